Source: an optimization exercise on an open RTL-to-GDS flow (aim: small area). Production flows keep margins and buffers that such runs may drop. At most, simulation tests tie the RTL to the original design; equivalence was not proved. Runs are listed by start time; runs that overlapped did not see each other's results, and the first one shown may already differ from the original design. The series may have gaps, and a smaller design here may also do less where the tests do not look. The RTL of runs 4, 7 to 13, 16, 21 and 22 was laid out without a check of its function. Power and IR drop assume default switching activity.

## flow/config.mk

```make
export PLATFORM = sky130hd
export DESIGN_NAME = playrec
export DESIGN_NICKNAME = playrec
export VERILOG_FILES = /design/flow/design.v
export SDC_FILE = /design/flow/constraint.sdc
export NUM_CORES = 4
export LEC_CHECK = 0
export CAP_MARGIN = 20
export CORE_MARGIN = 2
export CORE_UTILIZATION = 40
export SLEW_MARGIN = 20
```

## flow/constraint.sdc

```tcl
create_clock -name core_clock -period 10.0 [get_ports {CLOCK_50}]
set_input_delay 2.0000 -clock core_clock [delete_from_list [all_inputs] [get_ports {CLOCK_50}]]
set_output_delay 2.0000 -clock core_clock [all_outputs]
set_load 0.01 [all_outputs]
```

## flow/design.v

```verilog
module filter1 #(parameter N = 8, parameter W = 16, parameter H = 8)
               (input clock,
                input signed [W-1:0]Xin,
                output signed [W-1:0]Y);
  reg signed [W+H-1:0] y[0:N-1];
  wire signed [H-1:0] h[0:N-1];
  assign h[0] = -2;
  assign h[1] = 8;
  assign h[2] = -35;
  assign h[3] = 157;
  assign h[4] = 157;
  assign h[5] = -35;
  assign h[6] = 8;
  assign h[7] = -2;
  assign Y = y[N-1]>>H;
  integer i;
  always @(posedge clock)begin
      y[0] <= h[0]*Xin;
		for(i = 1; i < N; i = i + 1)
		   y[i] <= y[i-1]+h[N-1-i]*Xin;
  end
endmodule
module filter2 #(parameter N = 8, parameter W = 16)
               (input clock,
                input signed [W-1:0]Xin,
                output signed [W-1:0]Y);
  reg signed [W:0] y[0:N-1];  
  assign Y = y[N-1][W-1:0];
  always @(posedge clock)begin
      y[0] <= Xin;
		y[1] <= y[0];
		y[2] <= y[1];
		y[3] <= y[2];
		y[4] <= y[3];
		y[5] <= y[4];
		y[6] <= y[5];
		y[7] <= (y[6]>>1)+Xin;
  end
endmodule
module filter3 #(parameter N = 8, parameter W = 16, parameter H = 8)
               (input clock,
                input signed [W-1:0]Xin,
                output signed [W-1:0]Y);
  reg signed [W+H-1:0] y[0:N-1];
  wire signed [H-1:0] h[0:N-1];
  assign h[0] = -1;
  assign h[1] = 5;
  assign h[2] = 39;
  assign h[3] = 86;
  assign h[4] = 86;
  assign h[5] = 39;
  assign h[6] = 5;
  assign h[7] = -1;
  assign Y = y[N-1]>>H;
  integer i;
  always @(posedge clock)begin
      y[0] <= h[0]*Xin;
		for(i = 1; i < N; i = i + 1)
		   y[i] <= y[i-1]+h[N-1-i]*Xin;
  end
endmodule
module filter4 #(parameter N2 = 9, parameter W = 16, parameter H = 8)
               (input clock,
                input signed [W-1:0]Xin,
                output signed [W-1:0]Y);
  reg signed [W+H-1:0] y[0:N2-1];
  wire signed [H-1:0] h[0:N2-1];
  assign h[0] = 0;
  assign h[1] = -4;
  assign h[2] = -22;
  assign h[3] = -50;
  assign h[4] = 192;
  assign h[5] = -50;
  assign h[6] = -22;
  assign h[7] = -4;
  assign h[8] = 0;
  assign Y = y[N2-1]>>H;
  integer i;
  always @(posedge clock)begin
      y[0] <= h[0]*Xin;
		for(i = 1; i < N2; i = i + 1)
		   y[i] <= y[i-1]+h[N2-1-i]*Xin;
  end
endmodule
module playrec(
	input			CLOCK_50, reset,
	output reg	[21:0]	ram_addr,
	output	[15:0]	ram_data_in,
	output			ram_read, ram_write,
	input	[15:0]	ram_data_out,
	input			ram_valid, ram_waitrq,
	output	[15:0]	audio_out,
	input	[15:0]	audio_in,
	input			audio_out_allowed, audio_in_available,
	output			write_audio_out, read_audio_in,
	input			play, record, pause,
	input	[1:0]	speed,
	input [2:0] sel
);
localparam W = 16;
wire signed [W-1:0] Y1, Y2, Y3, Y4;
reg signed [W-1:0] Y;
filter1 filter (.clock(CLOCK_50), .Xin(audio_in), .Y(Y1));
filter2 echo (.clock(CLOCK_50), .Xin(audio_in), .Y(Y2));
filter3 hc1 (.clock(CLOCK_50), .Xin(audio_in), .Y(Y3));
filter4 hc (.clock(CLOCK_50), .Xin(audio_in), .Y(Y4));
always @(*)begin
  case(sel)
  0: Y = audio_in;
  1: Y = Y1;
  2: Y = Y2;
  3: Y = Y3;
  4: Y = Y4;
  default: Y = audio_in;
  endcase
end
reg [2:0] st, streg;
localparam	st_start = 0,
			st_rc_audio_wait = 1,
			st_rc_ram_nextaddr = 2,
			st_rc_ram_wait = 3,
			st_pl_ram_rd = 4,
			st_pl_audio_wait = 5,
			st_pl_ram_nextaddr = 6,
			st_input_check = 7;
always @(*) begin
	st = streg;
	case(streg)
		st_start: st = st_input_check;
		st_input_check:
			if(!pause)
				if(play) st = st_pl_audio_wait;
				else if(record) st = st_rc_audio_wait;
				else st = st_start;
		st_rc_audio_wait: if(audio_in_available) st = st_rc_ram_nextaddr;
		st_rc_ram_nextaddr: st = st_rc_ram_wait;
		st_rc_ram_wait: if(!ram_waitrq) st = st_input_check;
		st_pl_audio_wait: if(audio_out_allowed) st = st_pl_ram_rd;
		st_pl_ram_rd: if(!ram_waitrq && ram_valid) st = st_pl_ram_nextaddr;  
		st_pl_ram_nextaddr: st = st_input_check;
	endcase
end
always @(posedge CLOCK_50)
	if(reset) streg <= st_input_check;
	else streg <= st;
always @(posedge CLOCK_50)
	if(reset) ram_addr <= 0;
	else
		case(streg)
			st_start: ram_addr <= 0;
			st_rc_ram_nextaddr: ram_addr <= ram_addr + 1;
			st_pl_ram_nextaddr: ram_addr <= ram_addr + 1 + speed;
		endcase
assign read_audio_in = (streg == st_rc_ram_nextaddr) || (streg == st_start && audio_in_available);
assign write_audio_out = (st == st_pl_ram_nextaddr);
assign ram_data_in = Y;
assign audio_out = ram_data_out;
assign ram_write = (streg == st_rc_ram_wait);
assign ram_read = (streg == st_pl_ram_rd);
endmodule
```

## flow/run.sh

```bash
#!/bin/bash
# synth_recipe.tcl (not shown) runs the flow's synth.tcl, then flattens the netlist and writes it again
# the make line also repeats each setting of config.mk as NAME=value (left out here)
make -C /OpenROAD-flow-scripts/flow DESIGN_CONFIG=/design/flow/config.mk WORK_HOME=/design/flow/orfs CLKGATE_MAP_FILE= SYNTH_SCRIPT=/design/flow/synth_recipe.tcl finish
```

==> Implementation_results.wiki, run 1 <==
{| class="wikitable"
! Metric !! Value
|-
| Global-route total usage across every layer || between 20% and 30%
|-
| CTS tree || built
|-
| Worst setup path category || input port to flop
|-
| Crit path time final || around 8400 ps
|-
| Crit path setup slack, layout || between 1500 and 2000 ps
|-
| Cell count of the worst reg-to-reg path || 13
|-
| Worst Setup Start Kind || input port
|-
| Row Count || 124
|-
| H-Tree Depth || 3
|-
| HPWL after DPL || ~110000 µm
|-
| Longest Clk Path Bufs || 3
|-
| Post-CTS setup repair buffer count || 0
|-
| Leading cell type by number of instances after synthesis || sky130_fd_sc_hd__ha_1
|-
| Port bufs || roughly 70
|-
| Sum of negative setup slack || 0 ps
|-
| Seq cells post-synth || 628
|-
| Number of nets with antenna violations after detailed routing || 0
|-
| Launch instance of the worst register-to-register path || hc1.y[0][0]
|-
| Clock root buffer || sky130_fd_sc_hd__clkbuf_16
|-
| Setup repair after global routing missed its margin || no
|-
| Fmax || 119 MHz
|-
| Worst R2R Setup Slack || between 6000 and 7000 ps
|-
| Number of synthesized flops with an enable pin || 0
|-
| Clock-pin slew reported for the worst setup and hold paths after clock tree synthesis || about 60 ps
|-
| Post-synthesis instance total || 5039
|-
| Largest net degree at the start of global routing || 49
|-
| Boundary Pins || 104
|-
| Global-route wire length before repair || around 200000 µm
|-
| Cell depth of the worst hold path || 0
|-
| Main area contributors after synthesis || sky130_fd_sc_hd__dfxtp_1 (27%), sky130_fd_sc_hd__ha_1 (20%), sky130_fd_sc_hd__fa_1 (8.0%)
|-
| Total setup violations reported at the end of the flow || 0
|-
| Worst max-slew margin expressed relative to the limit || 33.0%
|-
| Required time at the worst-slack endpoint || about 11000 ps
|-
| Path category of the worst min-delay check || flop to flop
|-
| Sequential cell area || roughly 13000 µm²
|-
| Sequential fraction of the synthesis area || between 20% and 30%
|-
| Commonest cells post-synth || sky130_fd_sc_hd__ha_1 (759), sky130_fd_sc_hd__dfxtp_1 (628), sky130_fd_sc_hd__inv_1 (533)
|-
| First drt pass iteration count || 5
|-
| CTS buffer count || 73
|-
| Insertion delay of the later-clocked pin in the worst-skew pair || approximately 670 ps
|-
| Core Area || about 110000 µm²
|-
| DRT Wirelength || about 130000 µm
|-
| Post-CTS Resized || 0
|-
| Share of layout cells above drive strength 1 || 4.99%
|-
| Status || finished clean
|-
| Yosys synthesis warning count || 9
|-
| Final RePlAce weighted congestion || between 0.9 and 1
|-
| Initial standard-cell utilization of the core || 40.4%
|-
| Multi-input combinational cell area || approximately 32000 µm²
|-
| Number of failing hold endpoints at the final stage || 0
|-
| Final net count || approximately 6200
|-
| Slew @ Worst Pin || between 900 and 1000 ps
|-
| Maximum fanout count along the critical path || 4
|-
| Most used flip-flop cell after synthesis || sky130_fd_sc_hd__dfxtp_1
|-
| Total die area || roughly 120000 µm²
|-
| Hold buffer count at cts || 0
|-
| Hold path startpoint || echo.y[0][9]
|-
| Post-synthesis cell type count || 97
|-
| Worst endpoint data arrival time || around 8900 ps
|-
| Mean routed wirelength per cell || 19.5 µm
|-
| Num Clock Sinks || between 600 and 700
|-
| Via-per-instance ratio || 5.34
|-
| Fraction of registers with async set or reset after synthesis || 0%
|-
| Detailed-route DRC error count || 0
|-
| Post-synthesis area per instance || around 9 µm²
|-
| DIE WIDTH || roughly 340 µm
|-
| Most area-hungry cell type in the Yosys netlist || sky130_fd_sc_hd__dfxtp_1
|-
| Max-slew violation total from the final report || 0
|-
| Remaining global-route overflow || 0
|-
| Initial antenna violation count || 6
|-
| Layout fillers || between 10000 and 15000
|-
| Post-route clock period utilization || between 80% and 90%
|-
| Setup slack after placement || between 900 and 1000 ps
|-
| Via count of the routed design || roughly 36000
|-
| Number of violations of the max-capacitance limit || 0
|-
| Largest clock skew in the final design || 26.2 ps
|-
| End of the worst register-to-register path || filter.y[3][22]
|-
| Area Growth Syn to Fin || 11.1%
|-
| Fraction of synthesized cell area taken by the top area cell type || 27.1%
|-
| Floorplan die height || ~340 µm
|-
| Number of DRC markers after the initial detailed-route iteration || slightly above 2000
|-
| Vias in the first global route || between 30000 and 40000
|-
| Critical path endpoint category || flop
|-
| Synthesized cell area || 46400 µm²
|-
| Endpoint, Worst Hold || echo.y[1][9]
|}
[state kept, by name (all words and copies together), names as in the netlist]
| name | count |
|---|---|
| echo.y | 122 |
| filter.y | 153 |
| hc.y | 144 |
| hc1.y | 184 |
| ram_addr | 22 |
| streg | 3 |
[worst max-delay path by stage]
stage | start | end | depth (start not counted)
after detailed placement | audio_in[1] | hc.y[2][23] | 21
after CTS | audio_in[1] | hc.y[2][23] | 21
after global routing | audio_in[7] | hc1.y[3][22] | 26
final | audio_in[1] | hc.y[2][23] | 22
after floorplan | audio_in[15] | hc1.y[2][23] | 22
after global placement | audio_in[5] | hc.y[5][23] | 24
[stage by stage]
step	std cells	hold WS, ps	cell area [µm²]	util (%)
6_report	6744	311	51500	44.9
5_1_grt	6743	312	51500	44.9
4_1_cts	6742	307	51500	44.9
3_5_place_dp	6612	312	49000	42.8
3_3_place_gp	6612	310	49000	42.8
2_1_floorplan	5039	310	46400	-
[per-layer routing]
metal / wire length, µm / global-route usage [%] / part of all wire, %
met2: 60100 / 37.3 / 46
met4: 4580 / 7.95 / 3.5
met1: 60600 / 29.3 / 46
met3: 6080 / 2.47 / 4.6
met5: 0 / 0 / 0
[cell type report]
cell class,instances,share of cell area (%)
timing repair buffer,119,2.08
clock inverter,31,0.860
sequential,628,24.4
inverter,533,3.88
tap,1512,3.67
antenna,1,0.00486
multi-input combinational,3821,61.1
clock buffer,99,3.97
[cell families after synthesis]
family | share of synthesized area (%)
AO/OA/AOI/OAI | 17.0
AND/OR/NAND/NOR | 11.6
XOR/XNOR | 10.2
flip-flops | 27.1
adder cells (fa/ha/maj) | 28.6
buffers and inverters | 4.97
multiplexers | 0.572
[placed cells by master, fill, tap and decap left out, types with 35 or more instances in the layout]
master,n
sky130_fd_sc_hd__o21bai_1,51
sky130_fd_sc_hd__a211oi_1,53
sky130_fd_sc_hd__nor3_1,109
sky130_fd_sc_hd__ha_1,759
sky130_fd_sc_hd__nand2_1,205
sky130_fd_sc_hd__nor2_1,359
sky130_fd_sc_hd__clkbuf_16,73
sky130_fd_sc_hd__a31oi_1,35
sky130_fd_sc_hd__clkdlybuf4s50_1,69
sky130_fd_sc_hd__a21oi_1,367
sky130_fd_sc_hd__xor2_1,126
sky130_fd_sc_hd__fa_1,185
sky130_fd_sc_hd__a21o_1,134
sky130_fd_sc_hd__xnor2_1,406
sky130_fd_sc_hd__o21a_1,65
sky130_fd_sc_hd__inv_1,533
sky130_fd_sc_hd__nand3_1,107
sky130_fd_sc_hd__nand2b_1,58
sky130_fd_sc_hd__nor2b_1,68
sky130_fd_sc_hd__dfxtp_1,628
sky130_fd_sc_hd__or3_1,38
sky130_fd_sc_hd__o21ai_0,204
sky130_fd_sc_hd__buf_4,46
sky130_fd_sc_hd__and2_1,36
[worst max-delay path, stage by stage]
cell                              delay [ps]
sky130_fd_sc_hd__clkdlybuf4s50_1         800
sky130_fd_sc_hd__inv_1                   220
sky130_fd_sc_hd__ha_1                    400
sky130_fd_sc_hd__fa_1                    500
sky130_fd_sc_hd__inv_1                    60
sky130_fd_sc_hd__fa_1                    370
sky130_fd_sc_hd__inv_1                    70
sky130_fd_sc_hd__ha_1                    250
sky130_fd_sc_hd__nor2b_1                 140
sky130_fd_sc_hd__o21ai_1                 180
sky130_fd_sc_hd__a21oi_1                 160
sky130_fd_sc_hd__o41ai_1                 710
sky130_fd_sc_hd__o21ai_1                 240
sky130_fd_sc_hd__o41ai_2                 400
sky130_fd_sc_hd__o21bai_1                130
sky130_fd_sc_hd__a21oi_1                 190
sky130_fd_sc_hd__xor2_1                  550
sky130_fd_sc_hd__inv_1                   300
sky130_fd_sc_hd__ha_1                    300
sky130_fd_sc_hd__or4_1                   520
sky130_fd_sc_hd__a21oi_1                 180
sky130_fd_sc_hd__xor3_1                  250
Power of run 1 is left out: the tool's default activity adds up to more than one toggle a clock period on the data nets, which glitch-free logic cannot reach.
==> run 2: changes to the inputs <==
==> flow/design.v (replaced) <==
module playrec(
	input			CLOCK_50, reset,
	output reg	[21:0]	ram_addr,
	output	[15:0]	ram_data_in,
	output			ram_read, ram_write,
	input	[15:0]	ram_data_out,
	input			ram_valid, ram_waitrq,
	output	[15:0]	audio_out,
	input	[15:0]	audio_in,
	input			audio_out_allowed, audio_in_available,
	output			write_audio_out, read_audio_in,
	input			play, record, pause,
	input	[1:0]	speed,
	input [2:0] sel
);
reg signed [15:0] x1, x2, x3, x4, x5, x6, x7, x8;
always @(posedge CLOCK_50) begin
  x1 <= audio_in; x2 <= x1; x3 <= x2; x4 <= x3;
  x5 <= x4; x6 <= x5; x7 <= x6; x8 <= x7;
end
wire signed [16:0] s1 = x1 + x8;
wire signed [16:0] s2 = x2 + x7;
wire signed [16:0] s3 = x3 + x6;
wire signed [16:0] s4 = x4 + x5;
wire signed [16:0] u2 = x2 + x8;
wire signed [16:0] u3 = x3 + x7;
wire signed [16:0] u4 = x4 + x6;
wire f1_s1 = ~(s1[6] ^ s3[2]);
wire f1_k2 = s1[6] | s3[2];
wire f1_s3 = ~(s1[7] ^ s3[3]);
wire f1_k4 = s1[7] | s3[3];
wire f1_s5 = ~(s1[8] ^ s3[4]);
wire f1_k6 = s1[8] | s3[4];
wire f1_s7 = ~(s1[9] ^ s3[5]);
wire f1_k8 = s1[9] | s3[5];
wire f1_s9 = ~(s1[10] ^ s3[6]);
wire f1_k10 = s1[10] | s3[6];
wire f1_s11 = ~(s1[11] ^ s3[7]);
wire f1_k12 = s1[11] | s3[7];
wire f1_s13 = ~(s1[12] ^ s3[8]);
wire f1_k14 = s1[12] | s3[8];
wire f1_s15 = ~(s1[13] ^ s3[9]);
wire f1_k16 = s1[13] | s3[9];
wire f1_s17 = ~(s1[14] ^ s3[10]);
wire f1_k18 = s1[14] | s3[10];
wire f1_s19 = ~(s1[15] ^ s3[11]);
wire f1_k20 = s1[15] | s3[11];
wire f1_s21 = ~(s1[2] ^ s3[2]);
wire f1_k22 = s1[2] | s3[2];
wire f1_s23 = ~(s1[3] ^ s3[3]);
wire f1_k24 = s1[3] | s3[3];
wire f1_s25, f1_k26;
fa_cell u_f1_s25 (.a(s1[4]), .b(s3[0]), .c(s3[4]), .s(f1_s25), .k(f1_k26));
wire f1_s27 = ~(s3[5] ^ s4[0]);
wire f1_k28 = s3[5] | s4[0];
wire f1_s29, f1_k30;
fa_cell u_f1_s29 (.a(s1[5]), .b(s3[1]), .c(s3[5]), .s(f1_s29), .k(f1_k30));
wire f1_s31, f1_k32;
fa_cell u_f1_s31 (.a(s3[6]), .b(s4[0]), .c(s4[1]), .s(f1_s31), .k(f1_k32));
wire f1_s33 = ~(s4[5] ^ s4[6]);
wire f1_k34 = s4[5] | s4[6];
wire f1_s35, f1_k36;
fa_cell u_f1_s35 (.a(f1_s1), .b(s3[6]), .c(s3[7]), .s(f1_s35), .k(f1_k36));
wire f1_s37, f1_k38;
fa_cell u_f1_s37 (.a(s4[1]), .b(s4[2]), .c(s4[6]), .s(f1_s37), .k(f1_k38));
wire nx39 = ~s4[7];
wire f1_s40 = ~(s2[4] ^ nx39);
wire f1_k41 = s2[4] | nx39;
wire f1_s42, f1_k43;
fa_cell u_f1_s42 (.a(f1_k2), .b(f1_s3), .c(s3[7]), .s(f1_s42), .k(f1_k43));
wire f1_s44, f1_k45;
fa_cell u_f1_s44 (.a(s3[8]), .b(s4[2]), .c(s4[3]), .s(f1_s44), .k(f1_k45));
wire nx46 = ~s2[5];
wire f1_s47, f1_k48;
fa_cell u_f1_s47 (.a(nx46), .b(s4[7]), .c(s4[8]), .s(f1_s47), .k(f1_k48));
wire f1_s49, f1_k50;
fa_cell u_f1_s49 (.a(f1_k4), .b(f1_s5), .c(s3[8]), .s(f1_s49), .k(f1_k50));
wire f1_s51, f1_k52;
fa_cell u_f1_s51 (.a(s3[9]), .b(s4[3]), .c(s4[4]), .s(f1_s51), .k(f1_k52));
wire nx53 = ~s2[6];
wire f1_s54, f1_k55;
fa_cell u_f1_s54 (.a(nx53), .b(s4[8]), .c(s4[9]), .s(f1_s54), .k(f1_k55));
wire f1_s56, f1_k57;
fa_cell u_f1_s56 (.a(f1_k6), .b(f1_s7), .c(s3[9]), .s(f1_s56), .k(f1_k57));
wire f1_s58, f1_k59;
fa_cell u_f1_s58 (.a(s3[10]), .b(s4[4]), .c(s4[5]), .s(f1_s58), .k(f1_k59));
wire nx60 = ~s2[7];
wire f1_s61, f1_k62;
fa_cell u_f1_s61 (.a(nx60), .b(s4[9]), .c(s4[10]), .s(f1_s61), .k(f1_k62));
wire f1_s63, f1_k64;
fa_cell u_f1_s63 (.a(f1_k8), .b(f1_s9), .c(s3[10]), .s(f1_s63), .k(f1_k64));
wire f1_s65, f1_k66;
fa_cell u_f1_s65 (.a(s3[11]), .b(s4[5]), .c(s4[6]), .s(f1_s65), .k(f1_k66));
wire nx67 = ~s2[8];
wire f1_s68, f1_k69;
fa_cell u_f1_s68 (.a(nx67), .b(s4[10]), .c(s4[11]), .s(f1_s68), .k(f1_k69));
wire f1_s70, f1_k71;
fa_cell u_f1_s70 (.a(f1_k10), .b(f1_s11), .c(s3[11]), .s(f1_s70), .k(f1_k71));
wire f1_s72, f1_k73;
fa_cell u_f1_s72 (.a(s3[12]), .b(s4[6]), .c(s4[7]), .s(f1_s72), .k(f1_k73));
wire nx74 = ~s2[9];
wire f1_s75, f1_k76;
fa_cell u_f1_s75 (.a(nx74), .b(s4[11]), .c(s4[12]), .s(f1_s75), .k(f1_k76));
wire f1_s77, f1_k78;
fa_cell u_f1_s77 (.a(f1_k12), .b(f1_s13), .c(s3[12]), .s(f1_s77), .k(f1_k78));
wire f1_s79, f1_k80;
fa_cell u_f1_s79 (.a(s3[13]), .b(s4[7]), .c(s4[8]), .s(f1_s79), .k(f1_k80));
wire nx81 = ~s2[10];
wire f1_s82, f1_k83;
fa_cell u_f1_s82 (.a(nx81), .b(s4[12]), .c(s4[13]), .s(f1_s82), .k(f1_k83));
wire f1_s84, f1_k85;
fa_cell u_f1_s84 (.a(f1_k14), .b(f1_s15), .c(s3[13]), .s(f1_s84), .k(f1_k85));
wire f1_s86, f1_k87;
fa_cell u_f1_s86 (.a(s3[14]), .b(s4[8]), .c(s4[9]), .s(f1_s86), .k(f1_k87));
wire nx88 = ~s2[11];
wire f1_s89, f1_k90;
fa_cell u_f1_s89 (.a(nx88), .b(s4[13]), .c(s4[14]), .s(f1_s89), .k(f1_k90));
wire f1_s91, f1_k92;
fa_cell u_f1_s91 (.a(f1_k16), .b(f1_s17), .c(s3[14]), .s(f1_s91), .k(f1_k92));
wire f1_s93, f1_k94;
fa_cell u_f1_s93 (.a(s3[15]), .b(s4[9]), .c(s4[10]), .s(f1_s93), .k(f1_k94));
wire nx95 = ~s2[12];
wire f1_s96, f1_k97;
fa_cell u_f1_s96 (.a(nx95), .b(s4[14]), .c(s4[15]), .s(f1_s96), .k(f1_k97));
wire f1_s98, f1_k99;
fa_cell u_f1_s98 (.a(f1_k18), .b(f1_s19), .c(s3[15]), .s(f1_s98), .k(f1_k99));
wire f1_s100, f1_k101;
fa_cell u_f1_s100 (.a(s4[10]), .b(s4[11]), .c(s4[15]), .s(f1_s100), .k(f1_k101));
wire f1_s102, f1_k103;
fa_cell u_f1_s102 (.a(s2[13]), .b(s3[16]), .c(s4[16]), .s(f1_s102), .k(f1_k103));
wire f1_s104, f1_k105;
fa_cell u_f1_s104 (.a(f1_k20), .b(s3[12]), .c(s4[11]), .s(f1_s104), .k(f1_k105));
wire f1_s106, f1_k107;
fa_cell u_f1_s106 (.a(s1[16]), .b(s2[14]), .c(s3[16]), .s(f1_s106), .k(f1_k107));
wire nx108 = ~s4[12];
wire f1_s109, f1_k110;
ha_cell u_f1_s109 (.a(nx108), .b(s4[16]), .s(f1_s109), .k(f1_k110));
wire f1_s111 = ~(s3[13] ^ s4[12]);
wire f1_k112 = s3[13] | s4[12];
wire f1_s113 = ~(s1[0] ^ s3[0]);
wire f1_k114 = s1[0] | s3[0];
wire f1_s115, f1_k116;
fa_cell u_f1_s115 (.a(s1[1]), .b(s3[1]), .c(s3[2]), .s(f1_s115), .k(f1_k116));
wire f1_s117, f1_k118;
fa_cell u_f1_s117 (.a(f1_s21), .b(s3[3]), .c(s4[2]), .s(f1_s117), .k(f1_k118));
wire f1_s119 = ~s4[3];
wire f1_k120 = s4[3];
wire f1_s121, f1_k122;
fa_cell u_f1_s121 (.a(f1_k22), .b(f1_s23), .c(s3[4]), .s(f1_s121), .k(f1_k122));
wire nx123 = ~s2[1];
wire f1_s124, f1_k125;
fa_cell u_f1_s124 (.a(nx123), .b(s4[3]), .c(s4[4]), .s(f1_s124), .k(f1_k125));
wire f1_s126, f1_k127;
fa_cell u_f1_s126 (.a(f1_k24), .b(f1_s25), .c(f1_s27), .s(f1_s126), .k(f1_k127));
wire nx128 = ~s2[2];
wire f1_s129, f1_k130;
fa_cell u_f1_s129 (.a(nx128), .b(s4[4]), .c(s4[5]), .s(f1_s129), .k(f1_k130));
wire f1_s131, f1_k132;
fa_cell u_f1_s131 (.a(f1_k26), .b(f1_k28), .c(f1_s29), .s(f1_s131), .k(f1_k132));
wire nx133 = ~s2[3];
wire f1_s134, f1_k135;
fa_cell u_f1_s134 (.a(f1_s31), .b(f1_s33), .c(nx133), .s(f1_s134), .k(f1_k135));
wire f1_s136, f1_k137;
fa_cell u_f1_s136 (.a(f1_k30), .b(f1_k32), .c(f1_k34), .s(f1_s136), .k(f1_k137));
wire nx138 = ~f1_s40;
wire f1_s139, f1_k140;
fa_cell u_f1_s139 (.a(f1_s35), .b(f1_s37), .c(nx138), .s(f1_s139), .k(f1_k140));
wire f1_s141, f1_k142;
fa_cell u_f1_s141 (.a(f1_k36), .b(f1_k38), .c(f1_s42), .s(f1_s141), .k(f1_k142));
wire nx143 = ~f1_k41;
wire f1_s144, f1_k145;
fa_cell u_f1_s144 (.a(nx143), .b(f1_s44), .c(f1_s47), .s(f1_s144), .k(f1_k145));
wire f1_s146, f1_k147;
fa_cell u_f1_s146 (.a(f1_k43), .b(f1_k45), .c(f1_k48), .s(f1_s146), .k(f1_k147));
wire f1_s148, f1_k149;
fa_cell u_f1_s148 (.a(f1_s49), .b(f1_s51), .c(f1_s54), .s(f1_s148), .k(f1_k149));
wire f1_s150, f1_k151;
fa_cell u_f1_s150 (.a(f1_k50), .b(f1_k52), .c(f1_k55), .s(f1_s150), .k(f1_k151));
wire f1_s152, f1_k153;
fa_cell u_f1_s152 (.a(f1_s56), .b(f1_s58), .c(f1_s61), .s(f1_s152), .k(f1_k153));
wire f1_s154, f1_k155;
fa_cell u_f1_s154 (.a(f1_k57), .b(f1_k59), .c(f1_k62), .s(f1_s154), .k(f1_k155));
wire f1_s156, f1_k157;
fa_cell u_f1_s156 (.a(f1_s63), .b(f1_s65), .c(f1_s68), .s(f1_s156), .k(f1_k157));
wire f1_s158, f1_k159;
fa_cell u_f1_s158 (.a(f1_k64), .b(f1_k66), .c(f1_k69), .s(f1_s158), .k(f1_k159));
wire f1_s160, f1_k161;
fa_cell u_f1_s160 (.a(f1_s70), .b(f1_s72), .c(f1_s75), .s(f1_s160), .k(f1_k161));
wire f1_s162, f1_k163;
fa_cell u_f1_s162 (.a(f1_k71), .b(f1_k73), .c(f1_k76), .s(f1_s162), .k(f1_k163));
wire f1_s164, f1_k165;
fa_cell u_f1_s164 (.a(f1_s77), .b(f1_s79), .c(f1_s82), .s(f1_s164), .k(f1_k165));
wire f1_s166, f1_k167;
fa_cell u_f1_s166 (.a(f1_k78), .b(f1_k80), .c(f1_k83), .s(f1_s166), .k(f1_k167));
wire f1_s168, f1_k169;
fa_cell u_f1_s168 (.a(f1_s84), .b(f1_s86), .c(f1_s89), .s(f1_s168), .k(f1_k169));
wire f1_s170, f1_k171;
fa_cell u_f1_s170 (.a(f1_k85), .b(f1_k87), .c(f1_k90), .s(f1_s170), .k(f1_k171));
wire f1_s172, f1_k173;
fa_cell u_f1_s172 (.a(f1_s91), .b(f1_s93), .c(f1_s96), .s(f1_s172), .k(f1_k173));
wire f1_s174, f1_k175;
fa_cell u_f1_s174 (.a(f1_k92), .b(f1_k94), .c(f1_k97), .s(f1_s174), .k(f1_k175));
wire nx176 = ~f1_s102;
wire f1_s177, f1_k178;
fa_cell u_f1_s177 (.a(f1_s98), .b(f1_s100), .c(nx176), .s(f1_s177), .k(f1_k178));
wire f1_s179, f1_k180;
fa_cell u_f1_s179 (.a(f1_k99), .b(f1_k101), .c(f1_s104), .s(f1_s179), .k(f1_k180));
wire f1_s181, f1_k182;
fa_cell u_f1_s181 (.a(f1_k103), .b(f1_s106), .c(f1_s109), .s(f1_s181), .k(f1_k182));
wire f1_s183, f1_k184;
fa_cell u_f1_s183 (.a(f1_k105), .b(f1_s111), .c(s4[13]), .s(f1_s183), .k(f1_k184));
wire f1_s185, f1_k186;
fa_cell u_f1_s185 (.a(f1_k107), .b(f1_k110), .c(s2[15]), .s(f1_s185), .k(f1_k186));
wire f1_s187, f1_k188;
fa_cell u_f1_s187 (.a(f1_k112), .b(s2[16]), .c(s3[14]), .s(f1_s187), .k(f1_k188));
wire f1_s189 = ~(s4[13] ^ s4[14]);
wire f1_k190 = s4[13] | s4[14];
wire f1_s191, f1_k192;
fa_cell u_f1_s191 (.a(s3[15]), .b(s4[14]), .c(s4[15]), .s(f1_s191), .k(f1_k192));
wire f1_s193 = ~s4[15];
wire f1_k194 = s4[15];
wire f1_s195 = ~(f1_s113 ^ s3[1]);
wire f1_k196 = f1_s113 | s3[1];
wire f1_s197, f1_k198;
fa_cell u_f1_s197 (.a(f1_k114), .b(f1_s115), .c(s4[1]), .s(f1_s197), .k(f1_k198));
wire f1_s199, f1_k200;
fa_cell u_f1_s199 (.a(f1_k116), .b(f1_s117), .c(f1_s119), .s(f1_s199), .k(f1_k200));
wire f1_s201, f1_k202;
fa_cell u_f1_s201 (.a(f1_k118), .b(f1_k120), .c(f1_s121), .s(f1_s201), .k(f1_k202));
wire f1_s203, f1_k204;
fa_cell u_f1_s203 (.a(f1_k122), .b(f1_k125), .c(f1_s126), .s(f1_s203), .k(f1_k204));
wire f1_s205, f1_k206;
fa_cell u_f1_s205 (.a(f1_k127), .b(f1_k130), .c(f1_s131), .s(f1_s205), .k(f1_k206));
wire f1_s207, f1_k208;
fa_cell u_f1_s207 (.a(f1_k132), .b(f1_k135), .c(f1_s136), .s(f1_s207), .k(f1_k208));
wire f1_s209, f1_k210;
fa_cell u_f1_s209 (.a(f1_k137), .b(f1_k140), .c(f1_s141), .s(f1_s209), .k(f1_k210));
wire f1_s211, f1_k212;
fa_cell u_f1_s211 (.a(f1_k142), .b(f1_k145), .c(f1_s146), .s(f1_s211), .k(f1_k212));
wire f1_s213, f1_k214;
fa_cell u_f1_s213 (.a(f1_k147), .b(f1_k149), .c(f1_s150), .s(f1_s213), .k(f1_k214));
wire f1_s215, f1_k216;
fa_cell u_f1_s215 (.a(f1_k151), .b(f1_k153), .c(f1_s154), .s(f1_s215), .k(f1_k216));
wire f1_s217, f1_k218;
fa_cell u_f1_s217 (.a(f1_k155), .b(f1_k157), .c(f1_s158), .s(f1_s217), .k(f1_k218));
wire f1_s219, f1_k220;
fa_cell u_f1_s219 (.a(f1_k159), .b(f1_k161), .c(f1_s162), .s(f1_s219), .k(f1_k220));
wire f1_s221, f1_k222;
fa_cell u_f1_s221 (.a(f1_k163), .b(f1_k165), .c(f1_s166), .s(f1_s221), .k(f1_k222));
wire f1_s223, f1_k224;
fa_cell u_f1_s223 (.a(f1_k167), .b(f1_k169), .c(f1_s170), .s(f1_s223), .k(f1_k224));
wire f1_s225, f1_k226;
fa_cell u_f1_s225 (.a(f1_k171), .b(f1_k173), .c(f1_s174), .s(f1_s225), .k(f1_k226));
wire f1_s227, f1_k228;
fa_cell u_f1_s227 (.a(f1_k175), .b(f1_k178), .c(f1_s179), .s(f1_s227), .k(f1_k228));
wire nx229 = ~f1_k182;
wire f1_s230, f1_k231;
fa_cell u_f1_s230 (.a(f1_k180), .b(nx229), .c(f1_s183), .s(f1_s230), .k(f1_k231));
wire f1_s232, f1_k233;
fa_cell u_f1_s232 (.a(f1_k184), .b(f1_s187), .c(f1_s189), .s(f1_s232), .k(f1_k233));
wire f1_s234, f1_k235;
fa_cell u_f1_s234 (.a(f1_k188), .b(f1_k190), .c(f1_s191), .s(f1_s234), .k(f1_k235));
wire nx236 = ~s3[16];
wire f1_s237, f1_k238;
fa_cell u_f1_s237 (.a(f1_k192), .b(f1_s193), .c(nx236), .s(f1_s237), .k(f1_k238));
wire f1_s239 = ~f1_k194;
wire f1_k240 = f1_k194;
wire f1_s241 = ~(f1_s195 ^ s4[0]);
wire f1_k242 = f1_s195 | s4[0];
wire f1_s243, f1_k244;
fa_cell u_f1_s243 (.a(f1_k196), .b(f1_s197), .c(s4[2]), .s(f1_s243), .k(f1_k244));
wire nx245 = ~s2[0];
wire f1_s246, f1_k247;
fa_cell u_f1_s246 (.a(f1_k198), .b(f1_s199), .c(nx245), .s(f1_s246), .k(f1_k247));
wire f1_s248, f1_k249;
fa_cell u_f1_s248 (.a(f1_k200), .b(f1_s201), .c(f1_s124), .s(f1_s248), .k(f1_k249));
wire f1_s250, f1_k251;
fa_cell u_f1_s250 (.a(f1_k202), .b(f1_s203), .c(f1_s129), .s(f1_s250), .k(f1_k251));
wire f1_s252, f1_k253;
fa_cell u_f1_s252 (.a(f1_k204), .b(f1_s205), .c(f1_s134), .s(f1_s252), .k(f1_k253));
wire f1_s254, f1_k255;
fa_cell u_f1_s254 (.a(f1_k206), .b(f1_s207), .c(f1_s139), .s(f1_s254), .k(f1_k255));
wire f1_s256, f1_k257;
fa_cell u_f1_s256 (.a(f1_k208), .b(f1_s209), .c(f1_s144), .s(f1_s256), .k(f1_k257));
wire f1_s258, f1_k259;
fa_cell u_f1_s258 (.a(f1_k210), .b(f1_s211), .c(f1_s148), .s(f1_s258), .k(f1_k259));
wire f1_s260, f1_k261;
fa_cell u_f1_s260 (.a(f1_k212), .b(f1_s213), .c(f1_s152), .s(f1_s260), .k(f1_k261));
wire f1_s262, f1_k263;
fa_cell u_f1_s262 (.a(f1_k214), .b(f1_s215), .c(f1_s156), .s(f1_s262), .k(f1_k263));
wire f1_s264, f1_k265;
fa_cell u_f1_s264 (.a(f1_k216), .b(f1_s217), .c(f1_s160), .s(f1_s264), .k(f1_k265));
wire f1_s266, f1_k267;
fa_cell u_f1_s266 (.a(f1_k218), .b(f1_s219), .c(f1_s164), .s(f1_s266), .k(f1_k267));
wire f1_s268, f1_k269;
fa_cell u_f1_s268 (.a(f1_k220), .b(f1_s221), .c(f1_s168), .s(f1_s268), .k(f1_k269));
wire f1_s270, f1_k271;
fa_cell u_f1_s270 (.a(f1_k222), .b(f1_s223), .c(f1_s172), .s(f1_s270), .k(f1_k271));
wire f1_s272, f1_k273;
fa_cell u_f1_s272 (.a(f1_k224), .b(f1_s225), .c(f1_s177), .s(f1_s272), .k(f1_k273));
wire nx274 = ~f1_s181;
wire f1_s275, f1_k276;
fa_cell u_f1_s275 (.a(f1_k226), .b(f1_s227), .c(nx274), .s(f1_s275), .k(f1_k276));
wire nx277 = ~f1_s185;
wire f1_s278, f1_k279;
fa_cell u_f1_s278 (.a(f1_k228), .b(f1_s230), .c(nx277), .s(f1_s278), .k(f1_k279));
wire nx280 = ~f1_k186;
wire f1_s281, f1_k282;
fa_cell u_f1_s281 (.a(f1_k231), .b(f1_s232), .c(nx280), .s(f1_s281), .k(f1_k282));
wire f1_s283, f1_k284;
ha_cell u_f1_s283 (.a(f1_k233), .b(f1_s234), .s(f1_s283), .k(f1_k284));
wire nx285 = ~s4[16];
wire f1_s286, f1_k287;
fa_cell u_f1_s286 (.a(f1_k235), .b(f1_s237), .c(nx285), .s(f1_s286), .k(f1_k287));
wire nx288 = ~s4[16];
wire f1_s289, f1_k290;
fa_cell u_f1_s289 (.a(f1_k238), .b(f1_s239), .c(nx288), .s(f1_s289), .k(f1_k290));
wire f1_lc291 = (~s3[0]&~s4[0])|(~s3[0]&1'b0)|(~s4[0]&1'b0);
wire f1_lc292 = (~f1_s241&~s4[1])|(~f1_s241&f1_lc291)|(~s4[1]&f1_lc291);
wire f1_lc293 = (~f1_k242&~f1_s243)|(~f1_k242&f1_lc292)|(~f1_s243&f1_lc292);
wire f1_lc294 = (~f1_k244&~f1_s246)|(~f1_k244&f1_lc293)|(~f1_s246&f1_lc293);
wire f1_lc295 = (~f1_k247&~f1_s248)|(~f1_k247&f1_lc294)|(~f1_s248&f1_lc294);
wire f1_lc296 = (~f1_k249&~f1_s250)|(~f1_k249&f1_lc295)|(~f1_s250&f1_lc295);
wire f1_lc297 = (~f1_k251&~f1_s252)|(~f1_k251&f1_lc296)|(~f1_s252&f1_lc296);
wire f1_lc298 = (~f1_k253&~f1_s254)|(~f1_k253&f1_lc297)|(~f1_s254&f1_lc297);
wire [15:0] f1_A = {~f1_k290, ~f1_k287, ~f1_k284, ~f1_k282, ~f1_k279, ~f1_k276, ~f1_k273, ~f1_k271, ~f1_k269, ~f1_k267, ~f1_k265, ~f1_k263, ~f1_k261, ~f1_k259, ~f1_k257, ~f1_k255};
wire [15:0] f1_B = {~f1_k240, ~f1_s289, ~f1_s286, ~f1_s283, ~f1_s281, ~f1_s278, ~f1_s275, ~f1_s272, ~f1_s270, ~f1_s268, ~f1_s266, ~f1_s264, ~f1_s262, ~f1_s260, ~f1_s258, ~f1_s256};
wire f1_ci = f1_lc298;
wire f3_s299 = ~(s1[6] ^ s3[6]);
wire f3_k300 = s1[6] | s3[6];
wire f3_s301, f3_k302;
fa_cell u_f3_s301 (.a(s2[5]), .b(s2[7]), .c(s3[2]), .s(f3_s301), .k(f3_k302));
wire f3_s303, f3_k304;
fa_cell u_f3_s303 (.a(s2[6]), .b(s2[8]), .c(s3[3]), .s(f3_s303), .k(f3_k304));
wire f3_s305, f3_k306;
fa_cell u_f3_s305 (.a(s2[7]), .b(s2[9]), .c(s3[4]), .s(f3_s305), .k(f3_k306));
wire f3_s307, f3_k308;
fa_cell u_f3_s307 (.a(s2[8]), .b(s2[10]), .c(s3[5]), .s(f3_s307), .k(f3_k308));
wire f3_s309, f3_k310;
fa_cell u_f3_s309 (.a(s2[9]), .b(s2[11]), .c(s3[6]), .s(f3_s309), .k(f3_k310));
wire f3_s311, f3_k312;
fa_cell u_f3_s311 (.a(s2[10]), .b(s2[12]), .c(s3[7]), .s(f3_s311), .k(f3_k312));
wire f3_s313, f3_k314;
fa_cell u_f3_s313 (.a(s2[11]), .b(s2[13]), .c(s3[8]), .s(f3_s313), .k(f3_k314));
wire f3_s315, f3_k316;
fa_cell u_f3_s315 (.a(s2[12]), .b(s2[14]), .c(s3[9]), .s(f3_s315), .k(f3_k316));
wire f3_s317, f3_k318;
fa_cell u_f3_s317 (.a(s2[13]), .b(s2[15]), .c(s3[10]), .s(f3_s317), .k(f3_k318));
wire f3_s319, f3_k320;
fa_cell u_f3_s319 (.a(s1[16]), .b(s2[14]), .c(s3[11]), .s(f3_s319), .k(f3_k320));
wire f3_s321 = ~s2[16];
wire f3_k322 = s2[16];
wire f3_s323 = ~s4[16];
wire f3_k324 = s4[16];
wire f3_s325 = ~(s1[3] ^ s3[3]);
wire f3_k326 = s1[3] | s3[3];
wire f3_s327, f3_k328;
fa_cell u_f3_s327 (.a(s2[2]), .b(s2[4]), .c(s3[1]), .s(f3_s327), .k(f3_k328));
wire f3_s329 = ~(s1[4] ^ s3[4]);
wire f3_k330 = s1[4] | s3[4];
wire f3_s331, f3_k332;
fa_cell u_f3_s331 (.a(s2[3]), .b(s2[5]), .c(s3[0]), .s(f3_s331), .k(f3_k332));
wire f3_s333, f3_k334;
fa_cell u_f3_s333 (.a(s3[2]), .b(s4[1]), .c(s4[3]), .s(f3_s333), .k(f3_k334));
wire f3_s335 = ~(s1[5] ^ s3[5]);
wire f3_k336 = s1[5] | s3[5];
wire f3_s337, f3_k338;
fa_cell u_f3_s337 (.a(s2[4]), .b(s2[6]), .c(s3[1]), .s(f3_s337), .k(f3_k338));
wire f3_s339, f3_k340;
fa_cell u_f3_s339 (.a(s3[3]), .b(s4[0]), .c(s4[2]), .s(f3_s339), .k(f3_k340));
wire nx341 = ~f3_s299;
wire f3_s342, f3_k343;
fa_cell u_f3_s342 (.a(nx341), .b(s4[4]), .c(s4[5]), .s(f3_s342), .k(f3_k343));
wire f3_s344, f3_k345;
fa_cell u_f3_s344 (.a(f3_k300), .b(s1[7]), .c(s3[7]), .s(f3_s344), .k(f3_k345));
wire f3_s346, f3_k347;
fa_cell u_f3_s346 (.a(f3_s301), .b(s3[4]), .c(s4[1]), .s(f3_s346), .k(f3_k347));
wire f3_s348, f3_k349;
fa_cell u_f3_s348 (.a(s4[3]), .b(s4[5]), .c(s4[6]), .s(f3_s348), .k(f3_k349));
wire f3_s350, f3_k351;
fa_cell u_f3_s350 (.a(f3_k302), .b(f3_s303), .c(s3[5]), .s(f3_s350), .k(f3_k351));
wire f3_s352, f3_k353;
fa_cell u_f3_s352 (.a(s4[2]), .b(s4[4]), .c(s4[6]), .s(f3_s352), .k(f3_k353));
wire nx354 = ~s4[7];
wire f3_s355, f3_k356;
fa_cell u_f3_s355 (.a(s1[8]), .b(s3[8]), .c(nx354), .s(f3_s355), .k(f3_k356));
wire f3_s357, f3_k358;
fa_cell u_f3_s357 (.a(f3_k304), .b(f3_s305), .c(s3[6]), .s(f3_s357), .k(f3_k358));
wire f3_s359, f3_k360;
fa_cell u_f3_s359 (.a(s4[3]), .b(s4[5]), .c(s4[7]), .s(f3_s359), .k(f3_k360));
wire nx361 = ~s4[8];
wire f3_s362, f3_k363;
fa_cell u_f3_s362 (.a(s1[9]), .b(s3[9]), .c(nx361), .s(f3_s362), .k(f3_k363));
wire f3_s364, f3_k365;
fa_cell u_f3_s364 (.a(f3_k306), .b(f3_s307), .c(s3[7]), .s(f3_s364), .k(f3_k365));
wire f3_s366, f3_k367;
fa_cell u_f3_s366 (.a(s4[4]), .b(s4[6]), .c(s4[8]), .s(f3_s366), .k(f3_k367));
wire nx368 = ~s4[9];
wire f3_s369, f3_k370;
fa_cell u_f3_s369 (.a(s1[10]), .b(s3[10]), .c(nx368), .s(f3_s369), .k(f3_k370));
wire f3_s371, f3_k372;
fa_cell u_f3_s371 (.a(f3_k308), .b(f3_s309), .c(s3[8]), .s(f3_s371), .k(f3_k372));
wire f3_s373, f3_k374;
fa_cell u_f3_s373 (.a(s4[5]), .b(s4[7]), .c(s4[9]), .s(f3_s373), .k(f3_k374));
wire nx375 = ~s4[10];
wire f3_s376, f3_k377;
fa_cell u_f3_s376 (.a(s1[11]), .b(s3[11]), .c(nx375), .s(f3_s376), .k(f3_k377));
wire f3_s378, f3_k379;
fa_cell u_f3_s378 (.a(f3_k310), .b(f3_s311), .c(s3[9]), .s(f3_s378), .k(f3_k379));
wire f3_s380, f3_k381;
fa_cell u_f3_s380 (.a(s4[6]), .b(s4[8]), .c(s4[10]), .s(f3_s380), .k(f3_k381));
wire nx382 = ~s4[11];
wire f3_s383, f3_k384;
fa_cell u_f3_s383 (.a(s1[12]), .b(s3[12]), .c(nx382), .s(f3_s383), .k(f3_k384));
wire f3_s385, f3_k386;
fa_cell u_f3_s385 (.a(f3_k312), .b(f3_s313), .c(s3[10]), .s(f3_s385), .k(f3_k386));
wire f3_s387, f3_k388;
fa_cell u_f3_s387 (.a(s4[7]), .b(s4[9]), .c(s4[11]), .s(f3_s387), .k(f3_k388));
wire nx389 = ~s4[12];
wire f3_s390, f3_k391;
fa_cell u_f3_s390 (.a(s1[13]), .b(s3[13]), .c(nx389), .s(f3_s390), .k(f3_k391));
wire f3_s392, f3_k393;
fa_cell u_f3_s392 (.a(f3_k314), .b(f3_s315), .c(s3[11]), .s(f3_s392), .k(f3_k393));
wire f3_s394, f3_k395;
fa_cell u_f3_s394 (.a(s4[8]), .b(s4[10]), .c(s4[12]), .s(f3_s394), .k(f3_k395));
wire nx396 = ~s4[13];
wire f3_s397, f3_k398;
fa_cell u_f3_s397 (.a(s1[14]), .b(s3[14]), .c(nx396), .s(f3_s397), .k(f3_k398));
wire f3_s399, f3_k400;
fa_cell u_f3_s399 (.a(f3_k316), .b(f3_s317), .c(s3[12]), .s(f3_s399), .k(f3_k400));
wire f3_s401, f3_k402;
fa_cell u_f3_s401 (.a(s4[9]), .b(s4[11]), .c(s4[13]), .s(f3_s401), .k(f3_k402));
wire nx403 = ~s4[14];
wire f3_s404, f3_k405;
fa_cell u_f3_s404 (.a(s1[15]), .b(s3[15]), .c(nx403), .s(f3_s404), .k(f3_k405));
wire f3_s406, f3_k407;
fa_cell u_f3_s406 (.a(f3_k318), .b(f3_s319), .c(s3[13]), .s(f3_s406), .k(f3_k407));
wire f3_s408, f3_k409;
fa_cell u_f3_s408 (.a(s3[16]), .b(s4[10]), .c(s4[12]), .s(f3_s408), .k(f3_k409));
wire nx410 = ~f3_s321;
wire f3_s411, f3_k412;
fa_cell u_f3_s411 (.a(nx410), .b(s4[14]), .c(s4[15]), .s(f3_s411), .k(f3_k412));
wire f3_s413, f3_k414;
fa_cell u_f3_s413 (.a(f3_k320), .b(s2[15]), .c(s3[12]), .s(f3_s413), .k(f3_k414));
wire f3_s415, f3_k416;
fa_cell u_f3_s415 (.a(s3[14]), .b(s4[11]), .c(s4[13]), .s(f3_s415), .k(f3_k416));
wire nx417 = ~s4[15];
wire f3_s418, f3_k419;
fa_cell u_f3_s418 (.a(f3_k322), .b(f3_s323), .c(nx417), .s(f3_s418), .k(f3_k419));
wire f3_s420, f3_k421;
fa_cell u_f3_s420 (.a(f3_k324), .b(s2[16]), .c(s4[16]), .s(f3_s420), .k(f3_k421));
wire f3_s422, f3_k423;
fa_cell u_f3_s422 (.a(s3[13]), .b(s3[15]), .c(s4[12]), .s(f3_s422), .k(f3_k423));
wire f3_s424 = ~s3[16];
wire f3_k425 = s3[16];
wire f3_s426 = ~(s1[1] ^ s3[1]);
wire f3_k427 = s1[1] | s3[1];
wire f3_s428, f3_k429;
fa_cell u_f3_s428 (.a(s2[0]), .b(s2[2]), .c(s4[0]), .s(f3_s428), .k(f3_k429));
wire f3_s430 = ~(s1[2] ^ s3[2]);
wire f3_k431 = s1[2] | s3[2];
wire f3_s432, f3_k433;
fa_cell u_f3_s432 (.a(s2[1]), .b(s2[3]), .c(s3[0]), .s(f3_s432), .k(f3_k433));
wire nx434 = ~f3_s325;
wire f3_s435, f3_k436;
fa_cell u_f3_s435 (.a(nx434), .b(s4[1]), .c(s4[2]), .s(f3_s435), .k(f3_k436));
wire f3_s437, f3_k438;
fa_cell u_f3_s437 (.a(f3_s327), .b(s4[0]), .c(s4[2]), .s(f3_s437), .k(f3_k438));
wire nx439 = ~s4[3];
wire f3_s440, f3_k441;
fa_cell u_f3_s440 (.a(f3_k326), .b(f3_s329), .c(nx439), .s(f3_s440), .k(f3_k441));
wire f3_s442, f3_k443;
fa_cell u_f3_s442 (.a(f3_k328), .b(f3_s331), .c(f3_s333), .s(f3_s442), .k(f3_k443));
wire nx444 = ~s4[4];
wire f3_s445, f3_k446;
fa_cell u_f3_s445 (.a(f3_k330), .b(f3_s335), .c(nx444), .s(f3_s445), .k(f3_k446));
wire f3_s447, f3_k448;
fa_cell u_f3_s447 (.a(f3_k332), .b(f3_k334), .c(f3_s337), .s(f3_s447), .k(f3_k448));
wire nx449 = ~f3_k336;
wire f3_s450, f3_k451;
fa_cell u_f3_s450 (.a(nx449), .b(f3_s339), .c(f3_s342), .s(f3_s450), .k(f3_k451));
wire f3_s452, f3_k453;
fa_cell u_f3_s452 (.a(f3_k338), .b(f3_k340), .c(f3_k343), .s(f3_s452), .k(f3_k453));
wire nx454 = ~f3_s344;
wire f3_s455, f3_k456;
fa_cell u_f3_s455 (.a(nx454), .b(f3_s346), .c(f3_s348), .s(f3_s455), .k(f3_k456));
wire f3_s457, f3_k458;
fa_cell u_f3_s457 (.a(f3_k347), .b(f3_k349), .c(f3_s350), .s(f3_s457), .k(f3_k458));
wire nx459 = ~f3_s352;
wire f3_s460, f3_k461;
fa_cell u_f3_s460 (.a(f3_k345), .b(nx459), .c(f3_s355), .s(f3_s460), .k(f3_k461));
wire f3_s462, f3_k463;
fa_cell u_f3_s462 (.a(f3_k351), .b(f3_k353), .c(f3_s357), .s(f3_s462), .k(f3_k463));
wire nx464 = ~f3_s359;
wire f3_s465, f3_k466;
fa_cell u_f3_s465 (.a(f3_k356), .b(nx464), .c(f3_s362), .s(f3_s465), .k(f3_k466));
wire f3_s467, f3_k468;
fa_cell u_f3_s467 (.a(f3_k358), .b(f3_k360), .c(f3_s364), .s(f3_s467), .k(f3_k468));
wire nx469 = ~f3_s366;
wire f3_s470, f3_k471;
fa_cell u_f3_s470 (.a(f3_k363), .b(nx469), .c(f3_s369), .s(f3_s470), .k(f3_k471));
wire f3_s472, f3_k473;
fa_cell u_f3_s472 (.a(f3_k365), .b(f3_k367), .c(f3_s371), .s(f3_s472), .k(f3_k473));
wire nx474 = ~f3_s373;
wire f3_s475, f3_k476;
fa_cell u_f3_s475 (.a(f3_k370), .b(nx474), .c(f3_s376), .s(f3_s475), .k(f3_k476));
wire f3_s477, f3_k478;
fa_cell u_f3_s477 (.a(f3_k372), .b(f3_k374), .c(f3_s378), .s(f3_s477), .k(f3_k478));
wire nx479 = ~f3_s380;
wire f3_s480, f3_k481;
fa_cell u_f3_s480 (.a(f3_k377), .b(nx479), .c(f3_s383), .s(f3_s480), .k(f3_k481));
wire f3_s482, f3_k483;
fa_cell u_f3_s482 (.a(f3_k379), .b(f3_k381), .c(f3_s385), .s(f3_s482), .k(f3_k483));
wire nx484 = ~f3_s387;
wire f3_s485, f3_k486;
fa_cell u_f3_s485 (.a(f3_k384), .b(nx484), .c(f3_s390), .s(f3_s485), .k(f3_k486));
wire f3_s487, f3_k488;
fa_cell u_f3_s487 (.a(f3_k386), .b(f3_k388), .c(f3_s392), .s(f3_s487), .k(f3_k488));
wire nx489 = ~f3_s394;
wire f3_s490, f3_k491;
fa_cell u_f3_s490 (.a(f3_k391), .b(nx489), .c(f3_s397), .s(f3_s490), .k(f3_k491));
wire f3_s492, f3_k493;
fa_cell u_f3_s492 (.a(f3_k393), .b(f3_k395), .c(f3_s399), .s(f3_s492), .k(f3_k493));
wire nx494 = ~f3_s401;
wire f3_s495, f3_k496;
fa_cell u_f3_s495 (.a(f3_k398), .b(nx494), .c(f3_s404), .s(f3_s495), .k(f3_k496));
wire f3_s497, f3_k498;
fa_cell u_f3_s497 (.a(f3_k400), .b(f3_k402), .c(f3_s406), .s(f3_s497), .k(f3_k498));
wire nx499 = ~f3_k405;
wire f3_s500, f3_k501;
fa_cell u_f3_s500 (.a(nx499), .b(f3_s408), .c(f3_s411), .s(f3_s500), .k(f3_k501));
wire f3_s502, f3_k503;
fa_cell u_f3_s502 (.a(f3_k407), .b(f3_k409), .c(f3_k412), .s(f3_s502), .k(f3_k503));
wire nx504 = ~f3_s418;
wire f3_s505, f3_k506;
fa_cell u_f3_s505 (.a(f3_s413), .b(f3_s415), .c(nx504), .s(f3_s505), .k(f3_k506));
wire f3_s507, f3_k508;
fa_cell u_f3_s507 (.a(f3_k414), .b(f3_k416), .c(f3_s422), .s(f3_s507), .k(f3_k508));
wire nx509 = ~s4[14];
wire f3_s510, f3_k511;
fa_cell u_f3_s510 (.a(f3_k419), .b(f3_s420), .c(nx509), .s(f3_s510), .k(f3_k511));
wire f3_s512, f3_k513;
fa_cell u_f3_s512 (.a(f3_k423), .b(s3[14]), .c(s4[13]), .s(f3_s512), .k(f3_k513));
wire nx514 = ~s4[15];
wire f3_s515, f3_k516;
fa_cell u_f3_s515 (.a(f3_k421), .b(f3_s424), .c(nx514), .s(f3_s515), .k(f3_k516));
wire f3_s517, f3_k518;
ha_cell u_f3_s517 (.a(f3_k425), .b(s4[16]), .s(f3_s517), .k(f3_k518));
wire f3_s519, f3_k520;
ha_cell u_f3_s519 (.a(s3[15]), .b(s4[14]), .s(f3_s519), .k(f3_k520));
wire f3_s521 = ~s3[16];
wire f3_k522 = s3[16];
wire f3_s523 = ~f3_s426;
wire f3_k524 = f3_s426;
wire nx525 = ~f3_s428;
wire f3_s526, f3_k527;
fa_cell u_f3_s526 (.a(f3_k427), .b(nx525), .c(f3_s430), .s(f3_s526), .k(f3_k527));
wire f3_s528, f3_k529;
fa_cell u_f3_s528 (.a(f3_k429), .b(f3_s432), .c(f3_s435), .s(f3_s528), .k(f3_k529));
wire f3_s530, f3_k531;
fa_cell u_f3_s530 (.a(f3_k433), .b(f3_k436), .c(f3_s437), .s(f3_s530), .k(f3_k531));
wire nx532 = ~f3_k441;
wire f3_s533, f3_k534;
fa_cell u_f3_s533 (.a(f3_k438), .b(nx532), .c(f3_s442), .s(f3_s533), .k(f3_k534));
wire f3_s535, f3_k536;
fa_cell u_f3_s535 (.a(f3_k443), .b(f3_s447), .c(f3_s450), .s(f3_s535), .k(f3_k536));
wire f3_s537, f3_k538;
fa_cell u_f3_s537 (.a(f3_k448), .b(f3_k451), .c(f3_s452), .s(f3_s537), .k(f3_k538));
wire f3_s539, f3_k540;
fa_cell u_f3_s539 (.a(f3_k453), .b(f3_k456), .c(f3_s457), .s(f3_s539), .k(f3_k540));
wire nx541 = ~f3_k461;
wire f3_s542, f3_k543;
fa_cell u_f3_s542 (.a(f3_k458), .b(nx541), .c(f3_s462), .s(f3_s542), .k(f3_k543));
wire nx544 = ~f3_k466;
wire f3_s545, f3_k546;
fa_cell u_f3_s545 (.a(f3_k463), .b(nx544), .c(f3_s467), .s(f3_s545), .k(f3_k546));
wire nx547 = ~f3_k471;
wire f3_s548, f3_k549;
fa_cell u_f3_s548 (.a(f3_k468), .b(nx547), .c(f3_s472), .s(f3_s548), .k(f3_k549));
wire nx550 = ~f3_k476;
wire f3_s551, f3_k552;
fa_cell u_f3_s551 (.a(f3_k473), .b(nx550), .c(f3_s477), .s(f3_s551), .k(f3_k552));
wire nx553 = ~f3_k481;
wire f3_s554, f3_k555;
fa_cell u_f3_s554 (.a(f3_k478), .b(nx553), .c(f3_s482), .s(f3_s554), .k(f3_k555));
wire nx556 = ~f3_k486;
wire f3_s557, f3_k558;
fa_cell u_f3_s557 (.a(f3_k483), .b(nx556), .c(f3_s487), .s(f3_s557), .k(f3_k558));
wire nx559 = ~f3_k491;
wire f3_s560, f3_k561;
fa_cell u_f3_s560 (.a(f3_k488), .b(nx559), .c(f3_s492), .s(f3_s560), .k(f3_k561));
wire f3_s562, f3_k563;
fa_cell u_f3_s562 (.a(f3_k493), .b(f3_s497), .c(f3_s500), .s(f3_s562), .k(f3_k563));
wire f3_s564, f3_k565;
fa_cell u_f3_s564 (.a(f3_k498), .b(f3_k501), .c(f3_s502), .s(f3_s564), .k(f3_k565));
wire f3_s566, f3_k567;
fa_cell u_f3_s566 (.a(f3_k503), .b(f3_k506), .c(f3_s507), .s(f3_s566), .k(f3_k567));
wire nx568 = ~f3_k511;
wire f3_s569, f3_k570;
fa_cell u_f3_s569 (.a(f3_k508), .b(nx568), .c(f3_s512), .s(f3_s569), .k(f3_k570));
wire nx571 = ~f3_k513;
wire f3_s572, f3_k573;
fa_cell u_f3_s572 (.a(nx571), .b(f3_k516), .c(f3_s517), .s(f3_s572), .k(f3_k573));
wire nx574 = ~f3_k520;
wire f3_s575, f3_k576;
fa_cell u_f3_s575 (.a(f3_k518), .b(nx574), .c(f3_s521), .s(f3_s575), .k(f3_k576));
wire f3_s577 = ~(f3_k522 ^ s4[16]);
wire f3_k578 = f3_k522 | s4[16];
wire f3_s579 = ~(s1[0] ^ s3[0]);
wire f3_k580 = s1[0] | s3[0];
wire nx581 = ~f3_s523;
wire f3_s582, f3_k583;
fa_cell u_f3_s582 (.a(nx581), .b(s2[1]), .c(s4[0]), .s(f3_s582), .k(f3_k583));
wire nx584 = ~s4[1];
wire f3_s585, f3_k586;
fa_cell u_f3_s585 (.a(f3_k524), .b(f3_s526), .c(nx584), .s(f3_s585), .k(f3_k586));
wire nx587 = ~f3_s528;
wire f3_s588, f3_k589;
fa_cell u_f3_s588 (.a(f3_k527), .b(nx587), .c(f3_k431), .s(f3_s588), .k(f3_k589));
wire nx590 = ~f3_s440;
wire f3_s591, f3_k592;
fa_cell u_f3_s591 (.a(f3_k529), .b(f3_s530), .c(nx590), .s(f3_s591), .k(f3_k592));
wire nx593 = ~f3_s445;
wire f3_s594, f3_k595;
fa_cell u_f3_s594 (.a(f3_k531), .b(f3_s533), .c(nx593), .s(f3_s594), .k(f3_k595));
wire nx596 = ~f3_k446;
wire f3_s597, f3_k598;
fa_cell u_f3_s597 (.a(f3_k534), .b(f3_s535), .c(nx596), .s(f3_s597), .k(f3_k598));
wire f3_s599, f3_k600;
fa_cell u_f3_s599 (.a(f3_k536), .b(f3_s537), .c(f3_s455), .s(f3_s599), .k(f3_k600));
wire nx601 = ~f3_s460;
wire f3_s602, f3_k603;
fa_cell u_f3_s602 (.a(f3_k538), .b(f3_s539), .c(nx601), .s(f3_s602), .k(f3_k603));
wire nx604 = ~f3_s465;
wire f3_s605, f3_k606;
fa_cell u_f3_s605 (.a(f3_k540), .b(f3_s542), .c(nx604), .s(f3_s605), .k(f3_k606));
wire nx607 = ~f3_s470;
wire f3_s608, f3_k609;
fa_cell u_f3_s608 (.a(f3_k543), .b(f3_s545), .c(nx607), .s(f3_s608), .k(f3_k609));
wire nx610 = ~f3_s475;
wire f3_s611, f3_k612;
fa_cell u_f3_s611 (.a(f3_k546), .b(f3_s548), .c(nx610), .s(f3_s611), .k(f3_k612));
wire nx613 = ~f3_s480;
wire f3_s614, f3_k615;
fa_cell u_f3_s614 (.a(f3_k549), .b(f3_s551), .c(nx613), .s(f3_s614), .k(f3_k615));
wire nx616 = ~f3_s485;
wire f3_s617, f3_k618;
fa_cell u_f3_s617 (.a(f3_k552), .b(f3_s554), .c(nx616), .s(f3_s617), .k(f3_k618));
wire nx619 = ~f3_s490;
wire f3_s620, f3_k621;
fa_cell u_f3_s620 (.a(f3_k555), .b(f3_s557), .c(nx619), .s(f3_s620), .k(f3_k621));
wire nx622 = ~f3_s495;
wire f3_s623, f3_k624;
fa_cell u_f3_s623 (.a(f3_k558), .b(f3_s560), .c(nx622), .s(f3_s623), .k(f3_k624));
wire nx625 = ~f3_k496;
wire f3_s626, f3_k627;
fa_cell u_f3_s626 (.a(f3_k561), .b(f3_s562), .c(nx625), .s(f3_s626), .k(f3_k627));
wire f3_s628, f3_k629;
fa_cell u_f3_s628 (.a(f3_k563), .b(f3_s564), .c(f3_s505), .s(f3_s628), .k(f3_k629));
wire nx630 = ~f3_s510;
wire f3_s631, f3_k632;
fa_cell u_f3_s631 (.a(f3_k565), .b(f3_s566), .c(nx630), .s(f3_s631), .k(f3_k632));
wire nx633 = ~f3_s515;
wire f3_s634, f3_k635;
fa_cell u_f3_s634 (.a(f3_k567), .b(f3_s569), .c(nx633), .s(f3_s634), .k(f3_k635));
wire nx636 = ~f3_s572;
wire f3_s637, f3_k638;
fa_cell u_f3_s637 (.a(f3_k570), .b(nx636), .c(f3_s519), .s(f3_s637), .k(f3_k638));
wire nx639 = ~s4[15];
wire f3_s640, f3_k641;
fa_cell u_f3_s640 (.a(f3_k573), .b(f3_s575), .c(nx639), .s(f3_s640), .k(f3_k641));
wire f3_s642, f3_k643;
ha_cell u_f3_s642 (.a(f3_k576), .b(f3_s577), .s(f3_s642), .k(f3_k643));
wire f3_lc644 = (~f3_s579&s2[0])|(~f3_s579&1'b0)|(s2[0]&1'b0);
wire f3_lc645 = (~f3_k580&f3_s582)|(~f3_k580&f3_lc644)|(f3_s582&f3_lc644);
wire f3_lc646 = (f3_k583&~f3_s585)|(f3_k583&f3_lc645)|(~f3_s585&f3_lc645);
wire f3_lc647 = (~f3_k586&~f3_s588)|(~f3_k586&f3_lc646)|(~f3_s588&f3_lc646);
wire f3_lc648 = (~f3_k589&f3_s591)|(~f3_k589&f3_lc647)|(f3_s591&f3_lc647);
wire f3_lc649 = (f3_k592&f3_s594)|(f3_k592&f3_lc648)|(f3_s594&f3_lc648);
wire f3_lc650 = (f3_k595&f3_s597)|(f3_k595&f3_lc649)|(f3_s597&f3_lc649);
wire f3_lc651 = (f3_k598&f3_s599)|(f3_k598&f3_lc650)|(f3_s599&f3_lc650);
wire [15:0] f3_A = {~f3_k643, ~f3_k641, f3_k638, f3_k635, f3_k632, f3_k629, f3_k627, f3_k624, f3_k621, f3_k618, f3_k615, f3_k612, f3_k609, f3_k606, f3_k603, f3_k600};
wire [15:0] f3_B = {~f3_k578, ~f3_s642, ~f3_s640, f3_s637, f3_s634, f3_s631, f3_s628, f3_s626, f3_s623, f3_s620, f3_s617, f3_s614, f3_s611, f3_s608, f3_s605, f3_s602};
wire f3_ci = f3_lc651;
wire f4_s652 = ~(u2[3] ^ u3[1]);
wire f4_k653 = u2[3] | u3[1];
wire f4_s654, f4_k655;
fa_cell u_f4_s654 (.a(u2[4]), .b(u3[2]), .c(u3[4]), .s(f4_s654), .k(f4_k655));
wire f4_s656 = ~(u3[5] ^ u4[1]);
wire f4_k657 = u3[5] | u4[1];
wire f4_s658, f4_k659;
fa_cell u_f4_s658 (.a(u2[5]), .b(u3[3]), .c(u3[5]), .s(f4_s658), .k(f4_k659));
wire f4_s660, f4_k661;
fa_cell u_f4_s660 (.a(u3[6]), .b(u4[2]), .c(u4[3]), .s(f4_s660), .k(f4_k661));
wire f4_s662 = ~(u4[6] ^ x5[1]);
wire f4_k663 = u4[6] | x5[1];
wire f4_s664, f4_k665;
fa_cell u_f4_s664 (.a(u2[6]), .b(u3[4]), .c(u3[6]), .s(f4_s664), .k(f4_k665));
wire f4_s666, f4_k667;
fa_cell u_f4_s666 (.a(u3[7]), .b(u4[3]), .c(u4[4]), .s(f4_s666), .k(f4_k667));
wire f4_s668 = ~(u4[7] ^ x5[2]);
wire f4_k669 = u4[7] | x5[2];
wire f4_s670, f4_k671;
fa_cell u_f4_s670 (.a(u2[7]), .b(u3[5]), .c(u3[7]), .s(f4_s670), .k(f4_k671));
wire f4_s672, f4_k673;
fa_cell u_f4_s672 (.a(u3[8]), .b(u4[4]), .c(u4[5]), .s(f4_s672), .k(f4_k673));
wire f4_s674 = ~(u4[8] ^ x5[3]);
wire f4_k675 = u4[8] | x5[3];
wire f4_s676, f4_k677;
fa_cell u_f4_s676 (.a(u2[8]), .b(u3[6]), .c(u3[8]), .s(f4_s676), .k(f4_k677));
wire f4_s678, f4_k679;
fa_cell u_f4_s678 (.a(u3[9]), .b(u4[5]), .c(u4[6]), .s(f4_s678), .k(f4_k679));
wire f4_s680 = ~(u4[9] ^ x5[4]);
wire f4_k681 = u4[9] | x5[4];
wire f4_s682, f4_k683;
fa_cell u_f4_s682 (.a(u2[9]), .b(u3[7]), .c(u3[9]), .s(f4_s682), .k(f4_k683));
wire f4_s684, f4_k685;
fa_cell u_f4_s684 (.a(u3[10]), .b(u4[6]), .c(u4[7]), .s(f4_s684), .k(f4_k685));
wire f4_s686 = ~(u4[10] ^ x5[5]);
wire f4_k687 = u4[10] | x5[5];
wire f4_s688, f4_k689;
fa_cell u_f4_s688 (.a(u2[10]), .b(u3[8]), .c(u3[10]), .s(f4_s688), .k(f4_k689));
wire f4_s690, f4_k691;
fa_cell u_f4_s690 (.a(u3[11]), .b(u4[7]), .c(u4[8]), .s(f4_s690), .k(f4_k691));
wire f4_s692 = ~(u4[11] ^ x5[6]);
wire f4_k693 = u4[11] | x5[6];
wire f4_s694, f4_k695;
fa_cell u_f4_s694 (.a(u2[11]), .b(u3[9]), .c(u3[11]), .s(f4_s694), .k(f4_k695));
wire f4_s696, f4_k697;
fa_cell u_f4_s696 (.a(u3[12]), .b(u4[8]), .c(u4[9]), .s(f4_s696), .k(f4_k697));
wire f4_s698 = ~(u4[12] ^ x5[7]);
wire f4_k699 = u4[12] | x5[7];
wire f4_s700, f4_k701;
fa_cell u_f4_s700 (.a(u2[12]), .b(u3[10]), .c(u3[12]), .s(f4_s700), .k(f4_k701));
wire f4_s702, f4_k703;
fa_cell u_f4_s702 (.a(u3[13]), .b(u4[9]), .c(u4[10]), .s(f4_s702), .k(f4_k703));
wire f4_s704 = ~(u4[13] ^ x5[8]);
wire f4_k705 = u4[13] | x5[8];
wire f4_s706, f4_k707;
fa_cell u_f4_s706 (.a(u2[13]), .b(u3[11]), .c(u3[13]), .s(f4_s706), .k(f4_k707));
wire f4_s708, f4_k709;
fa_cell u_f4_s708 (.a(u3[14]), .b(u4[10]), .c(u4[11]), .s(f4_s708), .k(f4_k709));
wire f4_s710 = ~(u4[14] ^ x5[9]);
wire f4_k711 = u4[14] | x5[9];
wire f4_s712, f4_k713;
fa_cell u_f4_s712 (.a(u2[14]), .b(u3[12]), .c(u3[14]), .s(f4_s712), .k(f4_k713));
wire f4_s714, f4_k715;
fa_cell u_f4_s714 (.a(u3[15]), .b(u4[11]), .c(u4[12]), .s(f4_s714), .k(f4_k715));
wire f4_s716 = ~(u4[15] ^ x5[10]);
wire f4_k717 = u4[15] | x5[10];
wire f4_s718, f4_k719;
fa_cell u_f4_s718 (.a(u2[15]), .b(u3[13]), .c(u3[15]), .s(f4_s718), .k(f4_k719));
wire f4_s720, f4_k721;
fa_cell u_f4_s720 (.a(u4[12]), .b(u4[13]), .c(x5[11]), .s(f4_s720), .k(f4_k721));
wire f4_s722, f4_k723;
ha_cell u_f4_s722 (.a(u3[16]), .b(u4[16]), .s(f4_s722), .k(f4_k723));
wire f4_s724, f4_k725;
fa_cell u_f4_s724 (.a(u3[14]), .b(u4[13]), .c(u4[14]), .s(f4_s724), .k(f4_k725));
wire f4_s726 = ~(u2[16] ^ u3[16]);
wire f4_k727 = u2[16] | u3[16];
wire f4_s728 = ~(u2[0] ^ u3[0]);
wire f4_k729 = u2[0] | u3[0];
wire f4_s730, f4_k731;
fa_cell u_f4_s730 (.a(u2[1]), .b(u3[1]), .c(u3[2]), .s(f4_s730), .k(f4_k731));
wire f4_s732, f4_k733;
fa_cell u_f4_s732 (.a(u2[2]), .b(u3[0]), .c(u3[2]), .s(f4_s732), .k(f4_k733));
wire f4_s734 = ~(u3[3] ^ u4[0]);
wire f4_k735 = u3[3] | u4[0];
wire f4_s736, f4_k737;
fa_cell u_f4_s736 (.a(f4_s652), .b(u3[3]), .c(u3[4]), .s(f4_s736), .k(f4_k737));
wire f4_s738, f4_k739;
fa_cell u_f4_s738 (.a(u4[0]), .b(u4[1]), .c(u4[4]), .s(f4_s738), .k(f4_k739));
wire f4_s740, f4_k741;
fa_cell u_f4_s740 (.a(f4_k653), .b(f4_s654), .c(f4_s656), .s(f4_s740), .k(f4_k741));
wire f4_s742, f4_k743;
fa_cell u_f4_s742 (.a(u4[2]), .b(u4[5]), .c(x5[0]), .s(f4_s742), .k(f4_k743));
wire f4_s744, f4_k745;
fa_cell u_f4_s744 (.a(f4_k655), .b(f4_k657), .c(f4_s658), .s(f4_s744), .k(f4_k745));
wire f4_s746, f4_k747;
ha_cell u_f4_s746 (.a(f4_s660), .b(f4_s662), .s(f4_s746), .k(f4_k747));
wire f4_s748, f4_k749;
fa_cell u_f4_s748 (.a(f4_k659), .b(f4_k661), .c(f4_k663), .s(f4_s748), .k(f4_k749));
wire f4_s750, f4_k751;
fa_cell u_f4_s750 (.a(f4_s664), .b(f4_s666), .c(f4_s668), .s(f4_s750), .k(f4_k751));
wire f4_s752, f4_k753;
fa_cell u_f4_s752 (.a(f4_k665), .b(f4_k667), .c(f4_k669), .s(f4_s752), .k(f4_k753));
wire f4_s754, f4_k755;
fa_cell u_f4_s754 (.a(f4_s670), .b(f4_s672), .c(f4_s674), .s(f4_s754), .k(f4_k755));
wire f4_s756, f4_k757;
fa_cell u_f4_s756 (.a(f4_k671), .b(f4_k673), .c(f4_k675), .s(f4_s756), .k(f4_k757));
wire f4_s758, f4_k759;
fa_cell u_f4_s758 (.a(f4_s676), .b(f4_s678), .c(f4_s680), .s(f4_s758), .k(f4_k759));
wire f4_s760, f4_k761;
fa_cell u_f4_s760 (.a(f4_k677), .b(f4_k679), .c(f4_k681), .s(f4_s760), .k(f4_k761));
wire f4_s762, f4_k763;
fa_cell u_f4_s762 (.a(f4_s682), .b(f4_s684), .c(f4_s686), .s(f4_s762), .k(f4_k763));
wire f4_s764, f4_k765;
fa_cell u_f4_s764 (.a(f4_k683), .b(f4_k685), .c(f4_k687), .s(f4_s764), .k(f4_k765));
wire f4_s766, f4_k767;
fa_cell u_f4_s766 (.a(f4_s688), .b(f4_s690), .c(f4_s692), .s(f4_s766), .k(f4_k767));
wire f4_s768, f4_k769;
fa_cell u_f4_s768 (.a(f4_k689), .b(f4_k691), .c(f4_k693), .s(f4_s768), .k(f4_k769));
wire f4_s770, f4_k771;
fa_cell u_f4_s770 (.a(f4_s694), .b(f4_s696), .c(f4_s698), .s(f4_s770), .k(f4_k771));
wire f4_s772, f4_k773;
fa_cell u_f4_s772 (.a(f4_k695), .b(f4_k697), .c(f4_k699), .s(f4_s772), .k(f4_k773));
wire f4_s774, f4_k775;
fa_cell u_f4_s774 (.a(f4_s700), .b(f4_s702), .c(f4_s704), .s(f4_s774), .k(f4_k775));
wire f4_s776, f4_k777;
fa_cell u_f4_s776 (.a(f4_k701), .b(f4_k703), .c(f4_k705), .s(f4_s776), .k(f4_k777));
wire f4_s778, f4_k779;
fa_cell u_f4_s778 (.a(f4_s706), .b(f4_s708), .c(f4_s710), .s(f4_s778), .k(f4_k779));
wire f4_s780, f4_k781;
fa_cell u_f4_s780 (.a(f4_k707), .b(f4_k709), .c(f4_k711), .s(f4_s780), .k(f4_k781));
wire f4_s782, f4_k783;
fa_cell u_f4_s782 (.a(f4_s712), .b(f4_s714), .c(f4_s716), .s(f4_s782), .k(f4_k783));
wire f4_s784, f4_k785;
fa_cell u_f4_s784 (.a(f4_k713), .b(f4_k715), .c(f4_k717), .s(f4_s784), .k(f4_k785));
wire nx786 = ~f4_s722;
wire f4_s787, f4_k788;
fa_cell u_f4_s787 (.a(f4_s718), .b(f4_s720), .c(nx786), .s(f4_s787), .k(f4_k788));
wire f4_s789, f4_k790;
fa_cell u_f4_s789 (.a(f4_k719), .b(f4_k721), .c(f4_s724), .s(f4_s789), .k(f4_k790));
wire nx791 = ~x5[12];
wire f4_s792, f4_k793;
fa_cell u_f4_s792 (.a(f4_k723), .b(f4_s726), .c(nx791), .s(f4_s792), .k(f4_k793));
wire f4_s794, f4_k795;
fa_cell u_f4_s794 (.a(f4_k725), .b(u3[15]), .c(u4[14]), .s(f4_s794), .k(f4_k795));
wire nx796 = ~f4_k727;
wire f4_s797, f4_k798;
fa_cell u_f4_s797 (.a(nx796), .b(u4[15]), .c(x5[13]), .s(f4_s797), .k(f4_k798));
wire f4_s799, f4_k800;
ha_cell u_f4_s799 (.a(u4[15]), .b(x5[14]), .s(f4_s799), .k(f4_k800));
wire f4_s801, f4_k802;
ha_cell u_f4_s801 (.a(u3[16]), .b(u4[16]), .s(f4_s801), .k(f4_k802));
wire f4_s803 = ~(f4_s728 ^ u3[1]);
wire f4_k804 = f4_s728 | u3[1];
wire f4_s805, f4_k806;
fa_cell u_f4_s805 (.a(f4_k729), .b(f4_s730), .c(u4[2]), .s(f4_s805), .k(f4_k806));
wire f4_s807, f4_k808;
fa_cell u_f4_s807 (.a(f4_k731), .b(f4_s732), .c(f4_s734), .s(f4_s807), .k(f4_k808));
wire f4_s809, f4_k810;
fa_cell u_f4_s809 (.a(f4_k733), .b(f4_k735), .c(f4_s736), .s(f4_s809), .k(f4_k810));
wire f4_s811, f4_k812;
fa_cell u_f4_s811 (.a(f4_k737), .b(f4_k739), .c(f4_s740), .s(f4_s811), .k(f4_k812));
wire f4_s813, f4_k814;
fa_cell u_f4_s813 (.a(f4_k741), .b(f4_k743), .c(f4_s744), .s(f4_s813), .k(f4_k814));
wire f4_s815, f4_k816;
fa_cell u_f4_s815 (.a(f4_k745), .b(f4_k747), .c(f4_s748), .s(f4_s815), .k(f4_k816));
wire f4_s817, f4_k818;
fa_cell u_f4_s817 (.a(f4_k749), .b(f4_k751), .c(f4_s752), .s(f4_s817), .k(f4_k818));
wire f4_s819, f4_k820;
fa_cell u_f4_s819 (.a(f4_k753), .b(f4_k755), .c(f4_s756), .s(f4_s819), .k(f4_k820));
wire f4_s821, f4_k822;
fa_cell u_f4_s821 (.a(f4_k757), .b(f4_k759), .c(f4_s760), .s(f4_s821), .k(f4_k822));
wire f4_s823, f4_k824;
fa_cell u_f4_s823 (.a(f4_k761), .b(f4_k763), .c(f4_s764), .s(f4_s823), .k(f4_k824));
wire f4_s825, f4_k826;
fa_cell u_f4_s825 (.a(f4_k765), .b(f4_k767), .c(f4_s768), .s(f4_s825), .k(f4_k826));
wire f4_s827, f4_k828;
fa_cell u_f4_s827 (.a(f4_k769), .b(f4_k771), .c(f4_s772), .s(f4_s827), .k(f4_k828));
wire f4_s829, f4_k830;
fa_cell u_f4_s829 (.a(f4_k773), .b(f4_k775), .c(f4_s776), .s(f4_s829), .k(f4_k830));
wire f4_s831, f4_k832;
fa_cell u_f4_s831 (.a(f4_k777), .b(f4_k779), .c(f4_s780), .s(f4_s831), .k(f4_k832));
wire f4_s833, f4_k834;
fa_cell u_f4_s833 (.a(f4_k781), .b(f4_k783), .c(f4_s784), .s(f4_s833), .k(f4_k834));
wire f4_s835, f4_k836;
fa_cell u_f4_s835 (.a(f4_k785), .b(f4_k788), .c(f4_s789), .s(f4_s835), .k(f4_k836));
wire f4_s837, f4_k838;
fa_cell u_f4_s837 (.a(f4_k790), .b(f4_s794), .c(f4_s797), .s(f4_s837), .k(f4_k838));
wire f4_s839, f4_k840;
fa_cell u_f4_s839 (.a(f4_k795), .b(f4_k798), .c(f4_s799), .s(f4_s839), .k(f4_k840));
wire f4_s841, f4_k842;
fa_cell u_f4_s841 (.a(f4_k802), .b(u4[16]), .c(x5[15]), .s(f4_s841), .k(f4_k842));
wire f4_s843 = ~(f4_s803 ^ u4[1]);
wire f4_k844 = f4_s803 | u4[1];
wire f4_s845, f4_k846;
ha_cell u_f4_s845 (.a(f4_k804), .b(f4_s805), .s(f4_s845), .k(f4_k846));
wire f4_s847, f4_k848;
fa_cell u_f4_s847 (.a(f4_k806), .b(f4_s807), .c(u4[3]), .s(f4_s847), .k(f4_k848));
wire f4_s849, f4_k850;
fa_cell u_f4_s849 (.a(f4_k808), .b(f4_s809), .c(f4_s738), .s(f4_s849), .k(f4_k850));
wire f4_s851, f4_k852;
fa_cell u_f4_s851 (.a(f4_k810), .b(f4_s811), .c(f4_s742), .s(f4_s851), .k(f4_k852));
wire f4_s853, f4_k854;
fa_cell u_f4_s853 (.a(f4_k812), .b(f4_s813), .c(f4_s746), .s(f4_s853), .k(f4_k854));
wire f4_s855, f4_k856;
fa_cell u_f4_s855 (.a(f4_k814), .b(f4_s815), .c(f4_s750), .s(f4_s855), .k(f4_k856));
wire f4_s857, f4_k858;
fa_cell u_f4_s857 (.a(f4_k816), .b(f4_s817), .c(f4_s754), .s(f4_s857), .k(f4_k858));
wire f4_s859, f4_k860;
fa_cell u_f4_s859 (.a(f4_k818), .b(f4_s819), .c(f4_s758), .s(f4_s859), .k(f4_k860));
wire f4_s861, f4_k862;
fa_cell u_f4_s861 (.a(f4_k820), .b(f4_s821), .c(f4_s762), .s(f4_s861), .k(f4_k862));
wire f4_s863, f4_k864;
fa_cell u_f4_s863 (.a(f4_k822), .b(f4_s823), .c(f4_s766), .s(f4_s863), .k(f4_k864));
wire f4_s865, f4_k866;
fa_cell u_f4_s865 (.a(f4_k824), .b(f4_s825), .c(f4_s770), .s(f4_s865), .k(f4_k866));
wire f4_s867, f4_k868;
fa_cell u_f4_s867 (.a(f4_k826), .b(f4_s827), .c(f4_s774), .s(f4_s867), .k(f4_k868));
wire f4_s869, f4_k870;
fa_cell u_f4_s869 (.a(f4_k828), .b(f4_s829), .c(f4_s778), .s(f4_s869), .k(f4_k870));
wire f4_s871, f4_k872;
fa_cell u_f4_s871 (.a(f4_k830), .b(f4_s831), .c(f4_s782), .s(f4_s871), .k(f4_k872));
wire f4_s873, f4_k874;
fa_cell u_f4_s873 (.a(f4_k832), .b(f4_s833), .c(f4_s787), .s(f4_s873), .k(f4_k874));
wire nx875 = ~f4_s792;
wire f4_s876, f4_k877;
fa_cell u_f4_s876 (.a(f4_k834), .b(f4_s835), .c(nx875), .s(f4_s876), .k(f4_k877));
wire nx878 = ~f4_k793;
wire f4_s879, f4_k880;
fa_cell u_f4_s879 (.a(f4_k836), .b(f4_s837), .c(nx878), .s(f4_s879), .k(f4_k880));
wire nx881 = ~f4_s801;
wire f4_s882, f4_k883;
fa_cell u_f4_s882 (.a(f4_k838), .b(f4_s839), .c(nx881), .s(f4_s882), .k(f4_k883));
wire nx884 = ~f4_s841;
wire f4_s885, f4_k886;
fa_cell u_f4_s885 (.a(f4_k840), .b(nx884), .c(f4_k800), .s(f4_s885), .k(f4_k886));
wire f4_lc887 = (1'b0&1'b0)|(1'b0&1'b0)|(1'b0&1'b0);
wire f4_lc888 = (~u3[0]&~u4[0])|(~u3[0]&f4_lc887)|(~u4[0]&f4_lc887);
wire f4_lc889 = (~f4_s843&1'b1)|(~f4_s843&f4_lc888)|(1'b1&f4_lc888);
wire f4_lc890 = (~f4_k844&~f4_s845)|(~f4_k844&f4_lc889)|(~f4_s845&f4_lc889);
wire f4_lc891 = (~f4_k846&~f4_s847)|(~f4_k846&f4_lc890)|(~f4_s847&f4_lc890);
wire f4_lc892 = (~f4_k848&~f4_s849)|(~f4_k848&f4_lc891)|(~f4_s849&f4_lc891);
wire f4_lc893 = (~f4_k850&~f4_s851)|(~f4_k850&f4_lc892)|(~f4_s851&f4_lc892);
wire f4_lc894 = (~f4_k852&~f4_s853)|(~f4_k852&f4_lc893)|(~f4_s853&f4_lc893);
wire [15:0] f4_A = {1'b1, ~f4_k886, ~f4_k883, ~f4_k880, ~f4_k877, ~f4_k874, ~f4_k872, ~f4_k870, ~f4_k868, ~f4_k866, ~f4_k864, ~f4_k862, ~f4_k860, ~f4_k858, ~f4_k856, ~f4_k854};
wire [15:0] f4_B = {1'b0, f4_k842, ~f4_s885, ~f4_s882, ~f4_s879, ~f4_s876, ~f4_s873, ~f4_s871, ~f4_s869, ~f4_s867, ~f4_s865, ~f4_s863, ~f4_s861, ~f4_s859, ~f4_s857, ~f4_s855};
wire f4_ci = f4_lc894;
reg [15:0] mA, mB; reg mC;
always @(*) begin
  case (sel)
  3'd1: begin mA = f1_A; mB = f1_B; mC = f1_ci; end
  3'd2: begin mA = x1; mB = {x8[15], x8[15:1]}; mC = 1'b0; end
  3'd3: begin mA = f3_A; mB = f3_B; mC = f3_ci; end
  3'd4: begin mA = f4_A; mB = f4_B; mC = f4_ci; end
  default: begin mA = audio_in; mB = 16'd0; mC = 1'b0; end
  endcase
end
assign ram_data_in = mA + mB + mC;
reg [2:0] st, streg;
localparam	st_start = 0,
			st_rc_audio_wait = 1,
			st_rc_ram_nextaddr = 2,
			st_rc_ram_wait = 3,
			st_pl_ram_rd = 4,
			st_pl_audio_wait = 5,
			st_pl_ram_nextaddr = 6,
			st_input_check = 7;
always @(*) begin
	st = streg;
	case(streg)
		st_start: st = st_input_check;
		st_input_check:
			if(!pause)
				if(play) st = st_pl_audio_wait;
				else if(record) st = st_rc_audio_wait;
				else st = st_start;
		st_rc_audio_wait: if(audio_in_available) st = st_rc_ram_nextaddr;
		st_rc_ram_nextaddr: st = st_rc_ram_wait;
		st_rc_ram_wait: if(!ram_waitrq) st = st_input_check;
		st_pl_audio_wait: if(audio_out_allowed) st = st_pl_ram_rd;
		st_pl_ram_rd: if(!ram_waitrq && ram_valid) st = st_pl_ram_nextaddr;  
		st_pl_ram_nextaddr: st = st_input_check;
	endcase
end
always @(posedge CLOCK_50)
	if(reset) streg <= st_input_check;
	else streg <= st;
always @(posedge CLOCK_50)
	if(reset) ram_addr <= 0;
	else
		case(streg)
			st_start: ram_addr <= 0;
			st_rc_ram_nextaddr: ram_addr <= ram_addr + 1;
			st_pl_ram_nextaddr: ram_addr <= ram_addr + 1 + speed;
		endcase
assign read_audio_in = (streg == st_rc_ram_nextaddr) || (streg == st_start && audio_in_available);
assign write_audio_out = (st == st_pl_ram_nextaddr);
assign audio_out = ram_data_out;
assign ram_write = (streg == st_rc_ram_wait);
assign ram_read = (streg == st_pl_ram_rd);
endmodule
module fa_cell(input a, input b, input c, output s, output k);
  assign {k, s} = a + b + c;
endmodule
module ha_cell(input a, input b, output s, output k);
  assign {k, s} = a + b;
endmodule
--- a/flow/config.mk
+++ b/flow/config.mk
@@ -9,3 +9,5 @@
 export CORE_MARGIN = 2
 export CORE_UTILIZATION = 40
 export SLEW_MARGIN = 20
+export SYNTH_HIERARCHICAL = 1
+export SYNTH_MINIMUM_KEEP_SIZE = 0
==> Implementation_results.wiki, run 2 <==
{| class="wikitable"
! Metric !! Value
|-
| Status || finished clean
|-
| Fmax || 103 MHz (-14%)
|-
| Insertion delay of the later-clocked pin in the worst-skew pair || 440 ps (-230 ps)
|-
| Largest net degree at the start of global routing || 30 (-39%)
|-
| Crit path buf inv count || 2 (-3)
|-
| Seq cells post-synth || 153 (-76%)
|-
| Max-slew violation total from the final report || 0 (unchanged)
|-
| Longest Clk Path Bufs || 2 (-1)
|-
| Total setup violations reported at the end of the flow || 0 (unchanged)
|-
| Critical path endpoint category || output port
|-
| Number of nets with antenna violations after detailed routing || 0 (unchanged)
|-
| Largest clock skew in the final design || 10.5 ps (-15.7 ps)
|-
| CTS tree || built
|-
| Clock root buffer || sky130_fd_sc_hd__clkbuf_16
|-
| Floorplan die height || 223 µm (-35%)
|-
| Most common cell after layout, fill and taps aside || sky130_fd_sc_hd__fa_1
|-
| Mean routed wirelength per cell || 20.8 µm (+6.7%)
|-
| Share of layout cells above drive strength 1 || 7.58% (+2.6 points)
|-
| Synthesized cell area || 19200 µm² (-59%)
|-
| Boundary Pins || 104 (unchanged)
|-
| Post-route clock period utilization || 97.2% (+13 points)
|-
| Critical Path Most Common Cell || sky130_fd_sc_hd__fa_1
|-
| HPWL after DPL || 46800 µm (-57%)
|-
| Worst Setup Start Kind || flop
|-
| Worst max-slew margin expressed relative to the limit || 34.8% (+1.8 points)
|-
| Post-synthesis area per instance || 10.1 µm² (+9.5%)
|-
| Sequential fraction of the synthesis area || 15.9% (-11 points)
|-
| Vias in the first global route || 15233 (-58%)
|-
| Maximum fanout count along the critical path || 3 (-1)
|-
| Initial antenna violation count || 1 (-5)
|-
| Commonest cells post-synth || sky130_fd_sc_hd__fa_1 (337), sky130_fd_sc_hd__inv_1 (246), sky130_fd_sc_hd__ha_1 (181)
|-
| Number of synthesized flops with an enable pin || 0 (unchanged)
|-
| Core Area || 47500 µm² (-59%)
|-
| Required time at the worst-slack endpoint || 8000 ps (-2530 ps)
|-
| Total die area || 49800 µm² (-58%)
|-
| Fraction of registers with async set or reset after synthesis || 0% (unchanged)
|-
| Port bufs || 71 (unchanged)
|-
| Standard cell with the maximum stage delay on the critical path || sky130_fd_sc_hd__fa_1
|-
| Final RePlAce weighted congestion || 0.920 (-5.5%)
|-
| Detailed-route DRC error count || 0 (unchanged)
|-
| Largest stage delay on the critical path || 530 ps (-270 ps)
|-
| Number of DRC markers after the initial detailed-route iteration || 877 (-57%)
|-
| H-Tree Depth || 4 (+1)
|-
| Initial standard-cell utilization of the core || 40.4% (about the same)
|-
| Num Clock Sinks || 153 (-76%)
|-
| Final net count || 2570 (-58%)
|-
| Row Count || 80 (-35%)
|-
| Post-synthesis cell type count || 84 (-13%)
|-
| Remaining global-route overflow || 0 (unchanged)
|-
| Top register by number of flip-flops || ram_addr
|-
| Clock-pin slew reported for the worst setup and hold paths after clock tree synthesis || 60 ps (about the same)
|-
| Via-per-instance ratio || 5.45 (+2.1%)
|-
| First drt pass iteration count || 7 (+2)
|-
| DIE WIDTH || 223 µm (-35%)
|-
| Number of failing hold endpoints at the final stage || 0 (unchanged)
|-
| Path category of the worst min-delay check || flop to flop
|-
| Post-synthesis instance total || 1908 (-62%)
|-
| Via count of the routed design || 14363 (-60%)
|-
| Global-route total usage across every layer || 23.0% (+0.79 points)
|-
| Most used flip-flop cell after synthesis || sky130_fd_sc_hd__dfxtp_1
|-
| Flip-flop count of the largest register, all copies and words added || 22 (-88%)
|-
| Global-route wire length before repair || 86800 µm (-57%)
|-
| Kind of cell adding the most delay to the critical path || adder cells
|-
| Most area-hungry cell type in the Yosys netlist || sky130_fd_sc_hd__fa_1
|-
| CTS buffer count || 17 (-77%)
|-
| Worst setup path category || flop to output port
|-
| Most used cells in the layout excluding fill and tap cells || sky130_fd_sc_hd__fa_1 (336), sky130_fd_sc_hd__inv_1 (246), sky130_fd_sc_hd__ha_1 (181)
|-
| Number of violations of the max-capacitance limit || 0 (unchanged)
|-
| Crit path time final || 9720 ps (+1330 ps)
|-
| DRT Wirelength || 54700 µm (-58%)
|-
| Slew @ Worst Pin || 973 ps (-24.9 ps)
|-
| Number of inserted diodes || 0 (-1)
|-
| Yosys synthesis warning count || 7 (-2)
|-
| Leading cell type by number of instances after synthesis || sky130_fd_sc_hd__fa_1
|-
| Main area contributors after synthesis || sky130_fd_sc_hd__fa_1 (35%), sky130_fd_sc_hd__dfxtp_1 (16%), sky130_fd_sc_hd__ha_1 (12%)
|-
| Fraction of synthesized cell area taken by the top area cell type || 35.1% (+8.0 points)
|-
| Worst endpoint data arrival time || 7720 ps (-1200 ps)
|-
| Area Growth Syn to Fin || 12.7%
|-
| Finished Core Util || 45.6% (+0.62 points)
|}
-- run 2: worst paths after layout --
check	startpoint	end	slack, ps	cells past startpoint
setup / recovery	x2[0]	ram_data_in[13]	280	26
hold / removal	x5[12]	x6[12]	380	0
setup reg to reg	ram_addr[0]	ram_addr[19]	6840	9
hold reg to reg	x5[12]	x6[12]	380	0
-- run 2: per-layer routing --
metal / routed length (µm) / track usage (%) / vias to the layer above / part of all wire [%]
met5: 13 / 0 / - / 0.024
met2: 26500 / 38.6 / 390 / 48
met3: 2710 / 3.28 / 72 / 4.9
met1: 23700 / 30.3 / 7203 / 43
li1: - / - / 6696 / -
met4: 1800 / 8.16 / 2 / 3.3
-- run 2: worst reg2reg max path, cell delays in order (launching register included) --
cell,delay (ps)
sky130_fd_sc_hd__dfxtp_1,500
sky130_fd_sc_hd__ha_1,470
sky130_fd_sc_hd__nand4_2,230
sky130_fd_sc_hd__or3_1,380
sky130_fd_sc_hd__a21oi_2,210
sky130_fd_sc_hd__o221ai_2,130
sky130_fd_sc_hd__nor4_1,470
sky130_fd_sc_hd__a21oi_1,200
sky130_fd_sc_hd__or4_1,430
sky130_fd_sc_hd__nand3_1,90
-- run 2: cell type report --
| cell class | instances | area, µm² |
|---|---|---|
| clock buffers | 18 | 439 |
| clock inverters | 13 | 165 |
| fillers | 4534 | 25900 |
| inverters | 246 | 923 |
| multi-input cells | 1460 | 15200 |
| flip-flops and latches | 153 | 3060 |
| well taps | 615 | 769 |
| repair buffers | 128 | 1150 |
-- run 2: Yosys stat by module (local to each module, per instance) --
module	cell area [µm²]	times used
playrec	12500	1
fa_cell	20.0	327
ha_cell	12.5	10
-- run 2: timing repair --
action | CTS | global route
setup buffers | 0 | 3
hold buffers | 0 | 0
gates resized for setup | 24 | 30
endpoints found under the setup margin | 10 | 10
pin swaps | 5 | 10
-- run 2: cells by family after synthesis --
family | after synthesis | synth area share [%]
adders and majority gates | 524 | 47.2
xor gates and xnor gates | 123 | 5.61
buffers and inverters | 295 | 6.28
muxes | 4 | 0.221
DFF | 153 | 15.9
AOI/OAI and AO/OA | 423 | 14.7
and+or+nand+nor | 386 | 10.0
-- run 2: metrics by stage --
stage | worst slack, ps | area [µm²] | hold WS, ps | std cells | setup TNS, ps
global route | -13.7 | 21700 | 383 | 2633 | -13.7
floorplan | 1070 | 19200 | 355 | 1908 | 0
CTS | 25.7 | 21500 | 378 | 2630 | 0
global placement | 62.9 | 20800 | 364 | 2599 | 0
finish | 285 | 21700 | 379 | 2633 | 0
detailed placement | -27.4 | 20800 | 368 | 2599 | -27.4
Power of run 2 is not shown: the default activity estimate is doubtful for this run.
==> run 3: changes to the inputs <==
==> flow/design.v (replaced) <==
module playrec(
	input			CLOCK_50, reset,
	output reg	[21:0]	ram_addr,
	output	[15:0]	ram_data_in,
	output			ram_read, ram_write,
	input	[15:0]	ram_data_out,
	input			ram_valid, ram_waitrq,
	output	[15:0]	audio_out,
	input	[15:0]	audio_in,
	input			audio_out_allowed, audio_in_available,
	output			write_audio_out, read_audio_in,
	input			play, record, pause,
	input	[1:0]	speed,
	input [2:0] sel
);
reg signed [15:0] x1, x2, x3, x4, x5, x6, x7, x8;
always @(posedge CLOCK_50) begin
  x1 <= audio_in; x2 <= x1; x3 <= x2; x4 <= x3;
  x5 <= x4; x6 <= x5; x7 <= x6; x8 <= x7;
end
wire [16:0] s1_a = {x1[15], x1};
wire [16:0] s1_b = {x8[15], x8};
wire signed [16:0] s1;
wire [16:0] s1_p = s1_a ^ s1_b, s1_g = s1_a & s1_b;
wire [17:0] s1_c;
assign s1_c[0] = 1'b0;
assign s1_c[1] = s1_g[0] | (s1_p[0] & s1_c[0]);
assign s1_c[2] = s1_g[1] | (s1_p[1] & s1_g[0]) | (s1_p[1] & s1_p[0] & s1_c[0]);
assign s1_c[3] = s1_g[2] | (s1_p[2] & s1_c[2]);
assign s1_c[4] = s1_g[3] | (s1_p[3] & s1_g[2]) | (s1_p[3] & s1_p[2] & s1_c[2]);
assign s1_c[5] = s1_g[4] | (s1_p[4] & s1_c[4]);
assign s1_c[6] = s1_g[5] | (s1_p[5] & s1_g[4]) | (s1_p[5] & s1_p[4] & s1_c[4]);
assign s1_c[7] = s1_g[6] | (s1_p[6] & s1_c[6]);
assign s1_c[8] = s1_g[7] | (s1_p[7] & s1_g[6]) | (s1_p[7] & s1_p[6] & s1_c[6]);
assign s1_c[9] = s1_g[8] | (s1_p[8] & s1_c[8]);
assign s1_c[10] = s1_g[9] | (s1_p[9] & s1_g[8]) | (s1_p[9] & s1_p[8] & s1_c[8]);
assign s1_c[11] = s1_g[10] | (s1_p[10] & s1_c[10]);
assign s1_c[12] = s1_g[11] | (s1_p[11] & s1_g[10]) | (s1_p[11] & s1_p[10] & s1_c[10]);
assign s1_c[13] = s1_g[12] | (s1_p[12] & s1_c[12]);
assign s1_c[14] = s1_g[13] | (s1_p[13] & s1_g[12]) | (s1_p[13] & s1_p[12] & s1_c[12]);
assign s1_c[15] = s1_g[14] | (s1_p[14] & s1_c[14]);
assign s1_c[16] = s1_g[15] | (s1_p[15] & s1_g[14]) | (s1_p[15] & s1_p[14] & s1_c[14]);
assign s1_c[17] = s1_g[16] | (s1_p[16] & s1_c[16]);
assign s1 = s1_p ^ s1_c[16:0];
wire [16:0] s2_a = {x2[15], x2};
wire [16:0] s2_b = {x7[15], x7};
wire signed [16:0] s2;
wire [16:0] s2_p = s2_a ^ s2_b, s2_g = s2_a & s2_b;
wire [17:0] s2_c;
assign s2_c[0] = 1'b0;
assign s2_c[1] = s2_g[0] | (s2_p[0] & s2_c[0]);
assign s2_c[2] = s2_g[1] | (s2_p[1] & s2_g[0]) | (s2_p[1] & s2_p[0] & s2_c[0]);
assign s2_c[3] = s2_g[2] | (s2_p[2] & s2_c[2]);
assign s2_c[4] = s2_g[3] | (s2_p[3] & s2_g[2]) | (s2_p[3] & s2_p[2] & s2_c[2]);
assign s2_c[5] = s2_g[4] | (s2_p[4] & s2_c[4]);
assign s2_c[6] = s2_g[5] | (s2_p[5] & s2_g[4]) | (s2_p[5] & s2_p[4] & s2_c[4]);
assign s2_c[7] = s2_g[6] | (s2_p[6] & s2_c[6]);
assign s2_c[8] = s2_g[7] | (s2_p[7] & s2_g[6]) | (s2_p[7] & s2_p[6] & s2_c[6]);
assign s2_c[9] = s2_g[8] | (s2_p[8] & s2_c[8]);
assign s2_c[10] = s2_g[9] | (s2_p[9] & s2_g[8]) | (s2_p[9] & s2_p[8] & s2_c[8]);
assign s2_c[11] = s2_g[10] | (s2_p[10] & s2_c[10]);
assign s2_c[12] = s2_g[11] | (s2_p[11] & s2_g[10]) | (s2_p[11] & s2_p[10] & s2_c[10]);
assign s2_c[13] = s2_g[12] | (s2_p[12] & s2_c[12]);
assign s2_c[14] = s2_g[13] | (s2_p[13] & s2_g[12]) | (s2_p[13] & s2_p[12] & s2_c[12]);
assign s2_c[15] = s2_g[14] | (s2_p[14] & s2_c[14]);
assign s2_c[16] = s2_g[15] | (s2_p[15] & s2_g[14]) | (s2_p[15] & s2_p[14] & s2_c[14]);
assign s2_c[17] = s2_g[16] | (s2_p[16] & s2_c[16]);
assign s2 = s2_p ^ s2_c[16:0];
wire [16:0] s3_a = {x3[15], x3};
wire [16:0] s3_b = {x6[15], x6};
wire signed [16:0] s3;
wire [16:0] s3_p = s3_a ^ s3_b, s3_g = s3_a & s3_b;
wire [17:0] s3_c;
assign s3_c[0] = 1'b0;
assign s3_c[1] = s3_g[0] | (s3_p[0] & s3_c[0]);
assign s3_c[2] = s3_g[1] | (s3_p[1] & s3_g[0]) | (s3_p[1] & s3_p[0] & s3_c[0]);
assign s3_c[3] = s3_g[2] | (s3_p[2] & s3_c[2]);
assign s3_c[4] = s3_g[3] | (s3_p[3] & s3_g[2]) | (s3_p[3] & s3_p[2] & s3_c[2]);
assign s3_c[5] = s3_g[4] | (s3_p[4] & s3_c[4]);
assign s3_c[6] = s3_g[5] | (s3_p[5] & s3_g[4]) | (s3_p[5] & s3_p[4] & s3_c[4]);
assign s3_c[7] = s3_g[6] | (s3_p[6] & s3_c[6]);
assign s3_c[8] = s3_g[7] | (s3_p[7] & s3_g[6]) | (s3_p[7] & s3_p[6] & s3_c[6]);
assign s3_c[9] = s3_g[8] | (s3_p[8] & s3_c[8]);
assign s3_c[10] = s3_g[9] | (s3_p[9] & s3_g[8]) | (s3_p[9] & s3_p[8] & s3_c[8]);
assign s3_c[11] = s3_g[10] | (s3_p[10] & s3_c[10]);
assign s3_c[12] = s3_g[11] | (s3_p[11] & s3_g[10]) | (s3_p[11] & s3_p[10] & s3_c[10]);
assign s3_c[13] = s3_g[12] | (s3_p[12] & s3_c[12]);
assign s3_c[14] = s3_g[13] | (s3_p[13] & s3_g[12]) | (s3_p[13] & s3_p[12] & s3_c[12]);
assign s3_c[15] = s3_g[14] | (s3_p[14] & s3_c[14]);
assign s3_c[16] = s3_g[15] | (s3_p[15] & s3_g[14]) | (s3_p[15] & s3_p[14] & s3_c[14]);
assign s3_c[17] = s3_g[16] | (s3_p[16] & s3_c[16]);
assign s3 = s3_p ^ s3_c[16:0];
wire [16:0] s4_a = {x4[15], x4};
wire [16:0] s4_b = {x5[15], x5};
wire signed [16:0] s4;
wire [16:0] s4_p = s4_a ^ s4_b, s4_g = s4_a & s4_b;
wire [17:0] s4_c;
assign s4_c[0] = 1'b0;
assign s4_c[1] = s4_g[0] | (s4_p[0] & s4_c[0]);
assign s4_c[2] = s4_g[1] | (s4_p[1] & s4_g[0]) | (s4_p[1] & s4_p[0] & s4_c[0]);
assign s4_c[3] = s4_g[2] | (s4_p[2] & s4_c[2]);
assign s4_c[4] = s4_g[3] | (s4_p[3] & s4_g[2]) | (s4_p[3] & s4_p[2] & s4_c[2]);
assign s4_c[5] = s4_g[4] | (s4_p[4] & s4_c[4]);
assign s4_c[6] = s4_g[5] | (s4_p[5] & s4_g[4]) | (s4_p[5] & s4_p[4] & s4_c[4]);
assign s4_c[7] = s4_g[6] | (s4_p[6] & s4_c[6]);
assign s4_c[8] = s4_g[7] | (s4_p[7] & s4_g[6]) | (s4_p[7] & s4_p[6] & s4_c[6]);
assign s4_c[9] = s4_g[8] | (s4_p[8] & s4_c[8]);
assign s4_c[10] = s4_g[9] | (s4_p[9] & s4_g[8]) | (s4_p[9] & s4_p[8] & s4_c[8]);
assign s4_c[11] = s4_g[10] | (s4_p[10] & s4_c[10]);
assign s4_c[12] = s4_g[11] | (s4_p[11] & s4_g[10]) | (s4_p[11] & s4_p[10] & s4_c[10]);
assign s4_c[13] = s4_g[12] | (s4_p[12] & s4_c[12]);
assign s4_c[14] = s4_g[13] | (s4_p[13] & s4_g[12]) | (s4_p[13] & s4_p[12] & s4_c[12]);
assign s4_c[15] = s4_g[14] | (s4_p[14] & s4_c[14]);
assign s4_c[16] = s4_g[15] | (s4_p[15] & s4_g[14]) | (s4_p[15] & s4_p[14] & s4_c[14]);
assign s4_c[17] = s4_g[16] | (s4_p[16] & s4_c[16]);
assign s4 = s4_p ^ s4_c[16:0];
wire f1_0, fe_0, f3_0, f4_0, fr_0;
sel_dec u_dec0 (.sel(sel), .f1(f1_0), .fe(fe_0), .f3(f3_0), .f4(f4_0), .fr(fr_0));
wire f1_1, fe_1, f3_1, f4_1, fr_1;
sel_dec u_dec1 (.sel(sel), .f1(f1_1), .fe(fe_1), .f3(f3_1), .f4(f4_1), .fr(fr_1));
wire f1_2, fe_2, f3_2, f4_2, fr_2;
sel_dec u_dec2 (.sel(sel), .f1(f1_2), .fe(fe_2), .f3(f3_2), .f4(f4_2), .fr(fr_2));
wire f1_3, fe_3, f3_3, f4_3, fr_3;
sel_dec u_dec3 (.sel(sel), .f1(f1_3), .fe(fe_3), .f3(f3_3), .f4(f4_3), .fr(fr_3));
wire r0_6 = (f1_0 & ~s4[0]) | (f3_0 & s4[0]) | (f4_0 & ~s4[0]);
wire r0_7 = (f1_0 & ~s4[1]) | (f3_0 & s4[1]) | (f4_0 & ~s4[1]);
wire r0_8 = (f1_0 & ~s4[2]) | (f3_0 & s4[2]) | (f4_0 & ~s4[2]) | (fe_0 & x1[0]);
wire r0_9 = (f1_0 & ~s4[3]) | (f3_0 & s4[3]) | (f4_0 & ~s4[3]) | (fe_0 & x1[1]);
wire r0_10 = (f1_0 & ~s4[4]) | (f3_0 & s4[4]) | (f4_0 & ~s4[4]) | (fe_0 & x1[2]);
wire r0_11 = (f1_0 & ~s4[5]) | (f3_0 & s4[5]) | (f4_0 & ~s4[5]) | (fe_0 & x1[3]);
wire r0_12 = (f1_0 & ~s4[6]) | (f3_0 & s4[6]) | (f4_0 & ~s4[6]) | (fe_0 & x1[4]);
wire r0_13 = (f1_0 & ~s4[7]) | (f3_0 & s4[7]) | (f4_0 & ~s4[7]) | (fe_0 & x1[5]);
wire r0_14 = (f1_0 & ~s4[8]) | (f3_0 & s4[8]) | (f4_0 & ~s4[8]) | (fe_0 & x1[6]);
wire r0_15 = (f1_0 & ~s4[9]) | (f3_0 & s4[9]) | (f4_0 & ~s4[9]) | (fe_0 & x1[7]);
wire r0_16 = (f1_0 & ~s4[10]) | (f3_0 & s4[10]) | (f4_0 & ~s4[10]) | (fe_0 & x1[8]);
wire r0_17 = (f1_0 & ~s4[11]) | (f3_0 & s4[11]) | (f4_0 & ~s4[11]) | (fe_0 & x1[9]);
wire r0_18 = (f1_0 & ~s4[12]) | (f3_0 & s4[12]) | (f4_0 & ~s4[12]) | (fe_0 & x1[10]);
wire r0_19 = (f1_0 & ~s4[13]) | (f3_0 & s4[13]) | (f4_0 & ~s4[13]) | (fe_0 & x1[11]);
wire r0_20 = (f1_0 & ~s4[14]) | (f3_0 & s4[14]) | (f4_0 & ~s4[14]) | (fe_0 & x1[12]);
wire r0_21 = (f1_0 & ~s4[15]) | (f3_0 & s4[15]) | (f4_0 & ~s4[15]) | (fe_0 & x1[13]);
wire r0_22 = (f1_0 & s4[16]) | (f3_0 & ~s4[16]) | (f4_0 & s4[16]) | (fe_0 & x1[14]);
wire r0_23 = (fe_0 & ~x1[15]);
wire r1_1 = (f1_0 & ~s4[0]) | (f3_0 & ~s4[0]) | (f4_0 & ~x4[0]);
wire r1_2 = (f1_0 & ~s4[1]) | (f3_0 & ~s4[1]) | (f4_0 & ~x4[1]);
wire r1_3 = (f1_0 & ~s4[2]) | (f3_0 & ~s4[2]) | (f4_0 & ~x4[2]);
wire r1_4 = (f1_0 & ~s4[3]) | (f3_0 & ~s4[3]) | (f4_0 & ~x4[3]);
wire r1_5 = (f1_0 & ~s4[4]) | (f3_0 & ~s4[4]) | (f4_0 & ~x4[4]);
wire r1_6 = (f1_0 & ~s4[5]) | (f3_0 & ~s4[5]) | (f4_0 & ~x4[5]);
wire r1_7 = (f1_0 & ~s4[6]) | (f3_0 & ~s4[6]) | (f4_0 & ~x4[6]);
wire r1_8 = (f1_0 & ~s4[7]) | (f3_0 & ~s4[7]) | (f4_0 & ~x4[7]);
wire r1_9 = (f1_0 & ~s4[8]) | (f3_0 & ~s4[8]) | (f4_0 & ~x4[8]);
wire r1_10 = (f1_0 & ~s4[9]) | (f3_0 & ~s4[9]) | (f4_0 & ~x4[9]);
wire r1_11 = (f1_0 & ~s4[10]) | (f3_0 & ~s4[10]) | (f4_0 & ~x4[10]);
wire r1_12 = (f1_0 & ~s4[11]) | (f3_0 & ~s4[11]) | (f4_0 & ~x4[11]);
wire r1_13 = (f1_0 & ~s4[12]) | (f3_0 & ~s4[12]) | (f4_0 & ~x4[12]);
wire r1_14 = (f1_0 & ~s4[13]) | (f3_0 & ~s4[13]) | (f4_0 & ~x4[13]);
wire r1_15 = (f1_0 & ~s4[14]) | (f3_0 & ~s4[14]) | (f4_0 & ~x4[14]);
wire r1_16 = (f1_0 & ~s4[15]) | (f3_0 & ~s4[15]) | (f4_0 & x4[15]);
wire r1_17 = (f1_0 & s4[16]) | (f3_0 & s4[16]);
wire r2_2 = (f4_0 & ~x3[0]);
wire r2_3 = (f4_0 & ~x3[1]);
wire r2_4 = (f4_0 & ~x3[2]);
wire r2_5 = (f1_0 & ~s3[0]) | (f3_0 & s3[0]) | (f4_0 & ~x3[3]);
wire r2_6 = (f1_0 & ~s3[1]) | (f3_0 & s3[1]) | (f4_0 & ~x3[4]);
wire r2_7 = (f1_0 & ~s3[2]) | (f3_0 & s3[2]) | (f4_0 & ~x3[5]);
wire r2_8 = (f1_0 & ~s3[3]) | (f3_0 & s3[3]) | (f4_0 & ~x3[6]);
wire r2_9 = (f1_0 & ~s3[4]) | (f3_0 & s3[4]) | (f4_0 & ~x3[7]);
wire r2_10 = (f1_0 & ~s3[5]) | (f3_0 & s3[5]) | (f4_0 & ~x3[8]);
wire r2_11 = (f1_0 & ~s3[6]) | (f3_0 & s3[6]) | (f4_0 & ~x3[9]);
wire r2_12 = (f1_0 & ~s3[7]) | (f3_0 & s3[7]) | (f4_0 & ~x3[10]);
wire r2_13 = (f1_0 & ~s3[8]) | (f3_0 & s3[8]) | (f4_0 & ~x3[11]);
wire r2_14 = (f1_0 & ~s3[9]) | (f3_0 & s3[9]) | (f4_0 & ~x3[12]);
wire r2_15 = (f1_0 & ~s3[10]) | (f3_0 & s3[10]) | (f4_0 & ~x3[13]);
wire r2_16 = (f1_0 & ~s3[11]) | (f3_0 & s3[11]) | (f4_0 & ~x3[14]);
wire r2_17 = (f1_0 & ~s3[12]) | (f3_0 & s3[12]) | (f4_0 & x3[15]);
wire r2_18 = (f1_0 & ~s3[13]) | (f3_0 & s3[13]);
wire r2_19 = (f1_0 & ~s3[14]) | (f3_0 & s3[14]);
wire r2_20 = (f1_0 & ~s3[15]) | (f3_0 & s3[15]);
wire r2_21 = (f1_0 & s3[16]) | (f3_0 & ~s3[16]);
wire r3_1 = (f1_1 & ~s1[0]);
wire r3_2 = (f3_1 & s2[0]) | (f4_1 & ~s2[0]) | (f1_1 & ~s1[1]);
wire r3_3 = (f3_1 & s2[1]) | (f4_1 & ~s2[1]) | (f1_1 & ~s1[2]);
wire r3_4 = (f3_1 & s2[2]) | (f4_1 & ~s2[2]) | (f1_1 & ~s1[3]);
wire r3_5 = (f3_1 & s2[3]) | (f4_1 & ~s2[3]) | (f1_1 & ~s1[4]);
wire r3_6 = (f3_1 & s2[4]) | (f4_1 & ~s2[4]) | (f1_1 & ~s1[5]);
wire r3_7 = (f3_1 & s2[5]) | (f4_1 & ~s2[5]) | (f1_1 & ~s1[6]);
wire r3_8 = (f3_1 & s2[6]) | (f4_1 & ~s2[6]) | (f1_1 & ~s1[7]);
wire r3_9 = (f3_1 & s2[7]) | (f4_1 & ~s2[7]) | (f1_1 & ~s1[8]);
wire r3_10 = (f3_1 & s2[8]) | (f4_1 & ~s2[8]) | (f1_1 & ~s1[9]);
wire r3_11 = (f3_1 & s2[9]) | (f4_1 & ~s2[9]) | (f1_1 & ~s1[10]);
wire r3_12 = (f3_1 & s2[10]) | (f4_1 & ~s2[10]) | (f1_1 & ~s1[11]);
wire r3_13 = (f3_1 & s2[11]) | (f4_1 & ~s2[11]) | (f1_1 & ~s1[12]);
wire r3_14 = (f3_1 & s2[12]) | (f4_1 & ~s2[12]) | (f1_1 & ~s1[13]);
wire r3_15 = (f3_1 & s2[13]) | (f4_1 & ~s2[13]) | (f1_1 & ~s1[14]);
wire r3_16 = (f3_1 & s2[14]) | (f4_1 & ~s2[14]) | (f1_1 & ~s1[15]);
wire r3_17 = (f3_1 & s2[15]) | (f4_1 & ~s2[15]) | (f1_1 & s1[16]);
wire r3_18 = (f3_1 & ~s2[16]) | (f4_1 & s2[16]);
wire r4_0 = (f1_1 & ~s3[0]) | (f3_1 & ~s3[0]);
wire r4_1 = (f1_1 & ~s3[1]) | (f3_1 & ~s3[1]);
wire r4_2 = (f1_1 & ~s3[2]) | (f3_1 & ~s3[2]);
wire r4_3 = (f1_1 & ~s3[3]) | (f3_1 & ~s3[3]);
wire r4_4 = (f1_1 & ~s3[4]) | (f3_1 & ~s3[4]) | (f4_1 & ~s3[0]);
wire r4_5 = (f1_1 & ~s3[5]) | (f3_1 & ~s3[5]) | (f4_1 & ~s3[1]);
wire r4_6 = (f1_1 & ~s3[6]) | (f3_1 & ~s3[6]) | (f4_1 & ~s3[2]);
wire r4_7 = (f1_1 & ~s3[7]) | (f3_1 & ~s3[7]) | (f4_1 & ~s3[3]);
wire r4_8 = (f1_1 & ~s3[8]) | (f3_1 & ~s3[8]) | (f4_1 & ~s3[4]);
wire r4_9 = (f1_1 & ~s3[9]) | (f3_1 & ~s3[9]) | (f4_1 & ~s3[5]);
wire r4_10 = (f1_1 & ~s3[10]) | (f3_1 & ~s3[10]) | (f4_1 & ~s3[6]);
wire r4_11 = (f1_1 & ~s3[11]) | (f3_1 & ~s3[11]) | (f4_1 & ~s3[7]);
wire r4_12 = (f1_1 & ~s3[12]) | (f3_1 & ~s3[12]) | (f4_1 & ~s3[8]);
wire r4_13 = (f1_1 & ~s3[13]) | (f3_1 & ~s3[13]) | (f4_1 & ~s3[9]);
wire r4_14 = (f1_1 & ~s3[14]) | (f3_1 & ~s3[14]) | (f4_1 & ~s3[10]);
wire r4_15 = (f1_1 & ~s3[15]) | (f3_1 & ~s3[15]) | (f4_1 & ~s3[11]);
wire r4_16 = (f1_1 & s3[16]) | (f3_1 & s3[16]) | (f4_1 & ~s3[12]);
wire r4_17 = (f4_1 & ~s3[13]);
wire r4_18 = (f4_1 & ~s3[14]);
wire r4_19 = (f4_1 & ~s3[15]);
wire r4_20 = (f4_1 & s3[16]);
wire r5_0 = (f3_1 & ~s1[0]);
wire r5_1 = (f1_1 & ~s3[0]) | (f4_1 & ~s3[0]) | (f3_1 & ~s1[1]);
wire r5_2 = (f1_1 & ~s3[1]) | (f4_1 & ~s3[1]) | (f3_1 & ~s1[2]);
wire r5_3 = (f1_1 & ~s3[2]) | (f4_1 & ~s3[2]) | (f3_1 & ~s1[3]);
wire r5_4 = (f1_1 & ~s3[3]) | (f4_1 & ~s3[3]) | (f3_1 & ~s1[4]);
wire r5_5 = (f1_1 & ~s3[4]) | (f4_1 & ~s3[4]) | (f3_1 & ~s1[5]);
wire r5_6 = (f1_1 & ~s3[5]) | (f4_1 & ~s3[5]) | (f3_1 & ~s1[6]);
wire r5_7 = (f1_1 & ~s3[6]) | (f4_1 & ~s3[6]) | (f3_1 & ~s1[7]);
wire r5_8 = (f1_1 & ~s3[7]) | (f4_1 & ~s3[7]) | (f3_1 & ~s1[8]);
wire r5_9 = (f1_1 & ~s3[8]) | (f4_1 & ~s3[8]) | (f3_1 & ~s1[9]);
wire r5_10 = (f1_1 & ~s3[9]) | (f4_1 & ~s3[9]) | (f3_1 & ~s1[10]);
wire r5_11 = (f1_1 & ~s3[10]) | (f4_1 & ~s3[10]) | (f3_1 & ~s1[11]);
wire r5_12 = (f1_1 & ~s3[11]) | (f4_1 & ~s3[11]) | (f3_1 & ~s1[12]);
wire r5_13 = (f1_1 & ~s3[12]) | (f4_1 & ~s3[12]) | (f3_1 & ~s1[13]);
wire r5_14 = (f1_1 & ~s3[13]) | (f4_1 & ~s3[13]) | (f3_1 & ~s1[14]);
wire r5_15 = (f1_1 & ~s3[14]) | (f4_1 & ~s3[14]) | (f3_1 & ~s1[15]);
wire r5_16 = (f1_1 & ~s3[15]) | (f4_1 & ~s3[15]) | (f3_1 & s1[16]);
wire r5_17 = (f1_1 & s3[16]) | (f4_1 & s3[16]);
wire r6_3 = (f3_2 & s3[0]);
wire r6_4 = (f3_2 & s3[1]) | (f4_2 & x4[0]);
wire r6_5 = (f3_2 & s3[2]) | (f4_2 & x4[1]);
wire r6_6 = (f3_2 & s3[3]) | (f4_2 & x4[2]);
wire r6_7 = (f3_2 & s3[4]) | (f4_2 & x4[3]);
wire r6_8 = (f3_2 & s3[5]) | (f4_2 & x4[4]);
wire r6_9 = (f3_2 & s3[6]) | (f4_2 & x4[5]);
wire r6_10 = (f3_2 & s3[7]) | (f4_2 & x4[6]);
wire r6_11 = (f3_2 & s3[8]) | (f4_2 & x4[7]);
wire r6_12 = (f3_2 & s3[9]) | (f4_2 & x4[8]);
wire r6_13 = (f3_2 & s3[10]) | (f4_2 & x4[9]);
wire r6_14 = (f3_2 & s3[11]) | (f4_2 & x4[10]);
wire r6_15 = (f3_2 & s3[12]) | (f4_2 & x4[11]);
wire r6_16 = (f3_2 & s3[13]) | (f4_2 & x4[12]);
wire r6_17 = (f3_2 & s3[14]) | (f4_2 & x4[13]);
wire r6_18 = (f3_2 & s3[15]) | (f4_2 & x4[14]);
wire r6_19 = (f3_2 & ~s3[16]) | (f4_2 & ~x4[15]);
wire r7_3 = (f1_2 & s2[0]);
wire r7_4 = (f1_2 & s2[1]) | (f4_2 & ~x7[0]);
wire r7_5 = (f1_2 & s2[2]) | (f4_2 & ~x7[1]);
wire r7_6 = (f1_2 & s2[3]) | (f4_2 & ~x7[2]);
wire r7_7 = (f1_2 & s2[4]) | (f4_2 & ~x7[3]);
wire r7_8 = (f1_2 & s2[5]) | (f4_2 & ~x7[4]);
wire r7_9 = (f1_2 & s2[6]) | (f4_2 & ~x7[5]);
wire r7_10 = (f1_2 & s2[7]) | (f4_2 & ~x7[6]);
wire r7_11 = (f1_2 & s2[8]) | (f4_2 & ~x7[7]);
wire r7_12 = (f1_2 & s2[9]) | (f4_2 & ~x7[8]);
wire r7_13 = (f1_2 & s2[10]) | (f4_2 & ~x7[9]);
wire r7_14 = (f1_2 & s2[11]) | (f4_2 & ~x7[10]);
wire r7_15 = (f1_2 & s2[12]) | (f4_2 & ~x7[11]);
wire r7_16 = (f1_2 & s2[13]) | (f4_2 & ~x7[12]);
wire r7_17 = (f1_2 & s2[14]) | (f4_2 & ~x7[13]);
wire r7_18 = (f1_2 & s2[15]) | (f4_2 & ~x7[14]);
wire r7_19 = (f1_2 & ~s2[16]) | (f4_2 & x7[15]);
wire r8_1 = (f4_2 & ~x7[0]);
wire r8_2 = (f4_2 & ~x7[1]);
wire r8_3 = (f4_2 & ~x7[2]) | (f3_2 & ~s4[0]);
wire r8_4 = (f4_2 & ~x7[3]) | (f3_2 & ~s4[1]);
wire r8_5 = (f4_2 & ~x7[4]) | (f3_2 & ~s4[2]);
wire r8_6 = (f4_2 & ~x7[5]) | (f3_2 & ~s4[3]);
wire r8_7 = (f4_2 & ~x7[6]) | (f3_2 & ~s4[4]);
wire r8_8 = (f4_2 & ~x7[7]) | (f3_2 & ~s4[5]);
wire r8_9 = (f4_2 & ~x7[8]) | (f3_2 & ~s4[6]);
wire r8_10 = (f4_2 & ~x7[9]) | (f3_2 & ~s4[7]);
wire r8_11 = (f4_2 & ~x7[10]) | (f3_2 & ~s4[8]);
wire r8_12 = (f4_2 & ~x7[11]) | (f3_2 & ~s4[9]);
wire r8_13 = (f4_2 & ~x7[12]) | (f3_2 & ~s4[10]);
wire r8_14 = (f4_2 & ~x7[13]) | (f3_2 & ~s4[11]);
wire r8_15 = (f4_2 & ~x7[14]) | (f3_2 & ~s4[12]);
wire r8_16 = (f4_2 & x7[15]) | (f3_2 & ~s4[13]);
wire r8_17 = (f3_2 & ~s4[14]);
wire r8_18 = (f3_2 & ~s4[15]);
wire r8_19 = (f3_2 & s4[16]);
wire r9_0 = (f3_3 & s2[0]) | (f1_3 & ~s4[0]);
wire r9_1 = (f3_3 & s2[1]) | (f1_3 & ~s4[1]);
wire r9_2 = (f3_3 & s2[2]) | (f1_3 & ~s4[2]);
wire r9_3 = (f3_3 & s2[3]) | (f1_3 & ~s4[3]);
wire r9_4 = (f3_3 & s2[4]) | (f1_3 & ~s4[4]);
wire r9_5 = (f3_3 & s2[5]) | (f4_3 & ~x6[0]) | (f1_3 & ~s4[5]);
wire r9_6 = (f3_3 & s2[6]) | (f4_3 & ~x6[1]) | (f1_3 & ~s4[6]);
wire r9_7 = (f3_3 & s2[7]) | (f4_3 & ~x6[2]) | (f1_3 & ~s4[7]);
wire r9_8 = (f3_3 & s2[8]) | (f4_3 & ~x6[3]) | (f1_3 & ~s4[8]);
wire r9_9 = (f3_3 & s2[9]) | (f4_3 & ~x6[4]) | (f1_3 & ~s4[9]);
wire r9_10 = (f3_3 & s2[10]) | (f4_3 & ~x6[5]) | (f1_3 & ~s4[10]);
wire r9_11 = (f3_3 & s2[11]) | (f4_3 & ~x6[6]) | (f1_3 & ~s4[11]);
wire r9_12 = (f3_3 & s2[12]) | (f4_3 & ~x6[7]) | (f1_3 & ~s4[12]);
wire r9_13 = (f3_3 & s2[13]) | (f4_3 & ~x6[8]) | (f1_3 & ~s4[13]);
wire r9_14 = (f3_3 & s2[14]) | (f4_3 & ~x6[9]) | (f1_3 & ~s4[14]);
wire r9_15 = (f3_3 & s2[15]) | (f4_3 & ~x6[10]) | (f1_3 & ~s4[15]);
wire r9_16 = (f3_3 & ~s2[16]) | (f4_3 & ~x6[11]) | (f1_3 & s4[16]);
wire r9_17 = (f4_3 & ~x6[12]);
wire r9_18 = (f4_3 & ~x6[13]);
wire r9_19 = (f4_3 & ~x6[14]);
wire r9_20 = (f4_3 & x6[15]);
wire r10_2 = (f4_3 & ~x8[0]);
wire r10_3 = (f4_3 & ~x8[1]);
wire r10_4 = (f4_3 & ~x8[2]);
wire r10_5 = (f1_3 & ~s4[0]) | (f3_3 & s4[0]) | (f4_3 & ~x8[3]);
wire r10_6 = (f1_3 & ~s4[1]) | (f3_3 & s4[1]) | (f4_3 & ~x8[4]);
wire r10_7 = (f1_3 & ~s4[2]) | (f3_3 & s4[2]) | (fe_3 & x8[0]) | (f4_3 & ~x8[5]);
wire r10_8 = (f1_3 & ~s4[3]) | (f3_3 & s4[3]) | (fe_3 & x8[1]) | (fr_3 & audio_in[0]) | (f4_3 & ~x8[6]);
wire r10_9 = (f1_3 & ~s4[4]) | (f3_3 & s4[4]) | (fe_3 & x8[2]) | (fr_3 & audio_in[1]) | (f4_3 & ~x8[7]);
wire r10_10 = (f1_3 & ~s4[5]) | (f3_3 & s4[5]) | (fe_3 & x8[3]) | (fr_3 & audio_in[2]) | (f4_3 & ~x8[8]);
wire r10_11 = (f1_3 & ~s4[6]) | (f3_3 & s4[6]) | (fe_3 & x8[4]) | (fr_3 & audio_in[3]) | (f4_3 & ~x8[9]);
wire r10_12 = (f1_3 & ~s4[7]) | (f3_3 & s4[7]) | (fe_3 & x8[5]) | (fr_3 & audio_in[4]) | (f4_3 & ~x8[10]);
wire r10_13 = (f1_3 & ~s4[8]) | (f3_3 & s4[8]) | (fe_3 & x8[6]) | (fr_3 & audio_in[5]) | (f4_3 & ~x8[11]);
wire r10_14 = (f1_3 & ~s4[9]) | (f3_3 & s4[9]) | (fe_3 & x8[7]) | (fr_3 & audio_in[6]) | (f4_3 & ~x8[12]);
wire r10_15 = (f1_3 & ~s4[10]) | (f3_3 & s4[10]) | (fe_3 & x8[8]) | (fr_3 & audio_in[7]) | (f4_3 & ~x8[13]);
wire r10_16 = (f1_3 & ~s4[11]) | (f3_3 & s4[11]) | (fe_3 & x8[9]) | (fr_3 & audio_in[8]) | (f4_3 & ~x8[14]);
wire r10_17 = (f1_3 & ~s4[12]) | (f3_3 & s4[12]) | (fe_3 & x8[10]) | (fr_3 & audio_in[9]) | (f4_3 & x8[15]);
wire r10_18 = (f1_3 & ~s4[13]) | (f3_3 & s4[13]) | (fe_3 & x8[11]) | (fr_3 & audio_in[10]);
wire r10_19 = (f1_3 & ~s4[14]) | (f3_3 & s4[14]) | (fe_3 & x8[12]) | (fr_3 & audio_in[11]);
wire r10_20 = (f1_3 & ~s4[15]) | (f3_3 & s4[15]) | (fe_3 & x8[13]) | (fr_3 & audio_in[12]);
wire r10_21 = (f1_3 & s4[16]) | (f3_3 & ~s4[16]) | (fe_3 & x8[14]) | (fr_3 & audio_in[13]);
wire r10_22 = (fe_3 & ~x8[15]) | (fr_3 & audio_in[14]);
wire r10_23 = (fr_3 & ~audio_in[15]);
wire k_1 = f4_0;
wire k_2 = f3_0;
wire k_3 = f1_0 | f3_0;
wire k_4 = f4_0;
wire k_7 = f1_0 | f4_0;
wire k_16 = f3_0;
wire k_17 = f3_0;
wire k_18 = f3_0 | f4_0;
wire k_20 = f1_0;
wire k_21 = f1_0 | f3_0;
wire k_22 = f1_0 | f3_0 | fe_0;
wire k_23 = f4_0 | fr_0;
wire t_s1, t_c2;
fa_cell u_t_s1 (.a(r1_3), .b(r2_3), .c(r3_3), .s(t_s1), .k(t_c2));
wire t_s3, t_c4;
fa_cell u_t_s3 (.a(r1_4), .b(r2_4), .c(r3_4), .s(t_s3), .k(t_c4));
wire t_s5, t_c6;
ha_cell u_t_s5 (.a(r4_4), .b(r5_4), .s(t_s5), .k(t_c6));
wire t_s7, t_c8;
fa_cell u_t_s7 (.a(r1_5), .b(r2_5), .c(r3_5), .s(t_s7), .k(t_c8));
wire t_s9, t_c10;
ha_cell u_t_s9 (.a(r4_5), .b(r5_5), .s(t_s9), .k(t_c10));
wire t_s11, t_c12;
fa_cell u_t_s11 (.a(r0_6), .b(r1_6), .c(r2_6), .s(t_s11), .k(t_c12));
wire t_s13, t_c14;
fa_cell u_t_s13 (.a(r3_6), .b(r4_6), .c(r5_6), .s(t_s13), .k(t_c14));
wire t_s15, t_c16;
fa_cell u_t_s15 (.a(r0_7), .b(r1_7), .c(r2_7), .s(t_s15), .k(t_c16));
wire t_s17, t_c18;
fa_cell u_t_s17 (.a(r3_7), .b(r4_7), .c(r5_7), .s(t_s17), .k(t_c18));
wire t_s19, t_c20;
ha_cell u_t_s19 (.a(r6_7), .b(r7_7), .s(t_s19), .k(t_c20));
wire t_s21, t_c22;
fa_cell u_t_s21 (.a(r0_8), .b(r1_8), .c(r2_8), .s(t_s21), .k(t_c22));
wire t_s23, t_c24;
fa_cell u_t_s23 (.a(r3_8), .b(r4_8), .c(r5_8), .s(t_s23), .k(t_c24));
wire t_s25, t_c26;
ha_cell u_t_s25 (.a(r6_8), .b(r7_8), .s(t_s25), .k(t_c26));
wire t_s27, t_c28;
fa_cell u_t_s27 (.a(r0_9), .b(r1_9), .c(r2_9), .s(t_s27), .k(t_c28));
wire t_s29, t_c30;
fa_cell u_t_s29 (.a(r3_9), .b(r4_9), .c(r5_9), .s(t_s29), .k(t_c30));
wire t_s31, t_c32;
ha_cell u_t_s31 (.a(r6_9), .b(r7_9), .s(t_s31), .k(t_c32));
wire t_s33, t_c34;
fa_cell u_t_s33 (.a(r0_10), .b(r1_10), .c(r2_10), .s(t_s33), .k(t_c34));
wire t_s35, t_c36;
fa_cell u_t_s35 (.a(r3_10), .b(r4_10), .c(r5_10), .s(t_s35), .k(t_c36));
wire t_s37, t_c38;
ha_cell u_t_s37 (.a(r6_10), .b(r7_10), .s(t_s37), .k(t_c38));
wire t_s39, t_c40;
fa_cell u_t_s39 (.a(r0_11), .b(r1_11), .c(r2_11), .s(t_s39), .k(t_c40));
wire t_s41, t_c42;
fa_cell u_t_s41 (.a(r3_11), .b(r4_11), .c(r5_11), .s(t_s41), .k(t_c42));
wire t_s43, t_c44;
ha_cell u_t_s43 (.a(r6_11), .b(r7_11), .s(t_s43), .k(t_c44));
wire t_s45, t_c46;
fa_cell u_t_s45 (.a(r0_12), .b(r1_12), .c(r2_12), .s(t_s45), .k(t_c46));
wire t_s47, t_c48;
fa_cell u_t_s47 (.a(r3_12), .b(r4_12), .c(r5_12), .s(t_s47), .k(t_c48));
wire t_s49, t_c50;
ha_cell u_t_s49 (.a(r6_12), .b(r7_12), .s(t_s49), .k(t_c50));
wire t_s51, t_c52;
fa_cell u_t_s51 (.a(r0_13), .b(r1_13), .c(r2_13), .s(t_s51), .k(t_c52));
wire t_s53, t_c54;
fa_cell u_t_s53 (.a(r3_13), .b(r4_13), .c(r5_13), .s(t_s53), .k(t_c54));
wire t_s55, t_c56;
ha_cell u_t_s55 (.a(r6_13), .b(r7_13), .s(t_s55), .k(t_c56));
wire t_s57, t_c58;
fa_cell u_t_s57 (.a(r0_14), .b(r1_14), .c(r2_14), .s(t_s57), .k(t_c58));
wire t_s59, t_c60;
fa_cell u_t_s59 (.a(r3_14), .b(r4_14), .c(r5_14), .s(t_s59), .k(t_c60));
wire t_s61, t_c62;
ha_cell u_t_s61 (.a(r6_14), .b(r7_14), .s(t_s61), .k(t_c62));
wire t_s63, t_c64;
fa_cell u_t_s63 (.a(r0_15), .b(r1_15), .c(r2_15), .s(t_s63), .k(t_c64));
wire t_s65, t_c66;
fa_cell u_t_s65 (.a(r3_15), .b(r4_15), .c(r5_15), .s(t_s65), .k(t_c66));
wire t_s67, t_c68;
ha_cell u_t_s67 (.a(r6_15), .b(r7_15), .s(t_s67), .k(t_c68));
wire t_s69, t_c70;
fa_cell u_t_s69 (.a(r0_16), .b(r1_16), .c(r2_16), .s(t_s69), .k(t_c70));
wire t_s71, t_c72;
fa_cell u_t_s71 (.a(r3_16), .b(r4_16), .c(r5_16), .s(t_s71), .k(t_c72));
wire t_s73, t_c74;
fa_cell u_t_s73 (.a(r6_16), .b(r7_16), .c(r8_16), .s(t_s73), .k(t_c74));
wire t_s75, t_c76;
fa_cell u_t_s75 (.a(r0_17), .b(r1_17), .c(r2_17), .s(t_s75), .k(t_c76));
wire t_s77, t_c78;
fa_cell u_t_s77 (.a(r3_17), .b(r4_17), .c(r5_17), .s(t_s77), .k(t_c78));
wire t_s79, t_c80;
fa_cell u_t_s79 (.a(r6_17), .b(r7_17), .c(r8_17), .s(t_s79), .k(t_c80));
wire t_s81, t_c82;
fa_cell u_t_s81 (.a(r0_18), .b(r2_18), .c(r3_18), .s(t_s81), .k(t_c82));
wire t_s83, t_c84;
fa_cell u_t_s83 (.a(r4_18), .b(r6_18), .c(r7_18), .s(t_s83), .k(t_c84));
wire t_s85, t_c86;
ha_cell u_t_s85 (.a(r0_19), .b(r2_19), .s(t_s85), .k(t_c86));
wire t_s87, t_c88;
ha_cell u_t_s87 (.a(r1_1), .b(r3_1), .s(t_s87), .k(t_c88));
wire t_s89, t_c90;
fa_cell u_t_s89 (.a(r1_2), .b(r2_2), .c(r3_2), .s(t_s89), .k(t_c90));
wire t_s91, t_c92;
fa_cell u_t_s91 (.a(r4_2), .b(r5_2), .c(r8_2), .s(t_s91), .k(t_c92));
wire t_s93, t_c94;
fa_cell u_t_s93 (.a(t_s1), .b(r4_3), .c(r5_3), .s(t_s93), .k(t_c94));
wire t_s95, t_c96;
fa_cell u_t_s95 (.a(r6_3), .b(r7_3), .c(r8_3), .s(t_s95), .k(t_c96));
wire t_s97, t_c98;
ha_cell u_t_s97 (.a(r9_3), .b(r10_3), .s(t_s97), .k(t_c98));
wire t_s99, t_c100;
fa_cell u_t_s99 (.a(t_c2), .b(t_s3), .c(t_s5), .s(t_s99), .k(t_c100));
wire t_s101, t_c102;
fa_cell u_t_s101 (.a(r6_4), .b(r7_4), .c(r8_4), .s(t_s101), .k(t_c102));
wire t_s103, t_c104;
fa_cell u_t_s103 (.a(r9_4), .b(r10_4), .c(k_4), .s(t_s103), .k(t_c104));
wire t_s105, t_c106;
fa_cell u_t_s105 (.a(t_c4), .b(t_c6), .c(t_s7), .s(t_s105), .k(t_c106));
wire t_s107, t_c108;
fa_cell u_t_s107 (.a(t_s9), .b(r6_5), .c(r7_5), .s(t_s107), .k(t_c108));
wire t_s109, t_c110;
fa_cell u_t_s109 (.a(r8_5), .b(r9_5), .c(r10_5), .s(t_s109), .k(t_c110));
wire t_s111, t_c112;
fa_cell u_t_s111 (.a(t_c8), .b(t_c10), .c(t_s11), .s(t_s111), .k(t_c112));
wire t_s113, t_c114;
fa_cell u_t_s113 (.a(t_s13), .b(r6_6), .c(r7_6), .s(t_s113), .k(t_c114));
wire t_s115, t_c116;
fa_cell u_t_s115 (.a(r8_6), .b(r9_6), .c(r10_6), .s(t_s115), .k(t_c116));
wire t_s117, t_c118;
fa_cell u_t_s117 (.a(t_c12), .b(t_c14), .c(t_s15), .s(t_s117), .k(t_c118));
wire t_s119, t_c120;
fa_cell u_t_s119 (.a(t_s17), .b(t_s19), .c(r8_7), .s(t_s119), .k(t_c120));
wire t_s121, t_c122;
fa_cell u_t_s121 (.a(r9_7), .b(r10_7), .c(k_7), .s(t_s121), .k(t_c122));
wire t_s123, t_c124;
fa_cell u_t_s123 (.a(t_c16), .b(t_c18), .c(t_c20), .s(t_s123), .k(t_c124));
wire t_s125, t_c126;
fa_cell u_t_s125 (.a(t_s21), .b(t_s23), .c(t_s25), .s(t_s125), .k(t_c126));
wire t_s127, t_c128;
fa_cell u_t_s127 (.a(r8_8), .b(r9_8), .c(r10_8), .s(t_s127), .k(t_c128));
wire t_s129, t_c130;
fa_cell u_t_s129 (.a(t_c22), .b(t_c24), .c(t_c26), .s(t_s129), .k(t_c130));
wire t_s131, t_c132;
fa_cell u_t_s131 (.a(t_s27), .b(t_s29), .c(t_s31), .s(t_s131), .k(t_c132));
wire t_s133, t_c134;
fa_cell u_t_s133 (.a(r8_9), .b(r9_9), .c(r10_9), .s(t_s133), .k(t_c134));
wire t_s135, t_c136;
fa_cell u_t_s135 (.a(t_c28), .b(t_c30), .c(t_c32), .s(t_s135), .k(t_c136));
wire t_s137, t_c138;
fa_cell u_t_s137 (.a(t_s33), .b(t_s35), .c(t_s37), .s(t_s137), .k(t_c138));
wire t_s139, t_c140;
fa_cell u_t_s139 (.a(r8_10), .b(r9_10), .c(r10_10), .s(t_s139), .k(t_c140));
wire t_s141, t_c142;
fa_cell u_t_s141 (.a(t_c34), .b(t_c36), .c(t_c38), .s(t_s141), .k(t_c142));
wire t_s143, t_c144;
fa_cell u_t_s143 (.a(t_s39), .b(t_s41), .c(t_s43), .s(t_s143), .k(t_c144));
wire t_s145, t_c146;
fa_cell u_t_s145 (.a(r8_11), .b(r9_11), .c(r10_11), .s(t_s145), .k(t_c146));
wire t_s147, t_c148;
fa_cell u_t_s147 (.a(t_c40), .b(t_c42), .c(t_c44), .s(t_s147), .k(t_c148));
wire t_s149, t_c150;
fa_cell u_t_s149 (.a(t_s45), .b(t_s47), .c(t_s49), .s(t_s149), .k(t_c150));
wire t_s151, t_c152;
fa_cell u_t_s151 (.a(r8_12), .b(r9_12), .c(r10_12), .s(t_s151), .k(t_c152));
wire t_s153, t_c154;
fa_cell u_t_s153 (.a(t_c46), .b(t_c48), .c(t_c50), .s(t_s153), .k(t_c154));
wire t_s155, t_c156;
fa_cell u_t_s155 (.a(t_s51), .b(t_s53), .c(t_s55), .s(t_s155), .k(t_c156));
wire t_s157, t_c158;
fa_cell u_t_s157 (.a(r8_13), .b(r9_13), .c(r10_13), .s(t_s157), .k(t_c158));
wire t_s159, t_c160;
fa_cell u_t_s159 (.a(t_c52), .b(t_c54), .c(t_c56), .s(t_s159), .k(t_c160));
wire t_s161, t_c162;
fa_cell u_t_s161 (.a(t_s57), .b(t_s59), .c(t_s61), .s(t_s161), .k(t_c162));
wire t_s163, t_c164;
fa_cell u_t_s163 (.a(r8_14), .b(r9_14), .c(r10_14), .s(t_s163), .k(t_c164));
wire t_s165, t_c166;
fa_cell u_t_s165 (.a(t_c58), .b(t_c60), .c(t_c62), .s(t_s165), .k(t_c166));
wire t_s167, t_c168;
fa_cell u_t_s167 (.a(t_s63), .b(t_s65), .c(t_s67), .s(t_s167), .k(t_c168));
wire t_s169, t_c170;
fa_cell u_t_s169 (.a(r8_15), .b(r9_15), .c(r10_15), .s(t_s169), .k(t_c170));
wire t_s171, t_c172;
fa_cell u_t_s171 (.a(t_c64), .b(t_c66), .c(t_c68), .s(t_s171), .k(t_c172));
wire t_s173, t_c174;
fa_cell u_t_s173 (.a(t_s69), .b(t_s71), .c(t_s73), .s(t_s173), .k(t_c174));
wire t_s175, t_c176;
fa_cell u_t_s175 (.a(r9_16), .b(r10_16), .c(k_16), .s(t_s175), .k(t_c176));
wire t_s177, t_c178;
fa_cell u_t_s177 (.a(t_c70), .b(t_c72), .c(t_c74), .s(t_s177), .k(t_c178));
wire t_s179, t_c180;
fa_cell u_t_s179 (.a(t_s75), .b(t_s77), .c(t_s79), .s(t_s179), .k(t_c180));
wire t_s181, t_c182;
fa_cell u_t_s181 (.a(r9_17), .b(r10_17), .c(k_17), .s(t_s181), .k(t_c182));
wire t_s183, t_c184;
fa_cell u_t_s183 (.a(t_c76), .b(t_c78), .c(t_c80), .s(t_s183), .k(t_c184));
wire t_s185, t_c186;
fa_cell u_t_s185 (.a(t_s81), .b(t_s83), .c(r8_18), .s(t_s185), .k(t_c186));
wire t_s187, t_c188;
fa_cell u_t_s187 (.a(r9_18), .b(r10_18), .c(k_18), .s(t_s187), .k(t_c188));
wire t_s189, t_c190;
fa_cell u_t_s189 (.a(t_c82), .b(t_c84), .c(t_s85), .s(t_s189), .k(t_c190));
wire t_s191, t_c192;
fa_cell u_t_s191 (.a(r4_19), .b(r6_19), .c(r7_19), .s(t_s191), .k(t_c192));
wire t_s193, t_c194;
fa_cell u_t_s193 (.a(r8_19), .b(r9_19), .c(r10_19), .s(t_s193), .k(t_c194));
wire t_s195, t_c196;
fa_cell u_t_s195 (.a(t_c86), .b(r0_20), .c(r2_20), .s(t_s195), .k(t_c196));
wire t_s197, t_c198;
fa_cell u_t_s197 (.a(r4_20), .b(r9_20), .c(r10_20), .s(t_s197), .k(t_c198));
wire t_s199, t_c200;
fa_cell u_t_s199 (.a(t_s87), .b(r4_1), .c(r5_1), .s(t_s199), .k(t_c200));
wire t_s201, t_c202;
fa_cell u_t_s201 (.a(t_c88), .b(t_s89), .c(t_s91), .s(t_s201), .k(t_c202));
wire t_s203, t_c204;
ha_cell u_t_s203 (.a(r9_2), .b(r10_2), .s(t_s203), .k(t_c204));
wire t_s205, t_c206;
fa_cell u_t_s205 (.a(t_c90), .b(t_c92), .c(t_s93), .s(t_s205), .k(t_c206));
wire t_s207, t_c208;
fa_cell u_t_s207 (.a(t_s95), .b(t_s97), .c(k_3), .s(t_s207), .k(t_c208));
wire t_s209, t_c210;
fa_cell u_t_s209 (.a(t_c94), .b(t_c96), .c(t_c98), .s(t_s209), .k(t_c210));
wire t_s211, t_c212;
fa_cell u_t_s211 (.a(t_s99), .b(t_s101), .c(t_s103), .s(t_s211), .k(t_c212));
wire t_s213, t_c214;
fa_cell u_t_s213 (.a(t_c100), .b(t_c102), .c(t_c104), .s(t_s213), .k(t_c214));
wire t_s215, t_c216;
fa_cell u_t_s215 (.a(t_s105), .b(t_s107), .c(t_s109), .s(t_s215), .k(t_c216));
wire t_s217, t_c218;
fa_cell u_t_s217 (.a(t_c106), .b(t_c108), .c(t_c110), .s(t_s217), .k(t_c218));
wire t_s219, t_c220;
fa_cell u_t_s219 (.a(t_s111), .b(t_s113), .c(t_s115), .s(t_s219), .k(t_c220));
wire t_s221, t_c222;
fa_cell u_t_s221 (.a(t_c112), .b(t_c114), .c(t_c116), .s(t_s221), .k(t_c222));
wire t_s223, t_c224;
fa_cell u_t_s223 (.a(t_s117), .b(t_s119), .c(t_s121), .s(t_s223), .k(t_c224));
wire t_s225, t_c226;
fa_cell u_t_s225 (.a(t_c118), .b(t_c120), .c(t_c122), .s(t_s225), .k(t_c226));
wire t_s227, t_c228;
fa_cell u_t_s227 (.a(t_s123), .b(t_s125), .c(t_s127), .s(t_s227), .k(t_c228));
wire t_s229, t_c230;
fa_cell u_t_s229 (.a(t_c124), .b(t_c126), .c(t_c128), .s(t_s229), .k(t_c230));
wire t_s231, t_c232;
fa_cell u_t_s231 (.a(t_s129), .b(t_s131), .c(t_s133), .s(t_s231), .k(t_c232));
wire t_s233, t_c234;
fa_cell u_t_s233 (.a(t_c130), .b(t_c132), .c(t_c134), .s(t_s233), .k(t_c234));
wire t_s235, t_c236;
fa_cell u_t_s235 (.a(t_s135), .b(t_s137), .c(t_s139), .s(t_s235), .k(t_c236));
wire t_s237, t_c238;
fa_cell u_t_s237 (.a(t_c136), .b(t_c138), .c(t_c140), .s(t_s237), .k(t_c238));
wire t_s239, t_c240;
fa_cell u_t_s239 (.a(t_s141), .b(t_s143), .c(t_s145), .s(t_s239), .k(t_c240));
wire t_s241, t_c242;
fa_cell u_t_s241 (.a(t_c142), .b(t_c144), .c(t_c146), .s(t_s241), .k(t_c242));
wire t_s243, t_c244;
fa_cell u_t_s243 (.a(t_s147), .b(t_s149), .c(t_s151), .s(t_s243), .k(t_c244));
wire t_s245, t_c246;
fa_cell u_t_s245 (.a(t_c148), .b(t_c150), .c(t_c152), .s(t_s245), .k(t_c246));
wire t_s247, t_c248;
fa_cell u_t_s247 (.a(t_s153), .b(t_s155), .c(t_s157), .s(t_s247), .k(t_c248));
wire t_s249, t_c250;
fa_cell u_t_s249 (.a(t_c154), .b(t_c156), .c(t_c158), .s(t_s249), .k(t_c250));
wire t_s251, t_c252;
fa_cell u_t_s251 (.a(t_s159), .b(t_s161), .c(t_s163), .s(t_s251), .k(t_c252));
wire t_s253, t_c254;
fa_cell u_t_s253 (.a(t_c160), .b(t_c162), .c(t_c164), .s(t_s253), .k(t_c254));
wire t_s255, t_c256;
fa_cell u_t_s255 (.a(t_s165), .b(t_s167), .c(t_s169), .s(t_s255), .k(t_c256));
wire t_s257, t_c258;
fa_cell u_t_s257 (.a(t_c166), .b(t_c168), .c(t_c170), .s(t_s257), .k(t_c258));
wire t_s259, t_c260;
fa_cell u_t_s259 (.a(t_s171), .b(t_s173), .c(t_s175), .s(t_s259), .k(t_c260));
wire t_s261, t_c262;
fa_cell u_t_s261 (.a(t_c172), .b(t_c174), .c(t_c176), .s(t_s261), .k(t_c262));
wire t_s263, t_c264;
fa_cell u_t_s263 (.a(t_s177), .b(t_s179), .c(t_s181), .s(t_s263), .k(t_c264));
wire t_s265, t_c266;
fa_cell u_t_s265 (.a(t_c178), .b(t_c180), .c(t_c182), .s(t_s265), .k(t_c266));
wire t_s267, t_c268;
fa_cell u_t_s267 (.a(t_s183), .b(t_s185), .c(t_s187), .s(t_s267), .k(t_c268));
wire t_s269, t_c270;
fa_cell u_t_s269 (.a(t_c184), .b(t_c186), .c(t_c188), .s(t_s269), .k(t_c270));
wire t_s271, t_c272;
fa_cell u_t_s271 (.a(t_s189), .b(t_s191), .c(t_s193), .s(t_s271), .k(t_c272));
wire t_s273, t_c274;
fa_cell u_t_s273 (.a(t_c190), .b(t_c192), .c(t_c194), .s(t_s273), .k(t_c274));
wire t_s275, t_c276;
fa_cell u_t_s275 (.a(t_s195), .b(t_s197), .c(k_20), .s(t_s275), .k(t_c276));
wire t_s277, t_c278;
fa_cell u_t_s277 (.a(t_c196), .b(t_c198), .c(r0_21), .s(t_s277), .k(t_c278));
wire t_s279, t_c280;
fa_cell u_t_s279 (.a(r2_21), .b(r10_21), .c(k_21), .s(t_s279), .k(t_c280));
wire t_s281, t_c282;
ha_cell u_t_s281 (.a(r0_22), .b(r10_22), .s(t_s281), .k(t_c282));
wire t_s283, t_c284;
ha_cell u_t_s283 (.a(t_s199), .b(r8_1), .s(t_s283), .k(t_c284));
wire t_s285, t_c286;
fa_cell u_t_s285 (.a(t_c200), .b(t_s201), .c(t_s203), .s(t_s285), .k(t_c286));
wire t_s287, t_c288;
fa_cell u_t_s287 (.a(t_c202), .b(t_c204), .c(t_s205), .s(t_s287), .k(t_c288));
wire t_s289, t_c290;
fa_cell u_t_s289 (.a(t_c206), .b(t_c208), .c(t_s209), .s(t_s289), .k(t_c290));
wire t_s291, t_c292;
fa_cell u_t_s291 (.a(t_c210), .b(t_c212), .c(t_s213), .s(t_s291), .k(t_c292));
wire t_s293, t_c294;
fa_cell u_t_s293 (.a(t_c214), .b(t_c216), .c(t_s217), .s(t_s293), .k(t_c294));
wire t_s295, t_c296;
fa_cell u_t_s295 (.a(t_c218), .b(t_c220), .c(t_s221), .s(t_s295), .k(t_c296));
wire t_s297, t_c298;
fa_cell u_t_s297 (.a(t_c222), .b(t_c224), .c(t_s225), .s(t_s297), .k(t_c298));
wire t_s299, t_c300;
fa_cell u_t_s299 (.a(t_c226), .b(t_c228), .c(t_s229), .s(t_s299), .k(t_c300));
wire t_s301, t_c302;
fa_cell u_t_s301 (.a(t_c230), .b(t_c232), .c(t_s233), .s(t_s301), .k(t_c302));
wire t_s303, t_c304;
fa_cell u_t_s303 (.a(t_c234), .b(t_c236), .c(t_s237), .s(t_s303), .k(t_c304));
wire t_s305, t_c306;
fa_cell u_t_s305 (.a(t_c238), .b(t_c240), .c(t_s241), .s(t_s305), .k(t_c306));
wire t_s307, t_c308;
fa_cell u_t_s307 (.a(t_c242), .b(t_c244), .c(t_s245), .s(t_s307), .k(t_c308));
wire t_s309, t_c310;
fa_cell u_t_s309 (.a(t_c246), .b(t_c248), .c(t_s249), .s(t_s309), .k(t_c310));
wire t_s311, t_c312;
fa_cell u_t_s311 (.a(t_c250), .b(t_c252), .c(t_s253), .s(t_s311), .k(t_c312));
wire t_s313, t_c314;
fa_cell u_t_s313 (.a(t_c254), .b(t_c256), .c(t_s257), .s(t_s313), .k(t_c314));
wire t_s315, t_c316;
fa_cell u_t_s315 (.a(t_c258), .b(t_c260), .c(t_s261), .s(t_s315), .k(t_c316));
wire t_s317, t_c318;
fa_cell u_t_s317 (.a(t_c262), .b(t_c264), .c(t_s265), .s(t_s317), .k(t_c318));
wire t_s319, t_c320;
fa_cell u_t_s319 (.a(t_c266), .b(t_c268), .c(t_s269), .s(t_s319), .k(t_c320));
wire t_s321, t_c322;
fa_cell u_t_s321 (.a(t_c270), .b(t_c272), .c(t_s273), .s(t_s321), .k(t_c322));
wire t_s323, t_c324;
fa_cell u_t_s323 (.a(t_c274), .b(t_c276), .c(t_s277), .s(t_s323), .k(t_c324));
wire t_s325, t_c326;
fa_cell u_t_s325 (.a(t_c278), .b(t_c280), .c(t_s281), .s(t_s325), .k(t_c326));
wire t_x327 = t_c282 ^ r0_23 ^ r10_23;
wire t_s328, t_c329;
ha_cell u_t_s328 (.a(r4_0), .b(r5_0), .s(t_s328), .k(t_c329));
wire t_s330, t_c331;
fa_cell u_t_s330 (.a(t_s283), .b(r9_1), .c(k_1), .s(t_s330), .k(t_c331));
wire t_s332, t_c333;
fa_cell u_t_s332 (.a(t_c284), .b(t_s285), .c(k_2), .s(t_s332), .k(t_c333));
wire t_s334, t_c335;
fa_cell u_t_s334 (.a(t_c286), .b(t_s287), .c(t_s207), .s(t_s334), .k(t_c335));
wire t_s336, t_c337;
fa_cell u_t_s336 (.a(t_c288), .b(t_s289), .c(t_s211), .s(t_s336), .k(t_c337));
wire t_s338, t_c339;
fa_cell u_t_s338 (.a(t_c290), .b(t_s291), .c(t_s215), .s(t_s338), .k(t_c339));
wire t_s340, t_c341;
fa_cell u_t_s340 (.a(t_c292), .b(t_s293), .c(t_s219), .s(t_s340), .k(t_c341));
wire t_s342, t_c343;
fa_cell u_t_s342 (.a(t_c294), .b(t_s295), .c(t_s223), .s(t_s342), .k(t_c343));
wire t_s344, t_c345;
fa_cell u_t_s344 (.a(t_c296), .b(t_s297), .c(t_s227), .s(t_s344), .k(t_c345));
wire t_s346, t_c347;
fa_cell u_t_s346 (.a(t_c298), .b(t_s299), .c(t_s231), .s(t_s346), .k(t_c347));
wire t_s348, t_c349;
fa_cell u_t_s348 (.a(t_c300), .b(t_s301), .c(t_s235), .s(t_s348), .k(t_c349));
wire t_s350, t_c351;
fa_cell u_t_s350 (.a(t_c302), .b(t_s303), .c(t_s239), .s(t_s350), .k(t_c351));
wire t_s352, t_c353;
fa_cell u_t_s352 (.a(t_c304), .b(t_s305), .c(t_s243), .s(t_s352), .k(t_c353));
wire t_s354, t_c355;
fa_cell u_t_s354 (.a(t_c306), .b(t_s307), .c(t_s247), .s(t_s354), .k(t_c355));
wire t_s356, t_c357;
fa_cell u_t_s356 (.a(t_c308), .b(t_s309), .c(t_s251), .s(t_s356), .k(t_c357));
wire t_s358, t_c359;
fa_cell u_t_s358 (.a(t_c310), .b(t_s311), .c(t_s255), .s(t_s358), .k(t_c359));
wire t_s360, t_c361;
fa_cell u_t_s360 (.a(t_c312), .b(t_s313), .c(t_s259), .s(t_s360), .k(t_c361));
wire t_s362, t_c363;
fa_cell u_t_s362 (.a(t_c314), .b(t_s315), .c(t_s263), .s(t_s362), .k(t_c363));
wire t_s364, t_c365;
fa_cell u_t_s364 (.a(t_c316), .b(t_s317), .c(t_s267), .s(t_s364), .k(t_c365));
wire t_s366, t_c367;
fa_cell u_t_s366 (.a(t_c318), .b(t_s319), .c(t_s271), .s(t_s366), .k(t_c367));
wire t_s368, t_c369;
fa_cell u_t_s368 (.a(t_c320), .b(t_s321), .c(t_s275), .s(t_s368), .k(t_c369));
wire t_s370, t_c371;
fa_cell u_t_s370 (.a(t_c322), .b(t_s323), .c(t_s279), .s(t_s370), .k(t_c371));
wire t_s372, t_c373;
fa_cell u_t_s372 (.a(t_c324), .b(t_s325), .c(k_22), .s(t_s372), .k(t_c373));
wire t_x374 = t_c326 ^ t_x327 ^ k_23;
wire [23:0] ta = {t_c373, t_c371, t_c369, t_c367, t_c365, t_c363, t_c361, t_c359, t_c357, t_c355, t_c353, t_c351, t_c349, t_c347, t_c345, t_c343, t_c341, t_c339, t_c337, t_c335, t_c333, t_c331, t_c329, t_s328};
wire [23:0] tb = {t_x374, t_s372, t_s370, t_s368, t_s366, t_s364, t_s362, t_s360, t_s358, t_s356, t_s354, t_s352, t_s350, t_s348, t_s346, t_s344, t_s342, t_s340, t_s338, t_s336, t_s334, t_s332, t_s330, r9_0};
wire [23:0] tsum = ta + tb;
assign ram_data_in = tsum[23:8];
reg [2:0] st, streg;
localparam	st_start = 0,
			st_rc_audio_wait = 1,
			st_rc_ram_nextaddr = 2,
			st_rc_ram_wait = 3,
			st_pl_ram_rd = 4,
			st_pl_audio_wait = 5,
			st_pl_ram_nextaddr = 6,
			st_input_check = 7;
always @(*) begin
	st = streg;
	case(streg)
		st_start: st = st_input_check;
		st_input_check:
			if(!pause)
				if(play) st = st_pl_audio_wait;
				else if(record) st = st_rc_audio_wait;
				else st = st_start;
		st_rc_audio_wait: if(audio_in_available) st = st_rc_ram_nextaddr;
		st_rc_ram_nextaddr: st = st_rc_ram_wait;
		st_rc_ram_wait: if(!ram_waitrq) st = st_input_check;
		st_pl_audio_wait: if(audio_out_allowed) st = st_pl_ram_rd;
		st_pl_ram_rd: if(!ram_waitrq && ram_valid) st = st_pl_ram_nextaddr;  
		st_pl_ram_nextaddr: st = st_input_check;
	endcase
end
always @(posedge CLOCK_50)
	if(reset) streg <= st_input_check;
	else streg <= st;
always @(posedge CLOCK_50)
	if(reset) ram_addr <= 0;
	else
		case(streg)
			st_start: ram_addr <= 0;
			st_rc_ram_nextaddr: ram_addr <= ram_addr + 1;
			st_pl_ram_nextaddr: ram_addr <= ram_addr + 1 + speed;
		endcase
assign read_audio_in = (streg == st_rc_ram_nextaddr) || (streg == st_start && audio_in_available);
assign write_audio_out = (st == st_pl_ram_nextaddr);
assign audio_out = ram_data_out;
assign ram_write = (streg == st_rc_ram_wait);
assign ram_read = (streg == st_pl_ram_rd);
endmodule
module fa_cell(input a, input b, input c, output s, output k);
  assign {k, s} = a + b + c;
endmodule
module sel_dec(input [2:0] sel, output f1, output fe, output f3, output f4, output fr);
  assign f1 = (sel == 3'd1);
  assign fe = (sel == 3'd2);
  assign f3 = (sel == 3'd3);
  assign f4 = (sel == 3'd4);
  assign fr = ~(f1 | fe | f3 | f4);
endmodule
module ha_cell(input a, input b, output s, output k);
  assign {k, s} = a + b;
endmodule
==> Implementation_results.wiki, run 3 <==
{| class="wikitable"
! Metric !! Value
|-
| Number of violations of the max-capacitance limit || 0 (unchanged)
|-
| Post-synthesis area per instance || 9.85 µm² (-2.2%)
|-
| Status || complete, but fails checks
|-
| Required time at the worst-slack endpoint || 8000 ps (about the same)
|-
| Detailed-route DRC error count || 0 (unchanged)
|-
| Most common cell after layout, fill and taps aside || sky130_fd_sc_hd__buf_4
|-
| Sequential cell area || 3070 µm² (+0.16%)
|-
| Clock-pin slew reported for the worst setup and hold paths after clock tree synthesis || 60 ps (about the same)
|-
| HPWL after DPL || 40300 µm (-14%)
|-
| Number of nets with antenna violations after detailed routing || 0 (unchanged)
|-
| Worst max-slew margin expressed relative to the limit || 35.4% (+0.53 points)
|-
| Maximum fanout count along the critical path || 3 (unchanged)
|-
| Boundary Pins || 104 (unchanged)
|-
| H-Tree Depth || 4 (unchanged)
|-
| Largest net degree at the start of global routing || 27 (-10%)
|-
| Standard cell with the maximum stage delay on the critical path || sky130_fd_sc_hd__fa_2
|-
| Global-route total usage across every layer || 28.4% (+5.4 points)
|-
| Mean routed wirelength per cell || 23.4 µm (+12%)
|-
| Share of layout cells above drive strength 1 || 25.0% (+17 points)
|-
| Post-synthesis instance total || 1439 (-25%)
|-
| Via-per-instance ratio || 5.73 (+5.1%)
|-
| Core Area || 34700 µm² (-27%)
|-
| Floorplan die height || 192 µm (-14%)
|-
| Worst setup path category || flop to output port
|-
| DRT Wirelength || 50700 µm (-7.3%)
|-
| Largest stage delay on the critical path || 610 ps (+80 ps)
|-
| Post-route clock period utilization || 100% (+3.0 points)
|-
| DIE WIDTH || 192 µm (-14%)
|-
| Vias in the first global route || 12766 (-16%)
|-
| Crit path time final || 10020 ps (+301 ps)
|-
| Top register by number of flip-flops || ram_addr
|-
| Final RePlAce weighted congestion || 0.956 (+3.9%)
|-
| Most used cells in the layout excluding fill and tap cells || sky130_fd_sc_hd__buf_4 (226), sky130_fd_sc_hd__fa_1 (172), sky130_fd_sc_hd__nand2_1 (157)
|-
| Initial antenna violation count || 0 (-1)
|-
| Worst endpoint data arrival time || 8020 ps (+300 ps)
|-
| Critical Path Most Common Cell || sky130_fd_sc_hd__fa_2
|-
| Maximum VDD drop || roughly 370 µV
|-
| Insertion delay of the later-clocked pin in the worst-skew pair || 460 ps (+20 ps)
|-
| Longest Clk Path Bufs || 2 (unchanged)
|-
| Causes of the layout check failure || setup timing
|-
| Number of failing hold endpoints at the final stage || 0 (unchanged)
|-
| Via count of the routed design || 12438 (-13%)
|-
| Static leakage power || approximately 0.008 µW
|-
| Yosys synthesis warning count || 7 (unchanged)
|-
| Number of DRC markers after the initial detailed-route iteration || 1246 (+42%)
|-
| Power density of the placed cells || approximately 330 nW/µm²
|-
| Synthesized cell area || 14200 µm² (-26%)
|-
| Layout fillers || 3128 (-31%)
|-
| Critical path endpoint category || output port
|-
| Max-slew violation total from the final report || 0 (unchanged)
|-
| Path category of the worst min-delay check || flop to flop
|-
| First drt pass iteration count || 8 (+1)
|-
| CTS tree || built
|-
| Setup repair after global routing missed its margin || yes
|-
| Fmax || 99.8 MHz (-3.0%)
|-
| Final net count || 2051 (-20%)
|-
| Port bufs || 71 (unchanged)
|-
| Flip-flop count of the largest register, all copies and words added || 22 (unchanged)
|-
| Initial standard-cell utilization of the core || 40.8% (+0.41 points)
|-
| Row Count || 68 (-15%)
|-
| Num Clock Sinks || 153 (unchanged)
|-
| Total setup violations reported at the end of the flow || 1 (+1)
|-
| Largest clock skew in the final design || 8.75 ps (-1.78 ps)
|-
| Crit path setup slack, layout || -17.0 ps (-301 ps)
|-
| Multi-input combinational cell area || 11000 µm² (-28%)
|-
| Remaining global-route overflow || 0 (unchanged)
|-
| Dpl cell area || 16900 µm² (-19%)
|-
| Clock root buffer || sky130_fd_sc_hd__clkbuf_16
|-
| Worst Setup Start Kind || flop
|-
| Slew @ Worst Pin || 963 ps (-10.1 ps)
|-
| Fin area || 18200 µm² (-16%)
|-
| Global-route wire length before repair || 76900 µm (-11%)
|-
| Area Growth Syn to Fin || 28.6%
|-
| CTS buffer count || 17 (unchanged)
|-
| Power consumption || ~6000 µW
|-
| Total die area || 37000 µm² (-26%)
|}
## run 3: final cells by class
class	instances	area share (%)
sequential	153	16.8
multi-input combinational	1144	60.2
clock inverter	13	1.18
inverter	69	1.46
clock buffer	19	2.49
timing repair buffer	316	14.7
antenna	1	0.0137
tap	455	3.12
## run 3: critical path, delay by kind of cell, from the launching register on
family / cells / cell delay (ps)
adder cells (fa/ha/maj): 9 / 3640
AO/OA/AOI/OAI: 12 / 2320
AND/OR/NAND/NOR: 3 / 510
buffers and inverters: 3 / 380
flip-flops: 1 / 320
XOR/XNOR: 1 / 200
multiplexers: 1 / 190
## run 3: metrics by stage
stage                     hold slack (ps)  setup slack, ps  util (%)  TNS (ps)  cells
after global routing                  359             -297      52.5     -1030   2169
after CTS                             356             -180      51.9      -298   2158
after floorplan                       331              527         -         0   1439
after global placement                340             -949      48.7    -10550   2111
after detailed placement              344            -1090      48.7    -11410   2111
final                                 354            -17.0      52.5     -17.0   2170
## run 3: timing repair
item / CTS / global route
gates resized for setup: 122 / 56
buffers inserted: 15 / 12
gates cloned: 1 / 0
hold buffers: 0 / 0
pin swaps: 54 / 46
endpoints found under the setup margin: 15 / 14
## run 3: report_power, final
group / leakage [µW] / internal, µW / total, µW / switching (µW)
Clock: 0.000324 / 459 / 753 / 294
Combinational: 0.00659 / 2280 / 4590 / 2300
Sequential: 0.00128 / 640 / 680 / 40.4
Total: 0.00820 / 3380 / 6020 / 2640
## run 3: worst paths after layout
kind / startpoint / end / slack, ps / cells after the start
max: x3[0] / ram_data_in[15] / -20 / 29
min: x5[13] / x6[13] / 350 / 0
max reg2reg: ram_addr[0] / ram_addr[21] / 7290 / 8
min reg2reg: x5[13] / x6[13] / 350 / 0
## run 3: routing by layer
metal / global-route usage (%) / share of wire (%) / wire (µm) / vias to the layer above
met1: 38.1 / 42 / 21300 / 6151
met3: 8.75 / 10 / 5130 / 108
met2: 43.8 / 45 / 22600 / 622
met4: 8.90 / 3.3 / 1690 / 0
met5: 0 / 0 / 0 / -
li1: - / - / - / 5557
==> run 4: changes to the inputs <==
--- a/flow/design.v
+++ b/flow/design.v
@@ -742,21 +742,29 @@
 		st_rc_ram_nextaddr: st = st_rc_ram_wait;
 		st_rc_ram_wait: if(!ram_waitrq) st = st_input_check;
 		st_pl_audio_wait: if(audio_out_allowed) st = st_pl_ram_rd;
-		st_pl_ram_rd: if(!ram_waitrq && ram_valid) st = st_pl_ram_nextaddr;  
+		st_pl_ram_rd: if(!ram_waitrq && ram_valid) st = st_pl_ram_nextaddr;
 		st_pl_ram_nextaddr: st = st_input_check;
 	endcase
 end
 always @(posedge CLOCK_50)
 	if(reset) streg <= st_input_check;
 	else streg <= st;
+wire is_start = (streg == st_start);
+wire is_rcn = (streg == st_rc_ram_nextaddr);
+wire is_pln = (streg == st_pl_ram_nextaddr);
+wire [2:0] addr_inc = is_pln ? ({1'b0, speed} + 3'd1) : {2'b00, is_rcn};
+wire [3:0] addr_lo = {1'b0, ram_addr[2:0]} + {1'b0, addr_inc};
+wire [19:0] addr_cy;
+wire [21:0] addr_sum;
+assign addr_cy[0] = addr_lo[3];
+assign addr_sum[2:0] = addr_lo[2:0];
+genvar ai;
+generate for (ai = 3; ai < 22; ai = ai + 1) begin : g_inc
+	ha_cell u_inc (.a(ram_addr[ai]), .b(addr_cy[ai-3]), .s(addr_sum[ai]), .k(addr_cy[ai-2]));
+end endgenerate
 always @(posedge CLOCK_50)
-	if(reset) ram_addr <= 0;
-	else
-		case(streg)
-			st_start: ram_addr <= 0;
-			st_rc_ram_nextaddr: ram_addr <= ram_addr + 1;
-			st_pl_ram_nextaddr: ram_addr <= ram_addr + 1 + speed;
-		endcase
+	if(reset || is_start) ram_addr <= 0;
+	else ram_addr <= addr_sum;
 assign read_audio_in = (streg == st_rc_ram_nextaddr) || (streg == st_start && audio_in_available);
 assign write_audio_out = (st == st_pl_ram_nextaddr);
 assign audio_out = ram_data_out;
--- a/flow/config.mk
+++ b/flow/config.mk
@@ -8,6 +8,7 @@
 export CAP_MARGIN = 20
 export CORE_MARGIN = 2
 export CORE_UTILIZATION = 40
+export SETUP_SLACK_MARGIN = 0.3
 export SLEW_MARGIN = 20
 export SYNTH_HIERARCHICAL = 1
 export SYNTH_MINIMUM_KEEP_SIZE = 0
==> Implementation_results.wiki, run 4 <==
{| class="wikitable"
! Metric !! Value
|-
| Status || finished clean
|-
| Floorplan die height || 187 µm (-3.0%)
|-
| Critical Path Most Common Cell || sky130_fd_sc_hd__fa_2
|-
| Num Clock Sinks || 153 (unchanged)
|-
| Most used cells in the layout excluding fill and tap cells || sky130_fd_sc_hd__buf_4 (198), sky130_fd_sc_hd__fa_1 (152), sky130_fd_sc_hd__dfxtp_1 (150)
|-
| Clock-pin slew reported for the worst setup and hold paths after clock tree synthesis || 60 ps (about the same)
|-
| DRT Wirelength || 45300 µm (-11%)
|-
| Total die area || 34800 µm² (-5.8%)
|-
| Mean routed wirelength per cell || 23.0 µm (-1.7%)
|-
| First drt pass iteration count || 6 (-2)
|-
| Worst max-slew margin expressed relative to the limit || 37.6% (+2.2 points)
|-
| Initial standard-cell utilization of the core || 40.8% (-0.071 points)
|-
| Worst endpoint data arrival time || 7790 ps (-230 ps)
|-
| Hold path startpoint || x2[1]
|-
| Crit path setup slack, layout || 212 ps (+229 ps)
|-
| Worst setup path category || input port to output port
|-
| Number of inserted diodes || 0 (-1)
|-
| Power density of the placed cells || 324 nW/µm² (-2.1%)
|-
| Port bufs || 71 (unchanged)
|-
| Boundary Pins || 104 (unchanged)
|-
| Post-synthesis instance total || 1273 (-12%)
|-
| Number of failing hold endpoints at the final stage || 0 (unchanged)
|-
| Critical path cell sequence || dlygate4sd2_1 > buf_6 > nor3b_2 > buf_4 > clkinv_1 > buf_12 > nand2_1 > a22o_1 > fa_1 > fa_2 > fa_2 > fa_2 > fa_1 > ha_4 > nor3_2 > o21a_1 > nor2_1 > and2_2 > a221o_2 > a311oi_4 > buf_4 > nor2_2 > a211o_1 > buf_2
|-
| Worst R2R Setup Slack || 4790 ps (-2500 ps)
|-
| Core Area || 32700 µm² (-5.8%)
|-
| Row Count || 66 (-2.9%)
|-
| Crit path time final || 9790 ps (-229 ps)
|-
| Setup repair after global routing missed its margin || yes
|-
| Number of DRC markers after the initial detailed-route iteration || 740 (-41%)
|-
| Endpoint, Worst Hold || x3[1]
|-
| End of the worst register-to-register path || ram_addr[21]
|-
| Fmax || 102 MHz (+2.3%)
|-
| Kind of cell adding the most delay to the critical path || adder cells
|-
| Final RePlAce weighted congestion || 0.992 (+3.7%)
|-
| Number of nets with antenna violations after detailed routing || 0 (unchanged)
|-
| Flip-flop count of the largest register, all copies and words added || 22 (unchanged)
|-
| Standard cell with the maximum stage delay on the critical path || sky130_fd_sc_hd__fa_2
|-
| Largest clock skew in the final design || 5.93 ps (-2.83 ps)
|-
| Remaining global-route overflow || 0 (unchanged)
|-
| Largest stage delay on the critical path || 570 ps (-40 ps)
|-
| Maximum fanout count along the critical path || 9 (+6)
|-
| DIE WIDTH || 187 µm (-3.0%)
|-
| Final net count || 1886 (-8.0%)
|-
| Maximum VDD drop || 564 µV (+53%)
|-
| H-Tree Depth || 4 (unchanged)
|-
| Detailed-route DRC error count || 0 (unchanged)
|-
| Yosys synthesis warning count || 7 (unchanged)
|-
| Crit path buf inv count || 7 (+4)
|-
| Vias in the first global route || 11430 (-10%)
|-
| Area Growth Syn to Fin || 27.8%
|-
| Global-route wire length before repair || 68200 µm (-11%)
|-
| Via count of the routed design || 10859 (-13%)
|-
| Clock root buffer || sky130_fd_sc_hd__clkbuf_16
|-
| Critical path endpoint category || output port
|-
| Path category of the worst min-delay check || flop to flop
|-
| Total setup violations reported at the end of the flow || 0 (-1)
|-
| Post-route clock period utilization || 97.9% (-2.3 points)
|-
| Cell count of the worst reg-to-reg path || 26 (+18)
|-
| Launch instance of the worst register-to-register path || streg[1]
|-
| Largest net degree at the start of global routing || 28 (+3.7%)
|-
| Via-per-instance ratio || 5.51 (-3.9%)
|-
| Most common cell after layout, fill and taps aside || sky130_fd_sc_hd__buf_4
|-
| Global-route total usage across every layer || 26.3% (-2.1 points)
|-
| Post-synthesis area per instance || 10.5 µm² (+6.3%)
|-
| CTS buffer count || 17 (unchanged)
|-
| Synthesized cell area || 13300 µm² (-6.0%)
|-
| Insertion delay of the later-clocked pin in the worst-skew pair || 420 ps (-40 ps)
|-
| Worst Setup Start Kind || input port
|-
| Number of violations of the max-capacitance limit || 0 (unchanged)
|-
| Static leakage power || 0.00789 µW (-3.8%)
|-
| Required time at the worst-slack endpoint || 8000 ps (about the same)
|-
| Longest Clk Path Bufs || 2 (unchanged)
|-
| HPWL after DPL || 38300 µm (-5.1%)
|-
| Smallest hold slack || 352 ps (-2.02 ps)
|-
| Cell depth of the worst hold path || 0 (unchanged)
|-
| WP depth || 24 (-17%)
|-
| Top register by number of flip-flops || ram_addr
|-
| Slew @ Worst Pin || 933 ps (-29.7 ps)
|-
| CTS tree || built
|-
| Setup slack after placement || -608 ps (+480 ps)
|-
| Power consumption || 5510 µW (-8.5%)
|-
| Initial antenna violation count || 0 (unchanged)
|-
| Share of layout cells above drive strength 1 || 26.0% (+0.99 points)
|-
| Max-slew violation total from the final report || 0 (unchanged)
|}
-- run 4: cell types whose count changed in the layout (fill, tap and decap cells not counted), moves of 10 or more --
| cell | previous run | this run |
|---|---|---|
| sky130_fd_sc_hd__o21ai_1 | 21 | 11 |
| sky130_fd_sc_hd__ha_1 | 97 | 117 |
| sky130_fd_sc_hd__a21oi_1 | 36 | 21 |
| sky130_fd_sc_hd__fa_2 | 29 | 49 |
| sky130_fd_sc_hd__and2_1 | 10 | 27 |
| sky130_fd_sc_hd__buf_4 | 226 | 198 |
| sky130_fd_sc_hd__o21ai_0 | 71 | 59 |
| sky130_fd_sc_hd__fa_1 | 172 | 152 |
| sky130_fd_sc_hd__nor2_1 | 79 | 60 |
| sky130_fd_sc_hd__nand2_1 | 157 | 124 |
-- run 4: repair_timing --
| action | CTS | global route |
|---|---|---|
| resized for setup | 120 | 57 |
| setup buffers | 8 | 7 |
| gates cloned | 0 | 1 |
| pin swaps | 53 | 35 |
| endpoints found under the setup margin | 16 | 15 |
| hold buffers | 0 | 0 |
-- run 4: worst max path at each step --
stage / start / endpoint / slack, ps
2_1_floorplan: sel[0] / ram_data_in[12] / 500
3_3_place_gp: sel[2] / ram_data_in[12] / -550
3_5_place_dp: sel[2] / ram_data_in[12] / -610
4_1_cts: x4[0] / ram_data_in[14] / 90
5_1_grt: x4[0] / ram_data_in[15] / -70
6_report: sel[1] / ram_data_in[15] / 210
-- run 4: cell type report --
| type | instances | area, µm² |
|---|---|---|
| Clock inverter | 9 | 86.3 |
| Inverter | 61 | 233 |
| Sequential cell | 153 | 3070 |
| Clock buffer | 23 | 508 |
| Multi-Input combinational cell | 999 | 10200 |
| Tap cell | 442 | 553 |
| Fill cell | 2954 | 15700 |
| Timing Repair Buffer | 284 | 2360 |
-- run 4: through the flow --
stage          std cells  util, %  setup TNS, ps  cell area, µm²
3_3_place_gp        1923     48.6          -4780           15900
3_5_place_dp        1923     48.6          -5650           15900
6_report            1971     52.1              0           17000
5_1_grt             1971     52.1          -69.4           17000
4_1_cts             1963     51.4              0           16800
2_1_floorplan       1273        -              0           13300
-- run 4: layer usage --
metal	GRT usage, %	wire length, µm	part of all wire, %	vias up
li1	-	-	-	4895
met1	36.4	20500	45	5430
met2	38.9	18800	42	465
met3	9.12	4690	10	69
met4	7.57	1240	2.7	0
met5	0	0	0	-
-- run 4: power by group --
| group | switching [µW] | total (µW) | internal (µW) |
|---|---|---|---|
| sequential | 40.7 | 681 | 640 |
| clock | 253 | 636 | 383 |
| combinational | 1970 | 4190 | 2230 |
==> run 5: changes to the inputs <==
==> flow/design.v (replaced) <==
module playrec(
	input			CLOCK_50, reset,
	output reg	[21:0]	ram_addr,
	output	[15:0]	ram_data_in,
	output			ram_read, ram_write,
	input	[15:0]	ram_data_out,
	input			ram_valid, ram_waitrq,
	output	[15:0]	audio_out,
	input	[15:0]	audio_in,
	input			audio_out_allowed, audio_in_available,
	output			write_audio_out, read_audio_in,
	input			play, record, pause,
	input	[1:0]	speed,
	input [2:0] sel
);
reg signed [15:0] x1, x2, x3, x4, x5, x6, x7, x8;
always @(posedge CLOCK_50) begin
  x1 <= audio_in; x2 <= x1; x3 <= x2; x4 <= x3;
  x5 <= x4; x6 <= x5; x7 <= x6; x8 <= x7;
end
wire [16:0] s1_a = {x1[15], x1};
wire [16:0] s1_b = {x8[15], x8};
wire signed [16:0] s1;
wire [16:0] s1_p = s1_a ^ s1_b, s1_g = s1_a & s1_b;
wire [17:0] s1_c;
assign s1_c[0] = 1'b0;
assign s1_c[1] = s1_g[0] | (s1_p[0] & s1_c[0]);
assign s1_c[2] = s1_g[1] | (s1_p[1] & s1_g[0]) | (s1_p[1] & s1_p[0] & s1_c[0]);
assign s1_c[3] = s1_g[2] | (s1_p[2] & s1_c[2]);
assign s1_c[4] = s1_g[3] | (s1_p[3] & s1_g[2]) | (s1_p[3] & s1_p[2] & s1_c[2]);
assign s1_c[5] = s1_g[4] | (s1_p[4] & s1_c[4]);
assign s1_c[6] = s1_g[5] | (s1_p[5] & s1_g[4]) | (s1_p[5] & s1_p[4] & s1_c[4]);
assign s1_c[7] = s1_g[6] | (s1_p[6] & s1_c[6]);
assign s1_c[8] = s1_g[7] | (s1_p[7] & s1_g[6]) | (s1_p[7] & s1_p[6] & s1_c[6]);
assign s1_c[9] = s1_g[8] | (s1_p[8] & s1_c[8]);
assign s1_c[10] = s1_g[9] | (s1_p[9] & s1_g[8]) | (s1_p[9] & s1_p[8] & s1_c[8]);
assign s1_c[11] = s1_g[10] | (s1_p[10] & s1_c[10]);
assign s1_c[12] = s1_g[11] | (s1_p[11] & s1_g[10]) | (s1_p[11] & s1_p[10] & s1_c[10]);
assign s1_c[13] = s1_g[12] | (s1_p[12] & s1_c[12]);
assign s1_c[14] = s1_g[13] | (s1_p[13] & s1_g[12]) | (s1_p[13] & s1_p[12] & s1_c[12]);
assign s1_c[15] = s1_g[14] | (s1_p[14] & s1_c[14]);
assign s1_c[16] = s1_g[15] | (s1_p[15] & s1_g[14]) | (s1_p[15] & s1_p[14] & s1_c[14]);
assign s1_c[17] = s1_g[16] | (s1_p[16] & s1_c[16]);
assign s1 = s1_p ^ s1_c[16:0];
wire [16:0] s2_a = {x2[15], x2};
wire [16:0] s2_b = {x7[15], x7};
wire signed [16:0] s2;
wire [16:0] s2_p = s2_a ^ s2_b, s2_g = s2_a & s2_b;
wire [17:0] s2_c;
assign s2_c[0] = 1'b0;
assign s2_c[1] = s2_g[0] | (s2_p[0] & s2_c[0]);
assign s2_c[2] = s2_g[1] | (s2_p[1] & s2_g[0]) | (s2_p[1] & s2_p[0] & s2_c[0]);
assign s2_c[3] = s2_g[2] | (s2_p[2] & s2_c[2]);
assign s2_c[4] = s2_g[3] | (s2_p[3] & s2_g[2]) | (s2_p[3] & s2_p[2] & s2_c[2]);
assign s2_c[5] = s2_g[4] | (s2_p[4] & s2_c[4]);
assign s2_c[6] = s2_g[5] | (s2_p[5] & s2_g[4]) | (s2_p[5] & s2_p[4] & s2_c[4]);
assign s2_c[7] = s2_g[6] | (s2_p[6] & s2_c[6]);
assign s2_c[8] = s2_g[7] | (s2_p[7] & s2_g[6]) | (s2_p[7] & s2_p[6] & s2_c[6]);
assign s2_c[9] = s2_g[8] | (s2_p[8] & s2_c[8]);
assign s2_c[10] = s2_g[9] | (s2_p[9] & s2_g[8]) | (s2_p[9] & s2_p[8] & s2_c[8]);
assign s2_c[11] = s2_g[10] | (s2_p[10] & s2_c[10]);
assign s2_c[12] = s2_g[11] | (s2_p[11] & s2_g[10]) | (s2_p[11] & s2_p[10] & s2_c[10]);
assign s2_c[13] = s2_g[12] | (s2_p[12] & s2_c[12]);
assign s2_c[14] = s2_g[13] | (s2_p[13] & s2_g[12]) | (s2_p[13] & s2_p[12] & s2_c[12]);
assign s2_c[15] = s2_g[14] | (s2_p[14] & s2_c[14]);
assign s2_c[16] = s2_g[15] | (s2_p[15] & s2_g[14]) | (s2_p[15] & s2_p[14] & s2_c[14]);
assign s2_c[17] = s2_g[16] | (s2_p[16] & s2_c[16]);
assign s2 = s2_p ^ s2_c[16:0];
wire [16:0] s3_a = {x3[15], x3};
wire [16:0] s3_b = {x6[15], x6};
wire signed [16:0] s3;
wire [16:0] s3_p = s3_a ^ s3_b, s3_g = s3_a & s3_b;
wire [17:0] s3_c;
assign s3_c[0] = 1'b0;
assign s3_c[1] = s3_g[0] | (s3_p[0] & s3_c[0]);
assign s3_c[2] = s3_g[1] | (s3_p[1] & s3_g[0]) | (s3_p[1] & s3_p[0] & s3_c[0]);
assign s3_c[3] = s3_g[2] | (s3_p[2] & s3_c[2]);
assign s3_c[4] = s3_g[3] | (s3_p[3] & s3_g[2]) | (s3_p[3] & s3_p[2] & s3_c[2]);
assign s3_c[5] = s3_g[4] | (s3_p[4] & s3_c[4]);
assign s3_c[6] = s3_g[5] | (s3_p[5] & s3_g[4]) | (s3_p[5] & s3_p[4] & s3_c[4]);
assign s3_c[7] = s3_g[6] | (s3_p[6] & s3_c[6]);
assign s3_c[8] = s3_g[7] | (s3_p[7] & s3_g[6]) | (s3_p[7] & s3_p[6] & s3_c[6]);
assign s3_c[9] = s3_g[8] | (s3_p[8] & s3_c[8]);
assign s3_c[10] = s3_g[9] | (s3_p[9] & s3_g[8]) | (s3_p[9] & s3_p[8] & s3_c[8]);
assign s3_c[11] = s3_g[10] | (s3_p[10] & s3_c[10]);
assign s3_c[12] = s3_g[11] | (s3_p[11] & s3_g[10]) | (s3_p[11] & s3_p[10] & s3_c[10]);
assign s3_c[13] = s3_g[12] | (s3_p[12] & s3_c[12]);
assign s3_c[14] = s3_g[13] | (s3_p[13] & s3_g[12]) | (s3_p[13] & s3_p[12] & s3_c[12]);
assign s3_c[15] = s3_g[14] | (s3_p[14] & s3_c[14]);
assign s3_c[16] = s3_g[15] | (s3_p[15] & s3_g[14]) | (s3_p[15] & s3_p[14] & s3_c[14]);
assign s3_c[17] = s3_g[16] | (s3_p[16] & s3_c[16]);
assign s3 = s3_p ^ s3_c[16:0];
wire [16:0] s4_a = {x4[15], x4};
wire [16:0] s4_b = {x5[15], x5};
wire signed [16:0] s4;
wire [16:0] s4_p = s4_a ^ s4_b, s4_g = s4_a & s4_b;
wire [17:0] s4_c;
assign s4_c[0] = 1'b0;
assign s4_c[1] = s4_g[0] | (s4_p[0] & s4_c[0]);
assign s4_c[2] = s4_g[1] | (s4_p[1] & s4_g[0]) | (s4_p[1] & s4_p[0] & s4_c[0]);
assign s4_c[3] = s4_g[2] | (s4_p[2] & s4_c[2]);
assign s4_c[4] = s4_g[3] | (s4_p[3] & s4_g[2]) | (s4_p[3] & s4_p[2] & s4_c[2]);
assign s4_c[5] = s4_g[4] | (s4_p[4] & s4_c[4]);
assign s4_c[6] = s4_g[5] | (s4_p[5] & s4_g[4]) | (s4_p[5] & s4_p[4] & s4_c[4]);
assign s4_c[7] = s4_g[6] | (s4_p[6] & s4_c[6]);
assign s4_c[8] = s4_g[7] | (s4_p[7] & s4_g[6]) | (s4_p[7] & s4_p[6] & s4_c[6]);
assign s4_c[9] = s4_g[8] | (s4_p[8] & s4_c[8]);
assign s4_c[10] = s4_g[9] | (s4_p[9] & s4_g[8]) | (s4_p[9] & s4_p[8] & s4_c[8]);
assign s4_c[11] = s4_g[10] | (s4_p[10] & s4_c[10]);
assign s4_c[12] = s4_g[11] | (s4_p[11] & s4_g[10]) | (s4_p[11] & s4_p[10] & s4_c[10]);
assign s4_c[13] = s4_g[12] | (s4_p[12] & s4_c[12]);
assign s4_c[14] = s4_g[13] | (s4_p[13] & s4_g[12]) | (s4_p[13] & s4_p[12] & s4_c[12]);
assign s4_c[15] = s4_g[14] | (s4_p[14] & s4_c[14]);
assign s4_c[16] = s4_g[15] | (s4_p[15] & s4_g[14]) | (s4_p[15] & s4_p[14] & s4_c[14]);
assign s4_c[17] = s4_g[16] | (s4_p[16] & s4_c[16]);
assign s4 = s4_p ^ s4_c[16:0];
wire f1_0, fe_0, f3_0, f4_0, fr_0;
sel_dec u_dec0 (.sel(sel), .f1(f1_0), .fe(fe_0), .f3(f3_0), .f4(f4_0), .fr(fr_0));
wire f1_1, fe_1, f3_1, f4_1, fr_1;
sel_dec u_dec1 (.sel(sel), .f1(f1_1), .fe(fe_1), .f3(f3_1), .f4(f4_1), .fr(fr_1));
wire f1_2, fe_2, f3_2, f4_2, fr_2;
sel_dec u_dec2 (.sel(sel), .f1(f1_2), .fe(fe_2), .f3(f3_2), .f4(f4_2), .fr(fr_2));
wire f1_3, fe_3, f3_3, f4_3, fr_3;
sel_dec u_dec3 (.sel(sel), .f1(f1_3), .fe(fe_3), .f3(f3_3), .f4(f4_3), .fr(fr_3));
wire r0_4 = (f4_0 & ~s3[0]);
wire r0_5 = (f1_0 & ~s3[0]) | (f3_0 & s3[0]) | (f4_0 & ~s3[1]);
wire r0_6 = (f1_0 & ~s3[1]) | (f3_0 & s3[1]) | (f4_0 & ~s3[2]);
wire r0_7 = (f1_0 & ~s3[2]) | (f3_0 & s3[2]) | (f4_0 & ~s3[3]) | (fe_0 & x8[0]);
wire r0_8 = (f1_0 & ~s3[3]) | (f3_0 & s3[3]) | (f4_0 & ~s3[4]) | (fe_0 & x8[1]);
wire r0_9 = (f1_0 & ~s3[4]) | (f3_0 & s3[4]) | (f4_0 & ~s3[5]) | (fe_0 & x8[2]);
wire r0_10 = (f1_0 & ~s3[5]) | (f3_0 & s3[5]) | (f4_0 & ~s3[6]) | (fe_0 & x8[3]);
wire r0_11 = (f1_0 & ~s3[6]) | (f3_0 & s3[6]) | (f4_0 & ~s3[7]) | (fe_0 & x8[4]);
wire r0_12 = (f1_0 & ~s3[7]) | (f3_0 & s3[7]) | (f4_0 & ~s3[8]) | (fe_0 & x8[5]);
wire r0_13 = (f1_0 & ~s3[8]) | (f3_0 & s3[8]) | (f4_0 & ~s3[9]) | (fe_0 & x8[6]);
wire r0_14 = (f1_0 & ~s3[9]) | (f3_0 & s3[9]) | (f4_0 & ~s3[10]) | (fe_0 & x8[7]);
wire r0_15 = (f1_0 & ~s3[10]) | (f3_0 & s3[10]) | (f4_0 & ~s3[11]) | (fe_0 & x8[8]);
wire r0_16 = (f1_0 & ~s3[11]) | (f3_0 & s3[11]) | (f4_0 & ~s3[12]) | (fe_0 & x8[9]);
wire r0_17 = (f1_0 & ~s3[12]) | (f3_0 & s3[12]) | (f4_0 & ~s3[13]) | (fe_0 & x8[10]);
wire r0_18 = (f1_0 & ~s3[13]) | (f3_0 & s3[13]) | (f4_0 & ~s3[14]) | (fe_0 & x8[11]);
wire r0_19 = (f1_0 & ~s3[14]) | (f3_0 & s3[14]) | (f4_0 & ~s3[15]) | (fe_0 & x8[12]);
wire r0_20 = (f1_0 & ~s3[15]) | (f3_0 & s3[15]) | (f4_0 & s3[16]) | (fe_0 & x8[13]);
wire r0_21 = (f1_0 & s3[16]) | (f3_0 & ~s3[16]) | (fe_0 & x8[14]);
wire r0_22 = (fe_0 & ~x8[15]);
wire r1_2 = (f3_0 & s2[0]) | (f4_0 & ~s2[0]);
wire r1_3 = (f3_0 & s2[1]) | (f4_0 & ~s2[1]);
wire r1_4 = (f3_0 & s2[2]) | (f4_0 & ~s2[2]);
wire r1_5 = (f3_0 & s2[3]) | (f4_0 & ~s2[3]);
wire r1_6 = (f3_0 & s2[4]) | (f4_0 & ~s2[4]);
wire r1_7 = (f3_0 & s2[5]) | (f4_0 & ~s2[5]);
wire r1_8 = (f3_0 & s2[6]) | (f4_0 & ~s2[6]);
wire r1_9 = (f3_0 & s2[7]) | (f4_0 & ~s2[7]);
wire r1_10 = (f3_0 & s2[8]) | (f4_0 & ~s2[8]);
wire r1_11 = (f3_0 & s2[9]) | (f4_0 & ~s2[9]);
wire r1_12 = (f3_0 & s2[10]) | (f4_0 & ~s2[10]);
wire r1_13 = (f3_0 & s2[11]) | (f4_0 & ~s2[11]);
wire r1_14 = (f3_0 & s2[12]) | (f4_0 & ~s2[12]);
wire r1_15 = (f3_0 & s2[13]) | (f4_0 & ~s2[13]);
wire r1_16 = (f3_0 & s2[14]) | (f4_0 & ~s2[14]);
wire r1_17 = (f3_0 & s2[15]) | (f4_0 & ~s2[15]);
wire r1_18 = (f3_0 & ~s2[16]) | (f4_0 & s2[16]);
wire r2_0 = (f1_0 & ~s3[0]) | (f3_0 & ~s3[0]);
wire r2_1 = (f1_0 & ~s3[1]) | (f3_0 & ~s3[1]) | (f4_0 & ~x7[0]);
wire r2_2 = (f1_0 & ~s3[2]) | (f3_0 & ~s3[2]) | (f4_0 & ~x7[1]);
wire r2_3 = (f1_0 & ~s3[3]) | (f3_0 & ~s3[3]) | (f4_0 & ~x7[2]);
wire r2_4 = (f1_0 & ~s3[4]) | (f3_0 & ~s3[4]) | (f4_0 & ~x7[3]);
wire r2_5 = (f1_0 & ~s3[5]) | (f3_0 & ~s3[5]) | (f4_0 & ~x7[4]);
wire r2_6 = (f1_0 & ~s3[6]) | (f3_0 & ~s3[6]) | (f4_0 & ~x7[5]);
wire r2_7 = (f1_0 & ~s3[7]) | (f3_0 & ~s3[7]) | (f4_0 & ~x7[6]);
wire r2_8 = (f1_0 & ~s3[8]) | (f3_0 & ~s3[8]) | (f4_0 & ~x7[7]);
wire r2_9 = (f1_0 & ~s3[9]) | (f3_0 & ~s3[9]) | (f4_0 & ~x7[8]);
wire r2_10 = (f1_0 & ~s3[10]) | (f3_0 & ~s3[10]) | (f4_0 & ~x7[9]);
wire r2_11 = (f1_0 & ~s3[11]) | (f3_0 & ~s3[11]) | (f4_0 & ~x7[10]);
wire r2_12 = (f1_0 & ~s3[12]) | (f3_0 & ~s3[12]) | (f4_0 & ~x7[11]);
wire r2_13 = (f1_0 & ~s3[13]) | (f3_0 & ~s3[13]) | (f4_0 & ~x7[12]);
wire r2_14 = (f1_0 & ~s3[14]) | (f3_0 & ~s3[14]) | (f4_0 & ~x7[13]);
wire r2_15 = (f1_0 & ~s3[15]) | (f3_0 & ~s3[15]) | (f4_0 & ~x7[14]);
wire r2_16 = (f1_0 & s3[16]) | (f3_0 & s3[16]) | (f4_0 & x7[15]);
wire r3_0 = (f3_1 & ~s1[0]);
wire r3_1 = (f1_1 & ~s3[0]) | (f3_1 & ~s1[1]) | (f4_1 & ~s3[0]);
wire r3_2 = (f1_1 & ~s3[1]) | (f3_1 & ~s1[2]) | (f4_1 & ~s3[1]);
wire r3_3 = (f1_1 & ~s3[2]) | (f3_1 & ~s1[3]) | (f4_1 & ~s3[2]);
wire r3_4 = (f1_1 & ~s3[3]) | (f3_1 & ~s1[4]) | (f4_1 & ~s3[3]);
wire r3_5 = (f1_1 & ~s3[4]) | (f3_1 & ~s1[5]) | (f4_1 & ~s3[4]);
wire r3_6 = (f1_1 & ~s3[5]) | (f3_1 & ~s1[6]) | (f4_1 & ~s3[5]);
wire r3_7 = (f1_1 & ~s3[6]) | (f3_1 & ~s1[7]) | (f4_1 & ~s3[6]);
wire r3_8 = (f1_1 & ~s3[7]) | (f3_1 & ~s1[8]) | (f4_1 & ~s3[7]);
wire r3_9 = (f1_1 & ~s3[8]) | (f3_1 & ~s1[9]) | (f4_1 & ~s3[8]);
wire r3_10 = (f1_1 & ~s3[9]) | (f3_1 & ~s1[10]) | (f4_1 & ~s3[9]);
wire r3_11 = (f1_1 & ~s3[10]) | (f3_1 & ~s1[11]) | (f4_1 & ~s3[10]);
wire r3_12 = (f1_1 & ~s3[11]) | (f3_1 & ~s1[12]) | (f4_1 & ~s3[11]);
wire r3_13 = (f1_1 & ~s3[12]) | (f3_1 & ~s1[13]) | (f4_1 & ~s3[12]);
wire r3_14 = (f1_1 & ~s3[13]) | (f3_1 & ~s1[14]) | (f4_1 & ~s3[13]);
wire r3_15 = (f1_1 & ~s3[14]) | (f3_1 & ~s1[15]) | (f4_1 & ~s3[14]);
wire r3_16 = (f1_1 & ~s3[15]) | (f3_1 & s1[16]) | (f4_1 & ~s3[15]);
wire r3_17 = (f1_1 & s3[16]) | (f4_1 & s3[16]);
wire r4_3 = (f3_1 & s3[0]);
wire r4_4 = (f3_1 & s3[1]) | (f4_1 & ~x7[0]);
wire r4_5 = (f3_1 & s3[2]) | (f4_1 & ~x7[1]);
wire r4_6 = (f3_1 & s3[3]) | (f4_1 & ~x7[2]);
wire r4_7 = (f3_1 & s3[4]) | (f4_1 & ~x7[3]);
wire r4_8 = (f3_1 & s3[5]) | (f4_1 & ~x7[4]);
wire r4_9 = (f3_1 & s3[6]) | (f4_1 & ~x7[5]);
wire r4_10 = (f3_1 & s3[7]) | (f4_1 & ~x7[6]);
wire r4_11 = (f3_1 & s3[8]) | (f4_1 & ~x7[7]);
wire r4_12 = (f3_1 & s3[9]) | (f4_1 & ~x7[8]);
wire r4_13 = (f3_1 & s3[10]) | (f4_1 & ~x7[9]);
wire r4_14 = (f3_1 & s3[11]) | (f4_1 & ~x7[10]);
wire r4_15 = (f3_1 & s3[12]) | (f4_1 & ~x7[11]);
wire r4_16 = (f3_1 & s3[13]) | (f4_1 & ~x7[12]);
wire r4_17 = (f3_1 & s3[14]) | (f4_1 & ~x7[13]);
wire r4_18 = (f3_1 & s3[15]) | (f4_1 & ~x7[14]);
wire r4_19 = (f3_1 & ~s3[16]) | (f4_1 & x7[15]);
wire r5_5 = (f1_1 & ~s4[0]) | (f3_1 & ~s4[0]) | (f4_1 & ~x6[0]);
wire r5_6 = (f1_1 & ~s4[1]) | (f3_1 & ~s4[1]) | (f4_1 & ~x6[1]);
wire r5_7 = (f1_1 & ~s4[2]) | (f3_1 & ~s4[2]) | (f4_1 & ~x6[2]);
wire r5_8 = (f1_1 & ~s4[3]) | (f3_1 & ~s4[3]) | (f4_1 & ~x6[3]);
wire r5_9 = (f1_1 & ~s4[4]) | (f3_1 & ~s4[4]) | (f4_1 & ~x6[4]);
wire r5_10 = (f1_1 & ~s4[5]) | (f3_1 & ~s4[5]) | (f4_1 & ~x6[5]);
wire r5_11 = (f1_1 & ~s4[6]) | (f3_1 & ~s4[6]) | (f4_1 & ~x6[6]);
wire r5_12 = (f1_1 & ~s4[7]) | (f3_1 & ~s4[7]) | (f4_1 & ~x6[7]);
wire r5_13 = (f1_1 & ~s4[8]) | (f3_1 & ~s4[8]) | (f4_1 & ~x6[8]);
wire r5_14 = (f1_1 & ~s4[9]) | (f3_1 & ~s4[9]) | (f4_1 & ~x6[9]);
wire r5_15 = (f1_1 & ~s4[10]) | (f3_1 & ~s4[10]) | (f4_1 & ~x6[10]);
wire r5_16 = (f1_1 & ~s4[11]) | (f3_1 & ~s4[11]) | (f4_1 & ~x6[11]);
wire r5_17 = (f1_1 & ~s4[12]) | (f3_1 & ~s4[12]) | (f4_1 & ~x6[12]);
wire r5_18 = (f1_1 & ~s4[13]) | (f3_1 & ~s4[13]) | (f4_1 & ~x6[13]);
wire r5_19 = (f1_1 & ~s4[14]) | (f3_1 & ~s4[14]) | (f4_1 & ~x6[14]);
wire r5_20 = (f1_1 & ~s4[15]) | (f3_1 & ~s4[15]) | (f4_1 & x6[15]);
wire r5_21 = (f1_1 & s4[16]) | (f3_1 & s4[16]);
wire r6_1 = (f1_2 & ~s4[0]) | (f3_2 & ~s4[0]);
wire r6_2 = (f1_2 & ~s4[1]) | (f3_2 & ~s4[1]) | (f4_2 & ~x8[0]);
wire r6_3 = (f1_2 & ~s4[2]) | (f3_2 & ~s4[2]) | (f4_2 & ~x8[1]);
wire r6_4 = (f1_2 & ~s4[3]) | (f3_2 & ~s4[3]) | (f4_2 & ~x8[2]);
wire r6_5 = (f1_2 & ~s4[4]) | (f3_2 & ~s4[4]) | (f4_2 & ~x8[3]);
wire r6_6 = (f1_2 & ~s4[5]) | (f3_2 & ~s4[5]) | (f4_2 & ~x8[4]);
wire r6_7 = (f1_2 & ~s4[6]) | (f3_2 & ~s4[6]) | (f4_2 & ~x8[5]);
wire r6_8 = (f1_2 & ~s4[7]) | (f3_2 & ~s4[7]) | (f4_2 & ~x8[6]);
wire r6_9 = (f1_2 & ~s4[8]) | (f3_2 & ~s4[8]) | (f4_2 & ~x8[7]);
wire r6_10 = (f1_2 & ~s4[9]) | (f3_2 & ~s4[9]) | (f4_2 & ~x8[8]);
wire r6_11 = (f1_2 & ~s4[10]) | (f3_2 & ~s4[10]) | (f4_2 & ~x8[9]);
wire r6_12 = (f1_2 & ~s4[11]) | (f3_2 & ~s4[11]) | (f4_2 & ~x8[10]);
wire r6_13 = (f1_2 & ~s4[12]) | (f3_2 & ~s4[12]) | (f4_2 & ~x8[11]);
wire r6_14 = (f1_2 & ~s4[13]) | (f3_2 & ~s4[13]) | (f4_2 & ~x8[12]);
wire r6_15 = (f1_2 & ~s4[14]) | (f3_2 & ~s4[14]) | (f4_2 & ~x8[13]);
wire r6_16 = (f1_2 & ~s4[15]) | (f3_2 & ~s4[15]) | (f4_2 & ~x8[14]);
wire r6_17 = (f1_2 & s4[16]) | (f3_2 & s4[16]) | (f4_2 & x8[15]);
wire r7_0 = (f1_2 & ~s4[0]) | (f3_2 & s2[0]);
wire r7_1 = (f1_2 & ~s4[1]) | (f3_2 & s2[1]) | (f4_2 & ~x4[0]);
wire r7_2 = (f1_2 & ~s4[2]) | (f3_2 & s2[2]) | (f4_2 & ~x4[1]);
wire r7_3 = (f1_2 & ~s4[3]) | (f3_2 & s2[3]) | (f4_2 & ~x4[2]);
wire r7_4 = (f1_2 & ~s4[4]) | (f3_2 & s2[4]) | (f4_2 & ~x4[3]);
wire r7_5 = (f1_2 & ~s4[5]) | (f3_2 & s2[5]) | (f4_2 & ~x4[4]);
wire r7_6 = (f1_2 & ~s4[6]) | (f3_2 & s2[6]) | (f4_2 & ~x4[5]);
wire r7_7 = (f1_2 & ~s4[7]) | (f3_2 & s2[7]) | (f4_2 & ~x4[6]);
wire r7_8 = (f1_2 & ~s4[8]) | (f3_2 & s2[8]) | (f4_2 & ~x4[7]);
wire r7_9 = (f1_2 & ~s4[9]) | (f3_2 & s2[9]) | (f4_2 & ~x4[8]);
wire r7_10 = (f1_2 & ~s4[10]) | (f3_2 & s2[10]) | (f4_2 & ~x4[9]);
wire r7_11 = (f1_2 & ~s4[11]) | (f3_2 & s2[11]) | (f4_2 & ~x4[10]);
wire r7_12 = (f1_2 & ~s4[12]) | (f3_2 & s2[12]) | (f4_2 & ~x4[11]);
wire r7_13 = (f1_2 & ~s4[13]) | (f3_2 & s2[13]) | (f4_2 & ~x4[12]);
wire r7_14 = (f1_2 & ~s4[14]) | (f3_2 & s2[14]) | (f4_2 & ~x4[13]);
wire r7_15 = (f1_2 & ~s4[15]) | (f3_2 & s2[15]) | (f4_2 & ~x4[14]);
wire r7_16 = (f1_2 & s4[16]) | (f3_2 & ~s2[16]) | (f4_2 & x4[15]);
wire r8_6 = (f1_2 & ~s4[0]) | (f4_2 & ~s4[0]);
wire r8_7 = (f1_2 & ~s4[1]) | (f3_2 & s4[0]) | (f4_2 & ~s4[1]);
wire r8_8 = (f1_2 & ~s4[2]) | (f3_2 & s4[1]) | (f4_2 & ~s4[2]) | (fe_2 & x1[0]) | (fr_2 & audio_in[0]);
wire r8_9 = (f1_2 & ~s4[3]) | (f3_2 & s4[2]) | (f4_2 & ~s4[3]) | (fe_2 & x1[1]) | (fr_2 & audio_in[1]);
wire r8_10 = (f1_2 & ~s4[4]) | (f3_2 & s4[3]) | (f4_2 & ~s4[4]) | (fe_2 & x1[2]) | (fr_2 & audio_in[2]);
wire r8_11 = (f1_2 & ~s4[5]) | (f3_2 & s4[4]) | (f4_2 & ~s4[5]) | (fe_2 & x1[3]) | (fr_2 & audio_in[3]);
wire r8_12 = (f1_2 & ~s4[6]) | (f3_2 & s4[5]) | (f4_2 & ~s4[6]) | (fe_2 & x1[4]) | (fr_2 & audio_in[4]);
wire r8_13 = (f1_2 & ~s4[7]) | (f3_2 & s4[6]) | (f4_2 & ~s4[7]) | (fe_2 & x1[5]) | (fr_2 & audio_in[5]);
wire r8_14 = (f1_2 & ~s4[8]) | (f3_2 & s4[7]) | (f4_2 & ~s4[8]) | (fe_2 & x1[6]) | (fr_2 & audio_in[6]);
wire r8_15 = (f1_2 & ~s4[9]) | (f3_2 & s4[8]) | (f4_2 & ~s4[9]) | (fe_2 & x1[7]) | (fr_2 & audio_in[7]);
wire r8_16 = (f1_2 & ~s4[10]) | (f3_2 & s4[9]) | (f4_2 & ~s4[10]) | (fe_2 & x1[8]) | (fr_2 & audio_in[8]);
wire r8_17 = (f1_2 & ~s4[11]) | (f3_2 & s4[10]) | (f4_2 & ~s4[11]) | (fe_2 & x1[9]) | (fr_2 & audio_in[9]);
wire r8_18 = (f1_2 & ~s4[12]) | (f3_2 & s4[11]) | (f4_2 & ~s4[12]) | (fe_2 & x1[10]) | (fr_2 & audio_in[10]);
wire r8_19 = (f1_2 & ~s4[13]) | (f3_2 & s4[12]) | (f4_2 & ~s4[13]) | (fe_2 & x1[11]) | (fr_2 & audio_in[11]);
wire r8_20 = (f1_2 & ~s4[14]) | (f3_2 & s4[13]) | (f4_2 & ~s4[14]) | (fe_2 & x1[12]) | (fr_2 & audio_in[12]);
wire r8_21 = (f1_2 & ~s4[15]) | (f3_2 & s4[14]) | (f4_2 & ~s4[15]) | (fe_2 & x1[13]) | (fr_2 & audio_in[13]);
wire r8_22 = (f1_2 & s4[16]) | (f3_2 & s4[15]) | (f4_2 & s4[16]) | (fe_2 & x1[14]) | (fr_2 & audio_in[14]);
wire r8_23 = (f3_2 & ~s4[16]) | (fe_2 & ~x1[15]) | (fr_2 & ~audio_in[15]);
wire r9_3 = (f1_3 & s2[0]) | (f3_3 & ~s4[0]);
wire r9_4 = (f1_3 & s2[1]) | (f3_3 & ~s4[1]) | (f4_3 & x4[0]);
wire r9_5 = (f1_3 & s2[2]) | (f3_3 & ~s4[2]) | (f4_3 & x4[1]);
wire r9_6 = (f1_3 & s2[3]) | (f3_3 & ~s4[3]) | (f4_3 & x4[2]);
wire r9_7 = (f1_3 & s2[4]) | (f3_3 & ~s4[4]) | (f4_3 & x4[3]);
wire r9_8 = (f1_3 & s2[5]) | (f3_3 & ~s4[5]) | (f4_3 & x4[4]);
wire r9_9 = (f1_3 & s2[6]) | (f3_3 & ~s4[6]) | (f4_3 & x4[5]);
wire r9_10 = (f1_3 & s2[7]) | (f3_3 & ~s4[7]) | (f4_3 & x4[6]);
wire r9_11 = (f1_3 & s2[8]) | (f3_3 & ~s4[8]) | (f4_3 & x4[7]);
wire r9_12 = (f1_3 & s2[9]) | (f3_3 & ~s4[9]) | (f4_3 & x4[8]);
wire r9_13 = (f1_3 & s2[10]) | (f3_3 & ~s4[10]) | (f4_3 & x4[9]);
wire r9_14 = (f1_3 & s2[11]) | (f3_3 & ~s4[11]) | (f4_3 & x4[10]);
wire r9_15 = (f1_3 & s2[12]) | (f3_3 & ~s4[12]) | (f4_3 & x4[11]);
wire r9_16 = (f1_3 & s2[13]) | (f3_3 & ~s4[13]) | (f4_3 & x4[12]);
wire r9_17 = (f1_3 & s2[14]) | (f3_3 & ~s4[14]) | (f4_3 & x4[13]);
wire r9_18 = (f1_3 & s2[15]) | (f3_3 & ~s4[15]) | (f4_3 & x4[14]);
wire r9_19 = (f1_3 & ~s2[16]) | (f3_3 & s4[16]) | (f4_3 & ~x4[15]);
wire r10_1 = (f1_3 & ~s1[0]);
wire r10_2 = (f1_3 & ~s1[1]) | (f4_3 & ~x3[0]);
wire r10_3 = (f1_3 & ~s1[2]) | (f4_3 & ~x3[1]);
wire r10_4 = (f1_3 & ~s1[3]) | (f4_3 & ~x3[2]);
wire r10_5 = (f1_3 & ~s1[4]) | (f4_3 & ~x3[3]);
wire r10_6 = (f1_3 & ~s1[5]) | (f4_3 & ~x3[4]);
wire r10_7 = (f1_3 & ~s1[6]) | (f4_3 & ~x3[5]);
wire r10_8 = (f1_3 & ~s1[7]) | (f4_3 & ~x3[6]);
wire r10_9 = (f1_3 & ~s1[8]) | (f4_3 & ~x3[7]);
wire r10_10 = (f1_3 & ~s1[9]) | (f4_3 & ~x3[8]);
wire r10_11 = (f1_3 & ~s1[10]) | (f4_3 & ~x3[9]);
wire r10_12 = (f1_3 & ~s1[11]) | (f4_3 & ~x3[10]);
wire r10_13 = (f1_3 & ~s1[12]) | (f4_3 & ~x3[11]);
wire r10_14 = (f1_3 & ~s1[13]) | (f4_3 & ~x3[12]);
wire r10_15 = (f1_3 & ~s1[14]) | (f4_3 & ~x3[13]);
wire r10_16 = (f1_3 & ~s1[15]) | (f4_3 & ~x3[14]);
wire r10_17 = (f1_3 & s1[16]) | (f4_3 & x3[15]);
wire k_1 = f4_0;
wire k_2 = f3_0;
wire k_3 = f1_0 | f3_0;
wire k_4 = f4_0;
wire k_5 = f3_0;
wire k_7 = f1_0 | f4_0;
wire k_16 = f3_0;
wire k_17 = f3_0;
wire k_18 = f3_0 | f4_0;
wire k_20 = f1_0;
wire k_21 = f1_0 | f3_0;
wire k_22 = f1_0 | fe_0;
wire k_23 = f4_0 | fr_0;
wire t_s1, t_c2;
ha_cell u_t_s1 (.a(r0_4), .b(r1_4), .s(t_s1), .k(t_c2));
wire t_s3, t_c4;
fa_cell u_t_s3 (.a(r0_5), .b(r1_5), .c(r2_5), .s(t_s3), .k(t_c4));
wire t_s5, t_c6;
ha_cell u_t_s5 (.a(r3_5), .b(r4_5), .s(t_s5), .k(t_c6));
wire t_s7, t_c8;
fa_cell u_t_s7 (.a(r0_6), .b(r1_6), .c(r2_6), .s(t_s7), .k(t_c8));
wire t_s9, t_c10;
fa_cell u_t_s9 (.a(r3_6), .b(r4_6), .c(r5_6), .s(t_s9), .k(t_c10));
wire t_s11, t_c12;
fa_cell u_t_s11 (.a(r0_7), .b(r1_7), .c(r2_7), .s(t_s11), .k(t_c12));
wire t_s13, t_c14;
fa_cell u_t_s13 (.a(r3_7), .b(r4_7), .c(r5_7), .s(t_s13), .k(t_c14));
wire t_s15, t_c16;
ha_cell u_t_s15 (.a(r6_7), .b(r7_7), .s(t_s15), .k(t_c16));
wire t_s17, t_c18;
fa_cell u_t_s17 (.a(r0_8), .b(r1_8), .c(r2_8), .s(t_s17), .k(t_c18));
wire t_s19, t_c20;
fa_cell u_t_s19 (.a(r3_8), .b(r4_8), .c(r5_8), .s(t_s19), .k(t_c20));
wire t_s21, t_c22;
ha_cell u_t_s21 (.a(r6_8), .b(r7_8), .s(t_s21), .k(t_c22));
wire t_s23, t_c24;
fa_cell u_t_s23 (.a(r0_9), .b(r1_9), .c(r2_9), .s(t_s23), .k(t_c24));
wire t_s25, t_c26;
fa_cell u_t_s25 (.a(r3_9), .b(r4_9), .c(r5_9), .s(t_s25), .k(t_c26));
wire t_s27, t_c28;
ha_cell u_t_s27 (.a(r6_9), .b(r7_9), .s(t_s27), .k(t_c28));
wire t_s29, t_c30;
fa_cell u_t_s29 (.a(r0_10), .b(r1_10), .c(r2_10), .s(t_s29), .k(t_c30));
wire t_s31, t_c32;
fa_cell u_t_s31 (.a(r3_10), .b(r4_10), .c(r5_10), .s(t_s31), .k(t_c32));
wire t_s33, t_c34;
ha_cell u_t_s33 (.a(r6_10), .b(r7_10), .s(t_s33), .k(t_c34));
wire t_s35, t_c36;
fa_cell u_t_s35 (.a(r0_11), .b(r1_11), .c(r2_11), .s(t_s35), .k(t_c36));
wire t_s37, t_c38;
fa_cell u_t_s37 (.a(r3_11), .b(r4_11), .c(r5_11), .s(t_s37), .k(t_c38));
wire t_s39, t_c40;
ha_cell u_t_s39 (.a(r6_11), .b(r7_11), .s(t_s39), .k(t_c40));
wire t_s41, t_c42;
fa_cell u_t_s41 (.a(r0_12), .b(r1_12), .c(r2_12), .s(t_s41), .k(t_c42));
wire t_s43, t_c44;
fa_cell u_t_s43 (.a(r3_12), .b(r4_12), .c(r5_12), .s(t_s43), .k(t_c44));
wire t_s45, t_c46;
ha_cell u_t_s45 (.a(r6_12), .b(r7_12), .s(t_s45), .k(t_c46));
wire t_s47, t_c48;
fa_cell u_t_s47 (.a(r0_13), .b(r1_13), .c(r2_13), .s(t_s47), .k(t_c48));
wire t_s49, t_c50;
fa_cell u_t_s49 (.a(r3_13), .b(r4_13), .c(r5_13), .s(t_s49), .k(t_c50));
wire t_s51, t_c52;
ha_cell u_t_s51 (.a(r6_13), .b(r7_13), .s(t_s51), .k(t_c52));
wire t_s53, t_c54;
fa_cell u_t_s53 (.a(r0_14), .b(r1_14), .c(r2_14), .s(t_s53), .k(t_c54));
wire t_s55, t_c56;
fa_cell u_t_s55 (.a(r3_14), .b(r4_14), .c(r5_14), .s(t_s55), .k(t_c56));
wire t_s57, t_c58;
ha_cell u_t_s57 (.a(r6_14), .b(r7_14), .s(t_s57), .k(t_c58));
wire t_s59, t_c60;
fa_cell u_t_s59 (.a(r0_15), .b(r1_15), .c(r2_15), .s(t_s59), .k(t_c60));
wire t_s61, t_c62;
fa_cell u_t_s61 (.a(r3_15), .b(r4_15), .c(r5_15), .s(t_s61), .k(t_c62));
wire t_s63, t_c64;
ha_cell u_t_s63 (.a(r6_15), .b(r7_15), .s(t_s63), .k(t_c64));
wire t_s65, t_c66;
fa_cell u_t_s65 (.a(r0_16), .b(r1_16), .c(r2_16), .s(t_s65), .k(t_c66));
wire t_s67, t_c68;
fa_cell u_t_s67 (.a(r3_16), .b(r4_16), .c(r5_16), .s(t_s67), .k(t_c68));
wire t_s69, t_c70;
fa_cell u_t_s69 (.a(r6_16), .b(r7_16), .c(r8_16), .s(t_s69), .k(t_c70));
wire t_s71, t_c72;
fa_cell u_t_s71 (.a(r0_17), .b(r1_17), .c(r3_17), .s(t_s71), .k(t_c72));
wire t_s73, t_c74;
fa_cell u_t_s73 (.a(r4_17), .b(r5_17), .c(r6_17), .s(t_s73), .k(t_c74));
wire t_s75, t_c76;
ha_cell u_t_s75 (.a(r1_2), .b(r2_2), .s(t_s75), .k(t_c76));
wire t_s77, t_c78;
fa_cell u_t_s77 (.a(r1_3), .b(r2_3), .c(r3_3), .s(t_s77), .k(t_c78));
wire t_s79, t_c80;
fa_cell u_t_s79 (.a(r4_3), .b(r6_3), .c(r7_3), .s(t_s79), .k(t_c80));
wire t_s81, t_c82;
fa_cell u_t_s81 (.a(t_s1), .b(r2_4), .c(r3_4), .s(t_s81), .k(t_c82));
wire t_s83, t_c84;
fa_cell u_t_s83 (.a(r4_4), .b(r6_4), .c(r7_4), .s(t_s83), .k(t_c84));
wire t_s85, t_c86;
ha_cell u_t_s85 (.a(r9_4), .b(r10_4), .s(t_s85), .k(t_c86));
wire t_s87, t_c88;
fa_cell u_t_s87 (.a(t_c2), .b(t_s3), .c(t_s5), .s(t_s87), .k(t_c88));
wire t_s89, t_c90;
fa_cell u_t_s89 (.a(r5_5), .b(r6_5), .c(r7_5), .s(t_s89), .k(t_c90));
wire t_s91, t_c92;
fa_cell u_t_s91 (.a(r9_5), .b(r10_5), .c(k_5), .s(t_s91), .k(t_c92));
wire t_s93, t_c94;
fa_cell u_t_s93 (.a(t_c4), .b(t_c6), .c(t_s7), .s(t_s93), .k(t_c94));
wire t_s95, t_c96;
fa_cell u_t_s95 (.a(t_s9), .b(r6_6), .c(r7_6), .s(t_s95), .k(t_c96));
wire t_s97, t_c98;
fa_cell u_t_s97 (.a(r8_6), .b(r9_6), .c(r10_6), .s(t_s97), .k(t_c98));
wire t_s99, t_c100;
fa_cell u_t_s99 (.a(t_c8), .b(t_c10), .c(t_s11), .s(t_s99), .k(t_c100));
wire t_s101, t_c102;
fa_cell u_t_s101 (.a(t_s13), .b(t_s15), .c(r8_7), .s(t_s101), .k(t_c102));
wire t_s103, t_c104;
fa_cell u_t_s103 (.a(r9_7), .b(r10_7), .c(k_7), .s(t_s103), .k(t_c104));
wire t_s105, t_c106;
fa_cell u_t_s105 (.a(t_c12), .b(t_c14), .c(t_c16), .s(t_s105), .k(t_c106));
wire t_s107, t_c108;
fa_cell u_t_s107 (.a(t_s17), .b(t_s19), .c(t_s21), .s(t_s107), .k(t_c108));
wire t_s109, t_c110;
fa_cell u_t_s109 (.a(r8_8), .b(r9_8), .c(r10_8), .s(t_s109), .k(t_c110));
wire t_s111, t_c112;
fa_cell u_t_s111 (.a(t_c18), .b(t_c20), .c(t_c22), .s(t_s111), .k(t_c112));
wire t_s113, t_c114;
fa_cell u_t_s113 (.a(t_s23), .b(t_s25), .c(t_s27), .s(t_s113), .k(t_c114));
wire t_s115, t_c116;
fa_cell u_t_s115 (.a(r8_9), .b(r9_9), .c(r10_9), .s(t_s115), .k(t_c116));
wire t_s117, t_c118;
fa_cell u_t_s117 (.a(t_c24), .b(t_c26), .c(t_c28), .s(t_s117), .k(t_c118));
wire t_s119, t_c120;
fa_cell u_t_s119 (.a(t_s29), .b(t_s31), .c(t_s33), .s(t_s119), .k(t_c120));
wire t_s121, t_c122;
fa_cell u_t_s121 (.a(r8_10), .b(r9_10), .c(r10_10), .s(t_s121), .k(t_c122));
wire t_s123, t_c124;
fa_cell u_t_s123 (.a(t_c30), .b(t_c32), .c(t_c34), .s(t_s123), .k(t_c124));
wire t_s125, t_c126;
fa_cell u_t_s125 (.a(t_s35), .b(t_s37), .c(t_s39), .s(t_s125), .k(t_c126));
wire t_s127, t_c128;
fa_cell u_t_s127 (.a(r8_11), .b(r9_11), .c(r10_11), .s(t_s127), .k(t_c128));
wire t_s129, t_c130;
fa_cell u_t_s129 (.a(t_c36), .b(t_c38), .c(t_c40), .s(t_s129), .k(t_c130));
wire t_s131, t_c132;
fa_cell u_t_s131 (.a(t_s41), .b(t_s43), .c(t_s45), .s(t_s131), .k(t_c132));
wire t_s133, t_c134;
fa_cell u_t_s133 (.a(r8_12), .b(r9_12), .c(r10_12), .s(t_s133), .k(t_c134));
wire t_s135, t_c136;
fa_cell u_t_s135 (.a(t_c42), .b(t_c44), .c(t_c46), .s(t_s135), .k(t_c136));
wire t_s137, t_c138;
fa_cell u_t_s137 (.a(t_s47), .b(t_s49), .c(t_s51), .s(t_s137), .k(t_c138));
wire t_s139, t_c140;
fa_cell u_t_s139 (.a(r8_13), .b(r9_13), .c(r10_13), .s(t_s139), .k(t_c140));
wire t_s141, t_c142;
fa_cell u_t_s141 (.a(t_c48), .b(t_c50), .c(t_c52), .s(t_s141), .k(t_c142));
wire t_s143, t_c144;
fa_cell u_t_s143 (.a(t_s53), .b(t_s55), .c(t_s57), .s(t_s143), .k(t_c144));
wire t_s145, t_c146;
fa_cell u_t_s145 (.a(r8_14), .b(r9_14), .c(r10_14), .s(t_s145), .k(t_c146));
wire t_s147, t_c148;
fa_cell u_t_s147 (.a(t_c54), .b(t_c56), .c(t_c58), .s(t_s147), .k(t_c148));
wire t_s149, t_c150;
fa_cell u_t_s149 (.a(t_s59), .b(t_s61), .c(t_s63), .s(t_s149), .k(t_c150));
wire t_s151, t_c152;
fa_cell u_t_s151 (.a(r8_15), .b(r9_15), .c(r10_15), .s(t_s151), .k(t_c152));
wire t_s153, t_c154;
fa_cell u_t_s153 (.a(t_c60), .b(t_c62), .c(t_c64), .s(t_s153), .k(t_c154));
wire t_s155, t_c156;
fa_cell u_t_s155 (.a(t_s65), .b(t_s67), .c(t_s69), .s(t_s155), .k(t_c156));
wire t_s157, t_c158;
fa_cell u_t_s157 (.a(r9_16), .b(r10_16), .c(k_16), .s(t_s157), .k(t_c158));
wire t_s159, t_c160;
fa_cell u_t_s159 (.a(t_c66), .b(t_c68), .c(t_c70), .s(t_s159), .k(t_c160));
wire t_s161, t_c162;
fa_cell u_t_s161 (.a(t_s71), .b(t_s73), .c(r8_17), .s(t_s161), .k(t_c162));
wire t_s163, t_c164;
fa_cell u_t_s163 (.a(r9_17), .b(r10_17), .c(k_17), .s(t_s163), .k(t_c164));
wire t_s165, t_c166;
fa_cell u_t_s165 (.a(t_c72), .b(t_c74), .c(r0_18), .s(t_s165), .k(t_c166));
wire t_s167, t_c168;
fa_cell u_t_s167 (.a(r1_18), .b(r4_18), .c(r5_18), .s(t_s167), .k(t_c168));
wire t_s169, t_c170;
fa_cell u_t_s169 (.a(r8_18), .b(r9_18), .c(k_18), .s(t_s169), .k(t_c170));
wire t_s171, t_c172;
fa_cell u_t_s171 (.a(r0_19), .b(r4_19), .c(r5_19), .s(t_s171), .k(t_c172));
wire t_s173, t_c174;
fa_cell u_t_s173 (.a(r2_1), .b(r3_1), .c(r6_1), .s(t_s173), .k(t_c174));
wire t_s175, t_c176;
fa_cell u_t_s175 (.a(t_s75), .b(r3_2), .c(r6_2), .s(t_s175), .k(t_c176));
wire t_s177, t_c178;
ha_cell u_t_s177 (.a(r7_2), .b(r10_2), .s(t_s177), .k(t_c178));
wire t_s179, t_c180;
fa_cell u_t_s179 (.a(t_c76), .b(t_s77), .c(t_s79), .s(t_s179), .k(t_c180));
wire t_s181, t_c182;
fa_cell u_t_s181 (.a(r9_3), .b(r10_3), .c(k_3), .s(t_s181), .k(t_c182));
wire t_s183, t_c184;
fa_cell u_t_s183 (.a(t_c78), .b(t_c80), .c(t_s81), .s(t_s183), .k(t_c184));
wire t_s185, t_c186;
fa_cell u_t_s185 (.a(t_s83), .b(t_s85), .c(k_4), .s(t_s185), .k(t_c186));
wire t_s187, t_c188;
fa_cell u_t_s187 (.a(t_c82), .b(t_c84), .c(t_c86), .s(t_s187), .k(t_c188));
wire t_s189, t_c190;
fa_cell u_t_s189 (.a(t_s87), .b(t_s89), .c(t_s91), .s(t_s189), .k(t_c190));
wire t_s191, t_c192;
fa_cell u_t_s191 (.a(t_c88), .b(t_c90), .c(t_c92), .s(t_s191), .k(t_c192));
wire t_s193, t_c194;
fa_cell u_t_s193 (.a(t_s93), .b(t_s95), .c(t_s97), .s(t_s193), .k(t_c194));
wire t_s195, t_c196;
fa_cell u_t_s195 (.a(t_c94), .b(t_c96), .c(t_c98), .s(t_s195), .k(t_c196));
wire t_s197, t_c198;
fa_cell u_t_s197 (.a(t_s99), .b(t_s101), .c(t_s103), .s(t_s197), .k(t_c198));
wire t_s199, t_c200;
fa_cell u_t_s199 (.a(t_c100), .b(t_c102), .c(t_c104), .s(t_s199), .k(t_c200));
wire t_s201, t_c202;
fa_cell u_t_s201 (.a(t_s105), .b(t_s107), .c(t_s109), .s(t_s201), .k(t_c202));
wire t_s203, t_c204;
fa_cell u_t_s203 (.a(t_c106), .b(t_c108), .c(t_c110), .s(t_s203), .k(t_c204));
wire t_s205, t_c206;
fa_cell u_t_s205 (.a(t_s111), .b(t_s113), .c(t_s115), .s(t_s205), .k(t_c206));
wire t_s207, t_c208;
fa_cell u_t_s207 (.a(t_c112), .b(t_c114), .c(t_c116), .s(t_s207), .k(t_c208));
wire t_s209, t_c210;
fa_cell u_t_s209 (.a(t_s117), .b(t_s119), .c(t_s121), .s(t_s209), .k(t_c210));
wire t_s211, t_c212;
fa_cell u_t_s211 (.a(t_c118), .b(t_c120), .c(t_c122), .s(t_s211), .k(t_c212));
wire t_s213, t_c214;
fa_cell u_t_s213 (.a(t_s123), .b(t_s125), .c(t_s127), .s(t_s213), .k(t_c214));
wire t_s215, t_c216;
fa_cell u_t_s215 (.a(t_c124), .b(t_c126), .c(t_c128), .s(t_s215), .k(t_c216));
wire t_s217, t_c218;
fa_cell u_t_s217 (.a(t_s129), .b(t_s131), .c(t_s133), .s(t_s217), .k(t_c218));
wire t_s219, t_c220;
fa_cell u_t_s219 (.a(t_c130), .b(t_c132), .c(t_c134), .s(t_s219), .k(t_c220));
wire t_s221, t_c222;
fa_cell u_t_s221 (.a(t_s135), .b(t_s137), .c(t_s139), .s(t_s221), .k(t_c222));
wire t_s223, t_c224;
fa_cell u_t_s223 (.a(t_c136), .b(t_c138), .c(t_c140), .s(t_s223), .k(t_c224));
wire t_s225, t_c226;
fa_cell u_t_s225 (.a(t_s141), .b(t_s143), .c(t_s145), .s(t_s225), .k(t_c226));
wire t_s227, t_c228;
fa_cell u_t_s227 (.a(t_c142), .b(t_c144), .c(t_c146), .s(t_s227), .k(t_c228));
wire t_s229, t_c230;
fa_cell u_t_s229 (.a(t_s147), .b(t_s149), .c(t_s151), .s(t_s229), .k(t_c230));
wire t_s231, t_c232;
fa_cell u_t_s231 (.a(t_c148), .b(t_c150), .c(t_c152), .s(t_s231), .k(t_c232));
wire t_s233, t_c234;
fa_cell u_t_s233 (.a(t_s153), .b(t_s155), .c(t_s157), .s(t_s233), .k(t_c234));
wire t_s235, t_c236;
fa_cell u_t_s235 (.a(t_c154), .b(t_c156), .c(t_c158), .s(t_s235), .k(t_c236));
wire t_s237, t_c238;
fa_cell u_t_s237 (.a(t_s159), .b(t_s161), .c(t_s163), .s(t_s237), .k(t_c238));
wire t_s239, t_c240;
fa_cell u_t_s239 (.a(t_c160), .b(t_c162), .c(t_c164), .s(t_s239), .k(t_c240));
wire t_s241, t_c242;
fa_cell u_t_s241 (.a(t_s165), .b(t_s167), .c(t_s169), .s(t_s241), .k(t_c242));
wire t_s243, t_c244;
fa_cell u_t_s243 (.a(t_c166), .b(t_c168), .c(t_c170), .s(t_s243), .k(t_c244));
wire t_s245, t_c246;
fa_cell u_t_s245 (.a(t_s171), .b(r8_19), .c(r9_19), .s(t_s245), .k(t_c246));
wire t_s247, t_c248;
fa_cell u_t_s247 (.a(t_c172), .b(r0_20), .c(r5_20), .s(t_s247), .k(t_c248));
wire t_s249, t_c250;
ha_cell u_t_s249 (.a(r8_20), .b(k_20), .s(t_s249), .k(t_c250));
wire t_s251, t_c252;
fa_cell u_t_s251 (.a(r0_21), .b(r5_21), .c(r8_21), .s(t_s251), .k(t_c252));
wire t_s253, t_c254;
ha_cell u_t_s253 (.a(t_s173), .b(r7_1), .s(t_s253), .k(t_c254));
wire t_s255, t_c256;
fa_cell u_t_s255 (.a(t_c174), .b(t_s175), .c(t_s177), .s(t_s255), .k(t_c256));
wire t_s257, t_c258;
fa_cell u_t_s257 (.a(t_c176), .b(t_c178), .c(t_s179), .s(t_s257), .k(t_c258));
wire t_s259, t_c260;
fa_cell u_t_s259 (.a(t_c180), .b(t_c182), .c(t_s183), .s(t_s259), .k(t_c260));
wire t_s261, t_c262;
fa_cell u_t_s261 (.a(t_c184), .b(t_c186), .c(t_s187), .s(t_s261), .k(t_c262));
wire t_s263, t_c264;
fa_cell u_t_s263 (.a(t_c188), .b(t_c190), .c(t_s191), .s(t_s263), .k(t_c264));
wire t_s265, t_c266;
fa_cell u_t_s265 (.a(t_c192), .b(t_c194), .c(t_s195), .s(t_s265), .k(t_c266));
wire t_s267, t_c268;
fa_cell u_t_s267 (.a(t_c196), .b(t_c198), .c(t_s199), .s(t_s267), .k(t_c268));
wire t_s269, t_c270;
fa_cell u_t_s269 (.a(t_c200), .b(t_c202), .c(t_s203), .s(t_s269), .k(t_c270));
wire t_s271, t_c272;
fa_cell u_t_s271 (.a(t_c204), .b(t_c206), .c(t_s207), .s(t_s271), .k(t_c272));
wire t_s273, t_c274;
fa_cell u_t_s273 (.a(t_c208), .b(t_c210), .c(t_s211), .s(t_s273), .k(t_c274));
wire t_s275, t_c276;
fa_cell u_t_s275 (.a(t_c212), .b(t_c214), .c(t_s215), .s(t_s275), .k(t_c276));
wire t_s277, t_c278;
fa_cell u_t_s277 (.a(t_c216), .b(t_c218), .c(t_s219), .s(t_s277), .k(t_c278));
wire t_s279, t_c280;
fa_cell u_t_s279 (.a(t_c220), .b(t_c222), .c(t_s223), .s(t_s279), .k(t_c280));
wire t_s281, t_c282;
fa_cell u_t_s281 (.a(t_c224), .b(t_c226), .c(t_s227), .s(t_s281), .k(t_c282));
wire t_s283, t_c284;
fa_cell u_t_s283 (.a(t_c228), .b(t_c230), .c(t_s231), .s(t_s283), .k(t_c284));
wire t_s285, t_c286;
fa_cell u_t_s285 (.a(t_c232), .b(t_c234), .c(t_s235), .s(t_s285), .k(t_c286));
wire t_s287, t_c288;
fa_cell u_t_s287 (.a(t_c236), .b(t_c238), .c(t_s239), .s(t_s287), .k(t_c288));
wire t_s289, t_c290;
fa_cell u_t_s289 (.a(t_c240), .b(t_c242), .c(t_s243), .s(t_s289), .k(t_c290));
wire t_s291, t_c292;
fa_cell u_t_s291 (.a(t_c244), .b(t_c246), .c(t_s247), .s(t_s291), .k(t_c292));
wire t_s293, t_c294;
fa_cell u_t_s293 (.a(t_c248), .b(t_c250), .c(t_s251), .s(t_s293), .k(t_c294));
wire t_s295, t_c296;
fa_cell u_t_s295 (.a(t_c252), .b(r0_22), .c(r8_22), .s(t_s295), .k(t_c296));
wire t_s297, t_c298;
ha_cell u_t_s297 (.a(r2_0), .b(r3_0), .s(t_s297), .k(t_c298));
wire t_s299, t_c300;
fa_cell u_t_s299 (.a(t_s253), .b(r10_1), .c(k_1), .s(t_s299), .k(t_c300));
wire t_s301, t_c302;
fa_cell u_t_s301 (.a(t_c254), .b(t_s255), .c(k_2), .s(t_s301), .k(t_c302));
wire t_s303, t_c304;
fa_cell u_t_s303 (.a(t_c256), .b(t_s257), .c(t_s181), .s(t_s303), .k(t_c304));
wire t_s305, t_c306;
fa_cell u_t_s305 (.a(t_c258), .b(t_s259), .c(t_s185), .s(t_s305), .k(t_c306));
wire t_s307, t_c308;
fa_cell u_t_s307 (.a(t_c260), .b(t_s261), .c(t_s189), .s(t_s307), .k(t_c308));
wire t_s309, t_c310;
fa_cell u_t_s309 (.a(t_c262), .b(t_s263), .c(t_s193), .s(t_s309), .k(t_c310));
wire t_s311, t_c312;
fa_cell u_t_s311 (.a(t_c264), .b(t_s265), .c(t_s197), .s(t_s311), .k(t_c312));
wire t_s313, t_c314;
fa_cell u_t_s313 (.a(t_c266), .b(t_s267), .c(t_s201), .s(t_s313), .k(t_c314));
wire t_s315, t_c316;
fa_cell u_t_s315 (.a(t_c268), .b(t_s269), .c(t_s205), .s(t_s315), .k(t_c316));
wire t_s317, t_c318;
fa_cell u_t_s317 (.a(t_c270), .b(t_s271), .c(t_s209), .s(t_s317), .k(t_c318));
wire t_s319, t_c320;
fa_cell u_t_s319 (.a(t_c272), .b(t_s273), .c(t_s213), .s(t_s319), .k(t_c320));
wire t_s321, t_c322;
fa_cell u_t_s321 (.a(t_c274), .b(t_s275), .c(t_s217), .s(t_s321), .k(t_c322));
wire t_s323, t_c324;
fa_cell u_t_s323 (.a(t_c276), .b(t_s277), .c(t_s221), .s(t_s323), .k(t_c324));
wire t_s325, t_c326;
fa_cell u_t_s325 (.a(t_c278), .b(t_s279), .c(t_s225), .s(t_s325), .k(t_c326));
wire t_s327, t_c328;
fa_cell u_t_s327 (.a(t_c280), .b(t_s281), .c(t_s229), .s(t_s327), .k(t_c328));
wire t_s329, t_c330;
fa_cell u_t_s329 (.a(t_c282), .b(t_s283), .c(t_s233), .s(t_s329), .k(t_c330));
wire t_s331, t_c332;
fa_cell u_t_s331 (.a(t_c284), .b(t_s285), .c(t_s237), .s(t_s331), .k(t_c332));
wire t_s333, t_c334;
fa_cell u_t_s333 (.a(t_c286), .b(t_s287), .c(t_s241), .s(t_s333), .k(t_c334));
wire t_s335, t_c336;
fa_cell u_t_s335 (.a(t_c288), .b(t_s289), .c(t_s245), .s(t_s335), .k(t_c336));
wire t_s337, t_c338;
fa_cell u_t_s337 (.a(t_c290), .b(t_s291), .c(t_s249), .s(t_s337), .k(t_c338));
wire t_s339, t_c340;
fa_cell u_t_s339 (.a(t_c292), .b(t_s293), .c(k_21), .s(t_s339), .k(t_c340));
wire t_s341, t_c342;
fa_cell u_t_s341 (.a(t_c294), .b(t_s295), .c(k_22), .s(t_s341), .k(t_c342));
wire t_x343 = t_c296 ^ r8_23 ^ k_23;
wire [23:0] ta = {t_c342, t_c340, t_c338, t_c336, t_c334, t_c332, t_c330, t_c328, t_c326, t_c324, t_c322, t_c320, t_c318, t_c316, t_c314, t_c312, t_c310, t_c308, t_c306, t_c304, t_c302, t_c300, t_c298, t_s297};
wire [23:0] tb = {t_x343, t_s341, t_s339, t_s337, t_s335, t_s333, t_s331, t_s329, t_s327, t_s325, t_s323, t_s321, t_s319, t_s317, t_s315, t_s313, t_s311, t_s309, t_s307, t_s305, t_s303, t_s301, t_s299, r7_0};
wire [23:0] tsum = ta + tb;
assign ram_data_in = tsum[23:8];
reg [2:0] st, streg;
localparam	st_start = 0,
			st_rc_audio_wait = 1,
			st_rc_ram_nextaddr = 2,
			st_rc_ram_wait = 3,
			st_pl_ram_rd = 4,
			st_pl_audio_wait = 5,
			st_pl_ram_nextaddr = 6,
			st_input_check = 7;
always @(*) begin
	st = streg;
	case(streg)
		st_start: st = st_input_check;
		st_input_check:
			if(!pause)
				if(play) st = st_pl_audio_wait;
				else if(record) st = st_rc_audio_wait;
				else st = st_start;
		st_rc_audio_wait: if(audio_in_available) st = st_rc_ram_nextaddr;
		st_rc_ram_nextaddr: st = st_rc_ram_wait;
		st_rc_ram_wait: if(!ram_waitrq) st = st_input_check;
		st_pl_audio_wait: if(audio_out_allowed) st = st_pl_ram_rd;
		st_pl_ram_rd: if(!ram_waitrq && ram_valid) st = st_pl_ram_nextaddr;
		st_pl_ram_nextaddr: st = st_input_check;
	endcase
end
always @(posedge CLOCK_50)
	if(reset) streg <= st_input_check;
	else streg <= st;
wire is_start = (streg == st_start);
wire is_rcn = (streg == st_rc_ram_nextaddr);
wire is_pln = (streg == st_pl_ram_nextaddr);
wire [2:0] addr_inc = is_pln ? ({1'b0, speed} + 3'd1) : {2'b00, is_rcn};
wire [3:0] addr_lo = {1'b0, ram_addr[2:0]} + {1'b0, addr_inc};
wire [19:0] addr_cy;
wire [21:0] addr_sum;
assign addr_cy[0] = addr_lo[3];
assign addr_sum[2:0] = addr_lo[2:0];
genvar ai;
generate for (ai = 3; ai < 22; ai = ai + 1) begin : g_inc
	ha_cell u_inc (.a(ram_addr[ai]), .b(addr_cy[ai-3]), .s(addr_sum[ai]), .k(addr_cy[ai-2]));
end endgenerate
always @(posedge CLOCK_50)
	if(reset || is_start) ram_addr <= 0;
	else ram_addr <= addr_sum;
assign read_audio_in = (streg == st_rc_ram_nextaddr) || (streg == st_start && audio_in_available);
assign write_audio_out = (st == st_pl_ram_nextaddr);
assign audio_out = ram_data_out;
assign ram_write = (streg == st_rc_ram_wait);
assign ram_read = (streg == st_pl_ram_rd);
endmodule
module fa_cell(input a, input b, input c, output s, output k);
  assign {k, s} = a + b + c;
endmodule
module sel_dec(input [2:0] sel, output f1, output fe, output f3, output f4, output fr);
  assign f1 = (sel == 3'd1);
  assign fe = (sel == 3'd2);
  assign f3 = (sel == 3'd3);
  assign f4 = (sel == 3'd4);
  assign fr = ~(f1 | fe | f3 | f4);
endmodule
module ha_cell(input a, input b, output s, output k);
  assign {k, s} = a + b;
endmodule
--- a/flow/config.mk
+++ b/flow/config.mk
@@ -8,7 +8,7 @@
 export CAP_MARGIN = 20
 export CORE_MARGIN = 2
 export CORE_UTILIZATION = 40
-export SETUP_SLACK_MARGIN = 0.3
+export SETUP_SLACK_MARGIN = 0.2
 export SLEW_MARGIN = 20
 export SYNTH_HIERARCHICAL = 1
 export SYNTH_MINIMUM_KEEP_SIZE = 0
==> Implementation_results.wiki, run 5 <==
{| class="wikitable"
! Metric !! Value
|-
| End of the worst register-to-register path || ram_addr[21]
|-
| Worst R2R Setup Slack || 4720 ps (-70 ps)
|-
| Synthesized cell area || 12900 µm² (-3.1%)
|-
| Path category of the worst min-delay check || flop to flop
|-
| Hold path startpoint || x5[0]
|-
| Number of violations of the max-capacitance limit || 0 (unchanged)
|-
| Crit path buf inv count || 3 (-4)
|-
| Setup repair after global routing missed its margin || yes
|-
| Yosys synthesis warning count || 7 (unchanged)
|-
| Sw Pwr || 2630 µW (+16%)
|-
| Floorplan die height || 184 µm (-1.6%)
|-
| Row Count || 65 (-1.5%)
|-
| CTS tree || built
|-
| Mean routed wirelength per cell || 23.3 µm (+1.4%)
|-
| Post-synthesis area per instance || 10.3 µm² (-1.2%)
|-
| Final RePlAce weighted congestion || 1.01 (+1.4%)
|-
| Largest stage delay on the critical path || 610 ps (+40 ps)
|-
| Initial antenna violation count || 1 (+1)
|-
| Cell count of the worst reg-to-reg path || 26 (unchanged)
|-
| Final net count || 1841 (-2.4%)
|-
| Via count of the routed design || 11019 (+1.5%)
|-
| Critical path endpoint category || output port
|-
| Most common cell after layout, fill and taps aside || sky130_fd_sc_hd__buf_4
|-
| CTS buffer count || 17 (unchanged)
|-
| Insertion delay of the later-clocked pin in the worst-skew pair || 430 ps (about the same)
|-
| Total setup violations reported at the end of the flow || 0 (unchanged)
|-
| Number of inserted diodes || 0 (unchanged)
|-
| Port bufs || 71 (unchanged)
|-
| Status || finished clean
|-
| Fmax || 102 MHz (about the same)
|-
| Area Growth Syn to Fin || 29.5%
|-
| Vias in the first global route || 11483 (+0.46%)
|-
| First drt pass iteration count || 6 (unchanged)
|-
| Initial standard-cell utilization of the core || 40.8% (+0.047 points)
|-
| Remaining global-route overflow || 0 (unchanged)
|-
| Layout fillers || 2804 (-5.1%)
|-
| Clock-pin slew reported for the worst setup and hold paths after clock tree synthesis || 70 ps (about the same)
|-
| Launch instance of the worst register-to-register path || streg[1]
|-
| Detailed-route DRC error count || 0 (unchanged)
|-
| Global-route total usage across every layer || 26.7% (+0.40 points)
|-
| H-Tree Depth || 4 (unchanged)
|-
| Clock group share of total power || 10.3% (-1.2 points)
|-
| Gate power share || 78.9% (+2.8 points)
|-
| Slew @ Worst Pin || 931 ps (-2.14 ps)
|-
| Worst Setup Start Kind || flop
|-
| Most used cells in the layout excluding fill and tap cells || sky130_fd_sc_hd__buf_4 (190), sky130_fd_sc_hd__dfxtp_1 (149), sky130_fd_sc_hd__fa_1 (142)
|-
| Total instance count after detailed placement || 1850 (-3.8%)
|-
| Maximum fanout count along the critical path || 5 (-4)
|-
| Clock root buffer || sky130_fd_sc_hd__clkbuf_16
|-
| Longest Clk Path Bufs || 2 (unchanged)
|-
| Net switching fraction of the power || 41.8% (+0.76 points)
|-
| Largest net degree at the start of global routing || 22 (-21%)
|-
| Power density of the placed cells || 377 nW/µm² (+16%)
|-
| Endpoint, Worst Hold || x6[0]
|-
| Multi-input combinational cell area || 9920 µm² (-2.9%)
|-
| Num Clock Sinks || 153 (unchanged)
|-
| Finished Core Util || 52.8% (+0.77 points)
|-
| Worst max-slew margin expressed relative to the limit || 37.7% (+0.14 points)
|-
| Share of layout cells above drive strength 1 || 27.1% (+1.1 points)
|-
| Kind of cell adding the most delay to the critical path || adder cells
|-
| Critical Path Most Common Cell || sky130_fd_sc_hd__fa_1
|-
| Total die area || 33700 µm² (-3.1%)
|-
| Top register by number of flip-flops || ram_addr
|-
| Crit path time final || 9790 ps (+2.58 ps)
|-
| Required time at the worst-slack endpoint || 8000 ps (about the same)
|-
| Flip-flop count of the largest register, all copies and words added || 22 (unchanged)
|-
| Internal power component || 3660 µW (+13%)
|-
| Largest clock skew in the final design || 7.32 ps (+1.40 ps)
|-
| HPWL after DPL || 35400 µm (-7.4%)
|-
| Worst endpoint data arrival time || 7790 ps (about the same)
|-
| Global-route wire length before repair || 66900 µm (-1.9%)
|-
| DRT Wirelength || 44300 µm (-2.2%)
|-
| Standard cell with the maximum stage delay on the critical path || sky130_fd_sc_hd__fa_1
|-
| Finished Layout Cells || 1901 (-3.6%)
|-
| Number of failing hold endpoints at the final stage || 0 (unchanged)
|-
| Number of nets with antenna violations after detailed routing || 0 (unchanged)
|-
| Number of DRC markers after the initial detailed-route iteration || 1184 (+60%)
|-
| Core Area || 31600 µm² (-3.3%)
|-
| Sequential cell area || 3070 µm² (about the same)
|-
| Post-synthesis instance total || 1248 (-2.0%)
|-
| Max-slew violation total from the final report || 0 (unchanged)
|-
| Part of the total power dissipated in sequential elements || 10.8% (-1.6 points)
|-
| Via-per-instance ratio || 5.80 (+5.2%)
|-
| Static leakage power || 0.00754 µW (-4.3%)
|-
| Post-route clock period utilization || 97.9% (about the same)
|-
| Worst setup path category || flop to output port
|-
| Boundary Pins || 104 (unchanged)
|-
| DIE WIDTH || 184 µm (-1.6%)
|-
| Cell depth of the worst hold path || 0 (unchanged)
|-
| Maximum VDD drop || 705 µV (+25%)
|}
[run 5: final cells by class]
cell class	instances	area share (%)
clock inverter	11	0.808
tap	402	3.01
multi-input combinational	964	59.3
clock buffer	21	2.75
inverter	69	1.55
timing repair buffer	281	14.2
sequential	153	18.4
[run 5: stage by stage]
stage / total power (µW) / worst slack (ps) / hold slack [ps] / TNS (ps) / cell area, µm²
global route: 6760 / -59.8 / 350 / -86.4 / 16700
CTS: 5900 / 89.2 / 355 / 0 / 16300
detailed placement: 5100 / -708 / 340 / -7560 / 15400
global placement: 5050 / -719 / 335 / -7630 / 15400
floorplan: 2950 / 801 / 331 / 0 / 12900
finish: 6300 / 210 / 348 / 0 / 16700
[run 5: worst reg2reg max path, cell delays in order, from the launching register on]
cell and delay [ps]:
sky130_fd_sc_hd__dfxtp_1 480, sky130_fd_sc_hd__nor2b_1 250, sky130_fd_sc_hd__nand3_1 140, sky130_fd_sc_hd__inv_1 90, sky130_fd_sc_hd__ha_1 230, sky130_fd_sc_hd__a21o_1 180, sky130_fd_sc_hd__a21o_1 170, sky130_fd_sc_hd__ha_1 170
sky130_fd_sc_hd__ha_1 180, sky130_fd_sc_hd__ha_1 180, sky130_fd_sc_hd__ha_1 190, sky130_fd_sc_hd__ha_1 190, sky130_fd_sc_hd__ha_1 180, sky130_fd_sc_hd__ha_1 180, sky130_fd_sc_hd__ha_1 180, sky130_fd_sc_hd__ha_1 180
sky130_fd_sc_hd__ha_1 180, sky130_fd_sc_hd__ha_1 180, sky130_fd_sc_hd__ha_1 180, sky130_fd_sc_hd__ha_1 180, sky130_fd_sc_hd__ha_1 180, sky130_fd_sc_hd__ha_1 180, sky130_fd_sc_hd__ha_1 180, sky130_fd_sc_hd__ha_1 180
sky130_fd_sc_hd__ha_1 180, sky130_fd_sc_hd__ha_1 260, sky130_fd_sc_hd__and2_1 130
[run 5: how the worst max path moves through the flow]
stage / cells past startpoint / endpoint / from
6_report: 25 / ram_data_in[14] / x6[0]
3_5_place_dp: 24 / ram_data_in[14] / sel[2]
2_1_floorplan: 19 / ram_data_in[11] / sel[1]
4_1_cts: 27 / ram_data_in[14] / x2[0]
5_1_grt: 29 / ram_data_in[14] / x6[0]
3_3_place_gp: 24 / ram_data_in[14] / sel[2]
[run 5: power groups by stage]
stage          combinational, µW  clock [µW]  sequential [µW]
6_report                    4970         651              677
3_5_place_dp                4410           0              688
2_1_floorplan               2270           0              673
3_3_place_gp                4360           0              688
5_1_grt                     5380         694              681
4_1_cts                     4560         664              675
[run 5: routing by layer]
metal,track usage (%),vias to the layer above,routed length (µm)
met1,36.7,5386,18800
met4,9.63,2,1540
li1,-,4888,-
met5,0,-,13
met2,40.8,642,19200
met3,6.64,101,4730
[run 5: timing repair]
item / 4_1_cts / 5_1_grt
pin swaps: 60 / 77
buffers inserted: 8 / 10
endpoints found under the setup margin: 16 / 16
hold buffers: 0 / 0
resized for setup: 134 / 86
gates cloned: 1 / 0
==> run 6: changes to the inputs <==
--- a/flow/config.mk
+++ b/flow/config.mk
@@ -8,6 +8,7 @@
 export CAP_MARGIN = 20
 export CORE_MARGIN = 2
 export CORE_UTILIZATION = 40
+export GPL_TIMING_DRIVEN = 0
 export SETUP_SLACK_MARGIN = 0.2
 export SLEW_MARGIN = 20
 export SYNTH_HIERARCHICAL = 1
==> Implementation_results.wiki, run 6 <==
{| class="wikitable"
! Metric !! Value
|-
| Status || finished clean
|-
| Port bufs || 87 (+23%)
|-
| Number of failing hold endpoints at the final stage || 0 (unchanged)
|-
| Finished Core Util || 51.0% (-1.9 points)
|-
| Global-route total usage across every layer || 29.8% (+3.1 points)
|-
| Floorplan die height || 184 µm (unchanged)
|-
| Required time at the worst-slack endpoint || 8000 ps (about the same)
|-
| Area Growth Syn to Fin || 24.9%
|-
| Insertion delay of the later-clocked pin in the worst-skew pair || 450 ps (+20 ps)
|-
| Critical Path Most Common Cell || sky130_fd_sc_hd__fa_2
|-
| Via count of the routed design || 10984 (-0.32%)
|-
| Number of violations of the max-capacitance limit || 0 (unchanged)
|-
| First drt pass iteration count || 7 (+1)
|-
| Post-synthesis area per instance || 10.3 µm² (unchanged)
|-
| CTS buffer count || 17 (unchanged)
|-
| Global-route wire length before repair || 72300 µm (+7.9%)
|-
| Initial standard-cell utilization of the core || 40.8% (unchanged)
|-
| Total die area || 33700 µm² (unchanged)
|-
| Final net count || 1743 (-5.3%)
|-
| Sequential cell area || 3070 µm² (+0.12%)
|-
| Core Area || 31600 µm² (unchanged)
|-
| Remaining global-route overflow || 0 (unchanged)
|-
| Most common cell after layout, fill and taps aside || sky130_fd_sc_hd__fa_1
|-
| Slew @ Worst Pin || 974 ps (+43.4 ps)
|-
| Detailed-route DRC error count || 0 (unchanged)
|-
| Fin area || 16100 µm² (-3.6%)
|-
| Total setup violations reported at the end of the flow || 0 (unchanged)
|-
| Initial antenna violation count || 0 (-1)
|-
| Dpl cell area || 14300 µm² (-6.9%)
|-
| Clock-pin slew reported for the worst setup and hold paths after clock tree synthesis || 70 ps (about the same)
|-
| DIE WIDTH || 184 µm (unchanged)
|-
| Via-per-instance ratio || 6.09 (+5.1%)
|-
| DRT Wirelength || 49700 µm (+12%)
|-
| Critical path endpoint category || output port
|-
| Number of nets with antenna violations after detailed routing || 0 (unchanged)
|-
| Post-synthesis instance total || 1248 (unchanged)
|-
| Post-route clock period utilization || 98.3% (+0.41 points)
|-
| Multi-input combinational cell area || 10100 µm² (+1.6%)
|-
| Worst endpoint data arrival time || 7830 ps (+40 ps)
|-
| Path category of the worst min-delay check || flop to flop
|-
| Largest net degree at the start of global routing || 17 (-23%)
|-
| Most used cells in the layout excluding fill and tap cells || sky130_fd_sc_hd__fa_1 (150), sky130_fd_sc_hd__dfxtp_1 (148), sky130_fd_sc_hd__ha_1 (108)
|-
| Flip-flop count of the largest register, all copies and words added || 22 (unchanged)
|-
| Hold buffer count at cts || 0 (unchanged)
|-
| Final RePlAce weighted congestion || 0.965 (-4.0%)
|-
| Vias in the first global route || 11270 (-1.9%)
|-
| Number of DRC markers after the initial detailed-route iteration || 1329 (+12%)
|-
| Longest Clk Path Bufs || 2 (unchanged)
|-
| Standard cell with the maximum stage delay on the critical path || sky130_fd_sc_hd__fa_2
|-
| Maximum VDD drop || 759 µV (+7.6%)
|-
| CTS tree || built
|-
| Fmax || 102 MHz (-0.41%)
|-
| Crit path time final || 9830 ps (+40.7 ps)
|-
| Num Clock Sinks || 153 (unchanged)
|-
| Top register by number of flip-flops || ram_addr
|-
| Row Count || 65 (unchanged)
|-
| Worst max-slew margin expressed relative to the limit || 35.0% (-2.7 points)
|-
| Largest stage delay on the critical path || 550 ps (-60 ps)
|-
| Share of layout cells above drive strength 1 || 21.3% (-5.7 points)
|-
| H-Tree Depth || 4 (unchanged)
|-
| Boundary Pins || 104 (unchanged)
|-
| Setup repair after global routing missed its margin || yes
|-
| Yosys synthesis warning count || 7 (unchanged)
|-
| Static leakage power || 0.00709 µW (-6.0%)
|-
| Maximum fanout count along the critical path || 4 (-1)
|-
| Layout fillers || 2869 (+2.3%)
|-
| Clock root buffer || sky130_fd_sc_hd__clkbuf_16
|-
| Power density of the placed cells || 375 nW/µm² (-0.48%)
|-
| Synthesized cell area || 12900 µm² (unchanged)
|-
| Largest clock skew in the final design || 13.3 ps (+6.02 ps)
|-
| Mean routed wirelength per cell || 27.6 µm (+18%)
|-
| Worst Setup Start Kind || flop
|-
| Worst setup path category || flop to output port
|-
| HPWL after DPL || 37200 µm (+4.9%)
|-
| Number of inserted diodes || 0 (unchanged)
|-
| Max-slew violation total from the final report || 0 (unchanged)
|}
## run 6: cell count changes in the layout (fill, tap and decap cells not counted), moves of 7 or more
cell	previous run	this run
sky130_fd_sc_hd__buf_4	190	52
sky130_fd_sc_hd__clkdlybuf4s50_1	55	71
sky130_fd_sc_hd__clkbuf_2	5	15
sky130_fd_sc_hd__clkbuf_4	0	9
sky130_fd_sc_hd__buf_12	8	0
sky130_fd_sc_hd__fa_1	142	150
sky130_fd_sc_hd__fa_2	45	37
sky130_fd_sc_hd__clkbuf_8	2	9
## run 6: path summary, 6_finish.rpt
check	startpoint	to	slack (ps)	cells after the start
max	x7[0]	ram_data_in[15]	170	28
max reg2reg	streg[1]	ram_addr[21]	4660	27
min reg2reg	x2[11]	x3[11]	360	0
min	x2[11]	x3[11]	360	0
## run 6: metrics by stage
step | setup slack (ps) | total power (µW) | hold slack (ps) | TNS, ps | instances
2_1_floorplan | 801 | 2950 | 331 | 0 | 1248
3_3_place_gp | -2430 | 4360 | 338 | -27490 | 1737
3_5_place_dp | -2070 | 4400 | 342 | -25360 | 1738
4_1_cts | 55.4 | 5600 | 354 | 0 | 1793
5_1_grt | -89.3 | 6450 | 359 | -89.3 | 1803
6_report | 169 | 6040 | 356 | 0 | 1803
## run 6: timing repair
item                                    CTS  global route
endpoints found under the hold margin     0             0
resized for setup                       207           113
buffers inserted                         25            11
cloned                                    0             0
endpoints found under the setup margin   16            15
pin swaps                                54            66
## run 6: layout make-up
class | instances | share of cell area (%)
multi-input combinational | 964 | 62.5
sequential | 153 | 19.1
timing repair buffer | 124 | 7.09
tap | 402 | 3.12
clock buffer | 20 | 2.77
buffer | 59 | 2.68
inverter | 69 | 1.72
clock inverter | 12 | 1.02
## run 6: routing by layer
metal  up-vias  part of all wire, %  track usage [%]
li1       4690                    -                -
met1      5393                   40             40.1
met2       746                   43             44.9
met3       155                   11             7.21
met4         0                  5.3             15.0
met5         -                    0                0
## run 6: where the power goes
group          internal, µW  switching, µW  total, µW
clock network           403            278        681
registers               640           36.9        676
logic                  2340           2340       4680
## run 6: worst max-delay path: cells and delay by family, from the launching register on
kind            cells  cell delay, ps
simple gates        4             600
flops               1             350
xor+xnor            3             550
buf+inv             1             140
fa+ha+maj           9            3600
compound gates     11            2130
==> run 7: too many edits to list; what changed since run 6 <==
flow/design.v: 739 -> 867 lines; modules unchanged: 3
  playrec: edited, 726 -> 854 lines, shown in part
==> module playrec as of run 7, first 49 of 854 lines <==
module playrec(
	input			CLOCK_50, reset,
	output reg	[21:0]	ram_addr,
	output	[15:0]	ram_data_in,
	output			ram_read, ram_write,
	input	[15:0]	ram_data_out,
	input			ram_valid, ram_waitrq,
	output	[15:0]	audio_out,
	input	[15:0]	audio_in,
	input			audio_out_allowed, audio_in_available,
	output			write_audio_out, read_audio_in,
	input			play, record, pause,
	input	[1:0]	speed,
	input [2:0] sel
);
reg signed [15:0] x1, x2, x3, x4, x5, x6, x7, x8;
always @(posedge CLOCK_50) begin
  x1 <= audio_in; x2 <= x1; x3 <= x2; x4 <= x3;
  x5 <= x4; x6 <= x5; x7 <= x6; x8 <= x7;
end
wire signed [15:0] pa1 = audio_in;
wire [16:0] sn1_a = {pa1[15], pa1};
wire [16:0] sn1_b = {x7[15], x7};
wire signed [16:0] sn1;
wire sn1_s1, sn1_c2;
ha_cell u_sn1_s1 (.a(sn1_a[0]), .b(sn1_b[0]), .s(sn1_s1), .k(sn1_c2));
assign sn1[0] = sn1_s1;
wire sn1_s3, sn1_c4;
fa_cell u_sn1_s3 (.a(sn1_a[1]), .b(sn1_b[1]), .c(sn1_c2), .s(sn1_s3), .k(sn1_c4));
assign sn1[1] = sn1_s3;
wire sn1_s5, sn1_c6;
fa_cell u_sn1_s5 (.a(sn1_a[2]), .b(sn1_b[2]), .c(sn1_c4), .s(sn1_s5), .k(sn1_c6));
assign sn1[2] = sn1_s5;
wire sn1_s7, sn1_c8;
fa_cell u_sn1_s7 (.a(sn1_a[3]), .b(sn1_b[3]), .c(sn1_c6), .s(sn1_s7), .k(sn1_c8));
assign sn1[3] = sn1_s7;
wire sn1_s9, sn1_c10;
fa_cell u_sn1_s9 (.a(sn1_a[4]), .b(sn1_b[4]), .c(sn1_c8), .s(sn1_s9), .k(sn1_c10));
assign sn1[4] = sn1_s9;
wire sn1_s11, sn1_c12;
fa_cell u_sn1_s11 (.a(sn1_a[5]), .b(sn1_b[5]), .c(sn1_c10), .s(sn1_s11), .k(sn1_c12));
assign sn1[5] = sn1_s11;
wire sn1_s13, sn1_c14;
fa_cell u_sn1_s13 (.a(sn1_a[6]), .b(sn1_b[6]), .c(sn1_c12), .s(sn1_s13), .k(sn1_c14));
assign sn1[6] = sn1_s13;
wire sn1_s15, sn1_c16;
fa_cell u_sn1_s15 (.a(sn1_a[7]), .b(sn1_b[7]), .c(sn1_c14), .s(sn1_s15), .k(sn1_c16));
assign sn1[7] = sn1_s15;
wire sn1_s17, sn1_c18;
==> Implementation_results.wiki, run 7 <==
{| class="wikitable"
! Metric !! Value
|-
| Status || finished clean
|-
| Clock-pin slew reported for the worst setup and hold paths after clock tree synthesis || 60 ps (about the same)
|-
| Largest net degree at the start of global routing || 17 (unchanged)
|-
| Required time at the worst-slack endpoint || 8000 ps (about the same)
|-
| Remaining global-route overflow || 0 (unchanged)
|-
| CTS tree || built
|-
| CTS buffer count || 24 (+7)
|-
| Max-slew violation total from the final report || 0 (unchanged)
|-
| Yosys synthesis warning count || 7 (unchanged)
|-
| Fmax || 103 MHz (+1.3%)
|-
| Port bufs || 87 (unchanged)
|-
| Path category of the worst min-delay check || flop to flop
|-
| Number of failing hold endpoints at the final stage || 0 (unchanged)
|-
| Most used cells in the layout excluding fill and tap cells || sky130_fd_sc_hd__dfxtp_1 (221), sky130_fd_sc_hd__fa_1 (213), sky130_fd_sc_hd__nand2_1 (116)
|-
| Worst Setup Start Kind || input port
|-
| Largest clock skew in the final design || 15.0 ps (+1.62 ps)
|-
| Critical path endpoint category || output port
|-
| Synthesized cell area || 13300 µm² (+3.3%)
|-
| Via count of the routed design || 9746 (-11%)
|-
| Setup repair after global routing missed its margin || no
|-
| Vias in the first global route || 10207 (-9.4%)
|-
| Maximum fanout count along the critical path || 14 (+10)
|-
| Number of inserted diodes || 0 (unchanged)
|-
| Post-route clock period utilization || 97.0% (-1.3 points)
|-
| Post-synthesis instance total || 1142 (-8.5%)
|-
| Longest Clk Path Bufs || 3 (+1)
|-
| Smallest hold slack || 361 ps (+4.34 ps)
|-
| End of the worst register-to-register path || s3[16]
|-
| Number of violations of the max-capacitance limit || 0 (unchanged)
|-
| Hold path startpoint || x5[0]
|-
| Most common cell after layout, fill and taps aside || sky130_fd_sc_hd__dfxtp_1
|-
| Worst R2R Setup Slack || 2890 ps (-1770 ps)
|-
| Endpoint, Worst Hold || x6[0]
|-
| Global-route total usage across every layer || 22.5% (-7.3 points)
|-
| Clock root buffer || sky130_fd_sc_hd__clkbuf_16
|-
| Initial antenna violation count || 0 (unchanged)
|-
| Flip-flop count of the largest register, all copies and words added || 22 (unchanged)
|-
| Worst max-slew margin expressed relative to the limit || 52.0% (+17 points)
|-
| Worst endpoint data arrival time || 7700 ps (-130 ps)
|-
| Total die area || 34800 µm² (+3.2%)
|-
| Post-synthesis area per instance || 11.7 µm² (+13%)
|-
| Cell depth of the worst hold path || 0 (unchanged)
|-
| Total setup violations reported at the end of the flow || 0 (unchanged)
|-
| Top register by number of flip-flops || ram_addr
|-
| DIE WIDTH || 187 µm (+1.6%)
|-
| Row Count || 66 (+1.5%)
|-
| Via-per-instance ratio || 5.65 (-7.3%)
|-
| H-Tree Depth || 1 (-3)
|-
| Insertion delay of the later-clocked pin in the worst-skew pair || 540 ps (+90 ps)
|-
| Worst setup path category || input port to output port
|-
| Num Clock Sinks || 221 (+44%)
|-
| HPWL after DPL || 31900 µm (-14%)
|-
| Global-route wire length before repair || 60500 µm (-16%)
|-
| Detailed-route DRC error count || 0 (unchanged)
|-
| Floorplan die height || 187 µm (+1.6%)
|-
| Area Growth Syn to Fin || 20.3%
|-
| Share of layout cells above drive strength 1 || 13.8% (-7.5 points)
|-
| DRT Wirelength || 39600 µm (-20%)
|-
| Crit path time final || 9700 ps (-127 ps)
|-
| Slew @ Worst Pin || 712 ps (-262 ps)
|-
| Final RePlAce weighted congestion || 0.954 (-1.1%)
|-
| Mean routed wirelength per cell || 23.0 µm (-17%)
|-
| Core Area || 32700 µm² (+3.4%)
|-
| Boundary Pins || 104 (unchanged)
|-
| Cell count of the worst reg-to-reg path || 18 (-33%)
|-
| Launch instance of the worst register-to-register path || x2[0]
|-
| Number of nets with antenna violations after detailed routing || 0 (unchanged)
|-
| Number of DRC markers after the initial detailed-route iteration || 1039 (-22%)
|-
| First drt pass iteration count || 8 (+1)
|-
| Final net count || 1593 (-8.6%)
|-
| Initial standard-cell utilization of the core || 40.8% (about the same)
|-
| Hold buffer count at cts || 0 (unchanged)
|}
run 7: metal layers:
layer | vias up | track usage, % | wire, µm
met5 | - | 0.137 | 0
met4 | 0 | 8.24 | 1490
met3 | 97 | 3.59 | 2820
met2 | 455 | 35.6 | 18100
met1 | 4912 | 31.5 | 17200
li1 | 4282 | - | -
run 7: layout make-up:
cell class                 count  area, µm²
clock buffer                  32        701
buffer                        68        460
sequential                   221       4420
inverter                      18       70.1
multi-input combinational    834       8740
tap                          442        553
fill                        2992      16700
timing repair buffer          99        970
clock inverter                11        128
run 7: through the flow:
step           instance area [µm²]  worst slack, ps  util, %  instances  setup TNS [ps]
6_report                     16000              295     49.1       1725               0
5_1_grt                      16000              179     49.1       1725               0
2_1_floorplan                13300              798        -       1142               0
3_5_place_dp                 14800            -1780     45.1       1671          -25210
4_1_cts                      15900             87.8     48.6       1723               0
3_3_place_gp                 14800            -1760     45.1       1671          -24820
run 7: worst max path at each step:
| stage | slack (ps) | cells after the start | startpoint | to |
|---|---|---|---|---|
| 2_1_floorplan | 800 | 17 | sel[1] | ram_data_in[15] |
| 3_3_place_gp | -1760 | 19 | sel[2] | ram_data_in[11] |
| 3_5_place_dp | -1780 | 19 | sel[2] | ram_data_in[7] |
| 4_1_cts | 90 | 20 | sel[0] | ram_data_in[15] |
| 5_1_grt | 180 | 19 | sel[1] | ram_data_in[6] |
| 6_report | 300 | 20 | sel[1] | ram_data_in[13] |
run 7: critical path, stage by stage:
cell and delay (ps):
sky130_fd_sc_hd__buf_4 180, sky130_fd_sc_hd__and3b_2 230, sky130_fd_sc_hd__buf_6 160, sky130_fd_sc_hd__clkbuf_8 190
sky130_fd_sc_hd__a222oi_1 490, sky130_fd_sc_hd__o21ai_2 180, sky130_fd_sc_hd__fa_1 600, sky130_fd_sc_hd__fa_2 470
sky130_fd_sc_hd__fa_2 380, sky130_fd_sc_hd__fa_1 540, sky130_fd_sc_hd__fa_1 420, sky130_fd_sc_hd__ha_1 270
sky130_fd_sc_hd__clkbuf_4 180, sky130_fd_sc_hd__a21o_1 200, sky130_fd_sc_hd__a211oi_2 230, sky130_fd_sc_hd__a31oi_1 120
sky130_fd_sc_hd__a311o_1 350, sky130_fd_sc_hd__a21oi_2 120, sky130_fd_sc_hd__xnor2_1 130, sky130_fd_sc_hd__clkdlybuf4s15_2 250
run 7: what timing repair did:
action / CTS / global route
setup buffers: 10 / 2
pin swaps: 8 / 7
cloned: 0 / 0
gates resized for setup: 117 / 52
setup endpoints to repair: 16 / 15
Power of run 7 is not shown: the default activity estimate is doubtful for this run.
==> run 8: changes to the inputs <==
--- a/flow/config.mk
+++ b/flow/config.mk
@@ -8,6 +8,7 @@
 export CAP_MARGIN = 20
 export CORE_MARGIN = 2
 export CORE_UTILIZATION = 40
+export CTS_BUF_LIST = sky130_fd_sc_hd__clkbuf_8
 export GPL_TIMING_DRIVEN = 0
 export SETUP_SLACK_MARGIN = 0.2
 export SLEW_MARGIN = 20
==> Implementation_results.wiki, run 8 <==
{| class="wikitable"
! Metric !! Value
|-
| H-Tree Depth || 2 (+1)
|-
| Number of nets with antenna violations after detailed routing || 0 (unchanged)
|-
| CTS buffer count || 39 (+63%)
|-
| Critical Path Most Common Cell || sky130_fd_sc_hd__fa_1
|-
| Final net count || 1607 (+0.88%)
|-
| DIE WIDTH || 187 µm (unchanged)
|-
| Setup slack after placement || -1780 ps (unchanged)
|-
| Area Growth Syn to Fin || 20.0%
|-
| Insertion delay of the later-clocked pin in the worst-skew pair || 570 ps (+30 ps)
|-
| Post-synthesis instance total || 1142 (unchanged)
|-
| Crit path time final || 9680 ps (-29.2 ps)
|-
| Total setup violations reported at the end of the flow || 0 (unchanged)
|-
| Initial standard-cell utilization of the core || 40.8% (unchanged)
|-
| First drt pass iteration count || 7 (-1)
|-
| Final RePlAce weighted congestion || 0.954 (unchanged)
|-
| Standard cell with the maximum stage delay on the critical path || sky130_fd_sc_hd__fa_1
|-
| Critical path endpoint category || output port
|-
| Port bufs || 87 (unchanged)
|-
| Detailed-route DRC error count || 0 (unchanged)
|-
| HPWL after DPL || 31900 µm (unchanged)
|-
| Number of inserted diodes || 0 (unchanged)
|-
| Clock root buffer || sky130_fd_sc_hd__clkbuf_8
|-
| Hold buffer count at cts || 0 (unchanged)
|-
| Slew @ Worst Pin || 705 ps (-7.00 ps)
|-
| Via-per-instance ratio || 5.60 (-0.95%)
|-
| Post-synthesis area per instance || 11.7 µm² (unchanged)
|-
| Via count of the routed design || 9793 (+0.48%)
|-
| Vias in the first global route || 10432 (+2.2%)
|-
| Remaining global-route overflow || 0 (unchanged)
|-
| Critical path cell sequence || buf_4 > and3b_2 > buf_6 > clkbuf_8 > a222oi_1 > o21ai_2 > fa_1 > fa_2 > fa_2 > fa_1 > fa_1 > ha_1 > clkbuf_4 > a21o_1 > a211oi_2 > a31oi_1 > a311o_1 > a21oi_2 > xnor2_1 > buf_2
|-
| Status || finished clean
|-
| Num Clock Sinks || 221 (unchanged)
|-
| Max-slew violation total from the final report || 0 (unchanged)
|-
| Number of violations of the max-capacitance limit || 0 (unchanged)
|-
| Flip-flop count of the largest register, all copies and words added || 22 (unchanged)
|-
| Longest Clk Path Bufs || 3 (unchanged)
|-
| Path category of the worst min-delay check || flop to flop
|-
| Number of DRC markers after the initial detailed-route iteration || 948 (-8.8%)
|-
| Largest stage delay on the critical path || 600 ps (about the same)
|-
| Global-route total usage across every layer || 23.0% (+0.42 points)
|-
| Worst max-slew margin expressed relative to the limit || 52.5% (+0.47 points)
|-
| Total instance count after detailed placement || 1671 (unchanged)
|-
| Mean routed wirelength per cell || 22.8 µm (-0.51%)
|-
| Core Area || 32700 µm² (unchanged)
|-
| Fmax || 103 MHz (+0.30%)
|-
| Worst endpoint data arrival time || 7680 ps (-20 ps)
|-
| Largest clock skew in the final design || 34.0 ps (+19.0 ps)
|-
| Number of failing hold endpoints at the final stage || 0 (unchanged)
|-
| Global-route wire length before repair || 61300 µm (+1.3%)
|-
| Worst setup path category || input port to output port
|-
| DRT Wirelength || 40000 µm (+0.93%)
|-
| Most common cell after layout, fill and taps aside || sky130_fd_sc_hd__dfxtp_1
|-
| Finished Core Util || 48.9% (-0.13 points)
|-
| Boundary Pins || 104 (unchanged)
|-
| Clock-pin slew reported for the worst setup and hold paths after clock tree synthesis || 60 ps (about the same)
|-
| Setup repair after global routing missed its margin || no
|-
| CTS tree || built
|-
| Total die area || 34800 µm² (unchanged)
|-
| Share of layout cells above drive strength 1 || 14.6% (+0.81 points)
|-
| Initial antenna violation count || 0 (unchanged)
|-
| Floorplan die height || 187 µm (unchanged)
|-
| Crit path setup slack, layout || 325 ps (+29.2 ps)
|-
| Maximum fanout count along the critical path || 14 (unchanged)
|-
| Row Count || 66 (unchanged)
|-
| Required time at the worst-slack endpoint || 8000 ps (about the same)
|-
| Largest net degree at the start of global routing || 17 (unchanged)
|-
| Worst Setup Start Kind || input port
|-
| Post-route clock period utilization || 96.8% (-0.29 points)
|-
| Synthesized cell area || 13300 µm² (unchanged)
|-
| Finished Layout Cells || 1750 (+1.4%)
|-
| Yosys synthesis warning count || 7 (unchanged)
|-
| Top register by number of flip-flops || ram_addr
|-
| Most used cells in the layout excluding fill and tap cells || sky130_fd_sc_hd__dfxtp_1 (221), sky130_fd_sc_hd__fa_1 (213), sky130_fd_sc_hd__nand2_1 (116)
|}
## run 8: worst paths after layout
kind	startpoint	end	slack (ps)	depth (start not counted)
hold / removal	x5[0]	x6[0]	360	0
setup reg to reg	x2[0]	s3[16]	2890	18
setup / recovery	sel[1]	ram_data_in[13]	320	20
hold reg to reg	x5[0]	x6[0]	360	0
## run 8: critical path: cells and delay by family
family	cells	cell delay, ps
and+or+nand+nor	1	230
buffers and inverters	5	860
adders and majority gates	6	2680
AOI/OAI and AO/OA	7	1760
xor gates and xnor gates	1	120
## run 8: routing by layer
layer  GRT usage (%)  vias to the layer above  share of wire, %
met2            36.3                      505                46
met5           0.137                        -                 0
met1            31.5                     4884                42
met3            3.93                       91               7.6
met4            9.19                        0               3.6
li1                -                     4313                 -
## run 8: what timing repair did
action	CTS	global route
setup endpoints to repair	16	14
pin swaps	7	10
resized for setup	123	38
setup buffers	11	0
cloned	0	0
endpoints found under the hold margin	0	0
## run 8: final cells by class
cell class                      instances  area (µm²)
Fill cell                            3004       16700
Multi-Input combinational cell        834        8720
Sequential cell                       221        4420
Timing Repair Buffer                   98         952
Clock buffer                           47         647
Tap cell                              442         553
Buffer                                 68         459
Clock inverter                         22         174
Inverter                               18        70.1
## run 8: per-stage QoR
stage	hold slack (ps)	TNS, ps	cell area, µm²
final	361	0	16000
after global routing	364	0	16000
after CTS	358	0	15900
after detailed placement	351	-25210	14800
after global placement	348	-24820	14800
after floorplan	334	0	13300
Power of run 8 is not shown: the default activity estimate is doubtful for this run.
==> run 9: changes to the inputs <==
==> flow/flow/run.sh (new file) <==
#!/bin/bash
# Standard ORFS layout (standard.sh, unchanged synthesis) with two
# layout-only choices passed to the ORFS scripts:
#  - port buffers use the smallest buffer cell (every port is still buffered)
#  - clock tree synthesis without dummy loads
set -euo pipefail
export BUFFER_PORTS_ARGS="-buffer_cell sky130_fd_sc_hd__buf_1"
export CTS_ARGS="-sink_clustering_enable -repair_clock_nets -dont_use_dummy_load"
bash standard.sh > standard_flow.log 2>&1
==> flow/standard.sh (new file) <==
#!/bin/bash
# synth_recipe.tcl (not shown) runs the flow's synth.tcl, then flattens the netlist and writes it again
# the make line also repeats each setting of config.mk as NAME=value (left out here)
make -C /OpenROAD-flow-scripts/flow DESIGN_CONFIG=/design/flow/config.mk WORK_HOME=/design/flow/orfs CLKGATE_MAP_FILE= SYNTH_SCRIPT=/design/flow/synth_recipe.tcl "${@:-finish}"
--- a/flow/config.mk
+++ b/flow/config.mk
@@ -8,7 +8,6 @@
 export CAP_MARGIN = 20
 export CORE_MARGIN = 2
 export CORE_UTILIZATION = 40
-export CTS_BUF_LIST = sky130_fd_sc_hd__clkbuf_8
 export GPL_TIMING_DRIVEN = 0
 export SETUP_SLACK_MARGIN = 0.2
 export SLEW_MARGIN = 20
removed: flow/run.sh
==> Implementation_results.wiki, run 9 <==
{| class="wikitable"
! Metric !! Value
|-
| Setup repair after global routing missed its margin || no
|-
| Maximum fanout count along the critical path || 14 (unchanged)
|-
| Detailed-route DRC error count || 0 (unchanged)
|-
| Top register by number of flip-flops || ram_addr
|-
| Post-route clock period utilization || 96.6% (-0.15 points)
|-
| Longest Clk Path Bufs || 3 (unchanged)
|-
| Slew @ Worst Pin || 821 ps (+116 ps)
|-
| Largest stage delay on the critical path || 640 ps (+40 ps)
|-
| Via count of the routed design || 9651 (-1.5%)
|-
| Critical path cell sequence || buf_4 > nor2_2 > and2_2 > inv_1 > clkbuf_1 > o22ai_1 > fa_1 > fa_2 > fa_2 > fa_1 > fa_1 > ha_1 > buf_4 > a21o_1 > a211oi_2 > a31oi_1 > a311o_1 > a21oi_2 > xnor2_1 > buf_2
|-
| Critical path endpoint category || output port
|-
| Area Growth Syn to Fin || 13.8%
|-
| Global-route wire length before repair || 58900 µm (-4.0%)
|-
| End of the worst register-to-register path || s2[16]
|-
| Worst setup path category || input port to output port
|-
| Fin area || 15200 µm² (-5.2%)
|-
| Cell depth of the worst hold path || 0 (unchanged)
|-
| Fmax || 104 MHz (+0.15%)
|-
| Initial standard-cell utilization of the core || 40.8% (unchanged)
|-
| Core Area || 32700 µm² (unchanged)
|-
| Number of DRC markers after the initial detailed-route iteration || 1062 (+12%)
|-
| CTS buffer count || 24 (-38%)
|-
| First drt pass iteration count || 6 (-1)
|-
| Required time at the worst-slack endpoint || 8000 ps (about the same)
|-
| Total die area || 34800 µm² (unchanged)
|-
| Flip-flop count of the largest register, all copies and words added || 22 (unchanged)
|-
| Clock root buffer || sky130_fd_sc_hd__clkbuf_16
|-
| Row Count || 66 (unchanged)
|-
| Remaining global-route overflow || 0 (unchanged)
|-
| Num Clock Sinks || 221 (unchanged)
|-
| Dpl cell area || 14200 µm² (-3.7%)
|-
| Mean routed wirelength per cell || 22.4 µm (-1.8%)
|-
| Number of inserted diodes || 0 (unchanged)
|-
| Endpoint, Worst Hold || x6[0]
|-
| Number of failing hold endpoints at the final stage || 0 (unchanged)
|-
| Worst max-slew margin expressed relative to the limit || 45.3% (-7.2 points)
|-
| Initial antenna violation count || 0 (unchanged)
|-
| Largest clock skew in the final design || 40.1 ps (+6.07 ps)
|-
| Worst endpoint data arrival time || 7660 ps (-20 ps)
|-
| Max-slew violation total from the final report || 0 (unchanged)
|-
| Highest routing layer actually used || met4
|-
| DRT Wirelength || 38200 µm (-4.4%)
|-
| Crit path setup slack, layout || 339 ps (+14.7 ps)
|-
| Critical Path Most Common Cell || sky130_fd_sc_hd__fa_1
|-
| Launch instance of the worst register-to-register path || x6[0]
|-
| HPWL after DPL || 31000 µm (-2.6%)
|-
| Smallest hold slack || 361 ps (-0.772 ps)
|-
| Path category of the worst min-delay check || flop to flop
|-
| Final RePlAce weighted congestion || 0.927 (-2.8%)
|-
| Number of nets with antenna violations after detailed routing || 0 (unchanged)
|-
| Met1 layer wirelength in the final routing || 16200 µm (-4.8%)
|-
| DIE WIDTH || 187 µm (unchanged)
|-
| Hold path startpoint || x5[0]
|-
| Total length of routed met3 wires || 3380 µm (+11%)
|-
| Port bufs || 87 (unchanged)
|-
| Crit path time final || 9660 ps (-14.7 ps)
|-
| Vias in the first global route || 10074 (-3.4%)
|-
| Cell count of the worst reg-to-reg path || 18 (unchanged)
|-
| H-Tree Depth || 1 (-1)
|-
| Share of layout cells above drive strength 1 || 11.1% (-3.5 points)
|-
| Floorplan die height || 187 µm (unchanged)
|-
| Post-synthesis instance total || 1142 (unchanged)
|-
| Number of violations of the max-capacitance limit || 0 (unchanged)
|-
| CTS tree || built
|-
| Clock-pin slew reported for the worst setup and hold paths after clock tree synthesis || 60 ps (about the same)
|-
| Worst R2R Setup Slack || 2930 ps (+40 ps)
|-
| Boundary Pins || 104 (unchanged)
|-
| Most common cell after layout, fill and taps aside || sky130_fd_sc_hd__dfxtp_1
|-
| Status || finished clean
|-
| Worst Setup Start Kind || input port
|-
| Largest net degree at the start of global routing || 17 (unchanged)
|-
| Synthesized cell area || 13300 µm² (unchanged)
|-
| Yosys synthesis warning count || 7 (unchanged)
|-
| Post-synthesis area per instance || 11.7 µm² (unchanged)
|-
| Most used cells in the layout excluding fill and tap cells || sky130_fd_sc_hd__dfxtp_1 (221), sky130_fd_sc_hd__fa_1 (213), sky130_fd_sc_hd__nand2_1 (117)
|-
| Setup slack after placement || -1080 ps (+709 ps)
|-
| Routed wl met2 || 17300 µm (-6.8%)
|-
| Standard cell with the maximum stage delay on the critical path || sky130_fd_sc_hd__fa_1
|-
| Via-per-instance ratio || 5.66 (+1.2%)
|-
| Insertion delay of the later-clocked pin in the worst-skew pair || 520 ps (-50 ps)
|-
| Total setup violations reported at the end of the flow || 0 (unchanged)
|-
| Final net count || 1591 (-1.0%)
|-
| Global-route total usage across every layer || 22.0% (-0.97 points)
|}
[run 9: worst max-delay path, delay by kind of cell]
kind,cells,cell delay [ps]
AOI/OAI and AO/OA,6,1280
xor gates and xnor gates,1,140
adders and majority gates,6,2700
buffers and inverters,5,1270
and+or+nand+nor,2,280
[run 9: how the worst max path moves through the flow]
stage / cells after the start / from / endpoint / slack (ps)
5_1_grt: 19 / sel[0] / ram_data_in[7] / 200
6_report: 20 / sel[1] / ram_data_in[13] / 340
4_1_cts: 18 / sel[1] / ram_data_in[4] / 220
3_5_place_dp: 19 / sel[2] / ram_data_in[7] / -1080
2_1_floorplan: 17 / sel[1] / ram_data_in[15] / 800
3_3_place_gp: 19 / sel[2] / ram_data_in[7] / -1030
[run 9: per-stage QoR]
stage                     utilization [%]  instances  setup TNS [ps]
after floorplan                         -       1142               0
after global placement               43.5       1671          -13400
after detailed placement             43.5       1671          -13900
after CTS                            45.9       1699               0
after global routing                 46.4       1704               0
final                                46.4       1704               0
[run 9: metal layers]
metal	global-route usage, %	vias up
li1	-	4254
met1	30.3	4801
met5	0	-
met2	34.4	517
met3	4.31	79
met4	8.52	0
[run 9: repair_timing]
item                                    in CTS  in global routing
gates resized for setup                     66                 70
gates cloned                                 0                  0
buffers inserted                             5                  5
pin swaps                                    4                 11
hold buffers                                 0                  0
endpoints found under the setup margin      16                 14
[run 9: cell type report]
type                       count  area, µm²
buffer                        68        438
clock buffer                  24        601
fill                        3050      17500
inverter                      18       70.1
multi-input combinational    834       8670
sequential                   221       4420
tap                          442        553
timing repair buffer          97        419
Power of run 9 is not shown: the default activity estimate is doubtful for this run.
==> run 10: changes to the inputs <==
--- a/flow/flow/run.sh
+++ b/flow/flow/run.sh
@@ -5,5 +5,5 @@
 #  - clock tree synthesis without dummy loads
 set -euo pipefail
 export BUFFER_PORTS_ARGS="-buffer_cell sky130_fd_sc_hd__buf_1"
-export CTS_ARGS="-sink_clustering_enable -repair_clock_nets -dont_use_dummy_load"
+export CTS_ARGS="-sink_clustering_enable -repair_clock_nets -dont_use_dummy_load -buf_list sky130_fd_sc_hd__clkbuf_4"
 bash standard.sh > standard_flow.log 2>&1
==> Implementation_results.wiki, run 10 <==
{| class="wikitable"
! Metric !! Value
|-
| HPWL after DPL || 31000 µm (unchanged)
|-
| Cell count of the worst reg-to-reg path || 18 (unchanged)
|-
| Initial standard-cell utilization of the core || 40.8% (unchanged)
|-
| Fmax || 103 MHz (about the same)
|-
| Final net count || 1624 (+2.1%)
|-
| Num Clock Sinks || 221 (unchanged)
|-
| Global-route wire length before repair || 59300 µm (+0.70%)
|-
| Endpoint, Worst Hold || x3[4]
|-
| Max-slew violation total from the final report || 0 (unchanged)
|-
| DIE WIDTH || 187 µm (unchanged)
|-
| Critical path origin || sel[0]
|-
| Cell depth of the worst hold path || 0 (unchanged)
|-
| Most common cell after layout, fill and taps aside || sky130_fd_sc_hd__dfxtp_1
|-
| Port bufs || 87 (unchanged)
|-
| Yosys synthesis warning count || 7 (unchanged)
|-
| Largest net degree at the start of global routing || 17 (unchanged)
|-
| Crit path setup slack, layout || 331 ps (-8.64 ps)
|-
| Number of nets with antenna violations after detailed routing || 0 (unchanged)
|-
| Boundary Pins || 104 (unchanged)
|-
| Floorplan die height || 187 µm (unchanged)
|-
| Number of failing hold endpoints at the final stage || 0 (unchanged)
|-
| Status || finished clean
|-
| Post-synthesis area per instance || 11.7 µm² (unchanged)
|-
| Crit path time final || 9670 ps (+8.63 ps)
|-
| First drt pass iteration count || 6 (unchanged)
|-
| Clock root buffer || sky130_fd_sc_hd__clkbuf_4
|-
| Final RePlAce weighted congestion || 0.927 (unchanged)
|-
| Insertion delay of the later-clocked pin in the worst-skew pair || 660 ps (+140 ps)
|-
| Synthesized cell area || 13300 µm² (unchanged)
|-
| Largest clock skew in the final design || 67.2 ps (+27.2 ps)
|-
| Top register by number of flip-flops || ram_addr
|-
| End of the worst register-to-register path || s2[16]
|-
| Worst Setup Start Kind || input port
|-
| Maximum fanout count along the critical path || 14 (unchanged)
|-
| Flip-flop count of the largest register, all copies and words added || 22 (unchanged)
|-
| Worst setup path category || input port to output port
|-
| Via count of the routed design || 9836 (+1.9%)
|-
| Launch instance of the worst register-to-register path || x1[0]
|-
| Worst max-slew margin expressed relative to the limit || 47.2% (+1.9 points)
|-
| Fin area || 15000 µm² (-1.2%)
|-
| CTS buffer count || 56 (+130%)
|-
| Core Area || 32700 µm² (unchanged)
|-
| Share of layout cells above drive strength 1 || 13.3% (+2.2 points)
|-
| Most used cells in the layout excluding fill and tap cells || sky130_fd_sc_hd__dfxtp_1 (221), sky130_fd_sc_hd__fa_1 (213), sky130_fd_sc_hd__nand2_1 (117)
|-
| Remaining global-route overflow || 0 (unchanged)
|-
| Detailed-route DRC error count || 0 (unchanged)
|-
| GRT met1 Usage || 30.4% (+0.14 points)
|-
| Path category of the worst min-delay check || flop to flop
|-
| Post-synthesis instance total || 1142 (unchanged)
|-
| Global-route total usage across every layer || 22.2% (+0.25 points)
|-
| Met3 Usage GRT || 4.57% (+0.26 points)
|-
| H-Tree Depth || 2 (+1)
|-
| Number of DRC markers after the initial detailed-route iteration || 1021 (-3.9%)
|-
| Post-route clock period utilization || 96.7% (about the same)
|-
| Initial antenna violation count || 1 (+1)
|-
| Critical path endpoint category || output port
|-
| Hold path startpoint || x2[4]
|-
| Area Growth Syn to Fin || 12.5%
|-
| Total setup violations reported at the end of the flow || 0 (unchanged)
|-
| Number of violations of the max-capacitance limit || 0 (unchanged)
|-
| Clock-pin slew reported for the worst setup and hold paths after clock tree synthesis || 60 ps (about the same)
|-
| Worst endpoint data arrival time || 7670 ps (about the same)
|-
| Met2 global-route usage || 34.5% (+0.16 points)
|-
| Slew @ Worst Pin || 791 ps (-29.2 ps)
|-
| Setup repair after global routing missed its margin || no
|-
| Vias in the first global route || 10258 (+1.8%)
|-
| Required time at the worst-slack endpoint || 8000 ps (about the same)
|-
| Worst R2R Setup Slack || 2920 ps (about the same)
|-
| DRT Wirelength || 38500 µm (+0.65%)
|-
| Longest Clk Path Bufs || 3 (unchanged)
|-
| CTS tree || built
|-
| Total die area || 34800 µm² (unchanged)
|-
| Via-per-instance ratio || 5.66 (about the same)
|-
| Mean routed wirelength per cell || 22.1 µm (-1.3%)
|-
| Global routing's busiest layer || met2
|-
| Setup slack after placement || -1080 ps (unchanged)
|-
| Row Count || 66 (unchanged)
|-
| Dpl cell area || 14200 µm² (unchanged)
|}
[run 10: worst max path at each step]
stage | to | slack [ps] | depth (start not counted)
3_3_place_gp | ram_data_in[7] | -1030 | 19
5_1_grt | ram_data_in[7] | 190 | 19
6_report | ram_data_in[13] | 330 | 20
4_1_cts | ram_data_in[4] | 220 | 18
3_5_place_dp | ram_data_in[7] | -1080 | 19
2_1_floorplan | ram_data_in[15] | 800 | 17
[run 10: area by class of cell]
type                    instances  area (µm²)
clock buffers                  56         420
multi-input cells             834        8670
inverters                      18        70.1
diodes                          1        2.50
repair buffers                 98         434
plain buffers                  68         425
well taps                     442         553
fillers                      3082       17700
flip-flops and latches        221        4420
[run 10: stage by stage]
step | hold WS, ps | setup TNS (ps) | instances | utilization, %
6_report | 312 | 0 | 1738 | 45.9
5_1_grt | 325 | 0 | 1738 | 45.9
4_1_cts | 308 | 0 | 1731 | 45.4
2_1_floorplan | 334 | 0 | 1142 | -
3_5_place_dp | 350 | -13900 | 1671 | 43.5
3_3_place_gp | 341 | -13400 | 1671 | 43.5
[run 10: repair_timing]
action | in CTS | in global routing
hold buffers | 0 | 0
pin swaps | 4 | 9
resized for setup | 66 | 66
setup endpoints to repair | 16 | 14
setup buffers | 5 | 6
[run 10: layer usage]
metal  part of all wire [%]  vias up
met5                      0        -
met3                    8.0       85
met1                     43     4900
li1                       -     4336
met4                    3.6        0
met2                     45      515
[run 10: critical path: stages]
cell	delay (ps)
sky130_fd_sc_hd__buf_4	180
sky130_fd_sc_hd__nor2_2	50
sky130_fd_sc_hd__and2_2	220
sky130_fd_sc_hd__inv_1	100
sky130_fd_sc_hd__clkbuf_1	540
sky130_fd_sc_hd__o22ai_1	330
sky130_fd_sc_hd__fa_1	480
sky130_fd_sc_hd__fa_1	440
sky130_fd_sc_hd__fa_1	570
sky130_fd_sc_hd__fa_1	440
sky130_fd_sc_hd__fa_1	460
sky130_fd_sc_hd__ha_1	280
sky130_fd_sc_hd__clkbuf_4	180
sky130_fd_sc_hd__a21o_1	200
sky130_fd_sc_hd__a211oi_2	240
sky130_fd_sc_hd__a31oi_1	140
sky130_fd_sc_hd__a311o_1	360
sky130_fd_sc_hd__a21oi_2	130
sky130_fd_sc_hd__xnor2_1	140
sky130_fd_sc_hd__buf_2	170
Power of run 10 is not shown: the default activity estimate is doubtful for this run.
==> run 11: changes to the inputs <==
--- a/flow/flow/run.sh
+++ b/flow/flow/run.sh
@@ -5,5 +5,5 @@
 #  - clock tree synthesis without dummy loads
 set -euo pipefail
 export BUFFER_PORTS_ARGS="-buffer_cell sky130_fd_sc_hd__buf_1"
-export CTS_ARGS="-sink_clustering_enable -repair_clock_nets -dont_use_dummy_load -buf_list sky130_fd_sc_hd__clkbuf_4"
+export CTS_ARGS="-sink_clustering_enable -repair_clock_nets -dont_use_dummy_load -buf_list {sky130_fd_sc_hd__clkbuf_4 sky130_fd_sc_hd__clkbuf_8}"
 bash standard.sh > standard_flow.log 2>&1
==> Implementation_results.wiki, run 11 <==
{| class="wikitable"
! Metric !! Value
|-
| CTS buffer count || 38 (-32%)
|-
| Status || finished clean
|-
| Maximum fanout count along the critical path || 14 (unchanged)
|-
| Total setup violations reported at the end of the flow || 0 (unchanged)
|-
| Final RePlAce weighted congestion || 0.927 (unchanged)
|-
| Share of layout cells above drive strength 1 || 12.0% (-1.3 points)
|-
| Flip-flop count of the largest register, all copies and words added || 22 (unchanged)
|-
| Final net count || 1605 (-1.2%)
|-
| Endpoint, Worst Hold || x6[5]
|-
| End of the worst register-to-register path || s2[16]
|-
| Hold buffer count at cts || 0 (unchanged)
|-
| Largest stage delay on the critical path || 640 ps (+70 ps)
|-
| Post-synthesis area per instance || 11.7 µm² (unchanged)
|-
| Worst R2R Setup Slack || 2980 ps (+60 ps)
|-
| Longest Clk Path Bufs || 3 (unchanged)
|-
| Setup slack after placement || -1080 ps (unchanged)
|-
| Max-slew violation total from the final report || 0 (unchanged)
|-
| Worst setup path category || input port to output port
|-
| Global-route wire length before repair || 59200 µm (-0.17%)
|-
| Boundary Pins || 104 (unchanged)
|-
| Required time at the worst-slack endpoint || 8000 ps (about the same)
|-
| Standard cell with the maximum stage delay on the critical path || sky130_fd_sc_hd__fa_1
|-
| Mean routed wirelength per cell || 22.4 µm (+1.3%)
|-
| Insertion delay of the later-clocked pin in the worst-skew pair || 540 ps (-120 ps)
|-
| Number of violations of the max-capacitance limit || 0 (unchanged)
|-
| Detailed-route DRC error count || 0 (unchanged)
|-
| Floorplan die height || 187 µm (unchanged)
|-
| Clock root buffer || sky130_fd_sc_hd__clkbuf_8
|-
| Via-per-instance ratio || 5.67 (+0.17%)
|-
| Largest clock skew in the final design || 47.7 ps (-19.5 ps)
|-
| Fmax || 103 MHz (-0.20%)
|-
| Row Count || 66 (unchanged)
|-
| Post-route clock period utilization || 96.9% (+0.19 points)
|-
| Post-synthesis instance total || 1142 (unchanged)
|-
| Worst Setup Start Kind || input port
|-
| Clock-pin slew reported for the worst setup and hold paths after clock tree synthesis || 60 ps (about the same)
|-
| Slew @ Worst Pin || 803 ps (+12.0 ps)
|-
| CTS tree || built
|-
| Crit path time final || 9690 ps (+19.3 ps)
|-
| Worst endpoint data arrival time || 7690 ps (+20 ps)
|-
| Layout fillers || 3055 (-0.88%)
|-
| Critical path cell sequence || buf_4 > nor2_2 > and2_2 > inv_1 > clkbuf_1 > o22ai_1 > fa_1 > fa_2 > fa_2 > fa_1 > fa_1 > ha_1 > clkbuf_4 > a21o_1 > a211oi_2 > a31oi_1 > a311o_1 > a21oi_2 > xnor2_1 > buf_2
|-
| Cell depth of the worst hold path || 0 (unchanged)
|-
| Crit path setup slack, layout || 311 ps (-19.3 ps)
|-
| First drt pass iteration count || 6 (unchanged)
|-
| HPWL after DPL || 31000 µm (unchanged)
|-
| Global routing's busiest layer || met2
|-
| Path category of the worst min-delay check || flop to flop
|-
| Smallest hold slack || 356 ps (+43.9 ps)
|-
| Total die area || 34800 µm² (unchanged)
|-
| Initial antenna violation count || 0 (-1)
|-
| Number of inserted diodes || 0 (-1)
|-
| Cell count of the worst reg-to-reg path || 18 (unchanged)
|-
| Top register by number of flip-flops || ram_addr
|-
| Yosys synthesis warning count || 7 (unchanged)
|-
| Met2 global-route usage || 34.4% (-0.17 points)
|-
| Area Growth Syn to Fin || 13.2%
|-
| Most used cells in the layout excluding fill and tap cells || sky130_fd_sc_hd__dfxtp_1 (221), sky130_fd_sc_hd__fa_1 (213), sky130_fd_sc_hd__nand2_1 (117)
|-
| Num Clock Sinks || 221 (unchanged)
|-
| Via count of the routed design || 9739 (-0.99%)
|-
| Kind of cell adding the most delay to the critical path || adder cells
|-
| Global-route total usage across every layer || 22.2% (about the same)
|-
| Launch instance of the worst register-to-register path || x6[0]
|-
| Critical path endpoint category || output port
|-
| DRT Wirelength || 38500 µm (+0.14%)
|-
| Port bufs || 87 (unchanged)
|-
| Largest net degree at the start of global routing || 17 (unchanged)
|-
| GRT met1 Usage || 30.5% (+0.13 points)
|-
| Crit path buf inv count || 5 (unchanged)
|-
| Setup repair after global routing missed its margin || no
|-
| Total instance count after detailed placement || 1671 (unchanged)
|-
| H-Tree Depth || 2 (unchanged)
|-
| Number of DRC markers after the initial detailed-route iteration || 1014 (-0.69%)
|-
| Vias in the first global route || 10195 (-0.61%)
|-
| Synthesized cell area || 13300 µm² (unchanged)
|-
| DIE WIDTH || 187 µm (unchanged)
|-
| Hold path startpoint || x5[5]
|-
| Met3 Usage GRT || 4.50% (-0.075 points)
|-
| Core Area || 32700 µm² (unchanged)
|-
| Finished Core Util || 46.2% (+0.29 points)
|-
| Initial standard-cell utilization of the core || 40.8% (unchanged)
|-
| Worst max-slew margin expressed relative to the limit || 46.4% (-0.80 points)
|-
| Remaining global-route overflow || 0 (unchanged)
|-
| Finished Layout Cells || 1718 (-1.2%)
|-
| Number of failing hold endpoints at the final stage || 0 (unchanged)
|-
| Number of nets with antenna violations after detailed routing || 0 (unchanged)
|-
| Most common cell after layout, fill and taps aside || sky130_fd_sc_hd__dfxtp_1
|-
| Critical Path Most Common Cell || sky130_fd_sc_hd__fa_1
|}
==> run 11: timing repair <==
item / 4_1_cts / 5_1_grt
resized for setup: 66 / 66
pin swaps: 4 / 9
endpoints found under the setup margin: 16 / 14
endpoints found under the hold margin: 0 / 0
cloned: 0 / 0
buffers inserted: 5 / 5
==> run 11: final cells by class <==
type	instances	area (µm²)	area share, %
well taps	442	553	3.66
repair buffers	97	427	2.83
clock buffers	38	523	3.46
inverters	18	70.1	0.464
multi-input cells	834	8670	57.4
plain buffers	68	429	2.84
flip-flops and latches	221	4420	29.3
==> run 11: how the worst max path moves through the flow <==
| stage | from | end | slack (ps) | depth (start not counted) |
|---|---|---|---|---|
| 2_1_floorplan | sel[1] | ram_data_in[15] | 800 | 17 |
| 3_3_place_gp | sel[2] | ram_data_in[7] | -1030 | 19 |
| 3_5_place_dp | sel[2] | ram_data_in[7] | -1080 | 19 |
| 4_1_cts | sel[1] | ram_data_in[4] | 220 | 18 |
| 5_1_grt | sel[0] | ram_data_in[7] | 200 | 19 |
| 6_report | sel[0] | ram_data_in[13] | 310 | 20 |
==> run 11: metal layers <==
layer / share of wire [%] / up-vias
met2: 45 / 521
li1: - / 4281
met1: 42 / 4845
met4: 4.1 / 0
met3: 8.3 / 92
met5: 0 / -
==> run 11: metrics by stage <==
step	setup TNS, ps	instance area, µm²
after floorplan	0	13300
after global placement	-13400	14200
after detailed placement	-13900	14200
after CTS	0	14900
after global routing	0	15100
final	0	15100
Power of run 11 is not shown: the default activity estimate is doubtful for this run.
==> run 12: changes to the inputs <==
==> flow/flow/run.sh (replaced) <==
#!/bin/bash
# Standard ORFS layout (standard.sh, unchanged synthesis) with two
# layout-only choices passed to the ORFS scripts:
#  - port buffers use the smallest buffer cell (every port is still buffered)
#  - clock tree synthesis without dummy loads
set -euo pipefail
export BUFFER_PORTS_ARGS="-buffer_cell sky130_fd_sc_hd__buf_1"
export CTS_ARGS="-sink_clustering_enable -repair_clock_nets -dont_use_dummy_load -buf_list sky130_fd_sc_hd__clkbuf_4"
bash standard.sh > standard_flow.log 2>&1
--- a/flow/config.mk
+++ b/flow/config.mk
@@ -8,7 +8,6 @@
 export CAP_MARGIN = 20
 export CORE_MARGIN = 2
 export CORE_UTILIZATION = 40
-export GPL_TIMING_DRIVEN = 0
 export SETUP_SLACK_MARGIN = 0.2
 export SLEW_MARGIN = 20
 export SYNTH_HIERARCHICAL = 1
==> Implementation_results.wiki, run 12 <==
{| class="wikitable"
! Metric !! Value
|-
| Status || finished clean
|-
| Standard cell with the maximum stage delay on the critical path || sky130_fd_sc_hd__fa_1
|-
| Clock-pin slew reported for the worst setup and hold paths after clock tree synthesis || 60 ps (about the same)
|-
| Largest stage delay on the critical path || 590 ps (-50 ps)
|-
| DRT Wirelength || 37900 µm (-1.7%)
|-
| Mean routed wirelength per cell || 22.5 µm (+0.49%)
|-
| Clock root buffer || sky130_fd_sc_hd__clkbuf_4
|-
| Total setup violations reported at the end of the flow || 0 (unchanged)
|-
| Final RePlAce weighted congestion || 0.944 (+1.8%)
|-
| Number of violations of the max-capacitance limit || 0 (unchanged)
|-
| Number of DRC markers after the initial detailed-route iteration || 933 (-8.0%)
|-
| Path category of the worst min-delay check || flop to flop
|-
| Sum of negative setup slack || 0 ps (unchanged)
|-
| Number of failing hold endpoints at the final stage || 0 (unchanged)
|-
| Required time at the worst-slack endpoint || 8000 ps (about the same)
|-
| Slew @ Worst Pin || 637 ps (-166 ps)
|-
| Initial standard-cell utilization of the core || 40.8% (unchanged)
|-
| Flip-flop count of the largest register, all copies and words added || 22 (unchanged)
|-
| Most used cells in the layout excluding fill and tap cells || sky130_fd_sc_hd__dfxtp_1 (221), sky130_fd_sc_hd__fa_1 (215), sky130_fd_sc_hd__nand2_1 (117)
|-
| H-Tree Depth || 2 (unchanged)
|-
| Fmax || 105 MHz (+1.3%)
|-
| Via count of the routed design || 9626 (-1.2%)
|-
| Number of nets with antenna violations after detailed routing || 0 (unchanged)
|-
| Boundary Pins || 104 (unchanged)
|-
| Hold buffer count at cts || 0 (unchanged)
|-
| Detailed-route DRC error count || 0 (unchanged)
|-
| Kind of cell adding the most delay to the critical path || adder cells
|-
| Global-route total usage across every layer || 22.2% (-0.030 points)
|-
| Port bufs || 71 (-18%)
|-
| Area Growth Syn to Fin || 9.86%
|-
| Worst Setup Start Kind || input port
|-
| Worst setup path category || input port to output port
|-
| Synthesized cell area || 13300 µm² (unchanged)
|-
| Max-slew violation total from the final report || 0 (unchanged)
|-
| Top register by number of flip-flops || ram_addr
|-
| DIE WIDTH || 187 µm (unchanged)
|-
| Largest net degree at the start of global routing || 47 (+30)
|-
| Worst max-slew margin expressed relative to the limit || 57.1% (+11 points)
|-
| Num Clock Sinks || 221 (unchanged)
|-
| Setup repair after global routing missed its margin || yes
|-
| Maximum fanout count along the critical path || 34 (+20)
|-
| Critical Path Most Common Cell || sky130_fd_sc_hd__fa_1
|-
| Longest Clk Path Bufs || 3 (unchanged)
|-
| Critical path cell sequence || clkbuf_2 > buf_4 > and3b_2 > buf_12 > a222oi_1 > o21ai_1 > fa_1 > fa_1 > fa_1 > fa_1 > fa_1 > ha_1 > a21o_1 > a211oi_1 > a31oi_1 > a311o_1 > a21oi_1 > xnor2_1 > buf_1
|-
| Post-route clock period utilization || 95.6% (-1.3 points)
|-
| Core Area || 32700 µm² (unchanged)
|-
| Floorplan die height || 187 µm (unchanged)
|-
| Post-synthesis area per instance || 11.7 µm² (unchanged)
|-
| Largest clock skew in the final design || 92.1 ps (+44.4 ps)
|-
| Layout fillers || 3135 (+2.6%)
|-
| Via-per-instance ratio || 5.73 (+1.1%)
|-
| Most common cell after layout, fill and taps aside || sky130_fd_sc_hd__dfxtp_1
|-
| Global-route wire length before repair || 59700 µm (+0.93%)
|-
| HPWL after DPL || 30000 µm (-3.4%)
|-
| CTS tree || built
|-
| Remaining global-route overflow || 0 (unchanged)
|-
| Crit path time final || 9560 ps (-127 ps)
|-
| Yosys synthesis warning count || 7 (unchanged)
|-
| Final net count || 1566 (-2.4%)
|-
| CTS buffer count || 58 (+53%)
|-
| Critical path endpoint category || output port
|-
| Initial antenna violation count || 1 (+1)
|-
| Post-synthesis instance total || 1142 (unchanged)
|-
| First drt pass iteration count || 6 (unchanged)
|-
| Share of layout cells above drive strength 1 || 10.3% (-1.6 points)
|-
| Crit path buf inv count || 4 (-1)
|-
| Row Count || 66 (unchanged)
|-
| Vias in the first global route || 10258 (+0.62%)
|-
| Total die area || 34800 µm² (unchanged)
|-
| Insertion delay of the later-clocked pin in the worst-skew pair || 680 ps (+140 ps)
|-
| Worst endpoint data arrival time || 7560 ps (-130 ps)
|}
==> run 12: stage by stage <==
step | cell area (µm²) | instances | hold slack [ps] | utilization (%) | setup slack (ps)
after floorplan | 13300 | 1142 | 334 | - | 798
after global placement | 14200 | 1621 | 343 | 43.4 | 258
after detailed placement | 14200 | 1621 | 343 | 43.4 | 272
after CTS | 14600 | 1679 | 314 | 44.7 | 233
after global routing | 14600 | 1680 | 312 | 44.8 | 188
final | 14600 | 1680 | 326 | 44.8 | 438
==> run 12: final timing paths <==
| check | end | slack, ps | from | cells after the start |
|---|---|---|---|---|
| worst max-delay path | ram_data_in[13] | 440 | sel[0] | 19 |
| worst max register to register | s2[16] | 2950 | x6[0] | 18 |
| worst min-delay path | x3[4] | 330 | x2[4] | 0 |
| worst min register to register | x3[4] | 330 | x2[4] | 0 |
==> run 12: timing repair <==
item	CTS	global route
endpoints found under the setup margin	0	10
resized for setup	0	7
setup buffers	0	0
==> run 12: layout make-up <==
| class | instances | area [µm²] | area share [%] |
|---|---|---|---|
| multi-input cells | 834 | 8560 | 58.4 |
| clock buffers | 58 | 435 | 2.97 |
| well taps | 442 | 553 | 3.78 |
| flip-flops and latches | 221 | 4420 | 30.2 |
| inverters | 18 | 67.6 | 0.461 |
| repair buffers | 106 | 608 | 4.15 |
| diodes | 1 | 2.50 | 0.0171 |
==> run 12: routing by layer <==
layer  global-route usage (%)  share of wire [%]
met1                     30.4                 43
met2                     34.8                 46
met3                     5.15                9.0
met4                     7.48                2.6
met5                        0                  0
Power of run 12 is not shown: the default activity estimate is doubtful for this run.
==> run 13: changes to the inputs <==
--- a/flow/flow/run.sh
+++ b/flow/flow/run.sh
@@ -6,4 +6,5 @@
 set -euo pipefail
 export BUFFER_PORTS_ARGS="-buffer_cell sky130_fd_sc_hd__buf_1"
 export CTS_ARGS="-sink_clustering_enable -repair_clock_nets -dont_use_dummy_load -buf_list sky130_fd_sc_hd__clkbuf_4"
+export REMOVE_ABC_BUFFERS=1
 bash standard.sh > standard_flow.log 2>&1
--- a/flow/config.mk
+++ b/flow/config.mk
@@ -8,6 +8,7 @@
 export CAP_MARGIN = 20
 export CORE_MARGIN = 2
 export CORE_UTILIZATION = 40
+export GPL_TIMING_DRIVEN = 0
 export SETUP_SLACK_MARGIN = 0.2
 export SLEW_MARGIN = 20
 export SYNTH_HIERARCHICAL = 1
==> Implementation_results.wiki, run 13 <==
{| class="wikitable"
! Metric !! Value
|-
| Status || finished clean
|-
| Largest clock skew in the final design || 62.2 ps (-29.9 ps)
|-
| Worst Setup Start Kind || input port
|-
| Flip-flop count of the largest register, all copies and words added || 22 (unchanged)
|-
| Finished Core Util || 45.5% (+0.72 points)
|-
| Critical path cell sequence || clkbuf_4 > nor3b_2 > buf_6 > buf_4 > nand2_1 > o211ai_1 > fa_1 > fa_1 > fa_1 > fa_1 > fa_1 > ha_1 > a21o_1 > a21o_1 > a21oi_1 > o21a_1 > nor2_1 > a211oi_1 > buf_1
|-
| CTS buffer count || 56 (-3.4%)
|-
| DIE WIDTH || 187 µm (unchanged)
|-
| Synthesized cell area || 13300 µm² (unchanged)
|-
| Sum of negative setup slack || 0 ps (unchanged)
|-
| Maximum fanout count along the critical path || 17 (-50%)
|-
| Core Area || 32700 µm² (unchanged)
|-
| Path category of the worst min-delay check || flop to flop
|-
| Setup repair after global routing missed its margin || yes
|-
| Top register by number of flip-flops || ram_addr
|-
| Detailed-route DRC error count || 0 (unchanged)
|-
| Total setup violations reported at the end of the flow || 0 (unchanged)
|-
| Post-route clock period utilization || 96.7% (+1.1 points)
|-
| Kind of cell adding the most delay to the critical path || adder cells
|-
| Row Count || 66 (unchanged)
|-
| Critical path endpoint category || output port
|-
| Final RePlAce weighted congestion || 0.899 (-4.8%)
|-
| Number of DRC markers after the initial detailed-route iteration || 1243 (+33%)
|-
| Initial standard-cell utilization of the core || 40.8% (unchanged)
|-
| Remaining global-route overflow || 0 (unchanged)
|-
| Area Growth Syn to Fin || 11.6%
|-
| Worst endpoint data arrival time || 7670 ps (+110 ps)
|-
| Number of failing hold endpoints at the final stage || 0 (unchanged)
|-
| CTS tree || built
|-
| Insertion delay of the later-clocked pin in the worst-skew pair || 690 ps (about the same)
|-
| Worst max-slew margin expressed relative to the limit || 28.4% (-29 points)
|-
| Floorplan die height || 187 µm (unchanged)
|-
| Standard cell with the maximum stage delay on the critical path || sky130_fd_sc_hd__fa_1
|-
| Boundary Pins || 104 (unchanged)
|-
| Number of violations of the max-capacitance limit || 0 (unchanged)
|-
| Mean routed wirelength per cell || 23.0 µm (+2.2%)
|-
| Yosys synthesis warning count || 7 (unchanged)
|-
| Critical Path Most Common Cell || sky130_fd_sc_hd__fa_1
|-
| Slew @ Worst Pin || 1070 ps (+437 ps)
|-
| H-Tree Depth || 2 (unchanged)
|-
| Largest net degree at the start of global routing || 36 (-23%)
|-
| Number of nets with antenna violations after detailed routing || 0 (unchanged)
|-
| Total die area || 34800 µm² (unchanged)
|-
| Port bufs || 71 (unchanged)
|-
| Required time at the worst-slack endpoint || 8000 ps (about the same)
|-
| First drt pass iteration count || 6 (unchanged)
|-
| Initial antenna violation count || 1 (unchanged)
|-
| Share of layout cells above drive strength 1 || 12.3% (+2.0 points)
|-
| Global-route wire length before repair || 58900 µm (-1.4%)
|-
| HPWL after DPL || 28200 µm (-5.8%)
|-
| DRT Wirelength || 38900 µm (+2.9%)
|-
| Clock-pin slew reported for the worst setup and hold paths after clock tree synthesis || 60 ps (about the same)
|-
| Fmax || 103 MHz (-1.2%)
|-
| Most common cell after layout, fill and taps aside || sky130_fd_sc_hd__dfxtp_1
|-
| Final net count || 1577 (+0.70%)
|-
| Vias in the first global route || 10313 (+0.54%)
|-
| Via count of the routed design || 9783 (+1.6%)
|-
| Worst setup path category || input port to output port
|-
| Post-synthesis instance total || 1142 (unchanged)
|-
| Clock root buffer || sky130_fd_sc_hd__clkbuf_4
|-
| Most used cells in the layout excluding fill and tap cells || sky130_fd_sc_hd__dfxtp_1 (221), sky130_fd_sc_hd__fa_1 (215), sky130_fd_sc_hd__nand2_1 (117)
|-
| Hold buffer count at cts || 0 (unchanged)
|-
| Crit path time final || 9670 ps (+111 ps)
|-
| Longest Clk Path Bufs || 3 (unchanged)
|-
| Num Clock Sinks || 221 (unchanged)
|-
| Post-synthesis area per instance || 11.7 µm² (unchanged)
|-
| Largest stage delay on the critical path || 540 ps (-50 ps)
|-
| Max-slew violation total from the final report || 0 (unchanged)
|-
| Crit path buf inv count || 4 (unchanged)
|-
| Crit path setup slack, layout || 327 ps (-111 ps)
|-
| Setup slack after placement || -964 ps (-1240 ps)
|-
| Via-per-instance ratio || 5.79 (+0.97%)
|-
| Global-route total usage across every layer || 22.0% (-0.17 points)
|}
-- run 13: metrics by stage --
stage          cells  area [µm²]  hold WS, ps
3_5_place_dp    1600       14000          351
2_1_floorplan   1073       13000          334
4_1_cts         1676       14700          361
5_1_grt         1691       14900          367
6_report        1691       14900          353
3_3_place_gp    1586       13800          343
-- run 13: worst paths after layout --
check,start,to,slack (ps),depth (start not counted)
min,x2[12],x3[12],350,0
max reg2reg,x7[0],s1[16],2950,18
max,sel[1],ram_data_in[10],330,19
min reg2reg,x2[12],x3[12],350,0
-- run 13: area by class of cell --
cell class | instances | area (µm²)
flip-flops and latches | 221 | 4420
well taps | 442 | 553
repair inverters | 1 | 7.51
inverters | 18 | 91.3
diodes | 1 | 2.50
repair buffers | 115 | 692
multi-input cells | 837 | 8690
fillers | 3103 | 17800
clock buffers | 56 | 420
-- run 13: layer usage --
metal	global-route usage (%)	up-vias	wire length, µm
met5	0	-	0
met2	35.8	538	18800
met4	8.21	0	1310
li1	-	4239	-
met3	5.36	104	3270
met1	28.6	4902	15600
-- run 13: worst register-to-register path, cell delays in order, from the launching register on --
cell	delay, ps
sky130_fd_sc_hd__dfxtp_1	340
sky130_fd_sc_hd__ha_1	220
sky130_fd_sc_hd__fa_1	410
sky130_fd_sc_hd__fa_1	430
sky130_fd_sc_hd__fa_1	410
sky130_fd_sc_hd__fa_1	400
sky130_fd_sc_hd__fa_1	400
sky130_fd_sc_hd__fa_1	400
sky130_fd_sc_hd__fa_1	410
sky130_fd_sc_hd__fa_1	420
sky130_fd_sc_hd__fa_1	400
sky130_fd_sc_hd__fa_1	400
sky130_fd_sc_hd__fa_1	400
sky130_fd_sc_hd__fa_1	410
sky130_fd_sc_hd__fa_1	420
sky130_fd_sc_hd__fa_1	410
sky130_fd_sc_hd__fa_1	390
sky130_fd_sc_hd__xnor2_1	150
sky130_fd_sc_hd__xnor2_1	130
-- run 13: repair_timing --
action | CTS | global route
gates resized for setup | 23 | 20
cloned | 2 | 2
endpoints found under the setup margin | 16 | 14
buffers inserted | 18 | 12
pin swaps | 1 | 2
Power of run 13 is not shown: the default activity estimate is doubtful for this run.
--- run 14: outline of the changes from run 13 ---
flow/design.v: 867 -> 871 lines; modules unchanged: 3
  playrec: edited, 854 -> 858 lines, shown in part
==> module playrec, changes in run 14, first 30 of 691 lines <==
@@ -250,6 +250,10 @@
 sel_dec u_dec2 (.sel(sel), .f1(f1_2), .fe(fe_2), .f3(f3_2), .f4(f4_2), .fr(fr_2));
 wire f1_3, fe_3, f3_3, f4_3, fr_3;
 sel_dec u_dec3 (.sel(sel), .f1(f1_3), .fe(fe_3), .f3(f3_3), .f4(f4_3), .fr(fr_3));
+wire f1_4, fe_4, f3_4, f4_4, fr_4;
+sel_dec u_dec4 (.sel(sel), .f1(f1_4), .fe(fe_4), .f3(f3_4), .f4(f4_4), .fr(fr_4));
+wire f1_5, fe_5, f3_5, f4_5, fr_5;
+sel_dec u_dec5 (.sel(sel), .f1(f1_5), .fe(fe_5), .f3(f3_5), .f4(f4_5), .fr(fr_5));
 wire r0_4 = (f4_0 & ~s3[0]);
 wire r0_5 = (f1_0 & ~s3[0]) | (f3_0 & s3[0]) | (f4_0 & ~s3[1]);
 wire r0_6 = (f1_0 & ~s3[1]) | (f3_0 & s3[1]) | (f4_0 & ~s3[2]);
@@ -286,23 +290,23 @@
 wire r1_16 = (f3_0 & s2[14]) | (f4_0 & ~s2[14]);
 wire r1_17 = (f3_0 & s2[15]) | (f4_0 & ~s2[15]);
 wire r1_18 = (f3_0 & ~s2[16]) | (f4_0 & s2[16]);
-wire r2_0 = (f1_0 & ~s3[0]) | (f3_0 & ~s3[0]);
-wire r2_1 = (f1_0 & ~s3[1]) | (f3_0 & ~s3[1]) | (f4_0 & ~x7[0]);
-wire r2_2 = (f1_0 & ~s3[2]) | (f3_0 & ~s3[2]) | (f4_0 & ~x7[1]);
-wire r2_3 = (f1_0 & ~s3[3]) | (f3_0 & ~s3[3]) | (f4_0 & ~x7[2]);
-wire r2_4 = (f1_0 & ~s3[4]) | (f3_0 & ~s3[4]) | (f4_0 & ~x7[3]);
-wire r2_5 = (f1_0 & ~s3[5]) | (f3_0 & ~s3[5]) | (f4_0 & ~x7[4]);
-wire r2_6 = (f1_0 & ~s3[6]) | (f3_0 & ~s3[6]) | (f4_0 & ~x7[5]);
-wire r2_7 = (f1_0 & ~s3[7]) | (f3_0 & ~s3[7]) | (f4_0 & ~x7[6]);
-wire r2_8 = (f1_0 & ~s3[8]) | (f3_0 & ~s3[8]) | (f4_0 & ~x7[7]);
-wire r2_9 = (f1_0 & ~s3[9]) | (f3_0 & ~s3[9]) | (f4_0 & ~x7[8]);
-wire r2_10 = (f1_0 & ~s3[10]) | (f3_0 & ~s3[10]) | (f4_0 & ~x7[9]);
-wire r2_11 = (f1_0 & ~s3[11]) | (f3_0 & ~s3[11]) | (f4_0 & ~x7[10]);
-wire r2_12 = (f1_0 & ~s3[12]) | (f3_0 & ~s3[12]) | (f4_0 & ~x7[11]);
-wire r2_13 = (f1_0 & ~s3[13]) | (f3_0 & ~s3[13]) | (f4_0 & ~x7[12]);
-wire r2_14 = (f1_0 & ~s3[14]) | (f3_0 & ~s3[14]) | (f4_0 & ~x7[13]);
--- a/flow/flow/run.sh
+++ b/flow/flow/run.sh
@@ -6,5 +6,4 @@
 set -euo pipefail
 export BUFFER_PORTS_ARGS="-buffer_cell sky130_fd_sc_hd__buf_1"
 export CTS_ARGS="-sink_clustering_enable -repair_clock_nets -dont_use_dummy_load -buf_list sky130_fd_sc_hd__clkbuf_4"
-export REMOVE_ABC_BUFFERS=1
 bash standard.sh > standard_flow.log 2>&1
--- a/flow/config.mk
+++ b/flow/config.mk
@@ -8,7 +8,6 @@
 export CAP_MARGIN = 20
 export CORE_MARGIN = 2
 export CORE_UTILIZATION = 40
-export GPL_TIMING_DRIVEN = 0
 export SETUP_SLACK_MARGIN = 0.2
 export SLEW_MARGIN = 20
 export SYNTH_HIERARCHICAL = 1
==> Implementation_results.wiki, run 14 <==
{| class="wikitable"
! Metric !! Value
|-
| Largest stage delay on the critical path || 550 ps (about the same)
|-
| Total length of routed met3 wires || 3090 µm (-5.5%)
|-
| Max-slew violation total from the final report || 0 (unchanged)
|-
| Post-route clock period utilization || 96.0% (-0.72 points)
|-
| Vias in the first global route || 9936 (-3.7%)
|-
| Remaining global-route overflow || 0 (unchanged)
|-
| Final net count || 1513 (-4.1%)
|-
| Standard cell with the maximum stage delay on the critical path || sky130_fd_sc_hd__inv_1
|-
| Maximum fanout count along the critical path || 19 (+2)
|-
| Largest clock skew in the final design || 104 ps (+41.4 ps)
|-
| Port bufs || 71 (unchanged)
|-
| Crit path time final || 9600 ps (-71.6 ps)
|-
| Insertion delay of the later-clocked pin in the worst-skew pair || 690 ps (about the same)
|-
| Critical Path Most Common Cell || sky130_fd_sc_hd__fa_1
|-
| Layout fillers || 3080 (-0.74%)
|-
| Initial antenna violation count || 1 (unchanged)
|-
| Fmax || 104 MHz (+0.75%)
|-
| Via count of the routed design || 9140 (-6.6%)
|-
| Number of violations of the max-capacitance limit || 0 (unchanged)
|-
| Worst setup path category || input port to output port
|-
| Highest routing layer actually used || met4
|-
| Longest Clk Path Bufs || 3 (unchanged)
|-
| Status || finished clean
|-
| Share of layout cells above drive strength 1 || 10.2% (-2.1 points)
|-
| Met1 layer wirelength in the final routing || 15100 µm (-2.8%)
|-
| Worst max-slew margin expressed relative to the limit || 49.9% (+22 points)
|-
| Via-per-instance ratio || 5.62 (-2.9%)
|-
| Post-CTS setup repair buffer count || 0 (-18)
|-
| First drt pass iteration count || 8 (+2)
|-
| Clock-pin slew reported for the worst setup and hold paths after clock tree synthesis || 60 ps (about the same)
|-
| Number of failing hold endpoints at the final stage || 0 (unchanged)
|-
| Synthesized cell area || 13100 µm² (-1.7%)
|-
| Required time at the worst-slack endpoint || 8000 ps (about the same)
|-
| Hold buffer count at cts || 0 (unchanged)
|-
| H-Tree Depth || 2 (unchanged)
|-
| Smallest hold slack || 307 ps (-45.6 ps)
|-
| Clock root buffer || sky130_fd_sc_hd__clkbuf_4
|-
| Total die area || 34200 µm² (-1.7%)
|-
| Final RePlAce weighted congestion || 0.897 (-0.12%)
|-
| Critical path cell sequence || buf_1 > buf_4 > nor2_2 > and2_2 > inv_1 > o22ai_1 > fa_1 > fa_1 > fa_1 > fa_1 > fa_1 > ha_1 > a21oi_1 > o21ai_1 > o21ai_0 > o21ai_0 > a211o_1 > a21oi_1 > xnor2_1 > buf_1
|-
| Worst endpoint data arrival time || 7600 ps (-70 ps)
|-
| Setup repair after global routing missed its margin || yes
|-
| Post-synthesis area per instance || 12.0 µm² (+3.0%)
|-
| Flip-flop count of the largest register, all copies and words added || 22 (unchanged)
|-
| Initial standard-cell utilization of the core || 40.5% (-0.29 points)
|-
| Most used cells in the layout excluding fill and tap cells || sky130_fd_sc_hd__dfxtp_1 (221), sky130_fd_sc_hd__fa_1 (215), sky130_fd_sc_hd__nand2_1 (86)
|-
| Detailed-route DRC error count || 0 (unchanged)
|-
| CTS tree || built
|-
| Path category of the worst min-delay check || flop to flop
|-
| Boundary Pins || 104 (unchanged)
|-
| DIE WIDTH || 185 µm (-0.84%)
|-
| Core Area || 32400 µm² (-1.0%)
|-
| DRT Wirelength || 36300 µm (-6.8%)
|-
| Row Count || 66 (unchanged)
|-
| Most common cell after layout, fill and taps aside || sky130_fd_sc_hd__dfxtp_1
|-
| Slew @ Worst Pin || 751 ps (-324 ps)
|-
| Total setup violations reported at the end of the flow || 0 (unchanged)
|-
| Number of nets with antenna violations after detailed routing || 0 (unchanged)
|-
| Num Clock Sinks || 221 (unchanged)
|-
| Routed wl met2 || 16900 µm (-10%)
|-
| Floorplan die height || 185 µm (-0.84%)
|-
| Yosys synthesis warning count || 7 (unchanged)
|-
| Critical path endpoint category || output port
|-
| Global-route total usage across every layer || 21.9% (-0.14 points)
|-
| Worst Setup Start Kind || input port
|-
| Sum of negative setup slack || 0 ps (unchanged)
|-
| CTS buffer count || 58 (+3.6%)
|-
| Largest net degree at the start of global routing || 33 (-8.3%)
|-
| Post-synthesis instance total || 1090 (-4.6%)
|-
| Top register by number of flip-flops || ram_addr
|-
| Area Growth Syn to Fin || 9.24%
|-
| Worst R2R Setup Slack || 2990 ps (+40 ps)
|-
| Mean routed wirelength per cell || 22.3 µm (-3.1%)
|-
| Number of DRC markers after the initial detailed-route iteration || 868 (-30%)
|-
| HPWL after DPL || 28900 µm (+2.5%)
|-
| Global-route wire length before repair || 56300 µm (-4.3%)
|}
[run 14: cell types whose count changed in the layout (fill, tap and decap cells not counted), sizes merged, moves of 8 or more]
cell,before,now
a22oi,1,16
buf,113,96
inv,12,20
nand2,117,86
o211ai,32,13
o21ai,67,82
[run 14: layout make-up]
type / count / area (µm²) / share of cell area, %
antenna: 1 / 2.50 / 0.0175
clock buffer: 58 / 435 / 3.04
sequential: 221 / 4420 / 30.9
timing repair buffer: 97 / 475 / 3.32
multi-input combinational: 788 / 8350 / 58.3
inverter: 20 / 75.1 / 0.524
tap: 442 / 553 / 3.86
[run 14: metrics by stage]
step	util, %	instances	setup WS, ps	instance area [µm²]
after floorplan	-	1090	1160	13100
after global placement	42.8	1568	359	13900
after detailed placement	42.8	1568	237	13900
after CTS	44.2	1626	229	14300
after global routing	44.2	1627	198	14300
final	44.2	1627	398	14300
[run 14: what timing repair did]
item,in CTS,in global routing
setup endpoints to repair,0,9
gates resized for setup,0,6
hold endpoints to repair,0,0
[run 14: final timing paths]
path	from	cells past startpoint	endpoint
worst max register to register	x3[0]	18	s4[16]
worst min-delay path	x2[4]	0	x3[4]
worst min register to register	x2[4]	0	x3[4]
worst max-delay path	sel[0]	20	ram_data_in[15]
[run 14: per-layer routing]
layer | vias to the layer above | GRT usage, %
met1 | 4556 | 28.9
met3 | 70 | 5.25
met4 | 0 | 8.83
met5 | - | 0
li1 | 4021 | -
met2 | 493 | 34.8
[run 14: critical path, delay by kind of cell]
kind	cells	cell delay [ps]
buffers and inverters	4	1010
XOR/XNOR	1	130
adder cells (fa/ha/maj)	6	2620
AO/OA/AOI/OAI	7	1560
AND/OR/NAND/NOR	2	260
Power of run 14 is not shown: the default activity estimate is doubtful for this run.
==> run 15: changes to the inputs <==
--- a/flow/flow/run.sh
+++ b/flow/flow/run.sh
@@ -5,5 +5,5 @@
 #  - clock tree synthesis without dummy loads
 set -euo pipefail
 export BUFFER_PORTS_ARGS="-buffer_cell sky130_fd_sc_hd__buf_1"
-export CTS_ARGS="-sink_clustering_enable -repair_clock_nets -dont_use_dummy_load -buf_list sky130_fd_sc_hd__clkbuf_4"
+export CTS_ARGS="-sink_clustering_enable -repair_clock_nets -dont_use_dummy_load -buf_list sky130_fd_sc_hd__clkbuf_4 -sink_clustering_size 10 -sink_clustering_max_diameter 50"
 bash standard.sh > standard_flow.log 2>&1
==> Implementation_results.wiki, run 15 <==
{| class="wikitable"
! Metric !! Value
|-
| Vias in the first global route || 9719 (-2.2%)
|-
| Top register by number of flip-flops || ram_addr
|-
| Sum of negative setup slack || 0 ps (unchanged)
|-
| Global-route wire length before repair || 56000 µm (-0.66%)
|-
| DIE WIDTH || 185 µm (unchanged)
|-
| Worst setup path category || input port to output port
|-
| Kind of cell adding the most delay to the critical path || adder cells
|-
| Insertion delay of the later-clocked pin in the worst-skew pair || 730 ps (+40 ps)
|-
| Worst Setup Start Kind || input port
|-
| Remaining global-route overflow || 0 (unchanged)
|-
| Post-synthesis instance total || 1090 (unchanged)
|-
| Number of violations of the max-capacitance limit || 0 (unchanged)
|-
| Number of DRC markers after the initial detailed-route iteration || 914 (+5.3%)
|-
| Setup repair after global routing missed its margin || yes
|-
| Crit path time final || 9630 ps (+28.1 ps)
|-
| Fmax || 104 MHz (-0.29%)
|-
| Most used cells in the layout excluding fill and tap cells || sky130_fd_sc_hd__dfxtp_1 (221), sky130_fd_sc_hd__fa_1 (215), sky130_fd_sc_hd__nand2_1 (86)
|-
| Boundary Pins || 104 (unchanged)
|-
| Port bufs || 71 (unchanged)
|-
| Global-route total usage across every layer || 21.7% (-0.21 points)
|-
| Most common cell after layout, fill and taps aside || sky130_fd_sc_hd__dfxtp_1
|-
| Final net count || 1488 (-1.7%)
|-
| Share of layout cells above drive strength 1 || 8.54% (-1.7 points)
|-
| Total die area || 34200 µm² (unchanged)
|-
| CTS tree || built
|-
| Worst endpoint data arrival time || 7630 ps (+30 ps)
|-
| Clock-pin slew reported for the worst setup and hold paths after clock tree synthesis || 90 ps (+30 ps)
|-
| H-Tree Depth || 1 (-1)
|-
| Final RePlAce weighted congestion || 0.897 (unchanged)
|-
| Largest clock skew in the final design || 52.2 ps (-51.4 ps)
|-
| Hold buffer count at cts || 0 (unchanged)
|-
| Critical Path Most Common Cell || sky130_fd_sc_hd__fa_1
|-
| Number of failing hold endpoints at the final stage || 0 (unchanged)
|-
| Via count of the routed design || 9109 (-0.34%)
|-
| Required time at the worst-slack endpoint || 8000 ps (about the same)
|-
| Total setup violations reported at the end of the flow || 0 (unchanged)
|-
| DRT Wirelength || 36900 µm (+1.7%)
|-
| Post-route clock period utilization || 96.3% (+0.28 points)
|-
| HPWL after DPL || 28900 µm (unchanged)
|-
| Largest stage delay on the critical path || 520 ps (-30 ps)
|-
| Worst R2R Setup Slack || 2890 ps (-100 ps)
|-
| Largest net degree at the start of global routing || 33 (unchanged)
|-
| Via-per-instance ratio || 5.69 (+1.2%)
|-
| Slew @ Worst Pin || 761 ps (+10.6 ps)
|-
| Standard cell with the maximum stage delay on the critical path || sky130_fd_sc_hd__fa_1
|-
| Core Area || 32400 µm² (unchanged)
|-
| Flip-flop count of the largest register, all copies and words added || 22 (unchanged)
|-
| Synthesized cell area || 13100 µm² (unchanged)
|-
| Worst max-slew margin expressed relative to the limit || 49.2% (-0.70 points)
|-
| Detailed-route DRC error count || 0 (unchanged)
|-
| Initial standard-cell utilization of the core || 40.5% (unchanged)
|-
| Area Growth Syn to Fin || 8.03%
|-
| CTS buffer count || 31 (-47%)
|-
| Longest Clk Path Bufs || 3 (unchanged)
|-
| Mean routed wirelength per cell || 23.0 µm (+3.3%)
|-
| Status || finished clean
|-
| Crit path buf inv count || 5 (+1)
|-
| Maximum fanout count along the critical path || 32 (+13)
|-
| Critical path cell sequence || buf_1 > buf_4 > nor2_2 > and2_4 > inv_1 > buf_4 > o21ai_0 > fa_1 > fa_1 > fa_1 > fa_1 > fa_1 > ha_1 > a21oi_1 > o21ai_1 > o21ai_0 > o21ai_0 > a211o_1 > a21oi_1 > xnor2_1 > buf_1
|-
| First drt pass iteration count || 6 (-2)
|-
| Clock root buffer || sky130_fd_sc_hd__clkbuf_4
|-
| Num Clock Sinks || 221 (unchanged)
|-
| Post-synthesis area per instance || 12.0 µm² (unchanged)
|-
| Number of nets with antenna violations after detailed routing || 0 (unchanged)
|-
| Initial antenna violation count || 2 (+1)
|-
| Path category of the worst min-delay check || flop to flop
|-
| Floorplan die height || 185 µm (unchanged)
|-
| Yosys synthesis warning count || 7 (unchanged)
|-
| Critical path endpoint category || output port
|-
| Row Count || 66 (unchanged)
|-
| Max-slew violation total from the final report || 0 (unchanged)
|}
==> run 15: worst paths after layout <==
check	cells past startpoint	end	startpoint
worst max-delay path	21	ram_data_in[15]	sel[0]
worst max register to register	18	s2[16]	x1[0]
worst min register to register	0	x3[7]	x2[7]
worst min-delay path	0	x3[7]	x2[7]
==> run 15: worst register-to-register path: cells and delay by family, from the launching register on <==
| family | cells | cell delay (ps) |
|---|---|---|
| adders and majority gates | 16 | 6310 |
| DFF | 1 | 370 |
| xor gates and xnor gates | 2 | 260 |
==> run 15: per-layer routing <==
metal | track usage [%] | share of wire (%) | vias to the layer above
li1 | - | - | 3960
met1 | 29.2 | 41 | 4564
met2 | 35.2 | 47 | 493
met3 | 4.19 | 8.2 | 90
met4 | 7.40 | 3.5 | 2
met5 | 0 | 0.035 | -
==> run 15: area by class of cell <==
class	count	area, µm²
diodes	1	2.50
multi-input cells	789	8370
flip-flops and latches	221	4420
clock buffers	31	233
fillers	3086	18200
inverters	20	86.3
repair buffers	98	485
well taps	442	553
==> run 15: per-stage QoR <==
step | hold WS [ps] | instance area, µm² | util (%) | worst slack [ps] | cells
after global placement | 338 | 13900 | 42.8 | 359 | 1568
after global routing | 353 | 14200 | 43.7 | 183 | 1602
after CTS | 340 | 14100 | 43.5 | 227 | 1599
after detailed placement | 344 | 13900 | 42.8 | 237 | 1568
final | 330 | 14200 | 43.7 | 370 | 1602
after floorplan | 334 | 13100 | - | 1160 | 1090
==> run 15: what timing repair did <==
item | 4_1_cts | 5_1_grt
buffers inserted | 0 | 1
setup endpoints to repair | 0 | 7
hold endpoints to repair | 0 | 0
resized for setup | 0 | 15
Power of run 15 is not shown: the default activity estimate is doubtful for this run.
--- run 16: outline of the changes from run 15 ---
flow/design.v: 871 -> 847 lines; modules unchanged: 3
  playrec: edited, 858 -> 834 lines, shown in part
==> module playrec as of run 16, first 49 of 834 lines <==
module playrec(
	input			CLOCK_50, reset,
	output reg	[21:0]	ram_addr,
	output	[15:0]	ram_data_in,
	output			ram_read, ram_write,
	input	[15:0]	ram_data_out,
	input			ram_valid, ram_waitrq,
	output	[15:0]	audio_out,
	input	[15:0]	audio_in,
	input			audio_out_allowed, audio_in_available,
	output			write_audio_out, read_audio_in,
	input			play, record, pause,
	input	[1:0]	speed,
	input [2:0] sel
);
reg signed [15:0] x1, x2, x3, x4, x5, x6, x7, x8;
always @(posedge CLOCK_50) begin
  x1 <= audio_in; x2 <= x1; x3 <= x2; x4 <= x3;
  x5 <= x4; x6 <= x5; x7 <= x6; x8 <= x7;
end
wire signed [15:0] pa1 = audio_in;
wire [16:0] sn1_a = {pa1[15], pa1};
wire [16:0] sn1_b = {x7[15], x7};
wire signed [16:0] sn1;
wire sn1_s1, sn1_c2;
ha_cell u_sn1_s1 (.a(sn1_a[0]), .b(sn1_b[0]), .s(sn1_s1), .k(sn1_c2));
assign sn1[0] = sn1_s1;
wire sn1_s3, sn1_c4;
fa_cell u_sn1_s3 (.a(sn1_a[1]), .b(sn1_b[1]), .c(sn1_c2), .s(sn1_s3), .k(sn1_c4));
assign sn1[1] = sn1_s3;
wire sn1_s5, sn1_c6;
fa_cell u_sn1_s5 (.a(sn1_a[2]), .b(sn1_b[2]), .c(sn1_c4), .s(sn1_s5), .k(sn1_c6));
assign sn1[2] = sn1_s5;
wire sn1_s7, sn1_c8;
fa_cell u_sn1_s7 (.a(sn1_a[3]), .b(sn1_b[3]), .c(sn1_c6), .s(sn1_s7), .k(sn1_c8));
assign sn1[3] = sn1_s7;
wire sn1_s9, sn1_c10;
fa_cell u_sn1_s9 (.a(sn1_a[4]), .b(sn1_b[4]), .c(sn1_c8), .s(sn1_s9), .k(sn1_c10));
assign sn1[4] = sn1_s9;
wire sn1_s11, sn1_c12;
fa_cell u_sn1_s11 (.a(sn1_a[5]), .b(sn1_b[5]), .c(sn1_c10), .s(sn1_s11), .k(sn1_c12));
assign sn1[5] = sn1_s11;
wire sn1_s13, sn1_c14;
fa_cell u_sn1_s13 (.a(sn1_a[6]), .b(sn1_b[6]), .c(sn1_c12), .s(sn1_s13), .k(sn1_c14));
assign sn1[6] = sn1_s13;
wire sn1_s15, sn1_c16;
fa_cell u_sn1_s15 (.a(sn1_a[7]), .b(sn1_b[7]), .c(sn1_c14), .s(sn1_s15), .k(sn1_c16));
assign sn1[7] = sn1_s15;
wire sn1_s17, sn1_c18;
==> Implementation_results.wiki, run 16 <==
{| class="wikitable"
! Metric !! Value
|-
| Area Growth Syn to Fin || 8.50%
|-
| Global-route wire length before repair || 53700 µm (-4.0%)
|-
| Crit path setup slack, layout || 405 ps (+35.0 ps)
|-
| Worst setup path category || input port to output port
|-
| Total setup violations reported at the end of the flow || 0 (unchanged)
|-
| Number of violations of the max-capacitance limit || 0 (unchanged)
|-
| Number of synthesized flops with an enable pin || 0
|-
| Seq cells post-synth || 221
|-
| Slew @ Worst Pin || 683 ps (-77.8 ps)
|-
| Number of DRC markers after the initial detailed-route iteration || 861 (-5.8%)
|-
| Final RePlAce weighted congestion || 0.926 (+3.1%)
|-
| Port bufs || 71 (unchanged)
|-
| Num Clock Sinks || 221 (unchanged)
|-
| Largest clock skew in the final design || 106 ps (+53.5 ps)
|-
| Share of layout cells above drive strength 1 || 8.23% (-0.31 points)
|-
| Most used flip-flop cell after synthesis || sky130_fd_sc_hd__dfxtp_1
|-
| Post-route clock period utilization || 95.9% (-0.35 points)
|-
| Total die area || 33500 µm² (-2.3%)
|-
| Floorplan die height || 183 µm (-1.1%)
|-
| Fraction of synthesized cell area taken by the top area cell type || ~35%
|-
| Global-route total usage across every layer || 21.3% (-0.43 points)
|-
| Total instance count after detailed placement || 1496 (-4.6%)
|-
| Setup slack after placement || 281 ps (+44.7 ps)
|-
| Number of failing hold endpoints at the final stage || 0 (unchanged)
|-
| Flip-flop count of the largest register, all copies and words added || 22 (unchanged)
|-
| Main area contributors after synthesis || sky130_fd_sc_hd__dfxtp_1 (35%), sky130_fd_sc_hd__fa_1 (33%), sky130_fd_sc_hd__ha_1 (6.6%)
|-
| Layout fillers || 2994 (-3.0%)
|-
| Number of nets with antenna violations after detailed routing || 0 (unchanged)
|-
| Required time at the worst-slack endpoint || 8000 ps (about the same)
|-
| Hold buffer count at cts || 0 (unchanged)
|-
| Worst Setup Start Kind || input port
|-
| Row Count || 65 (-1.5%)
|-
| Longest Clk Path Bufs || 3 (unchanged)
|-
| Post-synthesis instance total || 1060 (-2.8%)
|-
| Remaining global-route overflow || 0 (unchanged)
|-
| Worst endpoint data arrival time || 7590 ps (-40 ps)
|-
| Dpl cell area || 13600 µm² (-2.2%)
|-
| Most area-hungry cell type in the Yosys netlist || sky130_fd_sc_hd__dfxtp_1
|-
| Path category of the worst min-delay check || flop to flop
|-
| CTS tree || built
|-
| Fin area || 13900 µm² (-1.9%)
|-
| Status || finished clean
|-
| Max-slew violation total from the final report || 0 (unchanged)
|-
| Initial standard-cell utilization of the core || 40.6% (+0.091 points)
|-
| Mean routed wirelength per cell || 22.4 µm (-3.0%)
|-
| Core Area || 31600 µm² (-2.5%)
|-
| Worst max-slew margin expressed relative to the limit || 54.0% (+4.8 points)
|-
| CTS buffer count || 34 (+9.7%)
|-
| DIE WIDTH || 183 µm (-1.1%)
|-
| Commonest cells post-synth || sky130_fd_sc_hd__dfxtp_1 (221), sky130_fd_sc_hd__fa_1 (209), sky130_fd_sc_hd__o21ai_0 (88)
|-
| Fraction of registers with async set or reset after synthesis || 0%
|-
| Finished Layout Cells || 1533 (-4.3%)
|-
| Boundary Pins || 104 (unchanged)
|-
| Detailed-route DRC error count || 0 (unchanged)
|-
| Critical path endpoint category || output port
|-
| Via count of the routed design || 8673 (-4.8%)
|-
| Via-per-instance ratio || 5.66 (-0.50%)
|-
| Maximum fanout count along the critical path || 27 (-16%)
|-
| Fmax || 104 MHz (+0.36%)
|-
| Vias in the first global route || 9430 (-3.0%)
|-
| Largest net degree at the start of global routing || 55 (+67%)
|-
| Synthesized cell area || 12800 µm² (-2.3%)
|-
| H-Tree Depth || 2 (+1)
|-
| Crit path time final || 9590 ps (-35.0 ps)
|-
| DRT Wirelength || 34300 µm (-7.2%)
|-
| Final net count || 1455 (-2.2%)
|-
| First drt pass iteration count || 5 (-1)
|-
| Sequential fraction of the synthesis area || 34.6%
|-
| Clock-pin slew reported for the worst setup and hold paths after clock tree synthesis || 110 ps (+20 ps)
|-
| Insertion delay of the later-clocked pin in the worst-skew pair || 680 ps (-50 ps)
|-
| Yosys synthesis warning count || 7 (unchanged)
|-
| Most common cell after layout, fill and taps aside || sky130_fd_sc_hd__dfxtp_1
|-
| Most used cells in the layout excluding fill and tap cells || sky130_fd_sc_hd__dfxtp_1 (221), sky130_fd_sc_hd__fa_1 (209), sky130_fd_sc_hd__o21ai_0 (86)
|-
| Setup repair after global routing missed its margin || yes
|-
| Sum of negative setup slack || 0 ps (unchanged)
|-
| Initial antenna violation count || 1 (-1)
|-
| Clock root buffer || sky130_fd_sc_hd__clkbuf_4
|-
| Top register by number of flip-flops || ram_addr
|-
| Leading cell type by number of instances after synthesis || sky130_fd_sc_hd__dfxtp_1
|-
| Post-synthesis cell type count || 61
|-
| HPWL after DPL || 27200 µm (-6.0%)
|-
| Post-synthesis area per instance || 12.1 µm² (+0.46%)
|}
[run 16: layout make-up]
class,instances,area [µm²],share of cell area (%)
antenna,1,2.50,0.0180
clock buffer,34,255,1.84
timing repair buffer,104,592,4.26
sequential,221,4420,31.8
inverter,26,100,0.720
multi-input combinational,745,8020,57.7
tap,402,503,3.62
[run 16: cell families after synthesis]
kind of cell    share of synthesized area, %
compound gates                          14.2
xor+xnor                                1.64
fa+ha+maj                               39.3
buf+inv                                 3.31
flops                                   34.6
mux                                   0.0782
simple gates                            6.86
[run 16: worst paths after layout]
check,startpoint,endpoint,slack [ps],depth (start not counted)
setup / recovery,sel[0],ram_data_in[13],410,20
hold / removal,x6[1],x7[1],360,0
setup reg to reg,x3[0],s4[16],2820,18
hold reg to reg,x6[1],x7[1],360,0
[run 16: Yosys stat by module, one instance, submodules excluded]
| module | flops+latches | area, µm² |
|---|---|---|
| playrec | 221 | 8070 |
| sel_dec | 0 | 47.5 |
| fa_cell | 0 | 20.0 |
| ha_cell | 0 | 12.5 |
[run 16: timing repair]
action	CTS	global route
gates resized for setup	0	14
buffers inserted	0	1
endpoints found under the setup margin	0	9
[run 16: metal layers]
metal  up-vias  track usage (%)  part of all wire (%)
li1       3860                -                     -
met1      4361             24.5                    38
met2       348             37.6                    51
met3       104             3.61                   5.1
met4         0             11.7                   5.8
met5         -                0                     0
[run 16: through the flow]
step,util [%],hold slack (ps)
detailed placement,43.0,348
finish,44.0,358
global placement,43.0,342
global route,44.0,355
floorplan,-,334
CTS,43.8,365
[run 16: worst max-delay path, stage by stage]
cell and delay, ps:
sky130_fd_sc_hd__buf_1 190, sky130_fd_sc_hd__nor2_2 90, sky130_fd_sc_hd__and2_2 270, sky130_fd_sc_hd__buf_12 190, sky130_fd_sc_hd__nor2_2 120, sky130_fd_sc_hd__buf_4 250, sky130_fd_sc_hd__o22ai_1 150, sky130_fd_sc_hd__fa_1 560
sky130_fd_sc_hd__fa_1 440, sky130_fd_sc_hd__fa_1 430, sky130_fd_sc_hd__fa_1 520, sky130_fd_sc_hd__fa_1 420, sky130_fd_sc_hd__ha_1 390, sky130_fd_sc_hd__o21a_1 170, sky130_fd_sc_hd__nor2b_1 210, sky130_fd_sc_hd__and4bb_2 310
sky130_fd_sc_hd__o31ai_4 360, sky130_fd_sc_hd__a221oi_2 110, sky130_fd_sc_hd__xnor2_1 200, sky130_fd_sc_hd__buf_1 200
Power of run 16 is not shown: the default activity estimate is doubtful for this run.
==> run 17: too many edits to list; what changed since run 16 <==
flow/design.v: 847 -> 861 lines; modules unchanged: 3
  playrec: edited, 834 -> 848 lines, shown in part
==> module playrec as of run 17, first 49 of 848 lines <==
module playrec(
	input			CLOCK_50, reset,
	output reg	[21:0]	ram_addr,
	output	[15:0]	ram_data_in,
	output			ram_read, ram_write,
	input	[15:0]	ram_data_out,
	input			ram_valid, ram_waitrq,
	output	[15:0]	audio_out,
	input	[15:0]	audio_in,
	input			audio_out_allowed, audio_in_available,
	output			write_audio_out, read_audio_in,
	input			play, record, pause,
	input	[1:0]	speed,
	input [2:0] sel
);
reg signed [15:0] x1, x2, x3, x4, x5, x6, x7, x8;
always @(posedge CLOCK_50) begin
  x1 <= audio_in; x2 <= x1; x3 <= x2; x4 <= x3;
  x5 <= x4; x6 <= x5; x7 <= x6; x8 <= x7;
end
wire signed [15:0] pa1 = audio_in;
wire [16:0] sn1_a = {pa1[15], pa1};
wire [16:0] sn1_b = {x7[15], x7};
wire signed [16:0] sn1;
wire sn1_s1, sn1_c2;
ha_cell u_sn1_s1 (.a(sn1_a[0]), .b(sn1_b[0]), .s(sn1_s1), .k(sn1_c2));
assign sn1[0] = sn1_s1;
wire sn1_s3, sn1_c4;
fa_cell u_sn1_s3 (.a(sn1_a[1]), .b(sn1_b[1]), .c(sn1_c2), .s(sn1_s3), .k(sn1_c4));
assign sn1[1] = sn1_s3;
wire sn1_s5, sn1_c6;
fa_cell u_sn1_s5 (.a(sn1_a[2]), .b(sn1_b[2]), .c(sn1_c4), .s(sn1_s5), .k(sn1_c6));
assign sn1[2] = sn1_s5;
wire sn1_s7, sn1_c8;
fa_cell u_sn1_s7 (.a(sn1_a[3]), .b(sn1_b[3]), .c(sn1_c6), .s(sn1_s7), .k(sn1_c8));
assign sn1[3] = sn1_s7;
wire sn1_s9, sn1_c10;
fa_cell u_sn1_s9 (.a(sn1_a[4]), .b(sn1_b[4]), .c(sn1_c8), .s(sn1_s9), .k(sn1_c10));
assign sn1[4] = sn1_s9;
wire sn1_s11, sn1_c12;
fa_cell u_sn1_s11 (.a(sn1_a[5]), .b(sn1_b[5]), .c(sn1_c10), .s(sn1_s11), .k(sn1_c12));
assign sn1[5] = sn1_s11;
wire sn1_s13, sn1_c14;
fa_cell u_sn1_s13 (.a(sn1_a[6]), .b(sn1_b[6]), .c(sn1_c12), .s(sn1_s13), .k(sn1_c14));
assign sn1[6] = sn1_s13;
wire sn1_s15, sn1_c16;
fa_cell u_sn1_s15 (.a(sn1_a[7]), .b(sn1_b[7]), .c(sn1_c14), .s(sn1_s15), .k(sn1_c16));
assign sn1[7] = sn1_s15;
wire sn1_s17, sn1_c18;
==> Implementation_results.wiki, run 17 <==
{| class="wikitable"
! Metric !! Value
|-
| Status || finished clean
|-
| Post-route clock period utilization || 96.3% (+0.34 points)
|-
| Number of nets with antenna violations after detailed routing || 0 (unchanged)
|-
| Most common cell after layout, fill and taps aside || sky130_fd_sc_hd__dfxtp_1
|-
| Vias in the first global route || 9032 (-4.2%)
|-
| Final net count || 1455 (unchanged)
|-
| Critical path cell sequence || buf_1 > and3b_2 > buf_8 > inv_1 > buf_6 > o22ai_1 > fa_1 > fa_1 > fa_1 > fa_1 > fa_1 > ha_1 > a21oi_2 > nand2_1 > or3_4 > o21ai_4 > nand2_2 > a2111o_1 > o311ai_1 > buf_1
|-
| Worst setup path category || input port to output port
|-
| Power density of the placed cells || approximately 330 nW/µm²
|-
| Multi-input combinational cell area || 8090 µm² (+0.87%)
|-
| DRT Wirelength || 32300 µm (-5.8%)
|-
| Sw Pwr || between 2000 and 2500 µW
|-
| Highest routing layer actually used || met4
|-
| Most used cells in the layout excluding fill and tap cells || sky130_fd_sc_hd__dfxtp_1 (221), sky130_fd_sc_hd__fa_1 (215), sky130_fd_sc_hd__o21ai_0 (90)
|-
| Standard cell with the maximum stage delay on the critical path || sky130_fd_sc_hd__fa_1
|-
| Gate power share || 67.2%
|-
| Critical path endpoint category || output port
|-
| Number of failing hold endpoints at the final stage || 0 (unchanged)
|-
| Largest clock skew in the final design || 99.0 ps (-6.68 ps)
|-
| Part of the total power dissipated in sequential elements || around a quarter
|-
| Fraction of synthesized cell area taken by the top area cell type || 34.3% (-0.23 points)
|-
| Number of synthesized flops with an enable pin || 0 (unchanged)
|-
| Internal power component || between 2000 and 2500 µW
|-
| Insertion delay of the later-clocked pin in the worst-skew pair || 680 ps (about the same)
|-
| DIE WIDTH || 184 µm (+0.32%)
|-
| Crit path buf inv count || 5 (+1)
|-
| Synth Area in Adders || 39.8% (+0.48 points)
|-
| Share of the synthesized area in compound gates (AO/OA/AOI/OAI) || 13.7% (-0.51 points)
|-
| Max-slew violation total from the final report || 0 (unchanged)
|-
| Xor-xnor portion of the synthesized cell area || 1.49% (-0.15 points)
|-
| Critical Path Most Common Cell || sky130_fd_sc_hd__fa_1
|-
| Clock root buffer || sky130_fd_sc_hd__clkbuf_4
|-
| First drt pass iteration count || 6 (+1)
|-
| Largest stage delay on the critical path || 470 ps (-90 ps)
|-
| Longest Clk Path Bufs || 3 (unchanged)
|-
| Maximum VDD drop || around 650 µV
|-
| Commonest cells post-synth || sky130_fd_sc_hd__dfxtp_1 (221), sky130_fd_sc_hd__fa_1 (215), sky130_fd_sc_hd__o21ai_0 (90)
|-
| Launch instance of the worst register-to-register path || x2[0]
|-
| Routed wl met2 || 13700 µm (-22%)
|-
| Initial standard-cell utilization of the core || 40.7% (+0.16 points)
|-
| Hold buffer count at cts || 0 (unchanged)
|-
| Detailed-route DRC error count || 0 (unchanged)
|-
| Boundary Pins || 104 (unchanged)
|-
| Worst R2R Setup Slack || 2820 ps (about the same)
|-
| Smallest hold slack || 302 ps (-56.1 ps)
|-
| Final RePlAce weighted congestion || 0.932 (+0.70%)
|-
| Layout fillers || 2977 (-0.57%)
|-
| Top register by number of flip-flops || ram_addr
|-
| Fmax || 104 MHz (-0.36%)
|-
| Number of DRC markers after the initial detailed-route iteration || 900 (+4.5%)
|-
| Area Growth Syn to Fin || 7.49%
|-
| Crit path time final || 9630 ps (+34.3 ps)
|-
| Port bufs || 71 (unchanged)
|-
| HPWL after DPL || 25800 µm (-5.2%)
|-
| Required time at the worst-slack endpoint || 8000 ps (about the same)
|-
| Sequential cell area || 4420 µm² (unchanged)
|-
| Share of layout cells above drive strength 1 || 6.57% (-1.7 points)
|-
| Post-Synth Simple-Gate Area || 7.34% (+0.48 points)
|-
| Row Count || 65 (unchanged)
|-
| Total length of routed met3 wires || 2780 µm (+59%)
|-
| Core Area || 31600 µm² (+0.26%)
|-
| Main area contributors after synthesis || sky130_fd_sc_hd__dfxtp_1 (34%), sky130_fd_sc_hd__fa_1 (33%), sky130_fd_sc_hd__ha_1 (6.4%)
|-
| Most used flip-flop cell after synthesis || sky130_fd_sc_hd__dfxtp_1
|-
| Met1 layer wirelength in the final routing || 15100 µm (+16%)
|-
| Synthesized cell area || 12900 µm² (+0.66%)
|-
| Cell depth of the worst hold path || 0 (unchanged)
|-
| Endpoint, Worst Hold || x2[8]
|-
| Clock-pin slew reported for the worst setup and hold paths after clock tree synthesis || 100 ps (about the same)
|-
| Yosys synthesis warning count || 7 (unchanged)
|-
| Via count of the routed design || 8641 (-0.37%)
|-
| Maximum fanout count along the critical path || 33 (+22%)
|-
| Global-route total usage across every layer || 19.7% (-1.6 points)
|-
| Post-synthesis cell type count || 61 (unchanged)
|-
| Worst Setup Start Kind || input port
|-
| Total setup violations reported at the end of the flow || 0 (unchanged)
|-
| Largest family of logic cells by synthesized area || adder cells
|-
| Static leakage power || roughly 0.006 µW
|-
| Largest net degree at the start of global routing || 49 (-11%)
|-
| Sequential fraction of the synthesis area || 34.3% (-0.23 points)
|-
| CTS tree || built
|-
| Total die area || 33700 µm² (+0.65%)
|-
| Post-synthesis instance total || 1068 (+0.75%)
|-
| Initial antenna violation count || 1 (unchanged)
|-
| Global-route wire length before repair || 51300 µm (-4.6%)
|-
| Worst endpoint data arrival time || 7630 ps (+40 ps)
|-
| Num Clock Sinks || 221 (unchanged)
|-
| Kind of cell adding the most delay to the critical path || adder cells
|-
| Mean routed wirelength per cell || 21.1 µm (-5.5%)
|-
| Flip-flop count of the largest register, all copies and words added || 22 (unchanged)
|-
| Share of cell area taken by muxes after synthesis || 0% (-0.078 points)
|-
| Clock group share of total power || around 9.0%
|-
| H-Tree Depth || 1 (-1)
|-
| Slew @ Worst Pin || 614 ps (-69.7 ps)
|-
| Leading cell type by number of instances after synthesis || sky130_fd_sc_hd__dfxtp_1
|-
| Number of violations of the max-capacitance limit || 0 (unchanged)
|-
| Floorplan die height || 184 µm (+0.32%)
|-
| Fraction of registers with async set or reset after synthesis || 0% (unchanged)
|-
| Worst max-slew margin expressed relative to the limit || 59.0% (+5.1 points)
|-
| Most area-hungry cell type in the Yosys netlist || sky130_fd_sc_hd__dfxtp_1
|-
| Sum of negative setup slack || 0 ps (unchanged)
|-
| Remaining global-route overflow || 0 (unchanged)
|-
| CTS buffer count || 30 (-12%)
|-
| Post-synthesis area per instance || 12.1 µm² (about the same)
|-
| Setup repair after global routing missed its margin || no
|-
| Seq cells post-synth || 221 (unchanged)
|-
| Via-per-instance ratio || 5.65 (-0.11%)
|-
| Path category of the worst min-delay check || flop to flop
|-
| Hold path startpoint || x1[8]
|-
| End of the worst register-to-register path || s3[16]
|-
| Cell count of the worst reg-to-reg path || 18 (unchanged)
|-
| Net switching fraction of the power || a little under half
|}
run 17: cell types whose count changed after synthesis, sizes merged, moves of 5 or more:
cell   change
fa         +6
nor2       -5
nor2b      +7
nor3       +6
buf        -6
run 17: timing repair:
action	in CTS	in global routing
setup buffers	0	3
gates resized for setup	0	11
setup endpoints to repair	0	9
run 17: worst register-to-register path: stages, from the launching register on:
cell and delay [ps]:
sky130_fd_sc_hd__dfxtp_1 330, sky130_fd_sc_hd__ha_1 220, sky130_fd_sc_hd__fa_1 390, sky130_fd_sc_hd__fa_1 400, sky130_fd_sc_hd__fa_1 400, sky130_fd_sc_hd__fa_1 420
sky130_fd_sc_hd__fa_1 420, sky130_fd_sc_hd__fa_1 400, sky130_fd_sc_hd__fa_1 410, sky130_fd_sc_hd__fa_1 420, sky130_fd_sc_hd__fa_1 400, sky130_fd_sc_hd__fa_1 420
sky130_fd_sc_hd__fa_1 440, sky130_fd_sc_hd__fa_1 440, sky130_fd_sc_hd__fa_1 420, sky130_fd_sc_hd__fa_1 420, sky130_fd_sc_hd__fa_1 400, sky130_fd_sc_hd__xnor2_1 190
sky130_fd_sc_hd__xnor2_1 130
run 17: kinds of logic after synthesis:
group           Yosys count
fa+ha+maj               281
simple gates            187
buf+inv                  94
xor+xnor                 22
flops                   221
compound gates          263
run 17: layer usage:
metal,vias to the layer above,track usage (%)
li1,3854,-
met1,4311,29.5
met2,413,28.9
met3,63,4.04
met4,0,5.15
met5,-,0
run 17: power by group through the flow:
stage	Sequential, µW	Clock [µW]	Combinational [µW]
global placement	1090	0	2950
global route	1090	464	3390
CTS	1070	430	3010
floorplan	1050	0	2190
detailed placement	1090	0	2990
finish	1070	405	3030
run 17: worst max-delay path by stage:
stage	slack, ps	startpoint	endpoint	cells after the start
2_1_floorplan	750	sel[2]	ram_data_in[15]	19
3_3_place_gp	330	sel[2]	ram_data_in[8]	20
3_5_place_dp	250	sel[2]	ram_data_in[8]	20
4_1_cts	240	sel[2]	ram_data_in[8]	20
5_1_grt	200	sel[1]	ram_data_in[8]	20
6_report	370	sel[1]	ram_data_in[8]	20
run 17: cell type report:
cell class	instances	share of cell area, %
Multi-Input combinational cell	753	58.4
Sequential cell	221	31.9
Timing Repair Buffer	93	3.65
Tap cell	402	3.63
Clock buffer	30	1.63
Inverter	29	0.786
Antenna cell	1	0.0181
run 17: metrics by stage:
step	power [µW]	worst slack, ps	area [µm²]	util (%)	cells
5_1_grt	4940	201	13900	43.8	1529
2_1_floorplan	3240	747	12900	-	1068
3_5_place_dp	4090	247	13500	42.8	1495
4_1_cts	4510	240	13800	43.5	1525
6_report	4510	371	13900	43.8	1529
3_3_place_gp	4040	326	13500	42.8	1495
run 17: Yosys stat by module (local to each module, per instance):
module | cell area (µm²) | copies in the design | flip-flops and latches | cells inside
ha_cell | 12.5 | 40 | 0 | 1
fa_cell | 20.0 | 214 | 0 | 1
playrec | 8060 | 1 | 221 | 808
sel_dec | 47.5 | 1 | 0 | 6
==> run 18: changes to the inputs <==
--- a/flow/config.mk
+++ b/flow/config.mk
@@ -7,7 +7,7 @@
 export LEC_CHECK = 0
 export CAP_MARGIN = 20
 export CORE_MARGIN = 2
-export CORE_UTILIZATION = 40
+export CORE_UTILIZATION = 60
 export SETUP_SLACK_MARGIN = 0.2
 export SLEW_MARGIN = 20
 export SYNTH_HIERARCHICAL = 1
==> Implementation_results.wiki, run 18 <==
{| class="wikitable"
! Metric !! Value
|-
| Initial antenna violation count || 1 (unchanged)
|-
| H-Tree Depth || 1 (unchanged)
|-
| Yosys synthesis warning count || 7 (unchanged)
|-
| Fraction of registers with async set or reset after synthesis || 0% (unchanged)
|-
| Largest stage delay on the critical path || 500 ps (+30 ps)
|-
| Required time at the worst-slack endpoint || 8000 ps (about the same)
|-
| Layout fillers || 1651 (-45%)
|-
| Global-route total usage across every layer || 29.3% (+9.7 points)
|-
| Most common cell after layout, fill and taps aside || sky130_fd_sc_hd__dfxtp_1
|-
| Sequential fraction of the synthesis area || 34.3% (unchanged)
|-
| Multi-input combinational cell area || 8080 µm² (about the same)
|-
| CTS tree || built
|-
| Commonest cells post-synth || sky130_fd_sc_hd__dfxtp_1 (221), sky130_fd_sc_hd__fa_1 (215), sky130_fd_sc_hd__o21ai_0 (90)
|-
| Seq cells post-synth || 221 (unchanged)
|-
| Initial standard-cell utilization of the core || 61.3% (+21 points)
|-
| Max-slew violation total from the final report || 0 (unchanged)
|-
| Top register by number of flip-flops || ram_addr
|-
| Number of failing hold endpoints at the final stage || 0 (unchanged)
|-
| HPWL after DPL || 24800 µm (-3.7%)
|-
| Number of violations of the max-capacitance limit || 0 (unchanged)
|-
| Via count of the routed design || 8657 (+0.19%)
|-
| Setup repair after global routing missed its margin || yes
|-
| Remaining global-route overflow || 0 (unchanged)
|-
| Critical path cell sequence || buf_1 > nor3b_4 > buf_4 > buf_6 > nor2_2 > buf_4 > o22ai_1 > fa_1 > fa_1 > fa_1 > fa_1 > fa_1 > ha_2 > a21oi_2 > nand2_1 > or3_4 > o21ai_4 > nand2_2 > a2111o_1 > o311ai_1 > buf_2
|-
| Maximum VDD drop || 304 µV (-53%)
|-
| Worst endpoint data arrival time || 7580 ps (-50 ps)
|-
| Largest net degree at the start of global routing || 49 (unchanged)
|-
| Sum of negative setup slack || 0 ps (unchanged)
|-
| Cell depth of the worst hold path || 0 (unchanged)
|-
| Total die area || 22700 µm² (-33%)
|-
| Vias in the first global route || 8997 (-0.39%)
|-
| Detailed-route DRC error count || 0 (unchanged)
|-
| Most used flip-flop cell after synthesis || sky130_fd_sc_hd__dfxtp_1
|-
| Static leakage power || 0.00601 µW (about the same)
|-
| Sequential cell area || 4420 µm² (unchanged)
|-
| Main area contributors after synthesis || sky130_fd_sc_hd__dfxtp_1 (34%), sky130_fd_sc_hd__fa_1 (33%), sky130_fd_sc_hd__ha_1 (6.4%)
|-
| Post-synthesis cell type count || 61 (unchanged)
|-
| Port bufs || 71 (unchanged)
|-
| Power consumption || 4500 µW (-0.22%)
|-
| DRT Wirelength || 31500 µm (-2.5%)
|-
| Fmax || 104 MHz (+0.47%)
|-
| Kind of cell adding the most delay to the critical path || adder cells
|-
| Total setup violations reported at the end of the flow || 0 (unchanged)
|-
| Most used cells in the layout excluding fill and tap cells || sky130_fd_sc_hd__dfxtp_1 (221), sky130_fd_sc_hd__fa_1 (215), sky130_fd_sc_hd__o21ai_0 (88)
|-
| Floorplan die height || 151 µm (-18%)
|-
| Status || finished clean
|-
| Worst Setup Start Kind || input port
|-
| Largest clock skew in the final design || 56.3 ps (-42.8 ps)
|-
| Critical path endpoint category || output port
|-
| First drt pass iteration count || 7 (+1)
|-
| Mean routed wirelength per cell || 22.5 µm (+6.6%)
|-
| Share of layout cells above drive strength 1 || 6.50% (-0.071 points)
|-
| End of the worst register-to-register path || s4[16]
|-
| Flip-flop count of the largest register, all copies and words added || 22 (unchanged)
|-
| CTS buffer count || 27 (-10%)
|-
| Insertion delay of the later-clocked pin in the worst-skew pair || 670 ps (about the same)
|-
| Cell count of the worst reg-to-reg path || 18 (unchanged)
|-
| Crit path time final || 9580 ps (-44.6 ps)
|-
| Num Clock Sinks || 221 (unchanged)
|-
| Final net count || 1452 (-0.21%)
|-
| Slew @ Worst Pin || 633 ps (+19.3 ps)
|-
| Critical Path Most Common Cell || sky130_fd_sc_hd__fa_1
|-
| Post-route clock period utilization || 95.8% (-0.45 points)
|-
| Worst max-slew margin expressed relative to the limit || 57.4% (-1.7 points)
|-
| Most area-hungry cell type in the Yosys netlist || sky130_fd_sc_hd__dfxtp_1
|-
| Final RePlAce weighted congestion || 0.935 (+0.33%)
|-
| Core Area || 21000 µm² (-34%)
|-
| Hold path startpoint || x2[0]
|-
| Clock root buffer || sky130_fd_sc_hd__clkbuf_4
|-
| Post-synthesis area per instance || 12.1 µm² (unchanged)
|-
| Synthesized cell area || 12900 µm² (unchanged)
|-
| Power density of the placed cells || 328 nW/µm² (+0.94%)
|-
| Area Growth Syn to Fin || 6.26%
|-
| Path category of the worst min-delay check || flop to flop
|-
| Clock-pin slew reported for the worst setup and hold paths after clock tree synthesis || 90 ps (about the same)
|-
| Post-synthesis instance total || 1068 (unchanged)
|-
| Fraction of synthesized cell area taken by the top area cell type || 34.3% (unchanged)
|-
| Via-per-instance ratio || 6.19 (+9.5%)
|-
| Global-route wire length before repair || 49900 µm (-2.6%)
|-
| Maximum fanout count along the critical path || 16 (-52%)
|-
| Number of DRC markers after the initial detailed-route iteration || 978 (+8.7%)
|-
| Leading cell type by number of instances after synthesis || sky130_fd_sc_hd__dfxtp_1
|-
| Endpoint, Worst Hold || x3[0]
|-
| Row Count || 53 (-18%)
|-
| Worst R2R Setup Slack || 2850 ps (+30 ps)
|-
| Launch instance of the worst register-to-register path || x4[0]
|-
| DIE WIDTH || 151 µm (-18%)
|-
| Worst setup path category || input port to output port
|-
| Number of nets with antenna violations after detailed routing || 0 (unchanged)
|-
| Longest Clk Path Bufs || 3 (unchanged)
|-
| Number of synthesized flops with an enable pin || 0 (unchanged)
|-
| Standard cell with the maximum stage delay on the critical path || sky130_fd_sc_hd__fa_1
|-
| Boundary Pins || 104 (unchanged)
|-
| Crit path buf inv count || 5 (unchanged)
|}
==> run 18: power breakdown <==
group	total [µW]	internal (µW)	switching, µW
registers	1080	967	110
clock network	391	123	268
logic	3030	1270	1760
total	4500	2360	2140
==> run 18: cell families (layout without fill, tap and decap cells) <==
kind of cell / after synthesis / in the layout / synth area share [%]
AOI/OAI and AO/OA: 263 / 263 / 13.7
xor gates and xnor gates: 22 / 22 / 1.49
adders and majority gates: 281 / 281 / 39.8
other: 0 / 1 / 0
and+or+nand+nor: 187 / 187 / 7.34
DFF: 221 / 221 / 34.3
buffers and inverters: 94 / 149 / 3.32
==> run 18: worst max path at each step <==
stage	start	slack (ps)	depth (start not counted)	endpoint
6_report	sel[0]	420	21	ram_data_in[8]
5_1_grt	sel[0]	150	21	ram_data_in[8]
4_1_cts	sel[0]	300	20	ram_data_in[8]
3_5_place_dp	sel[0]	320	20	ram_data_in[8]
3_3_place_gp	sel[2]	380	20	ram_data_in[8]
2_1_floorplan	sel[2]	750	19	ram_data_in[15]
==> run 18: per-module statistics from Yosys (local to each module, per instance) <==
module | area, µm² | flip-flops and latches | cells
playrec | 8060 | 221 | 808
fa_cell | 20.0 | 0 | 1
ha_cell | 12.5 | 0 | 1
sel_dec | 47.5 | 0 | 6
==> run 18: repair_timing <==
action	4_1_cts	5_1_grt
setup endpoints to repair	0	9
hold buffers	0	0
buffers inserted	0	2
gates resized for setup	0	14
==> run 18: area by class of cell <==
type / instances / area share (%)
Antenna cell: 1 / 0.0183
Tap cell: 275 / 2.51
Clock buffer: 27 / 1.48
Timing Repair Buffer: 93 / 3.86
Inverter: 29 / 0.813
Sequential cell: 221 / 32.3
Multi-Input combinational cell: 753 / 59.0
==> run 18: worst register-to-register path: cells and delay by family, from the launching register on <==
| kind | cells | cell delay (ps) |
|---|---|---|
| fa+ha+maj | 16 | 6430 |
| flops | 1 | 350 |
| xor+xnor | 2 | 280 |
==> run 18: per-stage QoR <==
| stage | cell area, µm² | hold WS (ps) | setup WS [ps] | std cells | utilization, % |
|---|---|---|---|---|---|
| global route | 13700 | 372 | 153 | 1399 | 65.2 |
| global placement | 13400 | 342 | 385 | 1369 | 63.9 |
| finish | 13700 | 363 | 415 | 1399 | 65.2 |
| CTS | 13600 | 366 | 302 | 1396 | 64.9 |
| floorplan | 12900 | 334 | 747 | 1068 | - |
| detailed placement | 13400 | 351 | 318 | 1369 | 63.9 |
==> run 18: per-layer routing <==
layer	GRT usage, %	vias to the layer above	part of all wire (%)
li1	-	3847	-
met1	45.0	4260	45
met2	40.6	483	41
met3	8.61	67	11
met4	8.27	0	2.8
met5	0	-	0
==> run 19: changes to the inputs <==
--- a/flow/config.mk
+++ b/flow/config.mk
@@ -7,8 +7,9 @@
 export LEC_CHECK = 0
 export CAP_MARGIN = 20
 export CORE_MARGIN = 2
-export CORE_UTILIZATION = 60
+export CORE_UTILIZATION = 40
 export SETUP_SLACK_MARGIN = 0.2
 export SLEW_MARGIN = 20
 export SYNTH_HIERARCHICAL = 1
 export SYNTH_MINIMUM_KEEP_SIZE = 0
+export TNS_END_PERCENT = 0
==> Implementation_results.wiki, run 19 <==
{| class="wikitable"
! Metric !! Value
|-
| Status || finished clean
|-
| Worst setup path category || input port to output port
|-
| Sum of negative setup slack || 0 ps (unchanged)
|-
| Share of layout cells above drive strength 1 || 6.57% (+0.071 points)
|-
| Largest clock skew in the final design || 99.0 ps (+42.8 ps)
|-
| Final net count || 1455 (+0.21%)
|-
| Setup repair after global routing missed its margin || no
|-
| Clock root buffer || sky130_fd_sc_hd__clkbuf_4
|-
| Clock-pin slew reported for the worst setup and hold paths after clock tree synthesis || 100 ps (about the same)
|-
| Path category of the worst min-delay check || flop to flop
|-
| Via-per-instance ratio || 5.65 (-8.7%)
|-
| Via count of the routed design || 8641 (-0.18%)
|-
| Fraction of registers with async set or reset after synthesis || 0% (unchanged)
|-
| Boundary Pins || 104 (unchanged)
|-
| DRT Wirelength || 32300 µm (+2.6%)
|-
| Top register by number of flip-flops || ram_addr
|-
| Fmax || 104 MHz (-0.46%)
|-
| Slew @ Worst Pin || 614 ps (-19.3 ps)
|-
| Post-synthesis instance total || 1068 (unchanged)
|-
| Most used flip-flop cell after synthesis || sky130_fd_sc_hd__dfxtp_1
|-
| Max-slew violation total from the final report || 0 (unchanged)
|-
| Maximum VDD drop || 649 µV (+110%)
|-
| Required time at the worst-slack endpoint || 8000 ps (about the same)
|-
| Worst max-slew margin expressed relative to the limit || 59.0% (+1.7 points)
|-
| H-Tree Depth || 1 (unchanged)
|-
| Critical Path Most Common Cell || sky130_fd_sc_hd__fa_1
|-
| Synthesized cell area || 12900 µm² (unchanged)
|-
| Row Count || 65 (+23%)
|-
| Standard cell with the maximum stage delay on the critical path || sky130_fd_sc_hd__fa_1
|-
| Total setup violations reported at the end of the flow || 0 (unchanged)
|-
| Critical path endpoint category || output port
|-
| End of the worst register-to-register path || s3[16]
|-
| Multi-input combinational cell area || 8090 µm² (about the same)
|-
| Remaining global-route overflow || 0 (unchanged)
|-
| Number of failing hold endpoints at the final stage || 0 (unchanged)
|-
| Critical path cell sequence || buf_1 > and3b_2 > buf_8 > inv_1 > buf_6 > o22ai_1 > fa_1 > fa_1 > fa_1 > fa_1 > fa_1 > ha_1 > a21oi_2 > nand2_1 > or3_4 > o21ai_4 > nand2_2 > a2111o_1 > o311ai_1 > buf_1
|-
| Number of DRC markers after the initial detailed-route iteration || 900 (-8.0%)
|-
| Port bufs || 71 (unchanged)
|-
| Initial standard-cell utilization of the core || 40.7% (-21 points)
|-
| Internal power component || 2360 µW (+0.16%)
|-
| Worst endpoint data arrival time || 7630 ps (+50 ps)
|-
| Worst Setup Start Kind || input port
|-
| Most area-hungry cell type in the Yosys netlist || sky130_fd_sc_hd__dfxtp_1
|-
| Launch instance of the worst register-to-register path || x2[0]
|-
| Fraction of synthesized cell area taken by the top area cell type || 34.3% (unchanged)
|-
| Global-route wire length before repair || 51300 µm (+2.7%)
|-
| Crit path time final || 9630 ps (+44.6 ps)
|-
| Area Growth Syn to Fin || 7.49%
|-
| Total die area || 33700 µm² (+49%)
|-
| First drt pass iteration count || 6 (-1)
|-
| Commonest cells post-synth || sky130_fd_sc_hd__dfxtp_1 (221), sky130_fd_sc_hd__fa_1 (215), sky130_fd_sc_hd__o21ai_0 (90)
|-
| Part of the total power dissipated in sequential elements || 23.8% (about the same)
|-
| Capturing element of the worst setup path || ram_data_in[8]
|-
| Flip-flop count of the largest register, all copies and words added || 22 (unchanged)
|-
| Largest net degree at the start of global routing || 49 (unchanged)
|-
| DIE WIDTH || 184 µm (+22%)
|-
| Global-route total usage across every layer || 19.7% (-9.7 points)
|-
| Leading cell type by number of instances after synthesis || sky130_fd_sc_hd__dfxtp_1
|-
| Number of nets with antenna violations after detailed routing || 0 (unchanged)
|-
| Floorplan die height || 184 µm (+22%)
|-
| Post-route clock period utilization || 96.3% (+0.45 points)
|-
| Sequential fraction of the synthesis area || 34.3% (unchanged)
|-
| Power density of the placed cells || 325 nW/µm² (-0.93%)
|-
| Net switching fraction of the power || 47.5% (about the same)
|-
| Insertion delay of the later-clocked pin in the worst-skew pair || 680 ps (about the same)
|-
| Initial antenna violation count || 1 (unchanged)
|-
| Post-synthesis cell type count || 61 (unchanged)
|-
| Longest Clk Path Bufs || 3 (unchanged)
|-
| Final RePlAce weighted congestion || 0.932 (-0.33%)
|-
| CTS tree || built
|-
| Number of violations of the max-capacitance limit || 0 (unchanged)
|-
| Sequential cell area || 4420 µm² (unchanged)
|-
| Core Area || 31600 µm² (+50%)
|-
| Largest stage delay on the critical path || 470 ps (-30 ps)
|-
| Gate power share || 67.2% (about the same)
|-
| Static leakage power || 0.00601 µW (about the same)
|-
| Post-synthesis area per instance || 12.1 µm² (unchanged)
|-
| CTS buffer count || 30 (+11%)
|-
| Hold buffer count at cts || 0 (unchanged)
|-
| Main area contributors after synthesis || sky130_fd_sc_hd__dfxtp_1 (34%), sky130_fd_sc_hd__fa_1 (33%), sky130_fd_sc_hd__ha_1 (6.4%)
|-
| Num Clock Sinks || 221 (unchanged)
|-
| Detailed-route DRC error count || 0 (unchanged)
|-
| Seq cells post-synth || 221 (unchanged)
|-
| Number of synthesized flops with an enable pin || 0 (unchanged)
|-
| Yosys synthesis warning count || 7 (unchanged)
|-
| Smallest hold slack || 302 ps (-60.9 ps)
|-
| Most common cell after layout, fill and taps aside || sky130_fd_sc_hd__dfxtp_1
|-
| Maximum fanout count along the critical path || 33 (+17)
|-
| Mean routed wirelength per cell || 21.1 µm (-6.1%)
|-
| Vias in the first global route || 9032 (+0.39%)
|-
| Clock group share of total power || 9.0% (+0.3 points)
|-
| Critical path origin || sel[1]
|-
| HPWL after DPL || 25800 µm (+3.8%)
|-
| Sw Pwr || 2140 µW (+0.27%)
|-
| Layout fillers || 2977 (+80%)
|-
| Worst R2R Setup Slack || 2820 ps (-30 ps)
|-
| Cell count of the worst reg-to-reg path || 18 (unchanged)
|-
| Most used cells in the layout excluding fill and tap cells || sky130_fd_sc_hd__dfxtp_1 (221), sky130_fd_sc_hd__fa_1 (215), sky130_fd_sc_hd__o21ai_0 (90)
|}
run 19: kinds of logic (layout without fill, tap and decap cells):
family | count (synthesis) | after routing | synth area share (%)
AOI/OAI and AO/OA | 263 | 263 | 13.7
buffers and inverters | 94 | 152 | 3.32
DFF | 221 | 221 | 34.3
and+or+nand+nor | 187 | 187 | 7.34
other | 0 | 1 | 0
adders and majority gates | 281 | 281 | 39.8
xor gates and xnor gates | 22 | 22 | 1.49
run 19: critical path: cells and delay by family:
kind                       cells  cell delay, ps
AOI/OAI and AO/OA              5            1220
and+or+nand+nor                4             890
buffers and inverters          5             870
adders and majority gates      6            2600
run 19: final cells by class:
type	count	area share, %
diodes	1	0.0181
clock buffers	30	1.63
flip-flops and latches	221	31.9
repair buffers	93	3.65
well taps	402	3.63
multi-input cells	753	58.4
inverters	29	0.786
run 19: power by group through the flow:
stage | combinational (µW) | clock (µW) | sequential, µW
2_1_floorplan | 2190 | 0 | 1050
3_3_place_gp | 2950 | 0 | 1090
3_5_place_dp | 2990 | 0 | 1090
4_1_cts | 3010 | 430 | 1070
5_1_grt | 3390 | 464 | 1090
6_report | 3030 | 405 | 1070
run 19: worst min-delay path by stage:
stage	to	slack (ps)	cells after the start	start
after floorplan	x6[0]	330	0	x5[0]
after global placement	x3[0]	350	0	x2[0]
after detailed placement	x6[0]	350	0	x5[0]
after CTS	x2[8]	280	0	x1[8]
after global routing	x6[11]	310	0	x5[11]
final	x2[8]	300	0	x1[8]
run 19: through the flow:
step	cell area (µm²)	util (%)	instances	total power [µW]	setup WS, ps
after floorplan	12900	-	1068	3240	747
after global placement	13500	42.8	1495	4040	326
after detailed placement	13500	42.8	1495	4090	247
after CTS	13800	43.5	1525	4510	240
after global routing	13900	43.8	1529	4940	201
final	13900	43.8	1529	4510	371
run 19: what timing repair did:
item | CTS | global route
resized for setup | 0 | 11
setup buffers | 0 | 3
endpoints found under the setup margin | 0 | 9
run 19: routing by layer:
| metal | vias up | share of wire (%) | GRT usage (%) |
|---|---|---|---|
| li1 | 3854 | - | - |
| met5 | - | 0 | 0 |
| met4 | 0 | 2.2 | 5.15 |
| met1 | 4311 | 47 | 29.5 |
| met3 | 63 | 8.6 | 4.04 |
| met2 | 413 | 43 | 28.9 |
run 19: Yosys stat by module (local to each module, per instance):
| module | area (µm²) | flops+latches | copies in the design |
|---|---|---|---|
| fa_cell | 20.0 | 0 | 214 |
| playrec | 8060 | 221 | 1 |
| ha_cell | 12.5 | 0 | 40 |
| sel_dec | 47.5 | 0 | 1 |
==> run 20: changes to the inputs <==
--- a/flow/config.mk
+++ b/flow/config.mk
@@ -8,8 +8,7 @@
 export CAP_MARGIN = 20
 export CORE_MARGIN = 2
 export CORE_UTILIZATION = 40
-export SETUP_SLACK_MARGIN = 0.2
+export SETUP_SLACK_MARGIN = 0.05
 export SLEW_MARGIN = 20
 export SYNTH_HIERARCHICAL = 1
 export SYNTH_MINIMUM_KEEP_SIZE = 0
-export TNS_END_PERCENT = 0
==> Implementation_results.wiki, run 20 <==
{| class="wikitable"
! Metric !! Value
|-
| Fraction of synthesized cell area taken by the top area cell type || 34.3% (unchanged)
|-
| Maximum VDD drop || 647 µV (-0.34%)
|-
| Post-CTS setup repair buffer count || 0 (unchanged)
|-
| Final net count || 1452 (-0.21%)
|-
| Post-synthesis cell type count || 61 (unchanged)
|-
| CTS buffer count || 30 (unchanged)
|-
| Largest family of logic cells by synthesized area || adder cells
|-
| Row Count || 65 (unchanged)
|-
| Post-route clock period utilization || 97.1% (+0.81 points)
|-
| Share of cell area taken by muxes after synthesis || 0% (unchanged)
|-
| Status || finished clean
|-
| Path category of the worst min-delay check || flop to flop
|-
| Critical path endpoint category || output port
|-
| Fmax || 103 MHz (-0.84%)
|-
| H-Tree Depth || 1 (unchanged)
|-
| Num Clock Sinks || 221 (unchanged)
|-
| Slew @ Worst Pin || 614 ps (-0.101 ps)
|-
| Total die area || 33700 µm² (unchanged)
|-
| Flip-flop count of the largest register, all copies and words added || 22 (unchanged)
|-
| Global-route total usage across every layer || 19.7% (unchanged)
|-
| Crit path time final || 9710 ps (+81.3 ps)
|-
| Xor-xnor portion of the synthesized cell area || 1.49% (unchanged)
|-
| Top register by number of flip-flops || ram_addr
|-
| Yosys synthesis warning count || 7 (unchanged)
|-
| Number of synthesized flops with an enable pin || 0 (unchanged)
|-
| CTS tree || built
|-
| Floorplan die height || 184 µm (unchanged)
|-
| Hold buffer count at cts || 0 (unchanged)
|-
| Most area-hungry cell type in the Yosys netlist || sky130_fd_sc_hd__dfxtp_1
|-
| Worst Setup Start Kind || input port
|-
| Maximum fanout count along the critical path || 33 (unchanged)
|-
| Share of layout cells above drive strength 1 || 6.06% (-0.52 points)
|-
| Global-route wire length before repair || 51300 µm (unchanged)
|-
| Via count of the routed design || 8664 (+0.27%)
|-
| Number of violations of the max-capacitance limit || 0 (unchanged)
|-
| Worst endpoint data arrival time || 7710 ps (+80 ps)
|-
| Number of nets with antenna violations after detailed routing || 0 (unchanged)
|-
| Commonest cells post-synth || sky130_fd_sc_hd__dfxtp_1 (221), sky130_fd_sc_hd__fa_1 (215), sky130_fd_sc_hd__o21ai_0 (90)
|-
| First drt pass iteration count || 5 (-1)
|-
| Most common cell after layout, fill and taps aside || sky130_fd_sc_hd__dfxtp_1
|-
| Largest stage delay on the critical path || 510 ps (+40 ps)
|-
| Largest clock skew in the final design || 98.1 ps (-0.917 ps)
|-
| Critical path cell sequence || buf_1 > and3b_2 > buf_4 > inv_1 > buf_6 > o22ai_1 > fa_1 > fa_1 > fa_1 > fa_1 > fa_1 > ha_1 > a21oi_2 > nand2_1 > or3_4 > o21ai_4 > nand2_2 > a2111o_1 > o311ai_1 > buf_1
|-
| Sum of negative setup slack || 0 ps (unchanged)
|-
| Final RePlAce weighted congestion || 0.932 (unchanged)
|-
| Core Area || 31600 µm² (unchanged)
|-
| Clock-pin slew reported for the worst setup and hold paths after clock tree synthesis || 100 ps (about the same)
|-
| Most used cells in the layout excluding fill and tap cells || sky130_fd_sc_hd__dfxtp_1 (221), sky130_fd_sc_hd__fa_1 (215), sky130_fd_sc_hd__o21ai_0 (90)
|-
| Fraction of registers with async set or reset after synthesis || 0% (unchanged)
|-
| Number of DRC markers after the initial detailed-route iteration || 913 (+1.4%)
|-
| Largest net degree at the start of global routing || 49 (unchanged)
|-
| Most used flip-flop cell after synthesis || sky130_fd_sc_hd__dfxtp_1
|-
| Worst max-slew margin expressed relative to the limit || 59.0% (about the same)
|-
| Post-Synth Simple-Gate Area || 7.34% (unchanged)
|-
| Longest Clk Path Bufs || 3 (unchanged)
|-
| Critical Path Most Common Cell || sky130_fd_sc_hd__fa_1
|-
| Worst setup path category || input port to output port
|-
| Required time at the worst-slack endpoint || 8000 ps (about the same)
|-
| Worst R2R Setup Slack || 2820 ps (about the same)
|-
| Remaining global-route overflow || 0 (unchanged)
|-
| Via-per-instance ratio || 5.68 (+0.46%)
|-
| Number of failing hold endpoints at the final stage || 0 (unchanged)
|-
| Boundary Pins || 104 (unchanged)
|-
| Standard cell with the maximum stage delay on the critical path || sky130_fd_sc_hd__fa_1
|-
| Sequential fraction of the synthesis area || 34.3% (unchanged)
|-
| Share of the synthesized area in compound gates (AO/OA/AOI/OAI) || 13.7% (unchanged)
|-
| DIE WIDTH || 184 µm (unchanged)
|-
| Area Growth Syn to Fin || 6.86%
|-
| Finished Core Util || 43.5% (-0.26 points)
|-
| Power density of the placed cells || 326 nW/µm² (+0.23%)
|-
| Insertion delay of the later-clocked pin in the worst-skew pair || 680 ps (about the same)
|-
| Synthesized cell area || 12900 µm² (unchanged)
|-
| Total setup violations reported at the end of the flow || 0 (unchanged)
|-
| Clock root buffer || sky130_fd_sc_hd__clkbuf_4
|-
| Vias in the first global route || 9032 (unchanged)
|-
| Detailed-route DRC error count || 0 (unchanged)
|-
| Post-CTS Resized || 0 (unchanged)
|-
| Post-synthesis area per instance || 12.1 µm² (unchanged)
|-
| Seq cells post-synth || 221 (unchanged)
|-
| Initial antenna violation count || 1 (unchanged)
|-
| Post-synthesis instance total || 1068 (unchanged)
|-
| HPWL after DPL || 25800 µm (unchanged)
|-
| Main area contributors after synthesis || sky130_fd_sc_hd__dfxtp_1 (34%), sky130_fd_sc_hd__fa_1 (33%), sky130_fd_sc_hd__ha_1 (6.4%)
|-
| Synth Area in Adders || 39.8% (unchanged)
|-
| Setup repair after global routing missed its margin || yes
|-
| Mean routed wirelength per cell || 21.1 µm (about the same)
|-
| Leading cell type by number of instances after synthesis || sky130_fd_sc_hd__dfxtp_1
|-
| DRT Wirelength || 32200 µm (-0.20%)
|-
| Port bufs || 71 (unchanged)
|-
| Initial standard-cell utilization of the core || 40.7% (unchanged)
|-
| Max-slew violation total from the final report || 0 (unchanged)
|-
| Static leakage power || 0.00598 µW (-0.56%)
|}
run 20: cell count changes in the layout (fill, tap and decap cells not counted), sizes merged:
cell	change
clkbuf	-1
buf	-2
run 20: modules after synthesis (local to each module, per instance):
| module | cells | area [µm²] | times used | flip-flops and latches |
|---|---|---|---|---|
| fa_cell | 1 | 20.0 | 214 | 0 |
| sel_dec | 6 | 47.5 | 1 | 0 |
| ha_cell | 1 | 12.5 | 40 | 0 |
| playrec | 808 | 8060 | 1 | 221 |
run 20: routing by layer:
| metal | wire, µm | track usage (%) | vias up |
|---|---|---|---|
| li1 | - | - | 3852 |
| met1 | 14800 | 29.5 | 4283 |
| met2 | 13700 | 28.9 | 461 |
| met3 | 2950 | 4.04 | 68 |
| met4 | 722 | 5.15 | 0 |
| met5 | 0 | 0 | - |
run 20: stage by stage:
stage	instances	hold slack (ps)	total power [µW]	setup WS (ps)	area, µm²
2_1_floorplan	1068	334	3240	747	12900
3_3_place_gp	1495	345	4040	326	13500
3_5_place_dp	1495	353	4090	247	13500
4_1_cts	1525	281	4510	240	13800
5_1_grt	1526	314	4920	41.9	13800
6_report	1526	306	4490	290	13800
run 20: cells by family after synthesis:
kind of cell,count (synthesis)
AOI/OAI and AO/OA,263
xor gates and xnor gates,22
buffers and inverters,94
and+or+nand+nor,187
adders and majority gates,281
DFF,221
run 20: layout make-up:
cell class	instances	area (µm²)
Fill cell	2985	17900
Multi-Input combinational cell	753	8060
Sequential cell	221	4420
Tap cell	402	503
Timing Repair Buffer	90	450
Clock buffer	30	225
Inverter	29	109
Antenna cell	1	2.50
run 20: worst max-delay path, delay by kind of cell:
| family | cells | cell delay [ps] |
|---|---|---|
| AO/OA/AOI/OAI | 5 | 1110 |
| AND/OR/NAND/NOR | 4 | 860 |
| adder cells (fa/ha/maj) | 6 | 2700 |
| buffers and inverters | 5 | 1000 |
run 20: worst paths after layout:
kind | start | endpoint | cells after the start
min | x1[8] | x2[8] | 0
max | sel[2] | ram_data_in[8] | 20
min reg2reg | x1[8] | x2[8] | 0
max reg2reg | x4[0] | s4[16] | 18
run 20: where the power goes:
| group | leakage (µW) | internal (µW) | switching (µW) |
|---|---|---|---|
| Sequential | 0.00186 | 967 | 107 |
| Clock | 0.000138 | 137 | 269 |
| Combinational | 0.00398 | 1260 | 1750 |
==> run 21: changes to the inputs <==
==> flow/design.v: back to that of run 16 <==
==> Implementation_results.wiki, run 21 <==
{| class="wikitable"
! Metric !! Value
|-
| Status || finished clean
|-
| Slew @ Worst Pin || 674 ps (+60.4 ps)
|-
| Worst max-slew margin expressed relative to the limit || 54.6% (-4.5 points)
|-
| Post-synthesis cell type count || 61 (unchanged)
|-
| Floorplan die height || 183 µm (-0.32%)
|-
| Number of synthesized flops with an enable pin || 0 (unchanged)
|-
| Number of DRC markers after the initial detailed-route iteration || 878 (-3.8%)
|-
| Leading cell type by number of instances after synthesis || sky130_fd_sc_hd__dfxtp_1
|-
| Critical path endpoint category || output port
|-
| Layout fillers || 2988 (+0.10%)
|-
| Area Growth Syn to Fin || 8.02%
|-
| Final net count || 1453 (+0.069%)
|-
| H-Tree Depth || 2 (+1)
|-
| Max-slew violation total from the final report || 0 (unchanged)
|-
| Sum of negative setup slack || 0 ps (unchanged)
|-
| Path category of the worst min-delay check || flop to flop
|-
| Yosys synthesis warning count || 7 (unchanged)
|-
| Global-route wire length before repair || 53700 µm (+4.8%)
|-
| Remaining global-route overflow || 0 (unchanged)
|-
| DRT Wirelength || 33900 µm (+5.3%)
|-
| Main area contributors after synthesis || sky130_fd_sc_hd__dfxtp_1 (35%), sky130_fd_sc_hd__fa_1 (33%), sky130_fd_sc_hd__ha_1 (6.6%)
|-
| Maximum fanout count along the critical path || 20 (-39%)
|-
| Total die area || 33500 µm² (-0.64%)
|-
| Number of violations of the max-capacitance limit || 0 (unchanged)
|-
| Via-per-instance ratio || 5.63 (-0.75%)
|-
| Global-route total usage across every layer || 21.3% (+1.6 points)
|-
| Worst setup path category || input port to output port
|-
| Post-route clock period utilization || 96.8% (-0.29 points)
|-
| Fmax || 103 MHz (+0.30%)
|-
| Share of layout cells above drive strength 1 || 7.80% (+1.7 points)
|-
| Port bufs || 71 (unchanged)
|-
| Post-synthesis instance total || 1060 (-0.75%)
|-
| Sequential fraction of the synthesis area || 34.6% (+0.23 points)
|-
| Most area-hungry cell type in the Yosys netlist || sky130_fd_sc_hd__dfxtp_1
|-
| Via count of the routed design || 8627 (-0.43%)
|-
| Number of nets with antenna violations after detailed routing || 0 (unchanged)
|-
| Synthesized cell area || 12800 µm² (-0.66%)
|-
| Most used cells in the layout excluding fill and tap cells || sky130_fd_sc_hd__dfxtp_1 (221), sky130_fd_sc_hd__fa_1 (209), sky130_fd_sc_hd__o21ai_0 (88)
|-
| Boundary Pins || 104 (unchanged)
|-
| Largest clock skew in the final design || 103 ps (+4.69 ps)
|-
| CTS tree || built
|-
| Critical path cell sequence || buf_1 > and3b_2 > inv_1 > buf_4 > o22ai_1 > fa_1 > fa_1 > fa_1 > fa_1 > fa_1 > ha_1 > a21o_1 > a21o_1 > a21oi_1 > o31ai_4 > a221oi_2 > xnor2_1 > buf_1
|-
| Final RePlAce weighted congestion || 0.926 (-0.70%)
|-
| Largest stage delay on the critical path || 600 ps (+90 ps)
|-
| Core Area || 31600 µm² (-0.26%)
|-
| Top register by number of flip-flops || ram_addr
|-
| Row Count || 65 (unchanged)
|-
| Flip-flop count of the largest register, all copies and words added || 22 (unchanged)
|-
| Fraction of synthesized cell area taken by the top area cell type || 34.6% (+0.23 points)
|-
| Initial antenna violation count || 1 (unchanged)
|-
| First drt pass iteration count || 7 (+2)
|-
| Mean routed wirelength per cell || 22.2 µm (+4.9%)
|-
| Crit path time final || 9680 ps (-29.0 ps)
|-
| Largest net degree at the start of global routing || 55 (+12%)
|-
| Post-CTS setup repair buffer count || 0 (unchanged)
|-
| CTS buffer count || 34 (+13%)
|-
| Worst Setup Start Kind || input port
|-
| DIE WIDTH || 183 µm (-0.32%)
|-
| Setup repair after global routing missed its margin || no
|-
| Commonest cells post-synth || sky130_fd_sc_hd__dfxtp_1 (221), sky130_fd_sc_hd__fa_1 (209), sky130_fd_sc_hd__o21ai_0 (88)
|-
| HPWL after DPL || 27200 µm (+5.5%)
|-
| Insertion delay of the later-clocked pin in the worst-skew pair || 680 ps (about the same)
|-
| Seq cells post-synth || 221 (unchanged)
|-
| Fraction of registers with async set or reset after synthesis || 0% (unchanged)
|-
| Detailed-route DRC error count || 0 (unchanged)
|-
| Most common cell after layout, fill and taps aside || sky130_fd_sc_hd__dfxtp_1
|-
| Total setup violations reported at the end of the flow || 0 (unchanged)
|-
| Initial standard-cell utilization of the core || 40.6% (-0.16 points)
|-
| Longest Clk Path Bufs || 3 (unchanged)
|-
| Most used flip-flop cell after synthesis || sky130_fd_sc_hd__dfxtp_1
|-
| Clock root buffer || sky130_fd_sc_hd__clkbuf_4
|-
| Num Clock Sinks || 221 (unchanged)
|-
| Worst endpoint data arrival time || 7680 ps (-30 ps)
|-
| Critical Path Most Common Cell || sky130_fd_sc_hd__fa_1
|-
| Number of failing hold endpoints at the final stage || 0 (unchanged)
|-
| Standard cell with the maximum stage delay on the critical path || sky130_fd_sc_hd__and3b_2
|-
| Required time at the worst-slack endpoint || 8000 ps (about the same)
|-
| Post-synthesis area per instance || 12.1 µm² (about the same)
|-
| Vias in the first global route || 9430 (+4.4%)
|-
| Clock-pin slew reported for the worst setup and hold paths after clock tree synthesis || 110 ps (about the same)
|}
-- run 21: changes by cell type after synthesis, sizes merged, moves of 4 or more --
cell    delta
buf        +6
a31oi      -4
o21a       +4
nor2       +5
nor3       -6
fa         -6
o221ai     +4
nor2b      -7
-- run 21: kinds of logic after synthesis --
family                   count (synthesis)  synth area share [%]
AO/OA/AOI/OAI                          267                  14.2
XOR/XNOR                                24                  1.64
adder cells (fa/ha/maj)                277                  39.3
buffers and inverters                   94                  3.31
flip-flops                             221                  34.6
multiplexers                             1                0.0782
AND/OR/NAND/NOR                        176                  6.86
-- run 21: Yosys stat by module (local to each module, per instance) --
module	area [µm²]	cells	flip-flops and latches
playrec	8070	804	221
ha_cell	12.5	1	0
sel_dec	47.5	6	0
fa_cell	20.0	1	0
-- run 21: final cells by class --
class	instances	area [µm²]	area share (%)
multi-input combinational	745	8000	57.8
inverter	26	97.6	0.706
timing repair buffer	102	549	3.97
sequential	221	4420	32.0
clock buffer	34	255	1.85
tap	402	503	3.64
antenna	1	2.50	0.0181
-- run 21: per-stage QoR --
stage	cells	utilization (%)	hold slack, ps	instance area [µm²]	setup WS (ps)
after floorplan	1060	-	334	12800	987
after global placement	1496	43.0	342	13600	322
after detailed placement	1496	43.0	348	13600	281
after CTS	1530	43.8	365	13800	255
after global routing	1531	43.8	355	13800	72.4
final	1531	43.8	360	13800	319
-- run 21: worst max-delay path, delay by kind of cell --
family | cells | cell delay (ps)
adders and majority gates | 6 | 2590
buffers and inverters | 4 | 890
and+or+nand+nor | 1 | 600
xor gates and xnor gates | 1 | 170
AOI/OAI and AO/OA | 6 | 1420
-- run 21: final timing paths --
check | startpoint | to | slack, ps | cells after the start
max | sel[2] | ram_data_in[13] | 320 | 18
min | x6[1] | x7[1] | 360 | 0
max reg2reg | x3[0] | s4[16] | 2800 | 18
min reg2reg | x6[1] | x7[1] | 360 | 0
-- run 21: timing repair --
item,CTS,global route
hold buffers,0,0
endpoints found under the setup margin,0,1
resized for setup,0,2
-- run 21: per-layer routing --
| layer | global-route usage (%) | wire length (µm) |
|---|---|---|
| met2 | 37.6 | 17500 |
| met1 | 24.5 | 12900 |
| met3 | 3.61 | 1620 |
| met5 | 0 | 0 |
| met4 | 11.7 | 1950 |
Power of run 21 is not shown: the default activity estimate is doubtful for this run.
--- run 22: outline of the changes from run 21 ---
flow/design.v: 847 -> 813 lines; modules unchanged: 3
  playrec: edited, 834 -> 800 lines, shown in part
==> module playrec as of run 22, first 49 of 800 lines <==
module playrec(
	input			CLOCK_50, reset,
	output reg	[21:0]	ram_addr,
	output	[15:0]	ram_data_in,
	output			ram_read, ram_write,
	input	[15:0]	ram_data_out,
	input			ram_valid, ram_waitrq,
	output	[15:0]	audio_out,
	input	[15:0]	audio_in,
	input			audio_out_allowed, audio_in_available,
	output			write_audio_out, read_audio_in,
	input			play, record, pause,
	input	[1:0]	speed,
	input [2:0] sel
);
reg signed [15:0] x1, x2, x3, x4, x5, x6, x7, x8;
always @(posedge CLOCK_50) begin
  x1 <= audio_in; x2 <= x1; x3 <= x2; x4 <= x3;
  x5 <= x4; x6 <= x5; x7 <= x6; x8 <= x7;
end
wire signed [15:0] pa2 = x1;
wire [16:0] sn2_a = {pa2[15], pa2};
wire [16:0] sn2_b = {x6[15], x6};
wire signed [16:0] sn2;
wire sn2_s1, sn2_c2;
ha_cell u_sn2_s1 (.a(sn2_a[0]), .b(sn2_b[0]), .s(sn2_s1), .k(sn2_c2));
assign sn2[0] = sn2_s1;
wire sn2_s3, sn2_c4;
fa_cell u_sn2_s3 (.a(sn2_a[1]), .b(sn2_b[1]), .c(sn2_c2), .s(sn2_s3), .k(sn2_c4));
assign sn2[1] = sn2_s3;
wire sn2_s5, sn2_c6;
fa_cell u_sn2_s5 (.a(sn2_a[2]), .b(sn2_b[2]), .c(sn2_c4), .s(sn2_s5), .k(sn2_c6));
assign sn2[2] = sn2_s5;
wire sn2_s7, sn2_c8;
fa_cell u_sn2_s7 (.a(sn2_a[3]), .b(sn2_b[3]), .c(sn2_c6), .s(sn2_s7), .k(sn2_c8));
assign sn2[3] = sn2_s7;
wire sn2_s9, sn2_c10;
fa_cell u_sn2_s9 (.a(sn2_a[4]), .b(sn2_b[4]), .c(sn2_c8), .s(sn2_s9), .k(sn2_c10));
assign sn2[4] = sn2_s9;
wire sn2_s11, sn2_c12;
fa_cell u_sn2_s11 (.a(sn2_a[5]), .b(sn2_b[5]), .c(sn2_c10), .s(sn2_s11), .k(sn2_c12));
assign sn2[5] = sn2_s11;
wire sn2_s13, sn2_c14;
fa_cell u_sn2_s13 (.a(sn2_a[6]), .b(sn2_b[6]), .c(sn2_c12), .s(sn2_s13), .k(sn2_c14));
assign sn2[6] = sn2_s13;
wire sn2_s15, sn2_c16;
fa_cell u_sn2_s15 (.a(sn2_a[7]), .b(sn2_b[7]), .c(sn2_c14), .s(sn2_s15), .k(sn2_c16));
assign sn2[7] = sn2_s15;
wire sn2_s17, sn2_c18;
==> Implementation_results.wiki, run 22 <==
{| class="wikitable"
! Metric !! Value
|-
| Fraction of synthesized cell area taken by the top area cell type || 32.2% (-2.3 points)
|-
| Final net count || 1470 (+1.2%)
|-
| Top register by number of flip-flops || ram_addr
|-
| Path category of the worst min-delay check || flop to flop
|-
| Number of DRC markers after the initial detailed-route iteration || 830 (-5.5%)
|-
| Largest stage delay on the critical path || 570 ps (-30 ps)
|-
| Post-synthesis area per instance || 11.5 µm² (-4.9%)
|-
| Post-CTS Resized || 0 (unchanged)
|-
| Core Area || 31400 µm² (-0.52%)
|-
| Num Clock Sinks || 204 (-7.7%)
|-
| Via count of the routed design || 8778 (+1.8%)
|-
| Main area contributors after synthesis || sky130_fd_sc_hd__dfxtp_1 (32%), sky130_fd_sc_hd__fa_1 (32%), sky130_fd_sc_hd__ha_1 (6.5%)
|-
| Vias in the first global route || 9277 (-1.6%)
|-
| Mean routed wirelength per cell || 21.4 µm (-3.5%)
|-
| Share of cell area taken by muxes after synthesis || 1.11% (+1.0 points)
|-
| Most area-hungry cell type in the Yosys netlist || sky130_fd_sc_hd__dfxtp_1
|-
| Detailed-route DRC error count || 0 (unchanged)
|-
| Boundary Pins || 104 (unchanged)
|-
| Commonest cells post-synth || sky130_fd_sc_hd__dfxtp_1 (204), sky130_fd_sc_hd__fa_1 (202), sky130_fd_sc_hd__nand2_1 (123)
|-
| HPWL after DPL || 26400 µm (-2.9%)
|-
| Clock-pin slew reported for the worst setup and hold paths after clock tree synthesis || 100 ps (about the same)
|-
| Maximum fanout count along the critical path || 20 (unchanged)
|-
| Most used flip-flop cell after synthesis || sky130_fd_sc_hd__dfxtp_1
|-
| Longest Clk Path Bufs || 3 (unchanged)
|-
| Layout fillers || 3030 (+1.4%)
|-
| Most used cells in the layout excluding fill and tap cells || sky130_fd_sc_hd__dfxtp_1 (204), sky130_fd_sc_hd__fa_1 (202), sky130_fd_sc_hd__nand2_1 (123)
|-
| Number of failing hold endpoints at the final stage || 0 (unchanged)
|-
| Sequential cell area || 4080 µm² (-7.7%)
|-
| Sequential fraction of the synthesis area || 32.2% (-2.3 points)
|-
| Kind of cell adding the most delay to the critical path || adder cells
|-
| Critical path cell sequence || buf_1 > nor3b_2 > buf_4 > nor2_2 > buf_4 > inv_1 > o2bb2ai_1 > fa_1 > fa_1 > fa_1 > fa_1 > fa_1 > ha_1 > a21oi_1 > o21ai_0 > nor3_1 > nor2_1 > o41ai_2 > xnor2_1 > buf_1
|-
| Post-synthesis cell type count || 54 (-11%)
|-
| DIE WIDTH || 182 µm (-0.53%)
|-
| Setup repair after global routing missed its margin || no
|-
| CTS buffer count || 27 (-21%)
|-
| Remaining global-route overflow || 0 (unchanged)
|-
| Fmax || 105 MHz (+2.0%)
|-
| Flip-flop count of the largest register, all copies and words added || 22 (unchanged)
|-
| Share of the synthesized area in compound gates (AO/OA/AOI/OAI) || 13.2% (-1.0 points)
|-
| Worst setup path category || input port to output port
|-
| Most common cell after layout, fill and taps aside || sky130_fd_sc_hd__dfxtp_1
|-
| Crit path buf inv count || 5 (+1)
|-
| H-Tree Depth || 1 (-1)
|-
| Cell depth of the worst hold path || 0 (unchanged)
|-
| Post-route clock period utilization || 94.9% (-1.9 points)
|-
| Largest net degree at the start of global routing || 45 (-18%)
|-
| Multi-input combinational cell area || 8160 µm² (+2.0%)
|-
| Total die area || 33100 µm² (-1.1%)
|-
| Area Growth Syn to Fin || 6.88%
|-
| Number of synthesized flops with an enable pin || 0 (unchanged)
|-
| WP depth || 20 (+2)
|-
| Sum of negative setup slack || 0 ps (unchanged)
|-
| CTS tree || built
|-
| Setup slack after placement || 554 ps (+272 ps)
|-
| Status || finished clean
|-
| DRT Wirelength || 33300 µm (-1.9%)
|-
| Largest clock skew in the final design || 56.4 ps (-46.4 ps)
|-
| Number of violations of the max-capacitance limit || 0 (unchanged)
|-
| Row Count || 65 (unchanged)
|-
| Worst Setup Start Kind || input port
|-
| Global-route total usage across every layer || 20.7% (-0.51 points)
|-
| Number of nets with antenna violations after detailed routing || 0 (unchanged)
|-
| Crit path time final || 9490 ps (-192 ps)
|-
| Floorplan die height || 182 µm (-0.53%)
|-
| Initial standard-cell utilization of the core || 40.3% (-0.23 points)
|-
| Required time at the worst-slack endpoint || 8000 ps (about the same)
|-
| Post-synthesis instance total || 1103 (+4.1%)
|-
| Slew @ Worst Pin || 680 ps (+6.19 ps)
|-
| Post-Synth Simple-Gate Area || 9.69% (+2.8 points)
|-
| Synth Area in Adders || 38.4% (-0.87 points)
|-
| Leading cell type by number of instances after synthesis || sky130_fd_sc_hd__dfxtp_1
|-
| Largest family of logic cells by synthesized area || adder cells
|-
| Final RePlAce weighted congestion || 0.947 (+2.3%)
|-
| Seq cells post-synth || 204 (-7.7%)
|-
| Via-per-instance ratio || 5.64 (about the same)
|-
| Hold buffer count at cts || 0 (unchanged)
|-
| Total setup violations reported at the end of the flow || 0 (unchanged)
|-
| Insertion delay of the later-clocked pin in the worst-skew pair || 710 ps (+30 ps)
|-
| Share of layout cells above drive strength 1 || 5.55% (-2.3 points)
|-
| Crit path setup slack, layout || 510 ps (+192 ps)
|-
| Max-slew violation total from the final report || 0 (unchanged)
|-
| Fraction of registers with async set or reset after synthesis || 0% (unchanged)
|-
| Critical Path Most Common Cell || sky130_fd_sc_hd__fa_1
|-
| Critical path endpoint category || output port
|-
| Yosys synthesis warning count || 7 (unchanged)
|-
| Xor-xnor portion of the synthesized cell area || 1.80% (+0.16 points)
|-
| Synthesized cell area || 12700 µm² (-1.1%)
|-
| Worst max-slew margin expressed relative to the limit || 54.2% (-0.42 points)
|-
| First drt pass iteration count || 6 (-1)
|-
| Port bufs || 71 (unchanged)
|-
| Clock root buffer || sky130_fd_sc_hd__clkbuf_4
|-
| Cell count of the worst reg-to-reg path || 18 (unchanged)
|-
| Standard cell with the maximum stage delay on the critical path || sky130_fd_sc_hd__o21ai_0
|-
| Global-route wire length before repair || 52900 µm (-1.6%)
|-
| Initial antenna violation count || 2 (+1)
|-
| Post-CTS setup repair buffer count || 0 (unchanged)
|-
| Worst endpoint data arrival time || 7490 ps (-190 ps)
|}
run 22: changes by cell type in the layout (fill, tap and decap cells not counted), moves of 11 or more:
cell | before | now
sky130_fd_sc_hd__mux2i_1 | 1 | 14
sky130_fd_sc_hd__nand2b_1 | 21 | 37
sky130_fd_sc_hd__o221ai_1 | 22 | 46
sky130_fd_sc_hd__dfxtp_1 | 221 | 204
sky130_fd_sc_hd__a21oi_1 | 13 | 24
sky130_fd_sc_hd__o22ai_1 | 58 | 31
sky130_fd_sc_hd__a22oi_1 | 16 | 30
sky130_fd_sc_hd__o211ai_1 | 3 | 19
sky130_fd_sc_hd__o21ai_0 | 88 | 49
sky130_fd_sc_hd__nand2_1 | 74 | 123
sky130_fd_sc_hd__a222oi_1 | 15 | 0
run 22: stage by stage:
stage | area, µm² | utilization [%] | hold slack [ps] | instances
4_1_cts | 13500 | 43.1 | 325 | 1556
3_5_place_dp | 13300 | 42.5 | 331 | 1529
6_report | 13500 | 43.1 | 326 | 1557
5_1_grt | 13500 | 43.1 | 332 | 1557
3_3_place_gp | 13300 | 42.5 | 326 | 1529
2_1_floorplan | 12700 | - | 323 | 1103
run 22: path summary, 6_finish.rpt:
kind	from	endpoint	slack (ps)
max	sel[2]	ram_data_in[15]	510
min reg2reg	x7[1]	x8[1]	330
max reg2reg	x1[0]	s2[16]	2860
min	x7[1]	x8[1]	330
run 22: logic make-up after synthesis:
family / Yosys count
adders and majority gates: 268
and+or+nand+nor: 256
AOI/OAI and AO/OA: 236
DFF: 204
buffers and inverters: 99
xor gates and xnor gates: 26
muxes: 14
run 22: layout make-up:
| class | instances | area share [%] |
|---|---|---|
| Multi-Input combinational cell | 800 | 60.3 |
| Sequential cell | 204 | 30.2 |
| Tap cell | 402 | 3.72 |
| Timing Repair Buffer | 94 | 3.52 |
| Clock buffer | 27 | 1.50 |
| Inverter | 29 | 0.804 |
| Antenna cell | 1 | 0.0185 |
run 22: modules after synthesis, one instance, submodules excluded:
| module | flops+latches | cell area (µm²) |
|---|---|---|
| fa_cell | 0 | 20.0 |
| ha_cell | 0 | 12.5 |
| playrec | 204 | 8090 |
| sel_dec | 0 | 47.5 |
run 22: layer usage:
metal,wire (µm),track usage [%],share of wire (%),vias up
met1,13700,27.5,41,4314
li1,-,-,-,3945
met2,15600,33.7,47,433
met3,2640,3.71,7.9,86
met5,0,0,0,-
met4,1350,8.65,4.1,0
Power of run 22 is not shown: the default activity estimate is doubtful for this run.
--- run 23: outline of the changes from run 22 ---
flow/design.v: 813 -> 816 lines; modules unchanged: 3
  playrec: edited, 800 -> 803 lines, shown in part
==> module playrec as of run 23, first 49 of 803 lines <==
module playrec(
	input			CLOCK_50, reset,
	output reg	[21:0]	ram_addr,
	output	[15:0]	ram_data_in,
	output			ram_read, ram_write,
	input	[15:0]	ram_data_out,
	input			ram_valid, ram_waitrq,
	output	[15:0]	audio_out,
	input	[15:0]	audio_in,
	input			audio_out_allowed, audio_in_available,
	output			write_audio_out, read_audio_in,
	input			play, record, pause,
	input	[1:0]	speed,
	input [2:0] sel
);
reg signed [15:0] x1, x2, x3, x4, x5, x6, x7, x8;
always @(posedge CLOCK_50) begin
  x1 <= audio_in; x2 <= x1; x3 <= x2; x4 <= x3;
  x5 <= x4; x6 <= x5; x7 <= x6; x8 <= x7;
end
wire signed [15:0] pa2 = x1;
wire [16:0] sn2_a = {pa2[15], pa2};
wire [16:0] sn2_b = {x6[15], x6};
wire signed [16:0] sn2;
wire sn2_s1, sn2_c2;
ha_cell u_sn2_s1 (.a(sn2_a[0]), .b(sn2_b[0]), .s(sn2_s1), .k(sn2_c2));
assign sn2[0] = sn2_s1;
wire sn2_s3, sn2_c4;
fa_cell u_sn2_s3 (.a(sn2_a[1]), .b(sn2_b[1]), .c(sn2_c2), .s(sn2_s3), .k(sn2_c4));
assign sn2[1] = sn2_s3;
wire sn2_s5, sn2_c6;
fa_cell u_sn2_s5 (.a(sn2_a[2]), .b(sn2_b[2]), .c(sn2_c4), .s(sn2_s5), .k(sn2_c6));
assign sn2[2] = sn2_s5;
wire sn2_s7, sn2_c8;
fa_cell u_sn2_s7 (.a(sn2_a[3]), .b(sn2_b[3]), .c(sn2_c6), .s(sn2_s7), .k(sn2_c8));
assign sn2[3] = sn2_s7;
wire sn2_s9, sn2_c10;
fa_cell u_sn2_s9 (.a(sn2_a[4]), .b(sn2_b[4]), .c(sn2_c8), .s(sn2_s9), .k(sn2_c10));
assign sn2[4] = sn2_s9;
wire sn2_s11, sn2_c12;
fa_cell u_sn2_s11 (.a(sn2_a[5]), .b(sn2_b[5]), .c(sn2_c10), .s(sn2_s11), .k(sn2_c12));
assign sn2[5] = sn2_s11;
wire sn2_s13, sn2_c14;
fa_cell u_sn2_s13 (.a(sn2_a[6]), .b(sn2_b[6]), .c(sn2_c12), .s(sn2_s13), .k(sn2_c14));
assign sn2[6] = sn2_s13;
wire sn2_s15, sn2_c16;
fa_cell u_sn2_s15 (.a(sn2_a[7]), .b(sn2_b[7]), .c(sn2_c14), .s(sn2_s15), .k(sn2_c16));
assign sn2[7] = sn2_s15;
wire sn2_s17, sn2_c18;
==> Implementation_results.wiki, run 23 <==
{| class="wikitable"
! Metric !! Value
|-
| Crit path time final || 9510 ps (+21.3 ps)
|-
| Layout fillers || 2949 (-2.7%)
|-
| Area Growth Syn to Fin || 6.96% (about the same)
|-
| Insertion delay of the later-clocked pin in the worst-skew pair || 690 ps (-20 ps)
|-
| Most used flip-flop cell after synthesis || sky130_fd_sc_hd__dfxtp_1
|-
| Largest stage delay on the critical path || 520 ps (-50 ps)
|-
| Longest Clk Path Bufs || 3 (unchanged)
|-
| Seq cells post-synth || 204 (unchanged)
|-
| Number of failing hold endpoints at the final stage || 0 (unchanged)
|-
| DIE WIDTH || 181 µm (-0.66%)
|-
| Final RePlAce weighted congestion || 0.916 (-3.3%)
|-
| Via-per-instance ratio || 5.78 (+2.4%)
|-
| Post-route clock period utilization || 95.1% (+0.21 points)
|-
| Fraction of registers with async set or reset after synthesis || 0% (unchanged)
|-
| Total die area || 32700 µm² (-1.3%)
|-
| Max-slew violation total from the final report || 0 (unchanged)
|-
| H-Tree Depth || 1 (unchanged)
|-
| Vias in the first global route || 9209 (-0.73%)
|-
| CTS buffer count || 30 (+11%)
|-
| Global-route total usage across every layer || 20.3% (-0.41 points)
|-
| Core Area || 30700 µm² (-2.3%)
|-
| Cell depth of the worst hold path || 0 (unchanged)
|-
| Number of violations of the max-capacitance limit || 0 (unchanged)
|-
| Number of nets with antenna violations after detailed routing || 0 (unchanged)
|-
| Port bufs || 71 (unchanged)
|-
| Sequential fraction of the synthesis area || 32.7% (+0.44 points)
|-
| Hold buffer count at cts || 0 (unchanged)
|-
| Row Count || 64 (-1.5%)
|-
| Most area-hungry cell type in the Yosys netlist || sky130_fd_sc_hd__dfxtp_1
|-
| Commonest cells post-synth || sky130_fd_sc_hd__dfxtp_1 (204), sky130_fd_sc_hd__fa_1 (203), sky130_fd_sc_hd__nand2_1 (118)
|-
| Clock root buffer || sky130_fd_sc_hd__clkbuf_4
|-
| Global-route wire length before repair || 52600 µm (-0.55%)
|-
| Post-synthesis cell type count || 52 (-3.7%)
|-
| Dpl cell area || 13100 µm² (-1.5%)
|-
| Worst setup path category || input port to output port
|-
| Launch instance of the worst register-to-register path || x1[0]
|-
| Setup slack after placement || 571 ps (+16.8 ps)
|-
| Critical Path Most Common Cell || sky130_fd_sc_hd__fa_1
|-
| Floorplan die height || 181 µm (-0.66%)
|-
| Detailed-route DRC error count || 0 (unchanged)
|-
| Number of synthesized flops with an enable pin || 0 (unchanged)
|-
| Fmax || 105 MHz (-0.22%)
|-
| Worst max-slew margin expressed relative to the limit || 45.6% (-8.6 points)
|-
| Cell count of the worst reg-to-reg path || 18 (unchanged)
|-
| DRT Wirelength || 32900 µm (-1.2%)
|-
| Yosys synthesis warning count || 7 (unchanged)
|-
| Required time at the worst-slack endpoint || 8000 ps (about the same)
|-
| HPWL after DPL || 25900 µm (-1.9%)
|-
| End of the worst register-to-register path || s2[16]
|-
| Hold path startpoint || x7[6]
|-
| Critical path endpoint category || output port
|-
| Crit path buf inv count || 3 (-2)
|-
| Sum of negative setup slack || 0 ps (unchanged)
|-
| Num Clock Sinks || 204 (unchanged)
|-
| Post-synthesis instance total || 1073 (-2.7%)
|-
| Status || finished clean
|-
| Largest clock skew in the final design || 70.1 ps (+13.7 ps)
|-
| Post-CTS Resized || 0 (unchanged)
|-
| Standard cell with the maximum stage delay on the critical path || sky130_fd_sc_hd__fa_1
|-
| Initial antenna violation count || 1 (-1)
|-
| Share of layout cells above drive strength 1 || 5.79% (+0.25 points)
|-
| Via count of the routed design || 8773 (-0.057%)
|-
| Crit path setup slack, layout || 489 ps (-21.3 ps)
|-
| Largest net degree at the start of global routing || 95 (+110%)
|-
| Total instance count after detailed placement || 1488 (-2.7%)
|-
| Synthesized cell area || 12500 µm² (-1.3%)
|-
| Setup repair after global routing missed its margin || no
|-
| Worst Setup Start Kind || input port
|-
| Initial standard-cell utilization of the core || 40.7% (+0.40 points)
|-
| Most used cells in the layout excluding fill and tap cells || sky130_fd_sc_hd__dfxtp_1 (204), sky130_fd_sc_hd__fa_1 (203), sky130_fd_sc_hd__nand2_1 (118)
|-
| Total setup violations reported at the end of the flow || 0 (unchanged)
|-
| Mean routed wirelength per cell || 21.7 µm (+1.3%)
|-
| Finished Layout Cells || 1519 (-2.4%)
|-
| Number of DRC markers after the initial detailed-route iteration || 963 (+16%)
|-
| Endpoint, Worst Hold || x8[6]
|-
| Most common cell after layout, fill and taps aside || sky130_fd_sc_hd__dfxtp_1
|-
| Slew @ Worst Pin || 812 ps (+132 ps)
|-
| Post-synthesis area per instance || 11.6 µm² (+1.4%)
|-
| Maximum fanout count along the critical path || 29 (+45%)
|-
| Path category of the worst min-delay check || flop to flop
|-
| CTS tree || built
|-
| Final net count || 1439 (-2.1%)
|-
| Flip-flop count of the largest register, all copies and words added || 22 (unchanged)
|-
| Top register by number of flip-flops || ram_addr
|-
| Critical path origin || sel[2]
|-
| First drt pass iteration count || 6 (unchanged)
|-
| Fin area || 13400 µm² (-1.3%)
|-
| Critical path cell sequence || buf_1 > and3b_2 > buf_4 > nand2_1 > o211ai_1 > fa_1 > fa_1 > fa_1 > fa_1 > fa_1 > ha_1 > a211oi_1 > nor2_1 > o31ai_1 > nand2_1 > o41ai_2 > xnor2_1 > buf_1
|-
| Leading cell type by number of instances after synthesis || sky130_fd_sc_hd__dfxtp_1
|-
| Main area contributors after synthesis || sky130_fd_sc_hd__dfxtp_1 (33%), sky130_fd_sc_hd__fa_1 (33%), sky130_fd_sc_hd__ha_1 (6.6%)
|-
| Remaining global-route overflow || 0 (unchanged)
|-
| Kind of cell adding the most delay to the critical path || adder cells
|-
| Post-CTS setup repair buffer count || 0 (unchanged)
|-
| Clock-pin slew reported for the worst setup and hold paths after clock tree synthesis || 100 ps (about the same)
|-
| Worst endpoint data arrival time || 7510 ps (+20 ps)
|-
| Boundary Pins || 104 (unchanged)
|-
| Worst R2R Setup Slack || 2900 ps (+40 ps)
|-
| Fraction of synthesized cell area taken by the top area cell type || 32.7% (+0.44 points)
|}
run 23: final cells by class:
class | count | area, µm² | area share, %
multi-input cells | 780 | 8030 | 60.1
clock buffers | 30 | 225 | 1.69
inverters | 17 | 63.8 | 0.477
repair buffers | 91 | 467 | 3.49
diodes | 1 | 2.50 | 0.0187
flip-flops and latches | 204 | 4080 | 30.6
well taps | 396 | 495 | 3.71
run 23: cell families (layout without fill, tap and decap cells):
| family | after synthesis | in the layout | synth area share, % |
|---|---|---|---|
| simple gates | 230 | 230 | 8.60 |
| buf+inv | 89 | 138 | 3.25 |
| compound gates | 255 | 255 | 14.5 |
| fa+ha+maj | 269 | 269 | 39.1 |
| flops | 204 | 204 | 32.7 |
| other cells | 0 | 1 | 0 |
| xor+xnor | 26 | 26 | 1.82 |
run 23: worst max-delay path by stage:
stage | endpoint | slack (ps) | cells after the start
final | ram_data_in[15] | 490 | 18
after global routing | ram_data_in[15] | 190 | 18
after CTS | ram_data_in[15] | 550 | 18
after detailed placement | ram_data_in[15] | 570 | 18
after global placement | ram_data_in[15] | 620 | 18
after floorplan | ram_data_in[14] | 760 | 19
run 23: Yosys stat by module (local to each module, per instance):
| module | cells | cell area (µm²) |
|---|---|---|
| fa_cell | 1 | 20.0 |
| ha_cell | 1 | 12.5 |
| playrec | 825 | 7900 |
| sel_dec | 6 | 47.5 |
run 23: metal layers:
layer / vias to the layer above / GRT usage, % / share of wire [%]
li1: 3891 / - / -
met1: 4369 / 29.0 / 44
met2: 439 / 31.3 / 45
met3: 74 / 4.01 / 8.1
met4: 0 / 6.19 / 2.8
met5: - / 0 / 0
run 23: per-stage QoR:
stage,hold slack [ps],util [%]
floorplan,323,-
global placement,328,42.8
detailed placement,327,42.8
CTS,299,43.6
global route,323,43.6
finish,308,43.6
Power of run 23 is not shown: the default activity estimate is doubtful for this run.
==> run 24: changes to the inputs <==
--- a/flow/config.mk
+++ b/flow/config.mk
@@ -8,7 +8,7 @@
 export CAP_MARGIN = 20
 export CORE_MARGIN = 2
 export CORE_UTILIZATION = 40
-export SETUP_SLACK_MARGIN = 0.05
+export SETUP_SLACK_MARGIN = 0
 export SLEW_MARGIN = 20
 export SYNTH_HIERARCHICAL = 1
 export SYNTH_MINIMUM_KEEP_SIZE = 0
==> Implementation_results.wiki, run 24 <==
{| class="wikitable"
! Metric !! Value
|-
| Worst setup path category || input port to output port
|-
| Worst Setup Start Kind || input port
|-
| Number of synthesized flops with an enable pin || 0 (unchanged)
|-
| Synthesized cell area || 12500 µm² (unchanged)
|-
| Remaining global-route overflow || 0 (unchanged)
|-
| Port bufs || 71 (unchanged)
|-
| Yosys synthesis warning count || 7 (unchanged)
|-
| Area Growth Syn to Fin || 6.96% (unchanged)
|-
| Boundary Pins || 104 (unchanged)
|-
| Setup repair after global routing missed its margin || no
|-
| Most area-hungry cell type in the Yosys netlist || sky130_fd_sc_hd__dfxtp_1
|-
| CTS buffer count || 30 (unchanged)
|-
| First drt pass iteration count || 6 (unchanged)
|-
| Post-CTS setup repair buffer count || 0 (unchanged)
|-
| Core Area || 30700 µm² (unchanged)
|-
| Initial antenna violation count || 1 (unchanged)
|-
| Largest net degree at the start of global routing || 95 (unchanged)
|-
| Post-synthesis instance total || 1073 (unchanged)
|-
| Number of DRC markers after the initial detailed-route iteration || 963 (unchanged)
|-
| Most used flip-flop cell after synthesis || sky130_fd_sc_hd__dfxtp_1
|-
| Clock-pin slew reported for the worst setup and hold paths after clock tree synthesis || 100 ps (about the same)
|-
| Kind of cell adding the most delay to the critical path || adder cells
|-
| Fmax || 105 MHz (unchanged)
|-
| Layout fillers || 2949 (unchanged)
|-
| Fraction of registers with async set or reset after synthesis || 0% (unchanged)
|-
| Post-synthesis area per instance || 11.6 µm² (unchanged)
|-
| Row Count || 64 (unchanged)
|-
| Clock root buffer || sky130_fd_sc_hd__clkbuf_4
|-
| Worst max-slew margin expressed relative to the limit || 45.6% (unchanged)
|-
| Fraction of synthesized cell area taken by the top area cell type || 32.7% (unchanged)
|-
| Worst endpoint data arrival time || 7510 ps (about the same)
|-
| Crit path time final || 9510 ps (unchanged)
|-
| Most used cells in the layout excluding fill and tap cells || sky130_fd_sc_hd__dfxtp_1 (204), sky130_fd_sc_hd__fa_1 (203), sky130_fd_sc_hd__nand2_1 (118)
|-
| Post-route clock period utilization || 95.1% (unchanged)
|-
| HPWL after DPL || 25900 µm (unchanged)
|-
| Mean routed wirelength per cell || 21.7 µm (unchanged)
|-
| DRT Wirelength || 32900 µm (unchanged)
|-
| Standard cell with the maximum stage delay on the critical path || sky130_fd_sc_hd__fa_1
|-
| Critical path cell sequence || buf_1 > and3b_2 > buf_4 > nand2_1 > o211ai_1 > fa_1 > fa_1 > fa_1 > fa_1 > fa_1 > ha_1 > a211oi_1 > nor2_1 > o31ai_1 > nand2_1 > o41ai_2 > xnor2_1 > buf_1
|-
| Final RePlAce weighted congestion || 0.916 (unchanged)
|-
| Insertion delay of the later-clocked pin in the worst-skew pair || 690 ps (about the same)
|-
| Most common cell after layout, fill and taps aside || sky130_fd_sc_hd__dfxtp_1
|-
| Initial standard-cell utilization of the core || 40.7% (unchanged)
|-
| Number of violations of the max-capacitance limit || 0 (unchanged)
|-
| Share of layout cells above drive strength 1 || 5.79% (unchanged)
|-
| Number of nets with antenna violations after detailed routing || 0 (unchanged)
|-
| Main area contributors after synthesis || sky130_fd_sc_hd__dfxtp_1 (33%), sky130_fd_sc_hd__fa_1 (33%), sky130_fd_sc_hd__ha_1 (6.6%)
|-
| Commonest cells post-synth || sky130_fd_sc_hd__dfxtp_1 (204), sky130_fd_sc_hd__fa_1 (203), sky130_fd_sc_hd__nand2_1 (118)
|-
| Via-per-instance ratio || 5.78 (unchanged)
|-
| Critical Path Most Common Cell || sky130_fd_sc_hd__fa_1
|-
| Maximum fanout count along the critical path || 29 (unchanged)
|-
| Flip-flop count of the largest register, all copies and words added || 22 (unchanged)
|-
| Via count of the routed design || 8773 (unchanged)
|-
| Final net count || 1439 (unchanged)
|-
| Number of failing hold endpoints at the final stage || 0 (unchanged)
|-
| Total setup violations reported at the end of the flow || 0 (unchanged)
|-
| H-Tree Depth || 1 (unchanged)
|-
| DIE WIDTH || 181 µm (unchanged)
|-
| Required time at the worst-slack endpoint || 8000 ps (about the same)
|-
| Critical path endpoint category || output port
|-
| Largest clock skew in the final design || 70.1 ps (unchanged)
|-
| Floorplan die height || 181 µm (unchanged)
|-
| Vias in the first global route || 9209 (unchanged)
|-
| CTS tree || built
|-
| Detailed-route DRC error count || 0 (unchanged)
|-
| Crit path buf inv count || 3 (unchanged)
|-
| Longest Clk Path Bufs || 3 (unchanged)
|-
| Status || finished clean
|-
| Post-synthesis cell type count || 52 (unchanged)
|-
| Total die area || 32700 µm² (unchanged)
|-
| Num Clock Sinks || 204 (unchanged)
|-
| Slew @ Worst Pin || 812 ps (unchanged)
|-
| Sequential cell area || 4080 µm² (unchanged)
|-
| Hold buffer count at cts || 0 (unchanged)
|-
| Global-route wire length before repair || 52600 µm (unchanged)
|-
| Post-CTS Resized || 0 (unchanged)
|-
| Largest stage delay on the critical path || 520 ps (about the same)
|-
| Multi-input combinational cell area || 8030 µm² (unchanged)
|-
| Max-slew violation total from the final report || 0 (unchanged)
|-
| Leading cell type by number of instances after synthesis || sky130_fd_sc_hd__dfxtp_1
|-
| Global-route total usage across every layer || 20.3% (unchanged)
|-
| Seq cells post-synth || 204 (unchanged)
|-
| Path category of the worst min-delay check || flop to flop
|-
| Sum of negative setup slack || 0 ps (unchanged)
|-
| Sequential fraction of the synthesis area || 32.7% (unchanged)
|-
| Top register by number of flip-flops || ram_addr
|}
run 24: cell counts after synthesis:
No cell type changed its count.
run 24: cell type report:
type	count	share of cell area, %
multi-input cells	780	60.1
repair buffers	91	3.49
flip-flops and latches	204	30.6
clock buffers	30	1.69
diodes	1	0.0187
well taps	396	3.71
inverters	17	0.477
run 24: logic make-up (layout without fill, tap and decap cells):
family / after synthesis / in the layout / share of synthesized area [%]
xor+xnor: 26 / 26 / 1.82
flops: 204 / 204 / 32.7
fa+ha+maj: 269 / 269 / 39.1
simple gates: 230 / 230 / 8.60
compound gates: 255 / 255 / 14.5
buf+inv: 89 / 138 / 3.25
other cells: 0 / 1 / 0
run 24: path summary, 6_finish.rpt:
path | cells after the start | from | to | slack (ps)
worst max-delay path | 18 | sel[2] | ram_data_in[15] | 490
worst min-delay path | 0 | x7[6] | x8[6] | 310
worst max register to register | 18 | x1[0] | s2[16] | 2900
worst min register to register | 0 | x7[6] | x8[6] | 310
run 24: per-layer routing:
layer / track usage, % / up-vias / share of wire [%]
li1: - / 3891 / -
met5: 0 / - / 0
met2: 31.3 / 439 / 45
met1: 29.0 / 4369 / 44
met4: 6.19 / 0 / 2.8
met3: 4.01 / 74 / 8.1
run 24: per-stage QoR:
| stage | hold WS, ps | instance area [µm²] | setup WS [ps] | std cells | util [%] |
|---|---|---|---|---|---|
| final | 308 | 13400 | 489 | 1519 | 43.6 |
| after global routing | 323 | 13400 | 190 | 1519 | 43.6 |
| after CTS | 299 | 13400 | 546 | 1518 | 43.6 |
| after floorplan | 323 | 12500 | 765 | 1073 | - |
| after detailed placement | 327 | 13100 | 571 | 1488 | 42.8 |
| after global placement | 328 | 13100 | 622 | 1488 | 42.8 |
run 24: Yosys stat by module, one instance, submodules excluded:
module   cells inside  area [µm²]
playrec           825        7900
ha_cell             1        12.5
fa_cell             1        20.0
sel_dec             6        47.5
Power of run 24 is not shown: the default activity estimate is doubtful for this run.
==> run 25: changes to the inputs <==
--- a/flow/design.v
+++ b/flow/design.v
@@ -748,8 +748,103 @@
 wire t_x450 = rb175_c23 ^ rb207_c23 ^ t_c403;
 wire [23:0] ta = {t_c449, t_c447, t_c445, t_c443, t_c441, t_c439, t_c437, t_c435, t_c433, t_c431, t_c429, t_c427, t_c425, t_c423, t_c421, t_c419, t_c417, t_c415, t_c413, t_c411, t_c409, t_c407, t_c405, t_s404};
 wire [23:0] tb = {t_x450, t_s448, t_s446, t_s444, t_s442, t_s440, t_s438, t_s436, t_s434, t_s432, t_s430, t_s428, t_s426, t_s424, t_s422, t_s420, t_s418, t_s416, t_s414, t_s412, t_s410, t_s408, t_s406, t_s274};
-wire [23:0] tsum = ta + tb;
-assign ram_data_in = tsum[23:8];
+wire [23:0] fg = ta & tb, fp = ta ^ tb;
+wire lg1 = fg[1] | (fp[1] & fg[0]);
+wire lp1 = fp[1] & fp[0];
+wire lg2 = fg[3] | (fp[3] & fg[2]);
+wire lp2 = fp[3] & fp[2];
+wire lg3 = fg[5] | (fp[5] & fg[4]);
+wire lp3 = fp[5] & fp[4];
+wire lg4 = fg[7] | (fp[7] & fg[6]);
+wire lp4 = fp[7] & fp[6];
+wire lg5 = lg2 | (lp2 & lg1);
+wire lp5 = lp2 & lp1;
+wire lg6 = lg4 | (lp4 & lg3);
+wire lp6 = lp4 & lp3;
+wire lg7 = lg6 | (lp6 & lg5);
+wire lp7 = lp6 & lp5;
+wire c8 = lg7;
+wire pg1 = fg[9] | (fp[9] & fg[8]);
+wire pp1 = fp[9] & fp[8];
+wire pg2 = fg[11] | (fp[11] & fg[10]);
+wire pp2 = fp[11] & fp[10];
+wire pg3 = fg[13] | (fp[13] & fg[12]);
+wire pp3 = fp[13] & fp[12];
+wire pg4 = fg[15] | (fp[15] & fg[14]);
+wire pp4 = fp[15] & fp[14];
+wire pg5 = fg[17] | (fp[17] & fg[16]);
+wire pp5 = fp[17] & fp[16];
+wire pg6 = fg[19] | (fp[19] & fg[18]);
+wire pp6 = fp[19] & fp[18];
+wire pg7 = fg[21] | (fp[21] & fg[20]);
+wire pp7 = fp[21] & fp[20];
+wire pg8 = fg[23] | (fp[23] & fg[22]);
+wire pp8 = fp[23] & fp[22];
+wire pg9 = fg[10] | (fp[10] & pg1);
+wire pp9 = fp[10] & pp1;
+wire pg10 = pg2 | (pp2 & pg1);
+wire pp10 = pp2 & pp1;
+wire pg11 = fg[14] | (fp[14] & pg3);
+wire pp11 = fp[14] & pp3;
+wire pg12 = pg4 | (pp4 & pg3);
+wire pp12 = pp4 & pp3;
+wire pg13 = fg[18] | (fp[18] & pg5);
+wire pp13 = fp[18] & pp5;
+wire pg14 = pg6 | (pp6 & pg5);
+wire pp14 = pp6 & pp5;
+wire pg15 = fg[22] | (fp[22] & pg7);
+wire pp15 = fp[22] & pp7;
+wire pg16 = pg8 | (pp8 & pg7);
+wire pp16 = pp8 & pp7;
+wire pg17 = fg[12] | (fp[12] & pg10);
+wire pp17 = fp[12] & pp10;
+wire pg18 = pg3 | (pp3 & pg10);
+wire pp18 = pp3 & pp10;
+wire pg19 = pg11 | (pp11 & pg10);
+wire pp19 = pp11 & pp10;
+wire pg20 = pg12 | (pp12 & pg10);
+wire pp20 = pp12 & pp10;
+wire pg21 = fg[20] | (fp[20] & pg14);
+wire pp21 = fp[20] & pp14;
+wire pg22 = pg7 | (pp7 & pg14);
+wire pp22 = pp7 & pp14;
+wire pg23 = pg15 | (pp15 & pg14);
+wire pp23 = pp15 & pp14;
+wire pg24 = pg16 | (pp16 & pg14);
+wire pp24 = pp16 & pp14;
+wire pg25 = fg[16] | (fp[16] & pg20);
+wire pp25 = fp[16] & pp20;
+wire pg26 = pg5 | (pp5 & pg20);
+wire pp26 = pp5 & pp20;
+wire pg27 = pg13 | (pp13 & pg20);
+wire pp27 = pp13 & pp20;
+wire pg28 = pg14 | (pp14 & pg20);
+wire pp28 = pp14 & pp20;
+wire pg29 = pg21 | (pp21 & pg20);
+wire pp29 = pp21 & pp20;
+wire pg30 = pg22 | (pp22 & pg20);
+wire pp30 = pp22 & pp20;
+wire pg31 = pg23 | (pp23 & pg20);
+wire pp31 = pp23 & pp20;
+wire pg32 = pg24 | (pp24 & pg20);
+wire pp32 = pp24 & pp20;
+wire cc33 = fg[8] | (fp[8] & c8);
+wire cc34 = pg1 | (pp1 & c8);
+wire cc35 = pg9 | (pp9 & c8);
+wire cc36 = pg10 | (pp10 & c8);
+wire cc37 = pg17 | (pp17 & c8);
+wire cc38 = pg18 | (pp18 & c8);
+wire cc39 = pg19 | (pp19 & c8);
+wire cc40 = pg20 | (pp20 & c8);
+wire cc41 = pg25 | (pp25 & c8);
+wire cc42 = pg26 | (pp26 & c8);
+wire cc43 = pg27 | (pp27 & c8);
+wire cc44 = pg28 | (pp28 & c8);
+wire cc45 = pg29 | (pp29 & c8);
+wire cc46 = pg30 | (pp30 & c8);
+wire cc47 = pg31 | (pp31 & c8);
+wire [15:0] hc = {cc47, cc46, cc45, cc44, cc43, cc42, cc41, cc40, cc39, cc38, cc37, cc36, cc35, cc34, cc33, c8};
+assign ram_data_in = fp[23:8] ^ hc;
 reg [2:0] st, streg;
 localparam	st_start = 0,
 			st_rc_audio_wait = 1,
--- a/flow/config.mk
+++ b/flow/config.mk
@@ -8,7 +8,7 @@
 export CAP_MARGIN = 20
 export CORE_MARGIN = 2
 export CORE_UTILIZATION = 40
-export SETUP_SLACK_MARGIN = 0
+export SETUP_SLACK_MARGIN = 0.05
 export SLEW_MARGIN = 20
 export SYNTH_HIERARCHICAL = 1
 export SYNTH_MINIMUM_KEEP_SIZE = 0
==> Implementation_results.wiki, run 25 <==
{| class="wikitable"
! Metric !! Value
|-
| Maximum fanout count along the critical path || 23 (-21%)
|-
| Crit path time final || 9610 ps (+94.8 ps)
|-
| Clock root buffer || sky130_fd_sc_hd__clkbuf_4
|-
| Total die area || 32500 µm² (-0.66%)
|-
| Area Growth Syn to Fin || 6.71%
|-
| Global-route wire length before repair || 50300 µm (-4.3%)
|-
| Setup repair after global routing missed its margin || no
|-
| Multi-input combinational cell area || 7970 µm² (-0.75%)
|-
| Critical path endpoint category || output port
|-
| Sequential fraction of the synthesis area || 32.9% (+0.22 points)
|-
| Total setup violations reported at the end of the flow || 0 (unchanged)
|-
| Slew @ Worst Pin || 1000 ps (+192 ps)
|-
| Vias in the first global route || 9042 (-1.8%)
|-
| Final net count || 1404 (-2.4%)
|-
| Yosys synthesis warning count || 7 (unchanged)
|-
| Layout fillers || 2893 (-1.9%)
|-
| Sequential cell area || 4080 µm² (unchanged)
|-
| Most area-hungry cell type in the Yosys netlist || sky130_fd_sc_hd__dfxtp_1
|-
| Worst max-slew margin expressed relative to the limit || 32.8% (-13 points)
|-
| Longest Clk Path Bufs || 3 (unchanged)
|-
| Final RePlAce weighted congestion || 0.902 (-1.5%)
|-
| Most used flip-flop cell after synthesis || sky130_fd_sc_hd__dfxtp_1
|-
| Number of failing hold endpoints at the final stage || 0 (unchanged)
|-
| Hold buffer count at cts || 0 (unchanged)
|-
| Core Area || 30600 µm² (-0.26%)
|-
| Num Clock Sinks || 204 (unchanged)
|-
| Remaining global-route overflow || 0 (unchanged)
|-
| Mean routed wirelength per cell || 21.2 µm (-1.9%)
|-
| Sum of negative setup slack || 0 ps (unchanged)
|-
| HPWL after DPL || 24300 µm (-6.2%)
|-
| DRT Wirelength || 31500 µm (-4.2%)
|-
| Fraction of registers with async set or reset after synthesis || 0% (unchanged)
|-
| Number of nets with antenna violations after detailed routing || 0 (unchanged)
|-
| Most used cells in the layout excluding fill and tap cells || sky130_fd_sc_hd__fa_1 (204), sky130_fd_sc_hd__dfxtp_1 (204), sky130_fd_sc_hd__nand2_1 (113)
|-
| Floorplan die height || 180 µm (-0.33%)
|-
| Seq cells post-synth || 204 (unchanged)
|-
| H-Tree Depth || 1 (unchanged)
|-
| Post-CTS setup repair buffer count || 0 (unchanged)
|-
| Insertion delay of the later-clocked pin in the worst-skew pair || 690 ps (about the same)
|-
| Worst endpoint data arrival time || 7610 ps (+100 ps)
|-
| Row Count || 64 (unchanged)
|-
| Required time at the worst-slack endpoint || 8000 ps (about the same)
|-
| Flip-flop count of the largest register, all copies and words added || 22 (unchanged)
|-
| Fmax || 104 MHz (-0.99%)
|-
| Post-route clock period utilization || 96.1% (+0.95 points)
|-
| Number of violations of the max-capacitance limit || 0 (unchanged)
|-
| Fin area || 13200 µm² (-0.91%)
|-
| Max-slew violation total from the final report || 0 (unchanged)
|-
| Initial antenna violation count || 1 (unchanged)
|-
| Worst Setup Start Kind || input port
|-
| Synthesized cell area || 12400 µm² (-0.68%)
|-
| DIE WIDTH || 180 µm (-0.33%)
|-
| Detailed-route DRC error count || 0 (unchanged)
|-
| Largest net degree at the start of global routing || 93 (-2.1%)
|-
| Worst setup path category || input port to output port
|-
| Number of DRC markers after the initial detailed-route iteration || 844 (-12%)
|-
| CTS tree || built
|-
| CTS buffer count || 28 (-6.7%)
|-
| Clock-pin slew reported for the worst setup and hold paths after clock tree synthesis || 100 ps (about the same)
|-
| Port bufs || 71 (unchanged)
|-
| Global-route total usage across every layer || 19.6% (-0.76 points)
|-
| Path category of the worst min-delay check || flop to flop
|-
| Largest clock skew in the final design || 101 ps (+31.0 ps)
|-
| Status || finished clean
|-
| Dpl cell area || 13000 µm² (-0.79%)
|-
| Main area contributors after synthesis || sky130_fd_sc_hd__dfxtp_1 (33%), sky130_fd_sc_hd__fa_1 (33%), sky130_fd_sc_hd__ha_1 (6.7%)
|-
| Top register by number of flip-flops || ram_addr
|-
| Post-synthesis area per instance || 11.9 µm² (+2.6%)
|-
| Post-synthesis cell type count || 58 (+12%)
|-
| Via count of the routed design || 8468 (-3.5%)
|-
| Post-CTS Resized || 0 (unchanged)
|-
| Fraction of synthesized cell area taken by the top area cell type || 32.9% (+0.22 points)
|-
| Post-synthesis instance total || 1039 (-3.2%)
|-
| Number of synthesized flops with an enable pin || 0 (unchanged)
|-
| Initial standard-cell utilization of the core || 40.6% (-0.17 points)
|-
| First drt pass iteration count || 8 (+2)
|-
| Boundary Pins || 104 (unchanged)
|-
| Share of layout cells above drive strength 1 || 6.08% (+0.28 points)
|-
| Commonest cells post-synth || sky130_fd_sc_hd__dfxtp_1 (204), sky130_fd_sc_hd__fa_1 (204), sky130_fd_sc_hd__nand2_1 (113)
|-
| Via-per-instance ratio || 5.71 (-1.1%)
|}
## run 25: changes by cell type after synthesis, moves of 3 or more
cell,delta
sky130_fd_sc_hd__a21o_1,+3
sky130_fd_sc_hd__xnor2_1,-5
sky130_fd_sc_hd__buf_2,-4
sky130_fd_sc_hd__o21ai_0,-5
sky130_fd_sc_hd__a21oi_1,-15
sky130_fd_sc_hd__nor3_1,-4
sky130_fd_sc_hd__nand2_1,-5
sky130_fd_sc_hd__o21ai_1,+4
sky130_fd_sc_hd__nor2_1,-9
## run 25: routing by layer
layer,share of wire (%),GRT usage [%],up-vias
li1,-,-,3761
met1,42,26.8,4280
met2,48,32.1,350
met3,6.1,2.43,77
met4,3.7,7.29,0
met5,0,0,-
## run 25: cell families (layout without fill, tap and decap cells)
logic type	Yosys count	count (layout)	share of synthesized area [%]
simple gates	207	207	7.98
flops	204	204	32.9
xor+xnor	23	23	1.62
other cells	0	1	0
fa+ha+maj	270	270	39.6
compound gates	250	250	14.9
buf+inv	85	132	3.05
## run 25: modules after synthesis, one instance, submodules excluded
module | times used | cell area (µm²) | flip-flops and latches | cells inside
fa_cell | 202 | 20.0 | 0 | 1
sel_dec | 1 | 47.5 | 0 | 6
ha_cell | 40 | 12.5 | 0 | 1
playrec | 1 | 7820 | 204 | 791
## run 25: final cells by class
type | count | share of cell area [%]
diodes | 1 | 0.0189
well taps | 396 | 3.74
inverters | 18 | 0.510
flip-flops and latches | 204 | 30.8
repair buffers | 86 | 3.15
clock buffers | 28 | 1.59
multi-input cells | 750 | 60.2
## run 25: final timing paths
kind | startpoint | to | slack, ps | cells after the start
min reg2reg | x2[11] | x3[11] | 320 | 0
min | x2[11] | x3[11] | 320 | 0
max reg2reg | x4[0] | s4[16] | 2940 | 18
max | sel[0] | ram_data_in[10] | 390 | 18
## run 25: critical path, cell delays in order
cell and delay, ps:
sky130_fd_sc_hd__buf_1 120, sky130_fd_sc_hd__nor3b_2 180, sky130_fd_sc_hd__buf_4 260, sky130_fd_sc_hd__nor2_2 710, sky130_fd_sc_hd__buf_4 370, sky130_fd_sc_hd__o22ai_1 170, sky130_fd_sc_hd__fa_1 540, sky130_fd_sc_hd__fa_1 450
sky130_fd_sc_hd__fa_1 540, sky130_fd_sc_hd__fa_1 410, sky130_fd_sc_hd__ha_1 350, sky130_fd_sc_hd__a21o_1 190, sky130_fd_sc_hd__a21oi_1 420, sky130_fd_sc_hd__a2bb2oi_2 240, sky130_fd_sc_hd__o311ai_2 160, sky130_fd_sc_hd__a21oi_2 180
sky130_fd_sc_hd__xnor2_1 130, sky130_fd_sc_hd__buf_1 170
## run 25: through the flow
stage / worst slack [ps] / std cells / util (%) / hold WS, ps
final: 394 / 1483 / 43.3 / 321
after CTS: 438 / 1482 / 43.3 / 319
after global placement: 507 / 1454 / 42.6 / 325
after global routing: 69.7 / 1483 / 43.3 / 310
after floorplan: 808 / 1039 / - / 323
after detailed placement: 441 / 1454 / 42.6 / 330
Power of run 25 is not shown: the default activity estimate is doubtful for this run.
==> run 26: changes to the inputs <==
==> flow/flow/run.sh (replaced) <==
#!/bin/bash
# Standard ORFS layout (standard.sh, unchanged synthesis) with two
# layout-only choices passed to the ORFS scripts:
#  - port buffers use the smallest buffer cell (every port is still buffered)
#  - clock tree synthesis without dummy loads
set -euo pipefail
export BUFFER_PORTS_ARGS="-buffer_cell sky130_fd_sc_hd__buf_1"
export CTS_ARGS="-sink_clustering_enable -repair_clock_nets -dont_use_dummy_load -buf_list sky130_fd_sc_hd__clkbuf_4 -sink_clustering_size 12 -sink_clustering_max_diameter 45"
bash standard.sh > standard_flow.log 2>&1
==> Implementation_results.wiki, run 26 <==
{| class="wikitable"
! Metric !! Value
|-
| End of the worst register-to-register path || s4[16]
|-
| Setup repair after global routing missed its margin || no
|-
| Number of nets with antenna violations after detailed routing || 0 (unchanged)
|-
| Port bufs || 71 (unchanged)
|-
| First drt pass iteration count || 10 (+2)
|-
| Post-synthesis cell type count || 58 (unchanged)
|-
| Row Count || 64 (unchanged)
|-
| Core Area || 30600 µm² (unchanged)
|-
| Sum of negative setup slack || 0 ps (unchanged)
|-
| Worst setup path category || input port to output port
|-
| Worst max-slew margin expressed relative to the limit || 33.4% (+0.60 points)
|-
| Initial antenna violation count || 1 (unchanged)
|-
| Cell count of the worst reg-to-reg path || 18 (unchanged)
|-
| CTS buffer count || 28 (unchanged)
|-
| Total die area || 32500 µm² (unchanged)
|-
| Clock-pin slew reported for the worst setup and hold paths after clock tree synthesis || 110 ps (about the same)
|-
| Commonest cells post-synth || sky130_fd_sc_hd__dfxtp_1 (204), sky130_fd_sc_hd__fa_1 (204), sky130_fd_sc_hd__nand2_1 (113)
|-
| Total setup violations reported at the end of the flow || 0 (unchanged)
|-
| Clock root buffer || sky130_fd_sc_hd__clkbuf_4
|-
| Finished Core Util || 43.3% (unchanged)
|-
| Worst R2R Setup Slack || 2960 ps (+20 ps)
|-
| Most area-hungry cell type in the Yosys netlist || sky130_fd_sc_hd__dfxtp_1
|-
| Share of layout cells above drive strength 1 || 6.08% (unchanged)
|-
| Post-synthesis instance total || 1039 (unchanged)
|-
| Fmax || 104 MHz (about the same)
|-
| Max-slew violation total from the final report || 0 (unchanged)
|-
| Mean routed wirelength per cell || 21.3 µm (+0.12%)
|-
| Critical path endpoint category || output port
|-
| Post-CTS Resized || 0 (unchanged)
|-
| Largest clock skew in the final design || 117 ps (+16.1 ps)
|-
| Longest Clk Path Bufs || 3 (unchanged)
|-
| Post-route clock period utilization || 96.0% (about the same)
|-
| Hold path startpoint || x5[8]
|-
| Global-route total usage across every layer || 19.5% (-0.039 points)
|-
| Number of violations of the max-capacitance limit || 0 (unchanged)
|-
| Most used flip-flop cell after synthesis || sky130_fd_sc_hd__dfxtp_1
|-
| Post-CTS setup repair buffer count || 0 (unchanged)
|-
| Worst endpoint data arrival time || 7600 ps (about the same)
|-
| Path category of the worst min-delay check || flop to flop
|-
| Fin area || 13200 µm² (unchanged)
|-
| Number of DRC markers after the initial detailed-route iteration || 853 (+1.1%)
|-
| Post-synthesis area per instance || 11.9 µm² (unchanged)
|-
| Fraction of synthesized cell area taken by the top area cell type || 32.9% (unchanged)
|-
| Floorplan die height || 180 µm (unchanged)
|-
| Hold buffer count at cts || 0 (unchanged)
|-
| Synthesized cell area || 12400 µm² (unchanged)
|-
| Boundary Pins || 104 (unchanged)
|-
| Slew @ Worst Pin || 996 ps (-8.92 ps)
|-
| Crit path time final || 9600 ps (-5.16 ps)
|-
| Main area contributors after synthesis || sky130_fd_sc_hd__dfxtp_1 (33%), sky130_fd_sc_hd__fa_1 (33%), sky130_fd_sc_hd__ha_1 (6.7%)
|-
| Number of failing hold endpoints at the final stage || 0 (unchanged)
|-
| Final net count || 1404 (unchanged)
|-
| Largest net degree at the start of global routing || 93 (unchanged)
|-
| Initial standard-cell utilization of the core || 40.6% (unchanged)
|-
| Most used cells in the layout excluding fill and tap cells || sky130_fd_sc_hd__fa_1 (204), sky130_fd_sc_hd__dfxtp_1 (204), sky130_fd_sc_hd__nand2_1 (113)
|-
| CTS tree || built
|-
| H-Tree Depth || 1 (unchanged)
|-
| Maximum fanout count along the critical path || 23 (unchanged)
|-
| Final RePlAce weighted congestion || 0.902 (unchanged)
|-
| Endpoint, Worst Hold || x6[8]
|-
| Fraction of registers with async set or reset after synthesis || 0% (unchanged)
|-
| Via-per-instance ratio || 5.79 (+1.5%)
|-
| Global-route wire length before repair || 50300 µm (-0.11%)
|-
| Cell depth of the worst hold path || 0 (unchanged)
|-
| DRT Wirelength || 31600 µm (+0.12%)
|-
| HPWL after DPL || 24300 µm (unchanged)
|-
| Sequential cell area || 4080 µm² (unchanged)
|-
| Detailed-route DRC error count || 0 (unchanged)
|-
| Remaining global-route overflow || 0 (unchanged)
|-
| Required time at the worst-slack endpoint || 8000 ps (about the same)
|-
| Top register by number of flip-flops || ram_addr
|-
| Yosys synthesis warning count || 7 (unchanged)
|-
| Number of synthesized flops with an enable pin || 0 (unchanged)
|-
| Insertion delay of the later-clocked pin in the worst-skew pair || 700 ps (about the same)
|-
| Num Clock Sinks || 204 (unchanged)
|-
| Status || finished clean
|-
| Via count of the routed design || 8591 (+1.5%)
|-
| Layout fillers || 2886 (-0.24%)
|-
| Area Growth Syn to Fin || 6.71% (unchanged)
|-
| Seq cells post-synth || 204 (unchanged)
|-
| Sequential fraction of the synthesis area || 32.9% (unchanged)
|-
| Multi-input combinational cell area || 7970 µm² (unchanged)
|-
| DIE WIDTH || 180 µm (unchanged)
|-
| Launch instance of the worst register-to-register path || x4[0]
|-
| Worst Setup Start Kind || input port
|-
| Vias in the first global route || 9040 (-0.022%)
|-
| Flip-flop count of the largest register, all copies and words added || 22 (unchanged)
|-
| Dpl cell area || 13000 µm² (unchanged)
|}
run 26: worst max path at each step:
stage,start,end,slack [ps],cells past startpoint
2_1_floorplan,sel[1],ram_data_in[15],810,18
3_3_place_gp,sel[0],ram_data_in[10],510,18
3_5_place_dp,sel[0],ram_data_in[10],440,18
4_1_cts,sel[0],ram_data_in[10],440,18
5_1_grt,sel[2],ram_data_in[12],70,18
6_report,sel[0],ram_data_in[10],400,18
run 26: cell families after synthesis:
| logic type | share of synthesized area (%) |
|---|---|
| flip-flops | 32.9 |
| AO/OA/AOI/OAI | 14.9 |
| AND/OR/NAND/NOR | 7.98 |
| buffers and inverters | 3.05 |
| adder cells (fa/ha/maj) | 39.6 |
| XOR/XNOR | 1.62 |
run 26: modules after synthesis (local to each module, per instance):
| module | cell area, µm² | flops+latches | times used | cells |
|---|---|---|---|---|
| fa_cell | 20.0 | 0 | 202 | 1 |
| playrec | 7820 | 204 | 1 | 791 |
| sel_dec | 47.5 | 0 | 1 | 6 |
| ha_cell | 12.5 | 0 | 40 | 1 |
run 26: area by class of cell:
type,count,area share [%]
clock buffer,28,1.59
sequential,204,30.8
tap,396,3.74
multi-input combinational,750,60.2
inverter,18,0.510
antenna,1,0.0189
timing repair buffer,86,3.15
run 26: stage by stage:
stage,cells,hold slack (ps),setup slack (ps)
2_1_floorplan,1039,323,808
3_3_place_gp,1454,325,507
3_5_place_dp,1454,330,441
4_1_cts,1482,317,438
5_1_grt,1483,316,69.7
6_report,1483,319,399
run 26: critical path: stages:
cell                        delay [ps]
sky130_fd_sc_hd__buf_1             120
sky130_fd_sc_hd__nor3b_2           180
sky130_fd_sc_hd__buf_4             260
sky130_fd_sc_hd__nor2_2            700
sky130_fd_sc_hd__buf_4             370
sky130_fd_sc_hd__o22ai_1           170
sky130_fd_sc_hd__fa_1              540
sky130_fd_sc_hd__fa_1              450
sky130_fd_sc_hd__fa_1              540
sky130_fd_sc_hd__fa_1              420
sky130_fd_sc_hd__ha_1              350
sky130_fd_sc_hd__a21o_1            190
sky130_fd_sc_hd__a21oi_1           420
sky130_fd_sc_hd__a2bb2oi_2         240
sky130_fd_sc_hd__o311ai_2          160
sky130_fd_sc_hd__a21oi_2           180
sky130_fd_sc_hd__xnor2_1           130
sky130_fd_sc_hd__buf_1             170
run 26: metal layers:
metal  vias up  GRT usage [%]  wire length [µm]
li1       3763              -                 -
met1      4321           26.4             13000
met2       421           32.1             15200
met3        86           2.75              2100
met4         0           7.23              1170
met5         -              0                 0
Power of run 26 is not shown: the default activity estimate is doubtful for this run.
==> run 27: changes to the inputs <==
==> flow/flow/run.sh (replaced) <==
#!/bin/bash
# Standard ORFS layout (standard.sh, unchanged synthesis) with two
# layout-only choices passed to the ORFS scripts:
#  - port buffers use the smallest buffer cell (every port is still buffered)
#  - clock tree synthesis without dummy loads
set -euo pipefail
export BUFFER_PORTS_ARGS="-buffer_cell sky130_fd_sc_hd__buf_1"
export CTS_ARGS="-sink_clustering_enable -repair_clock_nets -dont_use_dummy_load -buf_list sky130_fd_sc_hd__clkbuf_4 -sink_clustering_size 10 -sink_clustering_max_diameter 50"
bash standard.sh > standard_flow.log 2>&1
--- a/flow/config.mk
+++ b/flow/config.mk
@@ -8,6 +8,7 @@
 export CAP_MARGIN = 20
 export CORE_MARGIN = 2
 export CORE_UTILIZATION = 40
+export GPL_ROUTABILITY_DRIVEN = 0
 export SETUP_SLACK_MARGIN = 0.05
 export SLEW_MARGIN = 20
 export SYNTH_HIERARCHICAL = 1
==> Implementation_results.wiki, run 27 <==
{| class="wikitable"
! Metric !! Value
|-
| Status || finished clean
|-
| Area Growth Syn to Fin || 6.71% (unchanged)
|-
| Largest stage delay on the critical path || 710 ps (about the same)
|-
| Insertion delay of the later-clocked pin in the worst-skew pair || 690 ps (about the same)
|-
| Mean routed wirelength per cell || 21.2 µm (-0.12%)
|-
| DIE WIDTH || 180 µm (unchanged)
|-
| Clock-pin slew reported for the worst setup and hold paths after clock tree synthesis || 100 ps (about the same)
|-
| Total die area || 32500 µm² (unchanged)
|-
| Critical Path Most Common Cell || sky130_fd_sc_hd__fa_1
|-
| CTS buffer count || 28 (unchanged)
|-
| Clock root buffer || sky130_fd_sc_hd__clkbuf_4
|-
| Core Area || 30600 µm² (unchanged)
|-
| Initial standard-cell utilization of the core || 40.6% (unchanged)
|-
| Global-route total usage across every layer || 19.6% (+0.039 points)
|-
| HPWL after DPL || 24300 µm (unchanged)
|-
| Critical path cell sequence || buf_1 > nor3b_2 > buf_4 > nor2_2 > buf_4 > o22ai_1 > fa_1 > fa_1 > fa_1 > fa_1 > ha_1 > a21o_1 > a21oi_1 > a2bb2oi_2 > o311ai_2 > a21oi_2 > xnor2_1 > buf_1
|-
| Commonest cells post-synth || sky130_fd_sc_hd__dfxtp_1 (204), sky130_fd_sc_hd__fa_1 (204), sky130_fd_sc_hd__nand2_1 (113)
|-
| Initial antenna violation count || 1 (unchanged)
|-
| Fraction of synthesized cell area taken by the top area cell type || 32.9% (unchanged)
|-
| Global-route wire length before repair || 50300 µm (+0.11%)
|-
| Fraction of registers with async set or reset after synthesis || 0% (unchanged)
|-
| Detailed-route DRC error count || 0 (unchanged)
|-
| Number of violations of the max-capacitance limit || 0 (unchanged)
|-
| Required time at the worst-slack endpoint || 8000 ps (about the same)
|-
| Cell depth of the worst hold path || 0 (unchanged)
|-
| Vias in the first global route || 9042 (+0.022%)
|-
| Setup repair after global routing missed its margin || no
|-
| Remaining global-route overflow || 0 (unchanged)
|-
| Boundary Pins || 104 (unchanged)
|-
| Launch instance of the worst register-to-register path || x4[0]
|-
| Capturing element of the worst setup path || ram_data_in[10]
|-
| Longest Clk Path Bufs || 3 (unchanged)
|-
| Cell count of the worst reg-to-reg path || 18 (unchanged)
|-
| CTS tree || built
|-
| Post-CTS Resized || 0 (unchanged)
|-
| Slew @ Worst Pin || 1000 ps (+8.92 ps)
|-
| Share of cell area taken by muxes after synthesis || 0% (unchanged)
|-
| Fmax || 104 MHz (about the same)
|-
| Port bufs || 71 (unchanged)
|-
| Post-Synth Simple-Gate Area || 7.98% (unchanged)
|-
| Synthesized cell area || 12400 µm² (unchanged)
|-
| Most used flip-flop cell after synthesis || sky130_fd_sc_hd__dfxtp_1
|-
| Via-per-instance ratio || 5.71 (-1.4%)
|-
| Number of nets with antenna violations after detailed routing || 0 (unchanged)
|-
| Crit path setup slack, layout || 394 ps (-5.16 ps)
|-
| Worst endpoint data arrival time || 7610 ps (about the same)
|-
| Post-CTS setup repair buffer count || 0 (unchanged)
|-
| Setup slack after placement || 441 ps (unchanged)
|-
| Post-synthesis instance total || 1039 (unchanged)
|-
| Max-slew violation total from the final report || 0 (unchanged)
|-
| Main area contributors after synthesis || sky130_fd_sc_hd__dfxtp_1 (33%), sky130_fd_sc_hd__fa_1 (33%), sky130_fd_sc_hd__ha_1 (6.7%)
|-
| Sum of negative setup slack || 0 ps (unchanged)
|-
| Most area-hungry cell type in the Yosys netlist || sky130_fd_sc_hd__dfxtp_1
|-
| Via count of the routed design || 8468 (-1.4%)
|-
| Num Clock Sinks || 204 (unchanged)
|-
| Share of the synthesized area in compound gates (AO/OA/AOI/OAI) || 14.9% (unchanged)
|-
| Post-synthesis cell type count || 58 (unchanged)
|-
| Yosys synthesis warning count || 7 (unchanged)
|-
| Share of layout cells above drive strength 1 || 6.08% (unchanged)
|-
| Row Count || 64 (unchanged)
|-
| Crit path time final || 9610 ps (+5.16 ps)
|-
| Post-synthesis area per instance || 11.9 µm² (unchanged)
|-
| Largest clock skew in the final design || 101 ps (-16.1 ps)
|-
| H-Tree Depth || 1 (unchanged)
|-
| Standard cell with the maximum stage delay on the critical path || sky130_fd_sc_hd__nor2_2
|-
| Xor-xnor portion of the synthesized cell area || 1.62% (unchanged)
|-
| Maximum fanout count along the critical path || 23 (unchanged)
|-
| End of the worst register-to-register path || s4[16]
|-
| Floorplan die height || 180 µm (unchanged)
|-
| Top register by number of flip-flops || ram_addr
|-
| Most used cells in the layout excluding fill and tap cells || sky130_fd_sc_hd__fa_1 (204), sky130_fd_sc_hd__dfxtp_1 (204), sky130_fd_sc_hd__nand2_1 (113)
|-
| Sequential fraction of the synthesis area || 32.9% (unchanged)
|-
| Worst setup path category || input port to output port
|-
| Seq cells post-synth || 204 (unchanged)
|-
| Critical path endpoint category || output port
|-
| Hold buffer count at cts || 0 (unchanged)
|-
| Largest net degree at the start of global routing || 93 (unchanged)
|-
| Critical path origin || sel[0]
|-
| Synth Area in Adders || 39.6% (unchanged)
|-
| Flip-flop count of the largest register, all copies and words added || 22 (unchanged)
|-
| Worst max-slew margin expressed relative to the limit || 32.8% (-0.60 points)
|-
| Number of synthesized flops with an enable pin || 0 (unchanged)
|-
| DRT Wirelength || 31500 µm (-0.12%)
|-
| Post-route clock period utilization || 96.1% (about the same)
|-
| Number of failing hold endpoints at the final stage || 0 (unchanged)
|-
| Largest family of logic cells by synthesized area || adder cells
|-
| Number of DRC markers after the initial detailed-route iteration || 844 (-1.1%)
|-
| Final net count || 1404 (unchanged)
|-
| Worst Setup Start Kind || input port
|-
| Worst R2R Setup Slack || 2940 ps (-20 ps)
|-
| Total setup violations reported at the end of the flow || 0 (unchanged)
|-
| Path category of the worst min-delay check || flop to flop
|-
| First drt pass iteration count || 8 (-2)
|}
[run 27: cell counts in the layout (fill, tap and decap cells not counted)]
Identical to the previous run, type by type.
[run 27: worst min path at each step]
stage,start,end,slack (ps)
finish,x2[11],x3[11],320
global route,x2[11],x3[11],310
CTS,x2[11],x3[11],320
detailed placement,x7[8],x8[8],330
global placement,x7[9],x8[9],330
floorplan,x7[0],x8[0],320
[run 27: final cells by class]
type	count	area, µm²
clock buffers	28	210
fillers	2893	17300
diodes	1	2.50
inverters	18	67.6
flip-flops and latches	204	4080
multi-input cells	750	7970
well taps	396	495
repair buffers	86	417
[run 27: layer usage]
metal  track usage [%]  wire, µm  up-vias
li1                  -         -     3761
met1              26.8     13200     4280
met2              32.1     15200      350
met3              2.43      1910       77
met4              7.29      1160        0
met5                 0         0        -
[run 27: worst max-delay path: cells and delay by family]
| kind | cells | cell delay (ps) |
|---|---|---|
| buffers and inverters | 4 | 920 |
| AO/OA/AOI/OAI | 6 | 1360 |
| AND/OR/NAND/NOR | 2 | 890 |
| XOR/XNOR | 1 | 130 |
| adder cells (fa/ha/maj) | 5 | 2290 |
[run 27: kinds of logic after synthesis]
group           count (synthesis)
flops                         204
fa+ha+maj                     270
compound gates                250
xor+xnor                       23
buf+inv                        85
simple gates                  207
[run 27: Yosys stat by module (local to each module, per instance)]
module,flip-flops and latches,area [µm²]
ha_cell,0,12.5
fa_cell,0,20.0
sel_dec,0,47.5
playrec,204,7820
[run 27: metrics by stage]
step | hold slack [ps] | utilization, % | std cells | area (µm²)
final | 321 | 43.3 | 1483 | 13200
after global routing | 310 | 43.3 | 1483 | 13200
after CTS | 319 | 43.3 | 1482 | 13200
after detailed placement | 330 | 42.6 | 1454 | 13000
after global placement | 325 | 42.6 | 1454 | 13000
after floorplan | 323 | - | 1039 | 12400
Power of run 27 is not shown: the default activity estimate is doubtful for this run.
==> run 28: changes to the inputs <==
--- a/flow/config.mk
+++ b/flow/config.mk
@@ -8,7 +8,7 @@
 export CAP_MARGIN = 20
 export CORE_MARGIN = 2
 export CORE_UTILIZATION = 40
-export GPL_ROUTABILITY_DRIVEN = 0
+export GPL_TIMING_DRIVEN = 0
 export SETUP_SLACK_MARGIN = 0.05
 export SLEW_MARGIN = 20
 export SYNTH_HIERARCHICAL = 1
==> Implementation_results.wiki, run 28 <==
{| class="wikitable"
! Metric !! Value
|-
| Power density of the placed cells || ~340 nW/µm²
|-
| Number of failing hold endpoints at the final stage || 0 (unchanged)
|-
| Detailed-route DRC error count || 0 (unchanged)
|-
| Net switching fraction of the power || between 40% and 50%
|-
| Commonest cells post-synth || sky130_fd_sc_hd__dfxtp_1 (204), sky130_fd_sc_hd__fa_1 (204), sky130_fd_sc_hd__nand2_1 (113)
|-
| Number of synthesized flops with an enable pin || 0 (unchanged)
|-
| Smallest hold slack || 298 ps (-22.6 ps)
|-
| Remaining global-route overflow || 0 (unchanged)
|-
| Part of the total power dissipated in sequential elements || 21.7%
|-
| Vias in the first global route || 9642 (+6.6%)
|-
| Top register by number of flip-flops || ram_addr
|-
| Core Area || 30600 µm² (unchanged)
|-
| Number of DRC markers after the initial detailed-route iteration || 1096 (+30%)
|-
| Crit path buf inv count || 5 (+1)
|-
| Most used cells in the layout excluding fill and tap cells || sky130_fd_sc_hd__fa_1 (204), sky130_fd_sc_hd__dfxtp_1 (204), sky130_fd_sc_hd__nand2_1 (113)
|-
| Maximum VDD drop || 418 µV
|-
| Gate power share || 69.7%
|-
| Fraction of registers with async set or reset after synthesis || 0% (unchanged)
|-
| Most area-hungry cell type in the Yosys netlist || sky130_fd_sc_hd__dfxtp_1
|-
| DIE WIDTH || 180 µm (unchanged)
|-
| Fmax || 103 MHz (-1.3%)
|-
| H-Tree Depth || 1 (unchanged)
|-
| DRT Wirelength || 36300 µm (+15%)
|-
| Path category of the worst min-delay check || flop to flop
|-
| Largest net degree at the start of global routing || 15 (-84%)
|-
| Insertion delay of the later-clocked pin in the worst-skew pair || 730 ps (+40 ps)
|-
| Post-route clock period utilization || 97.3% (+1.3 points)
|-
| Crit path setup slack, layout || 267 ps (-127 ps)
|-
| Initial antenna violation count || 1 (unchanged)
|-
| Boundary Pins || 104 (unchanged)
|-
| Required time at the worst-slack endpoint || 8000 ps (about the same)
|-
| Post-synthesis cell type count || 58 (unchanged)
|-
| First drt pass iteration count || 6 (-2)
|-
| Row Count || 64 (unchanged)
|-
| Critical Path Most Common Cell || sky130_fd_sc_hd__fa_1
|-
| Layout fillers || 2969 (+2.6%)
|-
| Via count of the routed design || 9176 (+8.4%)
|-
| Global-route total usage across every layer || 22.4% (+2.8 points)
|-
| Maximum fanout count along the critical path || 10 (-57%)
|-
| Fraction of synthesized cell area taken by the top area cell type || 32.9% (unchanged)
|-
| Kind of cell adding the most delay to the critical path || adder cells
|-
| Sum of negative setup slack || 0 ps (unchanged)
|-
| Static leakage power || approximately 0.0058 µW
|-
| Number of violations of the max-capacitance limit || 0 (unchanged)
|-
| Largest stage delay on the critical path || 560 ps (-150 ps)
|-
| Share of layout cells above drive strength 1 || 7.96% (+1.9 points)
|-
| Clock-pin slew reported for the worst setup and hold paths after clock tree synthesis || 110 ps (about the same)
|-
| Standard cell with the maximum stage delay on the critical path || sky130_fd_sc_hd__fa_1
|-
| Initial standard-cell utilization of the core || 40.6% (unchanged)
|-
| CTS tree || built
|-
| Number of nets with antenna violations after detailed routing || 0 (unchanged)
|-
| Total setup violations reported at the end of the flow || 0 (unchanged)
|-
| Status || finished clean
|-
| Post-synthesis instance total || 1039 (unchanged)
|-
| Area Growth Syn to Fin || 9.05%
|-
| Worst max-slew margin expressed relative to the limit || 44.0% (+11 points)
|-
| Max-slew violation total from the final report || 0 (unchanged)
|-
| Critical path cell sequence || buf_1 > nor2_2 > and2_2 > inv_1 > clkbuf_2 > clkbuf_2 > o22ai_1 > fa_1 > fa_1 > fa_1 > fa_1 > fa_1 > ha_1 > and3_4 > a221o_1 > a2bb2oi_2 > o311ai_2 > a21oi_2 > xnor2_1 > buf_1
|-
| Flip-flop count of the largest register, all copies and words added || 22 (unchanged)
|-
| Critical path endpoint category || output port
|-
| Setup repair after global routing missed its margin || no
|-
| Worst Setup Start Kind || input port
|-
| Synthesized cell area || 12400 µm² (unchanged)
|-
| Setup slack after placement || -598 ps (-1040 ps)
|-
| Num Clock Sinks || 204 (unchanged)
|-
| Final RePlAce weighted congestion || slightly below 1
|-
| Post-synthesis area per instance || 11.9 µm² (unchanged)
|-
| Main area contributors after synthesis || sky130_fd_sc_hd__dfxtp_1 (33%), sky130_fd_sc_hd__fa_1 (33%), sky130_fd_sc_hd__ha_1 (6.7%)
|-
| Most used flip-flop cell after synthesis || sky130_fd_sc_hd__dfxtp_1
|-
| CTS buffer count || 29 (+3.6%)
|-
| Floorplan die height || 180 µm (unchanged)
|-
| Mean routed wirelength per cell || 23.4 µm (+9.9%)
|-
| Clock group share of total power || roughly 8.6%
|-
| Clock root buffer || sky130_fd_sc_hd__clkbuf_4
|-
| Global-route wire length before repair || 55400 µm (+10%)
|-
| Crit path time final || 9730 ps (+127 ps)
|-
| Largest clock skew in the final design || 98.1 ps (-2.97 ps)
|-
| Slew @ Worst Pin || 839 ps (-165 ps)
|-
| Via-per-instance ratio || 5.90 (+3.4%)
|-
| Longest Clk Path Bufs || 3 (unchanged)
|-
| Internal power component || 2380 µW
|-
| Sequential fraction of the synthesis area || 32.9% (unchanged)
|-
| Final net count || 1474 (+5.0%)
|-
| Worst endpoint data arrival time || 7730 ps (+120 ps)
|-
| HPWL after DPL || 28800 µm (+18%)
|-
| Total die area || 32500 µm² (unchanged)
|-
| Sw Pwr || around 2200 µW
|-
| Port bufs || 87 (+23%)
|-
| Worst setup path category || input port to output port
|-
| Yosys synthesis warning count || 7 (unchanged)
|-
| Seq cells post-synth || 204 (unchanged)
|}
run 28: cell counts after synthesis:
Identical to the previous run, type by type.
run 28: power groups by stage:
stage	clock [µW]	combinational, µW	sequential [µW]
after floorplan	0	2370	961
after global placement	0	3160	1010
after detailed placement	0	3200	1010
after CTS	413	3230	992
after global routing	439	3580	1000
final	395	3190	996
run 28: final timing paths:
| kind | startpoint | end | slack, ps | cells after the start |
|---|---|---|---|---|
| worst max-delay path | sel[1] | ram_data_in[10] | 270 | 20 |
| worst min-delay path | x7[5] | x8[5] | 300 | 0 |
| worst max register to register | x4[0] | s4[16] | 3030 | 18 |
| worst min register to register | x7[5] | x8[5] | 300 | 0 |
run 28: worst reg2reg max path, stage by stage (launching register included):
cell and delay (ps):
sky130_fd_sc_hd__dfxtp_1 370, sky130_fd_sc_hd__ha_1 210, sky130_fd_sc_hd__fa_1 410, sky130_fd_sc_hd__fa_1 410
sky130_fd_sc_hd__fa_1 410, sky130_fd_sc_hd__fa_1 410, sky130_fd_sc_hd__fa_1 410, sky130_fd_sc_hd__fa_1 390
sky130_fd_sc_hd__fa_1 390, sky130_fd_sc_hd__fa_1 400, sky130_fd_sc_hd__fa_1 420, sky130_fd_sc_hd__fa_1 420
sky130_fd_sc_hd__fa_1 400, sky130_fd_sc_hd__fa_1 390, sky130_fd_sc_hd__fa_1 410, sky130_fd_sc_hd__fa_1 400
sky130_fd_sc_hd__fa_1 390, sky130_fd_sc_hd__xnor2_1 150, sky130_fd_sc_hd__xnor2_1 130
run 28: kinds of logic (layout without fill, tap and decap cells):
kind of cell	Yosys count	count (layout)	synth area share, %
fa+ha+maj	270	270	39.6
xor+xnor	23	23	1.62
compound gates	250	250	14.9
other cells	0	2	0
buf+inv	85	202	3.05
simple gates	207	207	7.98
flops	204	204	32.9
run 28: through the flow:
stage	cell area, µm²	utilization, %	cells	power [µW]
3_5_place_dp	13200	43.3	1522	4210
2_1_floorplan	12400	-	1039	3330
6_report	13500	44.2	1554	4590
3_3_place_gp	13200	43.3	1522	4170
4_1_cts	13500	44.1	1551	4630
5_1_grt	13500	44.2	1553	5030
run 28: timing repair:
action	4_1_cts	5_1_grt
gates resized for setup	18	27
cloned	0	0
buffers inserted	0	2
hold buffers	0	0
setup endpoints to repair	16	15
run 28: layer usage:
metal | wire length (µm) | GRT usage (%) | share of wire [%] | vias up
met1 | 13800 | 28.2 | 38 | 4553
met4 | 1830 | 10.1 | 5.0 | 0
met5 | 0 | 0 | 0 | -
met2 | 17100 | 36.3 | 47 | 558
li1 | - | - | - | 3919
met3 | 3580 | 5.72 | 9.9 | 146
run 28: final cells by class:
class	count	area [µm²]	share of cell area, %
multi-input combinational	750	7970	58.9
sequential	204	4080	30.2
tap	396	495	3.66
buffer	66	348	2.57
timing repair buffer	89	343	2.53
clock buffer	29	218	1.61
inverter	18	67.6	0.499
antenna	2	5.00	0.0370
run 28: modules after synthesis, one instance, submodules excluded:
module / flops+latches / copies in the design / cell area, µm² / cells
playrec: 204 / 1 / 7820 / 791
fa_cell: 0 / 202 / 20.0 / 1
sel_dec: 0 / 1 / 47.5 / 6
ha_cell: 0 / 40 / 12.5 / 1
==> run 29: changes to the inputs <==
--- a/flow/design.v
+++ b/flow/design.v
@@ -188,11 +188,11 @@
 always @(posedge CLOCK_50) s4 <= sn4;
 wire f1_0, fe_0, f3_0, f4_0, fr_0;
 sel_dec u_dec0 (.sel(sel), .f1(f1_0), .fe(fe_0), .f3(f3_0), .f4(f4_0), .fr(fr_0));
-wire rb1_c3 = (f3_0 & s3[0]);
+wire rb1_c3 = (f3_0 & s3[0]) | f1_0;
 wire rb2_c4 = (f3_0 & s3[1]) | (f4_0 & x4[0]);
 wire rb3_c5 = (f3_0 & s3[2]) | (f4_0 & x4[1]);
 wire rb4_c6 = (f3_0 & s3[3]) | (f4_0 & x4[2]);
-wire rb5_c7 = (f3_0 & s3[4]) | (f4_0 & x4[3]);
+wire rb5_c7 = (f3_0 & s3[4]) | (f4_0 & x4[3]) | f1_0;
 wire rb6_c8 = (f3_0 & s3[5]) | (f4_0 & x4[4]);
 wire rb7_c9 = (f3_0 & s3[6]) | (f4_0 & x4[5]);
 wire rb8_c10 = (f3_0 & s3[7]) | (f4_0 & x4[6]);
@@ -205,7 +205,7 @@
 wire rb15_c17 = (f3_0 & s3[14]) | (f4_0 & x4[13]);
 wire rb16_c18 = (f3_0 & s3[15]) | (f4_0 & x4[14]);
 wire rb17_c19 = (f3_0 & ~s3[16]) | (f4_0 & ~x4[15]);
-wire rb18_c1 = (f1_0 & ~x8[0]);
+wire rb18_c1 = (f1_0 & ~x8[0]) | f4_0;
 wire rb19_c2 = (f1_0 & ~x8[1]) | (f3_0 & s2[0]) | (f4_0 & ~s2[0]);
 wire rb20_c3 = (f1_0 & ~x8[2]) | (f3_0 & s2[1]) | (f4_0 & ~s2[1]);
 wire rb21_c4 = (f1_0 & ~x8[3]) | (f3_0 & s2[2]) | (f4_0 & ~s2[2]);
@@ -240,7 +240,7 @@
 wire rb50_c14 = (f1_0 & ~s3[14]) | (f3_0 & ~s3[14]) | (f4_0 & ~x3[12]);
 wire rb51_c15 = (f1_0 & ~s3[15]) | (f3_0 & ~s3[15]) | (f4_0 & ~x3[13]);
 wire rb52_c16 = (f1_0 & s3[16]) | (f3_0 & s3[16]) | (f4_0 & ~x3[14]);
-wire rb53_c17 = (f4_0 & x3[15]);
+wire rb53_c17 = (f4_0 & x3[15]) | f3_0;
 wire rb54_c1 = (f1_0 & ~s4[0]) | (f3_0 & ~s4[0]);
 wire rb55_c2 = (f1_0 & ~s4[1]) | (f3_0 & ~s4[1]) | (f4_0 & ~x8[0]);
 wire rb56_c3 = (f1_0 & ~s4[2]) | (f3_0 & ~s4[2]) | (f4_0 & ~x8[1]);
@@ -327,7 +327,7 @@
 wire rb137_c19 = (f1_0 & ~s4[14]) | (f3_0 & ~s4[14]) | (f4_0 & ~s3[15]) | (fe_0 & x8[12]);
 wire rb138_c20 = (f1_0 & ~s4[15]) | (f3_0 & ~s4[15]) | (f4_0 & s3[16]) | (fe_0 & x8[13]);
 wire rb139_c21 = (f1_0 & s4[16]) | (f3_0 & s4[16]) | (fe_0 & x8[14]);
-wire rb140_c22 = (fe_0 & ~x8[15]);
+wire rb140_c22 = (fe_0 & ~x8[15]) | f1_0;
 wire rb141_c0 = (f1_0 & ~s4[0]) | (f3_0 & ~x8[0]);
 wire rb142_c1 = (f1_0 & ~s4[1]) | (f3_0 & ~x8[1]) | (f4_0 & ~x4[0]);
 wire rb143_c2 = (f1_0 & ~s4[2]) | (f3_0 & ~x8[2]) | (f4_0 & ~x4[1]);
@@ -344,7 +344,7 @@
 wire rb154_c13 = (f1_0 & ~s4[13]) | (f3_0 & ~x8[13]) | (f4_0 & ~x4[12]);
 wire rb155_c14 = (f1_0 & ~s4[14]) | (f3_0 & ~x8[14]) | (f4_0 & ~x4[13]);
 wire rb156_c15 = (f1_0 & ~s4[15]) | (f3_0 & x8[15]) | (f4_0 & ~x4[14]);
-wire rb157_c16 = (f1_0 & s4[16]) | (f4_0 & x4[15]);
+wire rb157_c16 = (f1_0 & s4[16]) | (f4_0 & x4[15]) | f3_0;
 wire rb158_c6 = (f1_0 & ~s4[0]) | (f4_0 & ~s4[0]);
 wire rb159_c7 = (f1_0 & ~s4[1]) | (f3_0 & s4[0]) | (f4_0 & ~s4[1]);
 wire rb160_c8 = (f1_0 & ~s4[2]) | (f3_0 & s4[1]) | (f4_0 & ~s4[2]) | (fe_0 & x1[0]) | (fr_0 & audio_in[0]);
@@ -362,7 +362,7 @@
 wire rb172_c20 = (f1_0 & ~s4[14]) | (f3_0 & s4[13]) | (f4_0 & ~s4[14]) | (fe_0 & x1[12]) | (fr_0 & audio_in[12]);
 wire rb173_c21 = (f1_0 & ~s4[15]) | (f3_0 & s4[14]) | (f4_0 & ~s4[15]) | (fe_0 & x1[13]) | (fr_0 & audio_in[13]);
 wire rb174_c22 = (f1_0 & s4[16]) | (f3_0 & s4[15]) | (f4_0 & s4[16]) | (fe_0 & x1[14]) | (fr_0 & audio_in[14]);
-wire rb175_c23 = (f3_0 & ~s4[16]) | (fe_0 & ~x1[15]) | (fr_0 & ~audio_in[15]);
+wire rb175_c23 = (f3_0 & ~s4[16]) | (fe_0 & ~x1[15]) | (fr_0 & ~audio_in[15]) | f4_0;
 wire rb176_c0 = (f3_0 & ~x1[0]);
 wire rb177_c1 = (f1_0 & ~s3[0]) | (f3_0 & ~x1[1]) | (f4_0 & ~s3[0]);
 wire rb178_c2 = (f1_0 & ~s3[1]) | (f3_0 & ~x1[2]) | (f4_0 & ~s3[1]);
@@ -382,19 +382,17 @@
 wire rb192_c16 = (f1_0 & ~s3[15]) | (f4_0 & ~s3[15]);
 wire rb193_c17 = (f1_0 & s3[16]) | (f4_0 & s3[16]);
 wire rb194_c0 = f3_0;
-wire rb195_c1 = f1_0 | f4_0;
+wire rb195_c1 = f1_0;
 wire rb196_c2 = f3_0;
-wire rb197_c3 = f1_0 | f3_0;
+wire rb197_c3 = f3_0;
 wire rb198_c4 = f4_0;
 wire rb199_c5 = f3_0;
-wire rb200_c7 = f1_0 | f4_0;
-wire rb201_c16 = f3_0;
-wire rb202_c17 = f3_0;
-wire rb203_c18 = f3_0 | f4_0;
-wire rb204_c20 = f1_0;
-wire rb205_c21 = f1_0 | f3_0;
-wire rb206_c22 = f1_0 | fe_0;
-wire rb207_c23 = f4_0 | fr_0;
+wire rb200_c7 = f4_0;
+wire rb201_c18 = f3_0 | f4_0;
+wire rb202_c20 = f1_0;
+wire rb203_c21 = f1_0 | f3_0;
+wire rb204_c22 = fe_0;
+wire rb205_c23 = fr_0;
 wire t_s100, t_c101;
 ha_cell u_t_s100 (.a(rb2_c4), .b(rb21_c4), .s(t_s100), .k(t_c101));
 wire t_s102, t_c103;
@@ -464,11 +462,11 @@
 wire t_s166, t_c167;
 fa_cell u_t_s166 (.a(rb69_c16), .b(rb87_c16), .c(rb99_c16), .s(t_s166), .k(t_c167));
 wire t_s168, t_c169;
-fa_cell u_t_s168 (.a(rb118_c16), .b(rb134_c16), .c(rb157_c16), .s(t_s168), .k(t_c169));
+ha_cell u_t_s168 (.a(rb118_c16), .b(rb134_c16), .s(t_s168), .k(t_c169));
 wire t_s170, t_c171;
 fa_cell u_t_s170 (.a(rb15_c17), .b(rb34_c17), .c(rb53_c17), .s(t_s170), .k(t_c171));
 wire t_s172, t_c173;
-fa_cell u_t_s172 (.a(rb70_c17), .b(rb100_c17), .c(rb119_c17), .s(t_s172), .k(t_c173));
+ha_cell u_t_s172 (.a(rb70_c17), .b(rb100_c17), .s(t_s172), .k(t_c173));
 wire t_s174, t_c175;
 ha_cell u_t_s174 (.a(rb18_c1), .b(rb37_c1), .s(t_s174), .k(t_c175));
 wire t_s176, t_c177;
@@ -550,23 +548,23 @@
 wire t_s252, t_c253;
 fa_cell u_t_s252 (.a(t_c155), .b(t_s158), .c(t_s160), .s(t_s252), .k(t_c253));
 wire t_s254, t_c255;
-fa_cell u_t_s254 (.a(rb168_c16), .b(rb192_c16), .c(rb201_c16), .s(t_s254), .k(t_c255));
+fa_cell u_t_s254 (.a(rb157_c16), .b(rb168_c16), .c(rb192_c16), .s(t_s254), .k(t_c255));
 wire t_s256, t_c257;
-fa_cell u_t_s256 (.a(t_c163), .b(t_c159), .c(t_c161), .s(t_s256), .k(t_c257));
+fa_cell u_t_s256 (.a(t_c163), .b(t_s168), .c(t_c159), .s(t_s256), .k(t_c257));
 wire t_s258, t_c259;
-fa_cell u_t_s258 (.a(t_s164), .b(t_s166), .c(t_s168), .s(t_s258), .k(t_c259));
+fa_cell u_t_s258 (.a(t_c161), .b(t_s164), .c(t_s166), .s(t_s258), .k(t_c259));
 wire t_s260, t_c261;
-fa_cell u_t_s260 (.a(rb135_c17), .b(rb169_c17), .c(rb193_c17), .s(t_s260), .k(t_c261));
+fa_cell u_t_s260 (.a(rb119_c17), .b(rb135_c17), .c(rb169_c17), .s(t_s260), .k(t_c261));
 wire t_s262, t_c263;
-fa_cell u_t_s262 (.a(rb202_c17), .b(t_c165), .c(t_c167), .s(t_s262), .k(t_c263));
+fa_cell u_t_s262 (.a(rb193_c17), .b(t_c169), .c(t_s172), .s(t_s262), .k(t_c263));
 wire t_s264, t_c265;
-fa_cell u_t_s264 (.a(t_c169), .b(t_s170), .c(t_s172), .s(t_s264), .k(t_c265));
+fa_cell u_t_s264 (.a(t_c165), .b(t_c167), .c(t_s170), .s(t_s264), .k(t_c265));
 wire t_s266, t_c267;
 fa_cell u_t_s266 (.a(rb16_c18), .b(rb35_c18), .c(rb101_c18), .s(t_s266), .k(t_c267));
 wire t_s268, t_c269;
 fa_cell u_t_s268 (.a(rb120_c18), .b(rb136_c18), .c(rb170_c18), .s(t_s268), .k(t_c269));
 wire t_s270, t_c271;
-fa_cell u_t_s270 (.a(rb203_c18), .b(t_c171), .c(t_c173), .s(t_s270), .k(t_c271));
+fa_cell u_t_s270 (.a(rb201_c18), .b(t_c173), .c(t_c171), .s(t_s270), .k(t_c271));
 wire t_s272, t_c273;
 fa_cell u_t_s272 (.a(rb17_c19), .b(rb102_c19), .c(rb121_c19), .s(t_s272), .k(t_c273));
 wire t_s274, t_c275;
@@ -636,9 +634,9 @@
 wire t_s338, t_c339;
 fa_cell u_t_s338 (.a(t_c253), .b(t_s256), .c(t_s258), .s(t_s338), .k(t_c339));
 wire t_s340, t_c341;
-fa_cell u_t_s340 (.a(t_c255), .b(t_s260), .c(t_c257), .s(t_s340), .k(t_c341));
+fa_cell u_t_s340 (.a(t_c255), .b(t_s260), .c(t_s262), .s(t_s340), .k(t_c341));
 wire t_s342, t_c343;
-fa_cell u_t_s342 (.a(t_c259), .b(t_s262), .c(t_s264), .s(t_s342), .k(t_c343));
+fa_cell u_t_s342 (.a(t_c257), .b(t_c259), .c(t_s264), .s(t_s342), .k(t_c343));
 wire t_s344, t_c345;
 fa_cell u_t_s344 (.a(t_c261), .b(t_s266), .c(t_s268), .s(t_s344), .k(t_c345));
 wire t_s346, t_c347;
@@ -650,7 +648,7 @@
 wire t_s352, t_c353;
 fa_cell u_t_s352 (.a(rb103_c20), .b(rb138_c20), .c(rb172_c20), .s(t_s352), .k(t_c353));
 wire t_s354, t_c355;
-ha_cell u_t_s354 (.a(rb204_c20), .b(t_c273), .s(t_s354), .k(t_c355));
+ha_cell u_t_s354 (.a(rb202_c20), .b(t_c273), .s(t_s354), .k(t_c355));
 wire t_s356, t_c357;
 fa_cell u_t_s356 (.a(rb104_c21), .b(rb139_c21), .c(rb173_c21), .s(t_s356), .k(t_c357));
 wire t_s358, t_c359;
@@ -696,9 +694,9 @@
 wire t_s398, t_c399;
 fa_cell u_t_s398 (.a(t_s352), .b(t_s354), .c(t_c349), .s(t_s398), .k(t_c399));
 wire t_s400, t_c401;
-fa_cell u_t_s400 (.a(rb205_c21), .b(t_c353), .c(t_s356), .s(t_s400), .k(t_c401));
+fa_cell u_t_s400 (.a(rb203_c21), .b(t_c353), .c(t_s356), .s(t_s400), .k(t_c401));
 wire t_s402, t_c403;
-fa_cell u_t_s402 (.a(rb140_c22), .b(rb174_c22), .c(rb206_c22), .s(t_s402), .k(t_c403));
+fa_cell u_t_s402 (.a(rb140_c22), .b(rb174_c22), .c(rb204_c22), .s(t_s402), .k(t_c403));
 wire t_s404, t_c405;
 ha_cell u_t_s404 (.a(rb194_c0), .b(t_s358), .s(t_s404), .k(t_c405));
 wire t_s406, t_c407;
@@ -745,7 +743,7 @@
 fa_cell u_t_s446 (.a(t_c355), .b(t_s400), .c(t_c399), .s(t_s446), .k(t_c447));
 wire t_s448, t_c449;
 fa_cell u_t_s448 (.a(t_c357), .b(t_s402), .c(t_c401), .s(t_s448), .k(t_c449));
-wire t_x450 = rb175_c23 ^ rb207_c23 ^ t_c403;
+wire t_x450 = rb175_c23 ^ rb205_c23 ^ t_c403;
 wire [23:0] ta = {t_c449, t_c447, t_c445, t_c443, t_c441, t_c439, t_c437, t_c435, t_c433, t_c431, t_c429, t_c427, t_c425, t_c423, t_c421, t_c419, t_c417, t_c415, t_c413, t_c411, t_c409, t_c407, t_c405, t_s404};
 wire [23:0] tb = {t_x450, t_s448, t_s446, t_s444, t_s442, t_s440, t_s438, t_s436, t_s434, t_s432, t_s430, t_s428, t_s426, t_s424, t_s422, t_s420, t_s418, t_s416, t_s414, t_s412, t_s410, t_s408, t_s406, t_s274};
 wire [23:0] fg = ta & tb, fp = ta ^ tb;
--- a/flow/config.mk
+++ b/flow/config.mk
@@ -8,7 +8,6 @@
 export CAP_MARGIN = 20
 export CORE_MARGIN = 2
 export CORE_UTILIZATION = 40
-export GPL_TIMING_DRIVEN = 0
 export SETUP_SLACK_MARGIN = 0.05
 export SLEW_MARGIN = 20
 export SYNTH_HIERARCHICAL = 1
==> Implementation_results.wiki, run 29 <==
{| class="wikitable"
! Metric !! Value
|-
| Number of violations of the max-capacitance limit || 0 (unchanged)
|-
| Mean routed wirelength per cell || 21.0 µm (-10%)
|-
| Global-route total usage across every layer || 19.7% (-2.6 points)
|-
| Boundary Pins || 104 (unchanged)
|-
| Core Area || 30300 µm² (-0.79%)
|-
| Fmax || 103 MHz (+0.45%)
|-
| Maximum VDD drop || 360 µV (-14%)
|-
| Commonest cells post-synth || sky130_fd_sc_hd__dfxtp_1 (204), sky130_fd_sc_hd__fa_1 (202), sky130_fd_sc_hd__nand2_1 (115)
|-
| Initial standard-cell utilization of the core || 40.3% (-0.25 points)
|-
| Post-synthesis instance total || 1026 (-1.3%)
|-
| Worst R2R Setup Slack || 3020 ps (about the same)
|-
| Slew @ Worst Pin || 630 ps (-209 ps)
|-
| CTS tree || built
|-
| Largest net degree at the start of global routing || 53 (+38)
|-
| Worst endpoint data arrival time || 7690 ps (-40 ps)
|-
| Num Clock Sinks || 204 (unchanged)
|-
| Clock-pin slew reported for the worst setup and hold paths after clock tree synthesis || 110 ps (about the same)
|-
| Longest Clk Path Bufs || 3 (unchanged)
|-
| Detailed-route DRC error count || 0 (unchanged)
|-
| First drt pass iteration count || 5 (-1)
|-
| Cell count of the worst reg-to-reg path || 18 (unchanged)
|-
| Sum of negative setup slack || 0 ps (unchanged)
|-
| Global-route wire length before repair || 48300 µm (-13%)
|-
| Max-slew violation total from the final report || 0 (unchanged)
|-
| Floorplan die height || 179 µm (-0.68%)
|-
| Net switching fraction of the power || 47.2% (-0.93 points)
|-
| Remaining global-route overflow || 0 (unchanged)
|-
| Post-route clock period utilization || 96.9% (-0.43 points)
|-
| Standard cell with the maximum stage delay on the critical path || sky130_fd_sc_hd__fa_1
|-
| Internal power component || 2190 µW (-8.0%)
|-
| DRT Wirelength || 30900 µm (-15%)
|-
| Largest clock skew in the final design || 110 ps (+12.0 ps)
|-
| Main area contributors after synthesis || sky130_fd_sc_hd__dfxtp_1 (33%), sky130_fd_sc_hd__fa_1 (33%), sky130_fd_sc_hd__ha_1 (7.0%)
|-
| Crit path setup slack, layout || 311 ps (+43.3 ps)
|-
| Setup slack after placement || 322 ps (+920 ps)
|-
| Launch instance of the worst register-to-register path || x4[0]
|-
| Multi-input combinational cell area || 7810 µm² (-2.0%)
|-
| Largest stage delay on the critical path || 570 ps (about the same)
|-
| Part of the total power dissipated in sequential elements || 23.9% (+2.2 points)
|-
| Static leakage power || 0.00563 µW (-3.0%)
|-
| Number of failing hold endpoints at the final stage || 0 (unchanged)
|-
| Required time at the worst-slack endpoint || 8000 ps (about the same)
|-
| Final RePlAce weighted congestion || 0.903 (-8.2%)
|-
| End of the worst register-to-register path || s4[16]
|-
| Most used flip-flop cell after synthesis || sky130_fd_sc_hd__dfxtp_1
|-
| Number of DRC markers after the initial detailed-route iteration || 812 (-26%)
|-
| Initial antenna violation count || 1 (unchanged)
|-
| Critical path cell sequence || buf_1 > and3b_2 > nor2_4 > buf_12 > o22ai_1 > fa_1 > fa_1 > fa_1 > fa_1 > fa_1 > ha_1 > a21o_1 > a21o_1 > o31ai_1 > o211a_1 > o21ai_2 > and4_4 > a2111oi_2 > buf_1
|-
| Fraction of registers with async set or reset after synthesis || 0% (unchanged)
|-
| Hold buffer count at cts || 0 (unchanged)
|-
| Status || finished clean
|-
| Maximum fanout count along the critical path || 49 (+39)
|-
| Gate power share || 67.0% (-2.7 points)
|-
| Total setup violations reported at the end of the flow || 0 (unchanged)
|-
| Sw Pwr || 1960 µW (-11%)
|-
| Total die area || 32000 µm² (-1.4%)
|-
| Setup repair after global routing missed its margin || no
|-
| Critical path endpoint category || output port
|-
| Sequential fraction of the synthesis area || 33.4% (+0.46 points)
|-
| Most common cell after layout, fill and taps aside || sky130_fd_sc_hd__dfxtp_1
|-
| Port bufs || 71 (-18%)
|-
| Most area-hungry cell type in the Yosys netlist || sky130_fd_sc_hd__dfxtp_1
|-
| Seq cells post-synth || 204 (unchanged)
|-
| Critical Path Most Common Cell || sky130_fd_sc_hd__fa_1
|-
| Clock root buffer || sky130_fd_sc_hd__clkbuf_4
|-
| Number of nets with antenna violations after detailed routing || 0 (unchanged)
|-
| Worst max-slew margin expressed relative to the limit || 57.9% (+14 points)
|-
| Vias in the first global route || 8803 (-8.7%)
|-
| Synthesized cell area || 12200 µm² (-1.4%)
|-
| Fraction of synthesized cell area taken by the top area cell type || 33.4% (+0.46 points)
|-
| DIE WIDTH || 179 µm (-0.68%)
|-
| Via count of the routed design || 8342 (-9.1%)
|-
| Clock group share of total power || 9.1% (+0.5 points)
|-
| Post-CTS setup repair buffer count || 0 (unchanged)
|-
| Post-synthesis cell type count || 47 (-19%)
|-
| Number of synthesized flops with an enable pin || 0 (unchanged)
|-
| Crit path time final || 9690 ps (-43.3 ps)
|-
| Path category of the worst min-delay check || flop to flop
|-
| Post-CTS Resized || 0 (-18)
|-
| Power density of the placed cells || 315 nW/µm² (-7.0%)
|-
| Row Count || 64 (unchanged)
|-
| Sequential cell area || 4080 µm² (unchanged)
|-
| Share of layout cells above drive strength 1 || 6.23% (-1.7 points)
|-
| Via-per-instance ratio || 5.66 (-4.1%)
|-
| Endpoint, Worst Hold || x6[0]
|-
| Worst setup path category || input port to output port
|-
| Insertion delay of the later-clocked pin in the worst-skew pair || 690 ps (-40 ps)
|-
| Hold path startpoint || x5[0]
|-
| Leading cell type by number of instances after synthesis || sky130_fd_sc_hd__dfxtp_1
|-
| Post-synthesis area per instance || 11.9 µm² (-0.14%)
|-
| Area Growth Syn to Fin || 7.44%
|-
| H-Tree Depth || 1 (unchanged)
|-
| CTS buffer count || 27 (-6.9%)
|-
| Most used cells in the layout excluding fill and tap cells || sky130_fd_sc_hd__dfxtp_1 (204), sky130_fd_sc_hd__fa_1 (202), sky130_fd_sc_hd__nand2_1 (115)
|-
| Top register by number of flip-flops || ram_addr
|-
| Yosys synthesis warning count || 7 (unchanged)
|-
| Final net count || 1394 (-5.4%)
|-
| Cell depth of the worst hold path || 0 (unchanged)
|-
| HPWL after DPL || 24100 µm (-16%)
|-
| Worst Setup Start Kind || input port
|-
| Flip-flop count of the largest register, all copies and words added || 22 (unchanged)
|-
| Layout fillers || 2823 (-4.9%)
|}
==> run 29: critical path, delay by kind of cell <==
kind / cells / cell delay [ps]
AOI/OAI and AO/OA: 7 / 1510
and+or+nand+nor: 3 / 780
adders and majority gates: 6 / 2690
buffers and inverters: 3 / 660
==> run 29: how the worst max path moves through the flow <==
| stage | start | cells after the start | to | slack, ps |
|---|---|---|---|---|
| after global routing | sel[2] | 19 | ram_data_in[15] | 120 |
| after floorplan | sel[2] | 19 | ram_data_in[15] | 670 |
| after global placement | sel[2] | 19 | ram_data_in[15] | 410 |
| after CTS | sel[2] | 19 | ram_data_in[15] | 320 |
| after detailed placement | sel[2] | 19 | ram_data_in[15] | 320 |
| final | sel[2] | 19 | ram_data_in[15] | 310 |
==> run 29: per-layer routing <==
metal  wire length, µm  GRT usage (%)
met1             12400           25.1
met2             15600           33.7
met3              1690           3.01
met4              1180           7.96
met5                 0              0
==> run 29: Yosys stat by module, one instance, submodules excluded <==
| module | cells | area, µm² | times used | flops+latches |
|---|---|---|---|---|
| fa_cell | 1 | 20.0 | 200 | 0 |
| ha_cell | 1 | 12.5 | 42 | 0 |
| playrec | 778 | 7660 | 1 | 204 |
| sel_dec | 6 | 47.5 | 1 | 0 |
==> run 29: logic make-up after synthesis <==
group                      Yosys count  synth area share [%]
adders and majority gates          270                  40.0
AOI/OAI and AO/OA                  238                  14.0
and+or+nand+nor                    206                  7.82
DFF                                204                  33.4
buffers and inverters               83                  3.04
xor gates and xnor gates            24                  1.72
muxes                                1                0.0818
==> run 29: stage by stage <==
step | power [µW] | cell area (µm²) | instances | util [%] | hold WS [ps]
global placement | 3790 | 12900 | 1445 | 42.6 | 327
CTS | 4220 | 13100 | 1472 | 43.3 | 306
global route | 4540 | 13100 | 1473 | 43.3 | 308
floorplan | 2990 | 12200 | 1026 | - | 323
finish | 4140 | 13100 | 1473 | 43.3 | 304
detailed placement | 3830 | 12900 | 1445 | 42.6 | 328
==> run 29: area by class of cell <==
cell class | count | area share [%]
diodes | 1 | 0.0190
clock buffers | 27 | 1.54
inverters | 14 | 0.400
multi-input cells | 739 | 59.4
flip-flops and latches | 204 | 31.1
well taps | 396 | 3.77
repair buffers | 92 | 3.80
==> run 29: power groups by stage <==
stage / sequential (µW) / clock, µW / combinational, µW
6_report: 991 / 377 / 2780
5_1_grt: 1000 / 424 / 3120
4_1_cts: 988 / 398 / 2840
3_5_place_dp: 1010 / 0 / 2820
3_3_place_gp: 1010 / 0 / 2790
2_1_floorplan: 961 / 0 / 2030

==> port drivers added, routing unchanged <==
The flow's constraints put no driver on any port. The routed layouts listed below were extracted and timed again, unchanged, in two steps.
Step 1 sets driving cells, clkbuf_16 on the clock port and buf_2 on the other inputs (assumed; they add their load-dependent delay and slew).
Step 2 times the ports against the registers' clock, not the clock port: input delays grow and output delays shrink by t, the midpoint of the rising clock arrivals with the driver on.
Three values: ideal ports, drivers, drivers and shift; two values: the first two.
run	t, ns	setup slack, ns	worst setup path after step 2	slew at the worst register clock pin (ns)
run 1	0.742	1.615 / 1.667 / 0.925	input to register	0.07 / 0.07
run 2	0.497	0.285 / 0.222 / 0.720	register to output	0.07 / 0.07
run 3	0.504	-0.017 / -0.069 / 0.056	input to output	0.07 / 0.07
run 4	0.467	0.212 / 0.175 / 0.187	input to output	0.06 / 0.06
run 5	0.476	0.210 / 0.165 / 0.392	input to output	0.07 / 0.07
run 6	0.488	0.169 / 0.119 / 0.202	input to output	0.07 / 0.07
run 7	0.585	0.295 / 0.274 / 0.274	input to output	0.07 / 0.07
run 8	0.602	0.325 / 0.303 / 0.303	input to output	0.07 / 0.07
run 9	0.551	0.339 / 0.315 / 0.315	input to output	0.06 / 0.06
run 10	0.672	0.331 / 0.305 / 0.305	input to output	0.07 / 0.07
run 11	0.559	0.311 / 0.285 / 0.285	input to output	0.06 / 0.06
run 12	0.681	0.438 / 0.415 / 0.415	input to output	0.07 / 0.07
run 13	0.695	0.327 / 0.304 / 0.304	input to output	0.07 / 0.07
run 14	0.679	0.398 / 0.377 / 0.377	input to output	0.07 / 0.07
run 15	0.744	0.370 / 0.351 / 0.351	input to output	0.11 / 0.11
run 16	0.673	0.405 / 0.383 / 0.383	input to output	0.11 / 0.11
run 17	0.669	0.371 / 0.347 / 0.347	input to output	0.11 / 0.11
run 18	0.684	0.415 / 0.390 / 0.390	input to output	0.11 / 0.11
run 19	0.669	0.371 / 0.347 / 0.347	input to output	0.11 / 0.11
run 20	0.672	0.290 / 0.263 / 0.263	input to output	0.11 / 0.11
run 21	0.673	0.319 / 0.298 / 0.298	input to output	0.11 / 0.11
run 22	0.730	0.510 / 0.489 / 0.489	input to output	0.10 / 0.10
run 23	0.697	0.489 / 0.468 / 0.468	input to output	0.11 / 0.11
run 24	0.697	0.489 / 0.468 / 0.468	input to output	0.11 / 0.11
run 25	0.677	0.394 / 0.374 / 0.374	input to output	0.11 / 0.11
run 26	0.679	0.399 / 0.380 / 0.380	input to output	0.13 / 0.13
run 27	0.677	0.394 / 0.374 / 0.374	input to output	0.11 / 0.11
run 28	0.722	0.267 / 0.246 / 0.246	input to output	0.11 / 0.11
run 29	0.680	0.311 / 0.287 / 0.287	input to output	0.11 / 0.11
For run 1, which loses most, drivers alone change the setup slack by +0.052 ns; drivers and shift together by -0.690 ns.
